From an optimization exercise on the open Yosys and OpenROAD flow, aimed at small area; shortcuts taken in it are not production practice. At most, simulation tests tie the RTL to the original design; equivalence was not proved. Order is by start time. A run may have started before the one above it ended, and the first run may already hold edits. The series may have gaps, and a smaller design here may also do less where the tests do not look. Function not checked in runs 1, 4 to 8 and 13: the RTL went through the layout flow alone. Power figures rest on the tool's default switching activity, not on a simulated workload.

==> flow/design.v <==
module spr_ball(input [4:0] row, input [3:0] col, input hi, output reg [7:0] pix, output reg transp);
always @* begin
  pix = 8'bx; transp = 1'bx;
  case ({row,col,hi})
    {5'd0,4'd0,1'b0}: begin pix = 8'h00; transp = 1'b1; end
    {5'd0,4'd0,1'b1}: begin pix = 8'h00; transp = 1'b1; end
    {5'd0,4'd1,1'b0}: begin pix = 8'h00; transp = 1'b1; end
    {5'd0,4'd1,1'b1}: begin pix = 8'h00; transp = 1'b1; end
    {5'd0,4'd2,1'b0}: begin pix = 8'h00; transp = 1'b1; end
    {5'd0,4'd2,1'b1}: begin pix = 8'h00; transp = 1'b1; end
    {5'd0,4'd3,1'b0}: begin pix = 8'h00; transp = 1'b1; end
    {5'd0,4'd3,1'b1}: begin pix = 8'h00; transp = 1'b1; end
    {5'd0,4'd4,1'b0}: begin pix = 8'h25; transp = 1'b0; end
    {5'd0,4'd4,1'b1}: begin pix = 8'h49; transp = 1'b0; end
    {5'd0,4'd5,1'b0}: begin pix = 8'h49; transp = 1'b0; end
    {5'd0,4'd5,1'b1}: begin pix = 8'h24; transp = 1'b0; end
    {5'd0,4'd6,1'b0}: begin pix = 8'h00; transp = 1'b1; end
    {5'd0,4'd6,1'b1}: begin pix = 8'h00; transp = 1'b1; end
    {5'd0,4'd7,1'b0}: begin pix = 8'h00; transp = 1'b1; end
    {5'd0,4'd7,1'b1}: begin pix = 8'h00; transp = 1'b1; end
    {5'd0,4'd8,1'b0}: begin pix = 8'h00; transp = 1'b1; end
    {5'd0,4'd8,1'b1}: begin pix = 8'h00; transp = 1'b1; end
    {5'd0,4'd9,1'b0}: begin pix = 8'h00; transp = 1'b1; end
    {5'd0,4'd9,1'b1}: begin pix = 8'h00; transp = 1'b1; end
    {5'd1,4'd0,1'b0}: begin pix = 8'h00; transp = 1'b1; end
    {5'd1,4'd0,1'b1}: begin pix = 8'h00; transp = 1'b1; end
    {5'd1,4'd1,1'b0}: begin pix = 8'h00; transp = 1'b1; end
    {5'd1,4'd1,1'b1}: begin pix = 8'h00; transp = 1'b1; end
    {5'd1,4'd2,1'b0}: begin pix = 8'h00; transp = 1'b0; end
    {5'd1,4'd2,1'b1}: begin pix = 8'h25; transp = 1'b0; end
    {5'd1,4'd3,1'b0}: begin pix = 8'hda; transp = 1'b0; end
    {5'd1,4'd3,1'b1}: begin pix = 8'hff; transp = 1'b0; end
    {5'd1,4'd4,1'b0}: begin pix = 8'hff; transp = 1'b0; end
    {5'd1,4'd4,1'b1}: begin pix = 8'hdb; transp = 1'b0; end
    {5'd1,4'd5,1'b0}: begin pix = 8'hff; transp = 1'b0; end
    {5'd1,4'd5,1'b1}: begin pix = 8'hff; transp = 1'b0; end
    {5'd1,4'd6,1'b0}: begin pix = 8'hff; transp = 1'b0; end
    {5'd1,4'd6,1'b1}: begin pix = 8'hb6; transp = 1'b0; end
    {5'd1,4'd7,1'b0}: begin pix = 8'h24; transp = 1'b1; end
    {5'd1,4'd7,1'b1}: begin pix = 8'h00; transp = 1'b1; end
    {5'd1,4'd8,1'b0}: begin pix = 8'h00; transp = 1'b1; end
    {5'd1,4'd8,1'b1}: begin pix = 8'h00; transp = 1'b1; end
    {5'd1,4'd9,1'b0}: begin pix = 8'h00; transp = 1'b1; end
    {5'd1,4'd9,1'b1}: begin pix = 8'h00; transp = 1'b1; end
    {5'd2,4'd0,1'b0}: begin pix = 8'h00; transp = 1'b1; end
    {5'd2,4'd0,1'b1}: begin pix = 8'h00; transp = 1'b1; end
    {5'd2,4'd1,1'b0}: begin pix = 8'h00; transp = 1'b1; end
    {5'd2,4'd1,1'b1}: begin pix = 8'h00; transp = 1'b1; end
    {5'd2,4'd2,1'b0}: begin pix = 8'hb6; transp = 1'b0; end
    {5'd2,4'd2,1'b1}: begin pix = 8'hff; transp = 1'b0; end
    {5'd2,4'd3,1'b0}: begin pix = 8'hff; transp = 1'b0; end
    {5'd2,4'd3,1'b1}: begin pix = 8'hff; transp = 1'b0; end
    {5'd2,4'd4,1'b0}: begin pix = 8'hff; transp = 1'b0; end
    {5'd2,4'd4,1'b1}: begin pix = 8'hb2; transp = 1'b0; end
    {5'd2,4'd5,1'b0}: begin pix = 8'hd7; transp = 1'b0; end
    {5'd2,4'd5,1'b1}: begin pix = 8'hff; transp = 1'b0; end
    {5'd2,4'd6,1'b0}: begin pix = 8'hff; transp = 1'b0; end
    {5'd2,4'd6,1'b1}: begin pix = 8'hff; transp = 1'b0; end
    {5'd2,4'd7,1'b0}: begin pix = 8'hff; transp = 1'b0; end
    {5'd2,4'd7,1'b1}: begin pix = 8'h92; transp = 1'b0; end
    {5'd2,4'd8,1'b0}: begin pix = 8'h00; transp = 1'b1; end
    {5'd2,4'd8,1'b1}: begin pix = 8'h00; transp = 1'b1; end
    {5'd2,4'd9,1'b0}: begin pix = 8'h00; transp = 1'b1; end
    {5'd2,4'd9,1'b1}: begin pix = 8'h00; transp = 1'b1; end
    {5'd3,4'd0,1'b0}: begin pix = 8'h00; transp = 1'b1; end
    {5'd3,4'd0,1'b1}: begin pix = 8'h00; transp = 1'b1; end
    {5'd3,4'd1,1'b0}: begin pix = 8'h00; transp = 1'b0; end
    {5'd3,4'd1,1'b1}: begin pix = 8'hdb; transp = 1'b0; end
    {5'd3,4'd2,1'b0}: begin pix = 8'hff; transp = 1'b0; end
    {5'd3,4'd2,1'b1}: begin pix = 8'hff; transp = 1'b0; end
    {5'd3,4'd3,1'b0}: begin pix = 8'hff; transp = 1'b0; end
    {5'd3,4'd3,1'b1}: begin pix = 8'hff; transp = 1'b0; end
    {5'd3,4'd4,1'b0}: begin pix = 8'hff; transp = 1'b0; end
    {5'd3,4'd4,1'b1}: begin pix = 8'h8e; transp = 1'b0; end
    {5'd3,4'd5,1'b0}: begin pix = 8'hb2; transp = 1'b0; end
    {5'd3,4'd5,1'b1}: begin pix = 8'hff; transp = 1'b0; end
    {5'd3,4'd6,1'b0}: begin pix = 8'hff; transp = 1'b0; end
    {5'd3,4'd6,1'b1}: begin pix = 8'hff; transp = 1'b0; end
    {5'd3,4'd7,1'b0}: begin pix = 8'hff; transp = 1'b0; end
    {5'd3,4'd7,1'b1}: begin pix = 8'hff; transp = 1'b0; end
    {5'd3,4'd8,1'b0}: begin pix = 8'hb6; transp = 1'b1; end
    {5'd3,4'd8,1'b1}: begin pix = 8'h00; transp = 1'b1; end
    {5'd3,4'd9,1'b0}: begin pix = 8'h00; transp = 1'b1; end
    {5'd3,4'd9,1'b1}: begin pix = 8'h00; transp = 1'b1; end
    {5'd4,4'd0,1'b0}: begin pix = 8'h00; transp = 1'b1; end
    {5'd4,4'd0,1'b1}: begin pix = 8'h00; transp = 1'b1; end
    {5'd4,4'd1,1'b0}: begin pix = 8'hb6; transp = 1'b0; end
    {5'd4,4'd1,1'b1}: begin pix = 8'hff; transp = 1'b0; end
    {5'd4,4'd2,1'b0}: begin pix = 8'hff; transp = 1'b0; end
    {5'd4,4'd2,1'b1}: begin pix = 8'hff; transp = 1'b0; end
    {5'd4,4'd3,1'b0}: begin pix = 8'hff; transp = 1'b0; end
    {5'd4,4'd3,1'b1}: begin pix = 8'hff; transp = 1'b0; end
    {5'd4,4'd4,1'b0}: begin pix = 8'hdb; transp = 1'b0; end
    {5'd4,4'd4,1'b1}: begin pix = 8'h66; transp = 1'b0; end
    {5'd4,4'd5,1'b0}: begin pix = 8'h8a; transp = 1'b0; end
    {5'd4,4'd5,1'b1}: begin pix = 8'hfb; transp = 1'b0; end
    {5'd4,4'd6,1'b0}: begin pix = 8'hff; transp = 1'b0; end
    {5'd4,4'd6,1'b1}: begin pix = 8'hff; transp = 1'b0; end
    {5'd4,4'd7,1'b0}: begin pix = 8'hff; transp = 1'b0; end
    {5'd4,4'd7,1'b1}: begin pix = 8'hff; transp = 1'b0; end
    {5'd4,4'd8,1'b0}: begin pix = 8'hff; transp = 1'b0; end
    {5'd4,4'd8,1'b1}: begin pix = 8'h6d; transp = 1'b0; end
    {5'd4,4'd9,1'b0}: begin pix = 8'h00; transp = 1'b1; end
    {5'd4,4'd9,1'b1}: begin pix = 8'h00; transp = 1'b1; end
    {5'd5,4'd0,1'b0}: begin pix = 8'h00; transp = 1'b0; end
    {5'd5,4'd0,1'b1}: begin pix = 8'h49; transp = 1'b0; end
    {5'd5,4'd1,1'b0}: begin pix = 8'hff; transp = 1'b0; end
    {5'd5,4'd1,1'b1}: begin pix = 8'hff; transp = 1'b0; end
    {5'd5,4'd2,1'b0}: begin pix = 8'hff; transp = 1'b0; end
    {5'd5,4'd2,1'b1}: begin pix = 8'hff; transp = 1'b0; end
    {5'd5,4'd3,1'b0}: begin pix = 8'hfb; transp = 1'b0; end
    {5'd5,4'd3,1'b1}: begin pix = 8'h66; transp = 1'b0; end
    {5'd5,4'd4,1'b0}: begin pix = 8'h66; transp = 1'b0; end
    {5'd5,4'd4,1'b1}: begin pix = 8'h66; transp = 1'b0; end
    {5'd5,4'd5,1'b0}: begin pix = 8'h66; transp = 1'b0; end
    {5'd5,4'd5,1'b1}: begin pix = 8'h66; transp = 1'b0; end
    {5'd5,4'd6,1'b0}: begin pix = 8'h6a; transp = 1'b0; end
    {5'd5,4'd6,1'b1}: begin pix = 8'hff; transp = 1'b0; end
    {5'd5,4'd7,1'b0}: begin pix = 8'hff; transp = 1'b0; end
    {5'd5,4'd7,1'b1}: begin pix = 8'hff; transp = 1'b0; end
    {5'd5,4'd8,1'b0}: begin pix = 8'hff; transp = 1'b0; end
    {5'd5,4'd8,1'b1}: begin pix = 8'hff; transp = 1'b0; end
    {5'd5,4'd9,1'b0}: begin pix = 8'h00; transp = 1'b1; end
    {5'd5,4'd9,1'b1}: begin pix = 8'h00; transp = 1'b1; end
    {5'd6,4'd0,1'b0}: begin pix = 8'h00; transp = 1'b0; end
    {5'd6,4'd0,1'b1}: begin pix = 8'hdb; transp = 1'b0; end
    {5'd6,4'd1,1'b0}: begin pix = 8'hff; transp = 1'b0; end
    {5'd6,4'd1,1'b1}: begin pix = 8'hff; transp = 1'b0; end
    {5'd6,4'd2,1'b0}: begin pix = 8'hff; transp = 1'b0; end
    {5'd6,4'd2,1'b1}: begin pix = 8'hfb; transp = 1'b0; end
    {5'd6,4'd3,1'b0}: begin pix = 8'h66; transp = 1'b0; end
    {5'd6,4'd3,1'b1}: begin pix = 8'h66; transp = 1'b0; end
    {5'd6,4'd4,1'b0}: begin pix = 8'h66; transp = 1'b0; end
    {5'd6,4'd4,1'b1}: begin pix = 8'h66; transp = 1'b0; end
    {5'd6,4'd5,1'b0}: begin pix = 8'h66; transp = 1'b0; end
    {5'd6,4'd5,1'b1}: begin pix = 8'h66; transp = 1'b0; end
    {5'd6,4'd6,1'b0}: begin pix = 8'h66; transp = 1'b0; end
    {5'd6,4'd6,1'b1}: begin pix = 8'h66; transp = 1'b0; end
    {5'd6,4'd7,1'b0}: begin pix = 8'hff; transp = 1'b0; end
    {5'd6,4'd7,1'b1}: begin pix = 8'hff; transp = 1'b0; end
    {5'd6,4'd8,1'b0}: begin pix = 8'hff; transp = 1'b0; end
    {5'd6,4'd8,1'b1}: begin pix = 8'hff; transp = 1'b0; end
    {5'd6,4'd9,1'b0}: begin pix = 8'h92; transp = 1'b1; end
    {5'd6,4'd9,1'b1}: begin pix = 8'h00; transp = 1'b1; end
    {5'd7,4'd0,1'b0}: begin pix = 8'h00; transp = 1'b0; end
    {5'd7,4'd0,1'b1}: begin pix = 8'hff; transp = 1'b0; end
    {5'd7,4'd1,1'b0}: begin pix = 8'hff; transp = 1'b0; end
    {5'd7,4'd1,1'b1}: begin pix = 8'hff; transp = 1'b0; end
    {5'd7,4'd2,1'b0}: begin pix = 8'hff; transp = 1'b0; end
    {5'd7,4'd2,1'b1}: begin pix = 8'h6a; transp = 1'b0; end
    {5'd7,4'd3,1'b0}: begin pix = 8'h66; transp = 1'b0; end
    {5'd7,4'd3,1'b1}: begin pix = 8'h66; transp = 1'b0; end
    {5'd7,4'd4,1'b0}: begin pix = 8'h66; transp = 1'b0; end
    {5'd7,4'd4,1'b1}: begin pix = 8'h66; transp = 1'b0; end
    {5'd7,4'd5,1'b0}: begin pix = 8'h66; transp = 1'b0; end
    {5'd7,4'd5,1'b1}: begin pix = 8'h66; transp = 1'b0; end
    {5'd7,4'd6,1'b0}: begin pix = 8'h66; transp = 1'b0; end
    {5'd7,4'd6,1'b1}: begin pix = 8'h66; transp = 1'b0; end
    {5'd7,4'd7,1'b0}: begin pix = 8'h8e; transp = 1'b0; end
    {5'd7,4'd7,1'b1}: begin pix = 8'hff; transp = 1'b0; end
    {5'd7,4'd8,1'b0}: begin pix = 8'hff; transp = 1'b0; end
    {5'd7,4'd8,1'b1}: begin pix = 8'hff; transp = 1'b0; end
    {5'd7,4'd9,1'b0}: begin pix = 8'hff; transp = 1'b1; end
    {5'd7,4'd9,1'b1}: begin pix = 8'h00; transp = 1'b1; end
    {5'd8,4'd0,1'b0}: begin pix = 8'h49; transp = 1'b0; end
    {5'd8,4'd0,1'b1}: begin pix = 8'hff; transp = 1'b0; end
    {5'd8,4'd1,1'b0}: begin pix = 8'hff; transp = 1'b0; end
    {5'd8,4'd1,1'b1}: begin pix = 8'hff; transp = 1'b0; end
    {5'd8,4'd2,1'b0}: begin pix = 8'hdb; transp = 1'b0; end
    {5'd8,4'd2,1'b1}: begin pix = 8'h66; transp = 1'b0; end
    {5'd8,4'd3,1'b0}: begin pix = 8'h66; transp = 1'b0; end
    {5'd8,4'd3,1'b1}: begin pix = 8'h66; transp = 1'b0; end
    {5'd8,4'd4,1'b0}: begin pix = 8'h66; transp = 1'b0; end
    {5'd8,4'd4,1'b1}: begin pix = 8'h66; transp = 1'b0; end
    {5'd8,4'd5,1'b0}: begin pix = 8'h66; transp = 1'b0; end
    {5'd8,4'd5,1'b1}: begin pix = 8'h66; transp = 1'b0; end
    {5'd8,4'd6,1'b0}: begin pix = 8'h66; transp = 1'b0; end
    {5'd8,4'd6,1'b1}: begin pix = 8'h66; transp = 1'b0; end
    {5'd8,4'd7,1'b0}: begin pix = 8'h66; transp = 1'b0; end
    {5'd8,4'd7,1'b1}: begin pix = 8'hff; transp = 1'b0; end
    {5'd8,4'd8,1'b0}: begin pix = 8'hff; transp = 1'b0; end
    {5'd8,4'd8,1'b1}: begin pix = 8'hff; transp = 1'b0; end
    {5'd8,4'd9,1'b0}: begin pix = 8'hff; transp = 1'b1; end
    {5'd8,4'd9,1'b1}: begin pix = 8'h00; transp = 1'b1; end
    {5'd9,4'd0,1'b0}: begin pix = 8'h49; transp = 1'b0; end
    {5'd9,4'd0,1'b1}: begin pix = 8'hff; transp = 1'b0; end
    {5'd9,4'd1,1'b0}: begin pix = 8'hff; transp = 1'b0; end
    {5'd9,4'd1,1'b1}: begin pix = 8'hff; transp = 1'b0; end
    {5'd9,4'd2,1'b0}: begin pix = 8'hd7; transp = 1'b0; end
    {5'd9,4'd2,1'b1}: begin pix = 8'h66; transp = 1'b0; end
    {5'd9,4'd3,1'b0}: begin pix = 8'h66; transp = 1'b0; end
    {5'd9,4'd3,1'b1}: begin pix = 8'h66; transp = 1'b0; end
    {5'd9,4'd4,1'b0}: begin pix = 8'h66; transp = 1'b0; end
    {5'd9,4'd4,1'b1}: begin pix = 8'h66; transp = 1'b0; end
    {5'd9,4'd5,1'b0}: begin pix = 8'h66; transp = 1'b0; end
    {5'd9,4'd5,1'b1}: begin pix = 8'h66; transp = 1'b0; end
    {5'd9,4'd6,1'b0}: begin pix = 8'h66; transp = 1'b0; end
    {5'd9,4'd6,1'b1}: begin pix = 8'h66; transp = 1'b0; end
    {5'd9,4'd7,1'b0}: begin pix = 8'h66; transp = 1'b0; end
    {5'd9,4'd7,1'b1}: begin pix = 8'hdb; transp = 1'b0; end
    {5'd9,4'd8,1'b0}: begin pix = 8'hff; transp = 1'b0; end
    {5'd9,4'd8,1'b1}: begin pix = 8'hff; transp = 1'b0; end
    {5'd9,4'd9,1'b0}: begin pix = 8'hff; transp = 1'b0; end
    {5'd9,4'd9,1'b1}: begin pix = 8'h24; transp = 1'b0; end
    {5'd10,4'd0,1'b0}: begin pix = 8'h49; transp = 1'b0; end
    {5'd10,4'd0,1'b1}: begin pix = 8'hff; transp = 1'b0; end
    {5'd10,4'd1,1'b0}: begin pix = 8'hff; transp = 1'b0; end
    {5'd10,4'd1,1'b1}: begin pix = 8'hff; transp = 1'b0; end
    {5'd10,4'd2,1'b0}: begin pix = 8'hd7; transp = 1'b0; end
    {5'd10,4'd2,1'b1}: begin pix = 8'h66; transp = 1'b0; end
    {5'd10,4'd3,1'b0}: begin pix = 8'h66; transp = 1'b0; end
    {5'd10,4'd3,1'b1}: begin pix = 8'h66; transp = 1'b0; end
    {5'd10,4'd4,1'b0}: begin pix = 8'h66; transp = 1'b0; end
    {5'd10,4'd4,1'b1}: begin pix = 8'h66; transp = 1'b0; end
    {5'd10,4'd5,1'b0}: begin pix = 8'h66; transp = 1'b0; end
    {5'd10,4'd5,1'b1}: begin pix = 8'h66; transp = 1'b0; end
    {5'd10,4'd6,1'b0}: begin pix = 8'h66; transp = 1'b0; end
    {5'd10,4'd6,1'b1}: begin pix = 8'h66; transp = 1'b0; end
    {5'd10,4'd7,1'b0}: begin pix = 8'h66; transp = 1'b0; end
    {5'd10,4'd7,1'b1}: begin pix = 8'hfb; transp = 1'b0; end
    {5'd10,4'd8,1'b0}: begin pix = 8'hff; transp = 1'b0; end
    {5'd10,4'd8,1'b1}: begin pix = 8'hff; transp = 1'b0; end
    {5'd10,4'd9,1'b0}: begin pix = 8'hff; transp = 1'b0; end
    {5'd10,4'd9,1'b1}: begin pix = 8'h24; transp = 1'b0; end
    {5'd11,4'd0,1'b0}: begin pix = 8'h25; transp = 1'b0; end
    {5'd11,4'd0,1'b1}: begin pix = 8'hff; transp = 1'b0; end
    {5'd11,4'd1,1'b0}: begin pix = 8'hff; transp = 1'b0; end
    {5'd11,4'd1,1'b1}: begin pix = 8'hff; transp = 1'b0; end
    {5'd11,4'd2,1'b0}: begin pix = 8'hff; transp = 1'b0; end
    {5'd11,4'd2,1'b1}: begin pix = 8'h66; transp = 1'b0; end
    {5'd11,4'd3,1'b0}: begin pix = 8'h66; transp = 1'b0; end
    {5'd11,4'd3,1'b1}: begin pix = 8'h66; transp = 1'b0; end
    {5'd11,4'd4,1'b0}: begin pix = 8'h66; transp = 1'b0; end
    {5'd11,4'd4,1'b1}: begin pix = 8'h66; transp = 1'b0; end
    {5'd11,4'd5,1'b0}: begin pix = 8'h66; transp = 1'b0; end
    {5'd11,4'd5,1'b1}: begin pix = 8'h66; transp = 1'b0; end
    {5'd11,4'd6,1'b0}: begin pix = 8'h66; transp = 1'b0; end
    {5'd11,4'd6,1'b1}: begin pix = 8'h66; transp = 1'b0; end
    {5'd11,4'd7,1'b0}: begin pix = 8'h66; transp = 1'b0; end
    {5'd11,4'd7,1'b1}: begin pix = 8'hff; transp = 1'b0; end
    {5'd11,4'd8,1'b0}: begin pix = 8'hff; transp = 1'b0; end
    {5'd11,4'd8,1'b1}: begin pix = 8'hff; transp = 1'b0; end
    {5'd11,4'd9,1'b0}: begin pix = 8'hff; transp = 1'b1; end
    {5'd11,4'd9,1'b1}: begin pix = 8'h00; transp = 1'b1; end
    {5'd12,4'd0,1'b0}: begin pix = 8'h00; transp = 1'b0; end
    {5'd12,4'd0,1'b1}: begin pix = 8'hff; transp = 1'b0; end
    {5'd12,4'd1,1'b0}: begin pix = 8'hff; transp = 1'b0; end
    {5'd12,4'd1,1'b1}: begin pix = 8'hff; transp = 1'b0; end
    {5'd12,4'd2,1'b0}: begin pix = 8'hff; transp = 1'b0; end
    {5'd12,4'd2,1'b1}: begin pix = 8'h8a; transp = 1'b0; end
    {5'd12,4'd3,1'b0}: begin pix = 8'h66; transp = 1'b0; end
    {5'd12,4'd3,1'b1}: begin pix = 8'h66; transp = 1'b0; end
    {5'd12,4'd4,1'b0}: begin pix = 8'h66; transp = 1'b0; end
    {5'd12,4'd4,1'b1}: begin pix = 8'h66; transp = 1'b0; end
    {5'd12,4'd5,1'b0}: begin pix = 8'h66; transp = 1'b0; end
    {5'd12,4'd5,1'b1}: begin pix = 8'h66; transp = 1'b0; end
    {5'd12,4'd6,1'b0}: begin pix = 8'h66; transp = 1'b0; end
    {5'd12,4'd6,1'b1}: begin pix = 8'h66; transp = 1'b0; end
    {5'd12,4'd7,1'b0}: begin pix = 8'hb2; transp = 1'b0; end
    {5'd12,4'd7,1'b1}: begin pix = 8'hff; transp = 1'b0; end
    {5'd12,4'd8,1'b0}: begin pix = 8'hff; transp = 1'b0; end
    {5'd12,4'd8,1'b1}: begin pix = 8'hff; transp = 1'b0; end
    {5'd12,4'd9,1'b0}: begin pix = 8'hff; transp = 1'b1; end
    {5'd12,4'd9,1'b1}: begin pix = 8'h00; transp = 1'b1; end
    {5'd13,4'd0,1'b0}: begin pix = 8'h00; transp = 1'b0; end
    {5'd13,4'd0,1'b1}: begin pix = 8'hb6; transp = 1'b0; end
    {5'd13,4'd1,1'b0}: begin pix = 8'hff; transp = 1'b0; end
    {5'd13,4'd1,1'b1}: begin pix = 8'hff; transp = 1'b0; end
    {5'd13,4'd2,1'b0}: begin pix = 8'hff; transp = 1'b0; end
    {5'd13,4'd2,1'b1}: begin pix = 8'hff; transp = 1'b0; end
    {5'd13,4'd3,1'b0}: begin pix = 8'h66; transp = 1'b0; end
    {5'd13,4'd3,1'b1}: begin pix = 8'h66; transp = 1'b0; end
    {5'd13,4'd4,1'b0}: begin pix = 8'h66; transp = 1'b0; end
    {5'd13,4'd4,1'b1}: begin pix = 8'h66; transp = 1'b0; end
    {5'd13,4'd5,1'b0}: begin pix = 8'h66; transp = 1'b0; end
    {5'd13,4'd5,1'b1}: begin pix = 8'h66; transp = 1'b0; end
    {5'd13,4'd6,1'b0}: begin pix = 8'h66; transp = 1'b0; end
    {5'd13,4'd6,1'b1}: begin pix = 8'h8a; transp = 1'b0; end
    {5'd13,4'd7,1'b0}: begin pix = 8'hff; transp = 1'b0; end
    {5'd13,4'd7,1'b1}: begin pix = 8'hff; transp = 1'b0; end
    {5'd13,4'd8,1'b0}: begin pix = 8'hff; transp = 1'b0; end
    {5'd13,4'd8,1'b1}: begin pix = 8'hff; transp = 1'b0; end
    {5'd13,4'd9,1'b0}: begin pix = 8'h92; transp = 1'b1; end
    {5'd13,4'd9,1'b1}: begin pix = 8'h00; transp = 1'b1; end
    {5'd14,4'd0,1'b0}: begin pix = 8'h00; transp = 1'b1; end
    {5'd14,4'd0,1'b1}: begin pix = 8'h00; transp = 1'b1; end
    {5'd14,4'd1,1'b0}: begin pix = 8'hff; transp = 1'b0; end
    {5'd14,4'd1,1'b1}: begin pix = 8'hff; transp = 1'b0; end
    {5'd14,4'd2,1'b0}: begin pix = 8'hff; transp = 1'b0; end
    {5'd14,4'd2,1'b1}: begin pix = 8'hff; transp = 1'b0; end
    {5'd14,4'd3,1'b0}: begin pix = 8'hff; transp = 1'b0; end
    {5'd14,4'd3,1'b1}: begin pix = 8'h8e; transp = 1'b0; end
    {5'd14,4'd4,1'b0}: begin pix = 8'h66; transp = 1'b0; end
    {5'd14,4'd4,1'b1}: begin pix = 8'h66; transp = 1'b0; end
    {5'd14,4'd5,1'b0}: begin pix = 8'h66; transp = 1'b0; end
    {5'd14,4'd5,1'b1}: begin pix = 8'h66; transp = 1'b0; end
    {5'd14,4'd6,1'b0}: begin pix = 8'hb2; transp = 1'b0; end
    {5'd14,4'd6,1'b1}: begin pix = 8'hff; transp = 1'b0; end
    {5'd14,4'd7,1'b0}: begin pix = 8'hff; transp = 1'b0; end
    {5'd14,4'd7,1'b1}: begin pix = 8'hff; transp = 1'b0; end
    {5'd14,4'd8,1'b0}: begin pix = 8'hff; transp = 1'b0; end
    {5'd14,4'd8,1'b1}: begin pix = 8'hff; transp = 1'b0; end
    {5'd14,4'd9,1'b0}: begin pix = 8'h00; transp = 1'b1; end
    {5'd14,4'd9,1'b1}: begin pix = 8'h00; transp = 1'b1; end
    {5'd15,4'd0,1'b0}: begin pix = 8'h00; transp = 1'b1; end
    {5'd15,4'd0,1'b1}: begin pix = 8'h00; transp = 1'b1; end
    {5'd15,4'd1,1'b0}: begin pix = 8'h6d; transp = 1'b0; end
    {5'd15,4'd1,1'b1}: begin pix = 8'hff; transp = 1'b0; end
    {5'd15,4'd2,1'b0}: begin pix = 8'hff; transp = 1'b0; end
    {5'd15,4'd2,1'b1}: begin pix = 8'hff; transp = 1'b0; end
    {5'd15,4'd3,1'b0}: begin pix = 8'hff; transp = 1'b0; end
    {5'd15,4'd3,1'b1}: begin pix = 8'hff; transp = 1'b0; end
    {5'd15,4'd4,1'b0}: begin pix = 8'hff; transp = 1'b0; end
    {5'd15,4'd4,1'b1}: begin pix = 8'hdb; transp = 1'b0; end
    {5'd15,4'd5,1'b0}: begin pix = 8'hdb; transp = 1'b0; end
    {5'd15,4'd5,1'b1}: begin pix = 8'hff; transp = 1'b0; end
    {5'd15,4'd6,1'b0}: begin pix = 8'hff; transp = 1'b0; end
    {5'd15,4'd6,1'b1}: begin pix = 8'hff; transp = 1'b0; end
    {5'd15,4'd7,1'b0}: begin pix = 8'hff; transp = 1'b0; end
    {5'd15,4'd7,1'b1}: begin pix = 8'hff; transp = 1'b0; end
    {5'd15,4'd8,1'b0}: begin pix = 8'hff; transp = 1'b0; end
    {5'd15,4'd8,1'b1}: begin pix = 8'h49; transp = 1'b0; end
    {5'd15,4'd9,1'b0}: begin pix = 8'h00; transp = 1'b1; end
    {5'd15,4'd9,1'b1}: begin pix = 8'h00; transp = 1'b1; end
    {5'd16,4'd0,1'b0}: begin pix = 8'h00; transp = 1'b1; end
    {5'd16,4'd0,1'b1}: begin pix = 8'h00; transp = 1'b1; end
    {5'd16,4'd1,1'b0}: begin pix = 8'h00; transp = 1'b0; end
    {5'd16,4'd1,1'b1}: begin pix = 8'h92; transp = 1'b0; end
    {5'd16,4'd2,1'b0}: begin pix = 8'hff; transp = 1'b0; end
    {5'd16,4'd2,1'b1}: begin pix = 8'hff; transp = 1'b0; end
    {5'd16,4'd3,1'b0}: begin pix = 8'hff; transp = 1'b0; end
    {5'd16,4'd3,1'b1}: begin pix = 8'hff; transp = 1'b0; end
    {5'd16,4'd4,1'b0}: begin pix = 8'hff; transp = 1'b0; end
    {5'd16,4'd4,1'b1}: begin pix = 8'hff; transp = 1'b0; end
    {5'd16,4'd5,1'b0}: begin pix = 8'hff; transp = 1'b0; end
    {5'd16,4'd5,1'b1}: begin pix = 8'hff; transp = 1'b0; end
    {5'd16,4'd6,1'b0}: begin pix = 8'hff; transp = 1'b0; end
    {5'd16,4'd6,1'b1}: begin pix = 8'hff; transp = 1'b0; end
    {5'd16,4'd7,1'b0}: begin pix = 8'hff; transp = 1'b0; end
    {5'd16,4'd7,1'b1}: begin pix = 8'hff; transp = 1'b0; end
    {5'd16,4'd8,1'b0}: begin pix = 8'h6d; transp = 1'b1; end
    {5'd16,4'd8,1'b1}: begin pix = 8'h00; transp = 1'b1; end
    {5'd16,4'd9,1'b0}: begin pix = 8'h00; transp = 1'b1; end
    {5'd16,4'd9,1'b1}: begin pix = 8'h00; transp = 1'b1; end
    {5'd17,4'd0,1'b0}: begin pix = 8'h00; transp = 1'b1; end
    {5'd17,4'd0,1'b1}: begin pix = 8'h00; transp = 1'b1; end
    {5'd17,4'd1,1'b0}: begin pix = 8'h00; transp = 1'b1; end
    {5'd17,4'd1,1'b1}: begin pix = 8'h00; transp = 1'b1; end
    {5'd17,4'd2,1'b0}: begin pix = 8'h6d; transp = 1'b0; end
    {5'd17,4'd2,1'b1}: begin pix = 8'hff; transp = 1'b0; end
    {5'd17,4'd3,1'b0}: begin pix = 8'hff; transp = 1'b0; end
    {5'd17,4'd3,1'b1}: begin pix = 8'hff; transp = 1'b0; end
    {5'd17,4'd4,1'b0}: begin pix = 8'hff; transp = 1'b0; end
    {5'd17,4'd4,1'b1}: begin pix = 8'hff; transp = 1'b0; end
    {5'd17,4'd5,1'b0}: begin pix = 8'hff; transp = 1'b0; end
    {5'd17,4'd5,1'b1}: begin pix = 8'hff; transp = 1'b0; end
    {5'd17,4'd6,1'b0}: begin pix = 8'hff; transp = 1'b0; end
    {5'd17,4'd6,1'b1}: begin pix = 8'hff; transp = 1'b0; end
    {5'd17,4'd7,1'b0}: begin pix = 8'hff; transp = 1'b0; end
    {5'd17,4'd7,1'b1}: begin pix = 8'h49; transp = 1'b0; end
    {5'd17,4'd8,1'b0}: begin pix = 8'h00; transp = 1'b1; end
    {5'd17,4'd8,1'b1}: begin pix = 8'h00; transp = 1'b1; end
    {5'd17,4'd9,1'b0}: begin pix = 8'h00; transp = 1'b1; end
    {5'd17,4'd9,1'b1}: begin pix = 8'h00; transp = 1'b1; end
    {5'd18,4'd0,1'b0}: begin pix = 8'h00; transp = 1'b1; end
    {5'd18,4'd0,1'b1}: begin pix = 8'h00; transp = 1'b1; end
    {5'd18,4'd1,1'b0}: begin pix = 8'h00; transp = 1'b1; end
    {5'd18,4'd1,1'b1}: begin pix = 8'h00; transp = 1'b1; end
    {5'd18,4'd2,1'b0}: begin pix = 8'h00; transp = 1'b1; end
    {5'd18,4'd2,1'b1}: begin pix = 8'h00; transp = 1'b1; end
    {5'd18,4'd3,1'b0}: begin pix = 8'h92; transp = 1'b0; end
    {5'd18,4'd3,1'b1}: begin pix = 8'hdb; transp = 1'b0; end
    {5'd18,4'd4,1'b0}: begin pix = 8'hff; transp = 1'b0; end
    {5'd18,4'd4,1'b1}: begin pix = 8'hff; transp = 1'b0; end
    {5'd18,4'd5,1'b0}: begin pix = 8'hff; transp = 1'b0; end
    {5'd18,4'd5,1'b1}: begin pix = 8'hff; transp = 1'b0; end
    {5'd18,4'd6,1'b0}: begin pix = 8'hdb; transp = 1'b0; end
    {5'd18,4'd6,1'b1}: begin pix = 8'h6d; transp = 1'b0; end
    {5'd18,4'd7,1'b0}: begin pix = 8'h00; transp = 1'b1; end
    {5'd18,4'd7,1'b1}: begin pix = 8'h00; transp = 1'b1; end
    {5'd18,4'd8,1'b0}: begin pix = 8'h00; transp = 1'b1; end
    {5'd18,4'd8,1'b1}: begin pix = 8'h00; transp = 1'b1; end
    {5'd18,4'd9,1'b0}: begin pix = 8'h00; transp = 1'b1; end
    {5'd18,4'd9,1'b1}: begin pix = 8'h00; transp = 1'b1; end
    {5'd19,4'd0,1'b0}: begin pix = 8'h00; transp = 1'b1; end
    {5'd19,4'd0,1'b1}: begin pix = 8'h00; transp = 1'b1; end
    {5'd19,4'd1,1'b0}: begin pix = 8'h00; transp = 1'b1; end
    {5'd19,4'd1,1'b1}: begin pix = 8'h00; transp = 1'b1; end
    {5'd19,4'd2,1'b0}: begin pix = 8'h00; transp = 1'b1; end
    {5'd19,4'd2,1'b1}: begin pix = 8'h00; transp = 1'b1; end
    {5'd19,4'd3,1'b0}: begin pix = 8'h00; transp = 1'b1; end
    {5'd19,4'd3,1'b1}: begin pix = 8'h00; transp = 1'b1; end
    {5'd19,4'd4,1'b0}: begin pix = 8'h00; transp = 1'b1; end
    {5'd19,4'd4,1'b1}: begin pix = 8'h00; transp = 1'b1; end
    {5'd19,4'd5,1'b0}: begin pix = 8'h00; transp = 1'b1; end
    {5'd19,4'd5,1'b1}: begin pix = 8'h00; transp = 1'b1; end
    {5'd19,4'd6,1'b0}: begin pix = 8'h00; transp = 1'b1; end
    {5'd19,4'd6,1'b1}: begin pix = 8'h00; transp = 1'b1; end
    {5'd19,4'd7,1'b0}: begin pix = 8'h00; transp = 1'b1; end
    {5'd19,4'd7,1'b1}: begin pix = 8'h00; transp = 1'b1; end
    {5'd19,4'd8,1'b0}: begin pix = 8'h00; transp = 1'b1; end
    {5'd19,4'd8,1'b1}: begin pix = 8'h00; transp = 1'b1; end
    {5'd19,4'd9,1'b0}: begin pix = 8'h00; transp = 1'b1; end
    {5'd19,4'd9,1'b1}: begin pix = 8'h00; transp = 1'b1; end
    default: ;
  endcase
end
endmodule
module spr_bar_a(input [6:0] row, input [3:0] col, input hi, output reg [7:0] pix);
always @* begin
  pix = 8'bx;
  case (row)
    7'd0: case ({col,hi})
      {4'd0,1'b0}: pix = 8'h00;
      {4'd0,1'b1}: pix = 8'h00;
      {4'd1,1'b0}: pix = 8'h00;
      {4'd1,1'b1}: pix = 8'h00;
      {4'd2,1'b0}: pix = 8'h00;
      {4'd2,1'b1}: pix = 8'h00;
      {4'd3,1'b0}: pix = 8'h00;
      {4'd3,1'b1}: pix = 8'h00;
      {4'd4,1'b0}: pix = 8'h00;
      {4'd4,1'b1}: pix = 8'h00;
      {4'd5,1'b0}: pix = 8'h00;
      {4'd5,1'b1}: pix = 8'h00;
      {4'd6,1'b0}: pix = 8'h00;
      {4'd6,1'b1}: pix = 8'h00;
      {4'd7,1'b0}: pix = 8'h00;
      {4'd7,1'b1}: pix = 8'h00;
      {4'd8,1'b0}: pix = 8'h00;
      {4'd8,1'b1}: pix = 8'h00;
      default: ;
    endcase
    7'd1: case ({col,hi})
      {4'd0,1'b0}: pix = 8'h29;
      {4'd0,1'b1}: pix = 8'h73;
      {4'd1,1'b0}: pix = 8'h52;
      {4'd1,1'b1}: pix = 8'h52;
      {4'd2,1'b0}: pix = 8'h52;
      {4'd2,1'b1}: pix = 8'h73;
      {4'd3,1'b0}: pix = 8'h00;
      {4'd3,1'b1}: pix = 8'h00;
      {4'd4,1'b0}: pix = 8'h00;
      {4'd4,1'b1}: pix = 8'h00;
      {4'd5,1'b0}: pix = 8'h00;
      {4'd5,1'b1}: pix = 8'h00;
      {4'd6,1'b0}: pix = 8'h73;
      {4'd6,1'b1}: pix = 8'h52;
      {4'd7,1'b0}: pix = 8'h52;
      {4'd7,1'b1}: pix = 8'h52;
      {4'd8,1'b0}: pix = 8'h73;
      {4'd8,1'b1}: pix = 8'h29;
      default: ;
    endcase
    7'd2: case ({col,hi})
      {4'd0,1'b0}: pix = 8'h29;
      {4'd0,1'b1}: pix = 8'h77;
      {4'd1,1'b0}: pix = 8'h53;
      {4'd1,1'b1}: pix = 8'h53;
      {4'd2,1'b0}: pix = 8'h73;
      {4'd2,1'b1}: pix = 8'h77;
      {4'd3,1'b0}: pix = 8'h25;
      {4'd3,1'b1}: pix = 8'h25;
      {4'd4,1'b0}: pix = 8'h25;
      {4'd4,1'b1}: pix = 8'h25;
      {4'd5,1'b0}: pix = 8'h25;
      {4'd5,1'b1}: pix = 8'h25;
      {4'd6,1'b0}: pix = 8'h77;
      {4'd6,1'b1}: pix = 8'h73;
      {4'd7,1'b0}: pix = 8'h53;
      {4'd7,1'b1}: pix = 8'h53;
      {4'd8,1'b0}: pix = 8'h77;
      {4'd8,1'b1}: pix = 8'h29;
      default: ;
    endcase
    7'd3: case ({col,hi})
      {4'd0,1'b0}: pix = 8'h29;
      {4'd0,1'b1}: pix = 8'h77;
      {4'd1,1'b0}: pix = 8'h52;
      {4'd1,1'b1}: pix = 8'h52;
      {4'd2,1'b0}: pix = 8'h52;
      {4'd2,1'b1}: pix = 8'h73;
      {4'd3,1'b0}: pix = 8'h52;
      {4'd3,1'b1}: pix = 8'h52;
      {4'd4,1'b0}: pix = 8'h52;
      {4'd4,1'b1}: pix = 8'h52;
      {4'd5,1'b0}: pix = 8'h52;
      {4'd5,1'b1}: pix = 8'h52;
      {4'd6,1'b0}: pix = 8'h73;
      {4'd6,1'b1}: pix = 8'h52;
      {4'd7,1'b0}: pix = 8'h52;
      {4'd7,1'b1}: pix = 8'h52;
      {4'd8,1'b0}: pix = 8'h77;
      {4'd8,1'b1}: pix = 8'h29;
      default: ;
    endcase
    7'd4: case ({col,hi})
      {4'd0,1'b0}: pix = 8'h29;
      {4'd0,1'b1}: pix = 8'h77;
      {4'd1,1'b0}: pix = 8'h53;
      {4'd1,1'b1}: pix = 8'h73;
      {4'd2,1'b0}: pix = 8'h73;
      {4'd2,1'b1}: pix = 8'h77;
      {4'd3,1'b0}: pix = 8'h00;
      {4'd3,1'b1}: pix = 8'h00;
      {4'd4,1'b0}: pix = 8'h00;
      {4'd4,1'b1}: pix = 8'h00;
      {4'd5,1'b0}: pix = 8'h00;
      {4'd5,1'b1}: pix = 8'h00;
      {4'd6,1'b0}: pix = 8'h77;
      {4'd6,1'b1}: pix = 8'h73;
      {4'd7,1'b0}: pix = 8'h73;
      {4'd7,1'b1}: pix = 8'h53;
      {4'd8,1'b0}: pix = 8'h77;
      {4'd8,1'b1}: pix = 8'h29;
      default: ;
    endcase
    7'd5: case ({col,hi})
      {4'd0,1'b0}: pix = 8'h29;
      {4'd0,1'b1}: pix = 8'h77;
      {4'd1,1'b0}: pix = 8'h52;
      {4'd1,1'b1}: pix = 8'h52;
      {4'd2,1'b0}: pix = 8'h52;
      {4'd2,1'b1}: pix = 8'h73;
      {4'd3,1'b0}: pix = 8'h00;
      {4'd3,1'b1}: pix = 8'h00;
      {4'd4,1'b0}: pix = 8'h00;
      {4'd4,1'b1}: pix = 8'h00;
      {4'd5,1'b0}: pix = 8'h00;
      {4'd5,1'b1}: pix = 8'h00;
      {4'd6,1'b0}: pix = 8'h73;
      {4'd6,1'b1}: pix = 8'h52;
      {4'd7,1'b0}: pix = 8'h52;
      {4'd7,1'b1}: pix = 8'h52;
      {4'd8,1'b0}: pix = 8'h77;
      {4'd8,1'b1}: pix = 8'h29;
      default: ;
    endcase
    7'd6: case ({col,hi})
      {4'd0,1'b0}: pix = 8'h29;
      {4'd0,1'b1}: pix = 8'h77;
      {4'd1,1'b0}: pix = 8'h4e;
      {4'd1,1'b1}: pix = 8'h00;
      {4'd2,1'b0}: pix = 8'h00;
      {4'd2,1'b1}: pix = 8'h00;
      {4'd3,1'b0}: pix = 8'h00;
      {4'd3,1'b1}: pix = 8'h00;
      {4'd4,1'b0}: pix = 8'h00;
      {4'd4,1'b1}: pix = 8'h00;
      {4'd5,1'b0}: pix = 8'h00;
      {4'd5,1'b1}: pix = 8'h00;
      {4'd6,1'b0}: pix = 8'h00;
      {4'd6,1'b1}: pix = 8'h00;
      {4'd7,1'b0}: pix = 8'h00;
      {4'd7,1'b1}: pix = 8'h4e;
      {4'd8,1'b0}: pix = 8'h77;
      {4'd8,1'b1}: pix = 8'h29;
      default: ;
    endcase
    7'd7: case ({col,hi})
      {4'd0,1'b0}: pix = 8'h29;
      {4'd0,1'b1}: pix = 8'h77;
      {4'd1,1'b0}: pix = 8'h4e;
      {4'd1,1'b1}: pix = 8'h00;
      {4'd2,1'b0}: pix = 8'h00;
      {4'd2,1'b1}: pix = 8'h00;
      {4'd3,1'b0}: pix = 8'h00;
      {4'd3,1'b1}: pix = 8'h00;
      {4'd4,1'b0}: pix = 8'h00;
      {4'd4,1'b1}: pix = 8'h00;
      {4'd5,1'b0}: pix = 8'h00;
      {4'd5,1'b1}: pix = 8'h00;
      {4'd6,1'b0}: pix = 8'h00;
      {4'd6,1'b1}: pix = 8'h00;
      {4'd7,1'b0}: pix = 8'h00;
      {4'd7,1'b1}: pix = 8'h4e;
      {4'd8,1'b0}: pix = 8'h77;
      {4'd8,1'b1}: pix = 8'h29;
      default: ;
    endcase
    7'd8: case ({col,hi})
      {4'd0,1'b0}: pix = 8'h29;
      {4'd0,1'b1}: pix = 8'h77;
      {4'd1,1'b0}: pix = 8'h4e;
      {4'd1,1'b1}: pix = 8'h00;
      {4'd2,1'b0}: pix = 8'h00;
      {4'd2,1'b1}: pix = 8'h00;
      {4'd3,1'b0}: pix = 8'h00;
      {4'd3,1'b1}: pix = 8'h00;
      {4'd4,1'b0}: pix = 8'h00;
      {4'd4,1'b1}: pix = 8'h00;
      {4'd5,1'b0}: pix = 8'h00;
      {4'd5,1'b1}: pix = 8'h00;
      {4'd6,1'b0}: pix = 8'h00;
      {4'd6,1'b1}: pix = 8'h00;
      {4'd7,1'b0}: pix = 8'h00;
      {4'd7,1'b1}: pix = 8'h4e;
      {4'd8,1'b0}: pix = 8'h77;
      {4'd8,1'b1}: pix = 8'h29;
      default: ;
    endcase
    7'd9: case ({col,hi})
      {4'd0,1'b0}: pix = 8'h29;
      {4'd0,1'b1}: pix = 8'h77;
      {4'd1,1'b0}: pix = 8'h4e;
      {4'd1,1'b1}: pix = 8'h00;
      {4'd2,1'b0}: pix = 8'h00;
      {4'd2,1'b1}: pix = 8'h00;
      {4'd3,1'b0}: pix = 8'h00;
      {4'd3,1'b1}: pix = 8'h00;
      {4'd4,1'b0}: pix = 8'h00;
      {4'd4,1'b1}: pix = 8'h00;
      {4'd5,1'b0}: pix = 8'h00;
      {4'd5,1'b1}: pix = 8'h00;
      {4'd6,1'b0}: pix = 8'h00;
      {4'd6,1'b1}: pix = 8'h00;
      {4'd7,1'b0}: pix = 8'h00;
      {4'd7,1'b1}: pix = 8'h4e;
      {4'd8,1'b0}: pix = 8'h77;
      {4'd8,1'b1}: pix = 8'h29;
      default: ;
    endcase
    7'd10: case ({col,hi})
      {4'd0,1'b0}: pix = 8'h29;
      {4'd0,1'b1}: pix = 8'h77;
      {4'd1,1'b0}: pix = 8'h4e;
      {4'd1,1'b1}: pix = 8'h00;
      {4'd2,1'b0}: pix = 8'h00;
      {4'd2,1'b1}: pix = 8'h00;
      {4'd3,1'b0}: pix = 8'h00;
      {4'd3,1'b1}: pix = 8'h00;
      {4'd4,1'b0}: pix = 8'h00;
      {4'd4,1'b1}: pix = 8'h00;
      {4'd5,1'b0}: pix = 8'h00;
      {4'd5,1'b1}: pix = 8'h00;
      {4'd6,1'b0}: pix = 8'h00;
      {4'd6,1'b1}: pix = 8'h00;
      {4'd7,1'b0}: pix = 8'h00;
      {4'd7,1'b1}: pix = 8'h4e;
      {4'd8,1'b0}: pix = 8'h77;
      {4'd8,1'b1}: pix = 8'h29;
      default: ;
    endcase
    7'd11: case ({col,hi})
      {4'd0,1'b0}: pix = 8'h2e;
      {4'd0,1'b1}: pix = 8'h77;
      {4'd1,1'b0}: pix = 8'h52;
      {4'd1,1'b1}: pix = 8'h00;
      {4'd2,1'b0}: pix = 8'h00;
      {4'd2,1'b1}: pix = 8'h00;
      {4'd3,1'b0}: pix = 8'h00;
      {4'd3,1'b1}: pix = 8'h00;
      {4'd4,1'b0}: pix = 8'h00;
      {4'd4,1'b1}: pix = 8'h00;
      {4'd5,1'b0}: pix = 8'h00;
      {4'd5,1'b1}: pix = 8'h00;
      {4'd6,1'b0}: pix = 8'h00;
      {4'd6,1'b1}: pix = 8'h00;
      {4'd7,1'b0}: pix = 8'h00;
      {4'd7,1'b1}: pix = 8'h52;
      {4'd8,1'b0}: pix = 8'h77;
      {4'd8,1'b1}: pix = 8'h2d;
      default: ;
    endcase
    7'd12: case ({col,hi})
      {4'd0,1'b0}: pix = 8'h04;
      {4'd0,1'b1}: pix = 8'h52;
      {4'd1,1'b0}: pix = 8'h25;
      {4'd1,1'b1}: pix = 8'h00;
      {4'd2,1'b0}: pix = 8'h00;
      {4'd2,1'b1}: pix = 8'h00;
      {4'd3,1'b0}: pix = 8'h00;
      {4'd3,1'b1}: pix = 8'h00;
      {4'd4,1'b0}: pix = 8'h00;
      {4'd4,1'b1}: pix = 8'h00;
      {4'd5,1'b0}: pix = 8'h00;
      {4'd5,1'b1}: pix = 8'h00;
      {4'd6,1'b0}: pix = 8'h00;
      {4'd6,1'b1}: pix = 8'h00;
      {4'd7,1'b0}: pix = 8'h00;
      {4'd7,1'b1}: pix = 8'h25;
      {4'd8,1'b0}: pix = 8'h52;
      {4'd8,1'b1}: pix = 8'h25;
      default: ;
    endcase
    7'd57: case ({col,hi})
      {4'd0,1'b0}: pix = 8'h25;
      {4'd0,1'b1}: pix = 8'h73;
      {4'd1,1'b0}: pix = 8'h29;
      {4'd1,1'b1}: pix = 8'h00;
      {4'd2,1'b0}: pix = 8'h00;
      {4'd2,1'b1}: pix = 8'h00;
      {4'd3,1'b0}: pix = 8'h00;
      {4'd3,1'b1}: pix = 8'h00;
      {4'd4,1'b0}: pix = 8'h00;
      {4'd4,1'b1}: pix = 8'h00;
      {4'd5,1'b0}: pix = 8'h00;
      {4'd5,1'b1}: pix = 8'h00;
      {4'd6,1'b0}: pix = 8'h00;
      {4'd6,1'b1}: pix = 8'h00;
      {4'd7,1'b0}: pix = 8'h00;
      {4'd7,1'b1}: pix = 8'h29;
      {4'd8,1'b0}: pix = 8'h73;
      {4'd8,1'b1}: pix = 8'h29;
      default: ;
    endcase
    7'd58: case ({col,hi})
      {4'd0,1'b0}: pix = 8'h29;
      {4'd0,1'b1}: pix = 8'h77;
      {4'd1,1'b0}: pix = 8'h52;
      {4'd1,1'b1}: pix = 8'h00;
      {4'd2,1'b0}: pix = 8'h00;
      {4'd2,1'b1}: pix = 8'h00;
      {4'd3,1'b0}: pix = 8'h00;
      {4'd3,1'b1}: pix = 8'h00;
      {4'd4,1'b0}: pix = 8'h00;
      {4'd4,1'b1}: pix = 8'h00;
      {4'd5,1'b0}: pix = 8'h00;
      {4'd5,1'b1}: pix = 8'h00;
      {4'd6,1'b0}: pix = 8'h00;
      {4'd6,1'b1}: pix = 8'h00;
      {4'd7,1'b0}: pix = 8'h00;
      {4'd7,1'b1}: pix = 8'h52;
      {4'd8,1'b0}: pix = 8'h77;
      {4'd8,1'b1}: pix = 8'h29;
      default: ;
    endcase
    7'd59: case ({col,hi})
      {4'd0,1'b0}: pix = 8'h29;
      {4'd0,1'b1}: pix = 8'h77;
      {4'd1,1'b0}: pix = 8'h4e;
      {4'd1,1'b1}: pix = 8'h00;
      {4'd2,1'b0}: pix = 8'h00;
      {4'd2,1'b1}: pix = 8'h00;
      {4'd3,1'b0}: pix = 8'h00;
      {4'd3,1'b1}: pix = 8'h00;
      {4'd4,1'b0}: pix = 8'h00;
      {4'd4,1'b1}: pix = 8'h00;
      {4'd5,1'b0}: pix = 8'h00;
      {4'd5,1'b1}: pix = 8'h00;
      {4'd6,1'b0}: pix = 8'h00;
      {4'd6,1'b1}: pix = 8'h00;
      {4'd7,1'b0}: pix = 8'h00;
      {4'd7,1'b1}: pix = 8'h4e;
      {4'd8,1'b0}: pix = 8'h77;
      {4'd8,1'b1}: pix = 8'h29;
      default: ;
    endcase
    7'd60: case ({col,hi})
      {4'd0,1'b0}: pix = 8'h29;
      {4'd0,1'b1}: pix = 8'h77;
      {4'd1,1'b0}: pix = 8'h4e;
      {4'd1,1'b1}: pix = 8'h00;
      {4'd2,1'b0}: pix = 8'h00;
      {4'd2,1'b1}: pix = 8'h00;
      {4'd3,1'b0}: pix = 8'h00;
      {4'd3,1'b1}: pix = 8'h00;
      {4'd4,1'b0}: pix = 8'h00;
      {4'd4,1'b1}: pix = 8'h00;
      {4'd5,1'b0}: pix = 8'h00;
      {4'd5,1'b1}: pix = 8'h00;
      {4'd6,1'b0}: pix = 8'h00;
      {4'd6,1'b1}: pix = 8'h00;
      {4'd7,1'b0}: pix = 8'h00;
      {4'd7,1'b1}: pix = 8'h4e;
      {4'd8,1'b0}: pix = 8'h77;
      {4'd8,1'b1}: pix = 8'h29;
      default: ;
    endcase
    7'd61: case ({col,hi})
      {4'd0,1'b0}: pix = 8'h29;
      {4'd0,1'b1}: pix = 8'h77;
      {4'd1,1'b0}: pix = 8'h4e;
      {4'd1,1'b1}: pix = 8'h00;
      {4'd2,1'b0}: pix = 8'h00;
      {4'd2,1'b1}: pix = 8'h00;
      {4'd3,1'b0}: pix = 8'h00;
      {4'd3,1'b1}: pix = 8'h00;
      {4'd4,1'b0}: pix = 8'h00;
      {4'd4,1'b1}: pix = 8'h00;
      {4'd5,1'b0}: pix = 8'h00;
      {4'd5,1'b1}: pix = 8'h00;
      {4'd6,1'b0}: pix = 8'h00;
      {4'd6,1'b1}: pix = 8'h00;
      {4'd7,1'b0}: pix = 8'h00;
      {4'd7,1'b1}: pix = 8'h4e;
      {4'd8,1'b0}: pix = 8'h77;
      {4'd8,1'b1}: pix = 8'h29;
      default: ;
    endcase
    7'd62: case ({col,hi})
      {4'd0,1'b0}: pix = 8'h29;
      {4'd0,1'b1}: pix = 8'h77;
      {4'd1,1'b0}: pix = 8'h4e;
      {4'd1,1'b1}: pix = 8'h00;
      {4'd2,1'b0}: pix = 8'h00;
      {4'd2,1'b1}: pix = 8'h00;
      {4'd3,1'b0}: pix = 8'h00;
      {4'd3,1'b1}: pix = 8'h00;
      {4'd4,1'b0}: pix = 8'h00;
      {4'd4,1'b1}: pix = 8'h00;
      {4'd5,1'b0}: pix = 8'h00;
      {4'd5,1'b1}: pix = 8'h00;
      {4'd6,1'b0}: pix = 8'h00;
      {4'd6,1'b1}: pix = 8'h00;
      {4'd7,1'b0}: pix = 8'h00;
      {4'd7,1'b1}: pix = 8'h4e;
      {4'd8,1'b0}: pix = 8'h77;
      {4'd8,1'b1}: pix = 8'h29;
      default: ;
    endcase
    7'd63: case ({col,hi})
      {4'd0,1'b0}: pix = 8'h29;
      {4'd0,1'b1}: pix = 8'h77;
      {4'd1,1'b0}: pix = 8'h4e;
      {4'd1,1'b1}: pix = 8'h00;
      {4'd2,1'b0}: pix = 8'h00;
      {4'd2,1'b1}: pix = 8'h00;
      {4'd3,1'b0}: pix = 8'h00;
      {4'd3,1'b1}: pix = 8'h00;
      {4'd4,1'b0}: pix = 8'h00;
      {4'd4,1'b1}: pix = 8'h00;
      {4'd5,1'b0}: pix = 8'h00;
      {4'd5,1'b1}: pix = 8'h00;
      {4'd6,1'b0}: pix = 8'h00;
      {4'd6,1'b1}: pix = 8'h00;
      {4'd7,1'b0}: pix = 8'h00;
      {4'd7,1'b1}: pix = 8'h4e;
      {4'd8,1'b0}: pix = 8'h77;
      {4'd8,1'b1}: pix = 8'h29;
      default: ;
    endcase
    7'd64: case ({col,hi})
      {4'd0,1'b0}: pix = 8'h29;
      {4'd0,1'b1}: pix = 8'h77;
      {4'd1,1'b0}: pix = 8'h73;
      {4'd1,1'b1}: pix = 8'h77;
      {4'd2,1'b0}: pix = 8'h77;
      {4'd2,1'b1}: pix = 8'h77;
      {4'd3,1'b0}: pix = 8'h00;
      {4'd3,1'b1}: pix = 8'h00;
      {4'd4,1'b0}: pix = 8'h00;
      {4'd4,1'b1}: pix = 8'h00;
      {4'd5,1'b0}: pix = 8'h00;
      {4'd5,1'b1}: pix = 8'h00;
      {4'd6,1'b0}: pix = 8'h77;
      {4'd6,1'b1}: pix = 8'h77;
      {4'd7,1'b0}: pix = 8'h77;
      {4'd7,1'b1}: pix = 8'h73;
      {4'd8,1'b0}: pix = 8'h77;
      {4'd8,1'b1}: pix = 8'h29;
      default: ;
    endcase
    7'd65: case ({col,hi})
      {4'd0,1'b0}: pix = 8'h29;
      {4'd0,1'b1}: pix = 8'h77;
      {4'd1,1'b0}: pix = 8'h52;
      {4'd1,1'b1}: pix = 8'h53;
      {4'd2,1'b0}: pix = 8'h73;
      {4'd2,1'b1}: pix = 8'h77;
      {4'd3,1'b0}: pix = 8'h00;
      {4'd3,1'b1}: pix = 8'h00;
      {4'd4,1'b0}: pix = 8'h00;
      {4'd4,1'b1}: pix = 8'h00;
      {4'd5,1'b0}: pix = 8'h00;
      {4'd5,1'b1}: pix = 8'h00;
      {4'd6,1'b0}: pix = 8'h77;
      {4'd6,1'b1}: pix = 8'h73;
      {4'd7,1'b0}: pix = 8'h53;
      {4'd7,1'b1}: pix = 8'h52;
      {4'd8,1'b0}: pix = 8'h77;
      {4'd8,1'b1}: pix = 8'h29;
      default: ;
    endcase
    7'd66: case ({col,hi})
      {4'd0,1'b0}: pix = 8'h29;
      {4'd0,1'b1}: pix = 8'h77;
      {4'd1,1'b0}: pix = 8'h52;
      {4'd1,1'b1}: pix = 8'h52;
      {4'd2,1'b0}: pix = 8'h52;
      {4'd2,1'b1}: pix = 8'h73;
      {4'd3,1'b0}: pix = 8'h77;
      {4'd3,1'b1}: pix = 8'h77;
      {4'd4,1'b0}: pix = 8'h77;
      {4'd4,1'b1}: pix = 8'h77;
      {4'd5,1'b0}: pix = 8'h77;
      {4'd5,1'b1}: pix = 8'h77;
      {4'd6,1'b0}: pix = 8'h73;
      {4'd6,1'b1}: pix = 8'h52;
      {4'd7,1'b0}: pix = 8'h52;
      {4'd7,1'b1}: pix = 8'h52;
      {4'd8,1'b0}: pix = 8'h77;
      {4'd8,1'b1}: pix = 8'h29;
      default: ;
    endcase
    7'd67: case ({col,hi})
      {4'd0,1'b0}: pix = 8'h29;
      {4'd0,1'b1}: pix = 8'h77;
      {4'd1,1'b0}: pix = 8'h73;
      {4'd1,1'b1}: pix = 8'h73;
      {4'd2,1'b0}: pix = 8'h73;
      {4'd2,1'b1}: pix = 8'h77;
      {4'd3,1'b0}: pix = 8'h00;
      {4'd3,1'b1}: pix = 8'h04;
      {4'd4,1'b0}: pix = 8'h04;
      {4'd4,1'b1}: pix = 8'h04;
      {4'd5,1'b0}: pix = 8'h04;
      {4'd5,1'b1}: pix = 8'h00;
      {4'd6,1'b0}: pix = 8'h77;
      {4'd6,1'b1}: pix = 8'h73;
      {4'd7,1'b0}: pix = 8'h73;
      {4'd7,1'b1}: pix = 8'h73;
      {4'd8,1'b0}: pix = 8'h77;
      {4'd8,1'b1}: pix = 8'h29;
      default: ;
    endcase
    7'd68: case ({col,hi})
      {4'd0,1'b0}: pix = 8'h29;
      {4'd0,1'b1}: pix = 8'h52;
      {4'd1,1'b0}: pix = 8'h52;
      {4'd1,1'b1}: pix = 8'h52;
      {4'd2,1'b0}: pix = 8'h52;
      {4'd2,1'b1}: pix = 8'h52;
      {4'd3,1'b0}: pix = 8'h00;
      {4'd3,1'b1}: pix = 8'h00;
      {4'd4,1'b0}: pix = 8'h00;
      {4'd4,1'b1}: pix = 8'h00;
      {4'd5,1'b0}: pix = 8'h00;
      {4'd5,1'b1}: pix = 8'h00;
      {4'd6,1'b0}: pix = 8'h52;
      {4'd6,1'b1}: pix = 8'h52;
      {4'd7,1'b0}: pix = 8'h52;
      {4'd7,1'b1}: pix = 8'h52;
      {4'd8,1'b0}: pix = 8'h52;
      {4'd8,1'b1}: pix = 8'h29;
      default: ;
    endcase
    7'd69: case ({col,hi})
      {4'd0,1'b0}: pix = 8'h00;
      {4'd0,1'b1}: pix = 8'h00;
      {4'd1,1'b0}: pix = 8'h00;
      {4'd1,1'b1}: pix = 8'h00;
      {4'd2,1'b0}: pix = 8'h00;
      {4'd2,1'b1}: pix = 8'h00;
      {4'd3,1'b0}: pix = 8'h00;
      {4'd3,1'b1}: pix = 8'h00;
      {4'd4,1'b0}: pix = 8'h00;
      {4'd4,1'b1}: pix = 8'h00;
      {4'd5,1'b0}: pix = 8'h00;
      {4'd5,1'b1}: pix = 8'h00;
      {4'd6,1'b0}: pix = 8'h00;
      {4'd6,1'b1}: pix = 8'h00;
      {4'd7,1'b0}: pix = 8'h00;
      {4'd7,1'b1}: pix = 8'h00;
      {4'd8,1'b0}: pix = 8'h00;
      {4'd8,1'b1}: pix = 8'h00;
      default: ;
    endcase
    default: case ({col,hi})
      {4'd0,1'b0}: pix = 8'h00;
      {4'd0,1'b1}: pix = 8'h52;
      {4'd1,1'b0}: pix = 8'h00;
      {4'd1,1'b1}: pix = 8'h00;
      {4'd2,1'b0}: pix = 8'h00;
      {4'd2,1'b1}: pix = 8'h00;
      {4'd3,1'b0}: pix = 8'h00;
      {4'd3,1'b1}: pix = 8'h00;
      {4'd4,1'b0}: pix = 8'h00;
      {4'd4,1'b1}: pix = 8'h00;
      {4'd5,1'b0}: pix = 8'h00;
      {4'd5,1'b1}: pix = 8'h00;
      {4'd6,1'b0}: pix = 8'h00;
      {4'd6,1'b1}: pix = 8'h00;
      {4'd7,1'b0}: pix = 8'h00;
      {4'd7,1'b1}: pix = 8'h00;
      {4'd8,1'b0}: pix = 8'h52;
      {4'd8,1'b1}: pix = 8'h00;
      default: ;
    endcase
  endcase
end
endmodule
module spr_bar_b(input [6:0] row, input [3:0] col, input hi, output reg [7:0] pix);
always @* begin
  pix = 8'bx;
  case (row)
    7'd0: case ({col,hi})
      {4'd0,1'b0}: pix = 8'h00;
      {4'd0,1'b1}: pix = 8'h20;
      {4'd1,1'b0}: pix = 8'h20;
      {4'd1,1'b1}: pix = 8'h20;
      {4'd2,1'b0}: pix = 8'h20;
      {4'd2,1'b1}: pix = 8'h20;
      {4'd3,1'b0}: pix = 8'h00;
      {4'd3,1'b1}: pix = 8'h00;
      {4'd4,1'b0}: pix = 8'h00;
      {4'd4,1'b1}: pix = 8'h00;
      {4'd5,1'b0}: pix = 8'h00;
      {4'd5,1'b1}: pix = 8'h00;
      {4'd6,1'b0}: pix = 8'h20;
      {4'd6,1'b1}: pix = 8'h20;
      {4'd7,1'b0}: pix = 8'h20;
      {4'd7,1'b1}: pix = 8'h20;
      {4'd8,1'b0}: pix = 8'h20;
      {4'd8,1'b1}: pix = 8'h00;
      default: ;
    endcase
    7'd1: case ({col,hi})
      {4'd0,1'b0}: pix = 8'h25;
      {4'd0,1'b1}: pix = 8'h66;
      {4'd1,1'b0}: pix = 8'h66;
      {4'd1,1'b1}: pix = 8'h66;
      {4'd2,1'b0}: pix = 8'h66;
      {4'd2,1'b1}: pix = 8'h8a;
      {4'd3,1'b0}: pix = 8'h00;
      {4'd3,1'b1}: pix = 8'h00;
      {4'd4,1'b0}: pix = 8'h00;
      {4'd4,1'b1}: pix = 8'h00;
      {4'd5,1'b0}: pix = 8'h00;
      {4'd5,1'b1}: pix = 8'h00;
      {4'd6,1'b0}: pix = 8'h66;
      {4'd6,1'b1}: pix = 8'h66;
      {4'd7,1'b0}: pix = 8'h66;
      {4'd7,1'b1}: pix = 8'h66;
      {4'd8,1'b0}: pix = 8'h66;
      {4'd8,1'b1}: pix = 8'h25;
      default: ;
    endcase
    7'd2: case ({col,hi})
      {4'd0,1'b0}: pix = 8'h21;
      {4'd0,1'b1}: pix = 8'h66;
      {4'd1,1'b0}: pix = 8'h66;
      {4'd1,1'b1}: pix = 8'h66;
      {4'd2,1'b0}: pix = 8'h66;
      {4'd2,1'b1}: pix = 8'h66;
      {4'd3,1'b0}: pix = 8'h45;
      {4'd3,1'b1}: pix = 8'h45;
      {4'd4,1'b0}: pix = 8'h45;
      {4'd4,1'b1}: pix = 8'h45;
      {4'd5,1'b0}: pix = 8'h45;
      {4'd5,1'b1}: pix = 8'h45;
      {4'd6,1'b0}: pix = 8'h66;
      {4'd6,1'b1}: pix = 8'h66;
      {4'd7,1'b0}: pix = 8'h66;
      {4'd7,1'b1}: pix = 8'h66;
      {4'd8,1'b0}: pix = 8'h66;
      {4'd8,1'b1}: pix = 8'h25;
      default: ;
    endcase
    7'd3: case ({col,hi})
      {4'd0,1'b0}: pix = 8'h21;
      {4'd0,1'b1}: pix = 8'h66;
      {4'd1,1'b0}: pix = 8'h66;
      {4'd1,1'b1}: pix = 8'h66;
      {4'd2,1'b0}: pix = 8'h66;
      {4'd2,1'b1}: pix = 8'h66;
      {4'd3,1'b0}: pix = 8'h45;
      {4'd3,1'b1}: pix = 8'h45;
      {4'd4,1'b0}: pix = 8'h45;
      {4'd4,1'b1}: pix = 8'h45;
      {4'd5,1'b0}: pix = 8'h45;
      {4'd5,1'b1}: pix = 8'h45;
      {4'd6,1'b0}: pix = 8'h66;
      {4'd6,1'b1}: pix = 8'h66;
      {4'd7,1'b0}: pix = 8'h66;
      {4'd7,1'b1}: pix = 8'h66;
      {4'd8,1'b0}: pix = 8'h66;
      {4'd8,1'b1}: pix = 8'h25;
      default: ;
    endcase
    7'd4: case ({col,hi})
      {4'd0,1'b0}: pix = 8'h21;
      {4'd0,1'b1}: pix = 8'h66;
      {4'd1,1'b0}: pix = 8'h66;
      {4'd1,1'b1}: pix = 8'h66;
      {4'd2,1'b0}: pix = 8'h66;
      {4'd2,1'b1}: pix = 8'h8a;
      {4'd3,1'b0}: pix = 8'h00;
      {4'd3,1'b1}: pix = 8'h00;
      {4'd4,1'b0}: pix = 8'h00;
      {4'd4,1'b1}: pix = 8'h00;
      {4'd5,1'b0}: pix = 8'h00;
      {4'd5,1'b1}: pix = 8'h00;
      {4'd6,1'b0}: pix = 8'h8a;
      {4'd6,1'b1}: pix = 8'h66;
      {4'd7,1'b0}: pix = 8'h66;
      {4'd7,1'b1}: pix = 8'h66;
      {4'd8,1'b0}: pix = 8'h66;
      {4'd8,1'b1}: pix = 8'h25;
      default: ;
    endcase
    7'd5: case ({col,hi})
      {4'd0,1'b0}: pix = 8'h21;
      {4'd0,1'b1}: pix = 8'h66;
      {4'd1,1'b0}: pix = 8'h66;
      {4'd1,1'b1}: pix = 8'h45;
      {4'd2,1'b0}: pix = 8'h45;
      {4'd2,1'b1}: pix = 8'h66;
      {4'd3,1'b0}: pix = 8'h00;
      {4'd3,1'b1}: pix = 8'h00;
      {4'd4,1'b0}: pix = 8'h00;
      {4'd4,1'b1}: pix = 8'h00;
      {4'd5,1'b0}: pix = 8'h00;
      {4'd5,1'b1}: pix = 8'h00;
      {4'd6,1'b0}: pix = 8'h66;
      {4'd6,1'b1}: pix = 8'h45;
      {4'd7,1'b0}: pix = 8'h45;
      {4'd7,1'b1}: pix = 8'h66;
      {4'd8,1'b0}: pix = 8'h66;
      {4'd8,1'b1}: pix = 8'h25;
      default: ;
    endcase
    7'd6: case ({col,hi})
      {4'd0,1'b0}: pix = 8'h21;
      {4'd0,1'b1}: pix = 8'h66;
      {4'd1,1'b0}: pix = 8'h66;
      {4'd1,1'b1}: pix = 8'h00;
      {4'd2,1'b0}: pix = 8'h00;
      {4'd2,1'b1}: pix = 8'h00;
      {4'd3,1'b0}: pix = 8'h00;
      {4'd3,1'b1}: pix = 8'h00;
      {4'd4,1'b0}: pix = 8'h00;
      {4'd4,1'b1}: pix = 8'h00;
      {4'd5,1'b0}: pix = 8'h00;
      {4'd5,1'b1}: pix = 8'h00;
      {4'd6,1'b0}: pix = 8'h00;
      {4'd6,1'b1}: pix = 8'h00;
      {4'd7,1'b0}: pix = 8'h00;
      {4'd7,1'b1}: pix = 8'h46;
      {4'd8,1'b0}: pix = 8'h66;
      {4'd8,1'b1}: pix = 8'h25;
      default: ;
    endcase
    7'd7: case ({col,hi})
      {4'd0,1'b0}: pix = 8'h21;
      {4'd0,1'b1}: pix = 8'h66;
      {4'd1,1'b0}: pix = 8'h66;
      {4'd1,1'b1}: pix = 8'h00;
      {4'd2,1'b0}: pix = 8'h00;
      {4'd2,1'b1}: pix = 8'h00;
      {4'd3,1'b0}: pix = 8'h00;
      {4'd3,1'b1}: pix = 8'h00;
      {4'd4,1'b0}: pix = 8'h00;
      {4'd4,1'b1}: pix = 8'h00;
      {4'd5,1'b0}: pix = 8'h00;
      {4'd5,1'b1}: pix = 8'h00;
      {4'd6,1'b0}: pix = 8'h00;
      {4'd6,1'b1}: pix = 8'h00;
      {4'd7,1'b0}: pix = 8'h00;
      {4'd7,1'b1}: pix = 8'h66;
      {4'd8,1'b0}: pix = 8'h66;
      {4'd8,1'b1}: pix = 8'h25;
      default: ;
    endcase
    7'd8: case ({col,hi})
      {4'd0,1'b0}: pix = 8'h21;
      {4'd0,1'b1}: pix = 8'h66;
      {4'd1,1'b0}: pix = 8'h66;
      {4'd1,1'b1}: pix = 8'h00;
      {4'd2,1'b0}: pix = 8'h00;
      {4'd2,1'b1}: pix = 8'h00;
      {4'd3,1'b0}: pix = 8'h00;
      {4'd3,1'b1}: pix = 8'h00;
      {4'd4,1'b0}: pix = 8'h00;
      {4'd4,1'b1}: pix = 8'h00;
      {4'd5,1'b0}: pix = 8'h00;
      {4'd5,1'b1}: pix = 8'h00;
      {4'd6,1'b0}: pix = 8'h00;
      {4'd6,1'b1}: pix = 8'h00;
      {4'd7,1'b0}: pix = 8'h00;
      {4'd7,1'b1}: pix = 8'h66;
      {4'd8,1'b0}: pix = 8'h66;
      {4'd8,1'b1}: pix = 8'h25;
      default: ;
    endcase
    7'd9: case ({col,hi})
      {4'd0,1'b0}: pix = 8'h21;
      {4'd0,1'b1}: pix = 8'h66;
      {4'd1,1'b0}: pix = 8'h66;
      {4'd1,1'b1}: pix = 8'h00;
      {4'd2,1'b0}: pix = 8'h00;
      {4'd2,1'b1}: pix = 8'h00;
      {4'd3,1'b0}: pix = 8'h00;
      {4'd3,1'b1}: pix = 8'h00;
      {4'd4,1'b0}: pix = 8'h00;
      {4'd4,1'b1}: pix = 8'h00;
      {4'd5,1'b0}: pix = 8'h00;
      {4'd5,1'b1}: pix = 8'h00;
      {4'd6,1'b0}: pix = 8'h00;
      {4'd6,1'b1}: pix = 8'h00;
      {4'd7,1'b0}: pix = 8'h00;
      {4'd7,1'b1}: pix = 8'h66;
      {4'd8,1'b0}: pix = 8'h66;
      {4'd8,1'b1}: pix = 8'h25;
      default: ;
    endcase
    7'd10: case ({col,hi})
      {4'd0,1'b0}: pix = 8'h21;
      {4'd0,1'b1}: pix = 8'h66;
      {4'd1,1'b0}: pix = 8'h66;
      {4'd1,1'b1}: pix = 8'h00;
      {4'd2,1'b0}: pix = 8'h00;
      {4'd2,1'b1}: pix = 8'h00;
      {4'd3,1'b0}: pix = 8'h00;
      {4'd3,1'b1}: pix = 8'h00;
      {4'd4,1'b0}: pix = 8'h00;
      {4'd4,1'b1}: pix = 8'h00;
      {4'd5,1'b0}: pix = 8'h00;
      {4'd5,1'b1}: pix = 8'h00;
      {4'd6,1'b0}: pix = 8'h00;
      {4'd6,1'b1}: pix = 8'h00;
      {4'd7,1'b0}: pix = 8'h00;
      {4'd7,1'b1}: pix = 8'h66;
      {4'd8,1'b0}: pix = 8'h66;
      {4'd8,1'b1}: pix = 8'h25;
      default: ;
    endcase
    7'd11: case ({col,hi})
      {4'd0,1'b0}: pix = 8'h25;
      {4'd0,1'b1}: pix = 8'h8a;
      {4'd1,1'b0}: pix = 8'h66;
      {4'd1,1'b1}: pix = 8'h00;
      {4'd2,1'b0}: pix = 8'h00;
      {4'd2,1'b1}: pix = 8'h00;
      {4'd3,1'b0}: pix = 8'h00;
      {4'd3,1'b1}: pix = 8'h00;
      {4'd4,1'b0}: pix = 8'h00;
      {4'd4,1'b1}: pix = 8'h00;
      {4'd5,1'b0}: pix = 8'h00;
      {4'd5,1'b1}: pix = 8'h00;
      {4'd6,1'b0}: pix = 8'h00;
      {4'd6,1'b1}: pix = 8'h00;
      {4'd7,1'b0}: pix = 8'h00;
      {4'd7,1'b1}: pix = 8'h66;
      {4'd8,1'b0}: pix = 8'h8a;
      {4'd8,1'b1}: pix = 8'h45;
      default: ;
    endcase
    7'd12: case ({col,hi})
      {4'd0,1'b0}: pix = 8'h00;
      {4'd0,1'b1}: pix = 8'h66;
      {4'd1,1'b0}: pix = 8'h21;
      {4'd1,1'b1}: pix = 8'h00;
      {4'd2,1'b0}: pix = 8'h00;
      {4'd2,1'b1}: pix = 8'h00;
      {4'd3,1'b0}: pix = 8'h00;
      {4'd3,1'b1}: pix = 8'h00;
      {4'd4,1'b0}: pix = 8'h00;
      {4'd4,1'b1}: pix = 8'h00;
      {4'd5,1'b0}: pix = 8'h00;
      {4'd5,1'b1}: pix = 8'h00;
      {4'd6,1'b0}: pix = 8'h00;
      {4'd6,1'b1}: pix = 8'h00;
      {4'd7,1'b0}: pix = 8'h00;
      {4'd7,1'b1}: pix = 8'h00;
      {4'd8,1'b0}: pix = 8'h66;
      {4'd8,1'b1}: pix = 8'h00;
      default: ;
    endcase
    7'd57: case ({col,hi})
      {4'd0,1'b0}: pix = 8'h20;
      {4'd0,1'b1}: pix = 8'h66;
      {4'd1,1'b0}: pix = 8'h45;
      {4'd1,1'b1}: pix = 8'h00;
      {4'd2,1'b0}: pix = 8'h00;
      {4'd2,1'b1}: pix = 8'h00;
      {4'd3,1'b0}: pix = 8'h00;
      {4'd3,1'b1}: pix = 8'h00;
      {4'd4,1'b0}: pix = 8'h00;
      {4'd4,1'b1}: pix = 8'h00;
      {4'd5,1'b0}: pix = 8'h00;
      {4'd5,1'b1}: pix = 8'h00;
      {4'd6,1'b0}: pix = 8'h00;
      {4'd6,1'b1}: pix = 8'h00;
      {4'd7,1'b0}: pix = 8'h00;
      {4'd7,1'b1}: pix = 8'h25;
      {4'd8,1'b0}: pix = 8'h66;
      {4'd8,1'b1}: pix = 8'h20;
      default: ;
    endcase
    7'd58: case ({col,hi})
      {4'd0,1'b0}: pix = 8'h25;
      {4'd0,1'b1}: pix = 8'h86;
      {4'd1,1'b0}: pix = 8'h66;
      {4'd1,1'b1}: pix = 8'h00;
      {4'd2,1'b0}: pix = 8'h00;
      {4'd2,1'b1}: pix = 8'h00;
      {4'd3,1'b0}: pix = 8'h00;
      {4'd3,1'b1}: pix = 8'h00;
      {4'd4,1'b0}: pix = 8'h00;
      {4'd4,1'b1}: pix = 8'h00;
      {4'd5,1'b0}: pix = 8'h00;
      {4'd5,1'b1}: pix = 8'h00;
      {4'd6,1'b0}: pix = 8'h00;
      {4'd6,1'b1}: pix = 8'h00;
      {4'd7,1'b0}: pix = 8'h00;
      {4'd7,1'b1}: pix = 8'h66;
      {4'd8,1'b0}: pix = 8'h8a;
      {4'd8,1'b1}: pix = 8'h25;
      default: ;
    endcase
    7'd59: case ({col,hi})
      {4'd0,1'b0}: pix = 8'h21;
      {4'd0,1'b1}: pix = 8'h66;
      {4'd1,1'b0}: pix = 8'h66;
      {4'd1,1'b1}: pix = 8'h00;
      {4'd2,1'b0}: pix = 8'h00;
      {4'd2,1'b1}: pix = 8'h00;
      {4'd3,1'b0}: pix = 8'h00;
      {4'd3,1'b1}: pix = 8'h00;
      {4'd4,1'b0}: pix = 8'h00;
      {4'd4,1'b1}: pix = 8'h00;
      {4'd5,1'b0}: pix = 8'h00;
      {4'd5,1'b1}: pix = 8'h00;
      {4'd6,1'b0}: pix = 8'h00;
      {4'd6,1'b1}: pix = 8'h00;
      {4'd7,1'b0}: pix = 8'h00;
      {4'd7,1'b1}: pix = 8'h66;
      {4'd8,1'b0}: pix = 8'h66;
      {4'd8,1'b1}: pix = 8'h25;
      default: ;
    endcase
    7'd60: case ({col,hi})
      {4'd0,1'b0}: pix = 8'h21;
      {4'd0,1'b1}: pix = 8'h66;
      {4'd1,1'b0}: pix = 8'h66;
      {4'd1,1'b1}: pix = 8'h00;
      {4'd2,1'b0}: pix = 8'h00;
      {4'd2,1'b1}: pix = 8'h00;
      {4'd3,1'b0}: pix = 8'h00;
      {4'd3,1'b1}: pix = 8'h00;
      {4'd4,1'b0}: pix = 8'h00;
      {4'd4,1'b1}: pix = 8'h00;
      {4'd5,1'b0}: pix = 8'h00;
      {4'd5,1'b1}: pix = 8'h00;
      {4'd6,1'b0}: pix = 8'h00;
      {4'd6,1'b1}: pix = 8'h00;
      {4'd7,1'b0}: pix = 8'h00;
      {4'd7,1'b1}: pix = 8'h66;
      {4'd8,1'b0}: pix = 8'h66;
      {4'd8,1'b1}: pix = 8'h25;
      default: ;
    endcase
    7'd61: case ({col,hi})
      {4'd0,1'b0}: pix = 8'h21;
      {4'd0,1'b1}: pix = 8'h66;
      {4'd1,1'b0}: pix = 8'h66;
      {4'd1,1'b1}: pix = 8'h00;
      {4'd2,1'b0}: pix = 8'h00;
      {4'd2,1'b1}: pix = 8'h00;
      {4'd3,1'b0}: pix = 8'h00;
      {4'd3,1'b1}: pix = 8'h00;
      {4'd4,1'b0}: pix = 8'h00;
      {4'd4,1'b1}: pix = 8'h00;
      {4'd5,1'b0}: pix = 8'h00;
      {4'd5,1'b1}: pix = 8'h00;
      {4'd6,1'b0}: pix = 8'h00;
      {4'd6,1'b1}: pix = 8'h00;
      {4'd7,1'b0}: pix = 8'h00;
      {4'd7,1'b1}: pix = 8'h66;
      {4'd8,1'b0}: pix = 8'h66;
      {4'd8,1'b1}: pix = 8'h25;
      default: ;
    endcase
    7'd62: case ({col,hi})
      {4'd0,1'b0}: pix = 8'h21;
      {4'd0,1'b1}: pix = 8'h66;
      {4'd1,1'b0}: pix = 8'h66;
      {4'd1,1'b1}: pix = 8'h00;
      {4'd2,1'b0}: pix = 8'h00;
      {4'd2,1'b1}: pix = 8'h00;
      {4'd3,1'b0}: pix = 8'h00;
      {4'd3,1'b1}: pix = 8'h00;
      {4'd4,1'b0}: pix = 8'h00;
      {4'd4,1'b1}: pix = 8'h00;
      {4'd5,1'b0}: pix = 8'h00;
      {4'd5,1'b1}: pix = 8'h00;
      {4'd6,1'b0}: pix = 8'h00;
      {4'd6,1'b1}: pix = 8'h00;
      {4'd7,1'b0}: pix = 8'h00;
      {4'd7,1'b1}: pix = 8'h66;
      {4'd8,1'b0}: pix = 8'h66;
      {4'd8,1'b1}: pix = 8'h25;
      default: ;
    endcase
    7'd63: case ({col,hi})
      {4'd0,1'b0}: pix = 8'h21;
      {4'd0,1'b1}: pix = 8'h66;
      {4'd1,1'b0}: pix = 8'h66;
      {4'd1,1'b1}: pix = 8'h00;
      {4'd2,1'b0}: pix = 8'h00;
      {4'd2,1'b1}: pix = 8'h00;
      {4'd3,1'b0}: pix = 8'h00;
      {4'd3,1'b1}: pix = 8'h00;
      {4'd4,1'b0}: pix = 8'h00;
      {4'd4,1'b1}: pix = 8'h00;
      {4'd5,1'b0}: pix = 8'h00;
      {4'd5,1'b1}: pix = 8'h00;
      {4'd6,1'b0}: pix = 8'h00;
      {4'd6,1'b1}: pix = 8'h00;
      {4'd7,1'b0}: pix = 8'h00;
      {4'd7,1'b1}: pix = 8'h66;
      {4'd8,1'b0}: pix = 8'h66;
      {4'd8,1'b1}: pix = 8'h25;
      default: ;
    endcase
    7'd64: case ({col,hi})
      {4'd0,1'b0}: pix = 8'h21;
      {4'd0,1'b1}: pix = 8'h66;
      {4'd1,1'b0}: pix = 8'h66;
      {4'd1,1'b1}: pix = 8'h66;
      {4'd2,1'b0}: pix = 8'h66;
      {4'd2,1'b1}: pix = 8'h8a;
      {4'd3,1'b0}: pix = 8'h00;
      {4'd3,1'b1}: pix = 8'h00;
      {4'd4,1'b0}: pix = 8'h00;
      {4'd4,1'b1}: pix = 8'h00;
      {4'd5,1'b0}: pix = 8'h00;
      {4'd5,1'b1}: pix = 8'h00;
      {4'd6,1'b0}: pix = 8'h8a;
      {4'd6,1'b1}: pix = 8'h66;
      {4'd7,1'b0}: pix = 8'h66;
      {4'd7,1'b1}: pix = 8'h66;
      {4'd8,1'b0}: pix = 8'h66;
      {4'd8,1'b1}: pix = 8'h25;
      default: ;
    endcase
    7'd65: case ({col,hi})
      {4'd0,1'b0}: pix = 8'h21;
      {4'd0,1'b1}: pix = 8'h66;
      {4'd1,1'b0}: pix = 8'h66;
      {4'd1,1'b1}: pix = 8'h66;
      {4'd2,1'b0}: pix = 8'h66;
      {4'd2,1'b1}: pix = 8'h66;
      {4'd3,1'b0}: pix = 8'h00;
      {4'd3,1'b1}: pix = 8'h00;
      {4'd4,1'b0}: pix = 8'h00;
      {4'd4,1'b1}: pix = 8'h00;
      {4'd5,1'b0}: pix = 8'h00;
      {4'd5,1'b1}: pix = 8'h00;
      {4'd6,1'b0}: pix = 8'h66;
      {4'd6,1'b1}: pix = 8'h66;
      {4'd7,1'b0}: pix = 8'h66;
      {4'd7,1'b1}: pix = 8'h66;
      {4'd8,1'b0}: pix = 8'h66;
      {4'd8,1'b1}: pix = 8'h25;
      default: ;
    endcase
    7'd66: case ({col,hi})
      {4'd0,1'b0}: pix = 8'h21;
      {4'd0,1'b1}: pix = 8'h66;
      {4'd1,1'b0}: pix = 8'h66;
      {4'd1,1'b1}: pix = 8'h66;
      {4'd2,1'b0}: pix = 8'h66;
      {4'd2,1'b1}: pix = 8'h66;
      {4'd3,1'b0}: pix = 8'h66;
      {4'd3,1'b1}: pix = 8'h66;
      {4'd4,1'b0}: pix = 8'h66;
      {4'd4,1'b1}: pix = 8'h66;
      {4'd5,1'b0}: pix = 8'h66;
      {4'd5,1'b1}: pix = 8'h66;
      {4'd6,1'b0}: pix = 8'h66;
      {4'd6,1'b1}: pix = 8'h66;
      {4'd7,1'b0}: pix = 8'h66;
      {4'd7,1'b1}: pix = 8'h66;
      {4'd8,1'b0}: pix = 8'h66;
      {4'd8,1'b1}: pix = 8'h25;
      default: ;
    endcase
    7'd67: case ({col,hi})
      {4'd0,1'b0}: pix = 8'h25;
      {4'd0,1'b1}: pix = 8'h66;
      {4'd1,1'b0}: pix = 8'h66;
      {4'd1,1'b1}: pix = 8'h66;
      {4'd2,1'b0}: pix = 8'h66;
      {4'd2,1'b1}: pix = 8'h66;
      {4'd3,1'b0}: pix = 8'h20;
      {4'd3,1'b1}: pix = 8'h20;
      {4'd4,1'b0}: pix = 8'h20;
      {4'd4,1'b1}: pix = 8'h20;
      {4'd5,1'b0}: pix = 8'h20;
      {4'd5,1'b1}: pix = 8'h00;
      {4'd6,1'b0}: pix = 8'h66;
      {4'd6,1'b1}: pix = 8'h66;
      {4'd7,1'b0}: pix = 8'h66;
      {4'd7,1'b1}: pix = 8'h66;
      {4'd8,1'b0}: pix = 8'h66;
      {4'd8,1'b1}: pix = 8'h25;
      default: ;
    endcase
    7'd68: case ({col,hi})
      {4'd0,1'b0}: pix = 8'h21;
      {4'd0,1'b1}: pix = 8'h66;
      {4'd1,1'b0}: pix = 8'h66;
      {4'd1,1'b1}: pix = 8'h66;
      {4'd2,1'b0}: pix = 8'h66;
      {4'd2,1'b1}: pix = 8'h66;
      {4'd3,1'b0}: pix = 8'h00;
      {4'd3,1'b1}: pix = 8'h00;
      {4'd4,1'b0}: pix = 8'h00;
      {4'd4,1'b1}: pix = 8'h00;
      {4'd5,1'b0}: pix = 8'h00;
      {4'd5,1'b1}: pix = 8'h00;
      {4'd6,1'b0}: pix = 8'h66;
      {4'd6,1'b1}: pix = 8'h66;
      {4'd7,1'b0}: pix = 8'h66;
      {4'd7,1'b1}: pix = 8'h66;
      {4'd8,1'b0}: pix = 8'h66;
      {4'd8,1'b1}: pix = 8'h25;
      default: ;
    endcase
    7'd69: case ({col,hi})
      {4'd0,1'b0}: pix = 8'h00;
      {4'd0,1'b1}: pix = 8'h00;
      {4'd1,1'b0}: pix = 8'h00;
      {4'd1,1'b1}: pix = 8'h00;
      {4'd2,1'b0}: pix = 8'h00;
      {4'd2,1'b1}: pix = 8'h00;
      {4'd3,1'b0}: pix = 8'h00;
      {4'd3,1'b1}: pix = 8'h00;
      {4'd4,1'b0}: pix = 8'h00;
      {4'd4,1'b1}: pix = 8'h00;
      {4'd5,1'b0}: pix = 8'h00;
      {4'd5,1'b1}: pix = 8'h00;
      {4'd6,1'b0}: pix = 8'h00;
      {4'd6,1'b1}: pix = 8'h00;
      {4'd7,1'b0}: pix = 8'h00;
      {4'd7,1'b1}: pix = 8'h00;
      {4'd8,1'b0}: pix = 8'h00;
      {4'd8,1'b1}: pix = 8'h00;
      default: ;
    endcase
    default: case ({col,hi})
      {4'd0,1'b0}: pix = 8'h00;
      {4'd0,1'b1}: pix = 8'h45;
      {4'd1,1'b0}: pix = 8'h00;
      {4'd1,1'b1}: pix = 8'h00;
      {4'd2,1'b0}: pix = 8'h00;
      {4'd2,1'b1}: pix = 8'h00;
      {4'd3,1'b0}: pix = 8'h00;
      {4'd3,1'b1}: pix = 8'h00;
      {4'd4,1'b0}: pix = 8'h00;
      {4'd4,1'b1}: pix = 8'h00;
      {4'd5,1'b0}: pix = 8'h00;
      {4'd5,1'b1}: pix = 8'h00;
      {4'd6,1'b0}: pix = 8'h00;
      {4'd6,1'b1}: pix = 8'h00;
      {4'd7,1'b0}: pix = 8'h00;
      {4'd7,1'b1}: pix = 8'h00;
      {4'd8,1'b0}: pix = 8'h66;
      {4'd8,1'b1}: pix = 8'h00;
      default: ;
    endcase
  endcase
end
endmodule
`timescale 1ns / 1ps
module top(
input clk,
input rst,
input [15:0] MemDB,
input [4:0] clt,
output reg [2:0] red,
output reg [2:0] green,
output reg [1:0] blue,
output hsync,
output vsync,
output [25:0] MemAdr,
output we_L,
output oe_L,
output ce_L,
output lb_L,
output ub_L,
output RamADV_L,
output RamCLK,
output RamCRE,
output FlashCS,
output reg [3:0] sel,
output reg [7:0] data
    );
assign we_L = 1;
assign oe_L = 0;
assign ce_L = 0;
assign lb_L = 0;
assign ub_L = 0;
assign RamADV_L = 0;
assign RamCLK = 0;
assign RamCRE = 0;
assign FlashCS = 1;
reg [16:0] cnt;
reg rnd5;
wire [5:0] random = {rnd5, cnt[4:0]};
wire scan_end = (cnt == 17'd99_999);
wire clk_40ns = (cnt[1:0] == 2'b01);
wire clk_80ns = (cnt[2:0] == 3'b011);
wire clk_c7   = (cnt[2:0] == 3'b111);
always@(posedge clk or posedge rst)
	if(rst) begin
		cnt <= 17'd0;
		rnd5 <= 1'b0;
	end else begin
		cnt <= scan_end ? 17'd0 : cnt + 17'd1;
		if(cnt[4:0] == 5'b11111)
			rnd5 <= ~rnd5;
	end
wire w_state, s_state, Ua_state, Da_state, Pause;
debounce u_db0(.clk(clk), .rst(rst), .in(clt[0]), .st(w_state));
debounce u_db1(.clk(clk), .rst(rst), .in(clt[1]), .st(s_state));
debounce u_db2(.clk(clk), .rst(rst), .in(clt[2]), .st(Ua_state));
debounce u_db3(.clk(clk), .rst(rst), .in(clt[3]), .st(Da_state));
debounce u_db4(.clk(clk), .rst(rst), .in(clt[4]), .st(Pause));
reg Up1, Up2, Down1, Down2, Back1, Back2, Enter1, Enter2, Pause1, Pause2;
wire Up = Up1 & ~Up2;
wire Down = Down1 & ~Down2;
wire Back = Back1 & ~Back2;
wire Enter = Enter1 & ~Enter2;
wire PAUSE = Pause1 & ~Pause2;
always@(posedge clk or posedge rst)
	if(rst) begin
		{Up1,Up2,Down1,Down2,Back1,Back2,Enter1,Enter2,Pause1,Pause2} <= 10'd0;
	end else begin
		Up1 <= Ua_state; Up2 <= Up1;
		Down1 <= s_state; Down2 <= Down1;
		Enter1 <= Da_state; Enter2 <= Enter1;
		Back1 <= w_state; Back2 <= Back1;
		Pause1 <= Pause; Pause2 <= Pause1;
	end
reg [3:0] state;
reg start;
reg Mark;
reg mflag;
reg [21:0] mwait;	 
wire [1:0] Winner;
wire game = (state == 4'd3) || (state == 4'd5) || (state == 4'd6);
wire frozen = (state == 4'd5) || (state == 4'd6);
always@(posedge clk or posedge rst)
	if(rst) start <= 0;
	else start <= game;
always@(posedge clk or posedge rst)
	if(rst) begin
		mwait <= 0;
		mflag <= 0;
	end else if(mwait == 22'd3_000_000) begin
		mwait <= 0;
		mflag <= 0;
	end else if(Mark) begin
		mwait <= 0;
		mflag <= 1;
	end else if(mflag)
		mwait <= mwait + 22'd1;
always@(posedge clk or posedge rst)
	if(rst) begin
		state <= 4'd0;
		Mark <= 0;
	end else
		case(state)
			4'd0: if(Up) state <= 4'd2; else if(Down) state <= 4'd1; else if(Enter) state <= 4'd3;
			4'd1: if(Up) state <= 4'd0; else if(Down) state <= 4'd2; else if(Enter) state <= 4'd4;
			4'd2: if(Up) state <= 4'd1; else if(Down) state <= 4'd0; else if(Enter) state <= 4'd7;
			4'd3: if(PAUSE) state <= 4'd5;
			4'd4: if(Enter || Back) state <= 4'd1;
			4'd5: if(PAUSE || Enter || Back) state <= 4'd3; else if(Up || Down) state <= 4'd6;
			4'd6:
				if(PAUSE || Back) state <= 4'd3;
				else if(Up || Down) state <= 4'd5;
				else if(Enter && Winner == 2'd1) begin state <= 4'd8; Mark <= 1; end
				else if(Enter && Winner == 2'd2) begin state <= 4'd9; Mark <= 1; end
				else if(Enter && Winner == 2'd3) begin state <= 4'd10; Mark <= 1; end
			4'd7: ;
			4'd8, 4'd9, 4'd10:
				if(Mark) Mark <= 0;
				else if(!mflag) state <= 4'd0;
			default: state <= 4'd0;
		endcase
reg [9:0] mcnt;		 
reg clk_50Hz;
wire tick = (mcnt == 10'd500) && !clk_50Hz && start && !frozen;
always@(posedge clk or posedge rst)
	if(rst) begin
		mcnt <= 0;
		clk_50Hz <= 0;
	end else if(!start)
		mcnt <= 0;
	else if(frozen)
		;
	else if(mcnt == 10'd500) begin
		clk_50Hz <= 1;
		mcnt <= mcnt + 10'd1;
	end else if(mcnt == 10'd1000) begin
		mcnt <= 0;
		clk_50Hz <= 0;
	end else
		mcnt <= mcnt + 10'd1;
reg [9:0] bar_a_y, bar_b_y;
wire [9:0] bar_a_sp = Pause ? 10'd0 : (s_state ? (w_state ? 10'd0 : 10'd3) : (w_state ? -10'd3 : 10'd0));
wire [9:0] bar_b_sp = Pause ? 10'd0 : (Da_state ? (Ua_state ? 10'd0 : 10'd3) : (Ua_state ? -10'd3 : 10'd0));
wire [9:0] bar_a_n = bar_a_y + bar_a_sp;
wire [9:0] bar_b_n = bar_b_y + bar_b_sp;
always@(posedge clk or posedge rst)
	if(rst) begin
		bar_a_y <= 10'd205;
		bar_b_y <= 10'd205;
	end else if(!start) begin
		bar_a_y <= 10'd205;
		bar_b_y <= 10'd205;
	end else if(tick) begin
		if(!(bar_a_n <= 10'd5) && !(bar_a_n >= 10'd405))
			bar_a_y <= bar_a_n;
		if(!(bar_b_n <= 10'd5) && !(bar_b_n >= 10'd405))
			bar_b_y <= bar_b_n;
	end
reg [9:0] ball_x, ball_y;
reg xs_neg, xs_4;
reg ys_neg;
reg [1:0] ys_m;		 
reg [1:0] win;
reg [5:0] bwait;
reg bmark;
wire [9:0] x_speed = xs_neg ? (xs_4 ? -10'd4 : -10'd3) : (xs_4 ? 10'd4 : 10'd3);
wire [9:0] ys_mag = {8'd0, ys_m} + 10'd2;
wire [9:0] y_speed = ys_neg ? -ys_mag : ys_mag;
wire scored = (win == 2'd1) || (win == 2'd2);
wire nx_neg = !random[5];
wire nx_4 = (random[5] == random[3]);
reg [1:0] ny_m;
always @* begin
	case({random[4],random[2],random[0]})
		3'd2, 3'd5: ny_m = 2'd1;
		3'd3, 3'd4: ny_m = 2'd0;
		default: ny_m = 2'd2;
	endcase
end
wire [9:0] bxs = ball_x + x_speed;
wire [9:0] bys = ball_y + y_speed;
wire [9:0] bar_a_end = bar_a_y + 10'd69;
wire [9:0] bar_b_end = bar_b_y + 10'd69;
always@(posedge clk or posedge rst)
	if(rst) begin
		ball_x <= 10'd132;
		xs_neg <= 1; xs_4 <= 0;
		win <= 2'd0;
	end else if(!start) begin
		ball_x <= 10'd320;
		xs_neg <= nx_neg; xs_4 <= nx_4;
		win <= 2'd0;
	end else if(!tick)
		;
	else if(scored) begin
		ball_x <= 10'd320;
		xs_neg <= nx_neg; xs_4 <= nx_4;
		win <= 2'd0;
	end else if(ball_x - 10'd10 + x_speed <= 10'd22 && ball_y >= bar_a_y && ball_y <= bar_a_end) begin
		ball_x <= 10'd32;
		xs_neg <= ~xs_neg;
		win <= 2'd0;
	end else if(ball_x + 10'd10 + x_speed >= 10'd617 && ball_y >= bar_b_y && ball_y <= bar_b_end) begin
		ball_x <= 10'd607;
		xs_neg <= ~xs_neg;
		win <= 2'd0;
	end else if(bxs <= 10'd15) begin
		ball_x <= 10'd15;
		xs_neg <= ~xs_neg;
		win <= 2'd2;
	end else if(bxs >= 10'd625) begin
		ball_x <= 10'd625;
		xs_neg <= ~xs_neg;
		win <= 2'd1;
	end else if(!bmark) begin
		ball_x <= bxs;
		win <= 2'd0;
	end
always@(posedge clk or posedge rst)
	if(rst) begin
		bwait <= 0;
		bmark <= 0;
	end else if(!start)
		bwait <= 0;
	else if(!tick)
		;
	else if(scored) begin
		bwait <= 0;
		bmark <= 1;
	end else if(bwait == 6'd50) begin
		bwait <= 0;
		bmark <= 0;
	end else if(bmark)
		bwait <= bwait + 6'd1;
wire in_a_x = (ball_x >= 10'd5) && (ball_x <= 10'd22);
wire in_b_x = (ball_x >= 10'd617) && (ball_x <= 10'd634);
always@(posedge clk or posedge rst)
	if(rst) begin
		ball_y <= 10'd280;
		ys_neg <= 0; ys_m <= 2'd1;
	end else if(!start) begin
		ball_y <= 10'd240;
		ys_neg <= 0; ys_m <= ny_m;
	end else if(!tick)
		;
	else if(scored) begin
		ball_y <= 10'd240;
		ys_neg <= 0; ys_m <= ny_m;
	end else if(ball_y + 10'd10 <= bar_a_y && ball_y + 10'd10 + y_speed >= bar_a_y && in_a_x) begin
		ball_y <= bar_a_y - 10'd10;
		ys_neg <= ~ys_neg;
	end else if(ball_y + 10'd10 <= bar_b_y && ball_y + 10'd10 + y_speed >= bar_b_y && in_b_x) begin
		ball_y <= bar_b_y - 10'd10;
		ys_neg <= ~ys_neg;
	end else if(ball_y - 10'd10 >= bar_a_end && ball_y - 10'd10 + y_speed <= bar_a_end && in_a_x) begin
		ball_y <= bar_a_y + 10'd79;
		ys_neg <= ~ys_neg;
	end else if(ball_y - 10'd10 >= bar_a_end && ball_y - 10'd10 + y_speed <= bar_b_end && in_b_x) begin
		ball_y <= bar_b_y + 10'd79;
		ys_neg <= ~ys_neg;
	end else if(bys <= 10'd15) begin
		ball_y <= 10'd15;
		ys_neg <= ~ys_neg;
	end else if(bys >= 10'd465) begin
		ball_y <= 10'd465;
		ys_neg <= ~ys_neg;
	end else if(!bmark)
		ball_y <= bys;
reg [1:0] win1, win2;
reg [7:0] scorea, scoreb;
assign Winner = (scorea > scoreb) ? 2'd1 : ((scorea == scoreb) ? 2'd3 : 2'd2);
always@(posedge clk or posedge rst)
	if(rst) begin
		win1 <= 0;
		win2 <= 0;
	end else begin
		win1 <= win;
		win2 <= win1;
	end
always@(posedge clk or posedge rst)
	if(rst) begin
		scorea <= 0;
		scoreb <= 0;
	end else if(!start) begin
		scorea <= 0;
		scoreb <= 0;
	end else if(win2 == 2'd0 && win1 == 2'd1) begin
		if(scorea[3:0] == 4'd9) begin
			scorea[3:0] <= 4'd0;
			scorea[7:4] <= scorea[7:4] + 4'd1;
		end else
			scorea[3:0] <= scorea[3:0] + 4'd1;
	end else if(win2 == 2'd0 && win1 == 2'd2) begin
		if(scoreb[3:0] == 4'd9) begin
			scoreb[3:0] <= 4'd0;
			scoreb[7:4] <= scoreb[7:4] + 4'd1;
		end else
			scoreb[3:0] <= scoreb[3:0] + 4'd1;
	end
always@(posedge clk or posedge rst)
	if(rst)
		sel <= 4'b0000;
	else if(scan_end)
		case(sel)
			4'b1110: sel <= 4'b1101;
			4'b1101: sel <= 4'b1011;
			4'b1011: sel <= 4'b0111;
			default: sel <= 4'b1110;
		endcase
reg [3:0] digit;
always @* begin
	if(sel == 4'b1110) digit = scoreb[3:0];
	else if(sel == 4'b1101) digit = scoreb[7:4];
	else if(sel == 4'b1011) digit = scorea[3:0];
	else digit = scorea[7:4];
	case(digit)
		4'h0: data = 8'b0000_0011;
		4'h1: data = 8'b1001_1111;
		4'h2: data = 8'b0010_0101;
		4'h3: data = 8'b0000_1101;
		4'h4: data = 8'b1001_1001;
		4'h5: data = 8'b0100_1001;
		4'h6: data = 8'b0100_0001;
		4'h7: data = 8'b0001_1111;
		4'h8: data = 8'b0000_0001;
		4'h9: data = 8'b0000_1001;
		4'ha: data = 8'b0001_0001;
		4'hb: data = 8'b1100_0001;
		4'hc: data = 8'b0110_0011;
		4'hd: data = 8'b1000_0101;
		4'he: data = 8'b0110_0001;
		default: data = 8'b0111_0001;
	endcase
end
reg [9:0] hcount, vcount;
reg display;
assign hsync = (hcount >= 10'd96);
assign vsync = (vcount >= 10'd2);
always@(posedge clk or posedge rst)
	if(rst) begin
		hcount <= 0;
		vcount <= 0;
		display <= 0;
	end else if(clk_40ns) begin
		if(hcount == 10'd799) begin
			hcount <= 0;
			vcount <= (vcount == 10'd520) ? 10'd0 : vcount + 10'd1;
		end else
			hcount <= hcount + 10'd1;
		display <= (hcount >= 10'd144) && (hcount <= 10'd783) && (vcount >= 10'd31) && (vcount <= 10'd510);
	end
wire [9:0] hx = hcount - 10'd144;
wire [9:0] vy = vcount - 10'd31;
reg [9:0] ball_x_tem, ball_y_tem;
reg [9:0] bar_a_y_tem, bar_b_y_tem;
reg bar_a_on, bar_b_on;		 
reg flag, flag_bar_a, flag_bar_b;
reg [4:0] b_row; reg [3:0] b_col;	 
reg [6:0] a_row; reg [3:0] a_col;	 
reg [6:0] c_row; reg [3:0] c_col;
wire b_end = (b_row == 5'd19) && (b_col == 4'd9);
wire a_end = (a_row == 7'd69) && (a_col == 4'd8);
wire c_end = (c_row == 7'd69) && (c_col == 4'd8);
wire b_hit = (hx >= ball_x_tem - 10'd10) && (hx <= ball_x_tem + 10'd9) &&
             (vy >= ball_y_tem - 10'd10) && (vy <= ball_y_tem + 10'd9) && (ball_x_tem != 10'd0);
wire a_hit = bar_a_on && (hx >= 10'd5) && (hx <= 10'd22) &&
             (vy >= bar_a_y_tem) && (vy <= bar_a_y_tem + 10'd69);
wire c_hit = bar_b_on && (hx >= 10'd617) && (hx <= 10'd634) &&
             (vy >= bar_b_y_tem) && (vy <= bar_b_y_tem + 10'd69);
always@(posedge clk or posedge rst)
	if(rst) begin
		ball_x_tem <= 0; ball_y_tem <= 0;
		bar_a_on <= 0; bar_a_y_tem <= 0;
		bar_b_on <= 0; bar_b_y_tem <= 0;
		flag <= 0; flag_bar_a <= 0; flag_bar_b <= 0;
	end else if(clk_80ns) begin
		if(b_end) begin
			ball_x_tem <= 0; ball_y_tem <= 0;
		end else if(vy == ball_y - 10'd11) begin
			ball_x_tem <= ball_x; ball_y_tem <= ball_y;
		end
		if(a_end) begin
			bar_a_on <= 0; bar_a_y_tem <= 0;
		end else if(vy == bar_a_y - 10'd1) begin
			bar_a_on <= 1; bar_a_y_tem <= bar_a_y;
		end
		if(c_end) begin
			bar_b_on <= 0; bar_b_y_tem <= 0;
		end else if(vy == bar_b_y - 10'd1) begin
			bar_b_on <= 1; bar_b_y_tem <= bar_b_y;
		end
		flag <= !b_end && b_hit;
		flag_bar_a <= !a_end && a_hit;
		flag_bar_b <= !c_end && c_hit;
	end
always@(posedge clk or posedge rst)
	if(rst) begin
		b_row <= 0; b_col <= 0;
		a_row <= 0; a_col <= 0;
		c_row <= 0; c_col <= 0;
	end else if(clk_c7) begin
		if(b_end) begin
			b_row <= 0; b_col <= 0;
		end else if(flag) begin
			if(b_col == 4'd9) begin b_col <= 0; b_row <= b_row + 5'd1; end
			else b_col <= b_col + 4'd1;
		end
		if(a_end) begin
			a_row <= 0; a_col <= 0;
		end else if(flag_bar_a) begin
			if(a_col == 4'd8) begin a_col <= 0; a_row <= a_row + 7'd1; end
			else a_col <= a_col + 4'd1;
		end
		if(c_end) begin
			c_row <= 0; c_col <= 0;
		end else if(flag_bar_b) begin
			if(c_col == 4'd8) begin c_col <= 0; c_row <= c_row + 7'd1; end
			else c_col <= c_col + 4'd1;
		end
	end
reg [20:0] madr;	 
assign MemAdr = {5'd0, madr};
reg [20:0] state_offset;
always @* begin
	case(state)
		4'd1: state_offset = 21'd153600;
		4'd2: state_offset = 21'd307200;
		4'd3: state_offset = 21'd460800;
		4'd4: state_offset = 21'd614400;
		4'd5: state_offset = 21'd768000;
		4'd6: state_offset = 21'd921600;
		4'd7: state_offset = 21'd307200;
		4'd8: state_offset = 21'd1075200;
		4'd9: state_offset = 21'd1228800;
		4'd10: state_offset = 21'd1382400;
		default: state_offset = 21'd0;
	endcase
end
always@(posedge clk or posedge rst)
	if(rst)
		madr <= 0;
	else if(clk_80ns) begin
		if(vcount == 10'd0)
			madr <= state_offset;
		else if(madr == state_offset + 21'd153599)
			madr <= state_offset;
		else if(display)
			madr <= madr + 21'd1;
	end
reg pcounter;
wire [7:0] ball_pix, bar_a_pix, bar_b_pix;
wire ball_transp;
spr_ball  u_spr_ball (.row(b_row), .col(b_col), .hi(!pcounter), .pix(ball_pix), .transp(ball_transp));
spr_bar_a u_spr_bar_a(.row(a_row), .col(a_col), .hi(!pcounter), .pix(bar_a_pix));
spr_bar_b u_spr_bar_b(.row(c_row), .col(c_col), .hi(!pcounter), .pix(bar_b_pix));
wire [7:0] bg = pcounter ? MemDB[7:0] : MemDB[15:8];
always@(posedge clk or posedge rst)
	if(rst) begin
		pcounter <= 0;
		{red, green, blue} <= 8'd0;
	end else if(clk_40ns) begin
		pcounter <= display ? ~pcounter : 1'b0;
		if(state == 4'd7 || !display)
			{red, green, blue} <= 8'd0;
		else if(flag_bar_a && game)
			{red, green, blue} <= bar_a_pix;
		else if(flag_bar_b && game)
			{red, green, blue} <= bar_b_pix;
		else if(flag && game && !ball_transp)
			{red, green, blue} <= ball_pix;
		else
			{red, green, blue} <= bg;
	end
endmodule
module debounce(
input clk,
input rst,
input in,
output reg st
    );
reg [9:0] cnt;
wire done = (cnt == 10'd1000);
always@(posedge clk or posedge rst)
	if(rst) begin
		cnt <= 0;
		st <= 0;
	end else begin
		if(done || in == st) cnt <= 0;
		else cnt <= cnt + 10'd1;
		if(done) st <= in;
	end
endmodule
==> flow/run.sh <==
#!/bin/bash
# synth_recipe.tcl (not shown) runs the flow's synth.tcl, then flattens the netlist and writes it again
# the make line also repeats each setting of config.mk as NAME=value (left out here)
make -C /OpenROAD-flow-scripts/flow DESIGN_CONFIG=/design/flow/config.mk WORK_HOME=/design/flow/orfs CLKGATE_MAP_FILE= SYNTH_SCRIPT=/design/flow/synth_recipe.tcl finish
==> flow/config.mk <==
export PLATFORM = sky130hd
export DESIGN_NAME = top
export DESIGN_NICKNAME = top
export VERILOG_FILES = /design/flow/design.v
export SDC_FILE = /design/flow/constraint.sdc
export NUM_CORES = 4
export LEC_CHECK = 0
export CAP_MARGIN = 20
export CORE_MARGIN = 2
export CORE_UTILIZATION = 40
export SLEW_MARGIN = 20
export SYNTH_MEMORY_MAX_BITS = 20000
==> flow/constraint.sdc <==
create_clock -name core_clock -period 10.0 [get_ports {clk}]
set_input_delay 2.0000 -clock core_clock [delete_from_list [all_inputs] [get_ports {clk}]]
set_output_delay 2.0000 -clock core_clock [all_outputs]
set_load 0.01 [all_outputs]
==> report_table.html, run 1 <==
<table>
<tr><th>Metric</th><th>Value</th></tr>
<tr><th colspan="2">Clock tree</th></tr>
<tr><td>TritonCTS clock tree</td><td>yes</td></tr>
<tr><td>CTS Buf Count</td><td>42</td></tr>
<tr><td>Buffer levels on the longest clock path</td><td>3</td></tr>
<tr><td>Post-cts repair resize count</td><td>0</td></tr>
<tr><td>Clock latency at the later pin of the worst-skew pair</td><td>0.59 ns</td></tr>
<tr><td>TritonCTS sink count</td><td>328</td></tr>
<tr><td>H-Tree Level Count</td><td>2</td></tr>
<tr><td>Post-CTS Setup Bufs</td><td>0</td></tr>
<tr><td>Clock root buffer master</td><td>sky130_fd_sc_hd__clkbuf_16</td></tr>
<tr><td>Clock input transition at the sequential cells of the worst setup and hold paths</td><td>0.07 ns</td></tr>
<tr><td>Hold buffers post-CTS</td><td>0</td></tr>
<tr><th colspan="2">Cells and area</th></tr>
<tr><td>Area growth from synthesis to final layout</td><td>9.56%</td></tr>
<tr><td>Filler-free cell count of the finished design</td><td>4913</td></tr>
<tr><td>Proportion of layout cells with a drive suffix above 1</td><td>5.49%</td></tr>
<tr><td>Total number of nets in the final design</td><td>4259</td></tr>
<tr><td>Most frequent standard cell in the layout excluding fill and tap cells</td><td>sky130_fd_sc_hd__ha_1</td></tr>
<tr><td>Diode insertion count for antenna repair</td><td>0</td></tr>
<tr><td>Storage cell area</td><td>8230 um2</td></tr>
<tr><td>Number of filler cells placed in the layout</td><td>7856</td></tr>
<tr><td>Area of the multi-input gates</td><td>22000 um2</td></tr>
<tr><td>Leading cell types in the layout, fill and taps excluded</td><td>sky130_fd_sc_hd__ha_1 (393), sky130_fd_sc_hd__nor2_1 (329), sky130_fd_sc_hd__nand2_1 (323), sky130_fd_sc_hd__dfrtp_1 (311), sky130_fd_sc_hd__a21oi_1 (268)</td></tr>
<tr><td>Core occupancy in the finished layout</td><td>44.2%</td></tr>
<tr><th colspan="2">STA</th></tr>
<tr><td>Total negative setup slack</td><td>0 ns</td></tr>
<tr><td>Tightest Pin Transition</td><td>0.970 ns</td></tr>
<tr><td>Min cycle time layout</td><td>6.19 ns</td></tr>
<tr><td>RSZ-0062 raised after global routing</td><td>false</td></tr>
<tr><td>Endpoints failing setup</td><td>0</td></tr>
<tr><td>Upper clock frequency limit</td><td>0.161 GHz</td></tr>
<tr><td>Final clock skew</td><td>0.0269 ns</td></tr>
<tr><td>Final hold viol count</td><td>0</td></tr>
<tr><td>Worst hold margin</td><td>0.375 ns</td></tr>
<tr><td>Fin crit share</td><td>61.9%</td></tr>
<tr><td>Remaining max-slew budget at the tightest pin</td><td>35.3%</td></tr>
<tr><td>Number of pins with negative max-slew slack in the final report</td><td>0</td></tr>
<tr><th colspan="2">Synthesis</th></tr>
<tr><td>Flip-flop and latch count after synthesis</td><td>328</td></tr>
<tr><td>Count of yosys warnings during synthesis</td><td>5</td></tr>
<tr><td>Post-synthesis cell area</td><td>31900 um2</td></tr>
<tr><td>Number of enable-type register cells in the synthesized netlist</td><td>0</td></tr>
<tr><td>Share of flip-flops with an asynchronous set or reset after synthesis</td><td>100%</td></tr>
<tr><td>Distinct cell type count after synthesis</td><td>93</td></tr>
<tr><td>Mean cell area of the mapped netlist</td><td>8.27 um2</td></tr>
<tr><td>Gate count of the mapped netlist</td><td>3851</td></tr>
<tr><td>Top_reg_cell synth</td><td>sky130_fd_sc_hd__dfrtp_1</td></tr>
<tr><td>Register area share after synthesis</td><td>25.8%</td></tr>
<tr><th colspan="2">Routing</th></tr>
<tr><td>Total length of routed wires</td><td>91800 um</td></tr>
<tr><td>DRC violation count after routing</td><td>0</td></tr>
<tr><td>Total via count after detailed routing</td><td>28.3k</td></tr>
<tr><td>Post-route ant nets</td><td>0</td></tr>
<tr><td>Via-per-instance ratio</td><td>5.77</td></tr>
<tr><td>Average wire length per cell after detail routing</td><td>18.7 um</td></tr>
<tr><td>TritonRoute pass-1 iters</td><td>6</td></tr>
<tr><td>Number of DRC markers after the initial detailed-route iteration</td><td>2484</td></tr>
<tr><th colspan="2">Place</th></tr>
<tr><td>Routability cong.</td><td>0.945</td></tr>
<tr><td>Cells after DPL</td><td>4836</td></tr>
<tr><td>Count of input and output buffers</td><td>64</td></tr>
<tr><td>Post-detailed-placement half-perimeter wirelength</td><td>68300 um</td></tr>
<tr><th colspan="2">Critical path</th></tr>
<tr><td>R2r startpoint</td><td>ball_y[1]</td></tr>
<tr><td>Required arrival time at the worst endpoint</td><td>10.50 ns</td></tr>
<tr><td>Stages on worst setup path</td><td>21</td></tr>
<tr><td>Crit path arrival time</td><td>6.69 ns</td></tr>
<tr><td>Critical path startpoint</td><td>ball_y[1]</td></tr>
<tr><td>Worst R2R Path Depth</td><td>21</td></tr>
<tr><td>Worst setup path category</td><td>reg -&gt; reg</td></tr>
<tr><td>CP startpoint kind</td><td>flip-flop</td></tr>
<tr><td>Cell chain of the critical path</td><td>inv_1, ha_1, inv_1, ha_1, a21oi_1, o21bai_1, a21oi_1, o21bai_1, a21oi_1, o21bai_1, a21oi_1, xnor2_1, ha_1, or4_1, a221oi_1, o221ai_1, a31oi_1, and2_1, nor3_1, a211o_1, o31ai_1</td></tr>
<tr><td>Cell type with the highest occurrence count on the critical path</td><td>sky130_fd_sc_hd__a21oi_1</td></tr>
<tr><td>CP endpoint kind</td><td>flip-flop</td></tr>
<tr><td>Number of buffer and inverter stages on the critical path</td><td>2</td></tr>
<tr><td>Max Fanout on Critical Path</td><td>17</td></tr>
<tr><td>Slowest cell delay on critical path</td><td>0.72 ns</td></tr>
<tr><td>Critical path's slowest cell</td><td>sky130_fd_sc_hd__dfrtp_1</td></tr>
<tr><td>Largest delay contributor family on the critical path</td><td>compound AO/OA/AOI/OAI gates</td></tr>
<tr><td>Register-to-Register Setup Slack</td><td>3.81 ns</td></tr>
<tr><th colspan="2">Die</th></tr>
<tr><td>Initial core utilization</td><td>40.4%</td></tr>
<tr><td>Row cnt</td><td>103</td></tr>
<tr><td>Overall die area</td><td>81900 um2</td></tr>
<tr><td>Total I/O pin count</td><td>80</td></tr>
<tr><td>Overall die width</td><td>286 um</td></tr>
<tr><td>Die outline height</td><td>286 um</td></tr>
<tr><td>Placeable core region</td><td>78900 um2</td></tr>
<tr><th colspan="2">Power and ir drop</th></tr>
<tr><td>Power after layout</td><td>5.67 mW</td></tr>
<tr><td>Standby leakage power</td><td>15.2 nW</td></tr>
<tr><td>Pwr Density</td><td>163 nW/um2</td></tr>
<tr><td>VDD IR max</td><td>0.136 mV</td></tr>
<tr><th colspan="2">Global route</th></tr>
<tr><td>GRT Residual Overflow</td><td>0</td></tr>
<tr><td>First-pass GRT wire length</td><td>146000 um</td></tr>
<tr><td>Global Route Usage Sum</td><td>21.9%</td></tr>
<tr><td>Maximum number of pins on one net before global-route repair</td><td>142</td></tr>
<tr><td>Number of antenna violations at the first check in global routing</td><td>0</td></tr>
<tr><td>Number of global-route vias before repair</td><td>26.6k</td></tr>
<tr><th colspan="2">Status</th></tr>
<tr><td>Result of the run</td><td>finished clean</td></tr>
<tr><th colspan="2">Hold path</th></tr>
<tr><td>Number of cells traversed by the worst hold path</td><td>0</td></tr>
<tr><td>Worst Hold Launch</td><td>Down1</td></tr>
<tr><td>Min-delay worst type</td><td>reg -&gt; reg</td></tr>
<tr><th colspan="2">Flow run</th></tr>
<tr><td>Number of maximum-capacitance constraint violations</td><td>0</td></tr>
</table>
==> registers in the layout (all words and copies together) (netlist names), 8 cells and up <==
| name | flops |
|---|---|
| u_db1.cnt | 10 |
| hcount | 10 |
| ball_y | 10 |
| cnt | 17 |
| ball_x | 10 |
| madr | 21 |
| bar_a_y_tem | 10 |
| u_db0.cnt | 10 |
| ball_y_tem | 10 |
| bar_b_y | 10 |
| mwait | 22 |
| scorea | 8 |
| bar_b_y_tem | 10 |
| u_db3.cnt | 10 |
| ball_x_tem | 10 |
| scoreb | 8 |
| u_db2.cnt | 10 |
| mcnt | 10 |
| u_db4.cnt | 10 |
| vcount | 10 |
| bar_a_y | 10 |
==> report_power, final <==
| part | internal (mW) | switching [mW] |
|---|---|---|
| registers | 1.42 | 0.157 |
| clock network | 0.999 | 0.634 |
| logic | 1.02 | 1.45 |
| total | 3.43 | 2.24 |
==> worst reg2reg max path, delay by kind of cell (launching register included) <==
kind | cells | cell delay, ns
XOR/XNOR | 1 | 0.11
AO/OA/AOI/OAI | 12 | 2.61
adder cells (fa/ha/maj) | 3 | 0.99
buffers and inverters | 2 | 0.43
flip-flops | 1 | 0.72
AND/OR/NAND/NOR | 3 | 1.26
==> cells by family (layout without fill, tap and decap cells) <==
| kind of cell | after synthesis | count (layout) | synth area share [%] |
|---|---|---|---|
| and+or+nand+nor | 1248 | 1248 | 19.1 |
| DFF | 328 | 328 | 25.8 |
| other | 2 | 15 | 0.0236 |
| muxes | 100 | 100 | 3.39 |
| buffers and inverters | 414 | 413 | 5.15 |
| AOI/OAI and AO/OA | 1008 | 1008 | 20.8 |
| adders and majority gates | 406 | 406 | 16.3 |
| xor gates and xnor gates | 345 | 345 | 9.49 |
==> layout make-up <==
type,count,area share (%)
Clock buffer,55,3.41
Clock inverter,22,0.868
Timing Repair Buffer,100,2.65
Tap cell,1050,3.76
Inverter,236,2.55
Multi-Input combinational cell,3122,63.2
Sequential cell,328,23.6
==> routing by layer <==
| metal | part of all wire, % | track usage [%] |
|---|---|---|
| met5 | 0 | 0 |
| met4 | 3.0 | 7.02 |
| met3 | 5.6 | 2.61 |
| met2 | 45 | 35.2 |
| met1 | 47 | 30.6 |
==> final timing paths <==
path                                        to
max in group asynchronous         u_db3.cnt[6]
worst min register to register           Down2
worst max register to register       ball_y[3]
worst min-delay path                     Down2
min in group asynchronous       bar_a_y_tem[0]
worst max-delay path                 ball_y[3]
==> per-stage QoR <==
step | cell area, um2 | worst slack, ns
floorplan | 31900 | 3.64
global placement | 33400 | 3.90
detailed placement | 33400 | 3.87
CTS | 34900 | 3.86
global route | 34900 | 3.32
finish | 34900 | 3.81
==> Yosys cell counts (17+ instances only) <==
cell type,number,area share [%]
sky130_fd_sc_hd__xnor2_1,232,6.4
sky130_fd_sc_hd__ha_1,393,15
sky130_fd_sc_hd__dfrtp_1,311,24
sky130_fd_sc_hd__nand2b_1,32,0.63
sky130_fd_sc_hd__a211o_1,18,0.49
sky130_fd_sc_hd__a211oi_1,50,1.2
sky130_fd_sc_hd__and3_1,55,1.1
sky130_fd_sc_hd__a221oi_1,18,0.49
sky130_fd_sc_hd__o211ai_1,23,0.54
sky130_fd_sc_hd__nand2_1,323,3.8
sky130_fd_sc_hd__or3_1,31,0.61
sky130_fd_sc_hd__mux2i_1,62,1.9
sky130_fd_sc_hd__clkbuf_1,135,1.6
sky130_fd_sc_hd__nor3_1,87,1.4
sky130_fd_sc_hd__buf_4,17,0.40
sky130_fd_sc_hd__mux2_2,30,1.1
sky130_fd_sc_hd__and2_1,24,0.47
sky130_fd_sc_hd__nand3_1,129,2.0
sky130_fd_sc_hd__o21ai_0,224,3.5
sky130_fd_sc_hd__dfstp_2,17,1.4
sky130_fd_sc_hd__o21a_1,33,0.78
sky130_fd_sc_hd__nor4_1,23,0.45
sky130_fd_sc_hd__nand4_1,65,1.3
sky130_fd_sc_hd__o31ai_1,20,0.47
sky130_fd_sc_hd__nor2_1,329,3.9
sky130_fd_sc_hd__inv_1,226,2.7
sky130_fd_sc_hd__or2_2,19,0.37
sky130_fd_sc_hd__a21o_1,52,1.2
sky130_fd_sc_hd__a31oi_1,42,0.82
sky130_fd_sc_hd__xor2_1,113,3.1
sky130_fd_sc_hd__nor2b_1,57,1.1
sky130_fd_sc_hd__a22o_1,31,0.85
sky130_fd_sc_hd__a21oi_1,268,4.2
sky130_fd_sc_hd__o21bai_1,28,0.66
==> inputs of run 2 (changes only) <==
--- a/flow/design.v
+++ b/flow/design.v
@@ -1 +1,60 @@
+`timescale 1ns / 1ps
+module clk_div(
+input clk,
+input rst,
+output [5:0] random,
+output scan_end,
+output clk_40ns,
+output clk_80ns,
+output clk_c7
+    );
+reg [4:0] lo;
+reg [11:0] hi;
+reg rnd5;
+wire lo_max = &lo;
+assign random = {rnd5, lo};
+assign scan_end = lo_max && (hi == 12'd1146);	 
+assign clk_40ns = (lo[1:0] == 2'b01);
+assign clk_80ns = (lo[2:0] == 3'b011);
+assign clk_c7   = (lo[2:0] == 3'b111);
+always@(posedge clk or posedge rst)
+	if(rst) begin
+		lo <= 5'd0;
+		hi <= 12'd0;
+		rnd5 <= 1'b0;
+	end else begin
+		lo <= lo + 5'd1;
+		if(lo_max) begin
+			rnd5 <= ~rnd5;
+			hi <= scan_end ? 12'd0 : {hi[10:0], ~(hi[11] ^ hi[5] ^ hi[3] ^ hi[0])};
+		end
+	end
+endmodule
+`timescale 1ns / 1ps
+module VGA_Display(
+input rst,
+input clk,
+input clk_40ns,
+output hsync,
+output vsync,
+output reg display,
+output reg [9:0] hcount,
+output reg [9:0] vcount
+    );
+assign hsync = (hcount >= 10'd96);
+assign vsync = (vcount >= 10'd2);
+always@(posedge clk or posedge rst)
+	if(rst) begin
+		hcount <= 0;
+		vcount <= 0;
+		display <= 0;
+	end else if(clk_40ns) begin
+		if(hcount == 10'd799) begin
+			hcount <= 0;
+			vcount <= (vcount == 10'd520) ? 10'd0 : vcount + 10'd1;
+		end else
+			hcount <= hcount + 10'd1;
+		display <= (hcount >= 10'd144) && (hcount <= 10'd783) && (vcount >= 10'd31) && (vcount <= 10'd510);
+	end
+endmodule
 module spr_ball(input [4:0] row, input [3:0] col, input hi, output reg [7:0] pix, output reg transp);
@@ -1557,51 +1616,44 @@
 `timescale 1ns / 1ps
-module top(
+module rom_ctl(
 input clk,
 input rst,
-input [15:0] MemDB,
-input [4:0] clt,
-output reg [2:0] red,
-output reg [2:0] green,
-output reg [1:0] blue,
-output hsync,
-output vsync,
-output [25:0] MemAdr,
-output we_L,
-output oe_L,
-output ce_L,
-output lb_L,
-output ub_L,
-output RamADV_L,
-output RamCLK,
-output RamCRE,
-output FlashCS,
-output reg [3:0] sel,
-output reg [7:0] data
+input start,
+input [3:0] state,
+output tick
     );
-assign we_L = 1;
-assign oe_L = 0;
-assign ce_L = 0;
-assign lb_L = 0;
-assign ub_L = 0;
-assign RamADV_L = 0;
-assign RamCLK = 0;
-assign RamCRE = 0;
-assign FlashCS = 1;
-reg [16:0] cnt;
-reg rnd5;
-wire [5:0] random = {rnd5, cnt[4:0]};
-wire scan_end = (cnt == 17'd99_999);
-wire clk_40ns = (cnt[1:0] == 2'b01);
-wire clk_80ns = (cnt[2:0] == 3'b011);
-wire clk_c7   = (cnt[2:0] == 3'b111);
+reg [9:0] counter;
+reg clk_50Hz;
+wire frozen = (state == 4'd5) || (state == 4'd6);
+wire half = (counter == 10'd347);	 
+wire full = (counter == 10'd356);	 
+wire [9:0] next = {counter[8:0], ~(counter[9] ^ counter[6])};
+assign tick = half && !clk_50Hz && start && !frozen;
+always@(posedge clk)
+	if(!start)
+		counter <= 0;
+	else if(frozen)
+		;
+	else if(full)
+		counter <= 0;
+	else
+		counter <= next;
 always@(posedge clk or posedge rst)
-	if(rst) begin
-		cnt <= 17'd0;
-		rnd5 <= 1'b0;
-	end else begin
-		cnt <= scan_end ? 17'd0 : cnt + 17'd1;
-		if(cnt[4:0] == 5'b11111)
-			rnd5 <= ~rnd5;
+	if(rst)
+		clk_50Hz <= 0;
+	else if(start && !frozen) begin
+		if(half) clk_50Hz <= 1;
+		else if(full) clk_50Hz <= 0;
 	end
-wire w_state, s_state, Ua_state, Da_state, Pause;
+endmodule
+`timescale 1ns / 1ps
+module Glitch_Reduce(
+input clk,
+input rst,
+input [4:0] clt,
+output w_state,
+output s_state,
+output Ua_state,
+output Da_state,
+output Pause
+    );
 debounce u_db0(.clk(clk), .rst(rst), .in(clt[0]), .st(w_state));
@@ -1611,212 +1663,32 @@
 debounce u_db4(.clk(clk), .rst(rst), .in(clt[4]), .st(Pause));
-reg Up1, Up2, Down1, Down2, Back1, Back2, Enter1, Enter2, Pause1, Pause2;
-wire Up = Up1 & ~Up2;
-wire Down = Down1 & ~Down2;
-wire Back = Back1 & ~Back2;
-wire Enter = Enter1 & ~Enter2;
-wire PAUSE = Pause1 & ~Pause2;
+endmodule
+module debounce(
+input clk,
+input rst,
+input in,
+output reg st
+    );
+reg [9:0] cnt;
+wire done = (cnt == 10'd356);	 
 always@(posedge clk or posedge rst)
 	if(rst) begin
-		{Up1,Up2,Down1,Down2,Back1,Back2,Enter1,Enter2,Pause1,Pause2} <= 10'd0;
+		cnt <= 0;
+		st <= 0;
 	end else begin
-		Up1 <= Ua_state; Up2 <= Up1;
-		Down1 <= s_state; Down2 <= Down1;
-		Enter1 <= Da_state; Enter2 <= Enter1;
-		Back1 <= w_state; Back2 <= Back1;
-		Pause1 <= Pause; Pause2 <= Pause1;
-	end
-reg [3:0] state;
-reg start;
-reg Mark;
-reg mflag;
-reg [21:0] mwait;	 
-wire [1:0] Winner;
-wire game = (state == 4'd3) || (state == 4'd5) || (state == 4'd6);
-wire frozen = (state == 4'd5) || (state == 4'd6);
-always@(posedge clk or posedge rst)
-	if(rst) start <= 0;
-	else start <= game;
-always@(posedge clk or posedge rst)
-	if(rst) begin
-		mwait <= 0;
-		mflag <= 0;
-	end else if(mwait == 22'd3_000_000) begin
-		mwait <= 0;
-		mflag <= 0;
-	end else if(Mark) begin
-		mwait <= 0;
-		mflag <= 1;
-	end else if(mflag)
-		mwait <= mwait + 22'd1;
-always@(posedge clk or posedge rst)
-	if(rst) begin
-		state <= 4'd0;
-		Mark <= 0;
-	end else
-		case(state)
-			4'd0: if(Up) state <= 4'd2; else if(Down) state <= 4'd1; else if(Enter) state <= 4'd3;
-			4'd1: if(Up) state <= 4'd0; else if(Down) state <= 4'd2; else if(Enter) state <= 4'd4;
-			4'd2: if(Up) state <= 4'd1; else if(Down) state <= 4'd0; else if(Enter) state <= 4'd7;
-			4'd3: if(PAUSE) state <= 4'd5;
-			4'd4: if(Enter || Back) state <= 4'd1;
-			4'd5: if(PAUSE || Enter || Back) state <= 4'd3; else if(Up || Down) state <= 4'd6;
-			4'd6:
-				if(PAUSE || Back) state <= 4'd3;
-				else if(Up || Down) state <= 4'd5;
-				else if(Enter && Winner == 2'd1) begin state <= 4'd8; Mark <= 1; end
-				else if(Enter && Winner == 2'd2) begin state <= 4'd9; Mark <= 1; end
-				else if(Enter && Winner == 2'd3) begin state <= 4'd10; Mark <= 1; end
-			4'd7: ;
-			4'd8, 4'd9, 4'd10:
-				if(Mark) Mark <= 0;
-				else if(!mflag) state <= 4'd0;
-			default: state <= 4'd0;
-		endcase
-reg [9:0] mcnt;		 
-reg clk_50Hz;
-wire tick = (mcnt == 10'd500) && !clk_50Hz && start && !frozen;
-always@(posedge clk or posedge rst)
-	if(rst) begin
-		mcnt <= 0;
-		clk_50Hz <= 0;
-	end else if(!start)
-		mcnt <= 0;
-	else if(frozen)
-		;
-	else if(mcnt == 10'd500) begin
-		clk_50Hz <= 1;
-		mcnt <= mcnt + 10'd1;
-	end else if(mcnt == 10'd1000) begin
-		mcnt <= 0;
-		clk_50Hz <= 0;
-	end else
-		mcnt <= mcnt + 10'd1;
-reg [9:0] bar_a_y, bar_b_y;
-wire [9:0] bar_a_sp = Pause ? 10'd0 : (s_state ? (w_state ? 10'd0 : 10'd3) : (w_state ? -10'd3 : 10'd0));
-wire [9:0] bar_b_sp = Pause ? 10'd0 : (Da_state ? (Ua_state ? 10'd0 : 10'd3) : (Ua_state ? -10'd3 : 10'd0));
-wire [9:0] bar_a_n = bar_a_y + bar_a_sp;
-wire [9:0] bar_b_n = bar_b_y + bar_b_sp;
-always@(posedge clk or posedge rst)
-	if(rst) begin
-		bar_a_y <= 10'd205;
-		bar_b_y <= 10'd205;
-	end else if(!start) begin
-		bar_a_y <= 10'd205;
-		bar_b_y <= 10'd205;
-	end else if(tick) begin
-		if(!(bar_a_n <= 10'd5) && !(bar_a_n >= 10'd405))
-			bar_a_y <= bar_a_n;
-		if(!(bar_b_n <= 10'd5) && !(bar_b_n >= 10'd405))
-			bar_b_y <= bar_b_n;
-	end
-reg [9:0] ball_x, ball_y;
-reg xs_neg, xs_4;
-reg ys_neg;
-reg [1:0] ys_m;		 
-reg [1:0] win;
-reg [5:0] bwait;
-reg bmark;
-wire [9:0] x_speed = xs_neg ? (xs_4 ? -10'd4 : -10'd3) : (xs_4 ? 10'd4 : 10'd3);
-wire [9:0] ys_mag = {8'd0, ys_m} + 10'd2;
-wire [9:0] y_speed = ys_neg ? -ys_mag : ys_mag;
-wire scored = (win == 2'd1) || (win == 2'd2);
-wire nx_neg = !random[5];
-wire nx_4 = (random[5] == random[3]);
-reg [1:0] ny_m;
-always @* begin
-	case({random[4],random[2],random[0]})
-		3'd2, 3'd5: ny_m = 2'd1;
-		3'd3, 3'd4: ny_m = 2'd0;
-		default: ny_m = 2'd2;
-	endcase
-end
-wire [9:0] bxs = ball_x + x_speed;
-wire [9:0] bys = ball_y + y_speed;
-wire [9:0] bar_a_end = bar_a_y + 10'd69;
-wire [9:0] bar_b_end = bar_b_y + 10'd69;
-always@(posedge clk or posedge rst)
-	if(rst) begin
-		ball_x <= 10'd132;
-		xs_neg <= 1; xs_4 <= 0;
-		win <= 2'd0;
-	end else if(!start) begin
-		ball_x <= 10'd320;
-		xs_neg <= nx_neg; xs_4 <= nx_4;
-		win <= 2'd0;
-	end else if(!tick)
-		;
-	else if(scored) begin
-		ball_x <= 10'd320;
-		xs_neg <= nx_neg; xs_4 <= nx_4;
-		win <= 2'd0;
-	end else if(ball_x - 10'd10 + x_speed <= 10'd22 && ball_y >= bar_a_y && ball_y <= bar_a_end) begin
-		ball_x <= 10'd32;
-		xs_neg <= ~xs_neg;
-		win <= 2'd0;
-	end else if(ball_x + 10'd10 + x_speed >= 10'd617 && ball_y >= bar_b_y && ball_y <= bar_b_end) begin
-		ball_x <= 10'd607;
-		xs_neg <= ~xs_neg;
-		win <= 2'd0;
-	end else if(bxs <= 10'd15) begin
-		ball_x <= 10'd15;
-		xs_neg <= ~xs_neg;
-		win <= 2'd2;
-	end else if(bxs >= 10'd625) begin
-		ball_x <= 10'd625;
-		xs_neg <= ~xs_neg;
-		win <= 2'd1;
-	end else if(!bmark) begin
-		ball_x <= bxs;
-		win <= 2'd0;
+		if(done || in == st) cnt <= 0;
+		else cnt <= {cnt[8:0], ~(cnt[9] ^ cnt[6])};
+		if(done) st <= in;
 	end
-always@(posedge clk or posedge rst)
-	if(rst) begin
-		bwait <= 0;
-		bmark <= 0;
-	end else if(!start)
-		bwait <= 0;
-	else if(!tick)
-		;
-	else if(scored) begin
-		bwait <= 0;
-		bmark <= 1;
-	end else if(bwait == 6'd50) begin
-		bwait <= 0;
-		bmark <= 0;
-	end else if(bmark)
-		bwait <= bwait + 6'd1;
-wire in_a_x = (ball_x >= 10'd5) && (ball_x <= 10'd22);
-wire in_b_x = (ball_x >= 10'd617) && (ball_x <= 10'd634);
-always@(posedge clk or posedge rst)
-	if(rst) begin
-		ball_y <= 10'd280;
-		ys_neg <= 0; ys_m <= 2'd1;
-	end else if(!start) begin
-		ball_y <= 10'd240;
-		ys_neg <= 0; ys_m <= ny_m;
-	end else if(!tick)
-		;
-	else if(scored) begin
-		ball_y <= 10'd240;
-		ys_neg <= 0; ys_m <= ny_m;
-	end else if(ball_y + 10'd10 <= bar_a_y && ball_y + 10'd10 + y_speed >= bar_a_y && in_a_x) begin
-		ball_y <= bar_a_y - 10'd10;
-		ys_neg <= ~ys_neg;
-	end else if(ball_y + 10'd10 <= bar_b_y && ball_y + 10'd10 + y_speed >= bar_b_y && in_b_x) begin
-		ball_y <= bar_b_y - 10'd10;
-		ys_neg <= ~ys_neg;
-	end else if(ball_y - 10'd10 >= bar_a_end && ball_y - 10'd10 + y_speed <= bar_a_end && in_a_x) begin
-		ball_y <= bar_a_y + 10'd79;
-		ys_neg <= ~ys_neg;
-	end else if(ball_y - 10'd10 >= bar_a_end && ball_y - 10'd10 + y_speed <= bar_b_end && in_b_x) begin
-		ball_y <= bar_b_y + 10'd79;
-		ys_neg <= ~ys_neg;
-	end else if(bys <= 10'd15) begin
-		ball_y <= 10'd15;
-		ys_neg <= ~ys_neg;
-	end else if(bys >= 10'd465) begin
-		ball_y <= 10'd465;
-		ys_neg <= ~ys_neg;
-	end else if(!bmark)
-		ball_y <= bys;
+endmodule
+`timescale 1ns / 1ps
+module score(
+input clk,
+input rst,
+input [1:0] win,
+input start,
+input scan_end,
+output reg [3:0] sel,
+output reg [7:0] data,
+output [1:0] Winner
+    );
 reg [1:0] win1, win2;
@@ -1887,24 +1759,160 @@
 end
-reg [9:0] hcount, vcount;
-reg display;
-assign hsync = (hcount >= 10'd96);
-assign vsync = (vcount >= 10'd2);
+endmodule
+`timescale 1ns / 1ps
+module Main_FSM(
+input clk,
+input rst,
+input w_state,
+input s_state,
+input Ua_state,
+input Da_state,
+input Pause,
+input [1:0] Winner,
+output reg start,
+output reg [3:0] state
+    );
+reg Up1, Up2, Down1, Down2, Back1, Back2, Enter1, Enter2, Pause1, Pause2;
+wire Up = Up1 & ~Up2;
+wire Down = Down1 & ~Down2;
+wire Back = Back1 & ~Back2;
+wire Enter = Enter1 & ~Enter2;
+wire PAUSE = Pause1 & ~Pause2;
 always@(posedge clk or posedge rst)
 	if(rst) begin
-		hcount <= 0;
-		vcount <= 0;
-		display <= 0;
-	end else if(clk_40ns) begin
-		if(hcount == 10'd799) begin
-			hcount <= 0;
-			vcount <= (vcount == 10'd520) ? 10'd0 : vcount + 10'd1;
-		end else
-			hcount <= hcount + 10'd1;
-		display <= (hcount >= 10'd144) && (hcount <= 10'd783) && (vcount >= 10'd31) && (vcount <= 10'd510);
+		{Up1,Up2,Down1,Down2,Back1,Back2,Enter1,Enter2,Pause1,Pause2} <= 10'd0;
+	end else begin
+		Up1 <= Ua_state; Up2 <= Up1;
+		Down1 <= s_state; Down2 <= Down1;
+		Enter1 <= Da_state; Enter2 <= Enter1;
+		Back1 <= w_state; Back2 <= Back1;
+		Pause1 <= Pause; Pause2 <= Pause1;
+	end
+reg Mark;
+reg flag;
+reg [21:0] Wait;
+wire wait_end = flag && (Wait == 22'd1261992);	 
+always@(posedge clk or posedge rst)
+	if(rst) start <= 0;
+	else start <= (state == 4'd3) || (state == 4'd5) || (state == 4'd6);
+always@(posedge clk)
+	if(Mark)
+		Wait <= 0;
+	else if(flag)
+		Wait <= {Wait[20:0], ~(Wait[21] ^ Wait[20])};
+always@(posedge clk or posedge rst)
+	if(rst)
+		flag <= 0;
+	else if(wait_end)
+		flag <= 0;
+	else if(Mark)
+		flag <= 1;
+always@(posedge clk or posedge rst)
+	if(rst) begin
+		state <= 4'd0;
+		Mark <= 0;
+	end else
+		case(state)
+			4'd0: if(Up) state <= 4'd2; else if(Down) state <= 4'd1; else if(Enter) state <= 4'd3;
+			4'd1: if(Up) state <= 4'd0; else if(Down) state <= 4'd2; else if(Enter) state <= 4'd4;
+			4'd2: if(Up) state <= 4'd1; else if(Down) state <= 4'd0; else if(Enter) state <= 4'd7;
+			4'd3: if(PAUSE) state <= 4'd5;
+			4'd4: if(Enter || Back) state <= 4'd1;
+			4'd5: if(PAUSE || Enter || Back) state <= 4'd3; else if(Up || Down) state <= 4'd6;
+			4'd6:
+				if(PAUSE || Back) state <= 4'd3;
+				else if(Up || Down) state <= 4'd5;
+				else if(Enter && Winner == 2'd1) begin state <= 4'd8; Mark <= 1; end
+				else if(Enter && Winner == 2'd2) begin state <= 4'd9; Mark <= 1; end
+				else if(Enter && Winner == 2'd3) begin state <= 4'd10; Mark <= 1; end
+			4'd7: ;
+			4'd8, 4'd9, 4'd10:
+				if(Mark) Mark <= 0;
+				else if(!flag) state <= 4'd0;
+			default: state <= 4'd0;
+		endcase
+endmodule
+`timescale 1ns / 1ps
+module bar_ctl(
+input clk,
+input w_state,
+input s_state,
+input Ua_state,
+input Da_state,
+input ESC_state,
+input start,
+input tick,
+output reg [9:0] bar_a_y,
+output reg [9:0] bar_b_y
+    );
+function [9:0] add10(input [9:0] a, input [9:0] b);
+	integer i; reg c;
+	begin
+		c = 1'b0;
+		for(i = 0; i < 10; i = i + 1) begin
+			add10[i] = a[i] ^ b[i] ^ c;
+			c = (a[i] & b[i]) | (c & (a[i] ^ b[i]));
+		end
+	end
+endfunction
+wire a_dn = !ESC_state && s_state && !w_state;
+wire a_up = !ESC_state && !s_state && w_state;
+wire b_dn = !ESC_state && Da_state && !Ua_state;
+wire b_up = !ESC_state && !Da_state && Ua_state;
+wire [9:0] a_n = add10(bar_a_y, a_up ? -10'd3 : 10'd3);
+wire [9:0] b_n = add10(bar_b_y, b_up ? -10'd3 : 10'd3);
+always@(posedge clk)
+	if(!start) begin
+		bar_a_y <= 10'd235;
+		bar_b_y <= 10'd235;
+	end else if(tick) begin
+		if((a_dn && bar_a_y != 10'd433) || (a_up && bar_a_y != 10'd37))
+			bar_a_y <= a_n;
+		if((b_dn && bar_b_y != 10'd433) || (b_up && bar_b_y != 10'd37))
+			bar_b_y <= b_n;
 	end
-wire [9:0] hx = hcount - 10'd144;
-wire [9:0] vy = vcount - 10'd31;
+endmodule
+`timescale 1ns / 1ps
+module ram_ctl(
+input clk,
+input rst,
+input clk_40ns,
+input clk_80ns,
+input clk_c7,
+input display,
+input [15:0] MemDB,
+input [9:0] hcount,
+input [9:0] vcount,
+input [9:0] ball_x,
+input [9:0] ball_y,
+input [9:0] bar_a_y,
+input [9:0] bar_b_y,
+input [3:0] state,
+output reg [2:0] red,
+output reg [2:0] green,
+output reg [1:0] blue,
+output [25:0] MemAdr
+    );
+wire game = (state == 4'd3) || (state == 4'd5) || (state == 4'd6);
+function [9:0] add10(input [9:0] a, input [9:0] b, input ci);
+	integer i; reg c;
+	begin
+		c = ci;
+		for(i = 0; i < 10; i = i + 1) begin
+			add10[i] = a[i] ^ b[i] ^ c;
+			c = (a[i] & b[i]) | (c & (a[i] ^ b[i]));
+		end
+	end
+endfunction
+function lt10(input [9:0] a, input [9:0] b);
+	integer i; reg c;
+	begin
+		c = 1'b0;
+		for(i = 0; i < 10; i = i + 1)
+			c = (a[i] ^ b[i]) ? b[i] : c;
+		lt10 = c;
+	end
+endfunction
 reg [9:0] ball_x_tem, ball_y_tem;
 reg [9:0] bar_a_y_tem, bar_b_y_tem;
-reg bar_a_on, bar_b_on;		 
+reg ball_on, bar_a_on, bar_b_on;
 reg flag, flag_bar_a, flag_bar_b;
@@ -1916,30 +1924,30 @@
 wire c_end = (c_row == 7'd69) && (c_col == 4'd8);
-wire b_hit = (hx >= ball_x_tem - 10'd10) && (hx <= ball_x_tem + 10'd9) &&
-             (vy >= ball_y_tem - 10'd10) && (vy <= ball_y_tem + 10'd9) && (ball_x_tem != 10'd0);
-wire a_hit = bar_a_on && (hx >= 10'd5) && (hx <= 10'd22) &&
-             (vy >= bar_a_y_tem) && (vy <= bar_a_y_tem + 10'd69);
-wire c_hit = bar_b_on && (hx >= 10'd617) && (hx <= 10'd634) &&
-             (vy >= bar_b_y_tem) && (vy <= bar_b_y_tem + 10'd69);
+wire [9:0] dx = add10(hcount, ~ball_x_tem, 1'b1);
+wire [9:0] dy = add10(vcount, ~ball_y_tem, 1'b1);
+wire [9:0] da = add10(vcount, ~bar_a_y_tem, 1'b1);
+wire [9:0] db = add10(vcount, ~bar_b_y_tem, 1'b1);
+wire b_hit = ball_on && lt10(dx, 10'd20) && (dy != 10'd0) && !lt10(10'd20, dy);
+wire a_hit = bar_a_on && !lt10(hcount, 10'd149) && !lt10(10'd166, hcount) && (da != 10'd0) && !lt10(10'd70, da);
+wire c_hit = bar_b_on && !lt10(hcount, 10'd761) && !lt10(10'd778, hcount) && (db != 10'd0) && !lt10(10'd70, db);
+always@(posedge clk)
+	if(clk_80ns) begin
+		if(!b_end && vcount == ball_y) begin
+			ball_x_tem <= ball_x; ball_y_tem <= ball_y;
+		end
+		if(!a_end && vcount == bar_a_y)
+			bar_a_y_tem <= bar_a_y;
+		if(!c_end && vcount == bar_b_y)
+			bar_b_y_tem <= bar_b_y;
+	end
 always@(posedge clk or posedge rst)
 	if(rst) begin
-		ball_x_tem <= 0; ball_y_tem <= 0;
-		bar_a_on <= 0; bar_a_y_tem <= 0;
-		bar_b_on <= 0; bar_b_y_tem <= 0;
+		ball_on <= 0; bar_a_on <= 0; bar_b_on <= 0;
 		flag <= 0; flag_bar_a <= 0; flag_bar_b <= 0;
 	end else if(clk_80ns) begin
-		if(b_end) begin
-			ball_x_tem <= 0; ball_y_tem <= 0;
-		end else if(vy == ball_y - 10'd11) begin
-			ball_x_tem <= ball_x; ball_y_tem <= ball_y;
-		end
-		if(a_end) begin
-			bar_a_on <= 0; bar_a_y_tem <= 0;
-		end else if(vy == bar_a_y - 10'd1) begin
-			bar_a_on <= 1; bar_a_y_tem <= bar_a_y;
-		end
-		if(c_end) begin
-			bar_b_on <= 0; bar_b_y_tem <= 0;
-		end else if(vy == bar_b_y - 10'd1) begin
-			bar_b_on <= 1; bar_b_y_tem <= bar_b_y;
-		end
+		if(b_end) ball_on <= 0;
+		else if(vcount == ball_y) ball_on <= 1;
+		if(a_end) bar_a_on <= 0;
+		else if(vcount == bar_a_y) bar_a_on <= 1;
+		if(c_end) bar_b_on <= 0;
+		else if(vcount == bar_b_y) bar_b_on <= 1;
 		flag <= !b_end && b_hit;
@@ -1973,20 +1981,30 @@
 	end
-reg [20:0] madr;	 
+reg [20:0] madr;
 assign MemAdr = {5'd0, madr};
 reg [20:0] state_offset;
+reg [9:0] end_hi;	 
 always @* begin
 	case(state)
-		4'd1: state_offset = 21'd153600;
-		4'd2: state_offset = 21'd307200;
-		4'd3: state_offset = 21'd460800;
-		4'd4: state_offset = 21'd614400;
-		4'd5: state_offset = 21'd768000;
-		4'd6: state_offset = 21'd921600;
-		4'd7: state_offset = 21'd307200;
-		4'd8: state_offset = 21'd1075200;
-		4'd9: state_offset = 21'd1228800;
-		4'd10: state_offset = 21'd1382400;
-		default: state_offset = 21'd0;
+		4'd1: begin state_offset = 21'd153600; end_hi = 10'd149; end
+		4'd2, 4'd7: begin state_offset = 21'd307200; end_hi = 10'd224; end
+		4'd3: begin state_offset = 21'd460800; end_hi = 10'd299; end
+		4'd4: begin state_offset = 21'd614400; end_hi = 10'd374; end
+		4'd5: begin state_offset = 21'd768000; end_hi = 10'd449; end
+		4'd6: begin state_offset = 21'd921600; end_hi = 10'd524; end
+		4'd8: begin state_offset = 21'd1075200; end_hi = 10'd599; end
+		4'd9: begin state_offset = 21'd1228800; end_hi = 10'd674; end
+		4'd10: begin state_offset = 21'd1382400; end_hi = 10'd749; end
+		default: begin state_offset = 21'd0; end_hi = 10'd74; end
 	endcase
 end
+reg [20:0] madr_inc;
+integer k;
+reg cy;
+always @* begin
+	cy = 1'b1;
+	for(k = 0; k < 21; k = k + 1) begin
+		madr_inc[k] = madr[k] ^ cy;
+		cy = cy & madr[k];
+	end
+end
 always@(posedge clk or posedge rst)
@@ -1997,6 +2015,6 @@
 			madr <= state_offset;
-		else if(madr == state_offset + 21'd153599)
+		else if(&madr[10:0] && madr[20:11] == end_hi)
 			madr <= state_offset;
 		else if(display)
-			madr <= madr + 21'd1;
+			madr <= madr_inc;
 	end
@@ -2027,19 +2045,226 @@
 endmodule
-module debounce(
+`timescale 1ns / 1ps
+module ball_fsm(
 input clk,
 input rst,
-input in,
-output reg st
+input start,
+input tick,
+input [5:0] random,
+input [9:0] bar_a_y,
+input [9:0] bar_b_y,
+output reg [9:0] ball_x,
+output reg [9:0] ball_y,
+output reg [1:0] win
     );
-reg [9:0] cnt;
-wire done = (cnt == 10'd1000);
+function [9:0] add10(input [9:0] a, input [9:0] b, input ci);
+	integer i; reg c;
+	begin
+		c = ci;
+		for(i = 0; i < 10; i = i + 1) begin
+			add10[i] = a[i] ^ b[i] ^ c;
+			c = (a[i] & b[i]) | (c & (a[i] ^ b[i]));
+		end
+	end
+endfunction
+function lt10(input [9:0] a, input [9:0] b);
+	integer i; reg c;
+	begin
+		c = 1'b0;
+		for(i = 0; i < 10; i = i + 1)
+			c = (a[i] ^ b[i]) ? b[i] : c;
+		lt10 = c;
+	end
+endfunction
+function slt10(input [9:0] a, input [9:0] b);
+	slt10 = lt10(a ^ 10'h200, b ^ 10'h200);
+endfunction
+reg xs_neg, xs_4;
+reg ys_neg;
+reg [1:0] ys_m;		 
+reg [5:0] bwait;	 
+reg bmark;
+wire [9:0] x_speed = xs_neg ? (xs_4 ? -10'd4 : -10'd3) : (xs_4 ? 10'd4 : 10'd3);
+wire [2:0] mag = {ys_m[1], ~ys_m[1], ys_m[0]};
+wire [9:0] ys_mag = {7'd0, mag};
+wire [9:0] y_speed = ys_neg ? -ys_mag : ys_mag;
+wire scored = (win == 2'd1) || (win == 2'd2);
+wire nx_neg = !random[5];
+wire nx_4 = (random[5] == random[3]);
+reg [1:0] ny_m;
+always @* begin
+	case({random[4],random[2],random[0]})
+		3'd2, 3'd5: ny_m = 2'd1;
+		3'd3, 3'd4: ny_m = 2'd0;
+		default: ny_m = 2'd2;
+	endcase
+end
+wire [9:0] bxs = add10(ball_x, x_speed, 1'b0);
+wire [9:0] bys = add10(ball_y, y_speed, 1'b0);
+wire [9:0] ea = add10(bar_a_y, ~ball_y, 1'b1);
+wire [9:0] eb = add10(bar_b_y, ~ball_y, 1'b1);
+wire hit_a_x = !lt10(10'd166, bxs);	 
+wire hit_b_x = !lt10(bxs, 10'd741);	 
+wire wall_l = !lt10(10'd149, bxs);	 
+wire wall_r = !lt10(bxs, 10'd759);	 
+wire on_a = !slt10(10'd10, ea) && !slt10(ea, -10'd59);
+wire on_b = !slt10(10'd10, eb) && !slt10(eb, -10'd59);
 always@(posedge clk or posedge rst)
-	if(rst) begin
-		cnt <= 0;
-		st <= 0;
-	end else begin
-		if(done || in == st) cnt <= 0;
-		else cnt <= cnt + 10'd1;
-		if(done) st <= in;
+	if(rst)
+		win <= 2'd0;
+	else if(!start)
+		win <= 2'd0;
+	else if(tick) begin
+		if(scored)
+			win <= 2'd0;
+		else if(hit_a_x && on_a)
+			win <= 2'd0;
+		else if(hit_b_x && on_b)
+			win <= 2'd0;
+		else if(wall_l)
+			win <= 2'd2;
+		else if(wall_r)
+			win <= 2'd1;
+		else if(!bmark)
+			win <= 2'd0;
 	end
+always@(posedge clk)
+	if(!start) begin
+		ball_x <= 10'd454;
+		xs_neg <= nx_neg; xs_4 <= nx_4;
+	end else if(!tick)
+		;
+	else if(scored) begin
+		ball_x <= 10'd454;
+		xs_neg <= nx_neg; xs_4 <= nx_4;
+	end else if(hit_a_x && on_a) begin
+		ball_x <= 10'd166;
+		xs_neg <= ~xs_neg;
+	end else if(hit_b_x && on_b) begin
+		ball_x <= 10'd741;
+		xs_neg <= ~xs_neg;
+	end else if(wall_l) begin
+		ball_x <= 10'd149;
+		xs_neg <= ~xs_neg;
+	end else if(wall_r) begin
+		ball_x <= 10'd759;
+		xs_neg <= ~xs_neg;
+	end else if(!bmark)
+		ball_x <= bxs;
+always@(posedge clk)
+	if(!start)
+		bwait <= 0;
+	else if(tick) begin
+		if(scored || bwait == 6'd19)	 
+			bwait <= 0;
+		else if(bmark)
+			bwait <= {bwait[4:0], ~(bwait[5] ^ bwait[4])};
+	end
+always@(posedge clk or posedge rst)
+	if(rst)
+		bmark <= 1'b0;
+	else if(start && tick) begin
+		if(scored)
+			bmark <= 1;
+		else if(bwait == 6'd19)
+			bmark <= 0;
+	end
+wire in_a_x = !lt10(10'd156, ball_x);
+wire in_b_x = !lt10(ball_x, 10'd751);
+wire [9:0] top_hi = 10'd20 + {7'd0, mag};		 
+wire [9:0] bot_lo = 10'd955 - {7'd0, mag};		 
+wire c1 = in_a_x && !ys_neg && !lt10(ea, 10'd20) && !lt10(top_hi, ea);
+wire c2 = in_b_x && !ys_neg && !lt10(eb, 10'd20) && !lt10(top_hi, eb);
+wire c3 = in_a_x && ys_neg && !lt10(ea, bot_lo) && !lt10(10'd955, ea);
+wire c4 = in_b_x && !slt10(-10'd69, ea) && !slt10(eb, add10(y_speed, -10'd69, 1'b0));
+wire wall_t = !lt10(10'd35, bys);	 
+wire wall_b = !lt10(bys, 10'd485);	 
+wire [9:0] bsel = (c1 || c3) ? bar_a_y : bar_b_y;
+wire [9:0] ynew = add10(bsel, (c1 || c2) ? -10'd20 : 10'd69, 1'b0);
+always@(posedge clk)
+	if(!start) begin
+		ball_y <= 10'd260;
+		ys_neg <= 0; ys_m <= ny_m;
+	end else if(!tick)
+		;
+	else if(scored) begin
+		ball_y <= 10'd260;
+		ys_neg <= 0; ys_m <= ny_m;
+	end else if(c1 || c2 || c3 || c4) begin
+		ball_y <= ynew;
+		ys_neg <= ~ys_neg;
+	end else if(wall_t) begin
+		ball_y <= 10'd35;
+		ys_neg <= ~ys_neg;
+	end else if(wall_b) begin
+		ball_y <= 10'd485;
+		ys_neg <= ~ys_neg;
+	end else if(!bmark)
+		ball_y <= bys;
+endmodule
+`timescale 1ns / 1ps
+module top(
+input clk,
+input rst,
+input [15:0] MemDB,
+input [4:0] clt,
+output [2:0] red,
+output [2:0] green,
+output [1:0] blue,
+output hsync,
+output vsync,
+output [25:0] MemAdr,
+output we_L,
+output oe_L,
+output ce_L,
+output lb_L,
+output ub_L,
+output RamADV_L,
+output RamCLK,
+output RamCRE,
+output FlashCS,
+output [3:0] sel,
+output [7:0] data
+    );
+assign we_L = 1;
+assign oe_L = 0;
+assign ce_L = 0;
+assign lb_L = 0;
+assign ub_L = 0;
+assign RamADV_L = 0;
+assign RamCLK = 0;
+assign RamCRE = 0;
+assign FlashCS = 1;
+wire [5:0] random;
+wire scan_end, clk_40ns, clk_80ns, clk_c7;
+clk_div u_clk_div(.clk(clk), .rst(rst), .random(random), .scan_end(scan_end),
+	.clk_40ns(clk_40ns), .clk_80ns(clk_80ns), .clk_c7(clk_c7));
+wire w_state, s_state, Ua_state, Da_state, Pause;
+Glitch_Reduce u_Glitch_Reduce(.clk(clk), .rst(rst), .clt(clt), .w_state(w_state),
+	.s_state(s_state), .Ua_state(Ua_state), .Da_state(Da_state), .Pause(Pause));
+wire [1:0] Winner;
+wire start;
+wire [3:0] state;
+Main_FSM u_Main_FSM(.clk(clk), .rst(rst), .w_state(w_state), .s_state(s_state),
+	.Ua_state(Ua_state), .Da_state(Da_state), .Pause(Pause), .Winner(Winner),
+	.start(start), .state(state));
+wire tick;
+rom_ctl u_rom_ctl(.clk(clk), .rst(rst), .start(start), .state(state), .tick(tick));
+wire [9:0] bar_a_y, bar_b_y;
+bar_ctl u_bar_ctl(.clk(clk), .w_state(w_state), .s_state(s_state),
+	.Ua_state(Ua_state), .Da_state(Da_state), .ESC_state(Pause), .start(start),
+	.tick(tick), .bar_a_y(bar_a_y), .bar_b_y(bar_b_y));
+wire [9:0] ball_x, ball_y;
+wire [1:0] win;
+ball_fsm u_ball_fsm(.clk(clk), .rst(rst), .start(start), .tick(tick), .random(random),
+	.bar_a_y(bar_a_y), .bar_b_y(bar_b_y), .ball_x(ball_x), .ball_y(ball_y), .win(win));
+score u_score(.clk(clk), .rst(rst), .win(win), .start(start), .scan_end(scan_end),
+	.sel(sel), .data(data), .Winner(Winner));
+wire display;
+wire [9:0] hcount, vcount;
+VGA_Display u_VGA_Display(.rst(rst), .clk(clk), .clk_40ns(clk_40ns), .hsync(hsync),
+	.vsync(vsync), .display(display), .hcount(hcount), .vcount(vcount));
+ram_ctl u_ram_ctl(.clk(clk), .rst(rst), .clk_40ns(clk_40ns), .clk_80ns(clk_80ns),
+	.clk_c7(clk_c7), .display(display), .MemDB(MemDB), .hcount(hcount), .vcount(vcount),
+	.ball_x(ball_x), .ball_y(ball_y), .bar_a_y(bar_a_y), .bar_b_y(bar_b_y), .state(state),
+	.red(red), .green(green), .blue(blue), .MemAdr(MemAdr));
 endmodule
==> run 2 against run 1 <==
  * Combinational power decreased by 64%
  * Global-route usage decreased by 0.55 points
  * Cell area decreased by 26%
  * Routed wire length decreased by 29%
  * Critical endpoint is now u_ball_fsm.ball_y[8]
  * Sequential power about the same
  * Total power decreased by 32%
  * Still clean on timing, DRC and antenna
  * Largest cell class unchanged
  * Register-to-register slack got worse by 1.8 ns
  * Highest routed layer unchanged
  * Fmax decreased by 22%
  * Core utilization increased by 0.57 points
==> report_table.html, run 2 <==
<table>
<tr><th>Metric</th><th>Value</th></tr>
<tr><th colspan="2">Critical path</th></tr>
<tr><td>Worst setup path category</td><td>reg -&gt; reg</td></tr>
<tr><td>Required arrival time at the worst endpoint</td><td>10.49 ns</td></tr>
<tr><td>Capturing point of the worst reg2reg path</td><td>u_ball_fsm.ball_y[8]</td></tr>
<tr><td>R2r startpoint</td><td>u_bar_ctl.bar_a_y[0]</td></tr>
<tr><td>Critical path's slowest cell</td><td>sky130_fd_sc_hd__o32ai_1</td></tr>
<tr><td>Register-to-Register Setup Slack</td><td>2.05 ns</td></tr>
<tr><td>Slowest cell delay on critical path</td><td>0.88 ns</td></tr>
<tr><td>Worst R2R Path Depth</td><td>35</td></tr>
<tr><td>Crit path arrival time</td><td>8.44 ns</td></tr>
<tr><td>CP startpoint kind</td><td>flip-flop</td></tr>
<tr><td>Number of buffer and inverter stages on the critical path</td><td>11</td></tr>
<tr><td>CP endpoint kind</td><td>flip-flop</td></tr>
<tr><td>Largest delay contributor family on the critical path</td><td>adder cells</td></tr>
<tr><td>Max Fanout on Critical Path</td><td>4</td></tr>
<tr><td>Cell type with the highest occurrence count on the critical path</td><td>sky130_fd_sc_hd__fa_1</td></tr>
<tr><th colspan="2">Global route</th></tr>
<tr><td>GRT Residual Overflow</td><td>0</td></tr>
<tr><td>Number of global-route vias before repair</td><td>19.1k</td></tr>
<tr><td>Number of antenna violations at the first check in global routing</td><td>0</td></tr>
<tr><td>First-pass GRT wire length</td><td>104000 um</td></tr>
<tr><td>Global Route Usage Sum</td><td>21.3%</td></tr>
<tr><td>Maximum number of pins on one net before global-route repair</td><td>81</td></tr>
<tr><th colspan="2">Synthesis</th></tr>
<tr><td>Post-synth top cells</td><td>sky130_fd_sc_hd__dfrtp_1 (206), sky130_fd_sc_hd__nand2_1 (191), sky130_fd_sc_hd__inv_1 (175), sky130_fd_sc_hd__nor2_1 (157), sky130_fd_sc_hd__o21ai_0 (147)</td></tr>
<tr><td>Cell taking the most area after synthesis</td><td>sky130_fd_sc_hd__dfrtp_1</td></tr>
<tr><td>Register area share after synthesis</td><td>34.3%</td></tr>
<tr><td>Gate count of the mapped netlist</td><td>2569</td></tr>
<tr><td>Top_reg_cell synth</td><td>sky130_fd_sc_hd__dfrtp_1</td></tr>
<tr><td>Post-synthesis cell area</td><td>23500 um2</td></tr>
<tr><td>Mean cell area of the mapped netlist</td><td>9.14 um2</td></tr>
<tr><td>Dominant cell by count in the synthesized netlist</td><td>sky130_fd_sc_hd__dfrtp_1</td></tr>
<tr><td>Distinct cell type count after synthesis</td><td>102</td></tr>
<tr><td>Flip-flop and latch count after synthesis</td><td>329</td></tr>
<tr><td>Count of yosys warnings during synthesis</td><td>12</td></tr>
<tr><td>Share of flip-flops with an asynchronous set or reset after synthesis</td><td>62.6%</td></tr>
<tr><td>Fraction of post-synthesis cell area in the top cell type by area</td><td>21.9%</td></tr>
<tr><td>Number of enable-type register cells in the synthesized netlist</td><td>44</td></tr>
<tr><td>Top area cells in the synthesized netlist</td><td>sky130_fd_sc_hd__dfrtp_1 (22%), sky130_fd_sc_hd__fa_1 (7.0%), sky130_fd_sc_hd__dfxtp_1 (6.7%)</td></tr>
<tr><th colspan="2">Hold path</th></tr>
<tr><td>Worst Hold Launch</td><td>u_Main_FSM.Up1</td></tr>
<tr><td>Worst Hold Endpoint</td><td>u_Main_FSM.Up2</td></tr>
<tr><td>Number of cells traversed by the worst hold path</td><td>0</td></tr>
<tr><td>Min-delay worst type</td><td>reg -&gt; reg</td></tr>
<tr><th colspan="2">STA</th></tr>
<tr><td>Fin crit share</td><td>79.5%</td></tr>
<tr><td>Total negative setup slack</td><td>0 ns</td></tr>
<tr><td>Final hold viol count</td><td>0</td></tr>
<tr><td>Least setup slack across all paths after layout</td><td>2.05 ns</td></tr>
<tr><td>Upper clock frequency limit</td><td>0.126 GHz</td></tr>
<tr><td>RSZ-0062 raised after global routing</td><td>false</td></tr>
<tr><td>Remaining max-slew budget at the tightest pin</td><td>21.9%</td></tr>
<tr><td>Final clock skew</td><td>0.0143 ns</td></tr>
<tr><td>Number of pins with negative max-slew slack in the final report</td><td>0</td></tr>
<tr><td>Endpoints failing setup</td><td>0</td></tr>
<tr><td>Min cycle time layout</td><td>7.95 ns</td></tr>
<tr><td>Tightest Pin Transition</td><td>1.16 ns</td></tr>
<tr><td>Worst hold margin</td><td>0.380 ns</td></tr>
<tr><th colspan="2">Die</th></tr>
<tr><td>Die outline height</td><td>246 um</td></tr>
<tr><td>Total I/O pin count</td><td>80</td></tr>
<tr><td>Initial core utilization</td><td>40.6%</td></tr>
<tr><td>Row cnt</td><td>88</td></tr>
<tr><td>Placeable core region</td><td>57900 um2</td></tr>
<tr><td>Overall die area</td><td>60700 um2</td></tr>
<tr><td>Overall die width</td><td>246 um</td></tr>
<tr><th colspan="2">Clock tree</th></tr>
<tr><td>Clock latency at the later pin of the worst-skew pair</td><td>0.56 ns</td></tr>
<tr><td>Post-cts repair resize count</td><td>0</td></tr>
<tr><td>Hold buffers post-CTS</td><td>0</td></tr>
<tr><td>Clock root buffer master</td><td>sky130_fd_sc_hd__clkbuf_16</td></tr>
<tr><td>Buffer levels on the longest clock path</td><td>3</td></tr>
<tr><td>TritonCTS clock tree</td><td>yes</td></tr>
<tr><td>CTS Buf Count</td><td>39</td></tr>
<tr><td>H-Tree Level Count</td><td>2</td></tr>
<tr><td>Clock input transition at the sequential cells of the worst setup and hold paths</td><td>0.06 ns</td></tr>
<tr><td>TritonCTS sink count</td><td>329</td></tr>
<tr><td>Post-CTS Setup Bufs</td><td>0</td></tr>
<tr><th colspan="2">Cells and area</th></tr>
<tr><td>Filler-free cell count of the finished design</td><td>3359</td></tr>
<tr><td>Most frequent standard cell in the layout excluding fill and tap cells</td><td>sky130_fd_sc_hd__dfrtp_1</td></tr>
<tr><td>Largest registers in the final layout</td><td>u_Main_FSM.Wait x22, u_ram_ctl.madr x21, u_clk_div.hi x12</td></tr>
<tr><td>Area growth from synthesis to final layout</td><td>10.5%</td></tr>
<tr><td>Leading cell types in the layout, fill and taps excluded</td><td>sky130_fd_sc_hd__dfrtp_1 (204), sky130_fd_sc_hd__nand2_1 (191), sky130_fd_sc_hd__inv_1 (174), sky130_fd_sc_hd__nor2_1 (157), sky130_fd_sc_hd__o21ai_0 (146)</td></tr>
<tr><td>Largest register by flop count</td><td>u_Main_FSM.Wait</td></tr>
<tr><td>Total number of nets in the final design</td><td>2788</td></tr>
<tr><td>Flip-flop count of the largest register after layout</td><td>22</td></tr>
<tr><td>Diode insertion count for antenna repair</td><td>0</td></tr>
<tr><td>Core occupancy in the finished layout</td><td>44.8%</td></tr>
<tr><td>Final design area excluding fillers</td><td>26000 um2</td></tr>
<tr><td>Proportion of layout cells with a drive suffix above 1</td><td>5.71%</td></tr>
<tr><th colspan="2">Place</th></tr>
<tr><td>Pre-CTS setup slack</td><td>2.01 ns</td></tr>
<tr><td>Routability cong.</td><td>0.979</td></tr>
<tr><td>Count of input and output buffers</td><td>64</td></tr>
<tr><td>Instance area after placement</td><td>24700 um2</td></tr>
<tr><td>Post-detailed-placement half-perimeter wirelength</td><td>47000 um</td></tr>
<tr><td>Cells after DPL</td><td>3287</td></tr>
<tr><th colspan="2">Routing</th></tr>
<tr><td>DRC violation count after routing</td><td>0</td></tr>
<tr><td>Post-route ant nets</td><td>0</td></tr>
<tr><td>TritonRoute pass-1 iters</td><td>7</td></tr>
<tr><td>Total length of routed wires</td><td>64900 um</td></tr>
<tr><td>Number of DRC markers after the initial detailed-route iteration</td><td>1649</td></tr>
<tr><td>Total via count after detailed routing</td><td>19.5k</td></tr>
<tr><td>Average wire length per cell after detail routing</td><td>19.3 um</td></tr>
<tr><td>Via-per-instance ratio</td><td>5.82</td></tr>
<tr><th colspan="2">Power and ir drop</th></tr>
<tr><td>Power after layout</td><td>3.86 mW</td></tr>
<tr><td>VDD IR max</td><td>0.140 mV</td></tr>
<tr><td>Pwr Density</td><td>149 nW/um2</td></tr>
<tr><td>Standby leakage power</td><td>10.9 nW</td></tr>
<tr><th colspan="2">Status</th></tr>
<tr><td>Result of the run</td><td>finished clean</td></tr>
<tr><th colspan="2">Flow run</th></tr>
<tr><td>Number of maximum-capacitance constraint violations</td><td>0</td></tr>
</table>
## run 2: cell count changes after synthesis, sizes merged, moves of 69 or more
cell | previous run | this run
dfrtp | 311 | 206
o21ai | 232 | 149
xnor2 | 232 | 98
fa | 13 | 82
a21oi | 269 | 126
xor2 | 113 | 19
nand2 | 323 | 191
dfxtp | 0 | 79
ha | 393 | 120
nor2 | 329 | 160
## run 2: area by class of cell
cell class | count | area [um2]
clock buffers | 54 | 1090
clock inverters | 18 | 194
fillers | 5559 | 32000
inverters | 177 | 672
multi-input cells | 1929 | 14200
flip-flops and latches | 329 | 8060
well taps | 765 | 957
repair buffers | 87 | 813
## run 2: cells by family after synthesis
logic type,count (synthesis),synth area share (%)
compound gates,626,17.9
xor+xnor,118,4.46
fa+ha+maj,202,13.4
buf+inv,324,5.70
flops,329,34.3
mux,104,4.55
other cells,2,0.0320
simple gates,864,19.7
## run 2: report_power, final
part / internal, mW / switching [mW]
sequential: 1.44 / 0.0996
clock: 0.849 / 0.582
combinational: 0.374 / 0.520
## run 2: how the worst max path moves through the flow
stage / start / endpoint / slack [ns] / depth (start not counted)
floorplan: rst / u_Glitch_Reduce.u_db0.cnt[0] / 2.38 / 1
global placement: u_bar_ctl.bar_a_y[0] / u_ball_fsm.ball_y[8] / 2.02 / 35
detailed placement: u_bar_ctl.bar_b_y[0] / u_ball_fsm.ball_y[8] / 2.01 / 35
CTS: u_bar_ctl.bar_b_y[0] / u_ball_fsm.ball_y[8] / 1.98 / 35
global route: u_bar_ctl.bar_a_y[0] / u_ball_fsm.ball_y[8] / 1.45 / 35
finish: u_bar_ctl.bar_a_y[0] / u_ball_fsm.ball_y[8] / 2.05 / 35
## run 2: metal layers
metal  track usage [%]  vias up  part of all wire (%)  wire length (um)
li1                  -     9212                     -                 -
met1              29.1     9504                    45             28900
met2              34.2      674                    46             30000
met3              3.31      143                   5.6              3660
met4              7.76        0                   3.5              2290
met5                 0        -                     0                 0
==> inputs of run 3 (changes only) <==
==> flow/design.v (replaced) <==
`timescale 1ns / 1ps
module clk_div(
input clk,
input rst,
output [5:0] random,
output scan_end,
output clk_40ns,
output clk_80ns,
output clk_c7
    );
reg [4:0] lo;
reg [11:0] hi;
reg rnd5;
wire lo_max = &lo;
assign random = {rnd5, lo};
assign scan_end = lo_max && (hi == 12'd1146);	 
assign clk_40ns = (lo[1:0] == 2'b01);
assign clk_80ns = (lo[2:0] == 3'b011);
assign clk_c7   = (lo[2:0] == 3'b111);
always@(posedge clk or posedge rst)
	if(rst) begin
		lo <= 5'd0;
		hi <= 12'd0;
		rnd5 <= 1'b0;
	end else begin
		lo <= lo + 5'd1;
		if(lo_max) begin
			rnd5 <= ~rnd5;
			hi <= scan_end ? 12'd0 : {hi[10:0], ~(hi[11] ^ hi[5] ^ hi[3] ^ hi[0])};
		end
	end
endmodule
`timescale 1ns / 1ps
module VGA_Display(
input rst,
input clk,
input clk_40ns,
output hsync,
output vsync,
output reg display,
output reg [9:0] hcount,
output reg [9:0] vcount
    );
assign hsync = (hcount >= 10'd96);
assign vsync = (vcount >= 10'd2);
always@(posedge clk or posedge rst)
	if(rst) begin
		hcount <= 0;
		vcount <= 0;
		display <= 0;
	end else if(clk_40ns) begin
		if(hcount == 10'd799) begin
			hcount <= 0;
			vcount <= (vcount == 10'd520) ? 10'd0 : vcount + 10'd1;
		end else
			hcount <= hcount + 10'd1;
		display <= (hcount >= 10'd144) && (hcount <= 10'd783) && (vcount >= 10'd31) && (vcount <= 10'd510);
	end
endmodule
module spr_ball(input [4:0] row, input [3:0] col, input hi, output [7:0] pix, output transp);
assign transp = (row[2] & col[3] & col[0])
	| (row[4] & row[1] & row[0])
	| (~row[3] & ~row[2] & ~col[2] & ~col[1] & ~col[0])
	| (~row[4] & ~row[3] & ~row[2] & ~row[1] & ~row[0] & col[1])
	| (~row[4] & ~row[3] & ~row[2] & ~row[1] & ~col[2] & ~col[1])
	| (~row[3] & ~row[2] & row[1] & ~row[0] & ~col[2] & ~col[1])
	| (row[3] & row[2] & row[1] & ~col[3] & ~col[2] & ~col[1] & ~col[0])
	| (~row[1] & ~row[0] & col[3] & col[0])
	| (row[1] & row[0] & col[3] & col[0])
	| (row[4] & row[0] & ~col[2] & ~col[1])
	| (row[4] & row[1] & ~col[2] & ~col[0])
	| (row[4] & row[1] & col[2] & col[1] & col[0])
	| (~row[3] & ~row[1] & ~row[0] & ~col[3] & ~col[2] & ~col[1] & ~col[0])
	| (~row[4] & ~row[3] & ~row[2] & ~row[1] & col[2] & col[1] & col[0]);
assign pix[0] = (col[3] & ~col[0])
	| (row[4] & col[2])
	| (row[3] & ~col[3] & ~col[2] & ~col[1] & col[0])
	| (~row[3] & ~row[1] & ~row[0] & col[1])
	| (row[3] & row[2] & row[1] & row[0])
	| (~row[3] & ~row[2] & ~col[2] & col[1] & hi)
	| (~row[2] & ~col[2] & ~col[1] & ~col[0])
	| (~row[4] & ~row[3] & ~col[2] & ~col[1] & hi)
	| (~row[3] & ~row[2] & col[2] & ~col[0] & ~hi)
	| (row[3] & ~col[2] & col[1] & ~col[0] & ~hi)
	| (row[3] & col[2] & col[1] & col[0] & hi)
	| (~row[3] & ~row[2] & row[1] & row[0] & col[1])
	| (~row[4] & ~row[3] & ~row[2] & ~row[0] & col[0] & ~hi)
	| (~row[3] & ~row[2] & ~row[1] & row[0] & ~col[1])
	| (row[2] & ~col[2] & col[1] & ~col[0] & ~hi)
	| (row[2] & col[2] & col[1] & col[0] & hi)
	| (col[3] & ~hi)
	| (row[4] & row[0])
	| (row[2] & row[0] & ~col[2] & ~col[1] & col[0])
	| (~row[3] & ~row[2] & row[1] & ~col[1] & col[0] & hi)
	| (~row[3] & row[2] & ~row[1] & col[1] & ~col[0] & hi)
	| (~row[3] & row[2] & ~row[1] & col[1] & col[0] & ~hi)
	| (row[2] & row[1] & ~row[0] & ~col[2] & col[1] & ~col[0])
	| (row[2] & row[1] & ~row[0] & col[2] & col[1] & col[0])
	| (~row[3] & ~row[2] & ~row[1] & ~row[0] & ~col[0])
	| (~row[3] & ~row[1] & ~row[0] & ~col[0] & ~hi)
	| (row[2] & ~row[0] & ~col[2] & ~col[1] & hi)
	| (row[2] & row[1] & ~col[2] & ~col[1] & col[0])
	| (row[3] & row[2] & row[1] & ~col[2] & ~hi)
	| (~row[3] & ~row[2] & row[1] & col[1] & ~col[0] & hi)
	| (~row[3] & row[2] & ~row[1] & ~row[0] & col[0] & hi)
	| (row[2] & ~row[1] & row[0] & ~col[2] & col[1] & ~col[0])
	| (row[2] & ~row[1] & row[0] & col[2] & col[1] & col[0])
	| (row[3] & row[2] & row[1] & col[1] & ~col[0] & hi);
assign pix[1] = ~((~col[3] & ~col[2] & ~col[1] & ~col[0] & ~hi)
	| (~row[4] & ~row[3] & ~row[2] & ~row[1] & ~row[0])
	| (col[3] & col[0] & hi)
	| (~row[3] & ~row[2] & ~col[2] & ~col[1] & ~hi)
	| (~row[4] & ~row[3] & ~row[2] & ~row[1] & ~col[2] & ~col[0])
	| (~row[3] & ~row[1] & ~row[0] & col[3] & hi)
	| (row[4] & row[0] & ~col[2] & ~col[0] & ~hi)
	| (row[4] & row[1] & col[2] & col[1] & hi)
	| (~row[3] & ~row[1] & ~col[3] & ~col[2] & ~col[1] & ~col[0])
	| (row[3] & row[2] & row[1] & row[0] & col[3] & hi)
	| (row[4] & row[0] & col[2] & col[1] & col[0] & hi)
	| (row[3] & row[2] & row[1] & row[0] & ~col[3] & ~col[2] & ~col[1] & ~hi));
assign pix[2] = (row[3] & ~col[2] & col[0])
	| (row[3] & ~row[2] & ~col[0] & hi)
	| (~row[3] & ~row[1] & ~row[0] & col[1])
	| (~row[3] & row[2] & row[1] & col[0])
	| (row[3] & ~row[2] & col[2] & ~hi)
	| (col[3] & ~hi)
	| (row[4] & col[2] & ~col[1])
	| (~row[4] & ~row[3] & row[1] & col[1] & ~hi)
	| (row[3] & ~row[0] & col[2] & ~col[1])
	| (~row[2] & col[1] & ~col[0] & hi)
	| (~row[1] & row[0] & ~col[1] & col[0])
	| (row[3] & row[0] & col[1] & ~hi)
	| (~row[3] & row[2] & col[2] & ~col[0] & hi)
	| (row[2] & col[1] & col[0] & hi)
	| (row[0] & col[2] & ~col[1] & ~col[0] & ~hi)
	| (row[3] & ~row[1] & ~col[1] & hi)
	| (row[1] & row[0] & col[2] & col[0] & hi)
	| (~row[3] & col[3])
	| (row[4] & row[0] & ~hi)
	| (row[3] & row[1] & ~col[2] & col[1])
	| (~row[1] & row[0] & ~col[2] & col[1] & hi)
	| (~row[4] & ~row[0] & ~col[2] & col[0])
	| (~row[4] & ~row[2] & col[2] & ~col[0] & ~hi)
	| (row[1] & ~row[0] & ~col[1] & col[0])
	| (~row[2] & row[1] & row[0] & ~col[0])
	| (~row[0] & col[2] & col[1] & ~col[0] & hi)
	| (row[2] & ~col[2] & col[1] & ~col[0] & ~hi)
	| (~row[2] & ~row[1] & ~row[0] & col[2] & col[0] & hi)
	| (~row[0] & col[3])
	| (~row[2] & row[1] & row[0] & col[1])
	| (row[1] & row[0] & col[2] & col[1])
	| (row[2] & row[1] & ~row[0] & col[0])
	| (~row[3] & row[2] & row[1] & col[2])
	| (~row[1] & row[0] & col[2] & col[0] & ~hi)
	| (~row[1] & ~row[0] & col[2] & col[1] & ~col[0])
	| (~row[3] & row[1] & row[0] & ~col[1] & ~col[0] & hi);
assign pix[3] = (col[3] & ~col[0])
	| (row[4] & col[2])
	| (row[2] & ~col[2] & col[1] & ~col[0])
	| (row[3] & ~col[3] & ~col[2] & ~col[1] & col[0])
	| (~row[3] & ~row[1] & ~row[0] & col[1])
	| (row[3] & row[2] & row[1] & row[0])
	| (~row[3] & ~row[2] & row[0] & col[1] & col[0])
	| (~row[4] & ~row[3] & ~col[2] & ~col[1] & hi)
	| (row[3] & col[2] & col[1] & col[0] & hi)
	| (~row[3] & ~row[2] & row[1] & row[0] & ~col[0])
	| (~row[3] & row[2] & col[2] & col[1] & col[0])
	| (~row[3] & ~row[2] & ~row[1] & row[0] & ~col[1])
	| (~row[2] & ~row[1] & ~col[2] & ~col[1] & ~col[0])
	| (~row[3] & ~row[2] & col[2] & col[1] & ~hi)
	| (~row[3] & ~row[2] & row[1] & ~col[2] & hi)
	| (row[3] & row[2] & row[1] & col[1] & col[0])
	| (col[3] & ~hi)
	| (row[4] & ~col[0])
	| (~row[3] & row[2] & ~row[1] & col[1] & ~hi)
	| (row[2] & row[0] & ~col[2] & ~col[1] & col[0])
	| (~row[0] & ~col[2] & ~col[1] & ~col[0] & hi)
	| (~row[3] & ~row[1] & ~row[0] & col[2] & col[0] & ~hi)
	| (~row[3] & ~row[2] & row[1] & ~col[1] & col[0] & hi)
	| (row[2] & ~row[1] & row[0] & col[2] & col[1] & hi)
	| (row[1] & row[0] & ~col[2] & ~col[1] & hi)
	| (row[2] & row[0] & col[2] & col[1] & col[0])
	| (row[2] & row[1] & ~col[2] & ~col[1] & col[0])
	| (~row[2] & ~row[0] & ~col[2] & ~col[1] & ~col[0])
	| (row[3] & row[2] & row[1] & col[1] & hi)
	| (~row[3] & ~row[2] & ~row[1] & ~row[0] & ~col[0] & hi)
	| (~row[4] & ~row[3] & ~row[2] & col[1] & col[0] & ~hi)
	| (~row[3] & ~row[2] & row[1] & col[1] & ~col[0] & hi)
	| (~row[3] & ~row[2] & row[1] & col[2] & ~col[0] & ~hi)
	| (row[1] & row[0] & ~col[2] & col[1] & ~col[0] & ~hi)
	| (~row[3] & row[2] & ~row[1] & ~row[0] & col[0] & hi)
	| (~row[3] & row[2] & ~row[1] & ~row[0] & ~col[0] & ~hi)
	| (~row[1] & ~row[0] & ~col[2] & col[1] & ~col[0] & ~hi);
assign pix[4] = ~((row[3] & ~row[2] & col[2] & ~col[1])
	| (row[3] & ~row[1] & col[2] & ~col[0])
	| (~col[3] & ~col[2] & ~col[1] & ~col[0] & ~hi)
	| (~row[3] & row[2] & row[0] & col[2] & ~col[1])
	| (row[2] & row[1] & ~row[0] & col[2] & ~col[1])
	| (row[3] & ~row[2] & ~col[2] & col[1] & hi)
	| (row[3] & ~row[2] & col[1] & col[0] & ~hi)
	| (row[3] & ~row[2] & col[2] & ~col[0])
	| (row[3] & ~row[1] & col[2] & ~col[1])
	| (~row[4] & ~row[3] & ~row[2] & ~row[1] & ~row[0])
	| (~row[3] & row[2] & row[1] & col[2] & ~col[0])
	| (row[3] & ~row[1] & ~col[2] & col[1] & col[0])
	| (~row[3] & row[2] & row[1] & ~col[2] & col[1] & col[0])
	| (col[3] & col[0] & hi)
	| (~row[3] & ~row[2] & ~col[2] & ~col[1] & ~hi)
	| (~row[4] & ~row[3] & ~row[2] & ~row[1] & ~col[2] & ~col[0])
	| (~row[4] & ~row[3] & ~row[1] & ~row[0] & ~col[1] & ~col[0] & hi)
	| (row[4] & row[0] & ~col[2] & ~col[0] & ~hi)
	| (row[4] & row[1] & col[2] & col[1] & hi)
	| (~row[3] & row[2] & col[2] & ~col[1] & col[0] & ~hi)
	| (~row[3] & ~row[1] & ~col[3] & ~col[2] & ~col[1] & ~col[0])
	| (~row[3] & row[2] & row[0] & col[2] & ~col[0] & ~hi)
	| (~row[3] & row[2] & row[1] & row[0] & col[2] & ~hi)
	| (row[3] & ~row[1] & ~row[0] & ~col[2] & col[1] & hi)
	| (row[3] & ~row[0] & ~col[2] & col[1] & col[0] & hi)
	| (row[3] & row[2] & row[1] & row[0] & col[3] & hi)
	| (row[4] & row[0] & col[2] & col[1] & col[0] & hi)
	| (~row[3] & ~row[2] & row[1] & row[0] & ~col[1] & ~col[0] & hi)
	| (~row[3] & row[2] & row[0] & ~col[2] & col[1] & col[0] & hi)
	| (~row[3] & row[2] & row[1] & row[0] & ~col[2] & col[1] & hi)
	| (row[3] & row[2] & row[1] & row[0] & ~col[3] & ~col[2] & ~col[1] & ~hi));
assign pix[5] = (row[3] & ~row[0] & col[2])
	| (row[3] & ~row[2] & ~col[2] & hi)
	| (~row[3] & col[1] & ~col[0] & hi)
	| (~row[2] & row[0] & col[2] & ~hi)
	| (row[3] & ~col[2] & col[0] & ~hi)
	| (row[2] & col[1] & ~col[0] & ~hi)
	| (col[3] & ~hi)
	| (col[2] & ~col[1] & col[0] & hi)
	| (row[2] & ~row[1] & row[0] & col[0])
	| (row[1] & row[0] & col[1] & hi)
	| (~row[3] & ~row[1] & ~row[0] & col[1])
	| (row[4] & col[2] & ~col[1])
	| (row[3] & ~row[1] & ~col[1] & hi)
	| (~row[4] & ~row[3] & row[1] & ~col[2] & col[1])
	| (~row[3] & row[2] & row[1] & col[2] & ~col[1])
	| (row[2] & ~col[2] & ~col[1] & col[0])
	| (~row[3] & col[3])
	| (row[4] & row[0] & ~col[2])
	| (row[0] & col[2] & ~col[0] & ~hi)
	| (row[3] & ~row[2] & row[1] & row[0])
	| (~row[4] & ~row[2] & col[2] & ~col[0] & ~hi)
	| (row[0] & ~col[2] & col[1] & hi)
	| (~row[3] & row[2] & col[2] & hi)
	| (~row[0] & col[2] & col[1] & col[0] & ~hi)
	| (row[3] & row[2] & row[1] & ~row[0] & ~col[0])
	| (row[2] & ~row[1] & ~col[2] & col[0])
	| (row[3] & ~row[2] & ~col[0] & hi)
	| (row[3] & col[1] & col[0] & ~hi)
	| (~row[2] & row[1] & ~row[0] & ~col[0] & hi)
	| (~row[3] & row[2] & row[1] & row[0] & hi);
assign pix[6] = (~row[3] & row[2] & hi)
	| (row[3] & col[2] & ~col[1])
	| (row[4] & col[2])
	| (col[3] & ~col[0])
	| (row[2] & ~col[2] & col[1] & ~hi)
	| (row[3] & ~col[3] & ~col[1] & col[0])
	| (row[0] & col[2] & ~col[0] & ~hi)
	| (row[1] & col[1] & ~col[0] & hi)
	| (~row[4] & row[1] & ~row[0] & col[0] & ~hi)
	| (row[4] & ~row[1] & col[1])
	| (row[0] & ~col[3] & col[0] & hi)
	| (row[3] & ~row[2] & ~row[1] & ~col[0])
	| (~row[2] & row[1] & ~col[3] & ~col[2] & hi)
	| (~row[2] & row[1] & row[0] & col[1])
	| (row[2] & ~row[0] & col[2] & hi)
	| (row[2] & row[0] & ~col[1] & col[0])
	| (row[3] & row[0] & col[0] & ~hi)
	| (~row[3] & ~row[1] & ~col[1] & ~col[0] & hi)
	| (~row[3] & row[1] & ~row[0] & col[2] & ~hi)
	| (~row[1] & col[1] & col[0] & hi)
	| (row[2] & ~row[0] & ~col[1] & hi)
	| (~row[3] & row[2] & ~row[1] & col[1])
	| (row[2] & row[0] & ~col[2] & col[1])
	| (row[3] & ~row[2] & ~row[0] & ~col[3])
	| (~row[4] & ~row[2] & ~row[1] & col[0] & ~hi)
	| (~row[3] & row[1] & ~row[0] & ~col[1] & col[0])
	| (row[2] & ~row[1] & ~row[0] & col[2] & ~col[0]);
assign pix[7] = (~row[3] & ~row[1] & ~row[0] & col[1])
	| (row[3] & row[2] & row[1] & col[1])
	| (~row[4] & ~row[3] & ~row[2] & row[1] & col[1])
	| (col[3] & ~hi)
	| (~col[3] & ~col[2] & ~col[1] & col[0] & hi)
	| (row[4] & col[2] & ~col[1])
	| (row[2] & col[2] & col[1] & col[0])
	| (~row[4] & ~row[3] & ~row[2] & row[0] & col[2])
	| (~row[2] & ~col[2] & ~col[1] & ~col[0] & hi)
	| (~row[3] & ~row[2] & ~col[2] & col[1] & col[0])
	| (row[2] & ~row[1] & ~col[2] & col[1] & ~col[0])
	| (~row[4] & ~row[0] & ~col[3] & ~col[2] & ~col[1] & col[0])
	| (~row[4] & ~row[3] & ~row[2] & row[1] & ~row[0])
	| (row[1] & ~col[2] & col[1] & ~col[0] & ~hi)
	| (~row[4] & col[2] & col[1] & col[0] & hi)
	| (~row[3] & row[1] & ~col[2] & ~col[1] & hi)
	| (row[3] & row[2] & row[1] & row[0] & col[2])
	| (row[3] & row[2] & ~row[1] & ~col[2] & ~col[1] & hi)
	| (row[4] & col[2] & ~hi)
	| (~row[1] & row[0] & ~col[3] & ~col[2] & ~col[1] & col[0])
	| (row[4] & ~row[1] & ~col[0] & hi)
	| (~row[3] & row[2] & ~row[1] & ~row[0] & ~hi)
	| (row[3] & ~col[2] & col[1] & ~col[0] & ~hi)
	| (row[2] & ~row[1] & row[0] & col[2] & col[1] & hi)
	| (~row[3] & row[0] & col[3])
	| (row[1] & ~row[0] & col[3] & ~col[0])
	| (~row[3] & ~row[0] & ~col[2] & col[1] & ~col[0])
	| (~row[3] & row[2] & ~row[1] & ~row[0] & col[0])
	| (~row[3] & row[2] & ~col[2] & ~col[1] & col[0])
	| (~row[3] & ~row[1] & col[1] & col[0] & ~hi)
	| (row[3] & ~row[2] & ~col[2] & ~col[1] & col[0] & ~hi);
endmodule
module spr_bar_a(input [6:0] row, input [3:0] col, input hi, output [7:0] pix);
assign pix[0] = ~((~row[5] & row[4])
	| (row[5] & ~row[4])
	| (row[4] & ~row[3])
	| (~row[1] & col[2] & ~col[1])
	| (row[3] & col[1] & ~hi)
	| (row[3] & row[1] & col[0])
	| (~row[6] & ~row[5] & row[0] & col[0])
	| (row[3] & col[1] & ~col[0])
	| (row[2] & row[1] & col[2])
	| (~row[1] & ~col[2] & col[1] & col[0])
	| (row[6] & row[2] & col[1])
	| (~row[6] & ~row[3] & ~row[2] & ~row[1] & ~row[0])
	| (row[0] & col[2] & ~col[1])
	| (~row[5] & row[3] & row[2] & row[0])
	| (row[4] & ~row[2] & ~row[1] & ~row[0])
	| (row[2] & row[1] & col[1])
	| (row[4] & row[2] & col[0])
	| (row[6] & row[2] & row[0])
	| (row[3] & ~row[2] & ~row[0] & col[2])
	| (~row[5] & row[3] & row[2] & row[1])
	| (row[3] & ~col[1] & col[0] & hi)
	| (~row[6] & row[0] & ~col[2] & col[1] & ~hi)
	| (~row[6] & row[0] & col[2] & ~col[0] & hi)
	| (row[2] & row[1] & col[0])
	| (row[6] & row[2] & col[0])
	| (row[0] & ~col[2] & col[1] & col[0])
	| (~row[5] & row[3] & row[2] & ~col[3] & ~col[0])
	| (row[6] & row[1] & ~row[0] & ~col[2] & ~col[1] & col[0])
	| (row[6] & row[1] & ~row[0] & col[2] & col[1] & hi)
	| (~row[5] & row[3] & ~row[2] & col[0])
	| (row[6] & row[2] & ~col[3] & hi)
	| (row[6] & row[2] & col[3] & ~hi)
	| (~row[5] & row[3] & row[2] & ~col[0] & ~hi)
	| (~row[5] & ~row[1] & row[0] & ~col[2] & col[0] & ~hi)
	| (~row[5] & ~row[1] & row[0] & col[2] & col[0] & hi)
	| (~row[5] & row[3] & row[1] & row[0] & ~col[3] & ~hi)
	| (row[6] & row[1] & ~row[0] & col[2] & col[1] & col[0])
	| (row[6] & row[1] & ~row[0] & ~col[2] & col[1] & ~col[0] & ~hi));
assign pix[1] = ~((~row[1] & col[2] & ~col[1])
	| (row[3] & ~col[2] & col[1])
	| (row[4] & ~row[3] & col[1])
	| (row[3] & col[2] & ~hi)
	| (row[5] & ~row[4] & col[0])
	| (col[3] & hi)
	| (row[5] & col[2] & ~col[0])
	| (row[5] & ~col[3] & ~col[0] & ~hi)
	| (row[2] & col[2] & ~col[1])
	| (~row[3] & ~col[3] & ~col[2] & ~col[1] & ~col[0] & ~hi)
	| (row[3] & col[2] & ~col[0])
	| (row[4] & ~row[3] & col[0])
	| (row[3] & ~col[1] & col[0] & hi)
	| (~row[1] & ~col[2] & col[1] & col[0])
	| (~row[5] & row[3] & row[2] & ~col[3] & ~hi)
	| (row[6] & row[2] & row[0])
	| (~row[6] & ~row[5] & ~row[4] & ~row[3] & ~row[2] & ~row[1] & ~row[0])
	| (row[5] & ~row[4] & col[1])
	| (~row[6] & ~row[0] & col[2] & ~col[1])
	| (~row[5] & row[4] & ~col[3] & ~hi)
	| (row[2] & row[1] & col[1] & ~hi)
	| (~row[5] & row[3] & row[2] & col[0])
	| (row[4] & ~row[2] & ~row[1] & col[0])
	| (row[6] & row[0] & col[2] & ~col[1])
	| (row[2] & row[1] & col[1] & ~col[0])
	| (~row[1] & ~col[3] & ~col[1] & ~col[0] & ~hi)
	| (~row[6] & ~row[0] & ~col[2] & col[1] & col[0])
	| (row[2] & row[1] & ~col[2] & col[0] & hi)
	| (row[6] & row[0] & ~col[2] & col[1] & col[0])
	| (~row[5] & row[4] & col[2])
	| (row[3] & ~row[0] & ~col[3] & ~col[0] & ~hi));
assign pix[2] = ~((~row[5] & row[4])
	| (row[5] & ~row[4])
	| (row[4] & ~row[3])
	| (~row[1] & col[2] & ~col[1])
	| (row[3] & ~col[2] & col[1])
	| (row[3] & col[2] & ~hi)
	| (row[6] & row[2])
	| (~row[6] & ~row[3] & ~row[2] & ~row[1])
	| (row[3] & col[2] & ~col[0])
	| (row[3] & ~col[1] & col[0] & hi)
	| (~row[6] & ~row[3] & ~row[1] & col[0])
	| (~row[6] & row[0] & col[1] & ~col[0])
	| (~row[5] & row[3] & row[2] & row[0])
	| (~row[3] & ~row[2] & ~col[3] & ~col[2] & ~col[1] & ~hi)
	| (~row[3] & col[3] & hi)
	| (row[2] & row[1] & ~col[3] & ~col[0] & ~hi)
	| (row[4] & col[3] & hi)
	| (row[0] & col[1] & col[0] & ~hi)
	| (row[0] & ~col[1] & col[0] & hi)
	| (~row[3] & ~row[2] & row[1] & col[2] & col[1] & hi)
	| (row[2] & col[2] & ~col[1])
	| (~row[5] & row[3] & row[2] & row[1])
	| (row[2] & row[1] & ~col[2] & col[1])
	| (~row[3] & ~row[1] & col[1] & col[0] & hi)
	| (~row[6] & ~row[3] & ~col[3] & ~col[2] & ~col[0] & ~hi)
	| (~row[6] & row[0] & col[2] & ~col[1])
	| (row[1] & ~col[2] & ~col[1] & col[0] & hi)
	| (row[1] & col[2] & col[1] & col[0] & ~hi)
	| (row[6] & row[1] & ~row[0] & col[1] & ~col[0])
	| (row[3] & ~row[2] & ~row[0] & ~col[3] & ~col[0] & ~hi)
	| (~row[2] & ~row[1] & col[3] & hi)
	| (row[0] & ~col[2] & col[1] & ~hi)
	| (row[2] & col[2] & ~col[0] & hi)
	| (row[4] & ~row[2] & ~row[1] & hi)
	| (row[4] & ~row[2] & ~row[0] & col[0])
	| (~row[5] & row[3] & row[1] & row[0] & col[0])
	| (row[4] & row[2] & ~col[3] & ~col[0] & ~hi)
	| (~row[1] & ~col[2] & col[1] & col[0])
	| (~row[6] & row[0] & ~col[2] & col[1])
	| (row[1] & ~row[0] & col[3] & hi)
	| (row[4] & ~row[2] & ~row[1] & col[0])
	| (row[4] & ~row[2] & ~row[1] & col[3])
	| (row[0] & col[2] & col[1] & ~col[0] & hi)
	| (~row[5] & row[3] & row[2] & col[3] & ~hi)
	| (row[4] & row[1] & ~col[3] & ~col[0] & ~hi)
	| (~row[5] & row[3] & row[2] & ~col[3] & ~col[2] & hi)
	| (~row[5] & ~row[1] & row[0] & ~col[3] & ~col[2] & ~col[0] & ~hi));
assign pix[3] = ~((~row[5] & row[4])
	| (row[5] & ~row[4])
	| (col[1] & ~col[0])
	| (col[2] & ~col[1])
	| (~col[3] & ~col[2] & hi)
	| (col[1] & ~hi)
	| (row[4] & ~row[3])
	| (col[3] & ~hi)
	| (~row[3] & ~row[2] & col[0])
	| (~row[5] & row[3] & row[2])
	| (~row[3] & ~row[1] & col[0])
	| (row[4] & ~row[2] & ~row[1] & ~row[0])
	| (row[6] & row[2] & row[0])
	| (row[4] & ~row[2] & ~row[0] & col[0])
	| (~row[6] & ~row[3] & ~row[2] & ~row[1] & ~row[0])
	| (~row[5] & ~row[2] & row[1] & row[0] & col[0])
	| (row[4] & ~row[2] & ~row[1] & ~col[3] & ~col[0]));
assign pix[4] = ~((~row[1] & col[2] & ~col[1])
	| (row[2] & row[1] & col[0])
	| (row[4] & ~row[3] & col[1])
	| (row[5] & ~row[4] & col[1])
	| (col[3] & hi)
	| (~row[5] & row[4] & col[0])
	| (row[5] & col[2] & ~col[1])
	| (~col[3] & ~col[2] & ~col[1] & ~col[0] & ~hi)
	| (row[3] & col[1] & ~col[0])
	| (row[2] & row[1] & col[2])
	| (~row[1] & ~col[2] & col[1] & col[0])
	| (row[3] & ~col[2] & col[0] & hi)
	| (row[6] & row[2] & row[0])
	| (~row[6] & ~row[0] & col[2] & ~col[1])
	| (~row[6] & ~row[5] & ~row[4] & ~row[3] & ~row[2] & ~row[1] & ~row[0])
	| (row[5] & row[0] & col[0])
	| (~row[4] & row[3] & ~row[0] & col[0])
	| (row[2] & row[1] & col[1])
	| (row[3] & col[1] & ~hi)
	| (row[3] & col[2] & ~col[1])
	| (row[5] & ~row[3] & col[0])
	| (row[6] & row[0] & col[2] & ~col[1])
	| (row[3] & ~row[1] & col[0])
	| (~row[5] & row[4] & col[2])
	| (~row[6] & ~row[0] & ~col[2] & col[1] & col[0])
	| (row[6] & row[0] & ~col[2] & col[1] & col[0]));
assign pix[5] = ~((~row[5] & row[4])
	| (row[5] & ~row[4])
	| (row[4] & ~row[3])
	| (~row[1] & col[2] & ~col[1])
	| (row[3] & col[1] & ~hi)
	| (row[3] & row[1] & col[0])
	| (~row[6] & ~row[5] & row[0] & col[0])
	| (row[3] & col[1] & ~col[0])
	| (row[2] & row[1] & col[2])
	| (~row[1] & ~col[2] & col[1] & col[0])
	| (row[6] & row[2] & col[1])
	| (~row[6] & ~row[3] & ~row[2] & ~row[1] & ~row[0])
	| (row[0] & col[2] & ~col[1])
	| (~row[5] & row[3] & row[2] & row[0])
	| (row[4] & ~row[2] & ~row[1] & ~row[0])
	| (row[2] & row[1] & col[1])
	| (row[4] & row[2] & col[0])
	| (row[6] & row[2] & row[0])
	| (row[1] & ~row[0] & ~col[2] & ~col[1] & col[0])
	| (row[3] & ~row[2] & ~row[0] & col[2])
	| (~row[5] & ~row[1] & row[0] & col[0])
	| (~row[5] & row[3] & row[2] & row[1])
	| (row[1] & ~row[0] & col[2] & col[1] & col[0])
	| (row[3] & ~col[1] & col[0] & hi)
	| (~row[6] & row[0] & ~col[2] & col[1] & ~hi)
	| (~row[6] & row[0] & col[2] & ~col[0] & hi)
	| (row[0] & ~col[2] & col[1] & col[0])
	| (~row[5] & row[3] & row[2] & ~col[3] & ~col[0])
	| (~row[5] & row[3] & ~row[2] & col[0])
	| (row[6] & row[2] & ~col[3] & hi)
	| (row[6] & row[2] & col[3] & ~hi)
	| (~row[3] & row[2] & ~col[2] & col[0] & ~hi)
	| (~row[3] & row[2] & col[1] & col[0] & hi)
	| (~row[5] & row[3] & row[2] & ~col[0] & ~hi)
	| (row[6] & row[1] & ~row[0] & col[2] & col[1] & hi)
	| (row[6] & row[1] & ~row[0] & ~col[2] & col[1] & ~col[0] & ~hi));
assign pix[6] = ~((~row[1] & col[2] & ~col[1])
	| (row[3] & ~col[2] & col[1])
	| (row[4] & ~row[3] & col[1])
	| (row[3] & col[2] & ~hi)
	| (row[5] & ~row[4] & col[0])
	| (col[3] & hi)
	| (~col[3] & ~col[2] & ~col[1] & ~col[0] & ~hi)
	| (row[5] & col[2] & ~col[0])
	| (~row[5] & row[4] & col[0])
	| (row[2] & col[2] & ~col[1])
	| (row[3] & col[2] & ~col[0])
	| (row[4] & ~row[3] & col[0])
	| (row[3] & ~col[1] & col[0] & hi)
	| (row[5] & ~row[4] & col[1])
	| (~row[1] & ~col[2] & col[1] & col[0])
	| (row[6] & row[2] & row[0])
	| (~row[6] & ~row[5] & ~row[4] & ~row[3] & ~row[2] & ~row[1] & ~row[0])
	| (~row[5] & row[3] & row[2] & col[0])
	| (~row[6] & ~row[0] & col[2] & ~col[1])
	| (row[2] & row[1] & col[1] & ~hi)
	| (row[4] & ~row[2] & ~row[1] & col[0])
	| (row[6] & row[0] & col[2] & ~col[1])
	| (~row[5] & row[4] & col[2])
	| (row[2] & row[1] & col[1] & ~col[0])
	| (~row[6] & ~row[0] & ~col[2] & col[1] & col[0])
	| (row[2] & row[1] & ~col[2] & col[0] & hi)
	| (row[6] & row[0] & ~col[2] & col[1] & col[0]));
assign pix[7] = 1'b0;
endmodule
module spr_bar_b(input [6:0] row, input [3:0] col, input hi, output [7:0] pix);
assign pix[0] = ~((~row[2] & col[1] & ~col[0])
	| (~row[1] & col[2] & ~col[1])
	| (row[2] & ~row[0] & col[1])
	| (row[3] & row[1] & col[0])
	| (row[4] & ~row[3] & ~hi)
	| (row[5] & ~row[4] & ~hi)
	| (~row[5] & ~row[2] & ~row[1] & col[0])
	| (row[2] & row[1] & col[2])
	| (row[5] & ~row[3] & col[0])
	| (col[3] & ~hi)
	| (row[6] & col[0])
	| (~row[5] & row[4] & col[0])
	| (~row[5] & ~row[4] & ~row[3] & ~col[3] & ~col[2] & ~col[0] & hi)
	| (~row[5] & row[4] & col[3])
	| (row[5] & ~row[4] & col[3])
	| (row[3] & col[2] & ~col[0])
	| (row[3] & ~col[2] & col[0] & hi)
	| (~row[5] & row[4] & ~hi)
	| (row[4] & ~row[3] & col[3])
	| (row[1] & ~col[2] & ~col[1] & col[0])
	| (row[2] & ~col[2] & col[1] & hi)
	| (row[6] & col[2])
	| (row[4] & ~row[3] & col[2])
	| (row[5] & ~row[0] & col[0])
	| (~row[4] & ~row[2] & col[2] & col[1])
	| (row[2] & row[0] & ~col[2] & col[0] & ~hi)
	| (~row[5] & row[3] & row[2] & col[3])
	| (~row[5] & row[3] & row[2] & ~col[0] & ~hi)
	| (~row[5] & ~row[4] & row[3] & ~row[2] & ~col[3] & hi)
	| (row[5] & row[4] & row[3] & row[1] & ~col[3] & hi)
	| (row[5] & ~row[4] & col[2])
	| (row[6] & row[2] & row[0])
	| (row[5] & row[4] & row[3] & ~row[2] & ~row[1] & row[0] & ~col[0])
	| (row[3] & col[1] & ~hi)
	| (~row[3] & ~row[1] & ~row[0] & col[0])
	| (row[5] & row[4] & row[3] & row[2] & ~col[3] & hi)
	| (~row[6] & ~row[5] & ~row[4] & ~row[3] & ~row[2] & ~row[1] & ~row[0])
	| (row[1] & col[1] & ~col[0])
	| (col[2] & col[1] & ~col[0] & ~hi)
	| (row[2] & col[1] & col[0] & hi)
	| (row[4] & ~row[2] & ~row[1] & col[3])
	| (row[4] & ~row[2] & ~row[1] & ~row[0] & ~hi)
	| (~row[5] & ~row[4] & ~row[1] & ~row[0] & ~col[3] & hi));
assign pix[1] = ~((~row[6] & col[2] & ~col[1])
	| (~row[5] & row[4] & ~col[3])
	| (row[5] & ~row[4] & ~col[3])
	| (row[4] & ~row[3] & ~col[3])
	| (col[3] & hi)
	| (row[3] & col[1] & ~hi)
	| (~col[3] & ~col[2] & ~col[1] & ~col[0] & ~hi)
	| (~row[1] & col[2] & ~col[1])
	| (row[3] & col[1] & ~col[0])
	| (~row[6] & ~col[2] & col[1] & col[0])
	| (row[3] & ~col[2] & col[0] & hi)
	| (row[6] & row[2] & row[0])
	| (~row[6] & ~row[5] & ~row[4] & ~row[3] & ~row[2] & ~row[1] & ~row[0])
	| (row[2] & row[1] & col[1] & ~col[0])
	| (~row[5] & row[3] & row[2] & col[0])
	| (~row[1] & ~col[2] & col[1] & col[0])
	| (row[0] & col[2] & ~col[1])
	| (row[4] & ~row[2] & ~row[1] & col[0])
	| (row[0] & ~col[2] & col[1] & col[0])
	| (row[2] & row[1] & col[1] & ~hi)
	| (row[2] & row[0] & ~col[2] & col[0] & hi)
	| (~row[5] & row[3] & row[2] & row[0] & ~col[3])
	| (row[2] & row[0] & ~col[2] & col[1] & ~hi)
	| (row[2] & row[0] & col[1] & col[0] & ~hi)
	| (row[2] & row[0] & col[2] & ~col[0] & hi)
	| (row[2] & row[1] & ~col[2] & col[0] & hi)
	| (~row[5] & row[3] & row[2] & row[1] & ~col[3])
	| (row[4] & ~row[2] & ~row[1] & ~row[0] & ~col[3]));
assign pix[2] = ~((~row[1] & col[2] & ~col[1])
	| (row[3] & ~col[2] & col[1])
	| (row[4] & ~row[3] & col[1])
	| (row[3] & col[2] & ~hi)
	| (row[5] & ~row[4] & col[0])
	| (row[5] & col[2] & ~col[0])
	| (row[2] & ~col[3] & ~col[1] & ~col[0] & ~hi)
	| (row[5] & ~row[3] & ~col[3] & ~hi)
	| (row[3] & col[2] & ~col[0])
	| (row[3] & ~col[1] & col[0] & hi)
	| (~row[1] & ~col[2] & col[1] & col[0])
	| (~row[5] & row[4] & col[3] & hi)
	| (row[5] & ~row[4] & col[3] & hi)
	| (row[4] & ~row[3] & col[0])
	| (~row[6] & ~row[5] & ~row[4] & ~row[3] & ~row[2] & ~row[1] & ~row[0])
	| (row[6] & row[2] & row[0])
	| (~row[5] & row[4] & ~col[3] & ~hi)
	| (row[2] & col[2] & ~col[1])
	| (~row[5] & row[3] & row[2] & col[0])
	| (row[4] & ~row[3] & col[3] & hi)
	| (~row[4] & ~row[0] & ~col[3] & ~col[2] & ~col[1] & ~col[0] & ~hi)
	| (row[5] & ~row[4] & col[1])
	| (row[2] & row[1] & col[1] & ~hi)
	| (row[6] & row[0] & col[2] & ~col[1])
	| (row[3] & ~row[1] & ~col[3] & ~col[0] & ~hi)
	| (~row[5] & row[3] & row[2] & col[3] & hi)
	| (~row[5] & row[4] & col[2])
	| (row[2] & row[1] & col[1] & ~col[0])
	| (row[2] & row[1] & ~col[2] & col[0] & hi)
	| (row[4] & ~row[2] & ~row[1] & ~row[0] & col[0])
	| (row[4] & ~row[2] & ~row[1] & col[3] & hi)
	| (row[5] & row[0] & ~col[3] & ~col[0] & ~hi)
	| (row[6] & row[0] & ~col[2] & col[1] & col[0])
	| (~row[6] & ~row[2] & ~row[1] & ~col[2] & col[1] & hi)
	| (~row[6] & ~row[1] & ~row[0] & ~col[2] & col[1] & hi)
	| (~row[2] & ~row[1] & ~row[0] & ~col[2] & col[1] & hi)
	| (~row[6] & ~row[1] & ~row[0] & col[2] & ~col[0] & ~hi)
	| (~row[2] & ~row[1] & ~row[0] & col[2] & ~col[0] & ~hi)
	| (row[6] & ~row[1] & ~col[3] & ~col[1] & ~col[0] & ~hi)
	| (~row[6] & ~row[3] & row[1] & ~col[3] & ~col[2] & ~col[1] & ~col[0] & ~hi)
	| (~row[5] & ~row[4] & row[3] & ~row[2] & row[1] & row[0] & col[3] & ~hi)
	| (row[5] & row[4] & row[3] & ~row[2] & row[1] & ~row[0] & col[3] & ~hi)
	| (~row[5] & ~row[4] & row[3] & ~row[2] & row[1] & row[0] & ~col[3] & ~col[2] & hi));
assign pix[3] = ~((col[0])
	| (row[4] & ~col[3])
	| (~row[3] & ~col[1])
	| (row[5] & ~row[4])
	| (row[3] & ~row[1])
	| (row[1] & col[1])
	| (row[2] & ~col[1])
	| (~row[6] & ~row[5] & ~row[2] & ~row[0])
	| (row[0] & col[2])
	| (~col[3] & ~col[2] & ~hi)
	| (col[3] & hi)
	| (row[6] & row[2])
	| (col[2] & hi)
	| (row[4] & row[0])
	| (row[2] & row[0])
	| (row[6] & row[0]));
assign pix[4] = 1'b0;
assign pix[5] = ~((~row[6] & col[2] & ~col[1])
	| (~row[5] & row[4] & ~col[3])
	| (row[5] & ~row[4] & ~col[3])
	| (row[4] & ~row[3] & ~col[3])
	| (row[3] & col[1] & ~hi)
	| (row[6] & row[2] & row[0])
	| (row[3] & col[1] & ~col[0])
	| (~row[5] & row[4] & hi)
	| (row[5] & ~row[4] & hi)
	| (~row[6] & ~col[2] & col[1] & col[0])
	| (row[3] & ~col[2] & col[0] & hi)
	| (~row[1] & col[2] & ~col[1])
	| (row[4] & ~row[3] & hi)
	| (row[2] & row[1] & col[1] & ~col[0])
	| (~row[5] & row[3] & row[2] & row[0] & ~col[3])
	| (~row[1] & ~col[2] & col[1] & col[0])
	| (~row[5] & row[3] & row[2] & col[3] & hi)
	| (~row[5] & row[3] & row[2] & row[1] & ~col[3])
	| (row[4] & ~row[2] & ~row[1] & ~row[0] & ~col[3])
	| (row[2] & row[1] & col[1] & ~hi)
	| (row[2] & row[0] & ~col[2] & col[0] & hi)
	| (~row[5] & row[2] & row[1] & ~row[0] & col[0] & hi)
	| (~row[5] & row[3] & row[1] & row[0] & ~col[2] & hi)
	| (~row[5] & row[3] & row[2] & col[1])
	| (row[0] & col[2] & ~col[1] & col[0] & hi)
	| (row[2] & row[0] & ~col[2] & col[1] & ~hi)
	| (row[2] & row[0] & col[1] & col[0] & ~hi)
	| (row[2] & row[0] & col[2] & ~col[0] & hi)
	| (row[4] & ~row[2] & ~row[1] & ~row[0] & hi)
	| (row[4] & ~row[2] & ~row[1] & ~col[2] & col[0])
	| (~row[6] & row[2] & ~row[0] & ~col[2] & col[1] & hi)
	| (~row[6] & row[2] & ~row[0] & col[2] & ~col[0] & ~hi)
	| (~row[5] & row[3] & row[2] & ~col[3] & ~col[0] & ~hi)
	| (row[4] & ~row[2] & ~row[0] & ~col[3] & ~col[2] & hi)
	| (~row[6] & ~row[3] & ~row[2] & ~row[1] & ~row[0] & col[3] & hi)
	| (~row[6] & ~row[2] & ~row[1] & row[0] & ~col[2] & col[1] & hi)
	| (~row[5] & ~row[4] & row[3] & ~row[2] & row[1] & row[0] & col[3])
	| (row[6] & ~row[2] & ~row[1] & ~row[0] & ~col[2] & col[1] & hi)
	| (row[6] & ~row[2] & ~row[1] & ~row[0] & col[2] & ~col[0] & ~hi)
	| (row[5] & row[4] & row[3] & ~row[2] & row[1] & ~row[0] & col[3] & ~hi)
	| (~row[6] & ~row[3] & ~row[2] & ~row[1] & ~row[0] & ~col[3] & ~col[1] & ~col[0] & ~hi));
assign pix[6] = ~((~row[1] & col[2] & ~col[1])
	| (row[3] & ~col[2] & col[1])
	| (row[4] & ~row[3] & col[1])
	| (row[3] & col[2] & ~hi)
	| (row[5] & ~row[4] & col[0])
	| (~col[3] & ~col[2] & ~col[1] & ~col[0] & ~hi)
	| (row[5] & col[2] & ~col[0])
	| (~row[5] & row[4] & col[0])
	| (~row[3] & col[3] & hi)
	| (row[2] & col[2] & ~col[1])
	| (row[3] & col[2] & ~col[0])
	| (row[4] & ~row[3] & col[0])
	| (row[3] & ~col[1] & col[0] & hi)
	| (~row[0] & col[3] & hi)
	| (row[5] & ~row[4] & col[1])
	| (~row[1] & ~col[2] & col[1] & col[0])
	| (row[6] & row[2] & row[0])
	| (~row[6] & ~row[5] & ~row[4] & ~row[3] & ~row[2] & ~row[1] & ~row[0])
	| (~row[1] & col[3] & hi)
	| (~row[5] & row[3] & row[2] & col[0])
	| (row[2] & col[3] & hi)
	| (~row[5] & row[4] & col[2])
	| (row[2] & row[1] & col[1] & ~hi)
	| (row[6] & row[0] & col[2] & ~col[1])
	| (row[4] & col[3] & hi)
	| (row[2] & row[1] & col[1] & ~col[0])
	| (row[4] & ~row[2] & ~row[1] & col[2])
	| (row[2] & row[1] & ~col[2] & col[0] & hi)
	| (row[6] & row[0] & ~col[2] & col[1] & col[0])
	| (row[5] & row[4] & row[3] & ~row[2] & row[1] & ~row[0] & ~col[0])
	| (row[5] & col[3] & hi)
	| (row[4] & ~row[2] & ~row[1] & ~row[0] & col[0])
	| (~row[6] & ~row[2] & ~row[1] & ~col[2] & col[1] & hi)
	| (~row[6] & ~row[1] & ~row[0] & ~col[2] & col[1] & hi)
	| (~row[2] & ~row[1] & ~row[0] & ~col[2] & col[1] & hi)
	| (~row[6] & ~row[1] & ~row[0] & col[2] & ~col[0] & ~hi)
	| (~row[2] & ~row[1] & ~row[0] & col[2] & ~col[0] & ~hi)
	| (~row[5] & ~row[4] & row[3] & ~row[2] & row[1] & row[0] & ~col[3] & ~col[0])
	| (~row[5] & ~row[4] & row[3] & ~row[2] & row[1] & row[0] & ~col[0] & ~hi));
assign pix[7] = ~((col[0])
	| (~row[3] & ~col[1])
	| (row[3] & ~row[1])
	| (row[1] & col[1])
	| (row[2] & ~col[1])
	| (row[4] & ~row[3])
	| (row[5] & ~row[4])
	| (~row[6] & ~row[2] & col[2])
	| (~col[3] & ~col[2] & ~hi)
	| (~row[6] & ~row[5] & ~row[2] & ~row[0])
	| (col[2] & hi)
	| (row[4] & row[0])
	| (row[2] & row[0])
	| (col[3] & hi)
	| (row[6] & row[0])
	| (row[6] & row[2]));
endmodule
`timescale 1ns / 1ps
module rom_ctl(
input clk,
input rst,
input start,
input [3:0] state,
output tick
    );
reg [9:0] counter;
reg clk_50Hz;
wire frozen = (state == 4'd5) || (state == 4'd6);
wire half = (counter == 10'd347);	 
wire full = (counter == 10'd356);	 
wire [9:0] next = {counter[8:0], ~(counter[9] ^ counter[6])};
assign tick = half && !clk_50Hz && start && !frozen;
always@(posedge clk)
	if(!start)
		counter <= 0;
	else if(frozen)
		;
	else if(full)
		counter <= 0;
	else
		counter <= next;
always@(posedge clk or posedge rst)
	if(rst)
		clk_50Hz <= 0;
	else if(start && !frozen) begin
		if(half) clk_50Hz <= 1;
		else if(full) clk_50Hz <= 0;
	end
endmodule
`timescale 1ns / 1ps
module Glitch_Reduce(
input clk,
input rst,
input [4:0] clt,
output w_state,
output s_state,
output Ua_state,
output Da_state,
output Pause
    );
debounce u_db0(.clk(clk), .rst(rst), .in(clt[0]), .st(w_state));
debounce u_db1(.clk(clk), .rst(rst), .in(clt[1]), .st(s_state));
debounce u_db2(.clk(clk), .rst(rst), .in(clt[2]), .st(Ua_state));
debounce u_db3(.clk(clk), .rst(rst), .in(clt[3]), .st(Da_state));
debounce u_db4(.clk(clk), .rst(rst), .in(clt[4]), .st(Pause));
endmodule
module debounce(
input clk,
input rst,
input in,
output reg st
    );
reg [9:0] cnt;
wire done = (cnt == 10'd356);	 
always@(posedge clk or posedge rst)
	if(rst) begin
		cnt <= 0;
		st <= 0;
	end else begin
		if(done || in == st) cnt <= 0;
		else cnt <= {cnt[8:0], ~(cnt[9] ^ cnt[6])};
		if(done) st <= in;
	end
endmodule
`timescale 1ns / 1ps
module score(
input clk,
input rst,
input [1:0] win,
input start,
input scan_end,
output reg [3:0] sel,
output reg [7:0] data,
output [1:0] Winner
    );
reg [1:0] win1, win2;
reg [7:0] scorea, scoreb;
assign Winner = (scorea > scoreb) ? 2'd1 : ((scorea == scoreb) ? 2'd3 : 2'd2);
always@(posedge clk or posedge rst)
	if(rst) begin
		win1 <= 0;
		win2 <= 0;
	end else begin
		win1 <= win;
		win2 <= win1;
	end
always@(posedge clk or posedge rst)
	if(rst) begin
		scorea <= 0;
		scoreb <= 0;
	end else if(!start) begin
		scorea <= 0;
		scoreb <= 0;
	end else if(win2 == 2'd0 && win1 == 2'd1) begin
		if(scorea[3:0] == 4'd9) begin
			scorea[3:0] <= 4'd0;
			scorea[7:4] <= scorea[7:4] + 4'd1;
		end else
			scorea[3:0] <= scorea[3:0] + 4'd1;
	end else if(win2 == 2'd0 && win1 == 2'd2) begin
		if(scoreb[3:0] == 4'd9) begin
			scoreb[3:0] <= 4'd0;
			scoreb[7:4] <= scoreb[7:4] + 4'd1;
		end else
			scoreb[3:0] <= scoreb[3:0] + 4'd1;
	end
always@(posedge clk or posedge rst)
	if(rst)
		sel <= 4'b0000;
	else if(scan_end)
		case(sel)
			4'b1110: sel <= 4'b1101;
			4'b1101: sel <= 4'b1011;
			4'b1011: sel <= 4'b0111;
			default: sel <= 4'b1110;
		endcase
reg [3:0] digit;
always @* begin
	if(sel == 4'b1110) digit = scoreb[3:0];
	else if(sel == 4'b1101) digit = scoreb[7:4];
	else if(sel == 4'b1011) digit = scorea[3:0];
	else digit = scorea[7:4];
	case(digit)
		4'h0: data = 8'b0000_0011;
		4'h1: data = 8'b1001_1111;
		4'h2: data = 8'b0010_0101;
		4'h3: data = 8'b0000_1101;
		4'h4: data = 8'b1001_1001;
		4'h5: data = 8'b0100_1001;
		4'h6: data = 8'b0100_0001;
		4'h7: data = 8'b0001_1111;
		4'h8: data = 8'b0000_0001;
		4'h9: data = 8'b0000_1001;
		4'ha: data = 8'b0001_0001;
		4'hb: data = 8'b1100_0001;
		4'hc: data = 8'b0110_0011;
		4'hd: data = 8'b1000_0101;
		4'he: data = 8'b0110_0001;
		default: data = 8'b0111_0001;
	endcase
end
endmodule
`timescale 1ns / 1ps
module Main_FSM(
input clk,
input rst,
input w_state,
input s_state,
input Ua_state,
input Da_state,
input Pause,
input [1:0] Winner,
output reg start,
output reg [3:0] state
    );
reg Up1, Up2, Down1, Down2, Back1, Back2, Enter1, Enter2, Pause1, Pause2;
wire Up = Up1 & ~Up2;
wire Down = Down1 & ~Down2;
wire Back = Back1 & ~Back2;
wire Enter = Enter1 & ~Enter2;
wire PAUSE = Pause1 & ~Pause2;
always@(posedge clk or posedge rst)
	if(rst) begin
		{Up1,Up2,Down1,Down2,Back1,Back2,Enter1,Enter2,Pause1,Pause2} <= 10'd0;
	end else begin
		Up1 <= Ua_state; Up2 <= Up1;
		Down1 <= s_state; Down2 <= Down1;
		Enter1 <= Da_state; Enter2 <= Enter1;
		Back1 <= w_state; Back2 <= Back1;
		Pause1 <= Pause; Pause2 <= Pause1;
	end
reg Mark;
reg flag;
reg [21:0] Wait;
wire wait_end = flag && (Wait == 22'd1261992);	 
always@(posedge clk or posedge rst)
	if(rst) start <= 0;
	else start <= (state == 4'd3) || (state == 4'd5) || (state == 4'd6);
always@(posedge clk)
	if(Mark)
		Wait <= 0;
	else if(flag)
		Wait <= {Wait[20:0], ~(Wait[21] ^ Wait[20])};
always@(posedge clk or posedge rst)
	if(rst)
		flag <= 0;
	else if(wait_end)
		flag <= 0;
	else if(Mark)
		flag <= 1;
always@(posedge clk or posedge rst)
	if(rst) begin
		state <= 4'd0;
		Mark <= 0;
	end else
		case(state)
			4'd0: if(Up) state <= 4'd2; else if(Down) state <= 4'd1; else if(Enter) state <= 4'd3;
			4'd1: if(Up) state <= 4'd0; else if(Down) state <= 4'd2; else if(Enter) state <= 4'd4;
			4'd2: if(Up) state <= 4'd1; else if(Down) state <= 4'd0; else if(Enter) state <= 4'd7;
			4'd3: if(PAUSE) state <= 4'd5;
			4'd4: if(Enter || Back) state <= 4'd1;
			4'd5: if(PAUSE || Enter || Back) state <= 4'd3; else if(Up || Down) state <= 4'd6;
			4'd6:
				if(PAUSE || Back) state <= 4'd3;
				else if(Up || Down) state <= 4'd5;
				else if(Enter && Winner == 2'd1) begin state <= 4'd8; Mark <= 1; end
				else if(Enter && Winner == 2'd2) begin state <= 4'd9; Mark <= 1; end
				else if(Enter && Winner == 2'd3) begin state <= 4'd10; Mark <= 1; end
			4'd7: ;
			4'd8, 4'd9, 4'd10:
				if(Mark) Mark <= 0;
				else if(!flag) state <= 4'd0;
			default: state <= 4'd0;
		endcase
endmodule
`timescale 1ns / 1ps
module bar_ctl(
input clk,
input w_state,
input s_state,
input Ua_state,
input Da_state,
input ESC_state,
input start,
input tick,
output reg [9:0] bar_a_y,
output reg [9:0] bar_b_y
    );
function [9:0] add10(input [9:0] a, input [9:0] b);
	integer i; reg c;
	begin
		c = 1'b0;
		for(i = 0; i < 10; i = i + 1) begin
			add10[i] = a[i] ^ b[i] ^ c;
			c = (a[i] & b[i]) | (c & (a[i] ^ b[i]));
		end
	end
endfunction
wire a_dn = !ESC_state && s_state && !w_state;
wire a_up = !ESC_state && !s_state && w_state;
wire b_dn = !ESC_state && Da_state && !Ua_state;
wire b_up = !ESC_state && !Da_state && Ua_state;
wire [9:0] a_n = add10(bar_a_y, a_up ? -10'd3 : 10'd3);
wire [9:0] b_n = add10(bar_b_y, b_up ? -10'd3 : 10'd3);
always@(posedge clk)
	if(!start) begin
		bar_a_y <= 10'd235;
		bar_b_y <= 10'd235;
	end else if(tick) begin
		if((a_dn && bar_a_y != 10'd433) || (a_up && bar_a_y != 10'd37))
			bar_a_y <= a_n;
		if((b_dn && bar_b_y != 10'd433) || (b_up && bar_b_y != 10'd37))
			bar_b_y <= b_n;
	end
endmodule
`timescale 1ns / 1ps
module ram_ctl(
input clk,
input rst,
input clk_40ns,
input clk_80ns,
input clk_c7,
input display,
input [15:0] MemDB,
input [9:0] hcount,
input [9:0] vcount,
input [9:0] ball_x,
input [9:0] ball_y,
input [9:0] bar_a_y,
input [9:0] bar_b_y,
input [3:0] state,
output reg [2:0] red,
output reg [2:0] green,
output reg [1:0] blue,
output [25:0] MemAdr
    );
wire game = (state == 4'd3) || (state == 4'd5) || (state == 4'd6);
wire flag, flag_bar_a, flag_bar_b;
wire [4:0] b_row; wire [3:0] b_col;
wire [6:0] a_row; wire [3:0] a_col;
wire [6:0] c_row; wire [3:0] c_col;
spr_ball_ctl u_ball_ctl(.clk(clk), .rst(rst), .clk_80ns(clk_80ns), .clk_c7(clk_c7),
	.hcount(hcount), .vcount(vcount), .ball_x(ball_x), .ball_y(ball_y),
	.flag(flag), .row(b_row), .col(b_col));
spr_bar_ctl #(.HLO(10'd149), .HHI(10'd166)) u_bar_a_ctl(.clk(clk), .rst(rst),
	.clk_40ns(clk_40ns), .clk_80ns(clk_80ns), .clk_c7(clk_c7), .hcount(hcount), .vcount(vcount),
	.bar_y(bar_a_y), .flag(flag_bar_a), .row(a_row), .col(a_col));
spr_bar_ctl #(.HLO(10'd761), .HHI(10'd778)) u_bar_b_ctl(.clk(clk), .rst(rst),
	.clk_40ns(clk_40ns), .clk_80ns(clk_80ns), .clk_c7(clk_c7), .hcount(hcount), .vcount(vcount),
	.bar_y(bar_b_y), .flag(flag_bar_b), .row(c_row), .col(c_col));
wire [20:0] madr;
assign MemAdr = {5'd0, madr};
bg_addr u_bg_addr(.clk(clk), .rst(rst), .clk_80ns(clk_80ns), .display(display),
	.vcount(vcount), .state(state), .madr(madr));
reg pcounter;
wire [7:0] ball_pix, bar_a_pix, bar_b_pix;
wire ball_transp;
spr_ball  u_spr_ball (.row(b_row), .col(b_col), .hi(!pcounter), .pix(ball_pix), .transp(ball_transp));
spr_bar_a u_spr_bar_a(.row(a_row), .col(a_col), .hi(!pcounter), .pix(bar_a_pix));
spr_bar_b u_spr_bar_b(.row(c_row), .col(c_col), .hi(!pcounter), .pix(bar_b_pix));
wire [7:0] bg = pcounter ? MemDB[7:0] : MemDB[15:8];
always@(posedge clk or posedge rst)
	if(rst) begin
		pcounter <= 0;
		{red, green, blue} <= 8'd0;
	end else if(clk_40ns) begin
		pcounter <= display ? ~pcounter : 1'b0;
		if(state == 4'd7 || !display)
			{red, green, blue} <= 8'd0;
		else if(flag_bar_a && game)
			{red, green, blue} <= bar_a_pix;
		else if(flag_bar_b && game)
			{red, green, blue} <= bar_b_pix;
		else if(flag && game && !ball_transp)
			{red, green, blue} <= ball_pix;
		else
			{red, green, blue} <= bg;
	end
endmodule
module spr_ball_ctl(
input clk,
input rst,
input clk_80ns,
input clk_c7,
input [9:0] hcount,
input [9:0] vcount,
input [9:0] ball_x,
input [9:0] ball_y,
output reg flag,
output reg [4:0] row,	 
output reg [3:0] col
    );
function [9:0] add10(input [9:0] a, input [9:0] b, input ci);
	integer i; reg c;
	begin
		c = ci;
		for(i = 0; i < 10; i = i + 1) begin
			add10[i] = a[i] ^ b[i] ^ c;
			c = (a[i] & b[i]) | (c & (a[i] ^ b[i]));
		end
	end
endfunction
function lt10(input [9:0] a, input [9:0] b);
	integer i; reg c;
	begin
		c = 1'b0;
		for(i = 0; i < 10; i = i + 1)
			c = (a[i] ^ b[i]) ? b[i] : c;
		lt10 = c;
	end
endfunction
reg [9:0] x_tem, y_tem;
reg on;
wire b_end = (row == 5'd19) && (col == 4'd9);
wire [9:0] dx = add10(hcount, ~x_tem, 1'b1);
wire hit = on && lt10(dx, 10'd20) && lt10(y_tem, vcount);
wire cap = (vcount == ball_y);
always@(posedge clk)
	if(clk_80ns && !b_end && cap) begin
		x_tem <= ball_x; y_tem <= ball_y;
	end
always@(posedge clk or posedge rst)
	if(rst) begin
		on <= 0;
		flag <= 0;
	end else if(clk_80ns) begin
		if(b_end) on <= 0;
		else if(cap) on <= 1;
		flag <= !b_end && hit;
	end
always@(posedge clk or posedge rst)
	if(rst) begin
		row <= 0; col <= 0;
	end else if(clk_c7) begin
		if(b_end) begin
			row <= 0; col <= 0;
		end else if(flag) begin
			if(col == 4'd9) begin col <= 0; row <= row + 5'd1; end
			else col <= col + 4'd1;
		end
	end
endmodule
module spr_bar_ctl #(parameter HLO = 10'd149, parameter HHI = 10'd166) (
input clk,
input rst,
input clk_40ns,
input clk_80ns,
input clk_c7,
input [9:0] hcount,
input [9:0] vcount,
input [9:0] bar_y,
output reg flag,
output reg [6:0] row,	 
output reg [3:0] col
    );
function lt10(input [9:0] a, input [9:0] b);
	integer i; reg c;
	begin
		c = 1'b0;
		for(i = 0; i < 10; i = i + 1)
			c = (a[i] ^ b[i]) ? b[i] : c;
		lt10 = c;
	end
endfunction
reg on;
reg same_line;
wire a_end = (row == 7'd69) && (col == 4'd8);
wire hit = on && !same_line && !lt10(hcount, HLO) && !lt10(HHI, hcount);
wire cap = (vcount == bar_y);
always@(posedge clk or posedge rst)
	if(rst) begin
		on <= 0;
		same_line <= 0;
		flag <= 0;
	end else begin
		if(clk_80ns) begin
			if(a_end) on <= 0;
			else if(cap) on <= 1;
			flag <= !a_end && hit;
		end
		if(clk_80ns && !a_end && cap)
			same_line <= 1;
		else if(clk_40ns && hcount == 10'd799)
			same_line <= 0;
	end
always@(posedge clk or posedge rst)
	if(rst) begin
		row <= 0; col <= 0;
	end else if(clk_c7) begin
		if(a_end) begin
			row <= 0; col <= 0;
		end else if(flag) begin
			if(col == 4'd8) begin col <= 0; row <= row + 7'd1; end
			else col <= col + 4'd1;
		end
	end
endmodule
module bg_addr(
input clk,
input rst,
input clk_80ns,
input display,
input [9:0] vcount,
input [3:0] state,
output reg [20:0] madr
    );
reg [20:0] state_offset;
reg [9:0] end_hi;	 
always @* begin
	case(state)
		4'd1: begin state_offset = 21'd153600; end_hi = 10'd149; end
		4'd2, 4'd7: begin state_offset = 21'd307200; end_hi = 10'd224; end
		4'd3: begin state_offset = 21'd460800; end_hi = 10'd299; end
		4'd4: begin state_offset = 21'd614400; end_hi = 10'd374; end
		4'd5: begin state_offset = 21'd768000; end_hi = 10'd449; end
		4'd6: begin state_offset = 21'd921600; end_hi = 10'd524; end
		4'd8: begin state_offset = 21'd1075200; end_hi = 10'd599; end
		4'd9: begin state_offset = 21'd1228800; end_hi = 10'd674; end
		4'd10: begin state_offset = 21'd1382400; end_hi = 10'd749; end
		default: begin state_offset = 21'd0; end_hi = 10'd74; end
	endcase
end
reg [20:0] madr_inc;
integer k;
reg cy;
always @* begin
	cy = 1'b1;
	for(k = 0; k < 21; k = k + 1) begin
		madr_inc[k] = madr[k] ^ cy;
		cy = cy & madr[k];
	end
end
always@(posedge clk or posedge rst)
	if(rst)
		madr <= 0;
	else if(clk_80ns) begin
		if(vcount == 10'd0)
			madr <= state_offset;
		else if(&madr[10:0] && madr[20:11] == end_hi)
			madr <= state_offset;
		else if(display)
			madr <= madr_inc;
	end
endmodule
`timescale 1ns / 1ps
module ball_fsm(
input clk,
input rst,
input start,
input tick,
input [5:0] random,
input [9:0] bar_a_y,
input [9:0] bar_b_y,
output reg [9:0] ball_x,
output reg [9:0] ball_y,
output reg [1:0] win
    );
function [9:0] add10(input [9:0] a, input [9:0] b, input ci);
	integer i; reg c;
	begin
		c = ci;
		for(i = 0; i < 10; i = i + 1) begin
			add10[i] = a[i] ^ b[i] ^ c;
			c = (a[i] & b[i]) | (c & (a[i] ^ b[i]));
		end
	end
endfunction
function lt10(input [9:0] a, input [9:0] b);
	integer i; reg c;
	begin
		c = 1'b0;
		for(i = 0; i < 10; i = i + 1)
			c = (a[i] ^ b[i]) ? b[i] : c;
		lt10 = c;
	end
endfunction
function slt10(input [9:0] a, input [9:0] b);
	slt10 = lt10(a ^ 10'h200, b ^ 10'h200);
endfunction
reg xs_neg, xs_4;
reg ys_neg;
reg [1:0] ys_m;		 
reg [5:0] bwait;	 
reg bmark;
wire [9:0] x_speed = xs_neg ? (xs_4 ? -10'd4 : -10'd3) : (xs_4 ? 10'd4 : 10'd3);
wire [2:0] mag = {ys_m[1], ~ys_m[1], ys_m[0]};
wire [9:0] ys_mag = {7'd0, mag};
wire [9:0] y_speed = ys_neg ? -ys_mag : ys_mag;
wire scored = (win == 2'd1) || (win == 2'd2);
wire nx_neg = !random[5];
wire nx_4 = (random[5] == random[3]);
reg [1:0] ny_m;
always @* begin
	case({random[4],random[2],random[0]})
		3'd2, 3'd5: ny_m = 2'd1;
		3'd3, 3'd4: ny_m = 2'd0;
		default: ny_m = 2'd2;
	endcase
end
wire [9:0] bxs = add10(ball_x, x_speed, 1'b0);
wire [9:0] bys = add10(ball_y, y_speed, 1'b0);
wire [9:0] ea = add10(bar_a_y, ~ball_y, 1'b1);
wire [9:0] eb = add10(bar_b_y, ~ball_y, 1'b1);
wire hit_a_x = !lt10(10'd166, bxs);	 
wire hit_b_x = !lt10(bxs, 10'd741);	 
wire wall_l = !lt10(10'd149, bxs);	 
wire wall_r = !lt10(bxs, 10'd759);	 
wire on_a = !slt10(10'd10, ea) && !slt10(ea, -10'd59);
wire on_b = !slt10(10'd10, eb) && !slt10(eb, -10'd59);
always@(posedge clk or posedge rst)
	if(rst)
		win <= 2'd0;
	else if(!start)
		win <= 2'd0;
	else if(tick) begin
		if(scored)
			win <= 2'd0;
		else if(hit_a_x && on_a)
			win <= 2'd0;
		else if(hit_b_x && on_b)
			win <= 2'd0;
		else if(wall_l)
			win <= 2'd2;
		else if(wall_r)
			win <= 2'd1;
		else if(!bmark)
			win <= 2'd0;
	end
always@(posedge clk)
	if(!start) begin
		ball_x <= 10'd454;
		xs_neg <= nx_neg; xs_4 <= nx_4;
	end else if(!tick)
		;
	else if(scored) begin
		ball_x <= 10'd454;
		xs_neg <= nx_neg; xs_4 <= nx_4;
	end else if(hit_a_x && on_a) begin
		ball_x <= 10'd166;
		xs_neg <= ~xs_neg;
	end else if(hit_b_x && on_b) begin
		ball_x <= 10'd741;
		xs_neg <= ~xs_neg;
	end else if(wall_l) begin
		ball_x <= 10'd149;
		xs_neg <= ~xs_neg;
	end else if(wall_r) begin
		ball_x <= 10'd759;
		xs_neg <= ~xs_neg;
	end else if(!bmark)
		ball_x <= bxs;
always@(posedge clk)
	if(!start)
		bwait <= 0;
	else if(tick) begin
		if(scored || bwait == 6'd19)	 
			bwait <= 0;
		else if(bmark)
			bwait <= {bwait[4:0], ~(bwait[5] ^ bwait[4])};
	end
always@(posedge clk or posedge rst)
	if(rst)
		bmark <= 1'b0;
	else if(start && tick) begin
		if(scored)
			bmark <= 1;
		else if(bwait == 6'd19)
			bmark <= 0;
	end
wire in_a_x = !lt10(10'd156, ball_x);
wire in_b_x = !lt10(ball_x, 10'd751);
wire [9:0] top_hi = 10'd20 + {7'd0, mag};		 
wire [9:0] bot_lo = 10'd955 - {7'd0, mag};		 
wire c1 = in_a_x && !ys_neg && !lt10(ea, 10'd20) && !lt10(top_hi, ea);
wire c2 = in_b_x && !ys_neg && !lt10(eb, 10'd20) && !lt10(top_hi, eb);
wire c3 = in_a_x && ys_neg && !lt10(ea, bot_lo) && !lt10(10'd955, ea);
wire c4 = in_b_x && !slt10(-10'd69, ea) && !slt10(eb, add10(y_speed, -10'd69, 1'b0));
wire wall_t = !lt10(10'd35, bys);	 
wire wall_b = !lt10(bys, 10'd485);	 
wire [9:0] bsel = (c1 || c3) ? bar_a_y : bar_b_y;
wire [9:0] ynew = add10(bsel, (c1 || c2) ? -10'd20 : 10'd69, 1'b0);
always@(posedge clk)
	if(!start) begin
		ball_y <= 10'd260;
		ys_neg <= 0; ys_m <= ny_m;
	end else if(!tick)
		;
	else if(scored) begin
		ball_y <= 10'd260;
		ys_neg <= 0; ys_m <= ny_m;
	end else if(c1 || c2 || c3 || c4) begin
		ball_y <= ynew;
		ys_neg <= ~ys_neg;
	end else if(wall_t) begin
		ball_y <= 10'd35;
		ys_neg <= ~ys_neg;
	end else if(wall_b) begin
		ball_y <= 10'd485;
		ys_neg <= ~ys_neg;
	end else if(!bmark)
		ball_y <= bys;
endmodule
`timescale 1ns / 1ps
module top(
input clk,
input rst,
input [15:0] MemDB,
input [4:0] clt,
output [2:0] red,
output [2:0] green,
output [1:0] blue,
output hsync,
output vsync,
output [25:0] MemAdr,
output we_L,
output oe_L,
output ce_L,
output lb_L,
output ub_L,
output RamADV_L,
output RamCLK,
output RamCRE,
output FlashCS,
output [3:0] sel,
output [7:0] data
    );
assign we_L = 1;
assign oe_L = 0;
assign ce_L = 0;
assign lb_L = 0;
assign ub_L = 0;
assign RamADV_L = 0;
assign RamCLK = 0;
assign RamCRE = 0;
assign FlashCS = 1;
wire [5:0] random;
wire scan_end, clk_40ns, clk_80ns, clk_c7;
clk_div u_clk_div(.clk(clk), .rst(rst), .random(random), .scan_end(scan_end),
	.clk_40ns(clk_40ns), .clk_80ns(clk_80ns), .clk_c7(clk_c7));
wire w_state, s_state, Ua_state, Da_state, Pause;
Glitch_Reduce u_Glitch_Reduce(.clk(clk), .rst(rst), .clt(clt), .w_state(w_state),
	.s_state(s_state), .Ua_state(Ua_state), .Da_state(Da_state), .Pause(Pause));
wire [1:0] Winner;
wire start;
wire [3:0] state;
Main_FSM u_Main_FSM(.clk(clk), .rst(rst), .w_state(w_state), .s_state(s_state),
	.Ua_state(Ua_state), .Da_state(Da_state), .Pause(Pause), .Winner(Winner),
	.start(start), .state(state));
wire tick;
rom_ctl u_rom_ctl(.clk(clk), .rst(rst), .start(start), .state(state), .tick(tick));
wire [9:0] bar_a_y, bar_b_y;
bar_ctl u_bar_ctl(.clk(clk), .w_state(w_state), .s_state(s_state),
	.Ua_state(Ua_state), .Da_state(Da_state), .ESC_state(Pause), .start(start),
	.tick(tick), .bar_a_y(bar_a_y), .bar_b_y(bar_b_y));
wire [9:0] ball_x, ball_y;
wire [1:0] win;
ball_fsm u_ball_fsm(.clk(clk), .rst(rst), .start(start), .tick(tick), .random(random),
	.bar_a_y(bar_a_y), .bar_b_y(bar_b_y), .ball_x(ball_x), .ball_y(ball_y), .win(win));
score u_score(.clk(clk), .rst(rst), .win(win), .start(start), .scan_end(scan_end),
	.sel(sel), .data(data), .Winner(Winner));
wire display;
wire [9:0] hcount, vcount;
VGA_Display u_VGA_Display(.rst(rst), .clk(clk), .clk_40ns(clk_40ns), .hsync(hsync),
	.vsync(vsync), .display(display), .hcount(hcount), .vcount(vcount));
ram_ctl u_ram_ctl(.clk(clk), .rst(rst), .clk_40ns(clk_40ns), .clk_80ns(clk_80ns),
	.clk_c7(clk_c7), .display(display), .MemDB(MemDB), .hcount(hcount), .vcount(vcount),
	.ball_x(ball_x), .ball_y(ball_y), .bar_a_y(bar_a_y), .bar_b_y(bar_b_y), .state(state),
	.red(red), .green(green), .blue(blue), .MemAdr(MemAdr));
endmodule
==> run 3 against run 2 <==
  * Fmax is 1.7% lower
  * Critical path depth is 4 lower
  * Die area is 6.2% lower
  * First-iteration DRC count is 17% higher
  * Routed wire length is 5.4% lower
  * Critical endpoint is now u_ball_fsm.ball_y[9]
  * Largest cell class unchanged
  * Largest power group unchanged
==> report_table.html, run 3 <==
<table>
<tr><th>Metric</th><th>Value</th></tr>
<tr><th colspan="2">Power and ir drop</th></tr>
<tr><td>Power after layout</td><td>4.00 mW</td></tr>
<tr><td>Standby leakage power</td><td>9.95 nW</td></tr>
<tr><td>VDD IR max</td><td>0.118 mV</td></tr>
<tr><td>Pwr Density</td><td>164 nW/um2</td></tr>
<tr><th colspan="2">Clock tree</th></tr>
<tr><td>Clock latency at the later pin of the worst-skew pair</td><td>0.57 ns</td></tr>
<tr><td>CTS Buf Count</td><td>39</td></tr>
<tr><td>Clock input transition at the sequential cells of the worst setup and hold paths</td><td>0.06 ns</td></tr>
<tr><td>TritonCTS clock tree</td><td>yes</td></tr>
<tr><td>Buffer levels on the longest clock path</td><td>3</td></tr>
<tr><td>Post-cts repair resize count</td><td>0</td></tr>
<tr><td>H-Tree Level Count</td><td>2</td></tr>
<tr><td>Clock root buffer master</td><td>sky130_fd_sc_hd__clkbuf_16</td></tr>
<tr><td>Hold buffers post-CTS</td><td>0</td></tr>
<tr><td>Post-CTS Setup Bufs</td><td>0</td></tr>
<tr><td>TritonCTS sink count</td><td>311</td></tr>
<tr><th colspan="2">STA</th></tr>
<tr><td>Final clock skew</td><td>0.0370 ns</td></tr>
<tr><td>Number of pins with negative max-slew slack in the final report</td><td>0</td></tr>
<tr><td>Least setup slack across all paths after layout</td><td>1.91 ns</td></tr>
<tr><td>Endpoints failing setup</td><td>0</td></tr>
<tr><td>Total negative setup slack</td><td>0 ns</td></tr>
<tr><td>Tightest Pin Transition</td><td>1.22 ns</td></tr>
<tr><td>Final hold viol count</td><td>0</td></tr>
<tr><td>RSZ-0062 raised after global routing</td><td>false</td></tr>
<tr><td>Fin crit share</td><td>80.9%</td></tr>
<tr><td>Upper clock frequency limit</td><td>0.124 GHz</td></tr>
<tr><td>Worst hold margin</td><td>0.372 ns</td></tr>
<tr><td>Remaining max-slew budget at the tightest pin</td><td>16.8%</td></tr>
<tr><td>Min cycle time layout</td><td>8.09 ns</td></tr>
<tr><th colspan="2">Hold path</th></tr>
<tr><td>Min-delay worst type</td><td>reg -&gt; reg</td></tr>
<tr><td>Worst Hold Launch</td><td>u_Main_FSM.Enter1</td></tr>
<tr><td>Worst Hold Endpoint</td><td>u_Main_FSM.Enter2</td></tr>
<tr><td>Number of cells traversed by the worst hold path</td><td>0</td></tr>
<tr><th colspan="2">Critical path</th></tr>
<tr><td>Worst R2R Path Depth</td><td>31</td></tr>
<tr><td>Crit path arrival time</td><td>8.56 ns</td></tr>
<tr><td>Max Fanout on Critical Path</td><td>12</td></tr>
<tr><td>CP startpoint kind</td><td>flip-flop</td></tr>
<tr><td>Cell type with the highest occurrence count on the critical path</td><td>sky130_fd_sc_hd__fa_1</td></tr>
<tr><td>Worst setup path category</td><td>reg -&gt; reg</td></tr>
<tr><td>CP endpoint kind</td><td>flip-flop</td></tr>
<tr><td>Critical path startpoint</td><td>u_ball_fsm.ball_y[0]</td></tr>
<tr><td>Required arrival time at the worst endpoint</td><td>10.47 ns</td></tr>
<tr><td>Capturing point of the worst reg2reg path</td><td>u_ball_fsm.ball_y[9]</td></tr>
<tr><td>R2r startpoint</td><td>u_ball_fsm.ball_y[0]</td></tr>
<tr><td>Critical path's slowest cell</td><td>sky130_fd_sc_hd__or4_1</td></tr>
<tr><td>Register-to-Register Setup Slack</td><td>1.91 ns</td></tr>
<tr><td>Slowest cell delay on critical path</td><td>0.57 ns</td></tr>
<tr><th colspan="2">Synthesis</th></tr>
<tr><td>Post-synth top cells</td><td>sky130_fd_sc_hd__dfrtp_1 (208), sky130_fd_sc_hd__nand2_1 (204), sky130_fd_sc_hd__nor2_1 (194), sky130_fd_sc_hd__o21ai_0 (148), sky130_fd_sc_hd__inv_1 (143)</td></tr>
<tr><td>Share of flip-flops with an asynchronous set or reset after synthesis</td><td>66.9%</td></tr>
<tr><td>Area share of fa/ha/maj cells after synthesis</td><td>11.0%</td></tr>
<tr><td>Dominant cell by count in the synthesized netlist</td><td>sky130_fd_sc_hd__dfrtp_1</td></tr>
<tr><td>Share of the synthesized area in compound gates (AO/OA/AOI/OAI)</td><td>19.8%</td></tr>
<tr><td>Post-synthesis cell area</td><td>22000 um2</td></tr>
<tr><td>Number of enable-type register cells in the synthesized netlist</td><td>24</td></tr>
<tr><td>Fraction of the mapped netlist area in simple logic gates</td><td>20.3%</td></tr>
<tr><td>Top area cells in the synthesized netlist</td><td>sky130_fd_sc_hd__dfrtp_1 (24%), sky130_fd_sc_hd__dfxtp_1 (7.2%), sky130_fd_sc_hd__fa_1 (5.4%)</td></tr>
<tr><td>Top_reg_cell synth</td><td>sky130_fd_sc_hd__dfrtp_1</td></tr>
<tr><td>Gate count of the mapped netlist</td><td>2507</td></tr>
<tr><td>Dominant combinational cell family by area after synthesis</td><td>simple AND/OR/NAND/NOR gates</td></tr>
<tr><td>Mean cell area of the mapped netlist</td><td>8.78 um2</td></tr>
<tr><td>Register area share after synthesis</td><td>34.1%</td></tr>
<tr><td>Multiplexer share of the synthesized area</td><td>4.35%</td></tr>
<tr><td>Cell taking the most area after synthesis</td><td>sky130_fd_sc_hd__dfrtp_1</td></tr>
<tr><td>Xor/xnor share of the synthesized area</td><td>4.43%</td></tr>
<tr><td>Distinct cell type count after synthesis</td><td>97</td></tr>
<tr><td>Count of yosys warnings during synthesis</td><td>13</td></tr>
<tr><td>Flip-flop and latch count after synthesis</td><td>311</td></tr>
<tr><td>Fraction of post-synthesis cell area in the top cell type by area</td><td>23.6%</td></tr>
<tr><th colspan="2">Routing</th></tr>
<tr><td>Post-route ant nets</td><td>0</td></tr>
<tr><td>Number of DRC markers after the initial detailed-route iteration</td><td>1922</td></tr>
<tr><td>Via-per-instance ratio</td><td>5.99</td></tr>
<tr><td>Total length of routed wires</td><td>61300 um</td></tr>
<tr><td>Total via count after detailed routing</td><td>19.2k</td></tr>
<tr><td>Average wire length per cell after detail routing</td><td>19.2 um</td></tr>
<tr><td>TritonRoute pass-1 iters</td><td>6</td></tr>
<tr><td>DRC violation count after routing</td><td>0</td></tr>
<tr><th colspan="2">Cells and area</th></tr>
<tr><td>Flip-flop count of the largest register after layout</td><td>22</td></tr>
<tr><td>Largest register by flop count</td><td>u_Main_FSM.Wait</td></tr>
<tr><td>Total number of nets in the final design</td><td>2648</td></tr>
<tr><td>Number of filler cells placed in the layout</td><td>5227</td></tr>
<tr><td>Core occupancy in the finished layout</td><td>45.0%</td></tr>
<tr><td>Most frequent standard cell in the layout excluding fill and tap cells</td><td>sky130_fd_sc_hd__dfrtp_1</td></tr>
<tr><td>Leading cell types in the layout, fill and taps excluded</td><td>sky130_fd_sc_hd__dfrtp_1 (205), sky130_fd_sc_hd__nand2_1 (204), sky130_fd_sc_hd__nor2_1 (194), sky130_fd_sc_hd__o21ai_0 (148), sky130_fd_sc_hd__inv_1 (142)</td></tr>
<tr><td>Largest registers in the final layout</td><td>u_Main_FSM.Wait x22, u_ram_ctl.u_bg_addr.madr x21, u_clk_div.hi x12</td></tr>
<tr><td>Proportion of layout cells with a drive suffix above 1</td><td>5.83%</td></tr>
<tr><td>Storage cell area</td><td>7510 um2</td></tr>
<tr><td>Area of the multi-input gates</td><td>13200 um2</td></tr>
<tr><td>Area growth from synthesis to final layout</td><td>10.6%</td></tr>
<tr><td>Diode insertion count for antenna repair</td><td>0</td></tr>
<tr><th colspan="2">Die</th></tr>
<tr><td>Total I/O pin count</td><td>80</td></tr>
<tr><td>Overall die width</td><td>239 um</td></tr>
<tr><td>Initial core utilization</td><td>40.7%</td></tr>
<tr><td>Overall die area</td><td>56900 um2</td></tr>
<tr><td>Row cnt</td><td>85</td></tr>
<tr><td>Placeable core region</td><td>54100 um2</td></tr>
<tr><td>Die outline height</td><td>239 um</td></tr>
<tr><th colspan="2">Global route</th></tr>
<tr><td>Global Route Usage Sum</td><td>21.4%</td></tr>
<tr><td>Number of antenna violations at the first check in global routing</td><td>0</td></tr>
<tr><td>Number of global-route vias before repair</td><td>18.6k</td></tr>
<tr><td>Maximum number of pins on one net before global-route repair</td><td>81</td></tr>
<tr><td>GRT Residual Overflow</td><td>0</td></tr>
<tr><td>First-pass GRT wire length</td><td>100000 um</td></tr>
<tr><th colspan="2">Place</th></tr>
<tr><td>Count of input and output buffers</td><td>64</td></tr>
<tr><td>Routability cong.</td><td>0.956</td></tr>
<tr><td>Post-detailed-placement half-perimeter wirelength</td><td>42500 um</td></tr>
<tr><td>Pre-CTS setup slack</td><td>1.94 ns</td></tr>
<tr><th colspan="2">Status</th></tr>
<tr><td>Result of the run</td><td>finished clean</td></tr>
<tr><th colspan="2">Flow run</th></tr>
<tr><td>Number of maximum-capacitance constraint violations</td><td>0</td></tr>
</table>
## run 3: cell count changes in the layout (fill, tap and decap cells not counted), sizes merged, moves of 13 or more
cell / change
a21oi: -14
and2: -15
edfxtp: -20
fa: -23
ha: -27
inv: -30
nand2: +13
nor2: +36
## run 3: worst max-delay path, delay by kind of cell (launching register included)
family                     cells  cell delay (ns)
xor gates and xnor gates       2             0.29
and+or+nand+nor                4             1.36
adders and majority gates     18             5.12
AOI/OAI and AO/OA              2             0.33
DFF                            1             0.47
buffers and inverters          5             0.42
## run 3: cell families (layout without fill, tap and decap cells)
family                     count (synthesis)  count (layout)
other                                      2              15
xor gates and xnor gates                 108             108
muxes                                     93              93
and+or+nand+nor                          871             871
AOI/OAI and AO/OA                        636             636
adders and majority gates                159             159
DFF                                      311             311
buffers and inverters                    327             310
## run 3: through the flow
stage	std cells	cell area, um2
floorplan	2520	22100
global placement	3128	23000
detailed placement	3128	23000
CTS	3199	24400
global route	3199	24400
finish	3199	24400
## run 3: cell type report
cell class | instances | share of cell area (%)
Clock buffer | 54 | 4.49
Clock inverter | 17 | 1.02
Inverter | 152 | 2.37
Multi-Input combinational cell | 1882 | 54.4
Sequential cell | 311 | 30.8
Tap cell | 696 | 3.58
Timing Repair Buffer | 87 | 3.34
## run 3: where the power goes
part           switching [mW]  leakage [nW]  internal [mW]
clock                   0.574         0.650          0.901
combinational           0.617          5.66          0.416
sequential              0.130          3.64           1.36
## run 3: layer usage
| layer | track usage [%] | wire length, um |
|---|---|---|
| met1 | 29.1 | 27100 |
| met2 | 34.7 | 28700 |
| met3 | 3.30 | 3910 |
| met4 | 7.41 | 1660 |
| met5 | 0 | 0 |
## run 3: how the worst max path moves through the flow
| stage | slack, ns | to | depth (start not counted) |
|---|---|---|---|
| final | 1.91 | u_ball_fsm.ball_y[9] | 31 |
| after detailed placement | 1.94 | u_ball_fsm.ball_y[9] | 31 |
| after global routing | 1.49 | u_ball_fsm.ball_y[9] | 32 |
| after CTS | 1.93 | u_ball_fsm.ball_y[9] | 31 |
| after global placement | 1.98 | u_ball_fsm.ball_y[9] | 31 |
| after floorplan | 2.21 | u_ball_fsm.ball_y[9] | 32 |
==> inputs of run 4 (changes only) <==
--- a/flow/design.v
+++ b/flow/design.v
@@ -841,3 +841,3 @@
 input scan_end,
-output reg [3:0] sel,
+output [3:0] sel,
 output reg [7:0] data,
@@ -848,10 +848,6 @@
 assign Winner = (scorea > scoreb) ? 2'd1 : ((scorea == scoreb) ? 2'd3 : 2'd2);
-always@(posedge clk or posedge rst)
-	if(rst) begin
-		win1 <= 0;
-		win2 <= 0;
-	end else begin
-		win1 <= win;
-		win2 <= win1;
-	end
+always@(posedge clk) begin
+	win1 <= win;
+	win2 <= win1;
+end
 always@(posedge clk or posedge rst)
@@ -876,18 +872,21 @@
 	end
+reg sel_on;
+reg [1:0] sel_i;
+assign sel = sel_on ? ~(4'b0001 << sel_i) : 4'b0000;
 always@(posedge clk or posedge rst)
-	if(rst)
-		sel <= 4'b0000;
-	else if(scan_end)
-		case(sel)
-			4'b1110: sel <= 4'b1101;
-			4'b1101: sel <= 4'b1011;
-			4'b1011: sel <= 4'b0111;
-			default: sel <= 4'b1110;
-		endcase
+	if(rst) begin
+		sel_on <= 0;
+		sel_i <= 0;
+	end else if(scan_end) begin
+		sel_on <= 1;
+		if(sel_on) sel_i <= sel_i + 2'd1;
+	end
 reg [3:0] digit;
 always @* begin
-	if(sel == 4'b1110) digit = scoreb[3:0];
-	else if(sel == 4'b1101) digit = scoreb[7:4];
-	else if(sel == 4'b1011) digit = scorea[3:0];
-	else digit = scorea[7:4];
+	case({sel_on, sel_i})
+		3'b100: digit = scoreb[3:0];
+		3'b101: digit = scoreb[7:4];
+		3'b110: digit = scorea[3:0];
+		default: digit = scorea[7:4];
+	endcase
 	case(digit)
@@ -951,3 +950,3 @@
 		Wait <= 0;
-	else if(flag)
+	else
 		Wait <= {Wait[20:0], ~(Wait[21] ^ Wait[20])};
@@ -1051,3 +1050,3 @@
 wire [6:0] c_row; wire [3:0] c_col;
-spr_ball_ctl u_ball_ctl(.clk(clk), .rst(rst), .clk_80ns(clk_80ns), .clk_c7(clk_c7),
+spr_ball_ctl u_ball_ctl(.clk(clk), .rst(rst), .clk_40ns(clk_40ns), .clk_80ns(clk_80ns), .clk_c7(clk_c7),
 	.hcount(hcount), .vcount(vcount), .ball_x(ball_x), .ball_y(ball_y),
@@ -1092,2 +1091,3 @@
 input rst,
+input clk_40ns,
 input clk_80ns,
@@ -1121,12 +1121,13 @@
 endfunction
-reg [9:0] x_tem, y_tem;
+reg [9:0] x_tem;
 reg on;
+reg same_line;	 
+reg wrapped;	 
 wire b_end = (row == 5'd19) && (col == 4'd9);
 wire [9:0] dx = add10(hcount, ~x_tem, 1'b1);
-wire hit = on && lt10(dx, 10'd20) && lt10(y_tem, vcount);
+wire hit = on && lt10(dx, 10'd20) && !same_line && (!wrapped || !lt10(vcount, 10'd503));
 wire cap = (vcount == ball_y);
 always@(posedge clk)
-	if(clk_80ns && !b_end && cap) begin
-		x_tem <= ball_x; y_tem <= ball_y;
-	end
+	if(clk_80ns && !b_end && cap)
+		x_tem <= ball_x;
 always@(posedge clk or posedge rst)
@@ -1135,6 +1136,17 @@
 		flag <= 0;
-	end else if(clk_80ns) begin
-		if(b_end) on <= 0;
-		else if(cap) on <= 1;
-		flag <= !b_end && hit;
+		same_line <= 0;
+		wrapped <= 0;
+	end else begin
+		if(clk_80ns) begin
+			if(b_end) on <= 0;
+			else if(cap) on <= 1;
+			flag <= !b_end && hit;
+		end
+		if(clk_80ns && !b_end && cap) begin
+			same_line <= 1;
+			wrapped <= 0;
+		end else if(clk_40ns && hcount == 10'd799) begin
+			same_line <= 0;
+			if(vcount == 10'd520) wrapped <= 1;
+		end
 	end
--- a/flow/config.mk
+++ b/flow/config.mk
@@ -10,2 +10,5 @@
 export CORE_UTILIZATION = 40
+export CTS_BUF_LIST = sky130_fd_sc_hd__clkbuf_8
+export CTS_CLUSTER_DIAMETER = 60
+export CTS_CLUSTER_SIZE = 15
 export SLEW_MARGIN = 20
==> run 4 against run 3 <==
  * Sequential power decreased by 5%
  * Routed wire length decreased by 0.44%
  * Largest power group unchanged
  * Global-route usage increased by 0.084 points
==> report_table.html, run 4 <==
<table>
<tr><th>Metric</th><th>Value</th></tr>
<tr><th colspan="2">Cells and area</th></tr>
<tr><td>Largest registers in the final layout</td><td>u_Main_FSM.Wait x22, u_ram_ctl.u_bg_addr.madr x21, u_clk_div.hi x12</td></tr>
<tr><td>Flip-flop count of the largest register after layout</td><td>22</td></tr>
<tr><td>Most frequent standard cell in the layout excluding fill and tap cells</td><td>sky130_fd_sc_hd__dfrtp_1</td></tr>
<tr><td>Diode insertion count for antenna repair</td><td>0</td></tr>
<tr><td>Proportion of layout cells with a drive suffix above 1</td><td>5.60%</td></tr>
<tr><td>Filler-free cell count of the finished design</td><td>3161</td></tr>
<tr><td>Largest register by flop count</td><td>u_Main_FSM.Wait</td></tr>
<tr><td>Total number of nets in the final design</td><td>2623</td></tr>
<tr><td>Area growth from synthesis to final layout</td><td>7.75%</td></tr>
<tr><td>Core occupancy in the finished layout</td><td>43.5%</td></tr>
<tr><td>Leading cell types in the layout, fill and taps excluded</td><td>sky130_fd_sc_hd__dfrtp_1 (203), sky130_fd_sc_hd__nand2_1 (190), sky130_fd_sc_hd__nor2_1 (176), sky130_fd_sc_hd__inv_1 (145), sky130_fd_sc_hd__o21ai_0 (138)</td></tr>
<tr><th colspan="2">Die</th></tr>
<tr><td>Overall die width</td><td>237 um</td></tr>
<tr><td>Total I/O pin count</td><td>80</td></tr>
<tr><td>Die outline height</td><td>237 um</td></tr>
<tr><td>Initial core utilization</td><td>40.3%</td></tr>
<tr><td>Row cnt</td><td>85</td></tr>
<tr><td>Placeable core region</td><td>53700 um2</td></tr>
<tr><td>Overall die area</td><td>56000 um2</td></tr>
<tr><th colspan="2">Synthesis</th></tr>
<tr><td>Number of enable-type register cells in the synthesized netlist</td><td>14</td></tr>
<tr><td>Count of yosys warnings during synthesis</td><td>13</td></tr>
<tr><td>Fraction of post-synthesis cell area in the top cell type by area</td><td>23.7%</td></tr>
<tr><td>Top_reg_cell synth</td><td>sky130_fd_sc_hd__dfrtp_1</td></tr>
<tr><td>Top area cells in the synthesized netlist</td><td>sky130_fd_sc_hd__dfrtp_1 (24%), sky130_fd_sc_hd__dfxtp_1 (7.7%), sky130_fd_sc_hd__ha_1 (5.8%)</td></tr>
<tr><td>Gate count of the mapped netlist</td><td>2480</td></tr>
<tr><td>Flip-flop and latch count after synthesis</td><td>302</td></tr>
<tr><td>Post-synthesis cell area</td><td>21700 um2</td></tr>
<tr><td>Mean cell area of the mapped netlist</td><td>8.74 um2</td></tr>
<tr><td>Distinct cell type count after synthesis</td><td>99</td></tr>
<tr><td>Cell taking the most area after synthesis</td><td>sky130_fd_sc_hd__dfrtp_1</td></tr>
<tr><td>Dominant cell by count in the synthesized netlist</td><td>sky130_fd_sc_hd__dfrtp_1</td></tr>
<tr><td>Share of flip-flops with an asynchronous set or reset after synthesis</td><td>67.9%</td></tr>
<tr><td>Post-synth top cells</td><td>sky130_fd_sc_hd__dfrtp_1 (205), sky130_fd_sc_hd__nand2_1 (190), sky130_fd_sc_hd__nor2_1 (176), sky130_fd_sc_hd__o21ai_0 (138), sky130_fd_sc_hd__inv_1 (136)</td></tr>
<tr><td>Register area share after synthesis</td><td>33.3%</td></tr>
<tr><th colspan="2">Global route</th></tr>
<tr><td>First-pass GRT wire length</td><td>99900 um</td></tr>
<tr><td>GRT Residual Overflow</td><td>0</td></tr>
<tr><td>Number of antenna violations at the first check in global routing</td><td>0</td></tr>
<tr><td>Maximum number of pins on one net before global-route repair</td><td>132</td></tr>
<tr><td>Number of global-route vias before repair</td><td>18.4k</td></tr>
<tr><td>Global Route Usage Sum</td><td>21.5%</td></tr>
<tr><th colspan="2">Hold path</th></tr>
<tr><td>Worst Hold Endpoint</td><td>u_Main_FSM.Pause2</td></tr>
<tr><td>Number of cells traversed by the worst hold path</td><td>0</td></tr>
<tr><td>Worst Hold Launch</td><td>u_Main_FSM.Pause1</td></tr>
<tr><td>Min-delay worst type</td><td>reg -&gt; reg</td></tr>
<tr><th colspan="2">STA</th></tr>
<tr><td>Final clock skew</td><td>0.0673 ns</td></tr>
<tr><td>Min cycle time layout</td><td>8.11 ns</td></tr>
<tr><td>Fin crit share</td><td>81.1%</td></tr>
<tr><td>Endpoints failing setup</td><td>0</td></tr>
<tr><td>Final hold viol count</td><td>0</td></tr>
<tr><td>Upper clock frequency limit</td><td>0.123 GHz</td></tr>
<tr><td>RSZ-0062 raised after global routing</td><td>false</td></tr>
<tr><td>Total negative setup slack</td><td>0 ns</td></tr>
<tr><td>Number of pins with negative max-slew slack in the final report</td><td>0</td></tr>
<tr><td>Remaining max-slew budget at the tightest pin</td><td>38.1%</td></tr>
<tr><td>Tightest Pin Transition</td><td>0.928 ns</td></tr>
<tr><th colspan="2">Critical path</th></tr>
<tr><td>CP startpoint kind</td><td>flip-flop</td></tr>
<tr><td>Slowest cell delay on critical path</td><td>0.56 ns</td></tr>
<tr><td>Register-to-Register Setup Slack</td><td>1.89 ns</td></tr>
<tr><td>R2r startpoint</td><td>u_bar_ctl.bar_a_y[0]</td></tr>
<tr><td>Worst setup path category</td><td>reg -&gt; reg</td></tr>
<tr><td>Cell type with the highest occurrence count on the critical path</td><td>sky130_fd_sc_hd__fa_1</td></tr>
<tr><td>Capturing point of the worst reg2reg path</td><td>u_ball_fsm.ball_y[9]</td></tr>
<tr><td>CP endpoint kind</td><td>flip-flop</td></tr>
<tr><td>Worst R2R Path Depth</td><td>32</td></tr>
<tr><td>Required arrival time at the worst endpoint</td><td>10.56 ns</td></tr>
<tr><td>Critical path's slowest cell</td><td>sky130_fd_sc_hd__or4_1</td></tr>
<tr><td>Crit path arrival time</td><td>8.67 ns</td></tr>
<tr><td>Max Fanout on Critical Path</td><td>14</td></tr>
<tr><td>Largest delay contributor family on the critical path</td><td>adder cells</td></tr>
<tr><td>Number of buffer and inverter stages on the critical path</td><td>5</td></tr>
<tr><th colspan="2">Clock tree</th></tr>
<tr><td>CTS Buf Count</td><td>30</td></tr>
<tr><td>Hold buffers post-CTS</td><td>0</td></tr>
<tr><td>Clock root buffer master</td><td>sky130_fd_sc_hd__clkbuf_8</td></tr>
<tr><td>Clock input transition at the sequential cells of the worst setup and hold paths</td><td>0.10 ns</td></tr>
<tr><td>Buffer levels on the longest clock path</td><td>3</td></tr>
<tr><td>TritonCTS sink count</td><td>302</td></tr>
<tr><td>Post-CTS Setup Bufs</td><td>0</td></tr>
<tr><td>Post-cts repair resize count</td><td>0</td></tr>
<tr><td>H-Tree Level Count</td><td>1</td></tr>
<tr><td>TritonCTS clock tree</td><td>yes</td></tr>
<tr><td>Clock latency at the later pin of the worst-skew pair</td><td>0.68 ns</td></tr>
<tr><th colspan="2">Routing</th></tr>
<tr><td>Via-per-instance ratio</td><td>6.00</td></tr>
<tr><td>Total length of routed wires</td><td>61100 um</td></tr>
<tr><td>Number of DRC markers after the initial detailed-route iteration</td><td>1837</td></tr>
<tr><td>Average wire length per cell after detail routing</td><td>19.3 um</td></tr>
<tr><td>Post-route ant nets</td><td>0</td></tr>
<tr><td>Total via count after detailed routing</td><td>19.0k</td></tr>
<tr><td>TritonRoute pass-1 iters</td><td>6</td></tr>
<tr><td>DRC violation count after routing</td><td>0</td></tr>
<tr><th colspan="2">Power and ir drop</th></tr>
<tr><td>Power Internal</td><td>2.05 mW</td></tr>
<tr><td>Clock network fraction of design power</td><td>27.1%</td></tr>
<tr><td>Net Switching</td><td>1.13 mW</td></tr>
<tr><td>VDD IR max</td><td>0.102 mV</td></tr>
<tr><td>Logic pwr share</td><td>28.2%</td></tr>
<tr><td>Standby leakage power</td><td>9.56 nW</td></tr>
<tr><td>Pwr Density</td><td>136 nW/um2</td></tr>
<tr><td>Switching share of power</td><td>35.5%</td></tr>
<tr><td>Sequential cell fraction of total power</td><td>44.7%</td></tr>
<tr><td>Power after layout</td><td>3.18 mW</td></tr>
<tr><th colspan="2">Place</th></tr>
<tr><td>Cells after DPL</td><td>3104</td></tr>
<tr><td>Routability cong.</td><td>0.957</td></tr>
<tr><td>Post-detailed-placement half-perimeter wirelength</td><td>42800 um</td></tr>
<tr><td>Count of input and output buffers</td><td>64</td></tr>
<tr><th colspan="2">Status</th></tr>
<tr><td>Result of the run</td><td>finished clean</td></tr>
<tr><th colspan="2">Flow run</th></tr>
<tr><td>Number of maximum-capacitance constraint violations</td><td>0</td></tr>
</table>
## run 4: cell types whose count changed after synthesis, moves of 12 or more
cell	delta
sky130_fd_sc_hd__nor2b_1	+36
sky130_fd_sc_hd__mux2i_1	-26
sky130_fd_sc_hd__a21oi_1	+21
sky130_fd_sc_hd__nor2_1	-18
sky130_fd_sc_hd__nand2_1	-14
sky130_fd_sc_hd__nand2b_1	-13
sky130_fd_sc_hd__nand4_1	-12
## run 4: how the worst max path moves through the flow
stage,startpoint,end,slack (ns),depth (start not counted)
global route,u_bar_ctl.bar_a_y[0],u_ball_fsm.ball_y[9],1.31,32
floorplan,u_bar_ctl.bar_a_y[0],u_ball_fsm.ball_y[9],2.33,33
finish,u_bar_ctl.bar_a_y[0],u_ball_fsm.ball_y[9],1.89,32
global placement,u_bar_ctl.bar_a_y[0],u_ball_fsm.ball_y[9],2.05,32
detailed placement,u_bar_ctl.bar_a_y[0],u_ball_fsm.ball_y[9],1.90,32
CTS,u_bar_ctl.bar_a_y[0],u_ball_fsm.ball_y[9],1.89,32
## run 4: final cells by class
class	instances	area, um2
clock inverters	24	226
fillers	5282	30400
repair buffers	91	845
well taps	696	871
clock buffers	32	440
inverters	151	574
flip-flops and latches	302	7210
multi-input cells	1865	13200
## run 4: cells by family after synthesis
family / after synthesis / share of synthesized area [%]
other cells: 2 / 0.0347
mux: 66 / 3.17
simple gates: 863 / 20.9
compound gates: 659 / 20.7
buf+inv: 326 / 6.25
fa+ha+maj: 159 / 11.2
xor+xnor: 103 / 4.43
flops: 302 / 33.3
## run 4: power by group through the flow
stage	Combinational [mW]	Clock, mW	Sequential [mW]
CTS	0.896	0.897	1.42
floorplan	0.693	0	1.40
detailed placement	0.892	0	1.45
global placement	0.880	0	1.44
global route	1.00	0.941	1.44
finish	0.899	0.861	1.42
## run 4: layer usage
layer	track usage, %	wire, um	vias up
li1	-	-	8871
met1	30.2	27300	9268
met2	34.4	28100	721
met3	2.77	3920	111
met4	6.67	1770	0
met5	0	0	-
## run 4: stage by stage
step / setup slack [ns] / instance area (um2) / hold WS (ns)
final: 1.89 / 23300 / 0.378
after global routing: 1.31 / 23300 / 0.399
after CTS: 1.89 / 23300 / 0.382
after detailed placement: 1.90 / 22700 / 0.365
after global placement: 2.05 / 22700 / 0.357
after floorplan: 2.33 / 21700 / 0.347
==> inputs of run 5 (changes only) <==
--- a/flow/config.mk
+++ b/flow/config.mk
@@ -10,5 +10,5 @@
 export CORE_UTILIZATION = 40
-export CTS_BUF_LIST = sky130_fd_sc_hd__clkbuf_8
-export CTS_CLUSTER_DIAMETER = 60
-export CTS_CLUSTER_SIZE = 15
+export CTS_BUF_LIST = sky130_fd_sc_hd__clkbuf_4 sky130_fd_sc_hd__clkbuf_8
+export CTS_CLUSTER_DIAMETER = 50
+export CTS_CLUSTER_SIZE = 12
 export SLEW_MARGIN = 20
==> run 5 against run 4 <==
  * Synthesized area is the same
  * Register-to-register slack is essentially flat
  * Highest routed layer unchanged
  * Via count fell by 0.11%
  * Combinational power barely moved
  * Non-clock buffer count up 1
  * Critical path depth stayed put
==> report_table.html, run 5 <==
<table>
<tr><th>Metric</th><th>Value</th></tr>
<tr><th colspan="2">Status</th></tr>
<tr><td>Result of the run</td><td>finished clean</td></tr>
<tr><th colspan="2">Place</th></tr>
<tr><td>Routability cong.</td><td>0.957</td></tr>
<tr><td>Post-detailed-placement half-perimeter wirelength</td><td>42800 um</td></tr>
<tr><td>Count of input and output buffers</td><td>64</td></tr>
<tr><th colspan="2">Routing</th></tr>
<tr><td>TritonRoute pass-1 iters</td><td>8</td></tr>
<tr><td>DRC violation count after routing</td><td>0</td></tr>
<tr><td>Number of DRC markers after the initial detailed-route iteration</td><td>2036</td></tr>
<tr><td>Total via count after detailed routing</td><td>19.0k</td></tr>
<tr><td>Post-route ant nets</td><td>0</td></tr>
<tr><td>Total length of routed wires</td><td>61600 um</td></tr>
<tr><td>Via-per-instance ratio</td><td>5.96</td></tr>
<tr><td>Average wire length per cell after detail routing</td><td>19.4 um</td></tr>
<tr><th colspan="2">Clock tree</th></tr>
<tr><td>Clock root buffer master</td><td>sky130_fd_sc_hd__clkbuf_8</td></tr>
<tr><td>Post-CTS Setup Bufs</td><td>0</td></tr>
<tr><td>Post-cts repair resize count</td><td>0</td></tr>
<tr><td>H-Tree Level Count</td><td>2</td></tr>
<tr><td>Hold buffers post-CTS</td><td>0</td></tr>
<tr><td>Buffer levels on the longest clock path</td><td>3</td></tr>
<tr><td>CTS Buf Count</td><td>40</td></tr>
<tr><td>Clock latency at the later pin of the worst-skew pair</td><td>0.65 ns</td></tr>
<tr><td>Clock input transition at the sequential cells of the worst setup and hold paths</td><td>0.08 ns</td></tr>
<tr><td>TritonCTS clock tree</td><td>yes</td></tr>
<tr><td>TritonCTS sink count</td><td>302</td></tr>
<tr><th colspan="2">Synthesis</th></tr>
<tr><td>Number of enable-type register cells in the synthesized netlist</td><td>14</td></tr>
<tr><td>Top_reg_cell synth</td><td>sky130_fd_sc_hd__dfrtp_1</td></tr>
<tr><td>Post-synth top cells</td><td>sky130_fd_sc_hd__dfrtp_1 (205), sky130_fd_sc_hd__nand2_1 (190), sky130_fd_sc_hd__nor2_1 (176), sky130_fd_sc_hd__o21ai_0 (138), sky130_fd_sc_hd__inv_1 (136)</td></tr>
<tr><td>Share of flip-flops with an asynchronous set or reset after synthesis</td><td>67.9%</td></tr>
<tr><td>Dominant cell by count in the synthesized netlist</td><td>sky130_fd_sc_hd__dfrtp_1</td></tr>
<tr><td>Mean cell area of the mapped netlist</td><td>8.74 um2</td></tr>
<tr><td>Gate count of the mapped netlist</td><td>2480</td></tr>
<tr><td>Register area share after synthesis</td><td>33.3%</td></tr>
<tr><td>Post-synthesis cell area</td><td>21700 um2</td></tr>
<tr><td>Flip-flop and latch count after synthesis</td><td>302</td></tr>
<tr><td>Fraction of post-synthesis cell area in the top cell type by area</td><td>23.7%</td></tr>
<tr><td>Distinct cell type count after synthesis</td><td>99</td></tr>
<tr><td>Cell taking the most area after synthesis</td><td>sky130_fd_sc_hd__dfrtp_1</td></tr>
<tr><td>Count of yosys warnings during synthesis</td><td>13</td></tr>
<tr><td>Top area cells in the synthesized netlist</td><td>sky130_fd_sc_hd__dfrtp_1 (24%), sky130_fd_sc_hd__dfxtp_1 (7.7%), sky130_fd_sc_hd__ha_1 (5.8%)</td></tr>
<tr><th colspan="2">STA</th></tr>
<tr><td>Endpoints failing setup</td><td>0</td></tr>
<tr><td>Final hold viol count</td><td>0</td></tr>
<tr><td>Number of pins with negative max-slew slack in the final report</td><td>0</td></tr>
<tr><td>RSZ-0062 raised after global routing</td><td>false</td></tr>
<tr><td>Min cycle time layout</td><td>8.11 ns</td></tr>
<tr><td>Upper clock frequency limit</td><td>0.123 GHz</td></tr>
<tr><td>Remaining max-slew budget at the tightest pin</td><td>37.2%</td></tr>
<tr><td>Total negative setup slack</td><td>0 ns</td></tr>
<tr><td>Worst hold margin</td><td>0.382 ns</td></tr>
<tr><td>Tightest Pin Transition</td><td>0.942 ns</td></tr>
<tr><td>Fin crit share</td><td>81.1%</td></tr>
<tr><td>Final clock skew</td><td>0.0639 ns</td></tr>
<tr><th colspan="2">Die</th></tr>
<tr><td>Die outline height</td><td>237 um</td></tr>
<tr><td>Row cnt</td><td>85</td></tr>
<tr><td>Overall die width</td><td>237 um</td></tr>
<tr><td>Initial core utilization</td><td>40.3%</td></tr>
<tr><td>Placeable core region</td><td>53700 um2</td></tr>
<tr><td>Total I/O pin count</td><td>80</td></tr>
<tr><td>Overall die area</td><td>56000 um2</td></tr>
<tr><th colspan="2">Cells and area</th></tr>
<tr><td>Most frequent standard cell in the layout excluding fill and tap cells</td><td>sky130_fd_sc_hd__dfrtp_1</td></tr>
<tr><td>Proportion of layout cells with a drive suffix above 1</td><td>6.68%</td></tr>
<tr><td>Largest register by flop count</td><td>u_Main_FSM.Wait</td></tr>
<tr><td>Leading cell types in the layout, fill and taps excluded</td><td>sky130_fd_sc_hd__dfrtp_1 (203), sky130_fd_sc_hd__nand2_1 (190), sky130_fd_sc_hd__nor2_1 (176), sky130_fd_sc_hd__o21ai_0 (138), sky130_fd_sc_hd__inv_1 (135)</td></tr>
<tr><td>Area growth from synthesis to final layout</td><td>9.26%</td></tr>
<tr><td>Largest registers in the final layout</td><td>u_Main_FSM.Wait x22, u_ram_ctl.u_bg_addr.madr x21, u_clk_div.hi x12</td></tr>
<tr><td>Flip-flop count of the largest register after layout</td><td>22</td></tr>
<tr><td>Diode insertion count for antenna repair</td><td>0</td></tr>
<tr><td>Total number of nets in the final design</td><td>2634</td></tr>
<tr><td>Core occupancy in the finished layout</td><td>44.1%</td></tr>
<tr><th colspan="2">Critical path</th></tr>
<tr><td>Slowest cell delay on critical path</td><td>0.56 ns</td></tr>
<tr><td>Max Fanout on Critical Path</td><td>14</td></tr>
<tr><td>Worst setup path category</td><td>reg -&gt; reg</td></tr>
<tr><td>Largest delay contributor family on the critical path</td><td>adder cells</td></tr>
<tr><td>Crit path arrival time</td><td>8.65 ns</td></tr>
<tr><td>CP endpoint kind</td><td>flip-flop</td></tr>
<tr><td>CP startpoint kind</td><td>flip-flop</td></tr>
<tr><td>Required arrival time at the worst endpoint</td><td>10.54 ns</td></tr>
<tr><td>Number of buffer and inverter stages on the critical path</td><td>5</td></tr>
<tr><td>Critical path's slowest cell</td><td>sky130_fd_sc_hd__or4_1</td></tr>
<tr><td>Cell type with the highest occurrence count on the critical path</td><td>sky130_fd_sc_hd__fa_1</td></tr>
<tr><th colspan="2">Global route</th></tr>
<tr><td>Number of antenna violations at the first check in global routing</td><td>0</td></tr>
<tr><td>GRT Residual Overflow</td><td>0</td></tr>
<tr><td>Global Route Usage Sum</td><td>21.8%</td></tr>
<tr><td>First-pass GRT wire length</td><td>101000 um</td></tr>
<tr><td>Maximum number of pins on one net before global-route repair</td><td>132</td></tr>
<tr><td>Number of global-route vias before repair</td><td>18.4k</td></tr>
<tr><th colspan="2">Flow run</th></tr>
<tr><td>Number of maximum-capacitance constraint violations</td><td>0</td></tr>
<tr><th colspan="2">Power and ir drop</th></tr>
<tr><td>VDD IR max</td><td>0.102 mV</td></tr>
<tr><td>Standby leakage power</td><td>9.70 nW</td></tr>
<tr><td>Pwr Density</td><td>146 nW/um2</td></tr>
<tr><th colspan="2">Hold path</th></tr>
<tr><td>Min-delay worst type</td><td>reg -&gt; reg</td></tr>
</table>
==> run 5: worst paths after layout <==
path	startpoint	end	slack, ns	cells after the start
min	u_Main_FSM.Enter1	u_Main_FSM.Enter2	0.38	0
min in group asynchronous	rst	u_Glitch_Reduce.u_db1.cnt[1]	1.94	2
max in group asynchronous	rst	u_Main_FSM.start	6.72	4
max	u_bar_ctl.bar_a_y[0]	u_ball_fsm.ball_y[9]	1.89	32
max reg2reg	u_bar_ctl.bar_a_y[0]	u_ball_fsm.ball_y[9]	1.89	32
min reg2reg	u_Main_FSM.Enter1	u_Main_FSM.Enter2	0.38	0
==> run 5: kinds of logic (layout without fill, tap and decap cells) <==
group                      count (synthesis)  after routing  share of synthesized area [%]
muxes                                     66             66                           3.17
DFF                                      302            302                           33.3
other                                      2             15                         0.0347
buffers and inverters                    326            317                           6.25
AOI/OAI and AO/OA                        659            659                           20.7
and+or+nand+nor                          863            863                           20.9
adders and majority gates                159            159                           11.2
xor gates and xnor gates                 103            103                           4.43
==> run 5: area by class of cell <==
class	instances	area (um2)
Tap cell	696	871
Inverter	151	574
Sequential cell	302	7210
Fill cell	5241	30000
Clock inverter	23	332
Clock buffer	51	639
Multi-Input combinational cell	1865	13200
Timing Repair Buffer	92	868
==> run 5: layer usage <==
metal / global-route usage [%] / part of all wire, % / routed length, um
met1: 30.4 / 45 / 27500
met2: 34.5 / 46 / 28200
met3: 3.47 / 6.3 / 3910
met4: 7.23 / 3.1 / 1920
met5: 0 / 0 / 0
==> run 5: report_power, final <==
| part | switching, mW | internal, mW | total [mW] | leakage (nW) |
|---|---|---|---|---|
| Clock | 0.538 | 0.601 | 1.14 | 0.498 |
| Sequential | 0.107 | 1.31 | 1.42 | 3.53 |
| Combinational | 0.533 | 0.367 | 0.900 | 5.67 |
| Total | 1.18 | 2.28 | 3.46 | 9.70 |
==> run 5: through the flow <==
| stage | std cells | setup WS [ns] | instance area, um2 | power (mW) |
|---|---|---|---|---|
| after floorplan | 2493 | 2.33 | 21700 | 2.10 |
| after global placement | 3104 | 2.05 | 22700 | 2.32 |
| after detailed placement | 3104 | 1.90 | 22700 | 2.34 |
| after CTS | 3178 | 1.90 | 23600 | 3.50 |
| after global routing | 3180 | 1.33 | 23700 | 3.67 |
| final | 3180 | 1.89 | 23700 | 3.46 |
==> run 5: worst register-to-register path: cells and delay by family (launching register included) <==
family | cells | cell delay, ns
adders and majority gates | 18 | 5.09
xor gates and xnor gates | 2 | 0.33
buffers and inverters | 5 | 0.37
DFF | 1 | 0.35
and+or+nand+nor | 3 | 0.87
AOI/OAI and AO/OA | 4 | 1.01
==> inputs of run 6 (changes only) <==
==> flow/config.mk (replaced) <==
export PLATFORM = sky130hd
export DESIGN_NAME = top
export DESIGN_NICKNAME = top
export VERILOG_FILES = /design/flow/design.v
export SDC_FILE = /design/flow/constraint.sdc
export NUM_CORES = 4
export LEC_CHECK = 0
export CAP_MARGIN = 0
export CORE_MARGIN = 2
export CORE_UTILIZATION = 40
export CTS_BUF_LIST = sky130_fd_sc_hd__clkbuf_8
export CTS_CLUSTER_DIAMETER = 70
export CTS_CLUSTER_SIZE = 20
export SLEW_MARGIN = 0
export SYNTH_MEMORY_MAX_BITS = 20000
==> run 6 against run 5 <==
  * Combinational power hardly changed
  * Clock skew is 0.035 ns lower
  * Flip-flop and latch count stayed put
  * Cell count is 0.88% lower
  * Still clean
==> report_table.html, run 6 <==
<table>
<tr><th>Metric</th><th>Value</th></tr>
<tr><th colspan="2">Synthesis</th></tr>
<tr><td>Mean cell area of the mapped netlist</td><td>8.74 um2</td></tr>
<tr><td>Distinct cell type count after synthesis</td><td>99</td></tr>
<tr><td>Top_reg_cell synth</td><td>sky130_fd_sc_hd__dfrtp_1</td></tr>
<tr><td>Top area cells in the synthesized netlist</td><td>sky130_fd_sc_hd__dfrtp_1 (24%), sky130_fd_sc_hd__dfxtp_1 (7.7%), sky130_fd_sc_hd__ha_1 (5.8%)</td></tr>
<tr><td>Post-synth top cells</td><td>sky130_fd_sc_hd__dfrtp_1 (205), sky130_fd_sc_hd__nand2_1 (190), sky130_fd_sc_hd__nor2_1 (176), sky130_fd_sc_hd__o21ai_0 (138), sky130_fd_sc_hd__inv_1 (136)</td></tr>
<tr><td>Flip-flop and latch count after synthesis</td><td>302</td></tr>
<tr><td>Fraction of post-synthesis cell area in the top cell type by area</td><td>23.7%</td></tr>
<tr><td>Number of enable-type register cells in the synthesized netlist</td><td>14</td></tr>
<tr><td>Gate count of the mapped netlist</td><td>2480</td></tr>
<tr><td>Share of flip-flops with an asynchronous set or reset after synthesis</td><td>67.9%</td></tr>
<tr><td>Dominant cell by count in the synthesized netlist</td><td>sky130_fd_sc_hd__dfrtp_1</td></tr>
<tr><td>Cell taking the most area after synthesis</td><td>sky130_fd_sc_hd__dfrtp_1</td></tr>
<tr><td>Register area share after synthesis</td><td>33.3%</td></tr>
<tr><td>Count of yosys warnings during synthesis</td><td>13</td></tr>
<tr><td>Post-synthesis cell area</td><td>21700 um2</td></tr>
<tr><th colspan="2">Critical path</th></tr>
<tr><td>Required arrival time at the worst endpoint</td><td>10.55 ns</td></tr>
<tr><td>Stages on worst setup path</td><td>32</td></tr>
<tr><td>Max Fanout on Critical Path</td><td>14</td></tr>
<tr><td>Slowest cell delay on critical path</td><td>0.55 ns</td></tr>
<tr><td>Capturing point of the worst reg2reg path</td><td>u_ball_fsm.ball_y[9]</td></tr>
<tr><td>R2r startpoint</td><td>u_bar_ctl.bar_a_y[0]</td></tr>
<tr><td>Crit path arrival time</td><td>8.69 ns</td></tr>
<tr><td>CP startpoint kind</td><td>flip-flop</td></tr>
<tr><td>Critical path startpoint</td><td>u_bar_ctl.bar_a_y[0]</td></tr>
<tr><td>Largest delay contributor family on the critical path</td><td>adder cells</td></tr>
<tr><td>CP endpoint kind</td><td>flip-flop</td></tr>
<tr><td>Critical Path End</td><td>u_ball_fsm.ball_y[9]</td></tr>
<tr><td>Worst setup path category</td><td>reg -&gt; reg</td></tr>
<tr><td>Register-to-Register Setup Slack</td><td>1.87 ns</td></tr>
<tr><td>Cell type with the highest occurrence count on the critical path</td><td>sky130_fd_sc_hd__fa_1</td></tr>
<tr><td>Worst R2R Path Depth</td><td>32</td></tr>
<tr><td>Number of buffer and inverter stages on the critical path</td><td>5</td></tr>
<tr><td>Critical path's slowest cell</td><td>sky130_fd_sc_hd__or4_1</td></tr>
<tr><th colspan="2">Die</th></tr>
<tr><td>Overall die area</td><td>56000 um2</td></tr>
<tr><td>Overall die width</td><td>237 um</td></tr>
<tr><td>Total I/O pin count</td><td>80</td></tr>
<tr><td>Row cnt</td><td>85</td></tr>
<tr><td>Placeable core region</td><td>53700 um2</td></tr>
<tr><td>Initial core utilization</td><td>40.3%</td></tr>
<tr><td>Die outline height</td><td>237 um</td></tr>
<tr><th colspan="2">Clock tree</th></tr>
<tr><td>Post-cts repair resize count</td><td>0</td></tr>
<tr><td>Buffer levels on the longest clock path</td><td>3</td></tr>
<tr><td>H-Tree Level Count</td><td>1</td></tr>
<tr><td>Clock latency at the later pin of the worst-skew pair</td><td>0.64 ns</td></tr>
<tr><td>TritonCTS clock tree</td><td>yes</td></tr>
<tr><td>Post-CTS Setup Bufs</td><td>0</td></tr>
<tr><td>TritonCTS sink count</td><td>302</td></tr>
<tr><td>Hold buffers post-CTS</td><td>0</td></tr>
<tr><td>CTS Buf Count</td><td>26</td></tr>
<tr><td>Clock input transition at the sequential cells of the worst setup and hold paths</td><td>0.12 ns</td></tr>
<tr><td>Clock root buffer master</td><td>sky130_fd_sc_hd__clkbuf_8</td></tr>
<tr><th colspan="2">Cells and area</th></tr>
<tr><td>Largest registers in the final layout</td><td>u_Main_FSM.Wait x22, u_ram_ctl.u_bg_addr.madr x21, u_clk_div.hi x12</td></tr>
<tr><td>Most frequent standard cell in the layout excluding fill and tap cells</td><td>sky130_fd_sc_hd__dfrtp_1</td></tr>
<tr><td>Proportion of layout cells with a drive suffix above 1</td><td>5.54%</td></tr>
<tr><td>Area growth from synthesis to final layout</td><td>7.61%</td></tr>
<tr><td>Area of the multi-input gates</td><td>13200 um2</td></tr>
<tr><td>Diode insertion count for antenna repair</td><td>0</td></tr>
<tr><td>Largest register by flop count</td><td>u_Main_FSM.Wait</td></tr>
<tr><td>Filler-free cell count of the finished design</td><td>3152</td></tr>
<tr><td>Leading cell types in the layout, fill and taps excluded</td><td>sky130_fd_sc_hd__dfrtp_1 (203), sky130_fd_sc_hd__nand2_1 (190), sky130_fd_sc_hd__nor2_1 (176), sky130_fd_sc_hd__o21ai_0 (138), sky130_fd_sc_hd__inv_1 (137)</td></tr>
<tr><td>Final design area excluding fillers</td><td>23300 um2</td></tr>
<tr><td>Total number of nets in the final design</td><td>2618</td></tr>
<tr><td>Number of filler cells placed in the layout</td><td>5221</td></tr>
<tr><td>Flip-flop count of the largest register after layout</td><td>22</td></tr>
<tr><td>Storage cell area</td><td>7210 um2</td></tr>
<tr><th colspan="2">STA</th></tr>
<tr><td>Number of pins with negative max-slew slack in the final report</td><td>0</td></tr>
<tr><td>Final hold viol count</td><td>0</td></tr>
<tr><td>Endpoints failing setup</td><td>0</td></tr>
<tr><td>Remaining max-slew budget at the tightest pin</td><td>29.2%</td></tr>
<tr><td>Fin crit share</td><td>81.3%</td></tr>
<tr><td>Upper clock frequency limit</td><td>0.123 GHz</td></tr>
<tr><td>RSZ-0062 raised after global routing</td><td>false</td></tr>
<tr><td>Total negative setup slack</td><td>0 ns</td></tr>
<tr><td>Final clock skew</td><td>0.0289 ns</td></tr>
<tr><td>Worst hold margin</td><td>0.389 ns</td></tr>
<tr><td>Min cycle time layout</td><td>8.13 ns</td></tr>
<tr><td>Tightest Pin Transition</td><td>1.06 ns</td></tr>
<tr><th colspan="2">Routing</th></tr>
<tr><td>TritonRoute pass-1 iters</td><td>6</td></tr>
<tr><td>Average wire length per cell after detail routing</td><td>19.4 um</td></tr>
<tr><td>Via-per-instance ratio</td><td>5.98</td></tr>
<tr><td>Number of DRC markers after the initial detailed-route iteration</td><td>1980</td></tr>
<tr><td>Post-route ant nets</td><td>0</td></tr>
<tr><td>Total via count after detailed routing</td><td>18.8k</td></tr>
<tr><td>DRC violation count after routing</td><td>0</td></tr>
<tr><td>Total length of routed wires</td><td>61100 um</td></tr>
<tr><th colspan="2">Flow run</th></tr>
<tr><td>Number of maximum-capacitance constraint violations</td><td>0</td></tr>
<tr><th colspan="2">Power and ir drop</th></tr>
<tr><td>Standby leakage power</td><td>9.51 nW</td></tr>
<tr><td>VDD IR max</td><td>0.106 mV</td></tr>
<tr><td>Logic pwr share</td><td>28.3%</td></tr>
<tr><td>Power Internal</td><td>2.03 mW</td></tr>
<tr><td>Pwr Density</td><td>136 nW/um2</td></tr>
<tr><td>Clock network fraction of design power</td><td>26.8%</td></tr>
<tr><td>Sequential cell fraction of total power</td><td>44.9%</td></tr>
<tr><td>Net Switching</td><td>1.14 mW</td></tr>
<tr><td>Switching share of power</td><td>36.0%</td></tr>
<tr><th colspan="2">Place</th></tr>
<tr><td>Routability cong.</td><td>0.957</td></tr>
<tr><td>Instance area after placement</td><td>22700 um2</td></tr>
<tr><td>Count of input and output buffers</td><td>64</td></tr>
<tr><td>Cells after DPL</td><td>3104</td></tr>
<tr><td>Post-detailed-placement half-perimeter wirelength</td><td>42800 um</td></tr>
<tr><th colspan="2">Global route</th></tr>
<tr><td>Maximum number of pins on one net before global-route repair</td><td>132</td></tr>
<tr><td>GRT Residual Overflow</td><td>0</td></tr>
<tr><td>First-pass GRT wire length</td><td>100000 um</td></tr>
<tr><td>Number of antenna violations at the first check in global routing</td><td>1</td></tr>
<tr><td>Global Route Usage Sum</td><td>21.5%</td></tr>
<tr><td>Number of global-route vias before repair</td><td>18.3k</td></tr>
<tr><th colspan="2">Hold path</th></tr>
<tr><td>Min-delay worst type</td><td>reg -&gt; reg</td></tr>
<tr><th colspan="2">Status</th></tr>
<tr><td>Result of the run</td><td>finished clean</td></tr>
</table>
## run 6: power groups by stage
stage | Clock (mW) | Combinational, mW | Sequential, mW
6_report | 0.849 | 0.898 | 1.42
4_1_cts | 0.881 | 0.895 | 1.42
2_1_floorplan | 0 | 0.693 | 1.40
5_1_grt | 0.930 | 1.00 | 1.44
3_3_place_gp | 0 | 0.880 | 1.44
3_5_place_dp | 0 | 0.889 | 1.44
## run 6: metrics by stage
step           util, %  worst slack (ns)  power [mW]
5_1_grt           43.4              1.35        3.37
4_1_cts           43.4              1.93        3.20
2_1_floorplan        -              2.33        2.10
3_5_place_dp      42.2              1.91        2.33
6_report          43.4              1.87        3.17
3_3_place_gp      42.2              2.05        2.32
## run 6: cell type report
type / count / share of cell area [%]
repair buffers: 90 / 3.58
flip-flops and latches: 302 / 30.9
inverters: 151 / 2.46
clock inverters: 20 / 1.12
clock buffers: 28 / 1.65
multi-input cells: 1865 / 56.5
well taps: 696 / 3.74
## run 6: worst reg2reg max path, delay by kind of cell (launching register included)
kind / cells / cell delay, ns
fa+ha+maj: 18 / 5.13
compound gates: 4 / 1.00
xor+xnor: 2 / 0.34
buf+inv: 5 / 0.37
simple gates: 3 / 0.87
flops: 1 / 0.36
## run 6: worst min path at each step
stage	from	slack [ns]	end	cells past startpoint
floorplan	u_Main_FSM.Enter1	0.35	u_Main_FSM.Enter2	0
global placement	u_Main_FSM.Enter1	0.36	u_Main_FSM.Enter2	0
detailed placement	u_Main_FSM.Pause1	0.37	u_Main_FSM.Pause2	0
CTS	u_Main_FSM.Pause1	0.39	u_Main_FSM.Pause2	0
global route	u_score.win1[0]	0.41	u_score.win2[0]	0
finish	u_Main_FSM.Pause1	0.39	u_Main_FSM.Pause2	0
## run 6: kinds of logic (layout without fill, tap and decap cells)
kind of cell	count (synthesis)	after routing	share of synthesized area (%)
muxes	66	66	3.17
adders and majority gates	159	159	11.2
DFF	302	302	33.3
and+or+nand+nor	863	863	20.9
AOI/OAI and AO/OA	659	659	20.7
buffers and inverters	326	289	6.25
other	2	15	0.0347
xor gates and xnor gates	103	103	4.43
## run 6: routing by layer
metal | vias up | routed length [um] | global-route usage, %
li1 | 8854 | - | -
met1 | 9143 | 27400 | 30.5
met2 | 712 | 28100 | 34.4
met3 | 137 | 3800 | 2.80
met4 | 2 | 1720 | 6.48
met5 | - | 11 | 0
==> inputs of run 7 (changes only) <==
==> flow/flow/run.sh (new file) <==
#!/bin/bash
# The standard layout (standard.sh, unchanged synthesis and steps), with
# one change: the port buffers that global placement inserts are the
# smallest buffer cell, sky130_fd_sc_hd__buf_1, instead of the one
# buffer_ports picks by default. Every port still gets its buffer.
set -euo pipefail
export BUFFER_PORTS_ARGS="-buffer_cell sky130_fd_sc_hd__buf_1"
bash standard.sh > standard.log 2>&1
==> flow/standard.sh (new file) <==
#!/bin/bash
# synth_recipe.tcl (not shown) runs the flow's synth.tcl, then flattens the netlist and writes it again
# the make line also repeats each setting of config.mk as NAME=value (left out here)
make -C /OpenROAD-flow-scripts/flow DESIGN_CONFIG=/design/flow/config.mk WORK_HOME=/design/flow/orfs CLKGATE_MAP_FILE= SYNTH_SCRIPT=/design/flow/synth_recipe.tcl "${@:-finish}"
--- a/flow/config.mk
+++ b/flow/config.mk
@@ -7,3 +7,3 @@
 export LEC_CHECK = 0
-export CAP_MARGIN = 0
+export CAP_MARGIN = 20
 export CORE_MARGIN = 2
@@ -11,5 +11,5 @@
 export CTS_BUF_LIST = sky130_fd_sc_hd__clkbuf_8
-export CTS_CLUSTER_DIAMETER = 70
-export CTS_CLUSTER_SIZE = 20
-export SLEW_MARGIN = 0
+export CTS_CLUSTER_DIAMETER = 60
+export CTS_CLUSTER_SIZE = 15
+export SLEW_MARGIN = 20
 export SYNTH_MEMORY_MAX_BITS = 20000
removed: flow/run.sh
==> run 7 against run 6 <==
  * Die area did not move
  * Critical path type unchanged
  * Largest cell class unchanged
  * Count of clock-buffer cells in the layout increased by 3
  * Still clean
  * Highest routed layer is now met4
  * Global-route usage up 0.37 points
==> report_table.html, run 7 <==
<table>
<tr><th>Metric</th><th>Value</th></tr>
<tr><th colspan="2">Status</th></tr>
<tr><td>Result of the run</td><td>finished clean</td></tr>
<tr><th colspan="2">Synthesis</th></tr>
<tr><td>Cell taking the most area after synthesis</td><td>sky130_fd_sc_hd__dfrtp_1</td></tr>
<tr><td>Post-synth top cells</td><td>sky130_fd_sc_hd__dfrtp_1 (205), sky130_fd_sc_hd__nand2_1 (190), sky130_fd_sc_hd__nor2_1 (176), sky130_fd_sc_hd__o21ai_0 (138), sky130_fd_sc_hd__inv_1 (136)</td></tr>
<tr><td>Register area share after synthesis</td><td>33.3%</td></tr>
<tr><td>Dominant cell by count in the synthesized netlist</td><td>sky130_fd_sc_hd__dfrtp_1</td></tr>
<tr><td>Flip-flop and latch count after synthesis</td><td>302</td></tr>
<tr><td>Number of enable-type register cells in the synthesized netlist</td><td>14</td></tr>
<tr><td>Share of flip-flops with an asynchronous set or reset after synthesis</td><td>67.9%</td></tr>
<tr><td>Gate count of the mapped netlist</td><td>2480</td></tr>
<tr><td>Post-synthesis cell area</td><td>21700 um2</td></tr>
<tr><td>Fraction of post-synthesis cell area in the top cell type by area</td><td>23.7%</td></tr>
<tr><td>Top area cells in the synthesized netlist</td><td>sky130_fd_sc_hd__dfrtp_1 (24%), sky130_fd_sc_hd__dfxtp_1 (7.7%), sky130_fd_sc_hd__ha_1 (5.8%)</td></tr>
<tr><td>Top_reg_cell synth</td><td>sky130_fd_sc_hd__dfrtp_1</td></tr>
<tr><td>Distinct cell type count after synthesis</td><td>99</td></tr>
<tr><td>Mean cell area of the mapped netlist</td><td>8.74 um2</td></tr>
<tr><td>Count of yosys warnings during synthesis</td><td>13</td></tr>
<tr><th colspan="2">Die</th></tr>
<tr><td>Initial core utilization</td><td>40.3%</td></tr>
<tr><td>Overall die area</td><td>56000 um2</td></tr>
<tr><td>Row cnt</td><td>85</td></tr>
<tr><td>Placeable core region</td><td>53700 um2</td></tr>
<tr><td>Die outline height</td><td>237 um</td></tr>
<tr><td>Overall die width</td><td>237 um</td></tr>
<tr><td>Total I/O pin count</td><td>80</td></tr>
<tr><th colspan="2">Global route</th></tr>
<tr><td>Met3 layer usage reported by global route</td><td>2.54%</td></tr>
<tr><td>Maximum number of pins on one net before global-route repair</td><td>134</td></tr>
<tr><td>First-pass GRT wire length</td><td>101000 um</td></tr>
<tr><td>Global-route met2 utilization</td><td>35.7%</td></tr>
<tr><td>Number of global-route vias before repair</td><td>18.4k</td></tr>
<tr><td>Global Route Usage Sum</td><td>21.9%</td></tr>
<tr><td>Met1 Use GR</td><td>30.7%</td></tr>
<tr><td>Gr busiest metal</td><td>met2</td></tr>
<tr><td>Number of antenna violations at the first check in global routing</td><td>0</td></tr>
<tr><td>GRT Residual Overflow</td><td>0</td></tr>
<tr><th colspan="2">Critical path</th></tr>
<tr><td>Largest delay contributor family on the critical path</td><td>adder cells</td></tr>
<tr><td>Worst setup path category</td><td>reg -&gt; reg</td></tr>
<tr><td>Critical Path End</td><td>u_ball_fsm.ball_y[9]</td></tr>
<tr><td>Worst R2R Path Depth</td><td>32</td></tr>
<tr><td>Max Fanout on Critical Path</td><td>14</td></tr>
<tr><td>Critical path's slowest cell</td><td>sky130_fd_sc_hd__or4_1</td></tr>
<tr><td>Register-to-Register Setup Slack</td><td>1.79 ns</td></tr>
<tr><td>R2r startpoint</td><td>u_bar_ctl.bar_a_y[0]</td></tr>
<tr><td>Required arrival time at the worst endpoint</td><td>10.53 ns</td></tr>
<tr><td>Critical path startpoint</td><td>u_bar_ctl.bar_a_y[0]</td></tr>
<tr><td>Stages on worst setup path</td><td>32</td></tr>
<tr><td>CP startpoint kind</td><td>flip-flop</td></tr>
<tr><td>CP endpoint kind</td><td>flip-flop</td></tr>
<tr><td>Slowest cell delay on critical path</td><td>0.56 ns</td></tr>
<tr><td>Capturing point of the worst reg2reg path</td><td>u_ball_fsm.ball_y[9]</td></tr>
<tr><td>Cell type with the highest occurrence count on the critical path</td><td>sky130_fd_sc_hd__fa_1</td></tr>
<tr><td>Number of buffer and inverter stages on the critical path</td><td>5</td></tr>
<tr><td>Crit path arrival time</td><td>8.74 ns</td></tr>
<tr><th colspan="2">Clock tree</th></tr>
<tr><td>Post-cts repair resize count</td><td>0</td></tr>
<tr><td>Hold buffers post-CTS</td><td>0</td></tr>
<tr><td>Clock input transition at the sequential cells of the worst setup and hold paths</td><td>0.10 ns</td></tr>
<tr><td>Post-CTS Setup Bufs</td><td>0</td></tr>
<tr><td>CTS Buf Count</td><td>29</td></tr>
<tr><td>H-Tree Level Count</td><td>1</td></tr>
<tr><td>Clock latency at the later pin of the worst-skew pair</td><td>0.64 ns</td></tr>
<tr><td>Clock root buffer master</td><td>sky130_fd_sc_hd__clkbuf_8</td></tr>
<tr><td>TritonCTS clock tree</td><td>yes</td></tr>
<tr><td>TritonCTS sink count</td><td>302</td></tr>
<tr><td>Buffer levels on the longest clock path</td><td>3</td></tr>
<tr><th colspan="2">Hold path</th></tr>
<tr><td>Number of cells traversed by the worst hold path</td><td>0</td></tr>
<tr><td>Worst Hold Launch</td><td>u_Main_FSM.Enter1</td></tr>
<tr><td>Min-delay worst type</td><td>reg -&gt; reg</td></tr>
<tr><th colspan="2">Cells and area</th></tr>
<tr><td>Most frequent standard cell in the layout excluding fill and tap cells</td><td>sky130_fd_sc_hd__dfrtp_1</td></tr>
<tr><td>Number of filler cells placed in the layout</td><td>5270</td></tr>
<tr><td>Total number of nets in the final design</td><td>2619</td></tr>
<tr><td>Largest register by flop count</td><td>u_Main_FSM.Wait</td></tr>
<tr><td>Proportion of layout cells with a drive suffix above 1</td><td>5.37%</td></tr>
<tr><td>Leading cell types in the layout, fill and taps excluded</td><td>sky130_fd_sc_hd__dfrtp_1 (203), sky130_fd_sc_hd__nand2_1 (190), sky130_fd_sc_hd__nor2_1 (176), sky130_fd_sc_hd__inv_1 (144), sky130_fd_sc_hd__o21ai_0 (138)</td></tr>
<tr><td>Flip-flop count of the largest register after layout</td><td>22</td></tr>
<tr><td>Largest registers in the final layout</td><td>u_Main_FSM.Wait x22, u_ram_ctl.u_bg_addr.madr x21, u_clk_div.hi x12</td></tr>
<tr><td>Diode insertion count for antenna repair</td><td>0</td></tr>
<tr><td>Storage cell area</td><td>7210 um2</td></tr>
<tr><td>Area growth from synthesis to final layout</td><td>5.69%</td></tr>
<tr><td>Area of the multi-input gates</td><td>13200 um2</td></tr>
<tr><th colspan="2">STA</th></tr>
<tr><td>Number of pins with negative max-slew slack in the final report</td><td>0</td></tr>
<tr><td>Tightest Pin Transition</td><td>0.988 ns</td></tr>
<tr><td>Endpoints failing setup</td><td>0</td></tr>
<tr><td>Total negative setup slack</td><td>0 ns</td></tr>
<tr><td>Fin crit share</td><td>82.1%</td></tr>
<tr><td>Final hold viol count</td><td>0</td></tr>
<tr><td>Upper clock frequency limit</td><td>0.122 GHz</td></tr>
<tr><td>Remaining max-slew budget at the tightest pin</td><td>33.6%</td></tr>
<tr><td>Least setup slack across all paths after layout</td><td>1.79 ns</td></tr>
<tr><td>RSZ-0062 raised after global routing</td><td>false</td></tr>
<tr><td>Final clock skew</td><td>0.0359 ns</td></tr>
<tr><td>Min cycle time layout</td><td>8.21 ns</td></tr>
<tr><th colspan="2">Routing</th></tr>
<tr><td>Number of DRC markers after the initial detailed-route iteration</td><td>1750</td></tr>
<tr><td>Total length of routed wires</td><td>62200 um</td></tr>
<tr><td>Total via count after detailed routing</td><td>18.9k</td></tr>
<tr><td>TritonRoute pass-1 iters</td><td>5</td></tr>
<tr><td>Via-per-instance ratio</td><td>5.99</td></tr>
<tr><td>Post-route ant nets</td><td>0</td></tr>
<tr><td>DRC violation count after routing</td><td>0</td></tr>
<tr><td>Average wire length per cell after detail routing</td><td>19.7 um</td></tr>
<tr><th colspan="2">Place</th></tr>
<tr><td>Post-detailed-placement half-perimeter wirelength</td><td>43500 um</td></tr>
<tr><td>Pre-CTS setup slack</td><td>1.90 ns</td></tr>
<tr><td>Routability cong.</td><td>0.925</td></tr>
<tr><td>Count of input and output buffers</td><td>64</td></tr>
<tr><th colspan="2">Power and ir drop</th></tr>
<tr><td>Standby leakage power</td><td>9.38 nW</td></tr>
<tr><td>VDD IR max</td><td>0.0938 mV</td></tr>
<tr><td>Pwr Density</td><td>138 nW/um2</td></tr>
<tr><th colspan="2">Flow run</th></tr>
<tr><td>Number of maximum-capacitance constraint violations</td><td>0</td></tr>
</table>
run 7: cell count changes in the layout (fill, tap and decap cells not counted), moves of 3 or more:
cell,previous run,this run
sky130_fd_sc_hd__buf_1,0,64
sky130_fd_sc_hd__clkdlybuf4s50_1,64,0
sky130_fd_sc_hd__inv_1,137,144
sky130_fd_sc_hd__clkinv_8,5,1
sky130_fd_sc_hd__buf_4,26,23
sky130_fd_sc_hd__clkbuf_8,28,31
run 7: metal layers:
metal	part of all wire, %	routed length, um	up-vias
li1	-	-	8866
met1	45	27900	9282
met2	47	29000	655
met3	5.9	3660	110
met4	2.6	1640	0
met5	0	0	-
run 7: area by class of cell:
class                      instances  area share [%]
multi-input combinational       1865            57.5
tap                              696            3.80
sequential                       302            31.5
clock inverter                    23           0.989
inverter                         151            2.51
timing repair buffer              88            1.82
clock buffer                      31            1.86
run 7: worst register-to-register path: cells and delay by family, from the launching register on:
| kind | cells | cell delay (ns) |
|---|---|---|
| compound gates | 4 | 1.02 |
| simple gates | 3 | 0.90 |
| xor+xnor | 2 | 0.33 |
| fa+ha+maj | 18 | 5.12 |
| buf+inv | 5 | 0.38 |
| flops | 1 | 0.36 |
run 7: worst min path at each step:
stage	end	slack [ns]
floorplan	u_Main_FSM.Enter2	0.35
global placement	u_Main_FSM.Enter2	0.36
detailed placement	u_Main_FSM.Back2	0.37
CTS	u_Main_FSM.Back2	0.39
global route	u_Main_FSM.Enter2	0.40
finish	u_Main_FSM.Enter2	0.38
run 7: cells by family after synthesis:
family                     count (synthesis)  synth area share, %
and+or+nand+nor                          863                 20.9
muxes                                     66                 3.17
other                                      2               0.0347
DFF                                      302                 33.3
adders and majority gates                159                 11.2
AOI/OAI and AO/OA                        659                 20.7
buffers and inverters                    326                 6.25
xor gates and xnor gates                 103                 4.43
run 7: metrics by stage:
| stage | power [mW] | hold slack (ns) | instances | cell area (um2) | util (%) |
|---|---|---|---|---|---|
| floorplan | 2.10 | 0.347 | 2493 | 21700 | - |
| global placement | 2.30 | 0.355 | 3101 | 22200 | 41.4 |
| detailed placement | 2.31 | 0.370 | 3102 | 22200 | 41.4 |
| CTS | 3.19 | 0.394 | 3156 | 22900 | 42.6 |
| global route | 3.35 | 0.401 | 3156 | 22900 | 42.6 |
| finish | 3.15 | 0.384 | 3156 | 22900 | 42.6 |
run 7: report_power, final:
group,switching (mW),internal (mW)
Clock,0.476,0.382
Sequential,0.106,1.31
Combinational,0.531,0.339
Total,1.11,2.04
==> inputs of run 8 (changes only) <==
==> flow/flow/run.sh (replaced) <==
#!/bin/bash
# The standard layout (standard.sh, unchanged synthesis and steps), with
# two changes: the port buffers that global placement inserts are the
# smallest buffer cell, sky130_fd_sc_hd__buf_1, instead of the one
# buffer_ports picks by default (every port still gets its buffer), and
# clock tree synthesis uses clkbuf_8 clusters without dummy loads.
set -euo pipefail
export BUFFER_PORTS_ARGS="-buffer_cell sky130_fd_sc_hd__buf_1"
export CTS_ARGS="-sink_clustering_enable -repair_clock_nets -buf_list sky130_fd_sc_hd__clkbuf_8 -sink_clustering_size 15 -sink_clustering_max_diameter 60 -dont_use_dummy_load"
bash standard.sh > standard.log 2>&1
==> run 8 against run 7 <==
  * Cell area fell by 1.1%
  * Worst setup slack got worse by 0.017 ns
  * Routed wire length barely moved
  * Non-clock buffer count did not move
  * Sequential power barely moved
  * First-iteration DRC count fell by 0.91%
  * Via count fell by 0.18%
==> report_table.html, run 8 <==
<table>
<tr><th>Metric</th><th>Value</th></tr>
<tr><th colspan="2">Critical path</th></tr>
<tr><td>Worst R2R Path Depth</td><td>32</td></tr>
<tr><td>Number of buffer and inverter stages on the critical path</td><td>5</td></tr>
<tr><td>Largest delay contributor family on the critical path</td><td>adder cells</td></tr>
<tr><td>Stages on worst setup path</td><td>32</td></tr>
<tr><td>Critical path's slowest cell</td><td>sky130_fd_sc_hd__or4_1</td></tr>
<tr><td>Crit path arrival time</td><td>8.74 ns</td></tr>
<tr><td>Worst setup path category</td><td>reg -&gt; reg</td></tr>
<tr><td>R2r startpoint</td><td>u_bar_ctl.bar_a_y[0]</td></tr>
<tr><td>CP endpoint kind</td><td>flip-flop</td></tr>
<tr><td>Max Fanout on Critical Path</td><td>14</td></tr>
<tr><td>Slowest cell delay on critical path</td><td>0.56 ns</td></tr>
<tr><td>Critical path startpoint</td><td>u_bar_ctl.bar_a_y[0]</td></tr>
<tr><td>Cell type with the highest occurrence count on the critical path</td><td>sky130_fd_sc_hd__fa_1</td></tr>
<tr><td>Required arrival time at the worst endpoint</td><td>10.51 ns</td></tr>
<tr><td>CP startpoint kind</td><td>flip-flop</td></tr>
<tr><th colspan="2">Cells and area</th></tr>
<tr><td>Most frequent standard cell in the layout excluding fill and tap cells</td><td>sky130_fd_sc_hd__dfrtp_1</td></tr>
<tr><td>Diode insertion count for antenna repair</td><td>0</td></tr>
<tr><td>Core occupancy in the finished layout</td><td>42.2%</td></tr>
<tr><td>Leading cell types in the layout, fill and taps excluded</td><td>sky130_fd_sc_hd__dfrtp_1 (203), sky130_fd_sc_hd__nand2_1 (190), sky130_fd_sc_hd__nor2_1 (176), sky130_fd_sc_hd__o21ai_0 (138), sky130_fd_sc_hd__inv_1 (135)</td></tr>
<tr><td>Largest registers in the final layout</td><td>u_Main_FSM.Wait x22, u_ram_ctl.u_bg_addr.madr x21, u_clk_div.hi x12</td></tr>
<tr><td>Proportion of layout cells with a drive suffix above 1</td><td>4.80%</td></tr>
<tr><td>Flip-flop count of the largest register after layout</td><td>22</td></tr>
<tr><td>Largest register by flop count</td><td>u_Main_FSM.Wait</td></tr>
<tr><td>Area growth from synthesis to final layout</td><td>4.52%</td></tr>
<tr><td>Final design area excluding fillers</td><td>22600 um2</td></tr>
<tr><td>Total number of nets in the final design</td><td>2619</td></tr>
<tr><th colspan="2">Synthesis</th></tr>
<tr><td>Register area share after synthesis</td><td>33.3%</td></tr>
<tr><td>Number of enable-type register cells in the synthesized netlist</td><td>14</td></tr>
<tr><td>Post-synth top cells</td><td>sky130_fd_sc_hd__dfrtp_1 (205), sky130_fd_sc_hd__nand2_1 (190), sky130_fd_sc_hd__nor2_1 (176), sky130_fd_sc_hd__o21ai_0 (138), sky130_fd_sc_hd__inv_1 (136)</td></tr>
<tr><td>Dominant cell by count in the synthesized netlist</td><td>sky130_fd_sc_hd__dfrtp_1</td></tr>
<tr><td>Mean cell area of the mapped netlist</td><td>8.74 um2</td></tr>
<tr><td>Flip-flop and latch count after synthesis</td><td>302</td></tr>
<tr><td>Fraction of post-synthesis cell area in the top cell type by area</td><td>23.7%</td></tr>
<tr><td>Cell taking the most area after synthesis</td><td>sky130_fd_sc_hd__dfrtp_1</td></tr>
<tr><td>Top_reg_cell synth</td><td>sky130_fd_sc_hd__dfrtp_1</td></tr>
<tr><td>Post-synthesis cell area</td><td>21700 um2</td></tr>
<tr><td>Top area cells in the synthesized netlist</td><td>sky130_fd_sc_hd__dfrtp_1 (24%), sky130_fd_sc_hd__dfxtp_1 (7.7%), sky130_fd_sc_hd__ha_1 (5.8%)</td></tr>
<tr><td>Share of flip-flops with an asynchronous set or reset after synthesis</td><td>67.9%</td></tr>
<tr><td>Count of yosys warnings during synthesis</td><td>13</td></tr>
<tr><td>Gate count of the mapped netlist</td><td>2480</td></tr>
<tr><td>Distinct cell type count after synthesis</td><td>99</td></tr>
<tr><th colspan="2">Global route</th></tr>
<tr><td>First-pass GRT wire length</td><td>101000 um</td></tr>
<tr><td>Maximum number of pins on one net before global-route repair</td><td>134</td></tr>
<tr><td>Number of global-route vias before repair</td><td>18.4k</td></tr>
<tr><td>Global Route Usage Sum</td><td>21.9%</td></tr>
<tr><td>Number of antenna violations at the first check in global routing</td><td>0</td></tr>
<tr><td>GRT Residual Overflow</td><td>0</td></tr>
<tr><th colspan="2">Routing</th></tr>
<tr><td>TritonRoute pass-1 iters</td><td>6</td></tr>
<tr><td>Number of DRC markers after the initial detailed-route iteration</td><td>1734</td></tr>
<tr><td>Total via count after detailed routing</td><td>18.9k</td></tr>
<tr><td>Via-per-instance ratio</td><td>6.03</td></tr>
<tr><td>Total length of routed wires</td><td>62200 um</td></tr>
<tr><td>Average wire length per cell after detail routing</td><td>19.9 um</td></tr>
<tr><td>Post-route ant nets</td><td>0</td></tr>
<tr><td>DRC violation count after routing</td><td>0</td></tr>
<tr><th colspan="2">STA</th></tr>
<tr><td>Total negative setup slack</td><td>0 ns</td></tr>
<tr><td>Final clock skew</td><td>0.0737 ns</td></tr>
<tr><td>Upper clock frequency limit</td><td>0.122 GHz</td></tr>
<tr><td>Number of pins with negative max-slew slack in the final report</td><td>0</td></tr>
<tr><td>Endpoints failing setup</td><td>0</td></tr>
<tr><td>Tightest Pin Transition</td><td>0.997 ns</td></tr>
<tr><td>Fin crit share</td><td>82.2%</td></tr>
<tr><td>Remaining max-slew budget at the tightest pin</td><td>33.0%</td></tr>
<tr><td>Final hold viol count</td><td>0</td></tr>
<tr><td>Min cycle time layout</td><td>8.22 ns</td></tr>
<tr><td>RSZ-0062 raised after global routing</td><td>false</td></tr>
<tr><td>Least setup slack across all paths after layout</td><td>1.78 ns</td></tr>
<tr><th colspan="2">Die</th></tr>
<tr><td>Row cnt</td><td>85</td></tr>
<tr><td>Total I/O pin count</td><td>80</td></tr>
<tr><td>Die outline height</td><td>237 um</td></tr>
<tr><td>Overall die area</td><td>56000 um2</td></tr>
<tr><td>Overall die width</td><td>237 um</td></tr>
<tr><td>Initial core utilization</td><td>40.3%</td></tr>
<tr><td>Placeable core region</td><td>53700 um2</td></tr>
<tr><th colspan="2">Hold path</th></tr>
<tr><td>Min-delay worst type</td><td>reg -&gt; reg</td></tr>
<tr><td>Worst Hold Launch</td><td>u_Main_FSM.Enter1</td></tr>
<tr><td>Number of cells traversed by the worst hold path</td><td>0</td></tr>
<tr><th colspan="2">Clock tree</th></tr>
<tr><td>Post-cts repair resize count</td><td>0</td></tr>
<tr><td>Clock latency at the later pin of the worst-skew pair</td><td>0.64 ns</td></tr>
<tr><td>CTS Buf Count</td><td>29</td></tr>
<tr><td>TritonCTS sink count</td><td>302</td></tr>
<tr><td>Clock input transition at the sequential cells of the worst setup and hold paths</td><td>0.10 ns</td></tr>
<tr><td>Hold buffers post-CTS</td><td>0</td></tr>
<tr><td>Buffer levels on the longest clock path</td><td>3</td></tr>
<tr><td>H-Tree Level Count</td><td>1</td></tr>
<tr><td>Clock root buffer master</td><td>sky130_fd_sc_hd__clkbuf_8</td></tr>
<tr><td>TritonCTS clock tree</td><td>yes</td></tr>
<tr><td>Post-CTS Setup Bufs</td><td>0</td></tr>
<tr><th colspan="2">Power and ir drop</th></tr>
<tr><td>Standby leakage power</td><td>9.22 nW</td></tr>
<tr><td>Power after layout</td><td>2.96 mW</td></tr>
<tr><td>VDD IR max</td><td>0.120 mV</td></tr>
<tr><td>Pwr Density</td><td>131 nW/um2</td></tr>
<tr><th colspan="2">Place</th></tr>
<tr><td>Routability cong.</td><td>0.925</td></tr>
<tr><td>Instance area after placement</td><td>22200 um2</td></tr>
<tr><td>Pre-CTS setup slack</td><td>1.90 ns</td></tr>
<tr><td>Post-detailed-placement half-perimeter wirelength</td><td>43500 um</td></tr>
<tr><td>Count of input and output buffers</td><td>64</td></tr>
<tr><th colspan="2">Status</th></tr>
<tr><td>Result of the run</td><td>finished clean</td></tr>
<tr><th colspan="2">Flow run</th></tr>
<tr><td>Number of maximum-capacitance constraint violations</td><td>0</td></tr>
</table>
==> run 8: where the power goes <==
group	internal, mW	switching [mW]	leakage, nW
clock	0.257	0.412	0.209
sequential	1.32	0.106	3.53
combinational	0.339	0.530	5.48
==> run 8: per-layer routing <==
layer / vias up / wire (um) / track usage (%)
li1: 8829 / - / -
met2: 720 / 28800 / 35.5
met5: - / 0 / 0
met3: 118 / 3950 / 2.56
met1: 9212 / 27700 / 30.6
met4: 0 / 1750 / 6.71
==> run 8: logic make-up after synthesis <==
family	after synthesis	share of synthesized area, %
xor gates and xnor gates	103	4.43
muxes	66	3.17
DFF	302	33.3
buffers and inverters	326	6.25
adders and majority gates	159	11.2
other	2	0.0347
and+or+nand+nor	863	20.9
AOI/OAI and AO/OA	659	20.7
==> run 8: through the flow <==
step                      cells  hold slack (ns)
after floorplan            2493            0.347
final                      3131            0.383
after CTS                  3131            0.393
after global routing       3131            0.400
after global placement     3101            0.355
after detailed placement   3102            0.370
==> run 8: final timing paths <==
path,endpoint,slack [ns]
max,u_ball_fsm.ball_y[9],1.78
min,u_Main_FSM.Enter2,0.38
max reg2reg,u_ball_fsm.ball_y[9],1.78
min reg2reg,u_Main_FSM.Enter2,0.38
max in group asynchronous,u_score.scorea[2],6.79
min in group asynchronous,u_Glitch_Reduce.u_db1.cnt[3],1.58
==> run 8: cell type report <==
class	instances	area (um2)
clock buffer	29	399
fill	5281	31100
inverter	151	574
multi-input combinational	1865	13200
sequential	302	7210
tap	696	871
timing repair buffer	88	418
==> inputs of run 9 (changes only) <==
--- a/flow/design.v
+++ b/flow/design.v
@@ -1133,13 +1133,11 @@
 always@(posedge clk or posedge rst)
-	if(rst) begin
+	if(rst)
 		on <= 0;
-		flag <= 0;
-		same_line <= 0;
-		wrapped <= 0;
-	end else begin
-		if(clk_80ns) begin
-			if(b_end) on <= 0;
-			else if(cap) on <= 1;
+	else if(clk_80ns) begin
+		if(b_end) on <= 0;
+		else if(cap) on <= 1;
+	end
+always@(posedge clk) begin
+		if(clk_80ns)
 			flag <= !b_end && hit;
-		end
 		if(clk_80ns && !b_end && cap) begin
@@ -1152,7 +1150,5 @@
 	end
-always@(posedge clk or posedge rst)
-	if(rst) begin
-		row <= 0; col <= 0;
-	end else if(clk_c7) begin
-		if(b_end) begin
+always@(posedge clk)
+	if(clk_c7) begin
+		if(b_end || !on) begin
 			row <= 0; col <= 0;
@@ -1192,12 +1188,11 @@
 always@(posedge clk or posedge rst)
-	if(rst) begin
+	if(rst)
 		on <= 0;
-		same_line <= 0;
-		flag <= 0;
-	end else begin
-		if(clk_80ns) begin
-			if(a_end) on <= 0;
-			else if(cap) on <= 1;
+	else if(clk_80ns) begin
+		if(a_end) on <= 0;
+		else if(cap) on <= 1;
+	end
+always@(posedge clk) begin
+		if(clk_80ns)
 			flag <= !a_end && hit;
-		end
 		if(clk_80ns && !a_end && cap)
@@ -1207,7 +1202,5 @@
 	end
-always@(posedge clk or posedge rst)
-	if(rst) begin
-		row <= 0; col <= 0;
-	end else if(clk_c7) begin
-		if(a_end) begin
+always@(posedge clk)
+	if(clk_c7) begin
+		if(a_end || !on) begin
 			row <= 0; col <= 0;
@@ -1322,3 +1315,2 @@
 wire [9:0] bxs = add10(ball_x, x_speed, 1'b0);
-wire [9:0] bys = add10(ball_y, y_speed, 1'b0);
 wire [9:0] ea = add10(bar_a_y, ~ball_y, 1'b1);
@@ -1399,6 +1391,10 @@
 wire c4 = in_b_x && !slt10(-10'd69, ea) && !slt10(eb, add10(y_speed, -10'd69, 1'b0));
+wire [3:0] d1 = ea[3:0] - 4'd4;		 
+wire [3:0] d2 = eb[3:0] - 4'd4;		 
+wire [3:0] d3 = ea[3:0] - 4'd11;	 
+wire [9:0] yop = c1 ? {{6{d1[3]}}, d1} : c2 ? {{6{d2[3]}}, d2} : c3 ? {{6{d3[3]}}, d3} : y_speed;
+wire [9:0] bys = add10(ball_y, yop, 1'b0);
+wire [9:0] y4 = add10(bar_b_y, 10'd69, 1'b0);
 wire wall_t = !lt10(10'd35, bys);	 
 wire wall_b = !lt10(bys, 10'd485);	 
-wire [9:0] bsel = (c1 || c3) ? bar_a_y : bar_b_y;
-wire [9:0] ynew = add10(bsel, (c1 || c2) ? -10'd20 : 10'd69, 1'b0);
 always@(posedge clk)
@@ -1412,4 +1408,7 @@
 		ys_neg <= 0; ys_m <= ny_m;
-	end else if(c1 || c2 || c3 || c4) begin
-		ball_y <= ynew;
+	end else if(c1 || c2 || c3) begin
+		ball_y <= bys;
+		ys_neg <= ~ys_neg;
+	end else if(c4) begin
+		ball_y <= y4;
 		ys_neg <= ~ys_neg;
--- a/flow/config.mk
+++ b/flow/config.mk
@@ -10,5 +10,2 @@
 export CORE_UTILIZATION = 40
-export CTS_BUF_LIST = sky130_fd_sc_hd__clkbuf_8
-export CTS_CLUSTER_DIAMETER = 60
-export CTS_CLUSTER_SIZE = 15
 export SLEW_MARGIN = 20
==> run 9 against run 8 <==
  * Total power increased by 1.7%
  * Core utilization increased by 0.20 points
  * Flip-flop and latch count unchanged
  * Sequential share of layout area increased by 0.58 points
  * Largest power group unchanged
==> report_table.html, run 9 <==
<table>
<tr><th>Metric</th><th>Value</th></tr>
<tr><th colspan="2">Synthesis</th></tr>
<tr><td>Register area share after synthesis</td><td>34.1%</td></tr>
<tr><td>Top area cells in the synthesized netlist</td><td>sky130_fd_sc_hd__dfrtp_1 (19%), sky130_fd_sc_hd__dfxtp_1 (8.1%), sky130_fd_sc_hd__edfxtp_1 (6.7%)</td></tr>
<tr><td>Count of yosys warnings during synthesis</td><td>13</td></tr>
<tr><td>Mean cell area of the mapped netlist</td><td>8.58 um2</td></tr>
<tr><td>Share of flip-flops with an asynchronous set or reset after synthesis</td><td>55.3%</td></tr>
<tr><td>Dominant cell by count in the synthesized netlist</td><td>sky130_fd_sc_hd__nand2_1</td></tr>
<tr><td>Fraction of post-synthesis cell area in the top cell type by area</td><td>19.4%</td></tr>
<tr><td>Post-synth top cells</td><td>sky130_fd_sc_hd__nand2_1 (228), sky130_fd_sc_hd__nor2_1 (196), sky130_fd_sc_hd__dfrtp_1 (167), sky130_fd_sc_hd__o21ai_0 (164), sky130_fd_sc_hd__a21oi_1 (145)</td></tr>
<tr><td>Distinct cell type count after synthesis</td><td>94</td></tr>
<tr><td>Post-synthesis cell area</td><td>21600 um2</td></tr>
<tr><td>Top_reg_cell synth</td><td>sky130_fd_sc_hd__dfrtp_1</td></tr>
<tr><td>Cell taking the most area after synthesis</td><td>sky130_fd_sc_hd__dfrtp_1</td></tr>
<tr><td>Number of enable-type register cells in the synthesized netlist</td><td>48</td></tr>
<tr><td>Flip-flop and latch count after synthesis</td><td>302</td></tr>
<tr><td>Gate count of the mapped netlist</td><td>2513</td></tr>
<tr><th colspan="2">Cells and area</th></tr>
<tr><td>Leading cell types in the layout, fill and taps excluded</td><td>sky130_fd_sc_hd__nand2_1 (228), sky130_fd_sc_hd__nor2_1 (196), sky130_fd_sc_hd__dfrtp_1 (164), sky130_fd_sc_hd__o21ai_0 (162), sky130_fd_sc_hd__a21oi_1 (145)</td></tr>
<tr><td>Number of filler cells placed in the layout</td><td>5307</td></tr>
<tr><td>Most frequent standard cell in the layout excluding fill and tap cells</td><td>sky130_fd_sc_hd__nand2_1</td></tr>
<tr><td>Area of the multi-input gates</td><td>13000 um2</td></tr>
<tr><td>Proportion of layout cells with a drive suffix above 1</td><td>4.51%</td></tr>
<tr><td>Storage cell area</td><td>7370 um2</td></tr>
<tr><td>Largest register by flop count</td><td>u_Main_FSM.Wait</td></tr>
<tr><td>Area growth from synthesis to final layout</td><td>5.31%</td></tr>
<tr><td>Flip-flop count of the largest register after layout</td><td>22</td></tr>
<tr><td>Total number of nets in the final design</td><td>2672</td></tr>
<tr><td>Largest registers in the final layout</td><td>u_Main_FSM.Wait x22, u_ram_ctl.u_bg_addr.madr x21, u_clk_div.hi x12</td></tr>
<tr><th colspan="2">Clock tree</th></tr>
<tr><td>Clock root buffer master</td><td>sky130_fd_sc_hd__clkbuf_8</td></tr>
<tr><td>Buffer levels on the longest clock path</td><td>3</td></tr>
<tr><td>Clock latency at the later pin of the worst-skew pair</td><td>0.64 ns</td></tr>
<tr><td>TritonCTS clock tree</td><td>yes</td></tr>
<tr><td>CTS Buf Count</td><td>31</td></tr>
<tr><td>Hold buffers post-CTS</td><td>0</td></tr>
<tr><td>Clock input transition at the sequential cells of the worst setup and hold paths</td><td>0.09 ns</td></tr>
<tr><td>TritonCTS sink count</td><td>302</td></tr>
<tr><td>H-Tree Level Count</td><td>1</td></tr>
<tr><th colspan="2">Global route</th></tr>
<tr><td>GRT Residual Overflow</td><td>0</td></tr>
<tr><td>Maximum number of pins on one net before global-route repair</td><td>86</td></tr>
<tr><td>Number of antenna violations at the first check in global routing</td><td>2</td></tr>
<tr><td>Global Route Usage Sum</td><td>21.0%</td></tr>
<tr><td>Number of global-route vias before repair</td><td>17.8k</td></tr>
<tr><td>First-pass GRT wire length</td><td>97200 um</td></tr>
<tr><th colspan="2">Routing</th></tr>
<tr><td>TritonRoute pass-1 iters</td><td>8</td></tr>
<tr><td>Post-route ant nets</td><td>0</td></tr>
<tr><td>Average wire length per cell after detail routing</td><td>18.9 um</td></tr>
<tr><td>Number of DRC markers after the initial detailed-route iteration</td><td>2044</td></tr>
<tr><td>DRC violation count after routing</td><td>0</td></tr>
<tr><td>Total length of routed wires</td><td>60100 um</td></tr>
<tr><td>Via-per-instance ratio</td><td>5.98</td></tr>
<tr><td>Total via count after detailed routing</td><td>19.0k</td></tr>
<tr><th colspan="2">STA</th></tr>
<tr><td>Final hold viol count</td><td>0</td></tr>
<tr><td>Tightest Pin Transition</td><td>1.01 ns</td></tr>
<tr><td>Upper clock frequency limit</td><td>0.104 GHz</td></tr>
<tr><td>Total negative setup slack</td><td>0 ns</td></tr>
<tr><td>Worst hold margin</td><td>0.374 ns</td></tr>
<tr><td>RSZ-0062 raised after global routing</td><td>false</td></tr>
<tr><td>Endpoints failing setup</td><td>0</td></tr>
<tr><td>Fin crit share</td><td>95.8%</td></tr>
<tr><td>Number of pins with negative max-slew slack in the final report</td><td>0</td></tr>
<tr><td>Final clock skew</td><td>0.0719 ns</td></tr>
<tr><td>Min cycle time layout</td><td>9.58 ns</td></tr>
<tr><td>Remaining max-slew budget at the tightest pin</td><td>32.5%</td></tr>
<tr><th colspan="2">Hold path</th></tr>
<tr><td>Min-delay worst type</td><td>reg -&gt; reg</td></tr>
<tr><td>Worst Hold Endpoint</td><td>u_Main_FSM.Enter2</td></tr>
<tr><td>Worst Hold Launch</td><td>u_Main_FSM.Enter1</td></tr>
<tr><td>Number of cells traversed by the worst hold path</td><td>0</td></tr>
<tr><th colspan="2">Die</th></tr>
<tr><td>Initial core utilization</td><td>40.2%</td></tr>
<tr><td>Overall die area</td><td>55800 um2</td></tr>
<tr><td>Total I/O pin count</td><td>80</td></tr>
<tr><td>Row cnt</td><td>85</td></tr>
<tr><td>Die outline height</td><td>236 um</td></tr>
<tr><td>Overall die width</td><td>236 um</td></tr>
<tr><td>Placeable core region</td><td>53600 um2</td></tr>
<tr><th colspan="2">Place</th></tr>
<tr><td>Routability cong.</td><td>0.963</td></tr>
<tr><td>Post-detailed-placement half-perimeter wirelength</td><td>42800 um</td></tr>
<tr><td>Count of input and output buffers</td><td>64</td></tr>
<tr><th colspan="2">Critical path</th></tr>
<tr><td>Capturing point of the worst reg2reg path</td><td>u_ball_fsm.ball_y[3]</td></tr>
<tr><td>CP endpoint kind</td><td>flip-flop</td></tr>
<tr><td>Max Fanout on Critical Path</td><td>6</td></tr>
<tr><td>Crit path arrival time</td><td>10.12 ns</td></tr>
<tr><td>Cell type with the highest occurrence count on the critical path</td><td>sky130_fd_sc_hd__fa_1</td></tr>
<tr><td>Worst R2R Path Depth</td><td>40</td></tr>
<tr><td>Slowest cell delay on critical path</td><td>0.49 ns</td></tr>
<tr><td>Critical path's slowest cell</td><td>sky130_fd_sc_hd__fa_1</td></tr>
<tr><td>CP startpoint kind</td><td>flip-flop</td></tr>
<tr><td>Register-to-Register Setup Slack</td><td>0.42 ns</td></tr>
<tr><td>Worst setup path category</td><td>reg -&gt; reg</td></tr>
<tr><td>Required arrival time at the worst endpoint</td><td>10.54 ns</td></tr>
<tr><td>R2r startpoint</td><td>u_bar_ctl.bar_a_y[0]</td></tr>
<tr><th colspan="2">Power and ir drop</th></tr>
<tr><td>Power after layout</td><td>3.01 mW</td></tr>
<tr><td>VDD IR max</td><td>0.106 mV</td></tr>
<tr><td>Pwr Density</td><td>132 nW/um2</td></tr>
<tr><td>Standby leakage power</td><td>9.26 nW</td></tr>
<tr><th colspan="2">Status</th></tr>
<tr><td>Result of the run</td><td>finished clean</td></tr>
<tr><th colspan="2">Flow run</th></tr>
<tr><td>Number of maximum-capacitance constraint violations</td><td>0</td></tr>
</table>
[run 9: area by class of cell]
class / instances / area share [%]
well taps: 696 / 3.83
repair buffers: 96 / 2.12
clock buffers: 31 / 1.88
diodes: 1 / 0.0110
flip-flops and latches: 302 / 32.4
multi-input cells: 1902 / 57.2
inverters: 151 / 2.52
[run 9: per-stage QoR]
step,std cells,util [%],cell area (um2),setup slack [ns]
6_report,3179,42.4,22700,0.423
3_3_place_gp,3147,41.5,22300,0.473
4_1_cts,3178,42.3,22700,0.381
2_1_floorplan,2526,-,21600,0.817
5_1_grt,3179,42.4,22700,0.00184
3_5_place_dp,3147,41.5,22300,0.386
[run 9: worst max-delay path by stage]
stage | startpoint | end | slack, ns | depth (start not counted)
floorplan | u_bar_ctl.bar_a_y[0] | u_ball_fsm.ball_y[1] | 0.82 | 40
global placement | u_ball_fsm.ball_y[0] | u_ball_fsm.ball_y[3] | 0.47 | 39
detailed placement | u_bar_ctl.bar_a_y[0] | u_ball_fsm.ball_y[3] | 0.39 | 40
CTS | u_bar_ctl.bar_a_y[0] | u_ball_fsm.ball_y[3] | 0.38 | 40
global route | u_bar_ctl.bar_a_y[0] | u_ball_fsm.ball_y[3] | 0.002 | 40
finish | u_bar_ctl.bar_a_y[0] | u_ball_fsm.ball_y[3] | 0.42 | 40
[run 9: cells by family (layout without fill, tap and decap cells)]
kind of cell             count (synthesis)  after routing  share of synthesized area [%]
XOR/XNOR                               107            107                           4.48
multiplexers                            56             56                           2.69
AND/OR/NAND/NOR                        906            906                           21.4
adder cells (fa/ha/maj)                166            166                           11.5
buffers and inverters                  322            278                           5.95
flip-flops                             302            302                           34.1
AO/OA/AOI/OAI                          652            652                           19.8
other                                    2             16                         0.0348
[run 9: worst max-delay path: cells and delay by family, from the launching register on]
family / cells / cell delay (ns)
DFF: 1 / 0.36
adders and majority gates: 18 / 5.94
and+or+nand+nor: 9 / 1.73
buffers and inverters: 8 / 0.67
AOI/OAI and AO/OA: 5 / 0.75
[run 9: what timing repair did]
action                     in CTS  in global routing
buffers inserted                0                  0
gates resized for setup         0                  2
setup endpoints to repair       0                  9
[run 9: layer usage]
layer	vias up	GRT usage [%]	part of all wire, %
met5	-	0	0
met4	0	6.33	2.7
met3	126	2.27	7.4
met2	853	33.0	45
met1	9145	30.3	45
li1	8896	-	-
[run 9: where the power goes]
| group | internal [mW] | switching, mW |
|---|---|---|
| logic | 0.346 | 0.533 |
| clock network | 0.273 | 0.404 |
| registers | 1.33 | 0.125 |
==> inputs of run 10 (changes only) <==
--- a/flow/config.mk
+++ b/flow/config.mk
@@ -9,3 +9,3 @@
 export CORE_MARGIN = 2
-export CORE_UTILIZATION = 40
+export CORE_UTILIZATION = 65
 export SLEW_MARGIN = 20
==> run 10 against run 9 <==
  * Fmax shrank 0.13%
  * Synthesized area stayed put
  * Non-clock buffer count decreased by 3
  * Largest cell class unchanged
  * Still clean
==> report_table.html, run 10 <==
<table>
<tr><th>Metric</th><th>Value</th></tr>
<tr><th colspan="2">Status</th></tr>
<tr><td>Result of the run</td><td>finished clean</td></tr>
<tr><th colspan="2">Cells and area</th></tr>
<tr><td>Final design area excluding fillers</td><td>22400 um2</td></tr>
<tr><td>Leading cell types in the layout, fill and taps excluded</td><td>sky130_fd_sc_hd__nand2_1 (228), sky130_fd_sc_hd__nor2_1 (195), sky130_fd_sc_hd__dfrtp_1 (164), sky130_fd_sc_hd__o21ai_0 (162), sky130_fd_sc_hd__a21oi_1 (145)</td></tr>
<tr><td>Number of filler cells placed in the layout</td><td>2721</td></tr>
<tr><td>Storage cell area</td><td>7370 um2</td></tr>
<tr><td>Diode insertion count for antenna repair</td><td>0</td></tr>
<tr><td>Largest register by flop count</td><td>u_Main_FSM.Wait</td></tr>
<tr><td>Core occupancy in the finished layout</td><td>68.5%</td></tr>
<tr><td>Filler-free cell count of the finished design</td><td>2918</td></tr>
<tr><td>Proportion of layout cells with a drive suffix above 1</td><td>4.32%</td></tr>
<tr><td>Largest registers in the final layout</td><td>u_Main_FSM.Wait x22, u_ram_ctl.u_bg_addr.madr x21, u_clk_div.hi x12</td></tr>
<tr><td>Area of the multi-input gates</td><td>13000 um2</td></tr>
<tr><td>Area growth from synthesis to final layout</td><td>3.67%</td></tr>
<tr><td>Most frequent standard cell in the layout excluding fill and tap cells</td><td>sky130_fd_sc_hd__nand2_1</td></tr>
<tr><td>Flip-flop count of the largest register after layout</td><td>22</td></tr>
<tr><td>Total number of nets in the final design</td><td>2666</td></tr>
<tr><th colspan="2">Routing</th></tr>
<tr><td>Average wire length per cell after detail routing</td><td>20.2 um</td></tr>
<tr><td>Post-route ant nets</td><td>0</td></tr>
<tr><td>Total via count after detailed routing</td><td>19.2k</td></tr>
<tr><td>TritonRoute pass-1 iters</td><td>7</td></tr>
<tr><td>Number of DRC markers after the initial detailed-route iteration</td><td>2220</td></tr>
<tr><td>Via-per-instance ratio</td><td>6.57</td></tr>
<tr><td>Total length of routed wires</td><td>58900 um</td></tr>
<tr><td>DRC violation count after routing</td><td>0</td></tr>
<tr><th colspan="2">Global route</th></tr>
<tr><td>Number of global-route vias before repair</td><td>18.0k</td></tr>
<tr><td>Maximum number of pins on one net before global-route repair</td><td>87</td></tr>
<tr><td>Global Route Usage Sum</td><td>33.8%</td></tr>
<tr><td>First-pass GRT wire length</td><td>94800 um</td></tr>
<tr><td>GRT Residual Overflow</td><td>0</td></tr>
<tr><td>Number of antenna violations at the first check in global routing</td><td>0</td></tr>
<tr><th colspan="2">STA</th></tr>
<tr><td>Min cycle time layout</td><td>9.59 ns</td></tr>
<tr><td>Endpoints failing setup</td><td>0</td></tr>
<tr><td>Fin crit share</td><td>95.9%</td></tr>
<tr><td>Worst hold margin</td><td>0.384 ns</td></tr>
<tr><td>Final hold viol count</td><td>0</td></tr>
<tr><td>Number of pins with negative max-slew slack in the final report</td><td>0</td></tr>
<tr><td>Least setup slack across all paths after layout</td><td>0.411 ns</td></tr>
<tr><td>Upper clock frequency limit</td><td>0.104 GHz</td></tr>
<tr><td>Tightest Pin Transition</td><td>1.17 ns</td></tr>
<tr><td>Remaining max-slew budget at the tightest pin</td><td>20.9%</td></tr>
<tr><td>Final clock skew</td><td>0.124 ns</td></tr>
<tr><th colspan="2">Place</th></tr>
<tr><td>Post-detailed-placement half-perimeter wirelength</td><td>41700 um</td></tr>
<tr><td>Pre-CTS setup slack</td><td>0.162 ns</td></tr>
<tr><td>Count of input and output buffers</td><td>64</td></tr>
<tr><td>Routability cong.</td><td>0.967</td></tr>
<tr><td>Instance area after placement</td><td>21900 um2</td></tr>
<tr><td>Cells after DPL</td><td>2886</td></tr>
<tr><th colspan="2">Clock tree</th></tr>
<tr><td>TritonCTS clock tree</td><td>yes</td></tr>
<tr><td>Clock latency at the later pin of the worst-skew pair</td><td>0.63 ns</td></tr>
<tr><td>H-Tree Level Count</td><td>1</td></tr>
<tr><td>TritonCTS sink count</td><td>302</td></tr>
<tr><td>Buffer levels on the longest clock path</td><td>3</td></tr>
<tr><td>Clock root buffer master</td><td>sky130_fd_sc_hd__clkbuf_8</td></tr>
<tr><td>CTS Buf Count</td><td>28</td></tr>
<tr><td>Clock input transition at the sequential cells of the worst setup and hold paths</td><td>0.10 ns</td></tr>
<tr><th colspan="2">Power and ir drop</th></tr>
<tr><td>Standby leakage power</td><td>9.23 nW</td></tr>
<tr><td>Pwr Density</td><td>133 nW/um2</td></tr>
<tr><td>VDD IR max</td><td>0.116 mV</td></tr>
<tr><th colspan="2">Critical path</th></tr>
<tr><td>Worst R2R Path Depth</td><td>39</td></tr>
<tr><td>CP endpoint kind</td><td>flip-flop</td></tr>
<tr><td>Slowest cell delay on critical path</td><td>0.50 ns</td></tr>
<tr><td>CP startpoint kind</td><td>flip-flop</td></tr>
<tr><td>Required arrival time at the worst endpoint</td><td>10.43 ns</td></tr>
<tr><td>R2r startpoint</td><td>u_bar_ctl.bar_a_y[0]</td></tr>
<tr><td>Worst setup path category</td><td>reg -&gt; reg</td></tr>
<tr><td>Register-to-Register Setup Slack</td><td>0.41 ns</td></tr>
<tr><td>Crit path arrival time</td><td>10.02 ns</td></tr>
<tr><td>Critical Path End</td><td>u_ball_fsm.ball_y[8]</td></tr>
<tr><td>Cell type with the highest occurrence count on the critical path</td><td>sky130_fd_sc_hd__fa_1</td></tr>
<tr><td>Capturing point of the worst reg2reg path</td><td>u_ball_fsm.ball_y[8]</td></tr>
<tr><td>Max Fanout on Critical Path</td><td>8</td></tr>
<tr><td>Critical path startpoint</td><td>u_bar_ctl.bar_a_y[0]</td></tr>
<tr><td>Critical path's slowest cell</td><td>sky130_fd_sc_hd__fa_1</td></tr>
<tr><th colspan="2">Die</th></tr>
<tr><td>Initial core utilization</td><td>66.1%</td></tr>
<tr><td>Overall die area</td><td>34700 um2</td></tr>
<tr><td>Placeable core region</td><td>32600 um2</td></tr>
<tr><td>Die outline height</td><td>186 um</td></tr>
<tr><td>Total I/O pin count</td><td>80</td></tr>
<tr><td>Row cnt</td><td>66</td></tr>
<tr><td>Overall die width</td><td>186 um</td></tr>
<tr><th colspan="2">Synthesis</th></tr>
<tr><td>Distinct cell type count after synthesis</td><td>94</td></tr>
<tr><td>Post-synthesis cell area</td><td>21600 um2</td></tr>
<tr><td>Gate count of the mapped netlist</td><td>2513</td></tr>
<tr><td>Post-synth top cells</td><td>sky130_fd_sc_hd__nand2_1 (228), sky130_fd_sc_hd__nor2_1 (196), sky130_fd_sc_hd__dfrtp_1 (167), sky130_fd_sc_hd__o21ai_0 (164), sky130_fd_sc_hd__a21oi_1 (145)</td></tr>
<tr><td>Dominant cell by count in the synthesized netlist</td><td>sky130_fd_sc_hd__nand2_1</td></tr>
<tr><td>Register area share after synthesis</td><td>34.1%</td></tr>
<tr><td>Flip-flop and latch count after synthesis</td><td>302</td></tr>
<tr><td>Number of enable-type register cells in the synthesized netlist</td><td>48</td></tr>
<tr><td>Share of flip-flops with an asynchronous set or reset after synthesis</td><td>55.3%</td></tr>
<tr><td>Count of yosys warnings during synthesis</td><td>13</td></tr>
<tr><td>Top area cells in the synthesized netlist</td><td>sky130_fd_sc_hd__dfrtp_1 (19%), sky130_fd_sc_hd__dfxtp_1 (8.1%), sky130_fd_sc_hd__edfxtp_1 (6.7%)</td></tr>
<tr><td>Fraction of post-synthesis cell area in the top cell type by area</td><td>19.4%</td></tr>
<tr><td>Top_reg_cell synth</td><td>sky130_fd_sc_hd__dfrtp_1</td></tr>
<tr><td>Cell taking the most area after synthesis</td><td>sky130_fd_sc_hd__dfrtp_1</td></tr>
<tr><td>Mean cell area of the mapped netlist</td><td>8.58 um2</td></tr>
<tr><th colspan="2">Hold path</th></tr>
<tr><td>Min-delay worst type</td><td>reg -&gt; reg</td></tr>
<tr><th colspan="2">Flow run</th></tr>
<tr><td>Number of maximum-capacitance constraint violations</td><td>0</td></tr>
</table>
-- run 10: critical path: cells and delay by family, from the launching register on --
family / cells / cell delay [ns]
adders and majority gates: 18 / 6.03
AOI/OAI and AO/OA: 5 / 0.98
buffers and inverters: 7 / 0.51
and+or+nand+nor: 9 / 1.61
DFF: 1 / 0.34
-- run 10: layer usage --
metal | wire length [um] | vias to the layer above | global-route usage, % | part of all wire, %
met5 | 0 | - | 0 | 0
met4 | 2140 | 0 | 12.1 | 3.6
met3 | 4720 | 157 | 4.42 | 8.0
met2 | 27000 | 961 | 54.3 | 46
met1 | 25000 | 9174 | 47.2 | 42
li1 | - | 8883 | - | -
-- run 10: layout make-up --
| type | count | area share, % |
|---|---|---|
| repair buffers | 93 | 2.07 |
| clock buffers | 28 | 1.72 |
| multi-input cells | 1902 | 58.2 |
| well taps | 442 | 2.47 |
| inverters | 151 | 2.56 |
| flip-flops and latches | 302 | 33.0 |
-- run 10: per-stage QoR --
stage               total power, mW  setup TNS, ns
floorplan                      2.11              0
global placement               2.30              0
detailed placement             2.33              0
CTS                            2.96              0
global route                   3.13        -0.0222
finish                         2.97              0
-- run 10: logic make-up after synthesis --
| family | synth area share, % |
|---|---|
| buffers and inverters | 5.95 |
| and+or+nand+nor | 21.4 |
| AOI/OAI and AO/OA | 19.8 |
| xor gates and xnor gates | 4.48 |
| other | 0.0348 |
| DFF | 34.1 |
| adders and majority gates | 11.5 |
| muxes | 2.69 |
-- run 10: report_power, final --
| part | internal [mW] | leakage [nW] | switching (mW) |
|---|---|---|---|
| logic | 0.346 | 5.74 | 0.531 |
| registers | 1.33 | 3.28 | 0.116 |
| clock network | 0.248 | 0.201 | 0.396 |
-- run 10: worst min path at each step --
stage                                 start                 to  cells past startpoint
after floorplan           u_Main_FSM.Enter1  u_Main_FSM.Enter2                      0
final                      u_Main_FSM.Down1   u_Main_FSM.Down2                      0
after CTS                 u_Main_FSM.Enter1  u_Main_FSM.Enter2                      0
after global placement     u_Main_FSM.Down1   u_Main_FSM.Down2                      0
after global routing      u_Main_FSM.Enter1  u_Main_FSM.Enter2                      0
after detailed placement   u_Main_FSM.Down1   u_Main_FSM.Down2                      0
-- run 10: timing repair --
action / 4_1_cts / 5_1_grt
hold buffers: 0 / 0
setup buffers: 0 / 4
resized for setup: 0 / 5
endpoints found under the setup margin: 0 / 11
endpoints found under the hold margin: 0 / 0
## Run 11: large edit since run 10, in outline
flow/design.v: 1490 -> 2133 lines; modules unchanged: 14
  spr_ball: edited, 254 -> 697 lines, shown in part
  spr_bar_a: edited, 225 -> 318 lines
  spr_bar_b: edited, 229 -> 336 lines
==> module spr_ball as of run 11, first 124 of 697 lines <==
module spr_ball(row, col, hi, pix, transp);
  input [4:0] row;
  wire [4:0] row;
  input [3:0] col;
  wire [3:0] col;
  input hi;
  wire hi;
  output [7:0] pix;
  wire [7:0] pix;
  output transp;
  wire transp;
  wire _000_;
  wire _001_;
  wire _002_;
  wire _003_;
  wire _004_;
  wire _005_;
  wire _006_;
  wire _007_;
  wire _008_;
  wire _009_;
  wire _010_;
  wire _011_;
  wire _012_;
  wire _013_;
  wire _014_;
  wire _015_;
  wire _016_;
  wire _017_;
  wire _018_;
  wire _019_;
  wire _020_;
  wire _021_;
  wire _022_;
  wire _023_;
  wire _024_;
  wire _025_;
  wire _026_;
  wire _027_;
  wire _028_;
  wire _029_;
  wire _030_;
  wire _031_;
  wire _032_;
  wire _033_;
  wire _034_;
  wire _035_;
  wire _036_;
  wire _037_;
  wire _038_;
  wire _039_;
  wire _040_;
  wire _041_;
  wire _042_;
  wire _043_;
  wire _044_;
  wire _045_;
  wire _046_;
  wire _047_;
  wire _048_;
  wire _049_;
  wire _050_;
  wire _051_;
  wire _052_;
  wire _053_;
  wire _054_;
  wire _055_;
  wire _056_;
  wire _057_;
  wire _058_;
  wire _059_;
  wire _060_;
  wire _061_;
  wire _062_;
  wire _063_;
  wire _064_;
  wire _065_;
  wire _066_;
  wire _067_;
  wire _068_;
  wire _069_;
  wire _070_;
  wire _071_;
  wire _072_;
  wire _073_;
  wire _074_;
  wire _075_;
  wire _076_;
  wire _077_;
  wire _078_;
  wire _079_;
  wire _080_;
  wire _081_;
  wire _082_;
  wire _083_;
  wire _084_;
  wire _085_;
  wire _086_;
  wire _087_;
  wire _088_;
  wire _089_;
  wire _090_;
  wire _091_;
  wire _092_;
  wire _093_;
  wire _094_;
  wire _095_;
  wire _096_;
  wire _097_;
  wire _098_;
  wire _099_;
  wire _100_;
  wire _101_;
  wire _102_;
  wire _103_;
  wire _104_;
  wire _105_;
  wire _106_;
  wire _107_;
  wire _108_;
  wire _109_;
  wire _110_;
  wire _111_;
  wire _112_;
==> module spr_bar_a as of run 11 <==
module spr_bar_a(row, col, hi, pix);
  input [6:0] row;
  wire [6:0] row;
  input [3:0] col;
  wire [3:0] col;
  input hi;
  wire hi;
  output [7:0] pix;
  wire [7:0] pix;
  wire _000_;
  wire _001_;
  wire _002_;
  wire _003_;
  wire _004_;
  wire _005_;
  wire _006_;
  wire _007_;
  wire _008_;
  wire _009_;
  wire _010_;
  wire _011_;
  wire _012_;
  wire _013_;
  wire _014_;
  wire _015_;
  wire _016_;
  wire _017_;
  wire _018_;
  wire _019_;
  wire _020_;
  wire _021_;
  wire _022_;
  wire _023_;
  wire _024_;
  wire _025_;
  wire _026_;
  wire _027_;
  wire _028_;
  wire _029_;
  wire _030_;
  wire _031_;
  wire _032_;
  wire _033_;
  wire _034_;
  wire _035_;
  wire _036_;
  wire _037_;
  wire _038_;
  wire _039_;
  wire _040_;
  wire _041_;
  wire _042_;
  wire _043_;
  wire _044_;
  wire _045_;
  wire _046_;
  wire _047_;
  wire _048_;
  wire _049_;
  wire _050_;
  wire _051_;
  wire _052_;
  wire _053_;
  wire _054_;
  wire _055_;
  wire _056_;
  wire _057_;
  wire _058_;
  wire _059_;
  wire _060_;
  wire _061_;
  wire _062_;
  wire _063_;
  wire _064_;
  wire _065_;
  wire _066_;
  wire _067_;
  wire _068_;
  wire _069_;
  wire _070_;
  wire _071_;
  wire _072_;
  wire _073_;
  wire _074_;
  wire _075_;
  wire _076_;
  wire _077_;
  wire _078_;
  wire _079_;
  wire _080_;
  wire _081_;
  wire _082_;
  wire _083_;
  wire _084_;
  wire _085_;
  wire _086_;
  wire _087_;
  wire _088_;
  wire _089_;
  wire _090_;
  wire _091_;
  wire _092_;
  wire _093_;
  wire _094_;
  wire _095_;
  wire _096_;
  wire _097_;
  wire _098_;
  wire _099_;
  wire _100_;
  wire _101_;
  wire _102_;
  wire _103_;
  wire _104_;
  wire _105_;
  wire _106_;
  wire _107_;
  wire _108_;
  wire _109_;
  wire _110_;
  wire _111_;
  wire _112_;
  wire _113_;
  wire _114_;
  wire _115_;
  wire _116_;
  wire _117_;
  wire _118_;
  wire _119_;
  wire _120_;
  wire _121_;
  wire _122_;
  wire _123_;
  wire _124_;
  wire _125_;
  wire _126_;
  wire _127_;
  wire _128_;
  wire _129_;
  wire _130_;
  wire _131_;
  wire _132_;
  wire _133_;
  wire _134_;
  wire _135_;
  wire _136_;
  wire _137_;
  wire _138_;
  wire _139_;
  wire _140_;
  wire _141_;
  wire _142_;
  wire _143_;
  wire _144_;
  wire _145_;
  wire _146_;
  wire _147_;
  wire _148_;
  wire _149_;
  assign _071_ = 4'h8 >> { row[2], row[3] };
  assign _072_ = 4'h4 >> { _071_, row[4] };
  assign _073_ = 4'h8 >> { col[0], row[4] };
  assign _074_ = 4'h1 >> { _071_, row[0] };
  assign _075_ = 4'h8 >> { _074_, _073_ };
  assign _076_ = 4'h1 >> { _075_, _072_ };
  assign _077_ = 4'h1 >> { hi, col[3] };
  assign _078_ = 4'h8 >> { hi, col[3] };
  assign _079_ = 4'h1 >> { _078_, _077_ };
  assign _080_ = 4'h4 >> { _079_, col[2] };
  assign _081_ = 4'h4 >> col[2:1];
  assign _082_ = 4'h1 >> { _081_, _080_ };
  assign _083_ = 4'h1 >> { row[1], row[2] };
  assign _084_ = 4'h2 >> { col[0], row[4] };
  assign _085_ = 4'h8 >> { _084_, _083_ };
  assign _086_ = 4'h1 >> { _085_, col[2] };
  assign _087_ = 4'h1 >> { _086_, hi };
  assign _088_ = 4'h2 >> { _087_, _082_ };
  assign _089_ = 4'h8 >> { _088_, _076_ };
  assign _090_ = 4'h1 >> { row[0], row[1] };
  assign _091_ = 4'h4 >> { _090_, row[2] };
  assign _092_ = 4'h2 >> { _091_, row[5] };
  assign _093_ = 4'h2 >> { _092_, row[4] };
  assign _094_ = 4'h1 >> { row[2], row[3] };
  assign _095_ = 4'h4 >> { _094_, row[6] };
  assign _096_ = 4'h8 >> { _095_, _090_ };
  assign _097_ = 4'h8 >> { row[3], row[4] };
  assign _098_ = 4'h1 >> { row[4], row[5] };
  assign _099_ = 4'h1 >> { _098_, _097_ };
  assign _100_ = 4'h1 >> { _099_, _096_ };
  assign _101_ = 4'h4 >> { _100_, _093_ };
  assign _102_ = 4'h1 >> col[1:0];
  assign _103_ = 4'h2 >> { _094_, col[0] };
  assign _104_ = 4'h1 >> { row[1], row[3] };
  assign _105_ = 4'h4 >> { row[0], row[5] };
  assign _106_ = 4'h8 >> { row[1], row[3] };
  assign _107_ = 4'h8 >> { _106_, _105_ };
  assign _108_ = 4'h1 >> { _107_, _104_ };
  assign _109_ = 4'h8 >> { _108_, _103_ };
  assign _110_ = 4'h1 >> { _109_, _102_ };
  assign _111_ = 4'h2 >> { hi, col[1] };
  assign _112_ = 4'h8 >> { row[6], row[2] };
  assign _113_ = 4'h8 >> { _112_, row[0] };
  assign _114_ = 4'h1 >> { _113_, _111_ };
  assign _115_ = 4'h4 >> { _114_, _110_ };
  assign _116_ = 4'h8 >> { _115_, _101_ };
  assign pix[3] = 4'h8 >> { _116_, _089_ };
  assign _117_ = 4'h8 >> { _102_, _082_ };
  assign _118_ = 4'h4 >> { _117_, _107_ };
  assign _119_ = 4'h8 >> { _094_, row[1] };
  assign _120_ = 4'h4 >> { hi, col[1] };
  assign _121_ = 4'h1 >> { _120_, _111_ };
  assign _122_ = 4'h1 >> { hi, col[2] };
  assign _123_ = 4'h1 >> { _122_, col[0] };
  assign _124_ = 4'h1 >> { _123_, _121_ };
  assign _125_ = 4'h4 >> { _124_, _104_ };
  assign _126_ = 4'h4 >> col[1:0];
  assign _127_ = 4'h8 >> { _126_, row[3] };
  assign _128_ = 4'h2 >> col[2:1];
  assign _129_ = 4'h8 >> { _128_, col[0] };
  assign _130_ = 4'h1 >> { _129_, _081_ };
  assign _131_ = 4'h4 >> { _130_, _127_ };
  assign _132_ = 4'h4 >> { _131_, _125_ };
  assign _133_ = 4'h1 >> { _132_, _119_ };
  assign _134_ = 4'h2 >> { _098_, _080_ };
  assign _135_ = 4'h1 >> { _134_, _101_ };
  assign _136_ = 4'h4 >> { row[6], row[0] };
  assign _137_ = 4'h2 >> { row[6], row[0] };
  assign _138_ = 4'h1 >> { _137_, _136_ };
  assign _139_ = 4'h4 >> { _138_, _130_ };
  assign _140_ = 4'h4 >> { _071_, row[5] };
  assign _141_ = 4'h1 >> { _140_, _099_ };
  assign _142_ = 4'h4 >> { _102_, _077_ };
  assign _143_ = 4'h1 >> { _142_, _141_ };
  assign _144_ = 4'h8 >> { row[1], row[2] };
  assign _145_ = 4'h8 >> { _144_, _126_ };
  assign _146_ = 4'h1 >> { _145_, _113_ };
  assign _147_ = 4'h8 >> { _083_, _073_ };
  assign _148_ = 4'h1 >> { _147_, _078_ };
  assign _149_ = 4'h8 >> { _148_, _146_ };
  assign _000_ = 4'h4 >> { _149_, _143_ };
  assign _001_ = 4'h4 >> { _000_, _139_ };
  assign _002_ = 4'h4 >> { _001_, _135_ };
  assign _003_ = 4'h4 >> { _002_, _133_ };
  assign pix[1] = 4'h4 >> { _003_, _118_ };
  assign _004_ = 4'h4 >> { _073_, row[5] };
  assign _005_ = 4'h1 >> { _004_, _117_ };
  assign pix[6] = 4'h8 >> { _005_, _003_ };
  assign _006_ = 4'h8 >> { _109_, _076_ };
  assign pix[4] = 4'h2 >> { _006_, pix[6] };
  assign _007_ = 4'h2 >> { _133_, _101_ };
  assign _008_ = 4'h8 >> { hi, col[2] };
  assign _009_ = 4'h1 >> { _008_, _122_ };
  assign _010_ = 4'h4 >> { _126_, _090_ };
  assign _011_ = 4'h4 >> { _010_, _138_ };
  assign _012_ = 4'h4 >> { _011_, _009_ };
  assign _013_ = 4'h2 >> { _130_, row[0] };
  assign _014_ = 4'h1 >> { _079_, col[1] };
  assign _015_ = 4'h2 >> { _014_, _112_ };
  assign _016_ = 4'h1 >> { _015_, _013_ };
  assign _017_ = 4'h4 >> { _016_, _012_ };
  assign _018_ = 4'h1 >> { _078_, col[0] };
  assign _019_ = 4'h2 >> { _018_, _090_ };
  assign _020_ = 4'h1 >> { _019_, _076_ };
  assign _021_ = 4'h2 >> { row[2], row[3] };
  assign _022_ = 4'h1 >> { _137_, row[5] };
  assign _023_ = 4'h4 >> { _022_, _021_ };
  assign _024_ = 4'h8 >> { _083_, row[5] };
  assign _025_ = 4'h2 >> { _024_, col[0] };
  assign _026_ = 4'h4 >> { _025_, _023_ };
  assign _027_ = 4'h2 >> { _026_, _146_ };
  assign _028_ = 4'h4 >> { _027_, _020_ };
  assign _029_ = 4'h8 >> { _028_, _017_ };
  assign _030_ = 4'h8 >> { _029_, _007_ };
  assign _031_ = 4'h2 >> { _081_, row[1] };
  assign _032_ = 4'h4 >> { _031_, _128_ };
  assign _033_ = 4'h1 >> { _136_, row[2] };
  assign _034_ = 4'h2 >> { _033_, _032_ };
  assign _035_ = 4'h4 >> { _105_, row[1] };
  assign _036_ = 4'h4 >> { _035_, _009_ };
  assign _037_ = 4'h1 >> { _036_, _112_ };
  assign _038_ = 4'h4 >> { _037_, _034_ };
  assign _039_ = 4'h2 >> { _038_, col[0] };
  assign _040_ = 4'h8 >> { _107_, _077_ };
  assign _041_ = 4'h1 >> { _040_, _039_ };
  assign pix[0] = 4'h8 >> { _041_, _030_ };
  assign _042_ = 4'h4 >> { _032_, _105_ };
  assign _043_ = 4'h2 >> { _032_, _105_ };
  assign _044_ = 4'h4 >> { row[2], row[3] };
  assign _045_ = 4'h4 >> { _044_, _009_ };
  assign _046_ = 4'h1 >> { _045_, _043_ };
  assign _047_ = 4'h4 >> { _046_, _042_ };
  assign _048_ = 4'h2 >> { _047_, col[0] };
  assign pix[5] = 4'h2 >> { _048_, _030_ };
  assign _049_ = 4'h8 >> { _149_, _076_ };
  assign _050_ = 4'h2 >> { _079_, _076_ };
  assign _051_ = 4'h1 >> { _050_, _080_ };
  assign _052_ = 4'h1 >> { _051_, _049_ };
  assign _053_ = 4'h1 >> { _052_, _024_ };
  assign _054_ = 4'h1 >> { _053_, _117_ };
  assign _055_ = 4'h2 >> { _108_, _103_ };
  assign _056_ = 4'h1 >> { _011_, _112_ };
  assign _057_ = 4'h4 >> { _056_, _055_ };
  assign _058_ = 4'h8 >> { _057_, _007_ };
  assign _059_ = 4'h8 >> { _126_, _091_ };
  assign _060_ = 4'h1 >> { _107_, _103_ };
  assign _061_ = 4'h8 >> { _060_, _130_ };
  assign _062_ = 4'h4 >> { _061_, _059_ };
  assign _063_ = 4'h8 >> { _062_, _089_ };
  assign _064_ = 4'h1 >> { _032_, row[0] };
  assign _065_ = 4'h2 >> { _032_, _095_ };
  assign _066_ = 4'h2 >> { _124_, _076_ };
  assign _067_ = 4'h4 >> { _066_, _065_ };
  assign _068_ = 4'h1 >> { _067_, _064_ };
  assign _069_ = 4'h1 >> { _068_, _063_ };
  assign _070_ = 4'h8 >> { _069_, _058_ };
  assign pix[2] = 4'h4 >> { _070_, _054_ };
  assign pix[7] = 1'h0;
endmodule
==> module spr_bar_b as of run 11 <==
module spr_bar_b(row, col, hi, pix);
  input [6:0] row;
  wire [6:0] row;
  input [3:0] col;
  wire [3:0] col;
  input hi;
  wire hi;
  output [7:0] pix;
  wire [7:0] pix;
  wire _000_;
  wire _001_;
  wire _002_;
  wire _003_;
  wire _004_;
  wire _005_;
  wire _006_;
  wire _007_;
  wire _008_;
  wire _009_;
  wire _010_;
  wire _011_;
  wire _012_;
  wire _013_;
  wire _014_;
  wire _015_;
  wire _016_;
  wire _017_;
  wire _018_;
  wire _019_;
  wire _020_;
  wire _021_;
  wire _022_;
  wire _023_;
  wire _024_;
  wire _025_;
  wire _026_;
  wire _027_;
  wire _028_;
  wire _029_;
  wire _030_;
  wire _031_;
  wire _032_;
  wire _033_;
  wire _034_;
  wire _035_;
  wire _036_;
  wire _037_;
  wire _038_;
  wire _039_;
  wire _040_;
  wire _041_;
  wire _042_;
  wire _043_;
  wire _044_;
  wire _045_;
  wire _046_;
  wire _047_;
  wire _048_;
  wire _049_;
  wire _050_;
  wire _051_;
  wire _052_;
  wire _053_;
  wire _054_;
  wire _055_;
  wire _056_;
  wire _057_;
  wire _058_;
  wire _059_;
  wire _060_;
  wire _061_;
  wire _062_;
  wire _063_;
  wire _064_;
  wire _065_;
  wire _066_;
  wire _067_;
  wire _068_;
  wire _069_;
  wire _070_;
  wire _071_;
  wire _072_;
  wire _073_;
  wire _074_;
  wire _075_;
  wire _076_;
  wire _077_;
  wire _078_;
  wire _079_;
  wire _080_;
  wire _081_;
  wire _082_;
  wire _083_;
  wire _084_;
  wire _085_;
  wire _086_;
  wire _087_;
  wire _088_;
  wire _089_;
  wire _090_;
  wire _091_;
  wire _092_;
  wire _093_;
  wire _094_;
  wire _095_;
  wire _096_;
  wire _097_;
  wire _098_;
  wire _099_;
  wire _100_;
  wire _101_;
  wire _102_;
  wire _103_;
  wire _104_;
  wire _105_;
  wire _106_;
  wire _107_;
  wire _108_;
  wire _109_;
  wire _110_;
  wire _111_;
  wire _112_;
  wire _113_;
  wire _114_;
  wire _115_;
  wire _116_;
  wire _117_;
  wire _118_;
  wire _119_;
  wire _120_;
  wire _121_;
  wire _122_;
  wire _123_;
  wire _124_;
  wire _125_;
  wire _126_;
  wire _127_;
  wire _128_;
  wire _129_;
  wire _130_;
  wire _131_;
  wire _132_;
  wire _133_;
  wire _134_;
  wire _135_;
  wire _136_;
  wire _137_;
  wire _138_;
  wire _139_;
  wire _140_;
  wire _141_;
  wire _142_;
  wire _143_;
  wire _144_;
  wire _145_;
  wire _146_;
  wire _147_;
  wire _148_;
  wire _149_;
  wire _150_;
  wire _151_;
  wire _152_;
  wire _153_;
  wire _154_;
  wire _155_;
  wire _156_;
  wire _157_;
  wire _158_;
  assign _079_ = 4'h8 >> { hi, col[3] };
  assign _080_ = 4'h1 >> { hi, col[3] };
  assign _081_ = 4'h1 >> { col[0], col[2] };
  assign _082_ = 4'h4 >> { _081_, col[1] };
  assign _083_ = 4'h8 >> { _082_, _080_ };
  assign _084_ = 4'h1 >> { _083_, _079_ };
  assign _085_ = 4'h1 >> { row[2], row[3] };
  assign _086_ = 4'h1 >> { row[1], row[6] };
  assign _087_ = 4'h8 >> { _086_, _085_ };
  assign _088_ = 4'h4 >> { _087_, row[0] };
  assign _089_ = 4'h4 >> { _088_, _084_ };
  assign _090_ = 4'h8 >> { col[0], hi };
  assign _091_ = 4'h2 >> { _090_, col[1] };
  assign _092_ = 4'h4 >> { _090_, col[2] };
  assign _093_ = 4'h1 >> { _092_, _091_ };
  assign _094_ = 4'h2 >> { _093_, row[3] };
  assign _095_ = 4'h8 >> { row[4], row[5] };
  assign _096_ = 4'h1 >> { _095_, row[0] };
  assign _097_ = 4'h1 >> { row[4], row[5] };
  assign _098_ = 4'h2 >> { _097_, row[0] };
  assign _099_ = 4'h4 >> { row[1], row[2] };
  assign _100_ = 4'h8 >> { _099_, row[3] };
  assign _101_ = 4'h4 >> { _100_, _098_ };
  assign _102_ = 4'h4 >> { _101_, _096_ };
  assign _103_ = 4'h2 >> { hi, col[3] };
  assign _104_ = 4'h1 >> col[3:2];
  assign _105_ = 4'h8 >> { _104_, hi };
  assign _106_ = 4'h1 >> { _105_, _103_ };
  assign _107_ = 4'h2 >> { _106_, _102_ };
  assign _108_ = 4'h1 >> { _107_, _094_ };
  assign _109_ = 4'h4 >> { _108_, _089_ };
  assign _110_ = 4'h2 >> { _081_, row[0] };
  assign _111_ = 4'h1 >> { row[2], row[0] };
  assign _112_ = 4'h2 >> { _111_, row[6] };
  assign _113_ = 4'h1 >> { _112_, _110_ };
  assign _114_ = 4'h1 >> { _099_, col[1] };
  assign _115_ = 4'h1 >> { col[0], hi };
  assign _116_ = 4'h1 >> { _115_, _081_ };
  assign _117_ = 4'h1 >> { _116_, _114_ };
  assign _118_ = 4'h8 >> { _117_, _113_ };
  assign _119_ = 4'h8 >> { row[2], row[0] };
  assign _120_ = 4'h4 >> { _111_, row[6] };
  assign _121_ = 4'h1 >> { _120_, _119_ };
  assign _122_ = 4'h1 >> { hi, col[2] };
  assign _123_ = 4'h1 >> { _122_, row[1] };
  assign _124_ = 4'h8 >> { _123_, _121_ };
  assign _125_ = 4'h8 >> { _124_, _118_ };
  assign _126_ = 4'h2 >> { col[1], col[2] };
  assign _127_ = 4'h4 >> { col[1], col[2] };
  assign _128_ = 4'h8 >> { _127_, col[0] };
  assign _129_ = 4'h1 >> { _128_, _126_ };
  assign _130_ = 4'h1 >> { _129_, row[1] };
  assign _131_ = 4'h8 >> { row[1], row[2] };
  assign _132_ = 4'h4 >> { _131_, _093_ };
  assign _133_ = 4'h1 >> { _132_, _130_ };
  assign _134_ = 4'h4 >> { _133_, _125_ };
  assign _135_ = 4'h2 >> { row[2], row[4] };
  assign _136_ = 4'h4 >> { _135_, row[1] };
  assign _137_ = 4'h8 >> { _136_, col[0] };
  assign _138_ = 4'h4 >> { _137_, col[2] };
  assign _139_ = 4'h2 >> { row[4], col[3] };
  assign _140_ = 4'h8 >> { _139_, _102_ };
  assign _141_ = 4'h1 >> { _140_, _138_ };
  assign _142_ = 4'h8 >> { _141_, _134_ };
  assign _143_ = 4'h8 >> { _142_, _109_ };
  assign _144_ = 4'h1 >> { _129_, row[6] };
  assign _145_ = 4'h1 >> { _122_, _116_ };
  assign _146_ = 4'h1 >> { _145_, _093_ };
  assign _147_ = 4'h1 >> { _146_, row[6] };
  assign _148_ = 4'h2 >> { _147_, _119_ };
  assign _149_ = 4'h1 >> { _148_, _144_ };
  assign _150_ = 4'h8 >> { _095_, row[3] };
  assign _151_ = 4'h8 >> { _150_, row[0] };
  assign _152_ = 4'h1 >> { _115_, row[1] };
  assign _153_ = 4'h1 >> { row[0], col[3] };
  assign _154_ = 4'h8 >> { _153_, _097_ };
  assign _155_ = 4'h8 >> { _154_, _152_ };
  assign _156_ = 4'h1 >> { _155_, _151_ };
  assign _157_ = 4'h1 >> { _150_, _097_ };
  assign _158_ = 4'h4 >> { row[2], row[5] };
  assign _000_ = 4'h8 >> { _158_, row[3] };
  assign _001_ = 4'h1 >> { _000_, _136_ };
  assign _002_ = 4'h4 >> { _001_, _157_ };
  assign _003_ = 4'h2 >> { _002_, _156_ };
  assign _004_ = 4'h4 >> { _003_, _103_ };
  assign _005_ = 4'h8 >> { _126_, row[0] };
  assign _006_ = 4'h4 >> row[1:0];
  assign _007_ = 4'h1 >> { _006_, row[3] };
  assign _008_ = 4'h2 >> { _007_, _158_ };
  assign _009_ = 4'h1 >> { _008_, _005_ };
  assign _010_ = 4'h2 >> { _009_, _090_ };
  assign _011_ = 4'h1 >> { _010_, _004_ };
  assign _012_ = 4'h8 >> { _011_, _149_ };
  assign pix[5] = 4'h8 >> { _012_, _143_ };
  assign _013_ = 4'h8 >> { row[0], row[6] };
  assign _014_ = 4'h4 >> { _013_, _129_ };
  assign _015_ = 4'h8 >> { _000_, col[0] };
  assign _016_ = 4'h1 >> { _015_, _014_ };
  assign _017_ = 4'h8 >> { _002_, _088_ };
  assign _018_ = 4'h1 >> { _017_, _094_ };
  assign _019_ = 4'h8 >> { row[3], row[4] };
  assign _020_ = 4'h1 >> { _019_, _081_ };
  assign _021_ = 4'h1 >> { _020_, col[1] };
  assign _022_ = 4'h2 >> { _021_, _157_ };
  assign _023_ = 4'h8 >> { _013_, row[2] };
  assign _024_ = 4'h4 >> { _126_, _085_ };
  assign _025_ = 4'h1 >> { _024_, _023_ };
  assign _026_ = 4'h4 >> { _025_, _022_ };
  assign _027_ = 4'h8 >> { _026_, _018_ };
  assign _028_ = 4'h8 >> { _027_, _016_ };
  assign _029_ = 4'h8 >> { _156_, _080_ };
  assign _030_ = 4'h4 >> { col[0], row[0] };
  assign _031_ = 4'h4 >> { _030_, row[1] };
  assign _032_ = 4'h1 >> { _031_, _079_ };
  assign _033_ = 4'h4 >> { _032_, _029_ };
  assign _034_ = 4'h1 >> { _033_, _002_ };
  assign _035_ = 4'h2 >> { _153_, _107_ };
  assign _036_ = 4'h4 >> { row[1], row[3] };
  assign _037_ = 4'h8 >> { _036_, _013_ };
  assign _038_ = 4'h1 >> { _037_, _087_ };
  assign _039_ = 4'h8 >> { _038_, _083_ };
  assign _040_ = 4'h4 >> { _039_, _102_ };
  assign _041_ = 4'h2 >> { _040_, _134_ };
  assign _042_ = 4'h4 >> { _041_, _035_ };
  assign _043_ = 4'h4 >> { _042_, _034_ };
  assign pix[2] = 4'h8 >> { _043_, _028_ };
  assign _044_ = 4'h2 >> { _137_, _084_ };
  assign _045_ = 4'h8 >> { _044_, _133_ };
  assign _046_ = 4'h4 >> { _016_, _004_ };
  assign _047_ = 4'h8 >> { _046_, _045_ };
  assign _048_ = 4'h8 >> { _047_, _149_ };
  assign pix[1] = 4'h8 >> { _048_, _018_ };
  assign _049_ = 4'h4 >> { col[2], row[6] };
  assign _050_ = 4'h2 >> { _049_, _006_ };
  assign _051_ = 4'h2 >> { _050_, row[4] };
  assign _052_ = 4'h4 >> { _121_, row[5] };
  assign _053_ = 4'h1 >> { _052_, _095_ };
  assign _054_ = 4'h1 >> { _036_, _094_ };
  assign _055_ = 4'h4 >> { _106_, col[2] };
  assign _056_ = 4'h2 >> { _055_, _118_ };
  assign _057_ = 4'h8 >> { _056_, _054_ };
  assign _058_ = 4'h4 >> { _057_, _053_ };
  assign pix[7] = 4'h4 >> { _058_, _051_ };
  assign _059_ = 4'h2 >> { _045_, _141_ };
  assign _060_ = 4'h4 >> { _107_, col[0] };
  assign _061_ = 4'h8 >> { _003_, col[0] };
  assign _062_ = 4'h1 >> { _061_, _125_ };
  assign _063_ = 4'h4 >> { _062_, _060_ };
  assign _064_ = 4'h4 >> { _063_, _059_ };
  assign pix[6] = 4'h8 >> { _064_, _028_ };
  assign _065_ = 4'h8 >> { _149_, col[0] };
  assign _066_ = 4'h2 >> { _065_, _002_ };
  assign _067_ = 4'h1 >> { _066_, _084_ };
  assign _068_ = 4'h8 >> { _149_, col[1] };
  assign _069_ = 4'h2 >> { _068_, hi };
  assign _070_ = 4'h4 >> { _011_, col[3] };
  assign _071_ = 4'h1 >> { _070_, _069_ };
  assign _072_ = 4'h2 >> { _081_, row[6] };
  assign _073_ = 4'h2 >> { _072_, _133_ };
  assign _074_ = 4'h8 >> { _073_, _027_ };
  assign _075_ = 4'h4 >> { _074_, _048_ };
  assign _076_ = 4'h4 >> { _075_, _071_ };
  assign pix[0] = 4'h4 >> { _076_, _067_ };
  assign _077_ = 4'h2 >> { row[0], col[3] };
  assign _078_ = 4'h2 >> { _077_, row[4] };
  assign pix[3] = 4'h2 >> { _078_, _058_ };
  assign pix[4] = 1'h0;
endmodule
--- a/flow/config.mk
+++ b/flow/config.mk
@@ -9,3 +9,3 @@
 export CORE_MARGIN = 2
-export CORE_UTILIZATION = 65
+export CORE_UTILIZATION = 40
 export SLEW_MARGIN = 20
==> run 11 against run 10 <==
  * Still clean
  * Worst setup slack better by 0.081 ns
  * Register-to-register slack better by 0.08 ns
  * Total power is 2.9% higher
  * Clock skew is 0.031 ns lower
  * Synthesized cell count is 11% lower
  * Critical path type unchanged
  * Critical endpoint is now u_ball_fsm.ball_y[5]
  * Largest power group unchanged
  * Highest routed layer unchanged
==> report_table.html, run 11 <==
<table>
<tr><th>Metric</th><th>Value</th></tr>
<tr><th colspan="2">Clock tree</th></tr>
<tr><td>CTS Buf Count</td><td>34</td></tr>
<tr><td>Buffer levels on the longest clock path</td><td>3</td></tr>
<tr><td>TritonCTS clock tree</td><td>yes</td></tr>
<tr><td>Clock latency at the later pin of the worst-skew pair</td><td>0.62 ns</td></tr>
<tr><td>Clock root buffer master</td><td>sky130_fd_sc_hd__clkbuf_8</td></tr>
<tr><td>TritonCTS sink count</td><td>302</td></tr>
<tr><td>H-Tree Level Count</td><td>2</td></tr>
<tr><td>Clock input transition at the sequential cells of the worst setup and hold paths</td><td>0.09 ns</td></tr>
<tr><th colspan="2">Critical path</th></tr>
<tr><td>Critical path's slowest cell</td><td>sky130_fd_sc_hd__or4b_4</td></tr>
<tr><td>Cell type with the highest occurrence count on the critical path</td><td>sky130_fd_sc_hd__fa_1</td></tr>
<tr><td>Slowest cell delay on critical path</td><td>0.57 ns</td></tr>
<tr><td>Crit path arrival time</td><td>9.99 ns</td></tr>
<tr><td>Max Fanout on Critical Path</td><td>7</td></tr>
<tr><td>R2r startpoint</td><td>u_bar_ctl.bar_a_y[0]</td></tr>
<tr><td>Required arrival time at the worst endpoint</td><td>10.48 ns</td></tr>
<tr><td>Worst R2R Path Depth</td><td>41</td></tr>
<tr><td>CP endpoint kind</td><td>flip-flop</td></tr>
<tr><td>CP startpoint kind</td><td>flip-flop</td></tr>
<tr><td>Worst setup path category</td><td>reg -&gt; reg</td></tr>
<tr><td>Critical path startpoint</td><td>u_bar_ctl.bar_a_y[0]</td></tr>
<tr><th colspan="2">Die</th></tr>
<tr><td>Overall die width</td><td>229 um</td></tr>
<tr><td>Row cnt</td><td>82</td></tr>
<tr><td>Placeable core region</td><td>50000 um2</td></tr>
<tr><td>Total I/O pin count</td><td>80</td></tr>
<tr><td>Overall die area</td><td>52300 um2</td></tr>
<tr><td>Initial core utilization</td><td>40.4%</td></tr>
<tr><td>Die outline height</td><td>229 um</td></tr>
<tr><th colspan="2">Cells and area</th></tr>
<tr><td>Proportion of layout cells with a drive suffix above 1</td><td>5.47%</td></tr>
<tr><td>Flip-flop count of the largest register after layout</td><td>22</td></tr>
<tr><td>Filler-free cell count of the finished design</td><td>2940</td></tr>
<tr><td>Final design area excluding fillers</td><td>21600 um2</td></tr>
<tr><td>Total number of nets in the final design</td><td>2474</td></tr>
<tr><td>Area growth from synthesis to final layout</td><td>7.22%</td></tr>
<tr><td>Most frequent standard cell in the layout excluding fill and tap cells</td><td>sky130_fd_sc_hd__nor2_1</td></tr>
<tr><td>Leading cell types in the layout, fill and taps excluded</td><td>sky130_fd_sc_hd__nor2_1 (205), sky130_fd_sc_hd__nand2_1 (196), sky130_fd_sc_hd__dfrtp_1 (167), sky130_fd_sc_hd__inv_1 (161), sky130_fd_sc_hd__ha_1 (126)</td></tr>
<tr><td>Number of filler cells placed in the layout</td><td>4928</td></tr>
<tr><td>Largest registers in the final layout</td><td>u_Main_FSM.Wait x22, u_ram_ctl.u_bg_addr.madr x21, u_clk_div.hi x12</td></tr>
<tr><td>Diode insertion count for antenna repair</td><td>0</td></tr>
<tr><td>Largest register by flop count</td><td>u_Main_FSM.Wait</td></tr>
<tr><th colspan="2">Hold path</th></tr>
<tr><td>Worst Hold Launch</td><td>u_Main_FSM.Up1</td></tr>
<tr><td>Number of cells traversed by the worst hold path</td><td>0</td></tr>
<tr><td>Min-delay worst type</td><td>reg -&gt; reg</td></tr>
<tr><th colspan="2">Synthesis</th></tr>
<tr><td>Fraction of post-synthesis cell area in the top cell type by area</td><td>20.7%</td></tr>
<tr><td>Top_reg_cell synth</td><td>sky130_fd_sc_hd__dfrtp_1</td></tr>
<tr><td>Gate count of the mapped netlist</td><td>2236</td></tr>
<tr><td>Top area cells in the synthesized netlist</td><td>sky130_fd_sc_hd__dfrtp_1 (21%), sky130_fd_sc_hd__dfxtp_1 (8.6%), sky130_fd_sc_hd__ha_1 (7.8%)</td></tr>
<tr><td>Flip-flop and latch count after synthesis</td><td>302</td></tr>
<tr><td>Multiplexer share of the synthesized area</td><td>3.11%</td></tr>
<tr><td>Dominant cell by count in the synthesized netlist</td><td>sky130_fd_sc_hd__nor2_1</td></tr>
<tr><td>Dominant combinational cell family by area after synthesis</td><td>simple AND/OR/NAND/NOR gates</td></tr>
<tr><td>Number of enable-type register cells in the synthesized netlist</td><td>48</td></tr>
<tr><td>Count of yosys warnings during synthesis</td><td>13</td></tr>
<tr><td>Post-synth top cells</td><td>sky130_fd_sc_hd__nor2_1 (206), sky130_fd_sc_hd__nand2_1 (197), sky130_fd_sc_hd__dfrtp_1 (167), sky130_fd_sc_hd__inv_1 (163), sky130_fd_sc_hd__ha_1 (126)</td></tr>
<tr><td>Share of the synthesized area in compound gates (AO/OA/AOI/OAI)</td><td>16.1%</td></tr>
<tr><td>Fraction of the mapped netlist area in simple logic gates</td><td>20.1%</td></tr>
<tr><td>Cell taking the most area after synthesis</td><td>sky130_fd_sc_hd__dfrtp_1</td></tr>
<tr><td>Mean cell area of the mapped netlist</td><td>9.02 um2</td></tr>
<tr><td>Xor/xnor share of the synthesized area</td><td>5.25%</td></tr>
<tr><td>Post-synthesis cell area</td><td>20200 um2</td></tr>
<tr><td>Register area share after synthesis</td><td>36.5%</td></tr>
<tr><td>Share of flip-flops with an asynchronous set or reset after synthesis</td><td>55.3%</td></tr>
<tr><td>Distinct cell type count after synthesis</td><td>87</td></tr>
<tr><td>Area share of fa/ha/maj cells after synthesis</td><td>13.3%</td></tr>
<tr><th colspan="2">Global route</th></tr>
<tr><td>First-pass GRT wire length</td><td>87400 um</td></tr>
<tr><td>Global Route Usage Sum</td><td>20.5%</td></tr>
<tr><td>Number of global-route vias before repair</td><td>16.0k</td></tr>
<tr><td>Number of antenna violations at the first check in global routing</td><td>0</td></tr>
<tr><td>Maximum number of pins on one net before global-route repair</td><td>67</td></tr>
<tr><td>GRT Residual Overflow</td><td>0</td></tr>
<tr><th colspan="2">Place</th></tr>
<tr><td>Cells after DPL</td><td>2905</td></tr>
<tr><td>Post-detailed-placement half-perimeter wirelength</td><td>40100 um</td></tr>
<tr><td>Routability cong.</td><td>0.939</td></tr>
<tr><td>Instance area after placement</td><td>21100 um2</td></tr>
<tr><td>Count of input and output buffers</td><td>64</td></tr>
<tr><th colspan="2">Routing</th></tr>
<tr><td>Average wire length per cell after detail routing</td><td>18.3 um</td></tr>
<tr><td>DRC violation count after routing</td><td>0</td></tr>
<tr><td>Met1 Routed Length</td><td>25000 um</td></tr>
<tr><td>Top Metal Used</td><td>met4</td></tr>
<tr><td>Total via count after detailed routing</td><td>16.6k</td></tr>
<tr><td>TritonRoute pass-1 iters</td><td>5</td></tr>
<tr><td>Routed length on met2</td><td>24700 um</td></tr>
<tr><td>Via-per-instance ratio</td><td>5.64</td></tr>
<tr><td>Post-route ant nets</td><td>0</td></tr>
<tr><td>Sum of met3 wire segment lengths after detailed routing</td><td>2620 um</td></tr>
<tr><td>Number of DRC markers after the initial detailed-route iteration</td><td>1568</td></tr>
<tr><td>Total length of routed wires</td><td>53900 um</td></tr>
<tr><th colspan="2">Status</th></tr>
<tr><td>Result of the run</td><td>finished clean</td></tr>
<tr><th colspan="2">STA</th></tr>
<tr><td>RSZ-0062 raised after global routing</td><td>false</td></tr>
<tr><td>Final hold viol count</td><td>0</td></tr>
<tr><td>Remaining max-slew budget at the tightest pin</td><td>31.8%</td></tr>
<tr><td>Fin crit share</td><td>95.1%</td></tr>
<tr><td>Number of pins with negative max-slew slack in the final report</td><td>0</td></tr>
<tr><td>Endpoints failing setup</td><td>0</td></tr>
<tr><td>Upper clock frequency limit</td><td>0.105 GHz</td></tr>
<tr><td>Min cycle time layout</td><td>9.51 ns</td></tr>
<tr><td>Final clock skew</td><td>0.0936 ns</td></tr>
<tr><td>Tightest Pin Transition</td><td>1.02 ns</td></tr>
<tr><th colspan="2">Flow run</th></tr>
<tr><td>Number of maximum-capacitance constraint violations</td><td>0</td></tr>
<tr><th colspan="2">Power and ir drop</th></tr>
<tr><td>Pwr Density</td><td>141 nW/um2</td></tr>
<tr><td>Standby leakage power</td><td>9.06 nW</td></tr>
<tr><td>VDD IR max</td><td>0.0786 mV</td></tr>
</table>
-- run 11: timing repair --
item,in CTS,in global routing
endpoints found under the hold margin,0,0
pin swaps,1,2
setup endpoints to repair,1,11
buffers inserted,0,1
hold buffers,0,0
gates cloned,0,0
resized for setup,1,14
-- run 11: power by group --
| part | switching, mW | internal [mW] |
|---|---|---|
| clock network | 0.425 | 0.303 |
| registers | 0.0890 | 1.33 |
| logic | 0.571 | 0.338 |
| total | 1.08 | 1.97 |
-- run 11: critical path, delay by kind of cell (launching register included) --
| family | cells | cell delay, ns |
|---|---|---|
| compound gates | 7 | 1.28 |
| fa+ha+maj | 18 | 5.76 |
| buf+inv | 8 | 0.53 |
| flops | 1 | 0.31 |
| simple gates | 8 | 1.53 |
-- run 11: layout make-up --
type                    count  area, um2  share of cell area [%]
repair buffers            104        541                    2.50
clock buffers              34        468                    2.16
inverters                 164        621                    2.87
well taps                 672        841                    3.89
multi-input cells        1664      11800                    54.6
flip-flops and latches    302       7360                    34.0
-- run 11: routing by layer --
layer,vias up,GRT usage (%)
met1,8105,28.4
met2,465,32.8
met5,-,0
li1,7929,-
met3,97,2.69
met4,0,7.17
-- run 11: metrics by stage --
stage          total power, mW  util (%)  setup WS, ns  TNS [ns]  hold slack (ns)
5_1_grt                   3.25      43.3        0.0157         0            0.409
2_1_floorplan             2.08         -         0.505         0            0.354
6_report                  3.05      43.3         0.492         0            0.393
4_1_cts                   3.09      43.2        0.0381         0            0.394
3_3_place_gp              2.33      42.2         0.181         0            0.364
3_5_place_dp              2.34      42.2      -0.00588   -0.0113            0.373
-- run 11: cells by family after synthesis --
group                      count (synthesis)
AOI/OAI and AO/OA                        483
and+or+nand+nor                          806
other                                      2
xor gates and xnor gates                 117
adders and majority gates                182
DFF                                      302
buffers and inverters                    283
muxes                                     61
-- run 11: worst paths after layout --
path | end | slack (ns)
worst max-delay path | u_ball_fsm.ball_y[5] | 0.49
worst min-delay path | u_Main_FSM.Up2 | 0.39
min in group asynchronous | u_Glitch_Reduce.u_db3.cnt[0] | 1.49
worst max register to register | u_ball_fsm.ball_y[5] | 0.49
max in group asynchronous | u_clk_div.hi[6] | 6.56
worst min register to register | u_Main_FSM.Up2 | 0.39
==> inputs of run 12 (changes only) <==
==> flow/design.v (replaced) <==
`timescale 1ns / 1ps
module clk_div(
input clk,
input rst,
output [5:0] random,
output scan_end,
output clk_40ns,
output clk_80ns,
output clk_c7
    );
reg [4:0] lo;
reg [11:0] hi;
reg rnd5;
wire lo_max = &lo;
assign random = {rnd5, lo};
assign scan_end = lo_max && (hi == 12'd1146);	 
assign clk_40ns = (lo[1:0] == 2'b01);
assign clk_80ns = (lo[2:0] == 3'b011);
assign clk_c7   = (lo[2:0] == 3'b111);
always@(posedge clk or posedge rst)
	if(rst) begin
		lo <= 5'd0;
		hi <= 12'd0;
		rnd5 <= 1'b0;
	end else begin
		lo <= lo + 5'd1;
		if(lo_max) begin
			rnd5 <= ~rnd5;
			hi <= scan_end ? 12'd0 : {hi[10:0], ~(hi[11] ^ hi[5] ^ hi[3] ^ hi[0])};
		end
	end
endmodule
`timescale 1ns / 1ps
module VGA_Display(
input rst,
input clk,
input clk_40ns,
output hsync,
output vsync,
output reg display,
output reg [9:0] hcount,
output reg [9:0] vcount
    );
assign hsync = (hcount >= 10'd96);
assign vsync = (vcount >= 10'd2);
always@(posedge clk or posedge rst)
	if(rst) begin
		hcount <= 0;
		vcount <= 0;
		display <= 0;
	end else if(clk_40ns) begin
		if(hcount == 10'd799) begin
			hcount <= 0;
			vcount <= (vcount == 10'd520) ? 10'd0 : vcount + 10'd1;
		end else
			hcount <= hcount + 10'd1;
		display <= (hcount >= 10'd144) && (hcount <= 10'd783) && (vcount >= 10'd31) && (vcount <= 10'd510);
	end
endmodule
module spr_ball(row, col, hi, pix, transp);
  input [4:0] row;
  wire [4:0] row;
  input [3:0] col;
  wire [3:0] col;
  input hi;
  wire hi;
  output [7:0] pix;
  wire [7:0] pix;
  output transp;
  wire transp;
  wire _000_;
  wire _001_;
  wire _002_;
  wire _003_;
  wire _004_;
  wire _005_;
  wire _006_;
  wire _007_;
  wire _008_;
  wire _009_;
  wire _010_;
  wire _011_;
  wire _012_;
  wire _013_;
  wire _014_;
  wire _015_;
  wire _016_;
  wire _017_;
  wire _018_;
  wire _019_;
  wire _020_;
  wire _021_;
  wire _022_;
  wire _023_;
  wire _024_;
  wire _025_;
  wire _026_;
  wire _027_;
  wire _028_;
  wire _029_;
  wire _030_;
  wire _031_;
  wire _032_;
  wire _033_;
  wire _034_;
  wire _035_;
  wire _036_;
  wire _037_;
  wire _038_;
  wire _039_;
  wire _040_;
  wire _041_;
  wire _042_;
  wire _043_;
  wire _044_;
  wire _045_;
  wire _046_;
  wire _047_;
  wire _048_;
  wire _049_;
  wire _050_;
  wire _051_;
  wire _052_;
  wire _053_;
  wire _054_;
  wire _055_;
  wire _056_;
  wire _057_;
  wire _058_;
  wire _059_;
  wire _060_;
  wire _061_;
  wire _062_;
  wire _063_;
  wire _064_;
  wire _065_;
  wire _066_;
  wire _067_;
  wire _068_;
  wire _069_;
  wire _070_;
  wire _071_;
  wire _072_;
  wire _073_;
  wire _074_;
  wire _075_;
  wire _076_;
  wire _077_;
  wire _078_;
  wire _079_;
  wire _080_;
  wire _081_;
  wire _082_;
  wire _083_;
  wire _084_;
  wire _085_;
  wire _086_;
  wire _087_;
  wire _088_;
  wire _089_;
  wire _090_;
  wire _091_;
  wire _092_;
  wire _093_;
  wire _094_;
  wire _095_;
  wire _096_;
  wire _097_;
  wire _098_;
  wire _099_;
  wire _100_;
  wire _101_;
  wire _102_;
  wire _103_;
  wire _104_;
  wire _105_;
  wire _106_;
  wire _107_;
  wire _108_;
  wire _109_;
  wire _110_;
  wire _111_;
  wire _112_;
  wire _113_;
  wire _114_;
  wire _115_;
  wire _116_;
  wire _117_;
  wire _118_;
  wire _119_;
  wire _120_;
  wire _121_;
  wire _122_;
  wire _123_;
  wire _124_;
  wire _125_;
  wire _126_;
  wire _127_;
  wire _128_;
  wire _129_;
  wire _130_;
  wire _131_;
  wire _132_;
  wire _133_;
  wire _134_;
  wire _135_;
  wire _136_;
  wire _137_;
  wire _138_;
  wire _139_;
  wire _140_;
  wire _141_;
  wire _142_;
  wire _143_;
  wire _144_;
  wire _145_;
  wire _146_;
  wire _147_;
  wire _148_;
  wire _149_;
  wire _150_;
  wire _151_;
  wire _152_;
  wire _153_;
  wire _154_;
  wire _155_;
  wire _156_;
  wire _157_;
  wire _158_;
  wire _159_;
  wire _160_;
  wire _161_;
  wire _162_;
  wire _163_;
  wire _164_;
  wire _165_;
  wire _166_;
  wire _167_;
  wire _168_;
  wire _169_;
  wire _170_;
  wire _171_;
  wire _172_;
  wire _173_;
  wire _174_;
  wire _175_;
  wire _176_;
  wire _177_;
  wire _178_;
  wire _179_;
  wire _180_;
  wire _181_;
  wire _182_;
  wire _183_;
  wire _184_;
  wire _185_;
  wire _186_;
  wire _187_;
  wire _188_;
  wire _189_;
  wire _190_;
  wire _191_;
  wire _192_;
  wire _193_;
  wire _194_;
  wire _195_;
  wire _196_;
  wire _197_;
  wire _198_;
  wire _199_;
  wire _200_;
  wire _201_;
  wire _202_;
  wire _203_;
  wire _204_;
  wire _205_;
  wire _206_;
  wire _207_;
  wire _208_;
  wire _209_;
  wire _210_;
  wire _211_;
  wire _212_;
  wire _213_;
  wire _214_;
  wire _215_;
  wire _216_;
  wire _217_;
  wire _218_;
  wire _219_;
  wire _220_;
  wire _221_;
  wire _222_;
  wire _223_;
  wire _224_;
  wire _225_;
  wire _226_;
  wire _227_;
  wire _228_;
  wire _229_;
  wire _230_;
  wire _231_;
  wire _232_;
  wire _233_;
  wire _234_;
  wire _235_;
  wire _236_;
  wire _237_;
  wire _238_;
  wire _239_;
  wire _240_;
  wire _241_;
  wire _242_;
  wire _243_;
  wire _244_;
  wire _245_;
  assign _098_ = 4'h1 >> row[1:0];
  assign _109_ = 4'h1 >> { col[1], hi };
  assign _120_ = 4'h2 >> { _109_, _098_ };
  assign _129_ = 4'h8 >> { col[2], hi };
  assign _140_ = 4'h2 >> { col[3], col[1] };
  assign _150_ = 4'h8 >> { _140_, row[1] };
  assign _159_ = 4'h4 >> { _150_, _129_ };
  assign _169_ = 4'h1 >> col[2:1];
  assign _174_ = 4'h4 >> { _169_, col[3] };
  assign _175_ = 4'h2 >> col[3:2];
  assign _176_ = 4'h1 >> { _175_, col[0] };
  assign _177_ = 4'h2 >> { col[3], hi };
  assign _178_ = 4'h4 >> { col[3], hi };
  assign _179_ = 4'h1 >> { _178_, _177_ };
  assign _180_ = 4'h4 >> { _179_, _176_ };
  assign _181_ = 4'h8 >> { col[2], col[0] };
  assign _182_ = 4'h8 >> { _181_, col[1] };
  assign _183_ = 4'h2 >> { _182_, _177_ };
  assign _184_ = 4'h1 >> { _183_, _180_ };
  assign _185_ = 4'h1 >> { _184_, _174_ };
  assign _186_ = 4'h8 >> { _184_, _174_ };
  assign _187_ = 4'h1 >> { _186_, _185_ };
  assign _188_ = 4'h2 >> { _098_, hi };
  assign _189_ = 4'h2 >> { col[3], col[0] };
  assign _190_ = 4'h1 >> { _174_, col[0] };
  assign _191_ = 4'h1 >> { _190_, _189_ };
  assign _192_ = 4'h4 >> { _191_, _188_ };
  assign _193_ = 4'h8 >> row[1:0];
  assign _194_ = 4'h2 >> { row[0], col[0] };
  assign _195_ = 4'h1 >> { _193_, _098_ };
  assign _196_ = 4'h1 >> { _195_, _120_ };
  assign _197_ = 4'h8 >> { _196_, _194_ };
  assign _198_ = 4'h1 >> { _197_, _193_ };
  assign _199_ = 4'h4 >> { _198_, _192_ };
  assign _200_ = 4'h8 >> { _199_, _187_ };
  assign _201_ = 4'h4 >> { _175_, col[1] };
  assign _202_ = 4'h1 >> { _201_, col[3] };
  assign _203_ = 4'h4 >> { _190_, hi };
  assign _204_ = 4'h4 >> { col[2], hi };
  assign _205_ = 4'h2 >> { _204_, _189_ };
  assign _206_ = 4'h1 >> { _205_, _140_ };
  assign _207_ = 4'h4 >> { _206_, _203_ };
  assign _208_ = 4'h1 >> { _207_, _202_ };
  assign _209_ = 4'h8 >> { col[2], row[1] };
  assign _210_ = 4'h2 >> { col[1], hi };
  assign _211_ = 4'h1 >> { col[2], hi };
  assign _212_ = 4'h1 >> { _211_, _210_ };
  assign _213_ = 4'h1 >> { _212_, _209_ };
  assign _214_ = 4'h2 >> { col[3], row[0] };
  assign _215_ = 4'h4 >> { _214_, _213_ };
  assign _216_ = 4'h1 >> { _215_, _208_ };
  assign _217_ = 4'h1 >> { _216_, _200_ };
  assign _218_ = 4'h1 >> { _217_, _159_ };
  assign _219_ = 4'h8 >> { col[1], hi };
  assign _220_ = 4'h4 >> { _219_, col[2] };
  assign _221_ = 4'h2 >> { _220_, _202_ };
  assign _222_ = 4'h2 >> { _221_, col[0] };
  assign _223_ = 4'h4 >> col[1:0];
  assign _224_ = 4'h4 >> { _223_, _204_ };
  assign _225_ = 4'h1 >> { col[3], col[0] };
  assign _226_ = 4'h4 >> { _225_, _224_ };
  assign _227_ = 4'h1 >> { _226_, _222_ };
  assign _228_ = 4'h1 >> { _175_, _140_ };
  assign _229_ = 4'h1 >> { _182_, _176_ };
  assign _230_ = 4'h4 >> { _229_, _228_ };
  assign _231_ = 4'h8 >> { _230_, row[0] };
  assign _232_ = 4'h1 >> { _231_, _098_ };
  assign _233_ = 4'h4 >> { _232_, _227_ };
  assign _234_ = 4'h1 >> { _187_, row[1] };
  assign _235_ = 4'h4 >> { _234_, _232_ };
  assign _236_ = 4'h1 >> { _235_, _233_ };
  assign _237_ = 4'h8 >> { _236_, _218_ };
  assign _238_ = 4'h4 >> { _237_, _120_ };
  assign _239_ = 4'h4 >> { _230_, row[0] };
  assign _240_ = 4'h1 >> { col[3], row[1] };
  assign _241_ = 4'h1 >> { _240_, _239_ };
  assign _242_ = 4'h2 >> { _194_, _169_ };
  assign _243_ = 4'h2 >> { _242_, row[4] };
  assign _244_ = 4'h4 >> { _243_, _241_ };
  assign _245_ = 4'h4 >> { _244_, _238_ };
  assign _000_ = 4'h2 >> row[3:2];
  assign _001_ = 4'h2 >> { _207_, _098_ };
  assign _002_ = 4'h2 >> { _001_, _241_ };
  assign _003_ = 4'h2 >> { _241_, _169_ };
  assign _004_ = 4'h1 >> { _003_, _002_ };
  assign _005_ = 4'h4 >> { _004_, _159_ };
  assign _006_ = 4'h4 >> { col[2], row[0] };
  assign _007_ = 4'h2 >> { _006_, _224_ };
  assign _008_ = 4'h4 >> { _182_, hi };
  assign _009_ = 4'h1 >> { _008_, _007_ };
  assign _010_ = 4'h8 >> { _009_, _005_ };
  assign _011_ = 4'h1 >> { _010_, _236_ };
  assign _012_ = 4'h8 >> row[3:2];
  assign _013_ = 4'h1 >> { _193_, col[3] };
  assign _014_ = 4'h1 >> { _013_, _187_ };
  assign _015_ = 4'h1 >> { _014_, _012_ };
  assign _016_ = 4'h2 >> { _015_, _011_ };
  assign _017_ = 4'h4 >> { _008_, col[3] };
  assign _018_ = 4'h2 >> { _017_, _193_ };
  assign _019_ = 4'h4 >> { _018_, _016_ };
  assign _020_ = 4'h2 >> { _019_, _000_ };
  assign _021_ = 4'h8 >> { _196_, _175_ };
  assign _022_ = 4'h8 >> { _021_, _020_ };
  assign _023_ = 4'h8 >> { _187_, row[1] };
  assign _024_ = 4'h2 >> { _239_, _195_ };
  assign _025_ = 4'h8 >> { _024_, _227_ };
  assign _026_ = 4'h2 >> { _001_, _000_ };
  assign _027_ = 4'h4 >> { _026_, _025_ };
  assign _028_ = 4'h4 >> { _027_, _023_ };
  assign _029_ = 4'h4 >> { _028_, _022_ };
  assign _030_ = 4'h4 >> { _009_, row[1] };
  assign _031_ = 4'h2 >> { _030_, row[2] };
  assign _032_ = 4'h2 >> { _031_, row[3] };
  assign _033_ = 4'h4 >> { _032_, _187_ };
  assign _034_ = 4'h4 >> { _193_, _179_ };
  assign _035_ = 4'h1 >> { _034_, _150_ };
  assign _036_ = 4'h4 >> { _035_, _230_ };
  assign _037_ = 4'h4 >> { row[2], col[1] };
  assign _038_ = 4'h8 >> { _037_, _195_ };
  assign _039_ = 4'h4 >> { _098_, row[2] };
  assign _040_ = 4'h1 >> { _039_, _038_ };
  assign _041_ = 4'h4 >> { _040_, _036_ };
  assign _042_ = 4'h1 >> row[3:2];
  assign _043_ = 4'h8 >> { _012_, _193_ };
  assign _044_ = 4'h1 >> { _043_, _042_ };
  assign _045_ = 4'h8 >> { _044_, _036_ };
  assign _046_ = 4'h1 >> { _045_, _041_ };
  assign _047_ = 4'h8 >> { _012_, row[1] };
  assign _048_ = 4'h1 >> { _047_, _042_ };
  assign _049_ = 4'h2 >> { _048_, _191_ };
  assign _050_ = 4'h1 >> { _049_, row[4] };
  assign _051_ = 4'h4 >> { _050_, _046_ };
  assign _052_ = 4'h4 >> { _051_, _033_ };
  assign _053_ = 4'h4 >> { _052_, _029_ };
  assign pix[7] = 4'he >> { _053_, _245_ };
  assign _054_ = 4'h8 >> { _211_, row[1] };
  assign _055_ = 4'h2 >> { _054_, row[4] };
  assign _056_ = 4'h8 >> { _055_, _004_ };
  assign _057_ = 4'h4 >> { _020_, _199_ };
  assign _058_ = 4'h1 >> { _057_, row[4] };
  assign _059_ = 4'h4 >> { _030_, _001_ };
  assign _060_ = 4'h4 >> { _210_, col[0] };
  assign _061_ = 4'h2 >> { col[3], row[1] };
  assign _062_ = 4'h4 >> { _061_, _060_ };
  assign _063_ = 4'h4 >> { _062_, _200_ };
  assign _064_ = 4'h1 >> { _063_, _059_ };
  assign _065_ = 4'h8 >> { _207_, _193_ };
  assign _066_ = 4'h1 >> { _065_, _036_ };
  assign _067_ = 4'h4 >> { _066_, _064_ };
  assign _068_ = 4'h2 >> { _067_, _042_ };
  assign _069_ = 4'h1 >> { _068_, _016_ };
  assign _070_ = 4'h8 >> { _069_, _058_ };
  assign pix[6] = 4'he >> { _070_, _056_ };
  assign _071_ = 4'h8 >> { _059_, _237_ };
  assign _072_ = 4'h2 >> { _071_, _005_ };
  assign _073_ = 4'h2 >> { _072_, row[4] };
  assign _074_ = 4'h4 >> { _032_, _184_ };
  assign _075_ = 4'h4 >> { _195_, row[2] };
  assign _076_ = 4'h2 >> { _075_, _191_ };
  assign _077_ = 4'h4 >> { _042_, row[1] };
  assign _078_ = 4'h8 >> { _077_, col[1] };
  assign _079_ = 4'h1 >> { _078_, _076_ };
  assign _080_ = 4'h4 >> { _098_, row[3] };
  assign _081_ = 4'h1 >> { _181_, col[3] };
  assign _082_ = 4'h4 >> { _081_, _080_ };
  assign _083_ = 4'h1 >> { _082_, _079_ };
  assign _084_ = 4'h8 >> { _083_, _074_ };
  assign _085_ = 4'h4 >> row[3:2];
  assign _086_ = 4'h4 >> { _013_, _194_ };
  assign _087_ = 4'h2 >> { _086_, _085_ };
  assign _088_ = 4'h1 >> { _087_, row[4] };
  assign _089_ = 4'h4 >> { _088_, _074_ };
  assign _090_ = 4'h1 >> { _089_, _084_ };
  assign _091_ = 4'h1 >> { _218_, row[2] };
  assign _092_ = 4'h4 >> { _195_, col[2] };
  assign _093_ = 4'h1 >> { _092_, _074_ };
  assign _094_ = 4'h8 >> { _085_, _140_ };
  assign _095_ = 4'h1 >> { _094_, col[2] };
  assign _096_ = 4'h1 >> { _095_, _093_ };
  assign _097_ = 4'h1 >> { _096_, _012_ };
  assign _099_ = 4'h1 >> { _097_, _011_ };
  assign _100_ = 4'h1 >> { _099_, _091_ };
  assign _101_ = 4'h1 >> { _100_, _065_ };
  assign _102_ = 4'h1 >> { _194_, _129_ };
  assign _103_ = 4'h2 >> { _102_, _063_ };
  assign _104_ = 4'h1 >> { _103_, _101_ };
  assign _105_ = 4'h2 >> { _140_, row[3] };
  assign _106_ = 4'h8 >> { _105_, _104_ };
  assign _107_ = 4'h8 >> { _020_, _191_ };
  assign _108_ = 4'h8 >> { _225_, _209_ };
  assign _110_ = 4'h2 >> { _108_, _218_ };
  assign _111_ = 4'h1 >> { _110_, row[3] };
  assign _112_ = 4'h1 >> { _111_, row[2] };
  assign _113_ = 4'h8 >> { _091_, _060_ };
  assign _114_ = 4'h8 >> { _016_, _219_ };
  assign _115_ = 4'h1 >> { _114_, _113_ };
  assign _116_ = 4'h4 >> { _115_, _112_ };
  assign _117_ = 4'h4 >> { _116_, _022_ };
  assign _118_ = 4'h4 >> { _117_, _107_ };
  assign _119_ = 4'h4 >> { _118_, _106_ };
  assign _121_ = 4'h1 >> { _119_, _090_ };
  assign pix[5] = 4'h1 >> { _121_, _073_ };
  assign _122_ = 4'h4 >> { _052_, _028_ };
  assign _123_ = 4'h8 >> { _122_, _115_ };
  assign pix[4] = 4'he >> { _123_, _245_ };
  assign _124_ = 4'h4 >> { _223_, _209_ };
  assign _125_ = 4'h1 >> { _124_, _200_ };
  assign _126_ = 4'h8 >> { _125_, _029_ };
  assign _127_ = 4'h4 >> { _012_, _236_ };
  assign _128_ = 4'h1 >> { _127_, _068_ };
  assign _130_ = 4'h2 >> { _128_, _115_ };
  assign _131_ = 4'h1 >> { row[3], hi };
  assign _132_ = 4'h8 >> { _131_, _194_ };
  assign _133_ = 4'h4 >> { _132_, _059_ };
  assign _134_ = 4'h1 >> { _133_, _016_ };
  assign _135_ = 4'h1 >> { _200_, _140_ };
  assign _136_ = 4'h4 >> { _135_, _134_ };
  assign _137_ = 4'h1 >> { _096_, row[4] };
  assign _138_ = 4'h4 >> { _137_, _136_ };
  assign _139_ = 4'h4 >> { _138_, _130_ };
  assign _141_ = 4'h4 >> { _139_, _126_ };
  assign pix[3] = 4'he >> { _141_, _056_ };
  assign _142_ = 4'h8 >> { row[1], hi };
  assign _143_ = 4'h1 >> { _142_, _059_ };
  assign _144_ = 4'h1 >> { _143_, _187_ };
  assign _145_ = 4'h4 >> { _000_, _201_ };
  assign _146_ = 4'h4 >> { _145_, _144_ };
  assign _147_ = 4'h1 >> { _146_, _126_ };
  assign _148_ = 4'h1 >> { _147_, _107_ };
  assign _149_ = 4'h4 >> { _090_, _150_ };
  assign _151_ = 4'h1 >> { _149_, _113_ };
  assign _152_ = 4'h8 >> { _151_, _104_ };
  assign _153_ = 4'h4 >> { _152_, _148_ };
  assign pix[2] = 4'h1 >> { _153_, _073_ };
  assign _154_ = 4'h1 >> { _042_, row[4] };
  assign _155_ = 4'h4 >> { _154_, _228_ };
  assign pix[1] = 4'he >> { _155_, pix[7] };
  assign _156_ = 4'h1 >> { _006_, hi };
  assign _157_ = 4'h1 >> { _156_, _129_ };
  assign _158_ = 4'h8 >> { _157_, _111_ };
  assign _160_ = 4'h1 >> { _158_, _128_ };
  assign _161_ = 4'h8 >> { _077_, _227_ };
  assign _162_ = 4'h1 >> { _161_, _085_ };
  assign _163_ = 4'h4 >> { _162_, _028_ };
  assign _164_ = 4'h2 >> { _163_, _185_ };
  assign _165_ = 4'h8 >> { _164_, _128_ };
  assign _166_ = 4'h1 >> { _165_, _160_ };
  assign _167_ = 4'h8 >> { _166_, _058_ };
  assign pix[0] = 4'he >> { _167_, _056_ };
  assign _168_ = 4'h4 >> { _193_, col[3] };
  assign _170_ = 4'h8 >> { _042_, _228_ };
  assign _171_ = 4'h4 >> { _170_, _168_ };
  assign _172_ = 4'h2 >> { _171_, _050_ };
  assign _173_ = 4'h4 >> { _172_, _083_ };
  assign transp = 4'h1 >> { _173_, _244_ };
endmodule
module spr_bar_a(row, col, hi, pix);
  input [6:0] row;
  wire [6:0] row;
  input [3:0] col;
  wire [3:0] col;
  input hi;
  wire hi;
  output [7:0] pix;
  wire [7:0] pix;
  wire _000_;
  wire _001_;
  wire _002_;
  wire _003_;
  wire _004_;
  wire _005_;
  wire _006_;
  wire _007_;
  wire _008_;
  wire _009_;
  wire _010_;
  wire _011_;
  wire _012_;
  wire _013_;
  wire _014_;
  wire _015_;
  wire _016_;
  wire _017_;
  wire _018_;
  wire _019_;
  wire _020_;
  wire _021_;
  wire _022_;
  wire _023_;
  wire _024_;
  wire _025_;
  wire _026_;
  wire _027_;
  wire _028_;
  wire _029_;
  wire _030_;
  wire _031_;
  wire _032_;
  wire _033_;
  wire _034_;
  wire _035_;
  wire _036_;
  wire _037_;
  wire _038_;
  wire _039_;
  wire _040_;
  wire _041_;
  wire _042_;
  wire _043_;
  wire _044_;
  wire _045_;
  wire _046_;
  wire _047_;
  wire _048_;
  wire _049_;
  wire _050_;
  wire _051_;
  wire _052_;
  wire _053_;
  wire _054_;
  wire _055_;
  wire _056_;
  wire _057_;
  wire _058_;
  wire _059_;
  wire _060_;
  wire _061_;
  wire _062_;
  wire _063_;
  wire _064_;
  wire _065_;
  wire _066_;
  wire _067_;
  wire _068_;
  wire _069_;
  wire _070_;
  wire _071_;
  wire _072_;
  wire _073_;
  wire _074_;
  wire _075_;
  wire _076_;
  wire _077_;
  wire _078_;
  wire _079_;
  wire _080_;
  wire _081_;
  wire _082_;
  wire _083_;
  wire _084_;
  wire _085_;
  wire _086_;
  wire _087_;
  wire _088_;
  wire _089_;
  wire _090_;
  wire _091_;
  wire _092_;
  wire _093_;
  wire _094_;
  wire _095_;
  wire _096_;
  wire _097_;
  wire _098_;
  wire _099_;
  wire _100_;
  wire _101_;
  wire _102_;
  wire _103_;
  wire _104_;
  wire _105_;
  wire _106_;
  wire _107_;
  wire _108_;
  wire _109_;
  wire _110_;
  wire _111_;
  wire _112_;
  wire _113_;
  wire _114_;
  wire _115_;
  wire _116_;
  wire _117_;
  wire _118_;
  wire _119_;
  assign _041_ = 4'h1 >> { col[1], col[2] };
  assign _042_ = 4'h4 >> { _041_, col[0] };
  assign _043_ = 4'h1 >> { _042_, col[3] };
  assign _044_ = 4'h4 >> { hi, col[2] };
  assign _045_ = 4'h2 >> { hi, col[2] };
  assign _046_ = 4'h1 >> { _045_, _044_ };
  assign _047_ = 4'h8 >> { col[1], col[2] };
  assign _048_ = 4'h1 >> { _047_, _041_ };
  assign _049_ = 4'h4 >> col[1:0];
  assign _050_ = 4'h1 >> { _049_, _048_ };
  assign _051_ = 4'h8 >> { _050_, _046_ };
  assign _052_ = 4'h4 >> { _051_, col[3] };
  assign _053_ = 4'h8 >> { col[3], hi };
  assign _054_ = 4'h1 >> { _053_, _052_ };
  assign _055_ = 4'h1 >> { _054_, _043_ };
  assign _056_ = 4'h2 >> { _049_, _048_ };
  assign _057_ = 4'h1 >> { _056_, row[5] };
  assign _058_ = 4'h1 >> { _057_, col[3] };
  assign _059_ = 4'h1 >> { row[5], row[6] };
  assign _060_ = 4'h2 >> { _059_, row[0] };
  assign _061_ = 4'h2 >> { _060_, row[1] };
  assign _062_ = 4'h2 >> { _061_, _058_ };
  assign _063_ = 4'h1 >> row[5:4];
  assign _064_ = 4'h4 >> { _063_, row[3] };
  assign _065_ = 4'h2 >> { row[6], row[3] };
  assign _066_ = 4'h8 >> row[5:4];
  assign _067_ = 4'h8 >> { _066_, _065_ };
  assign _068_ = 4'h1 >> { _067_, _064_ };
  assign _069_ = 4'h8 >> row[2:1];
  assign _070_ = 4'h8 >> { row[6], row[2] };
  assign _071_ = 4'h8 >> { _070_, row[0] };
  assign _072_ = 4'h1 >> { _071_, _069_ };
  assign _073_ = 4'h4 >> { _072_, _068_ };
  assign _074_ = 4'h4 >> { _073_, _062_ };
  assign _075_ = 4'h1 >> row[2:1];
  assign _076_ = 4'h1 >> { _070_, _068_ };
  assign _077_ = 4'h4 >> { _076_, _075_ };
  assign _078_ = 4'h8 >> { _065_, _063_ };
  assign _079_ = 4'h4 >> { _078_, row[2] };
  assign _080_ = 4'h1 >> { _079_, _077_ };
  assign _081_ = 4'h8 >> { _073_, row[0] };
  assign _082_ = 4'h2 >> { _081_, _080_ };
  assign _083_ = 4'h1 >> { _051_, row[0] };
  assign _084_ = 4'h8 >> { _083_, _058_ };
  assign _085_ = 4'h1 >> { _084_, _082_ };
  assign _086_ = 4'h1 >> { _085_, row[6] };
  assign _087_ = 4'h2 >> { _086_, _074_ };
  assign _088_ = 4'h4 >> { _064_, row[1] };
  assign _089_ = 4'h1 >> { _088_, _043_ };
  assign _090_ = 4'h1 >> { _089_, _087_ };
  assign _091_ = 4'h1 >> { _090_, _055_ };
  assign _092_ = 4'h8 >> { row[0], row[1] };
  assign _093_ = 4'h8 >> { _092_, _079_ };
  assign _094_ = 4'h8 >> { _052_, col[0] };
  assign _095_ = 4'h8 >> { _094_, _093_ };
  assign pix[4] = 4'he >> { _095_, _091_ };
  assign _096_ = 4'h1 >> { pix[4], _048_ };
  assign _097_ = 4'h2 >> { _096_, _043_ };
  assign _098_ = 4'h1 >> { _097_, _080_ };
  assign _099_ = 4'h2 >> { _058_, row[6] };
  assign _100_ = 4'h1 >> { row[5], row[0] };
  assign _101_ = 4'h4 >> { _100_, _069_ };
  assign _102_ = 4'h4 >> { _101_, _075_ };
  assign _103_ = 4'h4 >> { _102_, _099_ };
  assign _104_ = 4'h2 >> { _102_, _099_ };
  assign _105_ = 4'h1 >> { _104_, _103_ };
  assign _106_ = 4'h2 >> { _105_, _074_ };
  assign _107_ = 4'h4 >> { _049_, row[3] };
  assign _108_ = 4'h4 >> { _107_, _069_ };
  assign _109_ = 4'h4 >> { _108_, _046_ };
  assign _110_ = 4'h2 >> { _109_, _043_ };
  assign _111_ = 4'h2 >> { _110_, _106_ };
  assign _112_ = 4'h1 >> { _111_, _098_ };
  assign _113_ = 4'h8 >> { _106_, _056_ };
  assign _114_ = 4'h4 >> { row[1], col[1] };
  assign _115_ = 4'h1 >> { row[0], row[1] };
  assign _116_ = 4'h8 >> { _115_, col[1] };
  assign _117_ = 4'h1 >> { _116_, _114_ };
  assign _118_ = 4'h2 >> { _045_, col[0] };
  assign _119_ = 4'h1 >> { _118_, _117_ };
  assign _000_ = 4'h1 >> { _115_, _092_ };
  assign _001_ = 4'h2 >> { _000_, _044_ };
  assign _002_ = 4'h8 >> { _001_, _117_ };
  assign _003_ = 4'h1 >> { _002_, _119_ };
  assign _004_ = 4'h8 >> { _076_, row[6] };
  assign _005_ = 4'h4 >> { _004_, _003_ };
  assign _006_ = 4'h8 >> { _099_, _092_ };
  assign _007_ = 4'h2 >> { _006_, _110_ };
  assign _008_ = 4'h8 >> { _052_, row[0] };
  assign _009_ = 4'h8 >> { _008_, _067_ };
  assign _010_ = 4'h4 >> { _009_, _007_ };
  assign _011_ = 4'h1 >> { _010_, _005_ };
  assign _012_ = 4'h4 >> { _011_, _113_ };
  assign _013_ = 4'h2 >> { _012_, _112_ };
  assign _014_ = 4'h1 >> { _082_, _054_ };
  assign _015_ = 4'h1 >> { _014_, _087_ };
  assign _016_ = 4'h1 >> { _015_, _013_ };
  assign pix[3] = 4'h4 >> { _016_, pix[4] };
  assign _017_ = 4'h4 >> { _094_, _080_ };
  assign pix[6] = 4'he >> { _017_, _091_ };
  assign _018_ = 4'h4 >> { pix[6], _112_ };
  assign _019_ = 4'h4 >> { _093_, _043_ };
  assign _020_ = 4'h8 >> { _115_, row[2] };
  assign _021_ = 4'h8 >> { _020_, _078_ };
  assign _022_ = 4'h4 >> { _021_, _054_ };
  assign _023_ = 4'h1 >> { _022_, _019_ };
  assign _024_ = 4'h4 >> { _023_, _013_ };
  assign pix[2] = 4'hb >> { _024_, _018_ };
  assign _025_ = 4'h8 >> { _093_, _052_ };
  assign pix[1] = 4'he >> { _025_, pix[6] };
  assign _026_ = 4'h2 >> { pix[1], _016_ };
  assign _027_ = 4'h2 >> { _016_, _106_ };
  assign _028_ = 4'h2 >> { _027_, _023_ };
  assign _029_ = 4'h1 >> { _007_, _082_ };
  assign _030_ = 4'h2 >> { _029_, _028_ };
  assign _031_ = 4'h2 >> { _007_, _052_ };
  assign _032_ = 4'h4 >> { _031_, _028_ };
  assign _033_ = 4'h1 >> { _032_, _030_ };
  assign _034_ = 4'h1 >> { _033_, _026_ };
  assign _035_ = 4'h2 >> { _008_, _106_ };
  assign pix[0] = 4'hd >> { _035_, _034_ };
  assign _036_ = 4'h1 >> { pix[3], _106_ };
  assign _037_ = 4'h4 >> { row[6], row[0] };
  assign _038_ = 4'h2 >> { _037_, col[0] };
  assign _039_ = 4'h8 >> { _038_, _003_ };
  assign _040_ = 4'h1 >> { _039_, _036_ };
  assign pix[5] = 4'hd >> { _040_, _034_ };
  assign pix[7] = 1'h0;
endmodule
module spr_bar_b(row, col, hi, pix);
  input [6:0] row;
  wire [6:0] row;
  input [3:0] col;
  wire [3:0] col;
  input hi;
  wire hi;
  output [7:0] pix;
  wire [7:0] pix;
  wire _000_;
  wire _001_;
  wire _002_;
  wire _003_;
  wire _004_;
  wire _005_;
  wire _006_;
  wire _007_;
  wire _008_;
  wire _009_;
  wire _010_;
  wire _011_;
  wire _012_;
  wire _013_;
  wire _014_;
  wire _015_;
  wire _016_;
  wire _017_;
  wire _018_;
  wire _019_;
  wire _020_;
  wire _021_;
  wire _022_;
  wire _023_;
  wire _024_;
  wire _025_;
  wire _026_;
  wire _027_;
  wire _028_;
  wire _029_;
  wire _030_;
  wire _031_;
  wire _032_;
  wire _033_;
  wire _034_;
  wire _035_;
  wire _036_;
  wire _037_;
  wire _038_;
  wire _039_;
  wire _040_;
  wire _041_;
  wire _042_;
  wire _043_;
  wire _044_;
  wire _045_;
  wire _046_;
  wire _047_;
  wire _048_;
  wire _049_;
  wire _050_;
  wire _051_;
  wire _052_;
  wire _053_;
  wire _054_;
  wire _055_;
  wire _056_;
  wire _057_;
  wire _058_;
  wire _059_;
  wire _060_;
  wire _061_;
  wire _062_;
  wire _063_;
  wire _064_;
  wire _065_;
  wire _066_;
  wire _067_;
  wire _068_;
  wire _069_;
  wire _070_;
  wire _071_;
  wire _072_;
  wire _073_;
  wire _074_;
  wire _075_;
  wire _076_;
  wire _077_;
  wire _078_;
  wire _079_;
  wire _080_;
  wire _081_;
  wire _082_;
  wire _083_;
  wire _084_;
  wire _085_;
  wire _086_;
  wire _087_;
  wire _088_;
  wire _089_;
  wire _090_;
  wire _091_;
  wire _092_;
  wire _093_;
  wire _094_;
  wire _095_;
  wire _096_;
  wire _097_;
  wire _098_;
  wire _099_;
  wire _100_;
  wire _101_;
  wire _102_;
  wire _103_;
  wire _104_;
  wire _105_;
  wire _106_;
  wire _107_;
  wire _108_;
  wire _109_;
  wire _110_;
  wire _111_;
  wire _112_;
  wire _113_;
  wire _114_;
  wire _115_;
  wire _116_;
  wire _117_;
  wire _118_;
  wire _119_;
  wire _120_;
  wire _121_;
  wire _122_;
  wire _123_;
  assign _044_ = 4'h1 >> { row[4], row[5] };
  assign _045_ = 4'h4 >> { _044_, row[6] };
  assign _046_ = 4'h4 >> { _045_, row[2] };
  assign _047_ = 4'h8 >> { row[5], row[3] };
  assign _048_ = 4'h2 >> { row[6], row[4] };
  assign _049_ = 4'h8 >> { _048_, _047_ };
  assign _050_ = 4'h1 >> { row[1], row[2] };
  assign _051_ = 4'h2 >> { _050_, _049_ };
  assign _052_ = 4'h4 >> { _044_, row[3] };
  assign _053_ = 4'h1 >> { _052_, _051_ };
  assign _054_ = 4'h4 >> { _053_, _046_ };
  assign _055_ = 4'h1 >> { row[0], row[1] };
  assign _056_ = 4'h2 >> { _055_, row[2] };
  assign _057_ = 4'h8 >> { _056_, row[6] };
  assign _058_ = 4'h1 >> { row[6], row[3] };
  assign _059_ = 4'h8 >> { _058_, _050_ };
  assign _060_ = 4'h4 >> { _059_, row[0] };
  assign _061_ = 4'h1 >> { _060_, _057_ };
  assign _062_ = 4'h4 >> { _061_, _054_ };
  assign _063_ = 4'h1 >> col[2:1];
  assign _064_ = 4'h4 >> { _063_, col[0] };
  assign _065_ = 4'h1 >> { _064_, col[3] };
  assign _066_ = 4'h4 >> { col[3], hi };
  assign _067_ = 4'h2 >> { col[3], hi };
  assign _068_ = 4'h8 >> { _067_, _064_ };
  assign _069_ = 4'h1 >> { _068_, _066_ };
  assign _070_ = 4'h4 >> { _069_, _065_ };
  assign _071_ = 4'h8 >> { _070_, _062_ };
  assign _072_ = 4'h2 >> { row[1], row[3] };
  assign _073_ = 4'h4 >> { row[1], row[3] };
  assign _074_ = 4'h1 >> { _073_, _072_ };
  assign _075_ = 4'h4 >> { _074_, _054_ };
  assign _076_ = 4'h2 >> { _075_, _068_ };
  assign _077_ = 4'h1 >> { _076_, _071_ };
  assign _078_ = 4'h4 >> { row[1], row[2] };
  assign _079_ = 4'h1 >> { _049_, row[0] };
  assign _080_ = 4'h2 >> { _079_, _078_ };
  assign _081_ = 4'h2 >> { _080_, _062_ };
  assign _082_ = 4'h8 >> { _049_, row[0] };
  assign _083_ = 4'h1 >> { _082_, _081_ };
  assign _084_ = 4'h4 >> { _083_, _058_ };
  assign _085_ = 4'h1 >> { _084_, hi };
  assign _086_ = 4'h1 >> { _085_, _077_ };
  assign _087_ = 4'h1 >> { col[2], hi };
  assign _088_ = 4'h8 >> { col[2], hi };
  assign _089_ = 4'h1 >> { _088_, _087_ };
  assign _090_ = 4'h2 >> { _089_, col[0] };
  assign _091_ = 4'h1 >> { _056_, row[3] };
  assign _092_ = 4'h1 >> { _091_, _090_ };
  assign _093_ = 4'h2 >> { col[2], col[0] };
  assign _094_ = 4'h2 >> { _093_, col[1] };
  assign _095_ = 4'h1 >> { _094_, _063_ };
  assign _096_ = 4'h2 >> { _095_, _065_ };
  assign _097_ = 4'h4 >> { _096_, _092_ };
  assign _098_ = 4'h2 >> { _097_, _069_ };
  assign _099_ = 4'h8 >> { col[2], row[0] };
  assign _100_ = 4'h4 >> { _099_, _098_ };
  assign _101_ = 4'h2 >> { _100_, _065_ };
  assign _102_ = 4'h1 >> { _101_, _083_ };
  assign _103_ = 4'h2 >> { _095_, _090_ };
  assign _104_ = 4'h2 >> { col[3], row[3] };
  assign _105_ = 4'h8 >> { _104_, _103_ };
  assign _106_ = 4'h4 >> { _063_, hi };
  assign _107_ = 4'h8 >> { col[3], row[4] };
  assign _108_ = 4'h1 >> { _107_, _106_ };
  assign _109_ = 4'h4 >> { _108_, _105_ };
  assign _110_ = 4'h1 >> { _109_, _066_ };
  assign _111_ = 4'h1 >> { row[0], row[2] };
  assign _112_ = 4'h2 >> { _111_, row[6] };
  assign _113_ = 4'h1 >> { col[0], row[1] };
  assign _114_ = 4'h4 >> { _113_, _112_ };
  assign _115_ = 4'h8 >> { _114_, _089_ };
  assign _116_ = 4'h4 >> { _095_, col[3] };
  assign _117_ = 4'h1 >> { _116_, _115_ };
  assign _118_ = 4'h2 >> { col[1], row[0] };
  assign _119_ = 4'h8 >> { hi, col[0] };
  assign _120_ = 4'h8 >> { _119_, _118_ };
  assign _121_ = 4'h2 >> { _120_, row[6] };
  assign _122_ = 4'h4 >> { _121_, _075_ };
  assign _123_ = 4'h1 >> { _122_, _117_ };
  assign _000_ = 4'h2 >> { _123_, _091_ };
  assign _001_ = 4'h1 >> { _000_, _110_ };
  assign _002_ = 4'h4 >> { _001_, _102_ };
  assign _003_ = 4'h2 >> { _002_, _062_ };
  assign _004_ = 4'h2 >> { _083_, _077_ };
  assign _005_ = 4'h4 >> { _098_, _059_ };
  assign _006_ = 4'h4 >> { _005_, _004_ };
  assign _007_ = 4'h2 >> { _006_, _003_ };
  assign _008_ = 4'h1 >> { _007_, _086_ };
  assign _009_ = 4'h2 >> { row[1], row[2] };
  assign _010_ = 4'h8 >> { _009_, _117_ };
  assign _011_ = 4'h1 >> { _010_, _078_ };
  assign _012_ = 4'h8 >> { _058_, _044_ };
  assign _013_ = 4'h4 >> { _012_, _011_ };
  assign _014_ = 4'h4 >> { _013_, _003_ };
  assign _015_ = 4'h2 >> { _062_, hi };
  assign _016_ = 4'h2 >> { _015_, _103_ };
  assign _017_ = 4'h4 >> { _016_, _083_ };
  assign _018_ = 4'h1 >> { _017_, _014_ };
  assign _019_ = 4'h8 >> { _018_, _008_ };
  assign _020_ = 4'h1 >> { _003_, _102_ };
  assign _021_ = 4'h8 >> { col[1], row[2] };
  assign _022_ = 4'h2 >> { _021_, _055_ };
  assign _023_ = 4'h8 >> { _022_, _045_ };
  assign _024_ = 4'h4 >> { _023_, _098_ };
  assign _025_ = 4'h2 >> { _024_, _020_ };
  assign _026_ = 4'h2 >> { _098_, _062_ };
  assign _027_ = 4'h2 >> { _026_, _025_ };
  assign _028_ = 4'h2 >> { _027_, _105_ };
  assign _029_ = 4'h2 >> { _028_, _019_ };
  assign _030_ = 4'h1 >> { _027_, _019_ };
  assign _031_ = 4'h1 >> { _030_, _029_ };
  assign pix[0] = 4'he >> { _031_, _071_ };
  assign _032_ = 4'h2 >> { _075_, _066_ };
  assign _033_ = 4'h8 >> { _114_, col[1] };
  assign _034_ = 4'h4 >> { _033_, _091_ };
  assign _035_ = 4'h8 >> { _034_, _075_ };
  assign _036_ = 4'h1 >> { _035_, _032_ };
  assign _037_ = 4'h1 >> { _036_, pix[0] };
  assign _038_ = 4'h2 >> { _037_, _019_ };
  assign _039_ = 4'h2 >> { _020_, _070_ };
  assign pix[6] = 4'h1 >> { _039_, _038_ };
  assign pix[5] = 4'hd >> { _037_, _025_ };
  assign _040_ = 4'h1 >> { _031_, _068_ };
  assign _041_ = 4'h2 >> { _040_, row[5] };
  assign pix[7] = 4'h8 >> { _038_, _026_ };
  assign pix[3] = 4'h4 >> { pix[7], _041_ };
  assign pix[2] = 4'hd >> { _041_, _038_ };
  assign _042_ = 4'h4 >> { _036_, _026_ };
  assign _043_ = 4'h8 >> { _042_, _008_ };
  assign pix[1] = 4'h1 >> { _043_, pix[0] };
  assign pix[4] = 1'h0;
endmodule
`timescale 1ns / 1ps
module rom_ctl(
input clk,
input rst,
input start,
input [3:0] state,
output tick
    );
reg [9:0] counter;
reg clk_50Hz;
wire frozen = (state == 4'd5) || (state == 4'd6);
wire half = (counter == 10'd347);	 
wire full = (counter == 10'd356);	 
wire [9:0] next = {counter[8:0], ~(counter[9] ^ counter[6])};
assign tick = half && !clk_50Hz && start && !frozen;
always@(posedge clk)
	if(!start)
		counter <= 0;
	else if(frozen)
		;
	else if(full)
		counter <= 0;
	else
		counter <= next;
always@(posedge clk or posedge rst)
	if(rst)
		clk_50Hz <= 0;
	else if(start && !frozen) begin
		if(half) clk_50Hz <= 1;
		else if(full) clk_50Hz <= 0;
	end
endmodule
`timescale 1ns / 1ps
module Glitch_Reduce(
input clk,
input rst,
input [4:0] clt,
output w_state,
output s_state,
output Ua_state,
output Da_state,
output Pause
    );
debounce u_db0(.clk(clk), .rst(rst), .in(clt[0]), .st(w_state));
debounce u_db1(.clk(clk), .rst(rst), .in(clt[1]), .st(s_state));
debounce u_db2(.clk(clk), .rst(rst), .in(clt[2]), .st(Ua_state));
debounce u_db3(.clk(clk), .rst(rst), .in(clt[3]), .st(Da_state));
debounce u_db4(.clk(clk), .rst(rst), .in(clt[4]), .st(Pause));
endmodule
module debounce(
input clk,
input rst,
input in,
output reg st
    );
reg [9:0] cnt;
wire done = (cnt == 10'd356);	 
always@(posedge clk or posedge rst)
	if(rst) begin
		cnt <= 0;
		st <= 0;
	end else begin
		if(done || in == st) cnt <= 0;
		else cnt <= {cnt[8:0], ~(cnt[9] ^ cnt[6])};
		if(done) st <= in;
	end
endmodule
`timescale 1ns / 1ps
module score(
input clk,
input rst,
input [1:0] win,
input start,
input scan_end,
output [3:0] sel,
output reg [7:0] data,
output [1:0] Winner
    );
reg [1:0] win1, win2;
reg [7:0] scorea, scoreb;
assign Winner = (scorea > scoreb) ? 2'd1 : ((scorea == scoreb) ? 2'd3 : 2'd2);
always@(posedge clk) begin
	win1 <= win;
	win2 <= win1;
end
always@(posedge clk or posedge rst)
	if(rst) begin
		scorea <= 0;
		scoreb <= 0;
	end else if(!start) begin
		scorea <= 0;
		scoreb <= 0;
	end else if(win2 == 2'd0 && win1 == 2'd1) begin
		if(scorea[3:0] == 4'd9) begin
			scorea[3:0] <= 4'd0;
			scorea[7:4] <= scorea[7:4] + 4'd1;
		end else
			scorea[3:0] <= scorea[3:0] + 4'd1;
	end else if(win2 == 2'd0 && win1 == 2'd2) begin
		if(scoreb[3:0] == 4'd9) begin
			scoreb[3:0] <= 4'd0;
			scoreb[7:4] <= scoreb[7:4] + 4'd1;
		end else
			scoreb[3:0] <= scoreb[3:0] + 4'd1;
	end
reg sel_on;
reg [1:0] sel_i;
assign sel = sel_on ? ~(4'b0001 << sel_i) : 4'b0000;
always@(posedge clk or posedge rst)
	if(rst) begin
		sel_on <= 0;
		sel_i <= 0;
	end else if(scan_end) begin
		sel_on <= 1;
		if(sel_on) sel_i <= sel_i + 2'd1;
	end
reg [3:0] digit;
always @* begin
	case({sel_on, sel_i})
		3'b100: digit = scoreb[3:0];
		3'b101: digit = scoreb[7:4];
		3'b110: digit = scorea[3:0];
		default: digit = scorea[7:4];
	endcase
	case(digit)
		4'h0: data = 8'b0000_0011;
		4'h1: data = 8'b1001_1111;
		4'h2: data = 8'b0010_0101;
		4'h3: data = 8'b0000_1101;
		4'h4: data = 8'b1001_1001;
		4'h5: data = 8'b0100_1001;
		4'h6: data = 8'b0100_0001;
		4'h7: data = 8'b0001_1111;
		4'h8: data = 8'b0000_0001;
		4'h9: data = 8'b0000_1001;
		4'ha: data = 8'b0001_0001;
		4'hb: data = 8'b1100_0001;
		4'hc: data = 8'b0110_0011;
		4'hd: data = 8'b1000_0101;
		4'he: data = 8'b0110_0001;
		default: data = 8'b0111_0001;
	endcase
end
endmodule
`timescale 1ns / 1ps
module Main_FSM(
input clk,
input rst,
input w_state,
input s_state,
input Ua_state,
input Da_state,
input Pause,
input [1:0] Winner,
output reg start,
output reg [3:0] state
    );
reg Up1, Up2, Down1, Down2, Back1, Back2, Enter1, Enter2, Pause1, Pause2;
wire Up = Up1 & ~Up2;
wire Down = Down1 & ~Down2;
wire Back = Back1 & ~Back2;
wire Enter = Enter1 & ~Enter2;
wire PAUSE = Pause1 & ~Pause2;
always@(posedge clk or posedge rst)
	if(rst) begin
		{Up1,Up2,Down1,Down2,Back1,Back2,Enter1,Enter2,Pause1,Pause2} <= 10'd0;
	end else begin
		Up1 <= Ua_state; Up2 <= Up1;
		Down1 <= s_state; Down2 <= Down1;
		Enter1 <= Da_state; Enter2 <= Enter1;
		Back1 <= w_state; Back2 <= Back1;
		Pause1 <= Pause; Pause2 <= Pause1;
	end
reg Mark;
reg flag;
reg [21:0] Wait;
wire wait_end = flag && (Wait == 22'd1261992);	 
always@(posedge clk or posedge rst)
	if(rst) start <= 0;
	else start <= (state == 4'd3) || (state == 4'd5) || (state == 4'd6);
always@(posedge clk)
	if(Mark)
		Wait <= 0;
	else
		Wait <= {Wait[20:0], ~(Wait[21] ^ Wait[20])};
always@(posedge clk or posedge rst)
	if(rst)
		flag <= 0;
	else if(wait_end)
		flag <= 0;
	else if(Mark)
		flag <= 1;
always@(posedge clk or posedge rst)
	if(rst) begin
		state <= 4'd0;
		Mark <= 0;
	end else
		case(state)
			4'd0: if(Up) state <= 4'd2; else if(Down) state <= 4'd1; else if(Enter) state <= 4'd3;
			4'd1: if(Up) state <= 4'd0; else if(Down) state <= 4'd2; else if(Enter) state <= 4'd4;
			4'd2: if(Up) state <= 4'd1; else if(Down) state <= 4'd0; else if(Enter) state <= 4'd7;
			4'd3: if(PAUSE) state <= 4'd5;
			4'd4: if(Enter || Back) state <= 4'd1;
			4'd5: if(PAUSE || Enter || Back) state <= 4'd3; else if(Up || Down) state <= 4'd6;
			4'd6:
				if(PAUSE || Back) state <= 4'd3;
				else if(Up || Down) state <= 4'd5;
				else if(Enter && Winner == 2'd1) begin state <= 4'd8; Mark <= 1; end
				else if(Enter && Winner == 2'd2) begin state <= 4'd9; Mark <= 1; end
				else if(Enter && Winner == 2'd3) begin state <= 4'd10; Mark <= 1; end
			4'd7: ;
			4'd8, 4'd9, 4'd10:
				if(Mark) Mark <= 0;
				else if(!flag) state <= 4'd0;
			default: state <= 4'd0;
		endcase
endmodule
`timescale 1ns / 1ps
module bar_ctl(
input clk,
input w_state,
input s_state,
input Ua_state,
input Da_state,
input ESC_state,
input start,
input tick,
output reg [9:0] bar_a_y,
output reg [9:0] bar_b_y
    );
function [9:0] add10(input [9:0] a, input [9:0] b);
	integer i; reg c;
	begin
		c = 1'b0;
		for(i = 0; i < 10; i = i + 1) begin
			add10[i] = a[i] ^ b[i] ^ c;
			c = (a[i] & b[i]) | (c & (a[i] ^ b[i]));
		end
	end
endfunction
wire a_dn = !ESC_state && s_state && !w_state;
wire a_up = !ESC_state && !s_state && w_state;
wire b_dn = !ESC_state && Da_state && !Ua_state;
wire b_up = !ESC_state && !Da_state && Ua_state;
wire [9:0] a_n = add10(bar_a_y, a_up ? -10'd3 : 10'd3);
wire [9:0] b_n = add10(bar_b_y, b_up ? -10'd3 : 10'd3);
always@(posedge clk)
	if(!start) begin
		bar_a_y <= 10'd235;
		bar_b_y <= 10'd235;
	end else if(tick) begin
		if((a_dn && bar_a_y != 10'd433) || (a_up && bar_a_y != 10'd37))
			bar_a_y <= a_n;
		if((b_dn && bar_b_y != 10'd433) || (b_up && bar_b_y != 10'd37))
			bar_b_y <= b_n;
	end
endmodule
`timescale 1ns / 1ps
module ram_ctl(
input clk,
input rst,
input clk_40ns,
input clk_80ns,
input clk_c7,
input display,
input [15:0] MemDB,
input [9:0] hcount,
input [9:0] vcount,
input [9:0] ball_x,
input [9:0] ball_y,
input [9:0] bar_a_y,
input [9:0] bar_b_y,
input [3:0] state,
output reg [2:0] red,
output reg [2:0] green,
output reg [1:0] blue,
output [25:0] MemAdr
    );
wire game = (state == 4'd3) || (state == 4'd5) || (state == 4'd6);
wire flag, flag_bar_a, flag_bar_b;
wire [4:0] b_row; wire [3:0] b_col;
wire [6:0] a_row; wire [3:0] a_col;
wire [6:0] c_row; wire [3:0] c_col;
spr_ball_ctl u_ball_ctl(.clk(clk), .rst(rst), .clk_40ns(clk_40ns), .clk_80ns(clk_80ns), .clk_c7(clk_c7),
	.hcount(hcount), .vcount(vcount), .ball_x(ball_x), .ball_y(ball_y),
	.flag(flag), .row(b_row), .col(b_col));
spr_bar_ctl #(.HLO(10'd149), .HHI(10'd166)) u_bar_a_ctl(.clk(clk), .rst(rst),
	.clk_40ns(clk_40ns), .clk_80ns(clk_80ns), .clk_c7(clk_c7), .hcount(hcount), .vcount(vcount),
	.bar_y(bar_a_y), .flag(flag_bar_a), .row(a_row), .col(a_col));
spr_bar_ctl #(.HLO(10'd761), .HHI(10'd778)) u_bar_b_ctl(.clk(clk), .rst(rst),
	.clk_40ns(clk_40ns), .clk_80ns(clk_80ns), .clk_c7(clk_c7), .hcount(hcount), .vcount(vcount),
	.bar_y(bar_b_y), .flag(flag_bar_b), .row(c_row), .col(c_col));
wire [20:0] madr;
assign MemAdr = {5'd0, madr};
bg_addr u_bg_addr(.clk(clk), .rst(rst), .clk_80ns(clk_80ns), .display(display),
	.vcount(vcount), .state(state), .madr(madr));
reg pcounter;
wire [7:0] ball_pix, bar_a_pix, bar_b_pix;
wire ball_transp;
spr_ball  u_spr_ball (.row(b_row), .col(b_col), .hi(!pcounter), .pix(ball_pix), .transp(ball_transp));
spr_bar_a u_spr_bar_a(.row(a_row), .col(a_col), .hi(!pcounter), .pix(bar_a_pix));
spr_bar_b u_spr_bar_b(.row(c_row), .col(c_col), .hi(!pcounter), .pix(bar_b_pix));
wire [7:0] bg = pcounter ? MemDB[7:0] : MemDB[15:8];
always@(posedge clk or posedge rst)
	if(rst) begin
		pcounter <= 0;
		{red, green, blue} <= 8'd0;
	end else if(clk_40ns) begin
		pcounter <= display ? ~pcounter : 1'b0;
		if(state == 4'd7 || !display)
			{red, green, blue} <= 8'd0;
		else if(flag_bar_a && game)
			{red, green, blue} <= bar_a_pix;
		else if(flag_bar_b && game)
			{red, green, blue} <= bar_b_pix;
		else if(flag && game && !ball_transp)
			{red, green, blue} <= ball_pix;
		else
			{red, green, blue} <= bg;
	end
endmodule
module spr_ball_ctl(
input clk,
input rst,
input clk_40ns,
input clk_80ns,
input clk_c7,
input [9:0] hcount,
input [9:0] vcount,
input [9:0] ball_x,
input [9:0] ball_y,
output reg flag,
output reg [4:0] row,	 
output reg [3:0] col
    );
function [9:0] add10(input [9:0] a, input [9:0] b, input ci);
	integer i; reg c;
	begin
		c = ci;
		for(i = 0; i < 10; i = i + 1) begin
			add10[i] = a[i] ^ b[i] ^ c;
			c = (a[i] & b[i]) | (c & (a[i] ^ b[i]));
		end
	end
endfunction
function lt10(input [9:0] a, input [9:0] b);
	integer i; reg c;
	begin
		c = 1'b0;
		for(i = 0; i < 10; i = i + 1)
			c = (a[i] ^ b[i]) ? b[i] : c;
		lt10 = c;
	end
endfunction
reg [9:0] x_tem;
reg on;
reg same_line;	 
reg wrapped;	 
wire b_end = (row == 5'd19) && (col == 4'd9);
wire [9:0] dx = add10(hcount, ~x_tem, 1'b1);
wire hit = on && lt10(dx, 10'd20) && !same_line && (!wrapped || !lt10(vcount, 10'd503));
wire cap = (vcount == ball_y);
always@(posedge clk)
	if(clk_80ns && !b_end && cap)
		x_tem <= ball_x;
always@(posedge clk or posedge rst)
	if(rst)
		on <= 0;
	else if(clk_80ns) begin
		if(b_end) on <= 0;
		else if(cap) on <= 1;
	end
always@(posedge clk) begin
		if(clk_80ns)
			flag <= !b_end && hit;
		if(clk_80ns && !b_end && cap) begin
			same_line <= 1;
			wrapped <= 0;
		end else if(clk_40ns && hcount == 10'd799) begin
			same_line <= 0;
			if(vcount == 10'd520) wrapped <= 1;
		end
	end
always@(posedge clk)
	if(clk_c7) begin
		if(b_end || !on) begin
			row <= 0; col <= 0;
		end else if(flag) begin
			if(col == 4'd9) begin col <= 0; row <= row + 5'd1; end
			else col <= col + 4'd1;
		end
	end
endmodule
module spr_bar_ctl #(parameter HLO = 10'd149, parameter HHI = 10'd166) (
input clk,
input rst,
input clk_40ns,
input clk_80ns,
input clk_c7,
input [9:0] hcount,
input [9:0] vcount,
input [9:0] bar_y,
output reg flag,
output reg [6:0] row,	 
output reg [3:0] col
    );
function lt10(input [9:0] a, input [9:0] b);
	integer i; reg c;
	begin
		c = 1'b0;
		for(i = 0; i < 10; i = i + 1)
			c = (a[i] ^ b[i]) ? b[i] : c;
		lt10 = c;
	end
endfunction
reg on;
reg same_line;
wire a_end = (row == 7'd69) && (col == 4'd8);
wire hit = on && !same_line && !lt10(hcount, HLO) && !lt10(HHI, hcount);
wire cap = (vcount == bar_y);
always@(posedge clk or posedge rst)
	if(rst)
		on <= 0;
	else if(clk_80ns) begin
		if(a_end) on <= 0;
		else if(cap) on <= 1;
	end
always@(posedge clk) begin
		if(clk_80ns)
			flag <= !a_end && hit;
		if(clk_80ns && !a_end && cap)
			same_line <= 1;
		else if(clk_40ns && hcount == 10'd799)
			same_line <= 0;
	end
always@(posedge clk)
	if(clk_c7) begin
		if(a_end || !on) begin
			row <= 0; col <= 0;
		end else if(flag) begin
			if(col == 4'd8) begin col <= 0; row <= row + 7'd1; end
			else col <= col + 4'd1;
		end
	end
endmodule
module bg_addr(
input clk,
input rst,
input clk_80ns,
input display,
input [9:0] vcount,
input [3:0] state,
output reg [20:0] madr
    );
reg [20:0] state_offset;
reg [9:0] end_hi;	 
always @* begin
	case(state)
		4'd1: begin state_offset = 21'd153600; end_hi = 10'd149; end
		4'd2, 4'd7: begin state_offset = 21'd307200; end_hi = 10'd224; end
		4'd3: begin state_offset = 21'd460800; end_hi = 10'd299; end
		4'd4: begin state_offset = 21'd614400; end_hi = 10'd374; end
		4'd5: begin state_offset = 21'd768000; end_hi = 10'd449; end
		4'd6: begin state_offset = 21'd921600; end_hi = 10'd524; end
		4'd8: begin state_offset = 21'd1075200; end_hi = 10'd599; end
		4'd9: begin state_offset = 21'd1228800; end_hi = 10'd674; end
		4'd10: begin state_offset = 21'd1382400; end_hi = 10'd749; end
		default: begin state_offset = 21'd0; end_hi = 10'd74; end
	endcase
end
reg [20:0] madr_inc;
integer k;
reg cy;
always @* begin
	cy = 1'b1;
	for(k = 0; k < 21; k = k + 1) begin
		madr_inc[k] = madr[k] ^ cy;
		cy = cy & madr[k];
	end
end
always@(posedge clk or posedge rst)
	if(rst)
		madr <= 0;
	else if(clk_80ns) begin
		if(vcount == 10'd0)
			madr <= state_offset;
		else if(&madr[10:0] && madr[20:11] == end_hi)
			madr <= state_offset;
		else if(display)
			madr <= madr_inc;
	end
endmodule
`timescale 1ns / 1ps
module ball_fsm(
input clk,
input rst,
input start,
input tick,
input [5:0] random,
input [9:0] bar_a_y,
input [9:0] bar_b_y,
output reg [9:0] ball_x,
output reg [9:0] ball_y,
output reg [1:0] win
    );
function [9:0] add10(input [9:0] a, input [9:0] b, input ci);
	integer i; reg c;
	begin
		c = ci;
		for(i = 0; i < 10; i = i + 1) begin
			add10[i] = a[i] ^ b[i] ^ c;
			c = (a[i] & b[i]) | (c & (a[i] ^ b[i]));
		end
	end
endfunction
function lt10(input [9:0] a, input [9:0] b);
	integer i; reg c;
	begin
		c = 1'b0;
		for(i = 0; i < 10; i = i + 1)
			c = (a[i] ^ b[i]) ? b[i] : c;
		lt10 = c;
	end
endfunction
function slt10(input [9:0] a, input [9:0] b);
	slt10 = lt10(a ^ 10'h200, b ^ 10'h200);
endfunction
reg xs_neg, xs_4;
reg ys_neg;
reg [1:0] ys_m;		 
reg [5:0] bwait;	 
reg bmark;
wire [9:0] x_speed = xs_neg ? (xs_4 ? -10'd4 : -10'd3) : (xs_4 ? 10'd4 : 10'd3);
wire [2:0] mag = {ys_m[1], ~ys_m[1], ys_m[0]};
wire [9:0] ys_mag = {7'd0, mag};
wire [9:0] y_speed = ys_neg ? -ys_mag : ys_mag;
wire scored = (win == 2'd1) || (win == 2'd2);
wire nx_neg = !random[5];
wire nx_4 = (random[5] == random[3]);
reg [1:0] ny_m;
always @* begin
	case({random[4],random[2],random[0]})
		3'd2, 3'd5: ny_m = 2'd1;
		3'd3, 3'd4: ny_m = 2'd0;
		default: ny_m = 2'd2;
	endcase
end
wire [9:0] bxs = add10(ball_x, x_speed, 1'b0);
wire [9:0] ea = add10(bar_a_y, ~ball_y, 1'b1);
wire [9:0] eb = add10(bar_b_y, ~ball_y, 1'b1);
wire hit_a_x = !lt10(10'd166, bxs);	 
wire hit_b_x = !lt10(bxs, 10'd741);	 
wire wall_l = !lt10(10'd149, bxs);	 
wire wall_r = !lt10(bxs, 10'd759);	 
wire on_a = !slt10(10'd10, ea) && !slt10(ea, -10'd59);
wire on_b = !slt10(10'd10, eb) && !slt10(eb, -10'd59);
always@(posedge clk or posedge rst)
	if(rst)
		win <= 2'd0;
	else if(!start)
		win <= 2'd0;
	else if(tick) begin
		if(scored)
			win <= 2'd0;
		else if(hit_a_x && on_a)
			win <= 2'd0;
		else if(hit_b_x && on_b)
			win <= 2'd0;
		else if(wall_l)
			win <= 2'd2;
		else if(wall_r)
			win <= 2'd1;
		else if(!bmark)
			win <= 2'd0;
	end
always@(posedge clk)
	if(!start) begin
		ball_x <= 10'd454;
		xs_neg <= nx_neg; xs_4 <= nx_4;
	end else if(!tick)
		;
	else if(scored) begin
		ball_x <= 10'd454;
		xs_neg <= nx_neg; xs_4 <= nx_4;
	end else if(hit_a_x && on_a) begin
		ball_x <= 10'd166;
		xs_neg <= ~xs_neg;
	end else if(hit_b_x && on_b) begin
		ball_x <= 10'd741;
		xs_neg <= ~xs_neg;
	end else if(wall_l) begin
		ball_x <= 10'd149;
		xs_neg <= ~xs_neg;
	end else if(wall_r) begin
		ball_x <= 10'd759;
		xs_neg <= ~xs_neg;
	end else if(!bmark)
		ball_x <= bxs;
always@(posedge clk)
	if(!start)
		bwait <= 0;
	else if(tick) begin
		if(scored || bwait == 6'd19)	 
			bwait <= 0;
		else if(bmark)
			bwait <= {bwait[4:0], ~(bwait[5] ^ bwait[4])};
	end
always@(posedge clk or posedge rst)
	if(rst)
		bmark <= 1'b0;
	else if(start && tick) begin
		if(scored)
			bmark <= 1;
		else if(bwait == 6'd19)
			bmark <= 0;
	end
wire in_a_x = !lt10(10'd156, ball_x);
wire in_b_x = !lt10(ball_x, 10'd751);
wire [9:0] top_hi = 10'd20 + {7'd0, mag};		 
wire [9:0] bot_lo = 10'd955 - {7'd0, mag};		 
wire c1 = in_a_x && !ys_neg && !lt10(ea, 10'd20) && !lt10(top_hi, ea);
wire c2 = in_b_x && !ys_neg && !lt10(eb, 10'd20) && !lt10(top_hi, eb);
wire c3 = in_a_x && ys_neg && !lt10(ea, bot_lo) && !lt10(10'd955, ea);
wire c4 = in_b_x && !slt10(-10'd69, ea) && !slt10(eb, add10(y_speed, -10'd69, 1'b0));
wire [3:0] d1 = ea[3:0] - 4'd4;		 
wire [3:0] d2 = eb[3:0] - 4'd4;		 
wire [3:0] d3 = ea[3:0] - 4'd11;	 
wire [9:0] yop = c1 ? {{6{d1[3]}}, d1} : c2 ? {{6{d2[3]}}, d2} : c3 ? {{6{d3[3]}}, d3} : y_speed;
wire [9:0] bys = add10(ball_y, yop, 1'b0);
wire [9:0] y4 = add10(bar_b_y, 10'd69, 1'b0);
wire wall_t = !lt10(10'd35, bys);	 
wire wall_b = !lt10(bys, 10'd485);	 
always@(posedge clk)
	if(!start) begin
		ball_y <= 10'd260;
		ys_neg <= 0; ys_m <= ny_m;
	end else if(!tick)
		;
	else if(scored) begin
		ball_y <= 10'd260;
		ys_neg <= 0; ys_m <= ny_m;
	end else if(c1 || c2 || c3) begin
		ball_y <= bys;
		ys_neg <= ~ys_neg;
	end else if(c4) begin
		ball_y <= y4;
		ys_neg <= ~ys_neg;
	end else if(wall_t) begin
		ball_y <= 10'd35;
		ys_neg <= ~ys_neg;
	end else if(wall_b) begin
		ball_y <= 10'd485;
		ys_neg <= ~ys_neg;
	end else if(!bmark)
		ball_y <= bys;
endmodule
`timescale 1ns / 1ps
module top(
input clk,
input rst,
input [15:0] MemDB,
input [4:0] clt,
output [2:0] red,
output [2:0] green,
output [1:0] blue,
output hsync,
output vsync,
output [25:0] MemAdr,
output we_L,
output oe_L,
output ce_L,
output lb_L,
output ub_L,
output RamADV_L,
output RamCLK,
output RamCRE,
output FlashCS,
output [3:0] sel,
output [7:0] data
    );
assign we_L = 1;
assign oe_L = 0;
assign ce_L = 0;
assign lb_L = 0;
assign ub_L = 0;
assign RamADV_L = 0;
assign RamCLK = 0;
assign RamCRE = 0;
assign FlashCS = 1;
wire [5:0] random;
wire scan_end, clk_40ns, clk_80ns, clk_c7;
clk_div u_clk_div(.clk(clk), .rst(rst), .random(random), .scan_end(scan_end),
	.clk_40ns(clk_40ns), .clk_80ns(clk_80ns), .clk_c7(clk_c7));
wire w_state, s_state, Ua_state, Da_state, Pause;
Glitch_Reduce u_Glitch_Reduce(.clk(clk), .rst(rst), .clt(clt), .w_state(w_state),
	.s_state(s_state), .Ua_state(Ua_state), .Da_state(Da_state), .Pause(Pause));
wire [1:0] Winner;
wire start;
wire [3:0] state;
Main_FSM u_Main_FSM(.clk(clk), .rst(rst), .w_state(w_state), .s_state(s_state),
	.Ua_state(Ua_state), .Da_state(Da_state), .Pause(Pause), .Winner(Winner),
	.start(start), .state(state));
wire tick;
rom_ctl u_rom_ctl(.clk(clk), .rst(rst), .start(start), .state(state), .tick(tick));
wire [9:0] bar_a_y, bar_b_y;
bar_ctl u_bar_ctl(.clk(clk), .w_state(w_state), .s_state(s_state),
	.Ua_state(Ua_state), .Da_state(Da_state), .ESC_state(Pause), .start(start),
	.tick(tick), .bar_a_y(bar_a_y), .bar_b_y(bar_b_y));
wire [9:0] ball_x, ball_y;
wire [1:0] win;
ball_fsm u_ball_fsm(.clk(clk), .rst(rst), .start(start), .tick(tick), .random(random),
	.bar_a_y(bar_a_y), .bar_b_y(bar_b_y), .ball_x(ball_x), .ball_y(ball_y), .win(win));
score u_score(.clk(clk), .rst(rst), .win(win), .start(start), .scan_end(scan_end),
	.sel(sel), .data(data), .Winner(Winner));
wire display;
wire [9:0] hcount, vcount;
VGA_Display u_VGA_Display(.rst(rst), .clk(clk), .clk_40ns(clk_40ns), .hsync(hsync),
	.vsync(vsync), .display(display), .hcount(hcount), .vcount(vcount));
ram_ctl u_ram_ctl(.clk(clk), .rst(rst), .clk_40ns(clk_40ns), .clk_80ns(clk_80ns),
	.clk_c7(clk_c7), .display(display), .MemDB(MemDB), .hcount(hcount), .vcount(vcount),
	.ball_x(ball_x), .ball_y(ball_y), .bar_a_y(bar_a_y), .bar_b_y(bar_b_y), .state(state),
	.red(red), .green(green), .blue(blue), .MemAdr(MemAdr));
endmodule
==> run 12 against run 11 <==
  * First-iteration DRC count shrank 23%
  * Hold slack got worse by 0.021 ns
  * Non-clock buffer count is 15 lower
  * Sequential share of layout area increased by 0.35 points
  * Flip-flop and latch count stayed put
  * Largest power group unchanged
  * Die area fell by 0.34%
  * Sequential power increased by 4%
  * Highest routed layer unchanged
  * Worst setup slack better by 0.00052 ns
  * Cell area decreased by 1.0%
  * Synthesized cell count is 1.7% lower
  * Routed wire length decreased by 2.5%
==> report_table.html, run 12 <==
<table>
<tr><th>Metric</th><th>Value</th></tr>
<tr><th colspan="2">Clock tree</th></tr>
<tr><td>Clock input transition at the sequential cells of the worst setup and hold paths</td><td>0.08 ns</td></tr>
<tr><td>H-Tree Level Count</td><td>1</td></tr>
<tr><td>Hold buffers post-CTS</td><td>0</td></tr>
<tr><td>Buffer levels on the longest clock path</td><td>3</td></tr>
<tr><td>TritonCTS clock tree</td><td>yes</td></tr>
<tr><td>TritonCTS sink count</td><td>302</td></tr>
<tr><td>CTS Buf Count</td><td>29</td></tr>
<tr><td>Clock root buffer master</td><td>sky130_fd_sc_hd__clkbuf_8</td></tr>
<tr><td>Clock latency at the later pin of the worst-skew pair</td><td>0.63 ns</td></tr>
<tr><th colspan="2">Cells and area</th></tr>
<tr><td>Diode insertion count for antenna repair</td><td>0</td></tr>
<tr><td>Most frequent standard cell in the layout excluding fill and tap cells</td><td>sky130_fd_sc_hd__nand2_1</td></tr>
<tr><td>Largest registers in the final layout</td><td>u_Main_FSM.Wait x22, u_ram_ctl.u_bg_addr.madr x21, u_clk_div.hi x12</td></tr>
<tr><td>Total number of nets in the final design</td><td>2408</td></tr>
<tr><td>Area growth from synthesis to final layout</td><td>6.52%</td></tr>
<tr><td>Largest register by flop count</td><td>u_Main_FSM.Wait</td></tr>
<tr><td>Filler-free cell count of the finished design</td><td>2888</td></tr>
<tr><td>Leading cell types in the layout, fill and taps excluded</td><td>sky130_fd_sc_hd__nand2_1 (179), sky130_fd_sc_hd__dfrtp_1 (165), sky130_fd_sc_hd__inv_1 (155), sky130_fd_sc_hd__nor2_1 (141), sky130_fd_sc_hd__o21ai_0 (112)</td></tr>
<tr><td>Number of filler cells placed in the layout</td><td>4914</td></tr>
<tr><td>Flip-flop count of the largest register after layout</td><td>22</td></tr>
<tr><td>Proportion of layout cells with a drive suffix above 1</td><td>5.55%</td></tr>
<tr><th colspan="2">Synthesis</th></tr>
<tr><td>Xor/xnor share of the synthesized area</td><td>4.88%</td></tr>
<tr><td>Count of yosys warnings during synthesis</td><td>13</td></tr>
<tr><td>Gate count of the mapped netlist</td><td>2198</td></tr>
<tr><td>Dominant cell by count in the synthesized netlist</td><td>sky130_fd_sc_hd__nand2_1</td></tr>
<tr><td>Top area cells in the synthesized netlist</td><td>sky130_fd_sc_hd__dfrtp_1 (21%), sky130_fd_sc_hd__dfxtp_1 (8.7%), sky130_fd_sc_hd__edfxtp_1 (7.2%)</td></tr>
<tr><td>Fraction of post-synthesis cell area in the top cell type by area</td><td>20.8%</td></tr>
<tr><td>Register area share after synthesis</td><td>36.6%</td></tr>
<tr><td>Fraction of the mapped netlist area in simple logic gates</td><td>19.9%</td></tr>
<tr><td>Post-synth top cells</td><td>sky130_fd_sc_hd__nand2_1 (179), sky130_fd_sc_hd__dfrtp_1 (167), sky130_fd_sc_hd__inv_1 (156), sky130_fd_sc_hd__nor2_1 (141)</td></tr>
<tr><td>Mean cell area of the mapped netlist</td><td>9.15 um2</td></tr>
<tr><td>Share of flip-flops with an asynchronous set or reset after synthesis</td><td>55.3%</td></tr>
<tr><td>Flip-flop and latch count after synthesis</td><td>302</td></tr>
<tr><td>Top_reg_cell synth</td><td>sky130_fd_sc_hd__dfrtp_1</td></tr>
<tr><td>Share of the synthesized area in compound gates (AO/OA/AOI/OAI)</td><td>18.0%</td></tr>
<tr><td>Area share of fa/ha/maj cells after synthesis</td><td>12.5%</td></tr>
<tr><td>Distinct cell type count after synthesis</td><td>99</td></tr>
<tr><td>Number of enable-type register cells in the synthesized netlist</td><td>48</td></tr>
<tr><td>Cell taking the most area after synthesis</td><td>sky130_fd_sc_hd__dfrtp_1</td></tr>
<tr><td>Dominant combinational cell family by area after synthesis</td><td>simple AND/OR/NAND/NOR gates</td></tr>
<tr><td>Multiplexer share of the synthesized area</td><td>2.61%</td></tr>
<tr><td>Post-synthesis cell area</td><td>20100 um2</td></tr>
<tr><th colspan="2">Die</th></tr>
<tr><td>Overall die width</td><td>228 um</td></tr>
<tr><td>Placeable core region</td><td>49900 um2</td></tr>
<tr><td>Initial core utilization</td><td>40.3%</td></tr>
<tr><td>Total I/O pin count</td><td>80</td></tr>
<tr><td>Row cnt</td><td>82</td></tr>
<tr><td>Die outline height</td><td>228 um</td></tr>
<tr><td>Overall die area</td><td>52100 um2</td></tr>
<tr><th colspan="2">STA</th></tr>
<tr><td>Upper clock frequency limit</td><td>0.105 GHz</td></tr>
<tr><td>Remaining max-slew budget at the tightest pin</td><td>35.3%</td></tr>
<tr><td>Endpoints failing setup</td><td>0</td></tr>
<tr><td>RSZ-0062 raised after global routing</td><td>false</td></tr>
<tr><td>Final hold viol count</td><td>0</td></tr>
<tr><td>Final clock skew</td><td>0.0729 ns</td></tr>
<tr><td>Min cycle time layout</td><td>9.51 ns</td></tr>
<tr><td>Fin crit share</td><td>95.1%</td></tr>
<tr><td>Number of pins with negative max-slew slack in the final report</td><td>0</td></tr>
<tr><td>Total negative setup slack</td><td>0 ns</td></tr>
<tr><td>Tightest Pin Transition</td><td>0.956 ns</td></tr>
<tr><th colspan="2">Hold path</th></tr>
<tr><td>Number of cells traversed by the worst hold path</td><td>0</td></tr>
<tr><td>Min-delay worst type</td><td>reg -&gt; reg</td></tr>
<tr><td>Worst Hold Launch</td><td>u_Main_FSM.Enter1</td></tr>
<tr><td>Worst Hold Endpoint</td><td>u_Main_FSM.Enter2</td></tr>
<tr><th colspan="2">Critical path</th></tr>
<tr><td>CP endpoint kind</td><td>flip-flop</td></tr>
<tr><td>Max Fanout on Critical Path</td><td>5</td></tr>
<tr><td>Crit path arrival time</td><td>10.01 ns</td></tr>
<tr><td>Cell type with the highest occurrence count on the critical path</td><td>sky130_fd_sc_hd__fa_1</td></tr>
<tr><td>Largest delay contributor family on the critical path</td><td>adder cells</td></tr>
<tr><td>Worst setup path category</td><td>reg -&gt; reg</td></tr>
<tr><td>Capturing point of the worst reg2reg path</td><td>u_ball_fsm.ball_y[2]</td></tr>
<tr><td>Register-to-Register Setup Slack</td><td>0.49 ns</td></tr>
<tr><td>Slowest cell delay on critical path</td><td>0.56 ns</td></tr>
<tr><td>CP startpoint kind</td><td>flip-flop</td></tr>
<tr><td>R2r startpoint</td><td>u_bar_ctl.bar_a_y[0]</td></tr>
<tr><td>Critical path's slowest cell</td><td>sky130_fd_sc_hd__fa_1</td></tr>
<tr><td>Required arrival time at the worst endpoint</td><td>10.50 ns</td></tr>
<tr><td>Number of buffer and inverter stages on the critical path</td><td>8</td></tr>
<tr><td>Worst R2R Path Depth</td><td>38</td></tr>
<tr><th colspan="2">Global route</th></tr>
<tr><td>Number of antenna violations at the first check in global routing</td><td>0</td></tr>
<tr><td>First-pass GRT wire length</td><td>85900 um</td></tr>
<tr><td>Global Route Usage Sum</td><td>19.8%</td></tr>
<tr><td>Maximum number of pins on one net before global-route repair</td><td>113</td></tr>
<tr><td>Number of global-route vias before repair</td><td>16.0k</td></tr>
<tr><td>GRT Residual Overflow</td><td>0</td></tr>
<tr><th colspan="2">Routing</th></tr>
<tr><td>Total via count after detailed routing</td><td>16.3k</td></tr>
<tr><td>Average wire length per cell after detail routing</td><td>18.2 um</td></tr>
<tr><td>Post-route ant nets</td><td>0</td></tr>
<tr><td>TritonRoute pass-1 iters</td><td>5</td></tr>
<tr><td>Number of DRC markers after the initial detailed-route iteration</td><td>1200</td></tr>
<tr><td>DRC violation count after routing</td><td>0</td></tr>
<tr><td>Via-per-instance ratio</td><td>5.64</td></tr>
<tr><td>Total length of routed wires</td><td>52600 um</td></tr>
<tr><th colspan="2">Place</th></tr>
<tr><td>Cells after DPL</td><td>2856</td></tr>
<tr><td>Routability cong.</td><td>0.940</td></tr>
<tr><td>Post-detailed-placement half-perimeter wirelength</td><td>39300 um</td></tr>
<tr><td>Count of input and output buffers</td><td>64</td></tr>
<tr><th colspan="2">Power and ir drop</th></tr>
<tr><td>Standby leakage power</td><td>8.74 nW</td></tr>
<tr><td>Power Internal</td><td>1.98 mW</td></tr>
<tr><td>Sequential cell fraction of total power</td><td>46.3%</td></tr>
<tr><td>Logic pwr share</td><td>32.8%</td></tr>
<tr><td>Switching share of power</td><td>37.2%</td></tr>
<tr><td>VDD IR max</td><td>0.0915 mV</td></tr>
<tr><td>Clock network fraction of design power</td><td>20.8%</td></tr>
<tr><td>Pwr Density</td><td>147 nW/um2</td></tr>
<tr><td>Net Switching</td><td>1.17 mW</td></tr>
<tr><th colspan="2">Flow run</th></tr>
<tr><td>Number of maximum-capacitance constraint violations</td><td>0</td></tr>
<tr><th colspan="2">Status</th></tr>
<tr><td>Result of the run</td><td>finished clean</td></tr>
</table>
==> run 12: cell families (layout without fill, tap and decap cells) <==
group / after synthesis / in the layout
AOI/OAI and AO/OA: 530 / 530
adders and majority gates: 168 / 168
DFF: 302 / 302
muxes: 49 / 49
and+or+nand+nor: 765 / 765
xor gates and xnor gates: 110 / 110
other: 2 / 15
buffers and inverters: 272 / 277
==> run 12: per-stage QoR <==
step	setup slack (ns)	cell area (um2)	hold slack, ns	utilization, %	total power [mW]
6_report	0.492	21400	0.372	43.0	3.16
4_1_cts	0.115	21300	0.373	42.7	3.19
5_1_grt	0.0109	21400	0.387	43.0	3.38
2_1_floorplan	0.505	20200	0.343	-	2.22
3_3_place_gp	0.222	20900	0.351	41.9	2.49
3_5_place_dp	0.115	20900	0.354	41.9	2.51
==> run 12: worst max path at each step <==
stage,end,from,depth (start not counted),slack (ns)
after floorplan,u_ball_fsm.ball_y[2],u_bar_ctl.bar_a_y[0],38,0.50
after global placement,u_ball_fsm.ball_y[2],u_bar_ctl.bar_a_y[0],37,0.22
after detailed placement,u_ball_fsm.ball_y[2],u_bar_ctl.bar_a_y[0],38,0.12
after CTS,u_ball_fsm.ball_y[2],u_bar_ctl.bar_a_y[0],38,0.11
after global routing,u_ball_fsm.ball_y[2],u_bar_ctl.bar_a_y[0],38,0.01
final,u_ball_fsm.ball_y[2],u_bar_ctl.bar_a_y[0],38,0.49
==> run 12: area by class of cell <==
type,count,area [um2],share of cell area [%]
repair buffers,89,428,2.00
multi-input cells,1637,11800,55.0
inverters,159,604,2.82
flip-flops and latches,302,7360,34.4
well taps,672,841,3.93
clock buffers,29,399,1.86
==> run 12: power by group through the flow <==
stage	clock network (mW)	logic [mW]	registers [mW]
after floorplan	0	0.786	1.44
after global placement	0	1.01	1.48
after detailed placement	0	1.03	1.48
after CTS	0.691	1.03	1.46
after global routing	0.731	1.17	1.48
final	0.658	1.04	1.46
==> run 12: timing repair <==
action                     4_1_cts  5_1_grt
buffers inserted                 0        3
setup endpoints to repair        0       11
gates resized for setup          0       20
==> run 12: routing by layer <==
metal	part of all wire (%)	up-vias	track usage, %
met5	0	-	0
met4	1.7	0	4.06
met3	3.9	65	1.88
met2	47	371	33.3
met1	47	8007	27.9
li1	-	7847	-
==> inputs of run 13 (changes only) <==
--- a/flow/design.v
+++ b/flow/design.v
@@ -37,2 +37,3 @@
 input clk_40ns,
+input [4:0] lo,
 output hsync,
@@ -40,5 +41,8 @@
 output reg display,
-output reg [9:0] hcount,
+output [9:0] hcount,
 output reg [9:0] vcount
     );
+reg [6:0] hhi;
+wire [2:0] hlo = lo[4:2] + {2'b00, lo[1]};
+assign hcount = {hhi, hlo};
 assign hsync = (hcount >= 10'd96);
@@ -47,3 +51,3 @@
 	if(rst) begin
-		hcount <= 0;
+		hhi <= 0;
 		vcount <= 0;
@@ -52,6 +56,6 @@
 		if(hcount == 10'd799) begin
-			hcount <= 0;
+			hhi <= 0;
 			vcount <= (vcount == 10'd520) ? 10'd0 : vcount + 10'd1;
-		end else
-			hcount <= hcount + 10'd1;
+		end else if(hlo == 3'd7)
+			hhi <= hhi + 7'd1;
 		display <= (hcount >= 10'd144) && (hcount <= 10'd783) && (vcount >= 10'd31) && (vcount <= 10'd510);
@@ -1812,3 +1816,3 @@
 wire [9:0] hcount, vcount;
-VGA_Display u_VGA_Display(.rst(rst), .clk(clk), .clk_40ns(clk_40ns), .hsync(hsync),
+VGA_Display u_VGA_Display(.rst(rst), .clk(clk), .clk_40ns(clk_40ns), .lo(random[4:0]), .hsync(hsync),
 	.vsync(vsync), .display(display), .hcount(hcount), .vcount(vcount));
==> run 13 against run 12 <==
  * Still clean
  * Count of clock-buffer cells in the layout grew 2
  * Flip-flop and latch count shrank 3
  * Total power grew 0.12%
  * Clock power grew 3%
  * Critical path type unchanged
  * Largest power group unchanged
  * Highest routed layer unchanged
==> report_table.html, run 13 <==
<table>
<tr><th>Metric</th><th>Value</th></tr>
<tr><th colspan="2">Status</th></tr>
<tr><td>Result of the run</td><td>finished clean</td></tr>
<tr><th colspan="2">Synthesis</th></tr>
<tr><td>Post-synthesis cell area</td><td>20400 um2</td></tr>
<tr><td>Flip-flop and latch count after synthesis</td><td>299</td></tr>
<tr><td>Dominant cell by count in the synthesized netlist</td><td>sky130_fd_sc_hd__nand2_1</td></tr>
<tr><td>Fraction of post-synthesis cell area in the top cell type by area</td><td>20.1%</td></tr>
<tr><td>Register area share after synthesis</td><td>35.6%</td></tr>
<tr><td>Number of enable-type register cells in the synthesized netlist</td><td>48</td></tr>
<tr><td>Top area cells in the synthesized netlist</td><td>sky130_fd_sc_hd__dfrtp_1 (20%), sky130_fd_sc_hd__dfxtp_1 (8.5%), sky130_fd_sc_hd__edfxtp_1 (7.1%)</td></tr>
<tr><td>Share of flip-flops with an asynchronous set or reset after synthesis</td><td>54.8%</td></tr>
<tr><td>Post-synth top cells</td><td>sky130_fd_sc_hd__nand2_1 (185), sky130_fd_sc_hd__dfrtp_1 (164), sky130_fd_sc_hd__nor2_1 (150), sky130_fd_sc_hd__inv_1 (145), sky130_fd_sc_hd__o21ai_0 (119)</td></tr>
<tr><td>Distinct cell type count after synthesis</td><td>108</td></tr>
<tr><td>Mean cell area of the mapped netlist</td><td>9.13 um2</td></tr>
<tr><td>Gate count of the mapped netlist</td><td>2240</td></tr>
<tr><td>Count of yosys warnings during synthesis</td><td>13</td></tr>
<tr><td>Top_reg_cell synth</td><td>sky130_fd_sc_hd__dfrtp_1</td></tr>
<tr><td>Cell taking the most area after synthesis</td><td>sky130_fd_sc_hd__dfrtp_1</td></tr>
<tr><th colspan="2">Critical path</th></tr>
<tr><td>Worst R2R Path Depth</td><td>35</td></tr>
<tr><td>Max Fanout on Critical Path</td><td>6</td></tr>
<tr><td>Required arrival time at the worst endpoint</td><td>10.49 ns</td></tr>
<tr><td>Cell type with the highest occurrence count on the critical path</td><td>sky130_fd_sc_hd__fa_1</td></tr>
<tr><td>R2r startpoint</td><td>u_bar_ctl.bar_a_y[0]</td></tr>
<tr><td>Slowest cell delay on critical path</td><td>0.58 ns</td></tr>
<tr><td>CP startpoint kind</td><td>flip-flop</td></tr>
<tr><td>Register-to-Register Setup Slack</td><td>0.40 ns</td></tr>
<tr><td>Capturing point of the worst reg2reg path</td><td>u_ball_fsm.ball_y[2]</td></tr>
<tr><td>Worst setup path category</td><td>reg -&gt; reg</td></tr>
<tr><td>Critical path's slowest cell</td><td>sky130_fd_sc_hd__or4b_4</td></tr>
<tr><td>Crit path arrival time</td><td>10.09 ns</td></tr>
<tr><td>CP endpoint kind</td><td>flip-flop</td></tr>
<tr><th colspan="2">Global route</th></tr>
<tr><td>Number of antenna violations at the first check in global routing</td><td>0</td></tr>
<tr><td>Maximum number of pins on one net before global-route repair</td><td>99</td></tr>
<tr><td>First-pass GRT wire length</td><td>85800 um</td></tr>
<tr><td>Global Route Usage Sum</td><td>19.5%</td></tr>
<tr><td>GRT Residual Overflow</td><td>0</td></tr>
<tr><td>Number of global-route vias before repair</td><td>16.1k</td></tr>
<tr><th colspan="2">STA</th></tr>
<tr><td>Final clock skew</td><td>0.0484 ns</td></tr>
<tr><td>Min cycle time layout</td><td>9.60 ns</td></tr>
<tr><td>Least setup slack across all paths after layout</td><td>0.402 ns</td></tr>
<tr><td>Endpoints failing setup</td><td>0</td></tr>
<tr><td>RSZ-0062 raised after global routing</td><td>true</td></tr>
<tr><td>Upper clock frequency limit</td><td>0.104 GHz</td></tr>
<tr><td>Final hold viol count</td><td>0</td></tr>
<tr><td>Tightest Pin Transition</td><td>1.15 ns</td></tr>
<tr><td>Fin crit share</td><td>96.0%</td></tr>
<tr><td>Remaining max-slew budget at the tightest pin</td><td>23.2%</td></tr>
<tr><td>Worst hold margin</td><td>0.366 ns</td></tr>
<tr><td>Number of pins with negative max-slew slack in the final report</td><td>0</td></tr>
<tr><th colspan="2">Power and ir drop</th></tr>
<tr><td>Standby leakage power</td><td>8.78 nW</td></tr>
<tr><td>Logic pwr share</td><td>33.0%</td></tr>
<tr><td>Switching share of power</td><td>36.6%</td></tr>
<tr><td>Power Internal</td><td>2.01 mW</td></tr>
<tr><td>Pwr Density</td><td>145 nW/um2</td></tr>
<tr><td>VDD IR max</td><td>0.0890 mV</td></tr>
<tr><td>Sequential cell fraction of total power</td><td>45.6%</td></tr>
<tr><td>Net Switching</td><td>1.16 mW</td></tr>
<tr><td>Clock network fraction of design power</td><td>21.4%</td></tr>
<tr><th colspan="2">Die</th></tr>
<tr><td>Placeable core region</td><td>50300 um2</td></tr>
<tr><td>Total I/O pin count</td><td>80</td></tr>
<tr><td>Die outline height</td><td>230 um</td></tr>
<tr><td>Row cnt</td><td>82</td></tr>
<tr><td>Overall die width</td><td>230 um</td></tr>
<tr><td>Overall die area</td><td>52900 um2</td></tr>
<tr><td>Initial core utilization</td><td>40.7%</td></tr>
<tr><th colspan="2">Clock tree</th></tr>
<tr><td>Clock latency at the later pin of the worst-skew pair</td><td>0.62 ns</td></tr>
<tr><td>Hold buffers post-CTS</td><td>0</td></tr>
<tr><td>H-Tree Level Count</td><td>1</td></tr>
<tr><td>TritonCTS clock tree</td><td>yes</td></tr>
<tr><td>Buffer levels on the longest clock path</td><td>3</td></tr>
<tr><td>Clock input transition at the sequential cells of the worst setup and hold paths</td><td>0.09 ns</td></tr>
<tr><td>Clock root buffer master</td><td>sky130_fd_sc_hd__clkbuf_8</td></tr>
<tr><td>CTS Buf Count</td><td>31</td></tr>
<tr><td>TritonCTS sink count</td><td>299</td></tr>
<tr><th colspan="2">Routing</th></tr>
<tr><td>Total via count after detailed routing</td><td>16.5k</td></tr>
<tr><td>Total length of routed wires</td><td>52200 um</td></tr>
<tr><td>Via-per-instance ratio</td><td>5.65</td></tr>
<tr><td>Average wire length per cell after detail routing</td><td>17.8 um</td></tr>
<tr><td>DRC violation count after routing</td><td>0</td></tr>
<tr><td>Post-route ant nets</td><td>0</td></tr>
<tr><td>TritonRoute pass-1 iters</td><td>5</td></tr>
<tr><td>Number of DRC markers after the initial detailed-route iteration</td><td>1264</td></tr>
<tr><th colspan="2">Hold path</th></tr>
<tr><td>Worst Hold Launch</td><td>u_score.win1[0]</td></tr>
<tr><td>Number of cells traversed by the worst hold path</td><td>0</td></tr>
<tr><td>Worst Hold Endpoint</td><td>u_score.win2[0]</td></tr>
<tr><td>Min-delay worst type</td><td>reg -&gt; reg</td></tr>
<tr><th colspan="2">Place</th></tr>
<tr><td>Post-detailed-placement half-perimeter wirelength</td><td>38700 um</td></tr>
<tr><td>Routability cong.</td><td>0.961</td></tr>
<tr><td>Pre-CTS setup slack</td><td>0.161 ns</td></tr>
<tr><td>Count of input and output buffers</td><td>64</td></tr>
<tr><th colspan="2">Cells and area</th></tr>
<tr><td>Leading cell types in the layout, fill and taps excluded</td><td>sky130_fd_sc_hd__nand2_1 (185), sky130_fd_sc_hd__dfrtp_1 (163), sky130_fd_sc_hd__nor2_1 (149), sky130_fd_sc_hd__inv_1 (143), sky130_fd_sc_hd__o21ai_0 (117)</td></tr>
<tr><td>Diode insertion count for antenna repair</td><td>0</td></tr>
<tr><td>Largest registers in the final layout</td><td>u_Main_FSM.Wait x22, u_ram_ctl.u_bg_addr.madr x21, u_clk_div.hi x12</td></tr>
<tr><td>Proportion of layout cells with a drive suffix above 1</td><td>5.72%</td></tr>
<tr><td>Largest register by flop count</td><td>u_Main_FSM.Wait</td></tr>
<tr><td>Total number of nets in the final design</td><td>2445</td></tr>
<tr><td>Flip-flop count of the largest register after layout</td><td>22</td></tr>
<tr><td>Most frequent standard cell in the layout excluding fill and tap cells</td><td>sky130_fd_sc_hd__nand2_1</td></tr>
<tr><td>Area growth from synthesis to final layout</td><td>6.29%</td></tr>
<tr><th colspan="2">Flow run</th></tr>
<tr><td>Number of maximum-capacitance constraint violations</td><td>0</td></tr>
</table>
[run 13: cell count changes after synthesis, moves of 7 or more]
cell | before | now
sky130_fd_sc_hd__a21oi_1 | 101 | 90
sky130_fd_sc_hd__a21boi_0 | 22 | 29
sky130_fd_sc_hd__nor2_1 | 141 | 150
sky130_fd_sc_hd__o21ai_0 | 112 | 119
sky130_fd_sc_hd__o31ai_1 | 19 | 29
sky130_fd_sc_hd__inv_1 | 156 | 145
sky130_fd_sc_hd__mux2i_1 | 31 | 38
sky130_fd_sc_hd__a21o_1 | 19 | 11
[run 13: per-stage QoR]
step	std cells	area (um2)	power [mW]	util [%]	TNS, ns
6_report	2926	21700	3.16	43.2	0
5_1_grt	2926	21700	3.39	43.2	-0.0352
4_1_cts	2921	21600	3.19	43.0	0
3_5_place_dp	2890	21200	2.50	42.2	0
3_3_place_gp	2890	21200	2.48	42.2	0
2_1_floorplan	2253	20500	2.23	-	0
[run 13: layout make-up]
type	count	area (um2)
fillers	4921	28500
multi-input cells	1688	12200
flip-flops and latches	299	7290
well taps	672	841
inverters	149	564
clock buffers	31	427
repair buffers	87	413
[run 13: power groups by stage]
stage	Combinational, mW	Sequential [mW]	Clock [mW]
finish	1.04	1.44	0.677
global route	1.18	1.46	0.747
floorplan	0.799	1.43	0
CTS	1.04	1.44	0.706
global placement	1.02	1.46	0
detailed placement	1.03	1.47	0
[run 13: routing by layer]
metal | part of all wire [%] | vias to the layer above | global-route usage (%) | wire, um
li1 | - | 8023 | - | -
met1 | 47 | 8019 | 27.4 | 24600
met2 | 46 | 418 | 31.8 | 24000
met3 | 4.1 | 83 | 2.02 | 2120
met4 | 2.8 | 0 | 5.75 | 1490
met5 | 0 | - | 0 | 0
[run 13: worst max-delay path, delay by kind of cell, from the launching register on]
kind | cells | cell delay (ns)
fa+ha+maj | 18 | 5.91
simple gates | 4 | 1.48
compound gates | 6 | 1.23
buf+inv | 7 | 0.45
flops | 1 | 0.35
[run 13: cells by family after synthesis]
logic type	share of synthesized area, %
compound gates	17.9
xor+xnor	4.85
fa+ha+maj	12.2
buf+inv	5.35
flops	35.6
mux	2.85
other cells	0.0367
simple gates	21.2
[run 13: worst max path at each step]
stage                                end  cells after the start            startpoint  slack (ns)
global placement    u_ball_fsm.ball_y[2]                     35  u_bar_ctl.bar_a_y[0]        0.19
detailed placement  u_ball_fsm.ball_y[2]                     35  u_bar_ctl.bar_a_y[0]        0.16
floorplan           u_ball_fsm.ball_y[1]                     34  u_bar_ctl.bar_a_y[0]        0.19
finish              u_ball_fsm.ball_y[2]                     35  u_bar_ctl.bar_a_y[0]        0.40
CTS                 u_ball_fsm.ball_y[2]                     35  u_bar_ctl.bar_a_y[0]        0.10
global route        u_ball_fsm.ball_y[1]                     36  u_bar_ctl.bar_a_y[0]       -0.02
[run 13: repair_timing]
action / in CTS / in global routing
gates resized for setup: 0 / 16
setup endpoints to repair: 0 / 11
buffers inserted: 0 / 4
==> inputs of run 14 (changes only) <==
--- a/flow/design.v
+++ b/flow/design.v
@@ -37,3 +37,2 @@
 input clk_40ns,
-input [4:0] lo,
 output hsync,
@@ -41,8 +40,5 @@
 output reg display,
-output [9:0] hcount,
+output reg [9:0] hcount,
 output reg [9:0] vcount
     );
-reg [6:0] hhi;
-wire [2:0] hlo = lo[4:2] + {2'b00, lo[1]};
-assign hcount = {hhi, hlo};
 assign hsync = (hcount >= 10'd96);
@@ -51,3 +47,3 @@
 	if(rst) begin
-		hhi <= 0;
+		hcount <= 0;
 		vcount <= 0;
@@ -56,6 +52,6 @@
 		if(hcount == 10'd799) begin
-			hhi <= 0;
+			hcount <= 0;
 			vcount <= (vcount == 10'd520) ? 10'd0 : vcount + 10'd1;
-		end else if(hlo == 3'd7)
-			hhi <= hhi + 7'd1;
+		end else
+			hcount <= hcount + 10'd1;
 		display <= (hcount >= 10'd144) && (hcount <= 10'd783) && (vcount >= 10'd31) && (vcount <= 10'd510);
@@ -1168,150 +1164,756 @@
 `timescale 1ns / 1ps
-module score(
-input clk,
-input rst,
-input [1:0] win,
-input start,
-input scan_end,
-output [3:0] sel,
-output reg [7:0] data,
-output [1:0] Winner
-    );
-reg [1:0] win1, win2;
-reg [7:0] scorea, scoreb;
-assign Winner = (scorea > scoreb) ? 2'd1 : ((scorea == scoreb) ? 2'd3 : 2'd2);
-always@(posedge clk) begin
-	win1 <= win;
-	win2 <= win1;
-end
-always@(posedge clk or posedge rst)
-	if(rst) begin
-		scorea <= 0;
-		scoreb <= 0;
-	end else if(!start) begin
-		scorea <= 0;
-		scoreb <= 0;
-	end else if(win2 == 2'd0 && win1 == 2'd1) begin
-		if(scorea[3:0] == 4'd9) begin
-			scorea[3:0] <= 4'd0;
-			scorea[7:4] <= scorea[7:4] + 4'd1;
-		end else
-			scorea[3:0] <= scorea[3:0] + 4'd1;
-	end else if(win2 == 2'd0 && win1 == 2'd2) begin
-		if(scoreb[3:0] == 4'd9) begin
-			scoreb[3:0] <= 4'd0;
-			scoreb[7:4] <= scoreb[7:4] + 4'd1;
-		end else
-			scoreb[3:0] <= scoreb[3:0] + 4'd1;
-	end
-reg sel_on;
-reg [1:0] sel_i;
-assign sel = sel_on ? ~(4'b0001 << sel_i) : 4'b0000;
-always@(posedge clk or posedge rst)
-	if(rst) begin
-		sel_on <= 0;
-		sel_i <= 0;
-	end else if(scan_end) begin
-		sel_on <= 1;
-		if(sel_on) sel_i <= sel_i + 2'd1;
-	end
-reg [3:0] digit;
-always @* begin
-	case({sel_on, sel_i})
-		3'b100: digit = scoreb[3:0];
-		3'b101: digit = scoreb[7:4];
-		3'b110: digit = scorea[3:0];
-		default: digit = scorea[7:4];
-	endcase
-	case(digit)
-		4'h0: data = 8'b0000_0011;
-		4'h1: data = 8'b1001_1111;
-		4'h2: data = 8'b0010_0101;
-		4'h3: data = 8'b0000_1101;
-		4'h4: data = 8'b1001_1001;
-		4'h5: data = 8'b0100_1001;
-		4'h6: data = 8'b0100_0001;
-		4'h7: data = 8'b0001_1111;
-		4'h8: data = 8'b0000_0001;
-		4'h9: data = 8'b0000_1001;
-		4'ha: data = 8'b0001_0001;
-		4'hb: data = 8'b1100_0001;
-		4'hc: data = 8'b0110_0011;
-		4'hd: data = 8'b1000_0101;
-		4'he: data = 8'b0110_0001;
-		default: data = 8'b0111_0001;
-	endcase
-end
+module score(clk, rst, win, start, scan_end, sel, data, Winner);
+  input clk;
+  wire clk;
+  input rst;
+  wire rst;
+  input [1:0] win;
+  wire [1:0] win;
+  input start;
+  wire start;
+  input scan_end;
+  wire scan_end;
+  output [3:0] sel;
+  wire [3:0] sel;
+  output [7:0] data;
+  wire [7:0] data;
+  output [1:0] Winner;
+  wire [1:0] Winner;
+  wire [7:0] _000_;
+  wire [7:0] _001_;
+  wire _002_;
+  wire _003_;
+  wire _004_;
+  wire _005_;
+  wire _006_;
+  wire _007_;
+  wire _008_;
+  wire _009_;
+  wire _010_;
+  wire _011_;
+  wire _012_;
+  wire _013_;
+  wire _014_;
+  wire _015_;
+  wire _016_;
+  wire _017_;
+  wire _018_;
+  wire _019_;
+  wire _020_;
+  wire _021_;
+  wire _022_;
+  wire _023_;
+  wire _024_;
+  wire _025_;
+  wire _026_;
+  wire _027_;
+  wire _028_;
+  wire _029_;
+  wire _030_;
+  wire _031_;
+  wire _032_;
+  wire _033_;
+  wire _034_;
+  wire _035_;
+  wire _036_;
+  wire _037_;
+  wire _038_;
+  wire _039_;
+  wire _040_;
+  wire _041_;
+  wire _042_;
+  wire _043_;
+  wire _044_;
+  wire _045_;
+  wire _046_;
+  wire _047_;
+  wire _048_;
+  wire _049_;
+  wire _050_;
+  wire _051_;
+  wire _052_;
+  wire _053_;
+  wire _054_;
+  wire _055_;
+  wire _056_;
+  wire _057_;
+  wire _058_;
+  wire _059_;
+  wire _060_;
+  wire _061_;
+  wire _062_;
+  wire _063_;
+  wire _064_;
+  wire _065_;
+  wire _066_;
+  wire _067_;
+  wire _068_;
+  wire _069_;
+  wire _070_;
+  wire _071_;
+  wire _072_;
+  wire _073_;
+  wire _074_;
+  wire _075_;
+  wire _076_;
+  wire _077_;
+  wire _078_;
+  wire _079_;
+  wire _080_;
+  wire _081_;
+  wire _082_;
+  wire _083_;
+  wire _084_;
+  wire _085_;
+  wire _086_;
+  wire _087_;
+  wire _088_;
+  wire _089_;
+  wire _090_;
+  wire _091_;
+  wire _092_;
+  wire _093_;
+  wire _094_;
+  wire _095_;
+  wire _096_;
+  wire _097_;
+  wire _098_;
+  wire _099_;
+  wire _100_;
+  wire _101_;
+  wire _102_;
+  wire _103_;
+  wire _104_;
+  wire _105_;
+  wire _106_;
+  wire _107_;
+  wire _108_;
+  wire _109_;
+  wire _110_;
+  wire _111_;
+  wire _112_;
+  wire _113_;
+  wire _114_;
+  wire _115_;
+  wire _116_;
+  wire _117_;
+  wire _118_;
+  wire _119_;
+  wire _120_;
+  wire _121_;
+  wire _122_;
+  wire _123_;
+  wire _124_;
+  wire _125_;
+  wire _126_;
+  wire _127_;
+  wire _128_;
+  wire _129_;
+  wire _130_;
+  wire _131_;
+  wire _132_;
+  wire _133_;
+  wire _134_;
+  wire _135_;
+  wire _136_;
+  wire _137_;
+  wire _138_;
+  wire _139_;
+  wire _140_;
+  wire _141_;
+  wire _142_;
+  wire _143_;
+  wire _144_;
+  wire _145_;
+  wire _146_;
+  wire [1:0] _147_;
+  wire [1:0] _148_;
+  reg [7:0] scorea;
+  reg [7:0] scoreb;
+  reg [1:0] sel_i;
+  reg sel_on;
+  reg [1:0] win1;
+  reg [1:0] win2;
+  assign _113_ = 4'h8 >> scorea[5:4];
+  assign _114_ = 4'h1 >> { _113_, scorea[6] };
+  assign _115_ = 4'h8 >> { _113_, scorea[6] };
+  assign _116_ = 4'h2 >> { _115_, start };
+  assign _000_[6] = 4'h4 >> { _116_, _114_ };
+  assign _117_ = 4'h1 >> scorea[5:4];
+  assign _118_ = 4'h2 >> { _113_, start };
+  assign _000_[5] = 4'h4 >> { _118_, _117_ };
+  assign _000_[4] = 4'h4 >> { start, scorea[4] };
+  assign _119_ = 4'h1 >> sel_i;
+  assign _120_ = 4'h8 >> { _119_, sel_on };
+  assign _121_ = 4'h8 >> { _120_, scoreb[1] };
+  assign _122_ = 4'h8 >> sel_i;
+  assign sel[3] = 4'h2 >> { _122_, sel_on };
+  assign _123_ = 4'h2 >> { sel[3], scorea[5] };
+  assign _124_ = 4'h8 >> { scorea[1], sel_i[1] };
+  assign _125_ = 4'h8 >> { scoreb[5], sel_i[0] };
+  assign _126_ = 4'h1 >> { _125_, _124_ };
+  assign _127_ = 4'h2 >> { _126_, sel[3] };
+  assign _128_ = 4'h1 >> { _127_, _123_ };
+  assign _129_ = 4'h4 >> { _128_, _121_ };
+  assign _130_ = 4'h4 >> { _120_, scoreb[3] };
+  assign _131_ = 4'h1 >> { sel[3], scorea[7] };
+  assign _132_ = 4'h2 >> { scorea[3], sel_i[1] };
+  assign _133_ = 4'h2 >> { scoreb[7], sel_i[0] };
+  assign _134_ = 4'h1 >> { _133_, _132_ };
+  assign _135_ = 4'h2 >> { _134_, sel[3] };
+  assign _136_ = 4'h1 >> { _135_, _131_ };
+  assign _137_ = 4'h4 >> { _136_, _130_ };
+  assign _138_ = 4'h2 >> { _137_, _129_ };
+  assign _139_ = 4'h2 >> { sel[3], scorea[6] };
+  assign _140_ = 4'h8 >> { _120_, scoreb[2] };
+  assign _141_ = 4'h8 >> { scorea[2], sel_i[1] };
+  assign _142_ = 4'h8 >> { scoreb[6], sel_i[0] };
+  assign _143_ = 4'h1 >> { _142_, _141_ };
+  assign _144_ = 4'h2 >> { _143_, sel[3] };
+  assign _145_ = 4'h1 >> { _144_, _140_ };
+  assign _146_ = 4'h4 >> { _145_, _139_ };
+  assign _007_ = 4'h1 >> { _146_, _138_ };
+  assign _008_ = 4'h2 >> { sel[3], scorea[4] };
+  assign _009_ = 4'h8 >> { _120_, scoreb[0] };
+  assign _010_ = 4'h8 >> { scorea[0], sel_i[1] };
+  assign _011_ = 4'h8 >> { scoreb[4], sel_i[0] };
+  assign _012_ = 4'h1 >> { _011_, _010_ };
+  assign _013_ = 4'h2 >> { _012_, sel[3] };
+  assign _014_ = 4'h1 >> { _013_, _009_ };
+  assign _015_ = 4'h4 >> { _014_, _008_ };
+  assign _016_ = 4'h4 >> { _015_, _007_ };
+  assign _017_ = 4'h2 >> { _146_, _138_ };
+  assign _018_ = 4'h4 >> { _137_, _129_ };
+  assign _019_ = 4'h1 >> { _018_, _015_ };
+  assign _020_ = 4'h4 >> { _019_, _017_ };
+  assign data[6] = 4'h1 >> { _020_, _016_ };
+  assign _021_ = 4'h2 >> { _146_, _137_ };
+  assign _022_ = 4'h2 >> { _018_, _146_ };
+  assign _023_ = 4'h4 >> { _022_, _129_ };
+  assign _024_ = 4'h1 >> { _023_, _021_ };
+  assign data[5] = 4'h1 >> { _024_, _019_ };
+  assign _025_ = 4'h8 >> { _015_, _129_ };
+  assign _026_ = 4'h2 >> { _021_, _019_ };
+  assign _027_ = 4'h1 >> { _026_, _025_ };
+  assign _028_ = 4'h2 >> { _027_, _007_ };
+  assign _029_ = 4'h8 >> { _146_, _138_ };
+  assign data[1] = 4'he >> { _029_, _028_ };
+  assign _030_ = 4'h1 >> { data[1], data[5] };
+  assign _031_ = 4'h1 >> { _030_, _015_ };
+  assign _032_ = 4'h2 >> { _022_, _016_ };
+  assign data[4] = 4'he >> { _032_, _031_ };
+  assign data[3] = 4'he >> { _026_, _017_ };
+  assign _033_ = 4'h2 >> { _031_, _024_ };
+  assign data[2] = 4'h1 >> { _033_, data[6] };
+  assign _034_ = 4'h8 >> scorea[1:0];
+  assign _035_ = 4'h8 >> { _034_, scorea[2] };
+  assign _036_ = 4'h1 >> { _034_, scorea[2] };
+  assign _037_ = 4'h1 >> { _036_, _035_ };
+  assign _000_[2] = 4'h8 >> { _037_, start };
+  assign _038_ = 4'h8 >> { scorea[3], scorea[0] };
+  assign _039_ = 4'h4 >> { _038_, _037_ };
+  assign _040_ = 4'h2 >> { _039_, scorea[0] };
+  assign _041_ = 4'h1 >> { _040_, scorea[1] };
+  assign _042_ = 4'h2 >> { _041_, start };
+  assign _000_[1] = 4'h4 >> { _042_, _034_ };
+  assign _000_[0] = 4'h2 >> { scorea[0], start };
+  assign _043_ = 4'h8 >> scoreb[1:0];
+  assign _044_ = 4'h8 >> { _043_, scoreb[2] };
+  assign _045_ = 4'h1 >> { _043_, scoreb[2] };
+  assign _046_ = 4'h1 >> { _045_, _044_ };
+  assign _001_[2] = 4'h8 >> { _046_, start };
+  assign _047_ = 4'h8 >> { scoreb[3], scoreb[0] };
+  assign _048_ = 4'h8 >> { _047_, _045_ };
+  assign _049_ = 4'h2 >> { _048_, start };
+  assign _050_ = 4'h1 >> scoreb[1:0];
+  assign _051_ = 4'h1 >> { _050_, _043_ };
+  assign _001_[1] = 4'h8 >> { _051_, _049_ };
+  assign _001_[0] = 4'h2 >> { scoreb[0], start };
+  assign _052_ = 4'h8 >> scoreb[5:4];
+  assign _053_ = 4'h1 >> { _052_, scoreb[6] };
+  assign _054_ = 4'h8 >> { _052_, scoreb[6] };
+  assign _055_ = 4'h2 >> { _054_, start };
+  assign _001_[6] = 4'h4 >> { _055_, _053_ };
+  assign _056_ = 4'h1 >> scoreb[5:4];
+  assign _057_ = 4'h2 >> { _052_, start };
+  assign _001_[5] = 4'h4 >> { _057_, _056_ };
+  assign _001_[4] = 4'h2 >> { scoreb[4], start };
+  assign _148_[1] = 4'h1 >> { _122_, _119_ };
+  assign _058_ = 4'h4 >> sel_i;
+  assign sel[2] = 4'h2 >> { _058_, sel_on };
+  assign _059_ = 4'h2 >> sel_i;
+  assign sel[1] = 4'h2 >> { _059_, sel_on };
+  assign sel[0] = 4'h2 >> { _119_, sel_on };
+  assign _060_ = 4'h2 >> { scoreb[1], scorea[1] };
+  assign _061_ = 4'h2 >> { scoreb[7], scorea[7] };
+  assign _062_ = 4'h4 >> { scorea[6], scoreb[6] };
+  assign _063_ = 4'h1 >> { _062_, _061_ };
+  assign _064_ = 4'h2 >> { scoreb[4], scorea[4] };
+  assign _065_ = 4'h2 >> { scoreb[5], scorea[5] };
+  assign _066_ = 4'h1 >> { _065_, _064_ };
+  assign _067_ = 4'h8 >> { _066_, _063_ };
+  assign _068_ = 4'h2 >> { scoreb[2], scorea[2] };
+  assign _069_ = 4'h2 >> { scoreb[3], scorea[3] };
+  assign _070_ = 4'h1 >> { _069_, _068_ };
+  assign _071_ = 4'h8 >> { _070_, _067_ };
+  assign _072_ = 4'h4 >> { _071_, _060_ };
+  assign _073_ = 4'h2 >> { scoreb[0], scorea[0] };
+  assign _074_ = 4'h2 >> { _073_, _072_ };
+  assign _075_ = 4'h4 >> { scoreb[1], scorea[1] };
+  assign _076_ = 4'h4 >> { scoreb[2], scorea[2] };
+  assign _077_ = 4'h1 >> { _076_, _075_ };
+  assign _078_ = 4'h2 >> { _077_, _071_ };
+  assign _079_ = 4'h4 >> { scoreb[4], scorea[4] };
+  assign _080_ = 4'h4 >> { scoreb[3], scorea[3] };
+  assign _081_ = 4'h1 >> { _080_, _079_ };
+  assign _082_ = 4'h2 >> { _081_, _067_ };
+  assign _083_ = 4'h4 >> { scoreb[7], scorea[7] };
+  assign _084_ = 4'h4 >> { scoreb[5], scorea[5] };
+  assign _085_ = 4'h2 >> { scorea[6], scoreb[6] };
+  assign _086_ = 4'h1 >> { _085_, _084_ };
+  assign _087_ = 4'h2 >> { _086_, _063_ };
+  assign _088_ = 4'h1 >> { _087_, _083_ };
+  assign _089_ = 4'h4 >> { _088_, _082_ };
+  assign _090_ = 4'h4 >> { _089_, _078_ };
+  assign Winner[1] = 4'hb >> { _090_, _074_ };
+  assign _091_ = 4'h4 >> { scoreb[0], scorea[0] };
+  assign _092_ = 4'h8 >> { _091_, _072_ };
+  assign Winner[0] = 4'h2 >> { _092_, _090_ };
+  assign _093_ = 4'h2 >> { _017_, _015_ };
+  assign _094_ = 4'h1 >> { _031_, _026_ };
+  assign _095_ = 4'h1 >> { _094_, _029_ };
+  assign data[7] = 4'h1 >> { _095_, _093_ };
+  assign _096_ = 4'h8 >> { _115_, scorea[7] };
+  assign _097_ = 4'h1 >> { _115_, scorea[7] };
+  assign _098_ = 4'h2 >> { _097_, start };
+  assign _000_[7] = 4'h4 >> { _098_, _096_ };
+  assign _099_ = 4'h1 >> { _035_, scorea[3] };
+  assign _100_ = 4'h2 >> { _099_, start };
+  assign _000_[3] = 4'h4 >> { _100_, _039_ };
+  assign _101_ = 4'h1 >> { win2[0], win2[1] };
+  assign _102_ = 4'h4 >> { win1[0], win1[1] };
+  assign _103_ = 4'h8 >> { _102_, _101_ };
+  assign _002_ = 4'hd >> { _103_, start };
+  assign _104_ = 4'h4 >> { _047_, _046_ };
+  assign _105_ = 4'h1 >> { _044_, scoreb[3] };
+  assign _106_ = 4'h2 >> { _105_, start };
+  assign _001_[3] = 4'h4 >> { _106_, _104_ };
+  assign _107_ = 4'h4 >> { _002_, _000_[0] };
+  assign _003_ = 4'h4 >> { _107_, _042_ };
+  assign _108_ = 4'h8 >> { _054_, scoreb[7] };
+  assign _109_ = 4'h1 >> { _054_, scoreb[7] };
+  assign _110_ = 4'h2 >> { _109_, start };
+  assign _001_[7] = 4'h4 >> { _110_, _108_ };
+  assign _111_ = 4'h2 >> { win1[0], win1[1] };
+  assign _112_ = 4'h8 >> { _111_, _101_ };
+  assign _004_ = 4'hd >> { _112_, start };
+  assign _005_ = 4'h4 >> { _004_, _049_ };
+  assign _006_ = 4'h8 >> { scan_end, sel_on };
+  assign _147_[0] = 2'h1 >> sel_i[0];
+  always @(posedge clk, posedge rst)
+    if (rst) sel_i[0] <= 1'h0;
+    else if (_006_) sel_i[0] <= _147_[0];
+  always @(posedge clk, posedge rst)
+    if (rst) sel_i[1] <= 1'h0;
+    else if (_006_) sel_i[1] <= _148_[1];
+  always @(posedge clk, posedge rst)
+    if (rst) scoreb[4] <= 1'h0;
+    else if (_005_) scoreb[4] <= _001_[4];
+  always @(posedge clk, posedge rst)
+    if (rst) scoreb[5] <= 1'h0;
+    else if (_005_) scoreb[5] <= _001_[5];
+  always @(posedge clk, posedge rst)
+    if (rst) scoreb[6] <= 1'h0;
+    else if (_005_) scoreb[6] <= _001_[6];
+  always @(posedge clk, posedge rst)
+    if (rst) scoreb[7] <= 1'h0;
+    else if (_005_) scoreb[7] <= _001_[7];
+  always @(posedge clk, posedge rst)
+    if (rst) scoreb[0] <= 1'h0;
+    else if (_004_) scoreb[0] <= _001_[0];
+  always @(posedge clk, posedge rst)
+    if (rst) scoreb[1] <= 1'h0;
+    else if (_004_) scoreb[1] <= _001_[1];
+  always @(posedge clk, posedge rst)
+    if (rst) scoreb[2] <= 1'h0;
+    else if (_004_) scoreb[2] <= _001_[2];
+  always @(posedge clk, posedge rst)
+    if (rst) scoreb[3] <= 1'h0;
+    else if (_004_) scoreb[3] <= _001_[3];
+  always @(posedge clk, posedge rst)
+    if (rst) sel_on <= 1'h0;
+    else if (scan_end) sel_on <= 1'h1;
+  always @(posedge clk, posedge rst)
+    if (rst) scorea[4] <= 1'h0;
+    else if (_003_) scorea[4] <= _000_[4];
+  always @(posedge clk, posedge rst)
+    if (rst) scorea[5] <= 1'h0;
+    else if (_003_) scorea[5] <= _000_[5];
+  always @(posedge clk, posedge rst)
+    if (rst) scorea[6] <= 1'h0;
+    else if (_003_) scorea[6] <= _000_[6];
+  always @(posedge clk, posedge rst)
+    if (rst) scorea[7] <= 1'h0;
+    else if (_003_) scorea[7] <= _000_[7];
+  always @(posedge clk, posedge rst)
+    if (rst) scorea[0] <= 1'h0;
+    else if (_002_) scorea[0] <= _000_[0];
+  always @(posedge clk, posedge rst)
+    if (rst) scorea[1] <= 1'h0;
+    else if (_002_) scorea[1] <= _000_[1];
+  always @(posedge clk, posedge rst)
+    if (rst) scorea[2] <= 1'h0;
+    else if (_002_) scorea[2] <= _000_[2];
+  always @(posedge clk, posedge rst)
+    if (rst) scorea[3] <= 1'h0;
+    else if (_002_) scorea[3] <= _000_[3];
+  always @(posedge clk)
+    win1[0] <= win[0];
+  always @(posedge clk)
+    win1[1] <= win[1];
+  always @(posedge clk)
+    win2[0] <= win1[0];
+  always @(posedge clk)
+    win2[1] <= win1[1];
+  assign _148_[0] = _147_[0];
+  assign _147_[1] = sel_i[1];
+  assign data[0] = 1'h1;
 endmodule
 `timescale 1ns / 1ps
-module Main_FSM(
-input clk,
-input rst,
-input w_state,
-input s_state,
-input Ua_state,
-input Da_state,
-input Pause,
-input [1:0] Winner,
-output reg start,
-output reg [3:0] state
-    );
-reg Up1, Up2, Down1, Down2, Back1, Back2, Enter1, Enter2, Pause1, Pause2;
-wire Up = Up1 & ~Up2;
-wire Down = Down1 & ~Down2;
-wire Back = Back1 & ~Back2;
-wire Enter = Enter1 & ~Enter2;
-wire PAUSE = Pause1 & ~Pause2;
-always@(posedge clk or posedge rst)
-	if(rst) begin
-		{Up1,Up2,Down1,Down2,Back1,Back2,Enter1,Enter2,Pause1,Pause2} <= 10'd0;
-	end else begin
-		Up1 <= Ua_state; Up2 <= Up1;
-		Down1 <= s_state; Down2 <= Down1;
-		Enter1 <= Da_state; Enter2 <= Enter1;
-		Back1 <= w_state; Back2 <= Back1;
-		Pause1 <= Pause; Pause2 <= Pause1;
-	end
-reg Mark;
-reg flag;
-reg [21:0] Wait;
-wire wait_end = flag && (Wait == 22'd1261992);	 
-always@(posedge clk or posedge rst)
-	if(rst) start <= 0;
-	else start <= (state == 4'd3) || (state == 4'd5) || (state == 4'd6);
-always@(posedge clk)
-	if(Mark)
-		Wait <= 0;
-	else
-		Wait <= {Wait[20:0], ~(Wait[21] ^ Wait[20])};
-always@(posedge clk or posedge rst)
-	if(rst)
-		flag <= 0;
-	else if(wait_end)
-		flag <= 0;
-	else if(Mark)
-		flag <= 1;
-always@(posedge clk or posedge rst)
-	if(rst) begin
-		state <= 4'd0;
-		Mark <= 0;
-	end else
-		case(state)
-			4'd0: if(Up) state <= 4'd2; else if(Down) state <= 4'd1; else if(Enter) state <= 4'd3;
-			4'd1: if(Up) state <= 4'd0; else if(Down) state <= 4'd2; else if(Enter) state <= 4'd4;
-			4'd2: if(Up) state <= 4'd1; else if(Down) state <= 4'd0; else if(Enter) state <= 4'd7;
-			4'd3: if(PAUSE) state <= 4'd5;
-			4'd4: if(Enter || Back) state <= 4'd1;
-			4'd5: if(PAUSE || Enter || Back) state <= 4'd3; else if(Up || Down) state <= 4'd6;
-			4'd6:
-				if(PAUSE || Back) state <= 4'd3;
-				else if(Up || Down) state <= 4'd5;
-				else if(Enter && Winner == 2'd1) begin state <= 4'd8; Mark <= 1; end
-				else if(Enter && Winner == 2'd2) begin state <= 4'd9; Mark <= 1; end
-				else if(Enter && Winner == 2'd3) begin state <= 4'd10; Mark <= 1; end
-			4'd7: ;
-			4'd8, 4'd9, 4'd10:
-				if(Mark) Mark <= 0;
-				else if(!flag) state <= 4'd0;
-			default: state <= 4'd0;
-		endcase
+module Main_FSM(clk, rst, w_state, s_state, Ua_state, Da_state, Pause, Winner, start, state);
+  input clk;
+  wire clk;
+  input rst;
+  wire rst;
+  input w_state;
+  wire w_state;
+  input s_state;
+  wire s_state;
+  input Ua_state;
+  wire Ua_state;
+  input Da_state;
+  wire Da_state;
+  input Pause;
+  wire Pause;
+  input [1:0] Winner;
+  wire [1:0] Winner;
+  output start;
+  reg start;
+  output [3:0] state;
+  reg [3:0] state;
+  wire _000_;
+  wire _001_;
+  wire _002_;
+  wire _003_;
+  wire _004_;
+  wire _005_;
+  wire _006_;
+  wire _007_;
+  wire _008_;
+  wire _009_;
+  wire _010_;
+  wire _011_;
+  wire _012_;
+  wire _013_;
+  wire _014_;
+  wire _015_;
+  wire _016_;
+  wire _017_;
+  wire _018_;
+  wire _019_;
+  wire _020_;
+  wire _021_;
+  wire _022_;
+  wire _023_;
+  wire _024_;
+  wire _025_;
+  wire _026_;
+  wire _027_;
+  wire _028_;
+  wire _029_;
+  wire _030_;
+  wire _031_;
+  wire _032_;
+  wire _033_;
+  wire _034_;
+  wire _035_;
+  wire _036_;
+  wire _037_;
+  wire _038_;
+  wire _039_;
+  wire _040_;
+  wire _041_;
+  wire _042_;
+  wire _043_;
+  wire _044_;
+  wire _045_;
+  wire _046_;
+  wire _047_;
+  wire _048_;
+  wire _049_;
+  wire _050_;
+  wire _051_;
+  wire _052_;
+  wire _053_;
+  wire _054_;
+  wire _055_;
+  wire _056_;
+  wire _057_;
+  wire _058_;
+  wire _059_;
+  wire _060_;
+  wire _061_;
+  wire _062_;
+  wire _063_;
+  wire _064_;
+  wire _065_;
+  wire _066_;
+  wire _067_;
+  wire _068_;
+  wire _069_;
+  wire _070_;
+  wire _071_;
+  wire _072_;
+  wire _073_;
+  wire _074_;
+  wire _075_;
+  wire _076_;
+  wire _077_;
+  wire _078_;
+  wire _079_;
+  wire _080_;
+  wire _081_;
+  wire _082_;
+  wire _083_;
+  wire _084_;
+  wire _085_;
+  wire _086_;
+  wire _087_;
+  wire _088_;
+  wire _089_;
+  wire [3:0] _090_;
+  reg Back1;
+  reg Back2;
+  reg Down1;
+  reg Down2;
+  reg Enter1;
+  reg Enter2;
+  reg Mark;
+  reg Pause1;
+  reg Pause2;
+  reg Up1;
+  reg Up2;
+  reg [21:0] Wait;
+  reg flag;
+  assign _046_ = 4'h2 >> { Back2, Back1 };
+  assign _047_ = 4'h2 >> { Pause2, Pause1 };
+  assign _048_ = 4'h1 >> { _047_, _046_ };
+  assign _049_ = 4'h8 >> { state[0], state[1] };
+  assign _050_ = 4'h1 >> { _049_, state[2] };
+  assign _051_ = 4'h1 >> { state[0], state[1] };
+  assign _052_ = 4'h1 >> { _051_, state[3] };
+  assign _053_ = 4'h8 >> { _049_, state[2] };
+  assign _054_ = 4'h2 >> { _053_, _052_ };
+  assign _002_ = 4'h4 >> { _054_, _050_ };
+  assign _055_ = 4'h8 >> { _002_, _048_ };
+  assign _056_ = 4'h2 >> { Down2, Down1 };
+  assign _057_ = 4'h4 >> { Up1, Up2 };
+  assign _058_ = 4'h1 >> { _057_, _056_ };
+  assign _059_ = 4'h4 >> { _058_, state[0] };
+  assign _090_[3] = 4'h8 >> { _059_, _055_ };
+  assign _060_ = 4'h1 >> { _057_, state[0] };
+  assign _061_ = 4'h1 >> { _060_, state[2] };
+  assign _062_ = 4'h1 >> { _058_, _049_ };
+  assign _063_ = 4'h4 >> { _052_, state[2] };
+  assign _064_ = 4'h4 >> { _063_, _062_ };
+  assign _065_ = 4'h2 >> { Enter2, Enter1 };
+  assign _066_ = 4'h8 >> { _065_, state[0] };
+  assign _067_ = 4'h1 >> { _066_, _059_ };
+  assign _068_ = 4'h8 >> { _067_, _055_ };
+  assign _090_[2] = 4'he >> { _068_, _064_ };
+  assign _069_ = 4'h1 >> { _090_[2], _061_ };
+  assign _070_ = 4'h2 >> { _048_, state[2] };
+  assign _071_ = 4'h2 >> { _070_, state[1] };
+  assign _072_ = 4'h8 >> { _065_, state[2] };
+  assign _073_ = 4'h1 >> Winner;
+  assign _074_ = 4'h8 >> Winner;
+  assign _075_ = 4'h1 >> { _074_, _073_ };
+  assign _076_ = 4'h8 >> { _075_, _072_ };
+  assign _077_ = 4'h8 >> { _076_, Winner[1] };
+  assign _078_ = 4'h2 >> { _077_, _071_ };
+  assign _079_ = 4'h1 >> { _078_, _049_ };
+  assign _080_ = 4'h2 >> { _079_, _069_ };
+  assign _081_ = 4'h1 >> { _069_, state[1] };
+  assign _082_ = 4'h1 >> { _081_, state[3] };
+  assign _090_[0] = 4'h4 >> { _082_, _080_ };
+  assign _083_ = 4'h2 >> { _057_, _056_ };
+  assign _084_ = 4'h1 >> { _083_, state[2] };
+  assign _085_ = 4'h1 >> { _084_, state[1] };
+  assign _086_ = 4'h2 >> { _085_, state[0] };
+  assign _087_ = 4'h2 >> { _076_, _058_ };
+  assign _088_ = 4'h2 >> { _087_, _071_ };
+  assign _089_ = 4'h2 >> { _084_, _051_ };
+  assign _007_ = 4'h1 >> { _089_, state[3] };
+  assign _008_ = 4'h4 >> { _007_, _088_ };
+  assign _090_[1] = 4'h4 >> { _008_, _086_ };
+  assign _000_ = 4'h7 >> { _050_, state[3] };
+  assign _009_ = 4'h8 >> { _073_, _090_[3] };
+  assign _010_ = 4'h1 >> { _050_, _048_ };
+  assign _011_ = 4'h2 >> { _010_, _058_ };
+  assign _012_ = 4'h2 >> { _046_, state[2] };
+  assign _013_ = 4'h8 >> { _012_, _051_ };
+  assign _014_ = 4'h1 >> { _013_, _011_ };
+  assign _015_ = 4'h1 >> { _014_, _065_ };
+  assign _016_ = 4'h4 >> { _047_, state[2] };
+  assign _017_ = 4'h2 >> { _016_, _049_ };
+  assign _018_ = 4'h1 >> { _017_, _015_ };
+  assign _019_ = 4'h1 >> { _018_, state[3] };
+  assign _020_ = 4'h1 >> { _019_, _009_ };
+  assign _021_ = 4'h8 >> { _020_, _090_[3] };
+  assign _005_ = 4'hd >> { _021_, _000_ };
+  assign _022_ = 4'h4 >> Wait[3:2];
+  assign _023_ = 4'h4 >> Wait[5:4];
+  assign _024_ = 4'h8 >> { _023_, _022_ };
+  assign _025_ = 4'h4 >> { Wait[20], Wait[21] };
+  assign _026_ = 4'h1 >> { Wait[0], Wait[1] };
+  assign _027_ = 4'h8 >> { _026_, _025_ };
+  assign _028_ = 4'h8 >> { _027_, _024_ };
+  assign _029_ = 4'h1 >> { Wait[10], Wait[11] };
+  assign _030_ = 4'h1 >> { Wait[12], Wait[13] };
+  assign _031_ = 4'h8 >> { _030_, _029_ };
+  assign _032_ = 4'h4 >> Wait[7:6];
+  assign _033_ = 4'h4 >> { Wait[8], Wait[9] };
+  assign _034_ = 4'h8 >> { _033_, _032_ };
+  assign _035_ = 4'h8 >> { _034_, _031_ };
+  assign _036_ = 4'h1 >> { Wait[18], Wait[19] };
+  assign _037_ = 4'h8 >> { _036_, flag };
+  assign _038_ = 4'h4 >> { Wait[14], Wait[15] };
+  assign _039_ = 4'h8 >> Wait[17:16];
+  assign _040_ = 4'h8 >> { _039_, _038_ };
+  assign _041_ = 4'h8 >> { _040_, _037_ };
+  assign _042_ = 4'h8 >> { _041_, _035_ };
+  assign _001_ = 4'h7 >> { _042_, _028_ };
+  assign _003_ = 4'hb >> { _001_, Mark };
+  assign _043_ = 4'h1 >> { Mark, flag };
+  assign _044_ = 4'h1 >> { _043_, _000_ };
+  assign _004_ = 4'h2 >> { _044_, _020_ };
+  assign _045_ = 4'h2 >> { Wait[20], Wait[21] };
+  assign _006_ = 4'h1 >> { _045_, _025_ };
+  always @(posedge clk, posedge rst)
+    if (rst) Mark <= 1'h0;
+    else if (_005_) Mark <= _000_;
+  always @(posedge clk, posedge rst)
+    if (rst) state[0] <= 1'h0;
+    else if (_004_) state[0] <= _090_[0];
+  always @(posedge clk, posedge rst)
+    if (rst) state[1] <= 1'h0;
+    else if (_004_) state[1] <= _090_[1];
+  always @(posedge clk, posedge rst)
+    if (rst) state[2] <= 1'h0;
+    else if (_004_) state[2] <= _090_[2];
+  always @(posedge clk, posedge rst)
+    if (rst) state[3] <= 1'h0;
+    else if (_004_) state[3] <= _090_[3];
+  always @(posedge clk, posedge rst)
+    if (rst) flag <= 1'h0;
+    else if (_003_) flag <= _001_;
+  always @(posedge clk)
+    if (Mark) Wait[0] <= 1'h0;
+    else Wait[0] <= _006_;
+  always @(posedge clk)
+    if (Mark) Wait[1] <= 1'h0;
+    else Wait[1] <= Wait[0];
+  always @(posedge clk)
+    if (Mark) Wait[2] <= 1'h0;
+    else Wait[2] <= Wait[1];
+  always @(posedge clk)
+    if (Mark) Wait[3] <= 1'h0;
+    else Wait[3] <= Wait[2];
+  always @(posedge clk)
+    if (Mark) Wait[4] <= 1'h0;
+    else Wait[4] <= Wait[3];
+  always @(posedge clk)
+    if (Mark) Wait[5] <= 1'h0;
+    else Wait[5] <= Wait[4];
+  always @(posedge clk)
+    if (Mark) Wait[6] <= 1'h0;
+    else Wait[6] <= Wait[5];
+  always @(posedge clk)
+    if (Mark) Wait[7] <= 1'h0;
+    else Wait[7] <= Wait[6];
+  always @(posedge clk)
+    if (Mark) Wait[8] <= 1'h0;
+    else Wait[8] <= Wait[7];
+  always @(posedge clk)
+    if (Mark) Wait[9] <= 1'h0;
+    else Wait[9] <= Wait[8];
+  always @(posedge clk)
+    if (Mark) Wait[10] <= 1'h0;
+    else Wait[10] <= Wait[9];
+  always @(posedge clk)
+    if (Mark) Wait[11] <= 1'h0;
+    else Wait[11] <= Wait[10];
+  always @(posedge clk)
+    if (Mark) Wait[12] <= 1'h0;
+    else Wait[12] <= Wait[11];
+  always @(posedge clk)
+    if (Mark) Wait[13] <= 1'h0;
+    else Wait[13] <= Wait[12];
+  always @(posedge clk)
+    if (Mark) Wait[14] <= 1'h0;
+    else Wait[14] <= Wait[13];
+  always @(posedge clk)
+    if (Mark) Wait[15] <= 1'h0;
+    else Wait[15] <= Wait[14];
+  always @(posedge clk)
+    if (Mark) Wait[16] <= 1'h0;
+    else Wait[16] <= Wait[15];
+  always @(posedge clk)
+    if (Mark) Wait[17] <= 1'h0;
+    else Wait[17] <= Wait[16];
+  always @(posedge clk)
+    if (Mark) Wait[18] <= 1'h0;
+    else Wait[18] <= Wait[17];
+  always @(posedge clk)
+    if (Mark) Wait[19] <= 1'h0;
+    else Wait[19] <= Wait[18];
+  always @(posedge clk)
+    if (Mark) Wait[20] <= 1'h0;
+    else Wait[20] <= Wait[19];
+  always @(posedge clk)
+    if (Mark) Wait[21] <= 1'h0;
+    else Wait[21] <= Wait[20];
+  always @(posedge clk, posedge rst)
+    if (rst) start <= 1'h0;
+    else start <= _002_;
+  always @(posedge clk, posedge rst)
+    if (rst) Up1 <= 1'h0;
+    else Up1 <= Ua_state;
+  always @(posedge clk, posedge rst)
+    if (rst) Up2 <= 1'h0;
+    else Up2 <= Up1;
+  always @(posedge clk, posedge rst)
+    if (rst) Down1 <= 1'h0;
+    else Down1 <= s_state;
+  always @(posedge clk, posedge rst)
+    if (rst) Down2 <= 1'h0;
+    else Down2 <= Down1;
+  always @(posedge clk, posedge rst)
+    if (rst) Back1 <= 1'h0;
+    else Back1 <= w_state;
+  always @(posedge clk, posedge rst)
+    if (rst) Back2 <= 1'h0;
+    else Back2 <= Back1;
+  always @(posedge clk, posedge rst)
+    if (rst) Enter1 <= 1'h0;
+    else Enter1 <= Da_state;
+  always @(posedge clk, posedge rst)
+    if (rst) Enter2 <= 1'h0;
+    else Enter2 <= Enter1;
+  always @(posedge clk, posedge rst)
+    if (rst) Pause1 <= 1'h0;
+    else Pause1 <= Pause;
+  always @(posedge clk, posedge rst)
+    if (rst) Pause2 <= 1'h0;
+    else Pause2 <= Pause1;
 endmodule
@@ -1816,3 +2418,3 @@
 wire [9:0] hcount, vcount;
-VGA_Display u_VGA_Display(.rst(rst), .clk(clk), .clk_40ns(clk_40ns), .lo(random[4:0]), .hsync(hsync),
+VGA_Display u_VGA_Display(.rst(rst), .clk(clk), .clk_40ns(clk_40ns), .hsync(hsync),
 	.vsync(vsync), .display(display), .hcount(hcount), .vcount(vcount));
==> run 14 against run 13 <==
  * Critical endpoint is now u_ball_fsm.ball_y[4]
  * Register-to-register slack better by 0.04 ns
  * Cell count down 2.0%
  * Critical path type unchanged
  * Synthesized area down 2.1%
  * Hold slack better by 0.0068 ns
  * Critical path depth up 4
  * Combinational power down 18%
  * Highest routed layer unchanged
==> report_table.html, run 14 <==
<table>
<tr><th>Metric</th><th>Value</th></tr>
<tr><th colspan="2">Cells and area</th></tr>
<tr><td>Diode insertion count for antenna repair</td><td>0</td></tr>
<tr><td>Core occupancy in the finished layout</td><td>43.2%</td></tr>
<tr><td>Area growth from synthesis to final layout</td><td>6.20%</td></tr>
<tr><td>Flip-flop count of the largest register after layout</td><td>22</td></tr>
<tr><td>Number of filler cells placed in the layout</td><td>4841</td></tr>
<tr><td>Total number of nets in the final design</td><td>2380</td></tr>
<tr><td>Largest register by flop count</td><td>u_Main_FSM.Wait</td></tr>
<tr><td>Most frequent standard cell in the layout excluding fill and tap cells</td><td>sky130_fd_sc_hd__nand2_1</td></tr>
<tr><td>Filler-free cell count of the finished design</td><td>2868</td></tr>
<tr><td>Largest registers in the final layout</td><td>u_Main_FSM.Wait x22, u_ram_ctl.u_bg_addr.madr x21, u_clk_div.hi x12</td></tr>
<tr><td>Leading cell types in the layout, fill and taps excluded</td><td>sky130_fd_sc_hd__nand2_1 (180), sky130_fd_sc_hd__dfrtp_1 (166), sky130_fd_sc_hd__nor2_1 (163), sky130_fd_sc_hd__inv_1 (152), sky130_fd_sc_hd__ha_1 (96)</td></tr>
<tr><td>Final design area excluding fillers</td><td>21300 um2</td></tr>
<tr><td>Proportion of layout cells with a drive suffix above 1</td><td>5.22%</td></tr>
<tr><th colspan="2">Die</th></tr>
<tr><td>Placeable core region</td><td>49200 um2</td></tr>
<tr><td>Overall die width</td><td>228 um</td></tr>
<tr><td>Overall die area</td><td>51800 um2</td></tr>
<tr><td>Die outline height</td><td>228 um</td></tr>
<tr><td>Initial core utilization</td><td>40.7%</td></tr>
<tr><td>Total I/O pin count</td><td>80</td></tr>
<tr><td>Row cnt</td><td>81</td></tr>
<tr><th colspan="2">Routing</th></tr>
<tr><td>Total length of routed wires</td><td>50800 um</td></tr>
<tr><td>Total via count after detailed routing</td><td>16.2k</td></tr>
<tr><td>Average wire length per cell after detail routing</td><td>17.7 um</td></tr>
<tr><td>Via-per-instance ratio</td><td>5.66</td></tr>
<tr><td>Post-route ant nets</td><td>0</td></tr>
<tr><td>TritonRoute pass-1 iters</td><td>5</td></tr>
<tr><td>DRC violation count after routing</td><td>0</td></tr>
<tr><td>Number of DRC markers after the initial detailed-route iteration</td><td>1234</td></tr>
<tr><th colspan="2">Clock tree</th></tr>
<tr><td>TritonCTS sink count</td><td>302</td></tr>
<tr><td>Clock root buffer master</td><td>sky130_fd_sc_hd__clkbuf_8</td></tr>
<tr><td>CTS Buf Count</td><td>30</td></tr>
<tr><td>H-Tree Level Count</td><td>1</td></tr>
<tr><td>Clock input transition at the sequential cells of the worst setup and hold paths</td><td>0.10 ns</td></tr>
<tr><td>Buffer levels on the longest clock path</td><td>3</td></tr>
<tr><td>TritonCTS clock tree</td><td>yes</td></tr>
<tr><td>Clock latency at the later pin of the worst-skew pair</td><td>0.64 ns</td></tr>
<tr><th colspan="2">Critical path</th></tr>
<tr><td>Critical path startpoint</td><td>u_bar_ctl.bar_a_y[0]</td></tr>
<tr><td>R2r startpoint</td><td>u_bar_ctl.bar_a_y[0]</td></tr>
<tr><td>Slowest cell delay on critical path</td><td>0.53 ns</td></tr>
<tr><td>CP startpoint kind</td><td>flip-flop</td></tr>
<tr><td>CP endpoint kind</td><td>flip-flop</td></tr>
<tr><td>Critical path's slowest cell</td><td>sky130_fd_sc_hd__or4_1</td></tr>
<tr><td>Max Fanout on Critical Path</td><td>8</td></tr>
<tr><td>Required arrival time at the worst endpoint</td><td>10.55 ns</td></tr>
<tr><td>Crit path arrival time</td><td>10.11 ns</td></tr>
<tr><td>Worst setup path category</td><td>reg -&gt; reg</td></tr>
<tr><td>Cell type with the highest occurrence count on the critical path</td><td>sky130_fd_sc_hd__fa_1</td></tr>
<tr><td>Register-to-Register Setup Slack</td><td>0.44 ns</td></tr>
<tr><td>Critical Path End</td><td>u_ball_fsm.ball_y[4]</td></tr>
<tr><td>Capturing point of the worst reg2reg path</td><td>u_ball_fsm.ball_y[4]</td></tr>
<tr><td>Worst R2R Path Depth</td><td>39</td></tr>
<tr><th colspan="2">Synthesis</th></tr>
<tr><td>Post-synthesis cell area</td><td>20000 um2</td></tr>
<tr><td>Post-synth top cells</td><td>sky130_fd_sc_hd__nand2_1 (181), sky130_fd_sc_hd__dfrtp_1 (167), sky130_fd_sc_hd__nor2_1 (164), sky130_fd_sc_hd__inv_1 (153), sky130_fd_sc_hd__ha_1 (96)</td></tr>
<tr><td>Mean cell area of the mapped netlist</td><td>9.15 um2</td></tr>
<tr><td>Cell taking the most area after synthesis</td><td>sky130_fd_sc_hd__dfrtp_1</td></tr>
<tr><td>Dominant cell by count in the synthesized netlist</td><td>sky130_fd_sc_hd__nand2_1</td></tr>
<tr><td>Gate count of the mapped netlist</td><td>2188</td></tr>
<tr><td>Top_reg_cell synth</td><td>sky130_fd_sc_hd__dfrtp_1</td></tr>
<tr><td>Register area share after synthesis</td><td>36.8%</td></tr>
<tr><td>Number of enable-type register cells in the synthesized netlist</td><td>48</td></tr>
<tr><td>Share of flip-flops with an asynchronous set or reset after synthesis</td><td>55.3%</td></tr>
<tr><td>Distinct cell type count after synthesis</td><td>97</td></tr>
<tr><td>Flip-flop and latch count after synthesis</td><td>302</td></tr>
<tr><td>Count of yosys warnings during synthesis</td><td>13</td></tr>
<tr><td>Top area cells in the synthesized netlist</td><td>sky130_fd_sc_hd__dfrtp_1 (21%), sky130_fd_sc_hd__dfxtp_1 (8.7%), sky130_fd_sc_hd__edfxtp_1 (7.2%)</td></tr>
<tr><td>Fraction of post-synthesis cell area in the top cell type by area</td><td>20.9%</td></tr>
<tr><th colspan="2">Place</th></tr>
<tr><td>Count of input and output buffers</td><td>64</td></tr>
<tr><td>Routability cong.</td><td>0.945</td></tr>
<tr><td>Pre-CTS setup slack</td><td>0.190 ns</td></tr>
<tr><td>Instance area after placement</td><td>20800 um2</td></tr>
<tr><td>Post-detailed-placement half-perimeter wirelength</td><td>37800 um</td></tr>
<tr><td>Cells after DPL</td><td>2837</td></tr>
<tr><th colspan="2">STA</th></tr>
<tr><td>Number of pins with negative max-slew slack in the final report</td><td>0</td></tr>
<tr><td>Least setup slack across all paths after layout</td><td>0.440 ns</td></tr>
<tr><td>RSZ-0062 raised after global routing</td><td>false</td></tr>
<tr><td>Total negative setup slack</td><td>0 ns</td></tr>
<tr><td>Final hold viol count</td><td>0</td></tr>
<tr><td>Worst hold margin</td><td>0.373 ns</td></tr>
<tr><td>Fin crit share</td><td>95.6%</td></tr>
<tr><td>Tightest Pin Transition</td><td>1.08 ns</td></tr>
<tr><td>Min cycle time layout</td><td>9.56 ns</td></tr>
<tr><td>Final clock skew</td><td>0.0478 ns</td></tr>
<tr><td>Upper clock frequency limit</td><td>0.105 GHz</td></tr>
<tr><td>Remaining max-slew budget at the tightest pin</td><td>27.9%</td></tr>
<tr><td>Endpoints failing setup</td><td>0</td></tr>
<tr><th colspan="2">Power and ir drop</th></tr>
<tr><td>Pwr Density</td><td>138 nW/um2</td></tr>
<tr><td>VDD IR max</td><td>0.0977 mV</td></tr>
<tr><td>Power after layout</td><td>2.94 mW</td></tr>
<tr><td>Standby leakage power</td><td>8.86 nW</td></tr>
<tr><th colspan="2">Global route</th></tr>
<tr><td>Maximum number of pins on one net before global-route repair</td><td>102</td></tr>
<tr><td>Global Route Usage Sum</td><td>19.8%</td></tr>
<tr><td>Number of global-route vias before repair</td><td>15.5k</td></tr>
<tr><td>Number of antenna violations at the first check in global routing</td><td>0</td></tr>
<tr><td>GRT Residual Overflow</td><td>0</td></tr>
<tr><td>First-pass GRT wire length</td><td>83200 um</td></tr>
<tr><th colspan="2">Flow run</th></tr>
<tr><td>Number of maximum-capacitance constraint violations</td><td>0</td></tr>
<tr><th colspan="2">Hold path</th></tr>
<tr><td>Worst Hold Launch</td><td>u_score.win1[1]</td></tr>
<tr><td>Min-delay worst type</td><td>reg -&gt; reg</td></tr>
<tr><th colspan="2">Status</th></tr>
<tr><td>Result of the run</td><td>finished clean</td></tr>
</table>
==> run 14: area by class of cell <==
| cell class | count | area (um2) | area share [%] |
|---|---|---|---|
| Tap cell | 664 | 831 | 3.91 |
| Timing Repair Buffer | 85 | 398 | 1.87 |
| Sequential cell | 302 | 7360 | 34.6 |
| Inverter | 155 | 587 | 2.76 |
| Multi-Input combinational cell | 1632 | 11700 | 54.9 |
| Clock buffer | 30 | 413 | 1.94 |
==> run 14: timing repair <==
item                                   CTS  global route
hold buffers                             0             0
resized for setup                        0             6
setup buffers                            0             1
endpoints found under the hold margin    0             0
setup endpoints to repair                0            10
==> run 14: worst max-delay path: cells and delay by family (launching register included) <==
| kind | cells | cell delay (ns) |
|---|---|---|
| AND/OR/NAND/NOR | 9 | 1.47 |
| adder cells (fa/ha/maj) | 17 | 5.65 |
| flip-flops | 1 | 0.36 |
| multiplexers | 2 | 0.47 |
| XOR/XNOR | 1 | 0.46 |
| buffers and inverters | 9 | 0.81 |
| AO/OA/AOI/OAI | 1 | 0.27 |
==> run 14: worst min-delay path by stage <==
stage	endpoint	slack [ns]	cells after the start
5_1_grt	u_score.win2[1]	0.40	0
6_report	u_score.win2[1]	0.37	0
4_1_cts	u_score.win2[1]	0.38	0
3_5_place_dp	u_Main_FSM.Down2	0.36	0
3_3_place_gp	u_score.win2[0]	0.35	0
2_1_floorplan	u_score.win2[0]	0.34	0
==> run 14: report_power, final <==
part	internal (mW)	total (mW)	leakage (nW)	switching (mW)
clock network	0.265	0.673	0.216	0.408
logic	0.317	0.852	5.36	0.535
registers	1.30	1.42	3.29	0.113
total	1.89	2.94	8.86	1.06
==> run 14: cell families (layout without fill, tap and decap cells) <==
family,Yosys count,in the layout,synth area share (%)
buf+inv,267,270,5.35
xor+xnor,120,120,5.41
mux,57,57,3.05
simple gates,801,801,20.9
flops,302,302,36.8
other cells,2,15,0.0375
fa+ha+maj,151,151,11.5
compound gates,488,488,16.9
==> run 14: per-layer routing <==
metal | global-route usage, % | routed length, um
met1 | 27.7 | 23200
met2 | 32.2 | 23600
met3 | 2.29 | 2460
met4 | 5.92 | 1530
met5 | 0 | 0

## port drivers added, routing unchanged
The results above use ideal ports. As a check the final layouts listed here were re-extracted and re-timed, cells and wires unchanged. Step 1 assumes that a clkbuf_16 drives the clock port and a buf_2 every other input. Step 2 also shifts input and output timing later by t, the mid clock arrival at the registers, as if the neighbouring blocks saw the same clock. Slacks: no drivers / after step 1 / after step 2; pairs: no drivers / after step 1.
| run | t (ns) | setup WS [ns] | slew at the worst register clock pin (ns) | worst data-port slew with drivers (ns) | pins driven straight from the clock port |
|---|---|---|---|---|---|
| run 1 | 0.635 | 3.806 / 3.806 / 3.806 | 0.07 / 0.07 | 0.05 | 1 |
| run 2 | 0.607 | 2.050 / 2.050 / 2.050 | 0.07 / 0.07 | 0.05 | 1 |
| run 3 | 0.616 | 1.908 / 1.908 / 1.908 | 0.06 / 0.06 | 0.04 | 1 |
| run 4 | 0.700 | 1.891 / 1.891 / 1.891 | 0.10 / 0.10 | 0.04 | 1 |
| run 5 | 0.669 | 1.887 / 1.887 / 1.887 | 0.09 / 0.09 | 0.04 | 1 |
| run 6 | 0.678 | 1.867 / 1.867 / 1.867 | 0.12 / 0.12 | 0.04 | 1 |
| run 7 | 0.681 | 1.792 / 1.792 / 1.792 | 0.10 / 0.10 | 0.03 | 1 |
| run 8 | 0.657 | 1.775 / 1.775 / 1.775 | 0.10 / 0.10 | 0.03 | 1 |
| run 9 | 0.661 | 0.423 / 0.423 / 0.423 | 0.09 / 0.09 | 0.06 | 1 |
| run 10 | 0.623 | 0.411 / 0.411 / 0.411 | 0.10 / 0.10 | 0.05 | 1 |
| run 11 | 0.623 | 0.492 / 0.492 / 0.492 | 0.10 / 0.10 | 0.04 | 1 |
| run 12 | 0.647 | 0.492 / 0.492 / 0.492 | 0.10 / 0.10 | 0.04 | 1 |
| run 13 | 0.648 | 0.402 / 0.402 / 0.402 | 0.10 / 0.10 | 0.04 | 1 |
| run 14 | 0.670 | 0.440 / 0.440 / 0.440 | 0.10 / 0.10 | 0.04 | 1 |
After both steps every run listed still meets setup and hold.
